This design comes from an exercise in tuning for small area on the open sky130 flow, not from production work. At most, simulation tests tie the RTL to the original design; equivalence was not proved. Order is by start time. A run may have started before the one above it ended, and the first run may already hold edits. Not every run is shown, and edits may drop behaviour that the tests do not exercise. Only the layout flow was run in runs 6, 8 to 11, 21, 22, 24, 25 and 36; the RTL was not checked for function there. Power and IR drop assume default switching activity.

$ cat flow/run.sh
#!/bin/bash
# synth_recipe.tcl (not shown) runs the flow's synth.tcl, then flattens the netlist and writes it again
# the make line also repeats each setting of config.mk as NAME=value (left out here)
make -C /OpenROAD-flow-scripts/flow DESIGN_CONFIG=/design/flow/config.mk WORK_HOME=/design/flow/orfs CLKGATE_MAP_FILE= SYNTH_SCRIPT=/design/flow/synth_recipe.tcl finish
$ cat flow/config.mk
export PLATFORM = sky130hd
export DESIGN_NAME = ALU_sync
export DESIGN_NICKNAME = ALU_sync
export VERILOG_FILES = /design/flow/design.v
export SDC_FILE = /design/flow/constraint.sdc
export NUM_CORES = 4
export LEC_CHECK = 0
export CAP_MARGIN = 20
export CORE_MARGIN = 2
export CORE_UTILIZATION = 40
export SLEW_MARGIN = 20
$ cat flow/constraint.sdc
create_clock -name core_clock -period 35.0 [get_ports {clk}]
set_input_delay 7.0000 -clock core_clock [delete_from_list [all_inputs] [get_ports {clk}]]
set_output_delay 7.0000 -clock core_clock [all_outputs]
set_load 0.01 [all_outputs]
$ cat flow/design.v
module ALU_sync (
  input  wire        clk,           
  input  wire [15:0] A, B,          
  input  wire [3:0]  ALU_FUN,       
  output reg  [15:0] ALU_OUT,       
  output reg         Carry_flag,    
  output reg         Arith_flag,    
  output reg         Logic_flag,    
  output reg         CMP_flag,      
  output reg         Shift_flag     
);
always @(posedge clk ) begin
    Carry_flag  <= 0;
    Arith_flag  <= 0;
    Logic_flag  <= 0;
    CMP_flag    <= 0;
    Shift_flag  <= 0;
    case (ALU_FUN)
        4'b0000:begin  
        {Carry_flag,ALU_OUT} <= A+B;
        Arith_flag<=1;
        end
        4'b0001: begin   
        {Carry_flag, ALU_OUT} <= {1'b0, A} - {1'b0, B};
        Arith_flag <= 1;
      end
        4'b0010: begin   
        ALU_OUT <= A*B;
        Arith_flag <= 1;
      end
        4'b0011: begin   
        ALU_OUT <= (B != 0) ? A / B : 16'b0;   
        Arith_flag <= 1;
      end
      4'b0100: begin   
        ALU_OUT <= A & B;
        Logic_flag <= 1;
      end
      4'b0101: begin   
        ALU_OUT <= A | B;
        Logic_flag <= 1;
      end  
      4'b0110: begin   
        ALU_OUT <= ~(A & B);
        Logic_flag <= 1;
      end
      4'b0111: begin   
        ALU_OUT <= ~(A | B);
        Logic_flag <= 1;
      end        
      4'b1000: begin   
        ALU_OUT <= A ^ B;
        Logic_flag <= 1;
      end  
      4'b1001: begin   
        ALU_OUT <= ~(A ^ B);
        Logic_flag <= 1;
      end        
      4'b1010: begin   
        if (A==B) 
            ALU_OUT<=1;
            else
            ALU_OUT<=0;
        CMP_flag <= 1;
      end
      4'b1011: begin   
       if (A>B) 
            ALU_OUT<=2;
            else
            ALU_OUT<=0;
        CMP_flag <= 1;
      end 
      4'b1100: begin   
        if (A<B) 
            ALU_OUT<=3;
            else
            ALU_OUT<=0;
        CMP_flag <= 1;
      end
      4'b1101: begin   
        ALU_OUT <= A >> 1;
        Shift_flag <= 1;
      end
      4'b1110: begin   
        ALU_OUT <= A << 1;
        Shift_flag <= 1;
      end
      default: begin
        ALU_OUT <= 16'b0;
      end 
    endcase
end
endmodule
==> notes.md, run 1 <==
result of the run=complete, no violations; Pins Over Slew Limit=0; H-tree lvl count=1; clock sinks=21; min-delay worst type=input pin to flop; Setup CP Type=input pin to flop; Root Driver=clkbuf_16; Hold Vio Cnt, Final=0; Post-Synth Adder-Cell Area=0.316; Slowest-stage cell, CP=clkdlybuf4s50_1; sequential share of the synthesized area=0.0290; largest net degree at the start of global routing=61; grt total ovfl=0; main combinational cell family by area after synthesis=adder cells; final wirelength=57700 um; Num CTS Buffers=3; Synth top area share=0.203; FF+latch count, synth=21; post-layout util=0.450; Post-layout nets=2384; Max Cap Viol=0; Yosys top cell by area=ha_1; leakage power=7.21 nW; Critical Path End=ALU_OUT[0]$_DFF_P_; total track usage=0.296; Slowest Stage Delay on Critical Path=0.61 ns; Post-Syn Area per Cell=7.32 um^2; pwr dens=40.3 nW/um^2; Syn-to-layout area delta=10.5%; Ports=58; CP Data Required Time=35.15 ns; Die W=195 um; Mapped Nets=2339; final setup vio count=0; delay-heaviest family, CP=compound AO/OA/AOI/OAI gates; asr flop ratio synth=0; mux cell area share after synthesis=0.0167; crit path from=B[13]; residual DRC count=0; Yosys cell types=96; number of global-route vias before repair=15.3k; Post-synth top flop=dfxtp_1; ANT nets after route=0; Synth Area in Simple Gates=0.197; DPL Wire Length=44400 um; Fin Hold WS=7.62 ns; xor/xnor share of the synthesized area=0.0682; Via density=6.29; cell count after synthesis=1984; worst vdd rail ir drop=0.0371 mV; Mapped Area=14500 um^2; CP Max Fanout=18; critical path capture point type=flop; CTS tree=done; Slew headroom=0.296; total number of vias=15.7k; Critical Path Source Type=input pin; Critical Path Stages=118; synth top area cells=ha_1, fa_1, nand2_1; Synth warnings=1; first-pass GRT wire length=88200 um; crit path DAT=34.00 ns; number of synthesized flops with an enable pin=0; Compound-Gate Fraction of Synth Area=0.291; DRT iter0 DRCs=1591; Hold Crit Start=ALU_FUN[0]; proportion of layout cells with a drive suffix above 1=0.0922; Tmin final=33.85 ns; Core Region=35700 um^2; Die H=195 um; routability congestion estimate=0.996; # fillers=3678; initial antenna violation count=1; area of the die=37800 um^2; Highest Clock Rate=29.5 MHz; CP bufs+invs=10; starting density of the core=0.407; most frequent CP cell=ha_1; Final Cycle Share=0.967; Rows=69; I/O Buffers=57; clock slew at reported path FFs=0.08 ns; maximum buffer depth of the clock tree=2; WL per Instance=23.2 um; Slew @ Worst Pin=1.05 ns; first-pass iteration count of the detailed router=5
metrics by stage:
stage          cells  area (um^2)  total power [mW]  setup TNS [ns]  setup WS [ns]
2_1_floorplan   1984        14500             0.430               0           2.70
3_3_place_gp    2479        15700             0.593               0          0.131
3_5_place_dp    2479        15700             0.602          -0.451         -0.451
4_1_cts         2483        15800             0.635               0         0.0646
5_1_grt         2490        16000             0.702          -0.146         -0.146
6_report        2490        16000             0.647               0           1.15
logic make-up after synthesis:
logic type / Yosys count
AO/OA/AOI/OAI: 602
buffers and inverters: 285
multiplexers: 23
XOR/XNOR: 113
AND/OR/NAND/NOR: 622
flip-flops: 21
adder cells (fa/ha/maj): 318
cell usage after synthesis (all sizes together), types with 16 or more instances:
master	n
nand2	201
a21o	43
o21ai	120
a21oi	124
xnor2	80
nand3	33
clkbuf	79
a31oi	29
a211oi	24
nand2b	18
o221ai	16
inv	190
fa	82
or3	24
o211ai	28
o21a	43
a221oi	22
xor2	33
dfxtp	21
ha	236
nor3	64
nor2	189
cell usage in the layout, fill, tap and decap left out, types with 25 or more instances in the layout:
master,netlist,final
nor3_1,63,60
o21a_1,42,40
ha_1,236,236
nand3_1,33,32
nand2_1,201,200
o211ai_1,25,25
inv_1,189,189
xnor2_1,80,80
xor2_1,33,33
o21ai_0,111,103
clkdlybuf4s50_1,0,56
a31oi_1,28,27
a21o_1,41,40
nor2_1,189,187
fa_1,82,82
a21oi_1,122,114
buf_4,1,73
power by group:
| group | internal (mW) | switching [mW] |
|---|---|---|
| sequential | 0.0293 | 0.00277 |
| clock | 0.0157 | 0.0125 |
| combinational | 0.236 | 0.351 |
worst min-delay path by stage:
stage | endpoint | slack (ns) | cells past startpoint
CTS | ALU_OUT[1]$_DFF_P_ | 7.59 | 5
finish | ALU_OUT[2]$_DFF_P_ | 7.62 | 4
global route | ALU_OUT[2]$_DFF_P_ | 7.63 | 4
floorplan | Arith_flag$_DFF_P_ | 7.12 | 1
global placement | ALU_OUT[14] | 7.73 | 1
detailed placement | ALU_OUT[1] | 7.74 | 1
flip-flops by register name, summed over array words and instances (netlist names):
| signal | count |
|---|---|
| ALU_OUT | 16 |
| CMP_flag | 1 |
| Shift_flag | 1 |
| Carry_flag | 1 |
| Logic_flag | 1 |
| Arith_flag | 1 |
layout make-up:
class	count	area, um^2	area share
diodes	1	2.50	0.000156
clock buffers	4	78.8	0.00492
inverters	195	733	0.0457
multi-input cells	1678	13100	0.818
flip-flops and latches	21	420	0.0262
well taps	461	577	0.0360
repair buffers	130	1110	0.0695
tightest hold or removal path, stage by stage:
cell and delay (ns):
buf_2 0.10, buf_4 0.31, a21oi_1 0.21, o21ai_0 0.17
what timing repair did:
action | 4_1_cts | 5_1_grt
endpoints found under the hold margin | 0 | 0
hold buffers | 0 | 0
pin swaps | 0 | 7
setup endpoints to repair | 1 | 2
buffers inserted | 0 | 6
resized for setup | 5 | 49
per-layer routing:
metal,global-route usage,wire [um],vias to the layer above
met1,0.398,24700,7504
met4,0.122,2480,0
li1,-,-,7235
met2,0.480,25600,776
met5,0,0,-
met3,0.0364,4980,158
==> inputs of run 2 (changes only) <==
==> flow/design.v (replaced) <==
module ALU_sync (
  input  wire        clk,
  input  wire [15:0] A, B,
  input  wire [3:0]  ALU_FUN,
  output reg  [15:0] ALU_OUT,
  output reg         Carry_flag,
  output reg         Arith_flag,
  output reg         Logic_flag,
  output reg         CMP_flag,
  output reg         Shift_flag
);
  wire op_add = (ALU_FUN == 4'b0000);
  wire op_sub = (ALU_FUN == 4'b0001);
  wire op_mul = (ALU_FUN == 4'b0010);
  wire op_div = (ALU_FUN == 4'b0011);
  wire op_eq  = (ALU_FUN == 4'b1010);
  wire op_gt  = (ALU_FUN == 4'b1011);
  wire op_lt  = (ALU_FUN == 4'b1100);
  wire op_shr = (ALU_FUN == 4'b1101);
  wire op_shl = (ALU_FUN == 4'b1110);
  wire op_cmp = op_eq | op_gt | op_lt;
  wire sub0 = op_sub | op_cmp | op_div;
  wire fresh_en = ~op_mul;
  wire [15:0] bz;
  assign bz[0] = 1'b1;
  assign bz[1] = ~|B[15:15];
  assign bz[2] = ~|B[15:14];
  assign bz[3] = ~|B[15:13];
  assign bz[4] = ~|B[15:12];
  assign bz[5] = ~|B[15:11];
  assign bz[6] = ~|B[15:10];
  assign bz[7] = ~|B[15:9];
  assign bz[8] = ~|B[15:8];
  assign bz[9] = ~|B[15:7];
  assign bz[10] = ~|B[15:6];
  assign bz[11] = ~|B[15:5];
  assign bz[12] = ~|B[15:4];
  assign bz[13] = ~|B[15:3];
  assign bz[14] = ~|B[15:2];
  assign bz[15] = ~|B[15:1];
  wire bnz = |B;
  wire [0:0] x15, y15, s15;
  wire c15, q15;
  assign x15 = A[15] & fresh_en;
  assign y15 = op_mul ? (A[0:0] & {1{B[15]}}) : ~B[0:0];
  wire [1:0] k15;
  assign k15[0] = ~op_mul;
  assign s15[0] = x15[0] ^ y15[0] ^ k15[0];
  assign k15[1] = (x15[0] & y15[0]) | (k15[0] & (x15[0] ^ y15[0]));
  assign c15 = k15[1];
  assign q15 = c15 & bz[15];
  wire sel15 = op_mul | (op_div & q15);
  wire [0:0] o15 = sel15 ? s15 : x15;
  wire [1:0] x14, y14, s14;
  wire c14, q14;
  assign x14 = {o15, A[14] & fresh_en};
  assign y14 = op_mul ? (A[1:0] & {2{B[14]}}) : ~B[1:0];
  wire [2:0] k14;
  assign k14[0] = ~op_mul;
  assign s14[0] = x14[0] ^ y14[0] ^ k14[0];
  assign k14[1] = (x14[0] & y14[0]) | (k14[0] & (x14[0] ^ y14[0]));
  assign s14[1] = x14[1] ^ y14[1] ^ k14[1];
  assign k14[2] = (x14[1] & y14[1]) | (k14[1] & (x14[1] ^ y14[1]));
  assign c14 = k14[2];
  assign q14 = c14 & bz[14];
  wire sel14 = op_mul | (op_div & q14);
  wire [1:0] o14 = sel14 ? s14 : x14;
  wire [2:0] x13, y13, s13;
  wire c13, q13;
  assign x13 = {o14, A[13] & fresh_en};
  assign y13 = op_mul ? (A[2:0] & {3{B[13]}}) : ~B[2:0];
  wire [2:0] p13 = x13 ^ y13;
  wire [2:0] g13;
  assign g13[0] = (x13[0] & y13[0]) | (~op_mul & p13[0]);
  assign g13[2:1] = x13[2:1] & y13[2:1];
  wire G13_0 = g13[1] | (p13[1] & g13[0]);
  wire G13_1 = g13[2] | (p13[2] & G13_0);
  assign s13[0] = p13[0] ^ ~op_mul;
  assign s13[1] = p13[1] ^ g13[0];
  assign s13[2] = p13[2] ^ G13_0;
  assign c13 = G13_1;
  assign q13 = c13 & bz[13];
  wire sel13 = op_mul | (op_div & q13);
  wire [2:0] o13 = sel13 ? s13 : x13;
  wire [3:0] x12, y12, s12;
  wire c12, q12;
  assign x12 = {o13, A[12] & fresh_en};
  assign y12 = op_mul ? (A[3:0] & {4{B[12]}}) : ~B[3:0];
  wire [3:0] p12 = x12 ^ y12;
  wire [3:0] g12;
  assign g12[0] = (x12[0] & y12[0]) | (~op_mul & p12[0]);
  assign g12[3:1] = x12[3:1] & y12[3:1];
  wire G12_0 = g12[1] | (p12[1] & g12[0]);
  wire G12_1 = g12[3] | (p12[3] & g12[2]);
  wire P12_1 = p12[3] & p12[2];
  wire G12_2 = g12[2] | (p12[2] & G12_0);
  wire G12_3 = G12_1 | (P12_1 & G12_0);
  assign s12[0] = p12[0] ^ ~op_mul;
  assign s12[1] = p12[1] ^ g12[0];
  assign s12[2] = p12[2] ^ G12_0;
  assign s12[3] = p12[3] ^ G12_2;
  assign c12 = G12_3;
  assign q12 = c12 & bz[12];
  wire sel12 = op_mul | (op_div & q12);
  wire [3:0] o12 = sel12 ? s12 : x12;
  wire [4:0] x11, y11, s11;
  wire c11, q11;
  assign x11 = {o12, A[11] & fresh_en};
  assign y11 = op_mul ? (A[4:0] & {5{B[11]}}) : ~B[4:0];
  wire [4:0] p11 = x11 ^ y11;
  wire [4:0] g11;
  assign g11[0] = (x11[0] & y11[0]) | (~op_mul & p11[0]);
  assign g11[4:1] = x11[4:1] & y11[4:1];
  wire G11_0 = g11[1] | (p11[1] & g11[0]);
  wire G11_1 = g11[3] | (p11[3] & g11[2]);
  wire P11_1 = p11[3] & p11[2];
  wire G11_2 = g11[2] | (p11[2] & G11_0);
  wire G11_3 = G11_1 | (P11_1 & G11_0);
  wire G11_4 = g11[4] | (p11[4] & G11_3);
  assign s11[0] = p11[0] ^ ~op_mul;
  assign s11[1] = p11[1] ^ g11[0];
  assign s11[2] = p11[2] ^ G11_0;
  assign s11[3] = p11[3] ^ G11_2;
  assign s11[4] = p11[4] ^ G11_3;
  assign c11 = G11_4;
  assign q11 = c11 & bz[11];
  wire sel11 = op_mul | (op_div & q11);
  wire [4:0] o11 = sel11 ? s11 : x11;
  wire [5:0] x10, y10, s10;
  wire c10, q10;
  assign x10 = {o11, A[10] & fresh_en};
  assign y10 = op_mul ? (A[5:0] & {6{B[10]}}) : ~B[5:0];
  wire [5:0] p10 = x10 ^ y10;
  wire [5:0] g10;
  assign g10[0] = (x10[0] & y10[0]) | (~op_mul & p10[0]);
  assign g10[5:1] = x10[5:1] & y10[5:1];
  wire G10_0 = g10[1] | (p10[1] & g10[0]);
  wire G10_1 = g10[3] | (p10[3] & g10[2]);
  wire P10_1 = p10[3] & p10[2];
  wire G10_2 = g10[5] | (p10[5] & g10[4]);
  wire P10_2 = p10[5] & p10[4];
  wire G10_3 = g10[2] | (p10[2] & G10_0);
  wire G10_4 = G10_1 | (P10_1 & G10_0);
  wire G10_5 = g10[4] | (p10[4] & G10_4);
  wire G10_6 = G10_2 | (P10_2 & G10_4);
  assign s10[0] = p10[0] ^ ~op_mul;
  assign s10[1] = p10[1] ^ g10[0];
  assign s10[2] = p10[2] ^ G10_0;
  assign s10[3] = p10[3] ^ G10_3;
  assign s10[4] = p10[4] ^ G10_4;
  assign s10[5] = p10[5] ^ G10_5;
  assign c10 = G10_6;
  assign q10 = c10 & bz[10];
  wire sel10 = op_mul | (op_div & q10);
  wire [5:0] o10 = sel10 ? s10 : x10;
  wire [6:0] x9, y9, s9;
  wire c9, q9;
  assign x9 = {o10, A[9] & fresh_en};
  assign y9 = op_mul ? (A[6:0] & {7{B[9]}}) : ~B[6:0];
  wire [6:0] p9 = x9 ^ y9;
  wire [6:0] g9;
  assign g9[0] = (x9[0] & y9[0]) | (~op_mul & p9[0]);
  assign g9[6:1] = x9[6:1] & y9[6:1];
  wire G9_0 = g9[1] | (p9[1] & g9[0]);
  wire G9_1 = g9[3] | (p9[3] & g9[2]);
  wire P9_1 = p9[3] & p9[2];
  wire G9_2 = g9[5] | (p9[5] & g9[4]);
  wire P9_2 = p9[5] & p9[4];
  wire G9_3 = g9[2] | (p9[2] & G9_0);
  wire G9_4 = G9_1 | (P9_1 & G9_0);
  wire G9_5 = g9[6] | (p9[6] & G9_2);
  wire P9_5 = p9[6] & P9_2;
  wire G9_6 = g9[4] | (p9[4] & G9_4);
  wire G9_7 = G9_2 | (P9_2 & G9_4);
  wire G9_8 = G9_5 | (P9_5 & G9_4);
  assign s9[0] = p9[0] ^ ~op_mul;
  assign s9[1] = p9[1] ^ g9[0];
  assign s9[2] = p9[2] ^ G9_0;
  assign s9[3] = p9[3] ^ G9_3;
  assign s9[4] = p9[4] ^ G9_4;
  assign s9[5] = p9[5] ^ G9_6;
  assign s9[6] = p9[6] ^ G9_7;
  assign c9 = G9_8;
  assign q9 = c9 & bz[9];
  wire sel9 = op_mul | (op_div & q9);
  wire [6:0] o9 = sel9 ? s9 : x9;
  wire [7:0] x8, y8, s8;
  wire c8, q8;
  assign x8 = {o9, A[8] & fresh_en};
  assign y8 = op_mul ? (A[7:0] & {8{B[8]}}) : ~B[7:0];
  wire [7:0] p8 = x8 ^ y8;
  wire [7:0] g8;
  assign g8[0] = (x8[0] & y8[0]) | (~op_mul & p8[0]);
  assign g8[7:1] = x8[7:1] & y8[7:1];
  wire G8_0 = g8[1] | (p8[1] & g8[0]);
  wire G8_1 = g8[3] | (p8[3] & g8[2]);
  wire P8_1 = p8[3] & p8[2];
  wire G8_2 = g8[5] | (p8[5] & g8[4]);
  wire P8_2 = p8[5] & p8[4];
  wire G8_3 = g8[7] | (p8[7] & g8[6]);
  wire P8_3 = p8[7] & p8[6];
  wire G8_4 = g8[2] | (p8[2] & G8_0);
  wire G8_5 = G8_1 | (P8_1 & G8_0);
  wire G8_6 = g8[6] | (p8[6] & G8_2);
  wire P8_6 = p8[6] & P8_2;
  wire G8_7 = G8_3 | (P8_3 & G8_2);
  wire P8_7 = P8_3 & P8_2;
  wire G8_8 = g8[4] | (p8[4] & G8_5);
  wire G8_9 = G8_2 | (P8_2 & G8_5);
  wire G8_10 = G8_6 | (P8_6 & G8_5);
  wire G8_11 = G8_7 | (P8_7 & G8_5);
  assign s8[0] = p8[0] ^ ~op_mul;
  assign s8[1] = p8[1] ^ g8[0];
  assign s8[2] = p8[2] ^ G8_0;
  assign s8[3] = p8[3] ^ G8_4;
  assign s8[4] = p8[4] ^ G8_5;
  assign s8[5] = p8[5] ^ G8_8;
  assign s8[6] = p8[6] ^ G8_9;
  assign s8[7] = p8[7] ^ G8_10;
  assign c8 = G8_11;
  assign q8 = c8 & bz[8];
  wire sel8 = op_mul | (op_div & q8);
  wire [7:0] o8 = sel8 ? s8 : x8;
  wire [8:0] x7, y7, s7;
  wire c7, q7;
  assign x7 = {o8, A[7] & fresh_en};
  assign y7 = op_mul ? (A[8:0] & {9{B[7]}}) : ~B[8:0];
  wire [8:0] p7 = x7 ^ y7;
  wire [8:0] g7;
  assign g7[0] = (x7[0] & y7[0]) | (~op_mul & p7[0]);
  assign g7[8:1] = x7[8:1] & y7[8:1];
  wire G7_0 = g7[1] | (p7[1] & g7[0]);
  wire G7_1 = g7[3] | (p7[3] & g7[2]);
  wire P7_1 = p7[3] & p7[2];
  wire G7_2 = g7[5] | (p7[5] & g7[4]);
  wire P7_2 = p7[5] & p7[4];
  wire G7_3 = g7[7] | (p7[7] & g7[6]);
  wire P7_3 = p7[7] & p7[6];
  wire G7_4 = g7[2] | (p7[2] & G7_0);
  wire G7_5 = G7_1 | (P7_1 & G7_0);
  wire G7_6 = g7[6] | (p7[6] & G7_2);
  wire P7_6 = p7[6] & P7_2;
  wire G7_7 = G7_3 | (P7_3 & G7_2);
  wire P7_7 = P7_3 & P7_2;
  wire G7_8 = g7[4] | (p7[4] & G7_5);
  wire G7_9 = G7_2 | (P7_2 & G7_5);
  wire G7_10 = G7_6 | (P7_6 & G7_5);
  wire G7_11 = G7_7 | (P7_7 & G7_5);
  wire G7_12 = g7[8] | (p7[8] & G7_11);
  assign s7[0] = p7[0] ^ ~op_mul;
  assign s7[1] = p7[1] ^ g7[0];
  assign s7[2] = p7[2] ^ G7_0;
  assign s7[3] = p7[3] ^ G7_4;
  assign s7[4] = p7[4] ^ G7_5;
  assign s7[5] = p7[5] ^ G7_8;
  assign s7[6] = p7[6] ^ G7_9;
  assign s7[7] = p7[7] ^ G7_10;
  assign s7[8] = p7[8] ^ G7_11;
  assign c7 = G7_12;
  assign q7 = c7 & bz[7];
  wire sel7 = op_mul | (op_div & q7);
  wire [8:0] o7 = sel7 ? s7 : x7;
  wire [9:0] x6, y6, s6;
  wire c6, q6;
  assign x6 = {o7, A[6] & fresh_en};
  assign y6 = op_mul ? (A[9:0] & {10{B[6]}}) : ~B[9:0];
  wire [9:0] p6 = x6 ^ y6;
  wire [9:0] g6;
  assign g6[0] = (x6[0] & y6[0]) | (~op_mul & p6[0]);
  assign g6[9:1] = x6[9:1] & y6[9:1];
  wire G6_0 = g6[1] | (p6[1] & g6[0]);
  wire G6_1 = g6[3] | (p6[3] & g6[2]);
  wire P6_1 = p6[3] & p6[2];
  wire G6_2 = g6[5] | (p6[5] & g6[4]);
  wire P6_2 = p6[5] & p6[4];
  wire G6_3 = g6[7] | (p6[7] & g6[6]);
  wire P6_3 = p6[7] & p6[6];
  wire G6_4 = g6[9] | (p6[9] & g6[8]);
  wire P6_4 = p6[9] & p6[8];
  wire G6_5 = g6[2] | (p6[2] & G6_0);
  wire G6_6 = G6_1 | (P6_1 & G6_0);
  wire G6_7 = g6[6] | (p6[6] & G6_2);
  wire P6_7 = p6[6] & P6_2;
  wire G6_8 = G6_3 | (P6_3 & G6_2);
  wire P6_8 = P6_3 & P6_2;
  wire G6_9 = g6[4] | (p6[4] & G6_6);
  wire G6_10 = G6_2 | (P6_2 & G6_6);
  wire G6_11 = G6_7 | (P6_7 & G6_6);
  wire G6_12 = G6_8 | (P6_8 & G6_6);
  wire G6_13 = g6[8] | (p6[8] & G6_12);
  wire G6_14 = G6_4 | (P6_4 & G6_12);
  assign s6[0] = p6[0] ^ ~op_mul;
  assign s6[1] = p6[1] ^ g6[0];
  assign s6[2] = p6[2] ^ G6_0;
  assign s6[3] = p6[3] ^ G6_5;
  assign s6[4] = p6[4] ^ G6_6;
  assign s6[5] = p6[5] ^ G6_9;
  assign s6[6] = p6[6] ^ G6_10;
  assign s6[7] = p6[7] ^ G6_11;
  assign s6[8] = p6[8] ^ G6_12;
  assign s6[9] = p6[9] ^ G6_13;
  assign c6 = G6_14;
  assign q6 = c6 & bz[6];
  wire sel6 = op_mul | (op_div & q6);
  wire [9:0] o6 = sel6 ? s6 : x6;
  wire [10:0] x5, y5, s5;
  wire c5, q5;
  assign x5 = {o6, A[5] & fresh_en};
  assign y5 = op_mul ? (A[10:0] & {11{B[5]}}) : ~B[10:0];
  wire [10:0] p5 = x5 ^ y5;
  wire [10:0] g5;
  assign g5[0] = (x5[0] & y5[0]) | (~op_mul & p5[0]);
  assign g5[10:1] = x5[10:1] & y5[10:1];
  wire G5_0 = g5[1] | (p5[1] & g5[0]);
  wire G5_1 = g5[3] | (p5[3] & g5[2]);
  wire P5_1 = p5[3] & p5[2];
  wire G5_2 = g5[5] | (p5[5] & g5[4]);
  wire P5_2 = p5[5] & p5[4];
  wire G5_3 = g5[7] | (p5[7] & g5[6]);
  wire P5_3 = p5[7] & p5[6];
  wire G5_4 = g5[9] | (p5[9] & g5[8]);
  wire P5_4 = p5[9] & p5[8];
  wire G5_5 = g5[2] | (p5[2] & G5_0);
  wire G5_6 = G5_1 | (P5_1 & G5_0);
  wire G5_7 = g5[6] | (p5[6] & G5_2);
  wire P5_7 = p5[6] & P5_2;
  wire G5_8 = G5_3 | (P5_3 & G5_2);
  wire P5_8 = P5_3 & P5_2;
  wire G5_9 = g5[10] | (p5[10] & G5_4);
  wire P5_9 = p5[10] & P5_4;
  wire G5_10 = g5[4] | (p5[4] & G5_6);
  wire G5_11 = G5_2 | (P5_2 & G5_6);
  wire G5_12 = G5_7 | (P5_7 & G5_6);
  wire G5_13 = G5_8 | (P5_8 & G5_6);
  wire G5_14 = g5[8] | (p5[8] & G5_13);
  wire G5_15 = G5_4 | (P5_4 & G5_13);
  wire G5_16 = G5_9 | (P5_9 & G5_13);
  assign s5[0] = p5[0] ^ ~op_mul;
  assign s5[1] = p5[1] ^ g5[0];
  assign s5[2] = p5[2] ^ G5_0;
  assign s5[3] = p5[3] ^ G5_5;
  assign s5[4] = p5[4] ^ G5_6;
  assign s5[5] = p5[5] ^ G5_10;
  assign s5[6] = p5[6] ^ G5_11;
  assign s5[7] = p5[7] ^ G5_12;
  assign s5[8] = p5[8] ^ G5_13;
  assign s5[9] = p5[9] ^ G5_14;
  assign s5[10] = p5[10] ^ G5_15;
  assign c5 = G5_16;
  assign q5 = c5 & bz[5];
  wire sel5 = op_mul | (op_div & q5);
  wire [10:0] o5 = sel5 ? s5 : x5;
  wire [11:0] x4, y4, s4;
  wire c4, q4;
  assign x4 = {o5, A[4] & fresh_en};
  assign y4 = op_mul ? (A[11:0] & {12{B[4]}}) : ~B[11:0];
  wire [11:0] p4 = x4 ^ y4;
  wire [11:0] g4;
  assign g4[0] = (x4[0] & y4[0]) | (~op_mul & p4[0]);
  assign g4[11:1] = x4[11:1] & y4[11:1];
  wire G4_0 = g4[1] | (p4[1] & g4[0]);
  wire G4_1 = g4[3] | (p4[3] & g4[2]);
  wire P4_1 = p4[3] & p4[2];
  wire G4_2 = g4[5] | (p4[5] & g4[4]);
  wire P4_2 = p4[5] & p4[4];
  wire G4_3 = g4[7] | (p4[7] & g4[6]);
  wire P4_3 = p4[7] & p4[6];
  wire G4_4 = g4[9] | (p4[9] & g4[8]);
  wire P4_4 = p4[9] & p4[8];
  wire G4_5 = g4[11] | (p4[11] & g4[10]);
  wire P4_5 = p4[11] & p4[10];
  wire G4_6 = g4[2] | (p4[2] & G4_0);
  wire G4_7 = G4_1 | (P4_1 & G4_0);
  wire G4_8 = g4[6] | (p4[6] & G4_2);
  wire P4_8 = p4[6] & P4_2;
  wire G4_9 = G4_3 | (P4_3 & G4_2);
  wire P4_9 = P4_3 & P4_2;
  wire G4_10 = g4[10] | (p4[10] & G4_4);
  wire P4_10 = p4[10] & P4_4;
  wire G4_11 = G4_5 | (P4_5 & G4_4);
  wire P4_11 = P4_5 & P4_4;
  wire G4_12 = g4[4] | (p4[4] & G4_7);
  wire G4_13 = G4_2 | (P4_2 & G4_7);
  wire G4_14 = G4_8 | (P4_8 & G4_7);
  wire G4_15 = G4_9 | (P4_9 & G4_7);
  wire G4_16 = g4[8] | (p4[8] & G4_15);
  wire G4_17 = G4_4 | (P4_4 & G4_15);
  wire G4_18 = G4_10 | (P4_10 & G4_15);
  wire G4_19 = G4_11 | (P4_11 & G4_15);
  assign s4[0] = p4[0] ^ ~op_mul;
  assign s4[1] = p4[1] ^ g4[0];
  assign s4[2] = p4[2] ^ G4_0;
  assign s4[3] = p4[3] ^ G4_6;
  assign s4[4] = p4[4] ^ G4_7;
  assign s4[5] = p4[5] ^ G4_12;
  assign s4[6] = p4[6] ^ G4_13;
  assign s4[7] = p4[7] ^ G4_14;
  assign s4[8] = p4[8] ^ G4_15;
  assign s4[9] = p4[9] ^ G4_16;
  assign s4[10] = p4[10] ^ G4_17;
  assign s4[11] = p4[11] ^ G4_18;
  assign c4 = G4_19;
  assign q4 = c4 & bz[4];
  wire sel4 = op_mul | (op_div & q4);
  wire [11:0] o4 = sel4 ? s4 : x4;
  wire [12:0] x3, y3, s3;
  wire c3, q3;
  assign x3 = {o4, A[3] & fresh_en};
  assign y3 = op_mul ? (A[12:0] & {13{B[3]}}) : ~B[12:0];
  wire [12:0] p3 = x3 ^ y3;
  wire [12:0] g3;
  assign g3[0] = (x3[0] & y3[0]) | (~op_mul & p3[0]);
  assign g3[12:1] = x3[12:1] & y3[12:1];
  wire G3_0 = g3[1] | (p3[1] & g3[0]);
  wire G3_1 = g3[3] | (p3[3] & g3[2]);
  wire P3_1 = p3[3] & p3[2];
  wire G3_2 = g3[5] | (p3[5] & g3[4]);
  wire P3_2 = p3[5] & p3[4];
  wire G3_3 = g3[7] | (p3[7] & g3[6]);
  wire P3_3 = p3[7] & p3[6];
  wire G3_4 = g3[9] | (p3[9] & g3[8]);
  wire P3_4 = p3[9] & p3[8];
  wire G3_5 = g3[11] | (p3[11] & g3[10]);
  wire P3_5 = p3[11] & p3[10];
  wire G3_6 = g3[2] | (p3[2] & G3_0);
  wire G3_7 = G3_1 | (P3_1 & G3_0);
  wire G3_8 = g3[6] | (p3[6] & G3_2);
  wire P3_8 = p3[6] & P3_2;
  wire G3_9 = G3_3 | (P3_3 & G3_2);
  wire P3_9 = P3_3 & P3_2;
  wire G3_10 = g3[10] | (p3[10] & G3_4);
  wire P3_10 = p3[10] & P3_4;
  wire G3_11 = G3_5 | (P3_5 & G3_4);
  wire P3_11 = P3_5 & P3_4;
  wire G3_12 = g3[4] | (p3[4] & G3_7);
  wire G3_13 = G3_2 | (P3_2 & G3_7);
  wire G3_14 = G3_8 | (P3_8 & G3_7);
  wire G3_15 = G3_9 | (P3_9 & G3_7);
  wire G3_16 = g3[12] | (p3[12] & G3_11);
  wire P3_16 = p3[12] & P3_11;
  wire G3_17 = g3[8] | (p3[8] & G3_15);
  wire G3_18 = G3_4 | (P3_4 & G3_15);
  wire G3_19 = G3_10 | (P3_10 & G3_15);
  wire G3_20 = G3_11 | (P3_11 & G3_15);
  wire G3_21 = G3_16 | (P3_16 & G3_15);
  assign s3[0] = p3[0] ^ ~op_mul;
  assign s3[1] = p3[1] ^ g3[0];
  assign s3[2] = p3[2] ^ G3_0;
  assign s3[3] = p3[3] ^ G3_6;
  assign s3[4] = p3[4] ^ G3_7;
  assign s3[5] = p3[5] ^ G3_12;
  assign s3[6] = p3[6] ^ G3_13;
  assign s3[7] = p3[7] ^ G3_14;
  assign s3[8] = p3[8] ^ G3_15;
  assign s3[9] = p3[9] ^ G3_17;
  assign s3[10] = p3[10] ^ G3_18;
  assign s3[11] = p3[11] ^ G3_19;
  assign s3[12] = p3[12] ^ G3_20;
  assign c3 = G3_21;
  assign q3 = c3 & bz[3];
  wire sel3 = op_mul | (op_div & q3);
  wire [12:0] o3 = sel3 ? s3 : x3;
  wire [13:0] x2, y2, s2;
  wire c2, q2;
  assign x2 = {o3, A[2] & fresh_en};
  assign y2 = op_mul ? (A[13:0] & {14{B[2]}}) : ~B[13:0];
  wire [13:0] p2 = x2 ^ y2;
  wire [13:0] g2;
  assign g2[0] = (x2[0] & y2[0]) | (~op_mul & p2[0]);
  assign g2[13:1] = x2[13:1] & y2[13:1];
  wire G2_0 = g2[1] | (p2[1] & g2[0]);
  wire G2_1 = g2[3] | (p2[3] & g2[2]);
  wire P2_1 = p2[3] & p2[2];
  wire G2_2 = g2[5] | (p2[5] & g2[4]);
  wire P2_2 = p2[5] & p2[4];
  wire G2_3 = g2[7] | (p2[7] & g2[6]);
  wire P2_3 = p2[7] & p2[6];
  wire G2_4 = g2[9] | (p2[9] & g2[8]);
  wire P2_4 = p2[9] & p2[8];
  wire G2_5 = g2[11] | (p2[11] & g2[10]);
  wire P2_5 = p2[11] & p2[10];
  wire G2_6 = g2[13] | (p2[13] & g2[12]);
  wire P2_6 = p2[13] & p2[12];
  wire G2_7 = g2[2] | (p2[2] & G2_0);
  wire G2_8 = G2_1 | (P2_1 & G2_0);
  wire G2_9 = g2[6] | (p2[6] & G2_2);
  wire P2_9 = p2[6] & P2_2;
  wire G2_10 = G2_3 | (P2_3 & G2_2);
  wire P2_10 = P2_3 & P2_2;
  wire G2_11 = g2[10] | (p2[10] & G2_4);
  wire P2_11 = p2[10] & P2_4;
  wire G2_12 = G2_5 | (P2_5 & G2_4);
  wire P2_12 = P2_5 & P2_4;
  wire G2_13 = g2[4] | (p2[4] & G2_8);
  wire G2_14 = G2_2 | (P2_2 & G2_8);
  wire G2_15 = G2_9 | (P2_9 & G2_8);
  wire G2_16 = G2_10 | (P2_10 & G2_8);
  wire G2_17 = g2[12] | (p2[12] & G2_12);
  wire P2_17 = p2[12] & P2_12;
  wire G2_18 = G2_6 | (P2_6 & G2_12);
  wire P2_18 = P2_6 & P2_12;
  wire G2_19 = g2[8] | (p2[8] & G2_16);
  wire G2_20 = G2_4 | (P2_4 & G2_16);
  wire G2_21 = G2_11 | (P2_11 & G2_16);
  wire G2_22 = G2_12 | (P2_12 & G2_16);
  wire G2_23 = G2_17 | (P2_17 & G2_16);
  wire G2_24 = G2_18 | (P2_18 & G2_16);
  assign s2[0] = p2[0] ^ ~op_mul;
  assign s2[1] = p2[1] ^ g2[0];
  assign s2[2] = p2[2] ^ G2_0;
  assign s2[3] = p2[3] ^ G2_7;
  assign s2[4] = p2[4] ^ G2_8;
  assign s2[5] = p2[5] ^ G2_13;
  assign s2[6] = p2[6] ^ G2_14;
  assign s2[7] = p2[7] ^ G2_15;
  assign s2[8] = p2[8] ^ G2_16;
  assign s2[9] = p2[9] ^ G2_19;
  assign s2[10] = p2[10] ^ G2_20;
  assign s2[11] = p2[11] ^ G2_21;
  assign s2[12] = p2[12] ^ G2_22;
  assign s2[13] = p2[13] ^ G2_23;
  assign c2 = G2_24;
  assign q2 = c2 & bz[2];
  wire sel2 = op_mul | (op_div & q2);
  wire [13:0] o2 = sel2 ? s2 : x2;
  wire [14:0] x1, y1, s1;
  wire c1, q1;
  assign x1 = {o2, A[1] & fresh_en};
  assign y1 = op_mul ? (A[14:0] & {15{B[1]}}) : ~B[14:0];
  wire [14:0] p1 = x1 ^ y1;
  wire [14:0] g1;
  assign g1[0] = (x1[0] & y1[0]) | (~op_mul & p1[0]);
  assign g1[14:1] = x1[14:1] & y1[14:1];
  wire G1_0 = g1[1] | (p1[1] & g1[0]);
  wire G1_1 = g1[3] | (p1[3] & g1[2]);
  wire P1_1 = p1[3] & p1[2];
  wire G1_2 = g1[5] | (p1[5] & g1[4]);
  wire P1_2 = p1[5] & p1[4];
  wire G1_3 = g1[7] | (p1[7] & g1[6]);
  wire P1_3 = p1[7] & p1[6];
  wire G1_4 = g1[9] | (p1[9] & g1[8]);
  wire P1_4 = p1[9] & p1[8];
  wire G1_5 = g1[11] | (p1[11] & g1[10]);
  wire P1_5 = p1[11] & p1[10];
  wire G1_6 = g1[13] | (p1[13] & g1[12]);
  wire P1_6 = p1[13] & p1[12];
  wire G1_7 = g1[2] | (p1[2] & G1_0);
  wire G1_8 = G1_1 | (P1_1 & G1_0);
  wire G1_9 = g1[6] | (p1[6] & G1_2);
  wire P1_9 = p1[6] & P1_2;
  wire G1_10 = G1_3 | (P1_3 & G1_2);
  wire P1_10 = P1_3 & P1_2;
  wire G1_11 = g1[10] | (p1[10] & G1_4);
  wire P1_11 = p1[10] & P1_4;
  wire G1_12 = G1_5 | (P1_5 & G1_4);
  wire P1_12 = P1_5 & P1_4;
  wire G1_13 = g1[14] | (p1[14] & G1_6);
  wire P1_13 = p1[14] & P1_6;
  wire G1_14 = g1[4] | (p1[4] & G1_8);
  wire G1_15 = G1_2 | (P1_2 & G1_8);
  wire G1_16 = G1_9 | (P1_9 & G1_8);
  wire G1_17 = G1_10 | (P1_10 & G1_8);
  wire G1_18 = g1[12] | (p1[12] & G1_12);
  wire P1_18 = p1[12] & P1_12;
  wire G1_19 = G1_6 | (P1_6 & G1_12);
  wire P1_19 = P1_6 & P1_12;
  wire G1_20 = G1_13 | (P1_13 & G1_12);
  wire P1_20 = P1_13 & P1_12;
  wire G1_21 = g1[8] | (p1[8] & G1_17);
  wire G1_22 = G1_4 | (P1_4 & G1_17);
  wire G1_23 = G1_11 | (P1_11 & G1_17);
  wire G1_24 = G1_12 | (P1_12 & G1_17);
  wire G1_25 = G1_18 | (P1_18 & G1_17);
  wire G1_26 = G1_19 | (P1_19 & G1_17);
  wire G1_27 = G1_20 | (P1_20 & G1_17);
  assign s1[0] = p1[0] ^ ~op_mul;
  assign s1[1] = p1[1] ^ g1[0];
  assign s1[2] = p1[2] ^ G1_0;
  assign s1[3] = p1[3] ^ G1_7;
  assign s1[4] = p1[4] ^ G1_8;
  assign s1[5] = p1[5] ^ G1_14;
  assign s1[6] = p1[6] ^ G1_15;
  assign s1[7] = p1[7] ^ G1_16;
  assign s1[8] = p1[8] ^ G1_17;
  assign s1[9] = p1[9] ^ G1_21;
  assign s1[10] = p1[10] ^ G1_22;
  assign s1[11] = p1[11] ^ G1_23;
  assign s1[12] = p1[12] ^ G1_24;
  assign s1[13] = p1[13] ^ G1_25;
  assign s1[14] = p1[14] ^ G1_26;
  assign c1 = G1_27;
  assign q1 = c1 & bz[1];
  wire sel1 = op_mul | (op_div & q1);
  wire [14:0] o1 = sel1 ? s1 : x1;
  wire [15:0] x0, y0, s0;
  wire c0, q0;
  assign x0 = {o1, A[0] & fresh_en};
  assign y0 = op_mul ? (A & {16{B[0]}}) : (B ^ {16{sub0}});
  wire [15:0] p0 = x0 ^ y0;
  wire [15:0] g0;
  assign g0[0] = (x0[0] & y0[0]) | (sub0 & p0[0]);
  assign g0[15:1] = x0[15:1] & y0[15:1];
  wire G0_0 = g0[1] | (p0[1] & g0[0]);
  wire G0_1 = g0[3] | (p0[3] & g0[2]);
  wire P0_1 = p0[3] & p0[2];
  wire G0_2 = g0[5] | (p0[5] & g0[4]);
  wire P0_2 = p0[5] & p0[4];
  wire G0_3 = g0[7] | (p0[7] & g0[6]);
  wire P0_3 = p0[7] & p0[6];
  wire G0_4 = g0[9] | (p0[9] & g0[8]);
  wire P0_4 = p0[9] & p0[8];
  wire G0_5 = g0[11] | (p0[11] & g0[10]);
  wire P0_5 = p0[11] & p0[10];
  wire G0_6 = g0[13] | (p0[13] & g0[12]);
  wire P0_6 = p0[13] & p0[12];
  wire G0_7 = g0[15] | (p0[15] & g0[14]);
  wire P0_7 = p0[15] & p0[14];
  wire G0_8 = g0[2] | (p0[2] & G0_0);
  wire G0_9 = G0_1 | (P0_1 & G0_0);
  wire G0_10 = g0[6] | (p0[6] & G0_2);
  wire P0_10 = p0[6] & P0_2;
  wire G0_11 = G0_3 | (P0_3 & G0_2);
  wire P0_11 = P0_3 & P0_2;
  wire G0_12 = g0[10] | (p0[10] & G0_4);
  wire P0_12 = p0[10] & P0_4;
  wire G0_13 = G0_5 | (P0_5 & G0_4);
  wire P0_13 = P0_5 & P0_4;
  wire G0_14 = g0[14] | (p0[14] & G0_6);
  wire P0_14 = p0[14] & P0_6;
  wire G0_15 = G0_7 | (P0_7 & G0_6);
  wire P0_15 = P0_7 & P0_6;
  wire G0_16 = g0[4] | (p0[4] & G0_9);
  wire G0_17 = G0_2 | (P0_2 & G0_9);
  wire G0_18 = G0_10 | (P0_10 & G0_9);
  wire G0_19 = G0_11 | (P0_11 & G0_9);
  wire G0_20 = g0[12] | (p0[12] & G0_13);
  wire P0_20 = p0[12] & P0_13;
  wire G0_21 = G0_6 | (P0_6 & G0_13);
  wire P0_21 = P0_6 & P0_13;
  wire G0_22 = G0_14 | (P0_14 & G0_13);
  wire P0_22 = P0_14 & P0_13;
  wire G0_23 = G0_15 | (P0_15 & G0_13);
  wire P0_23 = P0_15 & P0_13;
  wire G0_24 = g0[8] | (p0[8] & G0_19);
  wire G0_25 = G0_4 | (P0_4 & G0_19);
  wire G0_26 = G0_12 | (P0_12 & G0_19);
  wire G0_27 = G0_13 | (P0_13 & G0_19);
  wire G0_28 = G0_20 | (P0_20 & G0_19);
  wire G0_29 = G0_21 | (P0_21 & G0_19);
  wire G0_30 = G0_22 | (P0_22 & G0_19);
  wire G0_31 = G0_23 | (P0_23 & G0_19);
  assign s0[0] = p0[0] ^ sub0;
  assign s0[1] = p0[1] ^ g0[0];
  assign s0[2] = p0[2] ^ G0_0;
  assign s0[3] = p0[3] ^ G0_8;
  assign s0[4] = p0[4] ^ G0_9;
  assign s0[5] = p0[5] ^ G0_16;
  assign s0[6] = p0[6] ^ G0_17;
  assign s0[7] = p0[7] ^ G0_18;
  assign s0[8] = p0[8] ^ G0_19;
  assign s0[9] = p0[9] ^ G0_24;
  assign s0[10] = p0[10] ^ G0_25;
  assign s0[11] = p0[11] ^ G0_26;
  assign s0[12] = p0[12] ^ G0_27;
  assign s0[13] = p0[13] ^ G0_28;
  assign s0[14] = p0[14] ^ G0_29;
  assign s0[15] = p0[15] ^ G0_30;
  assign c0 = G0_31;
  assign q0 = c0 & bz[0];
  wire [15:0] quo = {q15, q14, q13, q12, q11, q10, q9, q8, q7, q6, q5, q4, q3, q2, q1, q0};
  wire c0_out = c0;
  wire eq = ~|s0;
  wire lt = ~c0;
  wire gt = c0 & ~eq;
  reg [15:0] logic_out;
  always @(*) begin
    case (ALU_FUN)
      4'b0100: logic_out = A & B;
      4'b0101: logic_out = A | B;
      4'b0110: logic_out = ~(A & B);
      4'b0111: logic_out = ~(A | B);
      4'b1000: logic_out = A ^ B;
      4'b1001: logic_out = ~(A ^ B);
      default: logic_out = 16'b0;
    endcase
  end
  wire arith0 = op_add | op_sub | op_mul;
  wire [15:0] res = ({16{arith0}} & s0)
                  | ({16{op_div & bnz}} & quo)
                  | logic_out
                  | {14'b0, (op_gt & gt) | (op_lt & lt), (op_eq & eq) | (op_lt & lt)}
                  | ({16{op_shr}} & {1'b0, A[15:1]})
                  | ({16{op_shl}} & {A[14:0], 1'b0});
  always @(posedge clk) begin
    ALU_OUT    <= res;
    Carry_flag <= (op_add & c0) | (op_sub & ~c0);
    Arith_flag <= (ALU_FUN[3:2] == 2'b00);
    Logic_flag <= (ALU_FUN >= 4'b0100) & (ALU_FUN <= 4'b1001);
    CMP_flag   <= op_cmp;
    Shift_flag <= op_shr | op_shl;
  end
endmodule
--- a/flow/config.mk
+++ b/flow/config.mk
@@ -7,2 +7,3 @@
 export LEC_CHECK = 0
+export ABC_AREA = 1
 export CAP_MARGIN = 20
==> run 2 against run 1 <==
Combinational power shrank 47%; clock power shrank 3%; via count fell by 25%; design area decreased by 25%; count of clock-buffer cells in the layout shrank 1; power is 43% lower; utilization increased by 2.7 points; global-route usage rose by 0.15 points; largest power group unchanged; sequential power fell by 4%; maximum frequency increased by 2.3%; final cell count down 20%; critical path depth grew 50.
==> notes.md, run 2 <==
Die W=165 um; Commonest cells post-synth=nand2_1, inv_1, ha_1; Slew @ Worst Pin=0.985 ns; worst setup margin=1.91 ns; Slew headroom=0.343; number of flip-flops in the largest register=16; sequential share of power=0.082; DPL Wire Length=30700 um; Root Driver=clkbuf_16; number of synthesized flops with an enable pin=0; Slowest-stage cell, CP=fa_1; most frequent CP cell=nand2_1; total track usage=0.298; Via density=5.89; Combinational Power Share=0.844; total number of vias=11.8k; first-pass iteration count of the detailed router=6; Max Cap Viol=0; Synth warnings=1; number of global-route vias before repair=11.2k; Mapped Area=10300 um^2; starting density of the core=0.408; Setup CP Type=input pin to flop; Final Cycle Share=0.945; Pins Over Slew Limit=0; I/O Buffers=57; final wirelength=41200 um; crit path DAT=33.23 ns; grt total ovfl=0; Yosys top cell by area=ha_1; leakage power=5.84 nW; maximum buffer depth of the clock tree=2; most frequent cell after synthesis=nand2_1; CTS tree=done; clock sinks=21; DRT iter0 DRCs=1295; synth top area cells=ha_1, nand2_1, fa_1; largest net degree at the start of global routing=61; Place WS=-0.265 ns; H-tree lvl count=1; Rows=58; Post-Syn Area per Cell=6.54 um^2; pwr dens=30.8 nW/um^2; Post-CTS Hold Buffers=0; proportion of layout cells with a drive suffix above 1=0.157; Ports=58; Synth top area share=0.164; cell area after layout=12100 um^2; Critical Path Source Type=input pin; Die H=165 um; Slowest Stage Delay on Critical Path=0.55 ns; Net Sw Frac=0.550; critical path capture point type=flop; WL per Instance=20.6 um; asr flop ratio synth=0; ant diodes=0; sequential share of the synthesized area=0.0408; sw power=0.204 mW; CP Data Required Time=35.14 ns; Post-synth top flop=dfxtp_1; min-delay worst type=input pin to flop; clock network fraction of design power=0.074; Post-layout nets=1899; Yosys cell types=60; first-pass GRT wire length=62400 um; cell count after synthesis=1576; area of the die=27100 um^2; worst vdd rail ir drop=0.0194 mV; Hold Vio Cnt, Final=0; FF+latch count, synth=21; initial antenna violation count=0; Highest Clock Rate=30.2 MHz; routability congestion estimate=1.00; commonest non-fill, non-tap cells in the layout=nand2_1, inv_1, ha_1; residual DRC count=0; Post-DP Area=11400 um^2; result of the run=complete, no violations; Core Region=25300 um^2; Int Pwr=0.167 mW; Tmin final=33.09 ns; Mapped Nets=1801; Syn-to-layout area delta=16.9%; final setup vio count=0; most common cell after layout, fill and taps aside=nand2_1; Num CTS Buffers=3; Largest Register=ALU_OUT; clock slew at reported path FFs=0.07 ns; ANT nets after route=0; CP Max Fanout=9
[run 2: cell families after synthesis]
logic type | count (synthesis) | synth area share
buffers and inverters | 274 | 0.112
DFF | 21 | 0.0408
xor gates and xnor gates | 62 | 0.0527
adders and majority gates | 188 | 0.267
muxes | 5 | 0.00498
AOI/OAI and AO/OA | 379 | 0.230
and+or+nand+nor | 647 | 0.293
[run 2: routing by layer]
layer  wire length [um]  share of wire  up-vias  track usage
li1                   -              -     5574            -
met1              17100           0.42     5449        0.398
met2              18300           0.44      634        0.472
met3               3780          0.092      146       0.0490
met4               1990          0.048        0        0.132
met5                  0              0        -            0
[run 2: power groups by stage]
stage	clock, mW	combinational [mW]	sequential [mW]
after floorplan	0	0.205	0.0327
after global placement	0	0.289	0.0311
after detailed placement	0	0.288	0.0312
after CTS	0.0270	0.290	0.0306
after global routing	0.0280	0.348	0.0308
final	0.0274	0.313	0.0306
[run 2: timing repair]
item                                    4_1_cts  5_1_grt
cloned                                        0        9
gates resized for setup                       2       91
buffers inserted                              0       33
pin swaps                                     0       11
endpoints found under the setup margin        2       17
[run 2: area by class of cell]
type / instances / area, um^2
Fill cell: 2605 / 13200
Timing Repair Buffer: 149 / 1260
Clock inverter: 1 / 5.00
Clock buffer: 3 / 75.1
Tap cell: 330 / 413
Sequential cell: 21 / 420
Multi-Input combinational cell: 1282 / 9010
Timing Repair inverter: 8 / 55.1
Inverter: 209 / 810
[run 2: final timing paths]
kind,startpoint,end,slack [ns],cells past startpoint
setup / recovery,ALU_FUN[1],ALU_OUT[1]$_DFF_P_,1.91,168
hold / removal,ALU_FUN[3],Carry_flag$_DFF_P_,7.54,3
[run 2: through the flow]
stage                     instances  hold WS (ns)  utilization  setup TNS [ns]  total power [mW]
after floorplan                1576          7.10            -               0             0.237
after global placement         1957          7.74        0.451               0             0.320
after detailed placement       1957          7.74        0.451          -0.562             0.319
after CTS                      1961          7.54        0.454               0             0.348
after global routing           2003          7.56        0.477          -0.105             0.406
final                          2003          7.54        0.477               0             0.371
[run 2: critical path: cells and delay by family]
kind	cells	cell delay (ns)
adder cells (fa/ha/maj)	22	8.31
AO/OA/AOI/OAI	29	4.80
AND/OR/NAND/NOR	94	9.65
XOR/XNOR	2	0.33
multiplexers	1	0.25
buffers and inverters	20	2.85
==> run 3: too many edits to list; what changed since run 2 <==
flow/design.v: 702 -> 958 lines; modules unchanged: 0
  ALU_sync: edited, 702 -> 958 lines, shown in part
==> module ALU_sync, changes in run 3, first 53 of 1266 lines <==
@@ -41,2 +41,3 @@
   wire bnz = |B;
+  wire [15:0] ya = op_mul ? A : ~B;
   wire [0:0] x15, y15, s15;
@@ -44,3 +45,3 @@
   assign x15 = A[15] & fresh_en;
-  assign y15 = op_mul ? (A[0:0] & {1{B[15]}}) : ~B[0:0];
+  assign y15 = ya[0:0];
   wire [1:0] k15;
@@ -51,3 +52,3 @@
   assign q15 = c15 & bz[15];
-  wire sel15 = op_mul | (op_div & q15);
+  wire sel15 = (op_mul & B[15]) | (op_div & q15);
   wire [0:0] o15 = sel15 ? s15 : x15;
@@ -56,3 +57,3 @@
   assign x14 = {o15, A[14] & fresh_en};
-  assign y14 = op_mul ? (A[1:0] & {2{B[14]}}) : ~B[1:0];
+  assign y14 = ya[1:0];
   wire [2:0] k14;
@@ -65,3 +66,3 @@
   assign q14 = c14 & bz[14];
-  wire sel14 = op_mul | (op_div & q14);
+  wire sel14 = (op_mul & B[14]) | (op_div & q14);
   wire [1:0] o14 = sel14 ? s14 : x14;
@@ -70,3 +71,3 @@
   assign x13 = {o14, A[13] & fresh_en};
-  assign y13 = op_mul ? (A[2:0] & {3{B[13]}}) : ~B[2:0];
+  assign y13 = ya[2:0];
   wire [2:0] p13 = x13 ^ y13;
@@ -76,3 +77,5 @@
   wire G13_0 = g13[1] | (p13[1] & g13[0]);
-  wire G13_1 = g13[2] | (p13[2] & G13_0);
+  wire G13_1 = g13[2] | (p13[2] & g13[1]);
+  wire P13_1 = p13[2] & p13[1];
+  wire G13_2 = G13_1 | (P13_1 & g13[0]);
   assign s13[0] = p13[0] ^ ~op_mul;
@@ -80,5 +83,5 @@
   assign s13[2] = p13[2] ^ G13_0;
-  assign c13 = G13_1;
+  assign c13 = G13_2;
   assign q13 = c13 & bz[13];
-  wire sel13 = op_mul | (op_div & q13);
+  wire sel13 = (op_mul & B[13]) | (op_div & q13);
   wire [2:0] o13 = sel13 ? s13 : x13;
@@ -87,3 +90,3 @@
   assign x12 = {o13, A[12] & fresh_en};
-  assign y12 = op_mul ? (A[3:0] & {4{B[12]}}) : ~B[3:0];
+  assign y12 = ya[3:0];
   wire [3:0] p12 = x12 ^ y12;
@@ -93,6 +96,8 @@
   wire G12_0 = g12[1] | (p12[1] & g12[0]);
-  wire G12_1 = g12[3] | (p12[3] & g12[2]);
-  wire P12_1 = p12[3] & p12[2];
--- a/flow/config.mk
+++ b/flow/config.mk
@@ -10,3 +10,3 @@
 export CORE_MARGIN = 2
-export CORE_UTILIZATION = 40
+export CORE_UTILIZATION = 60
 export SLEW_MARGIN = 20
==> run 3 against run 2 <==
Now fails the layout checks on negative setup slack; first-iteration DRC count increased by 15%; highest routed layer unchanged; count of clock-buffer cells in the layout unchanged; sequential share of layout area decreased by 0.44 points; routed wire length increased by 6.5%; combinational power increased by 12%; flip-flop and latch count unchanged; critical endpoint is now ALU_OUT[8]$_DFF_P_; maximum frequency decreased by 6.4%; design area increased by 15%; non-clock buffer count increased by 89; utilization increased by 35 points; global-route usage increased by 9.3 points; largest power group unchanged; via count increased by 14%.
==> notes.md, run 3 <==
result of the run=failed layout checks; violated checks=negative setup slack; FF+latch count, synth=21; total track usage=0.390; CTS tree=done; maximum buffer depth of the clock tree=2; residual DRC count=0; Final Cycle Share=1.01; Post-DP Area=11500 um^2; Slowest Stage Delay on Critical Path=0.85 ns; initial antenna violation count=1; cell area after layout=13800 um^2; Post-Syn Area per Cell=6.25 um^2; Hold Vio Cnt, Final=0; DRT iter0 DRCs=1488; Via density=6.49; clock slew at reported path FFs=0.07 ns; proportion of layout cells with a drive suffix above 1=0.285; Synth top area share=0.186; Num CTS Buffers=3; number of flip-flops in the largest register=16; Hold Crit Start=ALU_FUN[3]; critical path capture point type=flop; Yosys cell types=55; Tmin final=35.36 ns; most frequent CP cell=nand2_1; Pins Over Slew Limit=0; largest net degree at the start of global routing=34; grt total ovfl=0; ANT nets after route=0; first-pass iteration count of the detailed router=6; final wirelength=43900 um; Slew @ Worst Pin=1.07 ns; final setup vio count=8; Yosys top cell by area=ha_1; Ports=58; Slew headroom=0.268; CP Data Required Time=35.11 ns; Die W=135 um; worst setup margin=-0.359 ns; end of the worst hold path=Logic_flag$_DFF_P_; Post-synth top flop=dfxtp_1; most common cell after layout, fill and taps aside=nand2_1; Synth warnings=1; DPL Wire Length=28400 um; RSZ-0062 raised after global routing=yes; Syn-to-layout area delta=34.9%; most frequent cell after synthesis=nand2_1; CP Max Fanout=10; first-pass GRT wire length=56300 um; Highest Clock Rate=28.3 MHz; worst vdd rail ir drop=0.0239 mV; number of synthesized flops with an enable pin=0; starting density of the core=0.615; Max Cap Viol=0; Hold Path Cell Cnt=3; Post-layout nets=2075; total number of vias=13.5k; H-tree lvl count=1; Mapped Area=10200 um^2; I/O Buffers=57; sequential share of the synthesized area=0.0411; ant diodes=0; crit path DAT=35.47 ns; clock sinks=21; number of global-route vias before repair=11.1k; leakage power=6.80 nW; Core Region=16600 um^2; pwr dens=29.6 nW/um^2; Rows=47; Slowest-stage cell, CP=a2111oi_0; Die H=135 um; asr flop ratio synth=0; Final Total Pwr=0.408 mW; Setup CP Type=input pin to flop; Critical Path Source Type=input pin; commonest non-fill, non-tap cells in the layout=nand2_1, inv_1, buf_4; synth top area cells=ha_1, nand2_1, inv_1; min-delay worst type=input pin to flop; Post-CTS Hold Buffers=0; Root Driver=clkbuf_16; area of the die=18100 um^2; WL per Instance=21.2 um; cell count after synthesis=1638; Commonest cells post-synth=nand2_1, inv_1, ha_1; Mapped Nets=1857; Largest Register=ALU_OUT; routability congestion estimate=1.05
-- run 3: cells by family after synthesis --
group / after synthesis / share of synthesized area
simple gates: 752 / 0.342
compound gates: 325 / 0.201
buf+inv: 287 / 0.110
fa+ha+maj: 182 / 0.245
xor+xnor: 71 / 0.0608
flops: 21 / 0.0411
-- run 3: report_power, final --
part,switching (mW),internal [mW],leakage [nW]
clock network,0.0105,0.0154,0.0409
registers,0.00143,0.0282,0.176
logic,0.205,0.148,6.58
-- run 3: stage by stage --
| step | setup TNS (ns) | instances | utilization | hold slack [ns] | setup slack (ns) |
|---|---|---|---|---|---|
| 3_3_place_gp | -13.88 | 1957 | 0.689 | 7.72 | -1.49 |
| 4_1_cts | 0 | 1988 | 0.717 | 7.47 | 0.0190 |
| 3_5_place_dp | -24.33 | 1957 | 0.689 | 7.73 | -2.10 |
| 5_1_grt | -15.95 | 2075 | 0.829 | 7.04 | -1.52 |
| 6_report | -2.00 | 2075 | 0.829 | 7.04 | -0.359 |
| 2_1_floorplan | 0 | 1638 | - | 7.09 | 1.82 |
-- run 3: layout make-up --
type	count	area, um^2
fill	1067	2840
multi-input combinational	1330	9980
clock buffer	3	75.1
timing repair inverter	4	30.0
clock inverter	1	5.00
tap	220	275
inverter	258	1010
sequential	21	420
timing repair buffer	238	2010
-- run 3: timing repair --
item	in CTS	in global routing
endpoints found under the hold margin	0	0
gates resized for setup	36	271
setup endpoints to repair	17	17
setup buffers	26	84
cloned	1	3
pin swaps	12	187
-- run 3: worst max-delay path by stage --
| stage | startpoint | endpoint | slack, ns |
|---|---|---|---|
| global placement | ALU_FUN[1] | ALU_OUT[13]$_DFF_P_ | -1.49 |
| CTS | ALU_FUN[1] | ALU_OUT[0]$_DFF_P_ | 0.02 |
| detailed placement | ALU_FUN[1] | ALU_OUT[13]$_DFF_P_ | -2.10 |
| floorplan | ALU_FUN[1] | ALU_OUT[0]$_DFF_P_ | 1.82 |
| global route | B[1] | ALU_OUT[1]$_DFF_P_ | -1.52 |
| finish | B[14] | ALU_OUT[8]$_DFF_P_ | -0.36 |
-- run 3: layer usage --
layer,vias up,GRT usage,wire length [um]
li1,5912,-,-
met1,6140,0.492,15900
met2,1068,0.663,19400
met3,356,0.0661,4780
met4,0,0.157,3760
met5,-,0,0
-- run 3: worst max-delay path: cells and delay by family --
kind	cells	cell delay, ns
AO/OA/AOI/OAI	63	9.88
AND/OR/NAND/NOR	99	10.79
buffers and inverters	23	3.11
XOR/XNOR	1	0.27
adder cells (fa/ha/maj)	15	4.31
==> inputs of run 4 (changes only) <==
==> flow/design.v (replaced) <==
module ALU_sync (
  input  wire        clk,
  input  wire [15:0] A, B,
  input  wire [3:0]  ALU_FUN,
  output reg  [15:0] ALU_OUT,
  output reg         Carry_flag,
  output reg         Arith_flag,
  output reg         Logic_flag,
  output reg         CMP_flag,
  output reg         Shift_flag
);
  wire op_add = (ALU_FUN == 4'b0000);
  wire op_sub = (ALU_FUN == 4'b0001);
  wire op_mul = (ALU_FUN == 4'b0010);
  wire op_div = (ALU_FUN == 4'b0011);
  wire op_eq  = (ALU_FUN == 4'b1010);
  wire op_gt  = (ALU_FUN == 4'b1011);
  wire op_lt  = (ALU_FUN == 4'b1100);
  wire op_shr = (ALU_FUN == 4'b1101);
  wire op_shl = (ALU_FUN == 4'b1110);
  wire op_cmp = op_eq | op_gt | op_lt;
  wire sub0 = op_sub | op_cmp | op_div;
  wire fresh_en = ~op_mul;
  wire [15:0] bz;
  assign bz[0] = 1'b1;
  assign bz[1] = ~|B[15:15];
  assign bz[2] = ~|B[15:14];
  assign bz[3] = ~|B[15:13];
  assign bz[4] = ~|B[15:12];
  assign bz[5] = ~|B[15:11];
  assign bz[6] = ~|B[15:10];
  assign bz[7] = ~|B[15:9];
  assign bz[8] = ~|B[15:8];
  assign bz[9] = ~|B[15:7];
  assign bz[10] = ~|B[15:6];
  assign bz[11] = ~|B[15:5];
  assign bz[12] = ~|B[15:4];
  assign bz[13] = ~|B[15:3];
  assign bz[14] = ~|B[15:2];
  assign bz[15] = ~|B[15:1];
  wire bnz = |B;
  wire [15:0] ya = op_mul ? A : ~B;
  wire [0:0] x15, y15, s15;
  wire c15, q15;
  assign x15 = A[15] & fresh_en;
  assign y15 = ya[0:0];
  wire [1:0] k15;
  assign k15[0] = ~op_mul;
  assign s15[0] = x15[0] ^ y15[0] ^ k15[0];
  assign k15[1] = (x15[0] & y15[0]) | (k15[0] & (x15[0] ^ y15[0]));
  assign c15 = k15[1];
  assign q15 = c15 & bz[15];
  wire sel15 = (op_mul & B[15]) | (op_div & q15);
  wire [0:0] o15 = sel15 ? s15 : x15;
  wire [1:0] x14, y14, s14;
  wire c14, q14;
  assign x14 = {o15, A[14] & fresh_en};
  assign y14 = ya[1:0];
  wire [2:0] k14;
  assign k14[0] = ~op_mul;
  assign s14[0] = x14[0] ^ y14[0] ^ k14[0];
  assign k14[1] = (x14[0] & y14[0]) | (k14[0] & (x14[0] ^ y14[0]));
  assign s14[1] = x14[1] ^ y14[1] ^ k14[1];
  assign k14[2] = (x14[1] & y14[1]) | (k14[1] & (x14[1] ^ y14[1]));
  assign c14 = k14[2];
  assign q14 = c14 & bz[14];
  wire sel14 = (op_mul & B[14]) | (op_div & q14);
  wire [1:0] o14 = sel14 ? s14 : x14;
  wire [2:0] x13, y13, s13;
  wire c13, q13;
  assign x13 = {o14, A[13] & fresh_en};
  assign y13 = ya[2:0];
  wire [2:0] p13 = x13 ^ y13;
  wire [2:0] g13;
  assign g13[0] = (x13[0] & y13[0]) | (~op_mul & p13[0]);
  assign g13[2:1] = x13[2:1] & y13[2:1];
  wire G13_0 = g13[1] | (p13[1] & g13[0]);
  wire G13_1 = g13[2] | (p13[2] & G13_0);
  assign s13[0] = p13[0] ^ ~op_mul;
  assign s13[1] = p13[1] ^ g13[0];
  assign s13[2] = p13[2] ^ G13_0;
  assign c13 = G13_1;
  assign q13 = c13 & bz[13];
  wire sel13 = (op_mul & B[13]) | (op_div & q13);
  wire [2:0] o13 = sel13 ? s13 : x13;
  wire [3:0] x12, y12, s12;
  wire c12, q12;
  assign x12 = {o13, A[12] & fresh_en};
  assign y12 = ya[3:0];
  wire [3:0] p12 = x12 ^ y12;
  wire [3:0] g12;
  assign g12[0] = (x12[0] & y12[0]) | (~op_mul & p12[0]);
  assign g12[3:1] = x12[3:1] & y12[3:1];
  wire G12_0 = g12[1] | (p12[1] & g12[0]);
  wire G12_1 = g12[3] | (p12[3] & g12[2]);
  wire P12_1 = p12[3] & p12[2];
  wire G12_2 = g12[2] | (p12[2] & G12_0);
  wire G12_3 = G12_1 | (P12_1 & G12_0);
  assign s12[0] = p12[0] ^ ~op_mul;
  assign s12[1] = p12[1] ^ g12[0];
  assign s12[2] = p12[2] ^ G12_0;
  assign s12[3] = p12[3] ^ G12_2;
  assign c12 = G12_3;
  assign q12 = c12 & bz[12];
  wire sel12 = (op_mul & B[12]) | (op_div & q12);
  wire [3:0] o12 = sel12 ? s12 : x12;
  wire [4:0] x11, y11, s11;
  wire c11, q11;
  assign x11 = {o12, A[11] & fresh_en};
  assign y11 = ya[4:0];
  wire [4:0] p11 = x11 ^ y11;
  wire [4:0] g11;
  assign g11[0] = (x11[0] & y11[0]) | (~op_mul & p11[0]);
  assign g11[4:1] = x11[4:1] & y11[4:1];
  wire G11_0 = g11[1] | (p11[1] & g11[0]);
  wire G11_1 = g11[3] | (p11[3] & g11[2]);
  wire P11_1 = p11[3] & p11[2];
  wire G11_2 = g11[2] | (p11[2] & G11_0);
  wire G11_3 = G11_1 | (P11_1 & G11_0);
  wire G11_4 = g11[4] | (p11[4] & G11_3);
  assign s11[0] = p11[0] ^ ~op_mul;
  assign s11[1] = p11[1] ^ g11[0];
  assign s11[2] = p11[2] ^ G11_0;
  assign s11[3] = p11[3] ^ G11_2;
  assign s11[4] = p11[4] ^ G11_3;
  assign c11 = G11_4;
  assign q11 = c11 & bz[11];
  wire sel11 = (op_mul & B[11]) | (op_div & q11);
  wire [4:0] o11 = sel11 ? s11 : x11;
  wire [5:0] x10, y10, s10;
  wire c10, q10;
  assign x10 = {o11, A[10] & fresh_en};
  assign y10 = ya[5:0];
  wire [5:0] p10 = x10 ^ y10;
  wire [5:0] g10;
  assign g10[0] = (x10[0] & y10[0]) | (~op_mul & p10[0]);
  assign g10[5:1] = x10[5:1] & y10[5:1];
  wire G10_0 = g10[1] | (p10[1] & g10[0]);
  wire G10_1 = g10[3] | (p10[3] & g10[2]);
  wire P10_1 = p10[3] & p10[2];
  wire G10_2 = g10[5] | (p10[5] & g10[4]);
  wire P10_2 = p10[5] & p10[4];
  wire G10_3 = g10[2] | (p10[2] & G10_0);
  wire G10_4 = G10_1 | (P10_1 & G10_0);
  wire G10_5 = g10[4] | (p10[4] & G10_4);
  wire G10_6 = G10_2 | (P10_2 & G10_4);
  assign s10[0] = p10[0] ^ ~op_mul;
  assign s10[1] = p10[1] ^ g10[0];
  assign s10[2] = p10[2] ^ G10_0;
  assign s10[3] = p10[3] ^ G10_3;
  assign s10[4] = p10[4] ^ G10_4;
  assign s10[5] = p10[5] ^ G10_5;
  assign c10 = G10_6;
  assign q10 = c10 & bz[10];
  wire sel10 = (op_mul & B[10]) | (op_div & q10);
  wire [5:0] o10 = sel10 ? s10 : x10;
  wire [6:0] x9, y9, s9;
  wire c9, q9;
  assign x9 = {o10, A[9] & fresh_en};
  assign y9 = ya[6:0];
  wire [6:0] p9 = x9 ^ y9;
  wire [6:0] g9;
  assign g9[0] = (x9[0] & y9[0]) | (~op_mul & p9[0]);
  assign g9[6:1] = x9[6:1] & y9[6:1];
  wire G9_0 = g9[1] | (p9[1] & g9[0]);
  wire G9_1 = g9[3] | (p9[3] & g9[2]);
  wire P9_1 = p9[3] & p9[2];
  wire G9_2 = g9[5] | (p9[5] & g9[4]);
  wire P9_2 = p9[5] & p9[4];
  wire G9_3 = g9[2] | (p9[2] & G9_0);
  wire G9_4 = G9_1 | (P9_1 & G9_0);
  wire G9_5 = g9[6] | (p9[6] & G9_2);
  wire P9_5 = p9[6] & P9_2;
  wire G9_6 = g9[4] | (p9[4] & G9_4);
  wire G9_7 = G9_2 | (P9_2 & G9_4);
  wire G9_8 = G9_5 | (P9_5 & G9_4);
  assign s9[0] = p9[0] ^ ~op_mul;
  assign s9[1] = p9[1] ^ g9[0];
  assign s9[2] = p9[2] ^ G9_0;
  assign s9[3] = p9[3] ^ G9_3;
  assign s9[4] = p9[4] ^ G9_4;
  assign s9[5] = p9[5] ^ G9_6;
  assign s9[6] = p9[6] ^ G9_7;
  assign c9 = G9_8;
  assign q9 = c9 & bz[9];
  wire sel9 = (op_mul & B[9]) | (op_div & q9);
  wire [6:0] o9 = sel9 ? s9 : x9;
  wire [7:0] x8, y8, s8;
  wire c8, q8;
  assign x8 = {o9, A[8] & fresh_en};
  assign y8 = ya[7:0];
  wire [7:0] p8 = x8 ^ y8;
  wire [7:0] g8;
  assign g8[0] = (x8[0] & y8[0]) | (~op_mul & p8[0]);
  assign g8[7:1] = x8[7:1] & y8[7:1];
  wire G8_0 = g8[1] | (p8[1] & g8[0]);
  wire G8_1 = g8[3] | (p8[3] & g8[2]);
  wire P8_1 = p8[3] & p8[2];
  wire G8_2 = g8[5] | (p8[5] & g8[4]);
  wire P8_2 = p8[5] & p8[4];
  wire G8_3 = g8[7] | (p8[7] & g8[6]);
  wire P8_3 = p8[7] & p8[6];
  wire G8_4 = g8[2] | (p8[2] & G8_0);
  wire G8_5 = G8_1 | (P8_1 & G8_0);
  wire G8_6 = g8[6] | (p8[6] & G8_2);
  wire P8_6 = p8[6] & P8_2;
  wire G8_7 = G8_3 | (P8_3 & G8_2);
  wire P8_7 = P8_3 & P8_2;
  wire G8_8 = g8[4] | (p8[4] & G8_5);
  wire G8_9 = G8_2 | (P8_2 & G8_5);
  wire G8_10 = G8_6 | (P8_6 & G8_5);
  wire G8_11 = G8_7 | (P8_7 & G8_5);
  assign s8[0] = p8[0] ^ ~op_mul;
  assign s8[1] = p8[1] ^ g8[0];
  assign s8[2] = p8[2] ^ G8_0;
  assign s8[3] = p8[3] ^ G8_4;
  assign s8[4] = p8[4] ^ G8_5;
  assign s8[5] = p8[5] ^ G8_8;
  assign s8[6] = p8[6] ^ G8_9;
  assign s8[7] = p8[7] ^ G8_10;
  assign c8 = G8_11;
  assign q8 = c8 & bz[8];
  wire sel8 = (op_mul & B[8]) | (op_div & q8);
  wire [7:0] o8 = sel8 ? s8 : x8;
  wire [8:0] x7, y7, s7;
  wire c7, q7;
  assign x7 = {o8, A[7] & fresh_en};
  assign y7 = ya[8:0];
  wire [8:0] p7 = x7 ^ y7;
  wire [8:0] g7;
  assign g7[0] = (x7[0] & y7[0]) | (~op_mul & p7[0]);
  assign g7[8:1] = x7[8:1] & y7[8:1];
  wire G7_0 = g7[1] | (p7[1] & g7[0]);
  wire G7_1 = g7[3] | (p7[3] & g7[2]);
  wire P7_1 = p7[3] & p7[2];
  wire G7_2 = g7[5] | (p7[5] & g7[4]);
  wire P7_2 = p7[5] & p7[4];
  wire G7_3 = g7[7] | (p7[7] & g7[6]);
  wire P7_3 = p7[7] & p7[6];
  wire G7_4 = g7[2] | (p7[2] & G7_0);
  wire G7_5 = G7_1 | (P7_1 & G7_0);
  wire G7_6 = g7[6] | (p7[6] & G7_2);
  wire P7_6 = p7[6] & P7_2;
  wire G7_7 = G7_3 | (P7_3 & G7_2);
  wire P7_7 = P7_3 & P7_2;
  wire G7_8 = g7[4] | (p7[4] & G7_5);
  wire G7_9 = G7_2 | (P7_2 & G7_5);
  wire G7_10 = G7_6 | (P7_6 & G7_5);
  wire G7_11 = G7_7 | (P7_7 & G7_5);
  wire G7_12 = g7[8] | (p7[8] & G7_11);
  assign s7[0] = p7[0] ^ ~op_mul;
  assign s7[1] = p7[1] ^ g7[0];
  assign s7[2] = p7[2] ^ G7_0;
  assign s7[3] = p7[3] ^ G7_4;
  assign s7[4] = p7[4] ^ G7_5;
  assign s7[5] = p7[5] ^ G7_8;
  assign s7[6] = p7[6] ^ G7_9;
  assign s7[7] = p7[7] ^ G7_10;
  assign s7[8] = p7[8] ^ G7_11;
  assign c7 = G7_12;
  assign q7 = c7 & bz[7];
  wire sel7 = (op_mul & B[7]) | (op_div & q7);
  wire [8:0] o7 = sel7 ? s7 : x7;
  wire [9:0] x6, y6, s6;
  wire c6, q6;
  assign x6 = {o7, A[6] & fresh_en};
  assign y6 = ya[9:0];
  wire [9:0] p6 = x6 ^ y6;
  wire [9:0] g6;
  assign g6[0] = (x6[0] & y6[0]) | (~op_mul & p6[0]);
  assign g6[9:1] = x6[9:1] & y6[9:1];
  wire G6_0 = g6[1] | (p6[1] & g6[0]);
  wire G6_1 = g6[3] | (p6[3] & g6[2]);
  wire P6_1 = p6[3] & p6[2];
  wire G6_2 = g6[5] | (p6[5] & g6[4]);
  wire P6_2 = p6[5] & p6[4];
  wire G6_3 = g6[7] | (p6[7] & g6[6]);
  wire P6_3 = p6[7] & p6[6];
  wire G6_4 = g6[9] | (p6[9] & g6[8]);
  wire P6_4 = p6[9] & p6[8];
  wire G6_5 = g6[2] | (p6[2] & G6_0);
  wire G6_6 = G6_1 | (P6_1 & G6_0);
  wire G6_7 = g6[6] | (p6[6] & G6_2);
  wire P6_7 = p6[6] & P6_2;
  wire G6_8 = G6_3 | (P6_3 & G6_2);
  wire P6_8 = P6_3 & P6_2;
  wire G6_9 = g6[4] | (p6[4] & G6_6);
  wire G6_10 = G6_2 | (P6_2 & G6_6);
  wire G6_11 = G6_7 | (P6_7 & G6_6);
  wire G6_12 = G6_8 | (P6_8 & G6_6);
  wire G6_13 = g6[8] | (p6[8] & G6_12);
  wire G6_14 = G6_4 | (P6_4 & G6_12);
  assign s6[0] = p6[0] ^ ~op_mul;
  assign s6[1] = p6[1] ^ g6[0];
  assign s6[2] = p6[2] ^ G6_0;
  assign s6[3] = p6[3] ^ G6_5;
  assign s6[4] = p6[4] ^ G6_6;
  assign s6[5] = p6[5] ^ G6_9;
  assign s6[6] = p6[6] ^ G6_10;
  assign s6[7] = p6[7] ^ G6_11;
  assign s6[8] = p6[8] ^ G6_12;
  assign s6[9] = p6[9] ^ G6_13;
  assign c6 = G6_14;
  assign q6 = c6 & bz[6];
  wire sel6 = (op_mul & B[6]) | (op_div & q6);
  wire [9:0] o6 = sel6 ? s6 : x6;
  wire [10:0] x5, y5, s5;
  wire c5, q5;
  assign x5 = {o6, A[5] & fresh_en};
  assign y5 = ya[10:0];
  wire [10:0] p5 = x5 ^ y5;
  wire [10:0] g5;
  assign g5[0] = (x5[0] & y5[0]) | (~op_mul & p5[0]);
  assign g5[10:1] = x5[10:1] & y5[10:1];
  wire G5_0 = g5[1] | (p5[1] & g5[0]);
  wire G5_1 = g5[3] | (p5[3] & g5[2]);
  wire P5_1 = p5[3] & p5[2];
  wire G5_2 = g5[5] | (p5[5] & g5[4]);
  wire P5_2 = p5[5] & p5[4];
  wire G5_3 = g5[7] | (p5[7] & g5[6]);
  wire P5_3 = p5[7] & p5[6];
  wire G5_4 = g5[9] | (p5[9] & g5[8]);
  wire P5_4 = p5[9] & p5[8];
  wire G5_5 = g5[2] | (p5[2] & G5_0);
  wire G5_6 = G5_1 | (P5_1 & G5_0);
  wire G5_7 = g5[6] | (p5[6] & G5_2);
  wire P5_7 = p5[6] & P5_2;
  wire G5_8 = G5_3 | (P5_3 & G5_2);
  wire P5_8 = P5_3 & P5_2;
  wire G5_9 = g5[10] | (p5[10] & G5_4);
  wire P5_9 = p5[10] & P5_4;
  wire G5_10 = g5[4] | (p5[4] & G5_6);
  wire G5_11 = G5_2 | (P5_2 & G5_6);
  wire G5_12 = G5_7 | (P5_7 & G5_6);
  wire G5_13 = G5_8 | (P5_8 & G5_6);
  wire G5_14 = g5[8] | (p5[8] & G5_13);
  wire G5_15 = G5_4 | (P5_4 & G5_13);
  wire G5_16 = G5_9 | (P5_9 & G5_13);
  assign s5[0] = p5[0] ^ ~op_mul;
  assign s5[1] = p5[1] ^ g5[0];
  assign s5[2] = p5[2] ^ G5_0;
  assign s5[3] = p5[3] ^ G5_5;
  assign s5[4] = p5[4] ^ G5_6;
  assign s5[5] = p5[5] ^ G5_10;
  assign s5[6] = p5[6] ^ G5_11;
  assign s5[7] = p5[7] ^ G5_12;
  assign s5[8] = p5[8] ^ G5_13;
  assign s5[9] = p5[9] ^ G5_14;
  assign s5[10] = p5[10] ^ G5_15;
  assign c5 = G5_16;
  assign q5 = c5 & bz[5];
  wire sel5 = (op_mul & B[5]) | (op_div & q5);
  wire [10:0] o5 = sel5 ? s5 : x5;
  wire [11:0] x4, y4, s4;
  wire c4, q4;
  assign x4 = {o5, A[4] & fresh_en};
  assign y4 = ya[11:0];
  wire [11:0] p4 = x4 ^ y4;
  wire [11:0] g4;
  assign g4[0] = (x4[0] & y4[0]) | (~op_mul & p4[0]);
  assign g4[11:1] = x4[11:1] & y4[11:1];
  wire G4_0 = g4[1] | (p4[1] & g4[0]);
  wire G4_1 = g4[3] | (p4[3] & g4[2]);
  wire P4_1 = p4[3] & p4[2];
  wire G4_2 = g4[5] | (p4[5] & g4[4]);
  wire P4_2 = p4[5] & p4[4];
  wire G4_3 = g4[7] | (p4[7] & g4[6]);
  wire P4_3 = p4[7] & p4[6];
  wire G4_4 = g4[9] | (p4[9] & g4[8]);
  wire P4_4 = p4[9] & p4[8];
  wire G4_5 = g4[11] | (p4[11] & g4[10]);
  wire P4_5 = p4[11] & p4[10];
  wire G4_6 = g4[2] | (p4[2] & G4_0);
  wire G4_7 = G4_1 | (P4_1 & G4_0);
  wire G4_8 = g4[6] | (p4[6] & G4_2);
  wire P4_8 = p4[6] & P4_2;
  wire G4_9 = G4_3 | (P4_3 & G4_2);
  wire P4_9 = P4_3 & P4_2;
  wire G4_10 = g4[10] | (p4[10] & G4_4);
  wire P4_10 = p4[10] & P4_4;
  wire G4_11 = G4_5 | (P4_5 & G4_4);
  wire P4_11 = P4_5 & P4_4;
  wire G4_12 = g4[4] | (p4[4] & G4_7);
  wire G4_13 = G4_2 | (P4_2 & G4_7);
  wire G4_14 = G4_8 | (P4_8 & G4_7);
  wire G4_15 = G4_9 | (P4_9 & G4_7);
  wire G4_16 = g4[8] | (p4[8] & G4_15);
  wire G4_17 = G4_4 | (P4_4 & G4_15);
  wire G4_18 = G4_10 | (P4_10 & G4_15);
  wire G4_19 = G4_11 | (P4_11 & G4_15);
  assign s4[0] = p4[0] ^ ~op_mul;
  assign s4[1] = p4[1] ^ g4[0];
  assign s4[2] = p4[2] ^ G4_0;
  assign s4[3] = p4[3] ^ G4_6;
  assign s4[4] = p4[4] ^ G4_7;
  assign s4[5] = p4[5] ^ G4_12;
  assign s4[6] = p4[6] ^ G4_13;
  assign s4[7] = p4[7] ^ G4_14;
  assign s4[8] = p4[8] ^ G4_15;
  assign s4[9] = p4[9] ^ G4_16;
  assign s4[10] = p4[10] ^ G4_17;
  assign s4[11] = p4[11] ^ G4_18;
  assign c4 = G4_19;
  assign q4 = c4 & bz[4];
  wire sel4 = (op_mul & B[4]) | (op_div & q4);
  wire [11:0] o4 = sel4 ? s4 : x4;
  wire [12:0] x3, y3, s3;
  wire c3, q3;
  assign x3 = {o4, A[3] & fresh_en};
  assign y3 = ya[12:0];
  wire [12:0] p3 = x3 ^ y3;
  wire [12:0] g3;
  assign g3[0] = (x3[0] & y3[0]) | (~op_mul & p3[0]);
  assign g3[12:1] = x3[12:1] & y3[12:1];
  wire G3_0 = g3[1] | (p3[1] & g3[0]);
  wire G3_1 = g3[3] | (p3[3] & g3[2]);
  wire P3_1 = p3[3] & p3[2];
  wire G3_2 = g3[5] | (p3[5] & g3[4]);
  wire P3_2 = p3[5] & p3[4];
  wire G3_3 = g3[7] | (p3[7] & g3[6]);
  wire P3_3 = p3[7] & p3[6];
  wire G3_4 = g3[9] | (p3[9] & g3[8]);
  wire P3_4 = p3[9] & p3[8];
  wire G3_5 = g3[11] | (p3[11] & g3[10]);
  wire P3_5 = p3[11] & p3[10];
  wire G3_6 = g3[2] | (p3[2] & G3_0);
  wire G3_7 = G3_1 | (P3_1 & G3_0);
  wire G3_8 = g3[6] | (p3[6] & G3_2);
  wire P3_8 = p3[6] & P3_2;
  wire G3_9 = G3_3 | (P3_3 & G3_2);
  wire P3_9 = P3_3 & P3_2;
  wire G3_10 = g3[10] | (p3[10] & G3_4);
  wire P3_10 = p3[10] & P3_4;
  wire G3_11 = G3_5 | (P3_5 & G3_4);
  wire P3_11 = P3_5 & P3_4;
  wire G3_12 = g3[4] | (p3[4] & G3_7);
  wire G3_13 = G3_2 | (P3_2 & G3_7);
  wire G3_14 = G3_8 | (P3_8 & G3_7);
  wire G3_15 = G3_9 | (P3_9 & G3_7);
  wire G3_16 = g3[12] | (p3[12] & G3_11);
  wire P3_16 = p3[12] & P3_11;
  wire G3_17 = g3[8] | (p3[8] & G3_15);
  wire G3_18 = G3_4 | (P3_4 & G3_15);
  wire G3_19 = G3_10 | (P3_10 & G3_15);
  wire G3_20 = G3_11 | (P3_11 & G3_15);
  wire G3_21 = G3_16 | (P3_16 & G3_15);
  assign s3[0] = p3[0] ^ ~op_mul;
  assign s3[1] = p3[1] ^ g3[0];
  assign s3[2] = p3[2] ^ G3_0;
  assign s3[3] = p3[3] ^ G3_6;
  assign s3[4] = p3[4] ^ G3_7;
  assign s3[5] = p3[5] ^ G3_12;
  assign s3[6] = p3[6] ^ G3_13;
  assign s3[7] = p3[7] ^ G3_14;
  assign s3[8] = p3[8] ^ G3_15;
  assign s3[9] = p3[9] ^ G3_17;
  assign s3[10] = p3[10] ^ G3_18;
  assign s3[11] = p3[11] ^ G3_19;
  assign s3[12] = p3[12] ^ G3_20;
  assign c3 = G3_21;
  assign q3 = c3 & bz[3];
  wire sel3 = (op_mul & B[3]) | (op_div & q3);
  wire [12:0] o3 = sel3 ? s3 : x3;
  wire [13:0] x2, y2, s2;
  wire c2, q2;
  assign x2 = {o3, A[2] & fresh_en};
  assign y2 = ya[13:0];
  wire [13:0] p2 = x2 ^ y2;
  wire [13:0] g2;
  assign g2[0] = (x2[0] & y2[0]) | (~op_mul & p2[0]);
  assign g2[13:1] = x2[13:1] & y2[13:1];
  wire G2_0 = g2[1] | (p2[1] & g2[0]);
  wire G2_1 = g2[3] | (p2[3] & g2[2]);
  wire P2_1 = p2[3] & p2[2];
  wire G2_2 = g2[5] | (p2[5] & g2[4]);
  wire P2_2 = p2[5] & p2[4];
  wire G2_3 = g2[7] | (p2[7] & g2[6]);
  wire P2_3 = p2[7] & p2[6];
  wire G2_4 = g2[9] | (p2[9] & g2[8]);
  wire P2_4 = p2[9] & p2[8];
  wire G2_5 = g2[11] | (p2[11] & g2[10]);
  wire P2_5 = p2[11] & p2[10];
  wire G2_6 = g2[13] | (p2[13] & g2[12]);
  wire P2_6 = p2[13] & p2[12];
  wire G2_7 = g2[2] | (p2[2] & G2_0);
  wire G2_8 = G2_1 | (P2_1 & G2_0);
  wire G2_9 = g2[6] | (p2[6] & G2_2);
  wire P2_9 = p2[6] & P2_2;
  wire G2_10 = G2_3 | (P2_3 & G2_2);
  wire P2_10 = P2_3 & P2_2;
  wire G2_11 = g2[10] | (p2[10] & G2_4);
  wire P2_11 = p2[10] & P2_4;
  wire G2_12 = G2_5 | (P2_5 & G2_4);
  wire P2_12 = P2_5 & P2_4;
  wire G2_13 = g2[4] | (p2[4] & G2_8);
  wire G2_14 = G2_2 | (P2_2 & G2_8);
  wire G2_15 = G2_9 | (P2_9 & G2_8);
  wire G2_16 = G2_10 | (P2_10 & G2_8);
  wire G2_17 = g2[12] | (p2[12] & G2_12);
  wire P2_17 = p2[12] & P2_12;
  wire G2_18 = G2_6 | (P2_6 & G2_12);
  wire P2_18 = P2_6 & P2_12;
  wire G2_19 = g2[8] | (p2[8] & G2_16);
  wire G2_20 = G2_4 | (P2_4 & G2_16);
  wire G2_21 = G2_11 | (P2_11 & G2_16);
  wire G2_22 = G2_12 | (P2_12 & G2_16);
  wire G2_23 = G2_17 | (P2_17 & G2_16);
  wire G2_24 = G2_18 | (P2_18 & G2_16);
  assign s2[0] = p2[0] ^ ~op_mul;
  assign s2[1] = p2[1] ^ g2[0];
  assign s2[2] = p2[2] ^ G2_0;
  assign s2[3] = p2[3] ^ G2_7;
  assign s2[4] = p2[4] ^ G2_8;
  assign s2[5] = p2[5] ^ G2_13;
  assign s2[6] = p2[6] ^ G2_14;
  assign s2[7] = p2[7] ^ G2_15;
  assign s2[8] = p2[8] ^ G2_16;
  assign s2[9] = p2[9] ^ G2_19;
  assign s2[10] = p2[10] ^ G2_20;
  assign s2[11] = p2[11] ^ G2_21;
  assign s2[12] = p2[12] ^ G2_22;
  assign s2[13] = p2[13] ^ G2_23;
  assign c2 = G2_24;
  assign q2 = c2 & bz[2];
  wire sel2 = (op_mul & B[2]) | (op_div & q2);
  wire [13:0] o2 = sel2 ? s2 : x2;
  wire [14:0] x1, y1, s1;
  wire c1, q1;
  assign x1 = {o2, A[1] & fresh_en};
  assign y1 = ya[14:0];
  wire [14:0] p1 = x1 ^ y1;
  wire [14:0] g1;
  assign g1[0] = (x1[0] & y1[0]) | (~op_mul & p1[0]);
  assign g1[14:1] = x1[14:1] & y1[14:1];
  wire G1_0 = g1[1] | (p1[1] & g1[0]);
  wire G1_1 = g1[3] | (p1[3] & g1[2]);
  wire P1_1 = p1[3] & p1[2];
  wire G1_2 = g1[5] | (p1[5] & g1[4]);
  wire P1_2 = p1[5] & p1[4];
  wire G1_3 = g1[7] | (p1[7] & g1[6]);
  wire P1_3 = p1[7] & p1[6];
  wire G1_4 = g1[9] | (p1[9] & g1[8]);
  wire P1_4 = p1[9] & p1[8];
  wire G1_5 = g1[11] | (p1[11] & g1[10]);
  wire P1_5 = p1[11] & p1[10];
  wire G1_6 = g1[13] | (p1[13] & g1[12]);
  wire P1_6 = p1[13] & p1[12];
  wire G1_7 = g1[2] | (p1[2] & G1_0);
  wire G1_8 = G1_1 | (P1_1 & G1_0);
  wire G1_9 = g1[6] | (p1[6] & G1_2);
  wire P1_9 = p1[6] & P1_2;
  wire G1_10 = G1_3 | (P1_3 & G1_2);
  wire P1_10 = P1_3 & P1_2;
  wire G1_11 = g1[10] | (p1[10] & G1_4);
  wire P1_11 = p1[10] & P1_4;
  wire G1_12 = G1_5 | (P1_5 & G1_4);
  wire P1_12 = P1_5 & P1_4;
  wire G1_13 = g1[14] | (p1[14] & G1_6);
  wire P1_13 = p1[14] & P1_6;
  wire G1_14 = g1[4] | (p1[4] & G1_8);
  wire G1_15 = G1_2 | (P1_2 & G1_8);
  wire G1_16 = G1_9 | (P1_9 & G1_8);
  wire G1_17 = G1_10 | (P1_10 & G1_8);
  wire G1_18 = g1[12] | (p1[12] & G1_12);
  wire P1_18 = p1[12] & P1_12;
  wire G1_19 = G1_6 | (P1_6 & G1_12);
  wire P1_19 = P1_6 & P1_12;
  wire G1_20 = G1_13 | (P1_13 & G1_12);
  wire P1_20 = P1_13 & P1_12;
  wire G1_21 = g1[8] | (p1[8] & G1_17);
  wire G1_22 = G1_4 | (P1_4 & G1_17);
  wire G1_23 = G1_11 | (P1_11 & G1_17);
  wire G1_24 = G1_12 | (P1_12 & G1_17);
  wire G1_25 = G1_18 | (P1_18 & G1_17);
  wire G1_26 = G1_19 | (P1_19 & G1_17);
  wire G1_27 = G1_20 | (P1_20 & G1_17);
  assign s1[0] = p1[0] ^ ~op_mul;
  assign s1[1] = p1[1] ^ g1[0];
  assign s1[2] = p1[2] ^ G1_0;
  assign s1[3] = p1[3] ^ G1_7;
  assign s1[4] = p1[4] ^ G1_8;
  assign s1[5] = p1[5] ^ G1_14;
  assign s1[6] = p1[6] ^ G1_15;
  assign s1[7] = p1[7] ^ G1_16;
  assign s1[8] = p1[8] ^ G1_17;
  assign s1[9] = p1[9] ^ G1_21;
  assign s1[10] = p1[10] ^ G1_22;
  assign s1[11] = p1[11] ^ G1_23;
  assign s1[12] = p1[12] ^ G1_24;
  assign s1[13] = p1[13] ^ G1_25;
  assign s1[14] = p1[14] ^ G1_26;
  assign c1 = G1_27;
  assign q1 = c1 & bz[1];
  wire sel1 = (op_mul & B[1]) | (op_div & q1);
  wire [14:0] o1 = sel1 ? s1 : x1;
  wire [15:0] x0, y0, s0;
  wire c0, q0;
  assign x0 = {o1, A[0] & fresh_en};
  assign y0 = op_mul ? A : (B ^ {16{sub0}});
  wire [15:0] p0 = x0 ^ y0;
  wire [15:0] g0;
  assign g0[0] = (x0[0] & y0[0]) | (sub0 & p0[0]);
  assign g0[15:1] = x0[15:1] & y0[15:1];
  wire G0_0 = g0[1] | (p0[1] & g0[0]);
  wire G0_1 = g0[3] | (p0[3] & g0[2]);
  wire P0_1 = p0[3] & p0[2];
  wire G0_2 = g0[5] | (p0[5] & g0[4]);
  wire P0_2 = p0[5] & p0[4];
  wire G0_3 = g0[7] | (p0[7] & g0[6]);
  wire P0_3 = p0[7] & p0[6];
  wire G0_4 = g0[9] | (p0[9] & g0[8]);
  wire P0_4 = p0[9] & p0[8];
  wire G0_5 = g0[11] | (p0[11] & g0[10]);
  wire P0_5 = p0[11] & p0[10];
  wire G0_6 = g0[13] | (p0[13] & g0[12]);
  wire P0_6 = p0[13] & p0[12];
  wire G0_7 = g0[15] | (p0[15] & g0[14]);
  wire P0_7 = p0[15] & p0[14];
  wire G0_8 = g0[2] | (p0[2] & G0_0);
  wire G0_9 = G0_1 | (P0_1 & G0_0);
  wire G0_10 = g0[6] | (p0[6] & G0_2);
  wire P0_10 = p0[6] & P0_2;
  wire G0_11 = G0_3 | (P0_3 & G0_2);
  wire P0_11 = P0_3 & P0_2;
  wire G0_12 = g0[10] | (p0[10] & G0_4);
  wire P0_12 = p0[10] & P0_4;
  wire G0_13 = G0_5 | (P0_5 & G0_4);
  wire P0_13 = P0_5 & P0_4;
  wire G0_14 = g0[14] | (p0[14] & G0_6);
  wire P0_14 = p0[14] & P0_6;
  wire G0_15 = G0_7 | (P0_7 & G0_6);
  wire P0_15 = P0_7 & P0_6;
  wire G0_16 = g0[4] | (p0[4] & G0_9);
  wire G0_17 = G0_2 | (P0_2 & G0_9);
  wire G0_18 = G0_10 | (P0_10 & G0_9);
  wire G0_19 = G0_11 | (P0_11 & G0_9);
  wire G0_20 = g0[12] | (p0[12] & G0_13);
  wire P0_20 = p0[12] & P0_13;
  wire G0_21 = G0_6 | (P0_6 & G0_13);
  wire P0_21 = P0_6 & P0_13;
  wire G0_22 = G0_14 | (P0_14 & G0_13);
  wire P0_22 = P0_14 & P0_13;
  wire G0_23 = G0_15 | (P0_15 & G0_13);
  wire P0_23 = P0_15 & P0_13;
  wire G0_24 = g0[8] | (p0[8] & G0_19);
  wire G0_25 = G0_4 | (P0_4 & G0_19);
  wire G0_26 = G0_12 | (P0_12 & G0_19);
  wire G0_27 = G0_13 | (P0_13 & G0_19);
  wire G0_28 = G0_20 | (P0_20 & G0_19);
  wire G0_29 = G0_21 | (P0_21 & G0_19);
  wire G0_30 = G0_22 | (P0_22 & G0_19);
  wire G0_31 = G0_23 | (P0_23 & G0_19);
  assign s0[0] = p0[0] ^ sub0;
  assign s0[1] = p0[1] ^ g0[0];
  assign s0[2] = p0[2] ^ G0_0;
  assign s0[3] = p0[3] ^ G0_8;
  assign s0[4] = p0[4] ^ G0_9;
  assign s0[5] = p0[5] ^ G0_16;
  assign s0[6] = p0[6] ^ G0_17;
  assign s0[7] = p0[7] ^ G0_18;
  assign s0[8] = p0[8] ^ G0_19;
  assign s0[9] = p0[9] ^ G0_24;
  assign s0[10] = p0[10] ^ G0_25;
  assign s0[11] = p0[11] ^ G0_26;
  assign s0[12] = p0[12] ^ G0_27;
  assign s0[13] = p0[13] ^ G0_28;
  assign s0[14] = p0[14] ^ G0_29;
  assign s0[15] = p0[15] ^ G0_30;
  assign c0 = G0_31;
  assign q0 = c0 & bz[0];
  wire [15:0] quo = {q15, q14, q13, q12, q11, q10, q9, q8, q7, q6, q5, q4, q3, q2, q1, q0};
  wire c0_out = c0;
  wire eq = ~|s0;
  wire lt = ~c0;
  wire gt = c0 & ~eq;
  reg [15:0] logic_out;
  always @(*) begin
    case (ALU_FUN)
      4'b0100: logic_out = A & B;
      4'b0101: logic_out = A | B;
      4'b0110: logic_out = ~(A & B);
      4'b0111: logic_out = ~(A | B);
      4'b1000: logic_out = A ^ B;
      4'b1001: logic_out = ~(A ^ B);
      default: logic_out = 16'b0;
    endcase
  end
  wire arith0 = op_add | op_sub | (op_mul & B[0]);
  wire [15:0] res = ({16{arith0}} & s0)
                  | ({16{op_mul & ~B[0]}} & x0)
                  | ({16{op_div & bnz}} & quo)
                  | logic_out
                  | {14'b0, (op_gt & gt) | (op_lt & lt), (op_eq & eq) | (op_lt & lt)}
                  | ({16{op_shr}} & {1'b0, A[15:1]})
                  | ({16{op_shl}} & {A[14:0], 1'b0});
  always @(posedge clk) begin
    ALU_OUT    <= res;
    Carry_flag <= (op_add & c0) | (op_sub & ~c0);
    Arith_flag <= (ALU_FUN[3:2] == 2'b00);
    Logic_flag <= (ALU_FUN >= 4'b0100) & (ALU_FUN <= 4'b1001);
    CMP_flag   <= op_cmp;
    Shift_flag <= op_shr | op_shl;
  end
endmodule
==> run 4 against run 3 <==
The flow now stops in clock tree synthesis; synthesized area down 3.4%; synthesized cell count fell by 13%.
==> notes.md, run 4 <==
Post-Syn Area per Cell=6.97 um^2; Mapped Area=9880 um^2; Post-CTS Hold Buffers=0; Mapped Nets=1653; cell count after synthesis=1417; Post-synth top flop=dfxtp_1; result of the run=stopped before the end; Die W=132 um; Yosys top cell by area=ha_1; stage reached=clock tree synthesis; number of synthesized flops with an enable pin=0; Synth warnings=1; most frequent cell after synthesis=nand2_1; Ports=58; FF+latch count, synth=21; Rows=46; clock sinks=21; CTS resizes=153; Root Driver=clkbuf_16; Num CTS Buffers=3; sequential share of the synthesized area=0.0425; I/O Buffers=57; Synth top area share=0.170; Die H=132 um; # placed instances=2075; Post-CTS Setup Inserts=218; Commonest cells post-synth=nand2_1, inv_1, ha_1; Yosys cell types=64; Place WS=-2.42 ns; synth top area cells=ha_1, fa_1, nand2_1; maximum buffer depth of the clock tree=2; Error=[ERROR DPL-0038] Utilization greater than 100%, impossible to legalize; asr flop ratio synth=0; starting density of the core=0.618; Post-DP Area=13700 um^2; routability congestion estimate=1.03; H-tree lvl count=1; DPL Wire Length=29000 um
run 4: worst max-delay path by stage:
stage,startpoint,endpoint,slack (ns),cells after the start
global placement,ALU_FUN[3],ALU_OUT[0]$_DFF_P_,-1.18,234
detailed placement,ALU_FUN[0],ALU_OUT[1]$_DFF_P_,-2.42,230
floorplan,ALU_FUN[3],ALU_OUT[1]$_DFF_P_,0.01,240
run 4: cells by family after synthesis:
group                      synth area share
AOI/OAI and AO/OA                     0.167
xor gates and xnor gates             0.0470
adders and majority gates             0.301
buffers and inverters                 0.107
DFF                                  0.0425
and+or+nand+nor                       0.335
run 4: power by group through the flow:
stage               clock [mW]  sequential, mW  combinational, mW
global placement             0          0.0296              0.290
detailed placement           0          0.0297              0.304
floorplan                    0          0.0319              0.168
==> inputs of run 5 (changes only) <==
==> flow/design.v: back to that of run 2 <==
==> flow/flow/run.sh (new file) <==
#!/bin/bash
# The standard layout, with the input and output port buffers made from
# the platform's smallest plain buffer instead of the resizer's default pick.
set -euo pipefail
export BUFFER_PORTS_ARGS="-buffer_cell sky130_fd_sc_hd__buf_1"
bash standard.sh "BUFFER_PORTS_ARGS=-buffer_cell sky130_fd_sc_hd__buf_1" finish > standard.log 2>&1
==> flow/standard.sh (new file) <==
#!/bin/bash
# synth_recipe.tcl (not shown) runs the flow's synth.tcl, then flattens the netlist and writes it again
# the make line also repeats each setting of config.mk as NAME=value (left out here)
make -C /OpenROAD-flow-scripts/flow DESIGN_CONFIG=/design/flow/config.mk WORK_HOME=/design/flow/orfs CLKGATE_MAP_FILE= SYNTH_SCRIPT=/design/flow/synth_recipe.tcl "${@:-finish}"
--- a/flow/config.mk
+++ b/flow/config.mk
@@ -10,3 +10,3 @@
 export CORE_MARGIN = 2
-export CORE_UTILIZATION = 60
+export CORE_UTILIZATION = 40
 export SLEW_MARGIN = 20
removed: flow/run.sh
==> run 5 against run 4 <==
Synthesized area increased by 4.3%; the run now finishes clean; synthesized cell count increased by 11%.
==> notes.md, run 5 <==
ant diodes=0; Critical Path Source Type=input pin; final wirelength=40000 um; Setup CP Type=input pin to flop; min-delay worst type=input pin to flop; residual DRC count=0; CTS tree=done; Largest Register=ALU_OUT; routability congestion estimate=1.01; # placed instances=1946; Post-Synth Adder-Cell Area=0.267; area of the die=27100 um^2; Die H=165 um; Post-synth top flop=dfxtp_1; clock sinks=21; Pins Over Slew Limit=0; WL per Instance=20.3 um; final setup vio count=0; FF+latch count, synth=21; Slowest Stage Delay on Critical Path=0.54 ns; Tmin final=33.01 ns; Slew headroom=0.369; number of global-route vias before repair=10.6k; clock slew at reported path FFs=0.06 ns; Synth warnings=1; grt total ovfl=0; total track usage=0.285; Post-Syn Area per Cell=6.54 um^2; number of flip-flops in the largest register=16; Final Cycle Share=0.943; # fillers=2691; Post-layout nets=1867; commonest non-fill, non-tap cells in the layout=nand2_1, inv_1, ha_1; largest net degree at the start of global routing=95; Slowest-stage cell, CP=fa_1; first-pass GRT wire length=59700 um; Post-CTS Hold Buffers=0; Highest Clock Rate=30.3 MHz; Ports=58; post-route insts no fill=1971; maximum buffer depth of the clock tree=2; leakage power=5.52 nW; I/O Buffers=57; DPL Wire Length=30200 um; Yosys top cell by area=ha_1; CP Data Required Time=35.13 ns; Rows=58; total number of vias=11.6k; initial antenna violation count=0; post-layout util=0.449; xor/xnor share of the synthesized area=0.0527; Hold Vio Cnt, Final=0; Synth Area in Simple Gates=0.293; Via density=5.90; Max Cap Viol=0; main combinational cell family by area after synthesis=simple AND/OR/NAND/NOR gates; Syn-to-layout area delta=9.99%; DRT iter0 DRCs=995; H-tree lvl count=1; crit path DAT=33.14 ns; asr flop ratio synth=0; proportion of layout cells with a drive suffix above 1=0.126; result of the run=complete, no violations; mux cell area share after synthesis=0.00498; synth top area cells=ha_1, nand2_1, fa_1; Mapped Nets=1801; Mapped Area=10300 um^2; sequential share of the synthesized area=0.0408; Slew @ Worst Pin=0.946 ns; most frequent CP cell=nand2_1; Die W=165 um; delay-heaviest family, CP=simple AND/OR/NAND/NOR gates; ANT nets after route=0; Root Driver=clkbuf_16; Synth top area share=0.164; number of synthesized flops with an enable pin=0; Core Region=25300 um^2; Yosys cell types=60; CP bufs+invs=16; most common cell after layout, fill and taps aside=nand2_1; CP Max Fanout=16; Compound-Gate Fraction of Synth Area=0.230; starting density of the core=0.408; first-pass iteration count of the detailed router=6; worst vdd rail ir drop=0.0191 mV; critical path capture point type=flop; Place WS=0.323 ns; worst setup margin=1.99 ns; cell count after synthesis=1576; most frequent cell after synthesis=nand2_1; Num CTS Buffers=3; pwr dens=30.7 nW/um^2; Commonest cells post-synth=nand2_1, inv_1, ha_1
run 5: final cells by class:
class                           count  area, um^2  area share
Multi-Input combinational cell   1282        8880       0.783
Inverter                          209         810      0.0714
Timing Repair Buffer              117         678      0.0598
Sequential cell                    21         420      0.0371
Tap cell                          330         413      0.0364
Clock buffer                        3        75.1     0.00662
Timing Repair inverter              8        55.1     0.00486
Clock inverter                      1        5.00    0.000441
run 5: power breakdown:
group,total [mW],switching (mW),leakage [nW],internal [mW]
clock network,0.0270,0.0115,0.0409,0.0155
registers,0.0303,0.00172,0.176,0.0286
logic,0.291,0.184,5.30,0.108
run 5: worst paths after layout:
kind,from,endpoint,depth (start not counted)
min,ALU_FUN[3],Carry_flag$_DFF_P_,2
max,ALU_FUN[2],ALU_OUT[1]$_DFF_P_,171
run 5: cell families (layout without fill, tap and decap cells):
| family | count (synthesis) | after routing |
|---|---|---|
| xor+xnor | 62 | 62 |
| buf+inv | 274 | 338 |
| mux | 5 | 5 |
| compound gates | 379 | 379 |
| fa+ha+maj | 188 | 188 |
| flops | 21 | 21 |
| simple gates | 647 | 648 |
run 5: metal layers:
metal,global-route usage,wire [um]
met5,0,0
met4,0.108,1730
met3,0.0382,3150
met2,0.462,17900
met1,0.386,17300
run 5: timing repair:
item,4_1_cts,5_1_grt
setup buffers,0,12
setup endpoints to repair,0,17
resized for setup,0,62
run 5: through the flow:
stage / setup TNS, ns / cell area [um^2] / hold WS (ns) / total power, mW
floorplan: 0 / 10300 / 7.10 / 0.237
detailed placement: 0 / 11000 / 7.36 / 0.309
global route: -0.156 / 11300 / 7.07 / 0.383
finish: 0 / 11300 / 7.06 / 0.348
global placement: 0 / 11000 / 7.35 / 0.310
CTS: 0 / 11000 / 7.08 / 0.337
## Run 6: large edit since run 5, in outline
flow/design.v: 702 -> 921 lines; modules unchanged: 0
  ALU_sync: edited, 702 -> 921 lines, shown in part
==> module ALU_sync, changes in run 6, first 53 of 1095 lines <==
@@ -41,2 +41,3 @@
   wire bnz = |B;
+  wire [15:0] ya = op_mul ? A : ~B;
   wire [0:0] x15, y15, s15;
@@ -44,3 +45,3 @@
   assign x15 = A[15] & fresh_en;
-  assign y15 = op_mul ? (A[0:0] & {1{B[15]}}) : ~B[0:0];
+  assign y15 = ya[0:0];
   wire [1:0] k15;
@@ -51,3 +52,3 @@
   assign q15 = c15 & bz[15];
-  wire sel15 = op_mul | (op_div & q15);
+  wire sel15 = (op_mul & B[15]) | (op_div & q15);
   wire [0:0] o15 = sel15 ? s15 : x15;
@@ -56,3 +57,3 @@
   assign x14 = {o15, A[14] & fresh_en};
-  assign y14 = op_mul ? (A[1:0] & {2{B[14]}}) : ~B[1:0];
+  assign y14 = ya[1:0];
   wire [2:0] k14;
@@ -65,3 +66,3 @@
   assign q14 = c14 & bz[14];
-  wire sel14 = op_mul | (op_div & q14);
+  wire sel14 = (op_mul & B[14]) | (op_div & q14);
   wire [1:0] o14 = sel14 ? s14 : x14;
@@ -70,3 +71,3 @@
   assign x13 = {o14, A[13] & fresh_en};
-  assign y13 = op_mul ? (A[2:0] & {3{B[13]}}) : ~B[2:0];
+  assign y13 = ya[2:0];
   wire [2:0] p13 = x13 ^ y13;
@@ -82,3 +83,3 @@
   assign q13 = c13 & bz[13];
-  wire sel13 = op_mul | (op_div & q13);
+  wire sel13 = (op_mul & B[13]) | (op_div & q13);
   wire [2:0] o13 = sel13 ? s13 : x13;
@@ -87,3 +88,3 @@
   assign x12 = {o13, A[12] & fresh_en};
-  assign y12 = op_mul ? (A[3:0] & {4{B[12]}}) : ~B[3:0];
+  assign y12 = ya[3:0];
   wire [3:0] p12 = x12 ^ y12;
@@ -103,3 +104,3 @@
   assign q12 = c12 & bz[12];
-  wire sel12 = op_mul | (op_div & q12);
+  wire sel12 = (op_mul & B[12]) | (op_div & q12);
   wire [3:0] o12 = sel12 ? s12 : x12;
@@ -108,3 +109,3 @@
   assign x11 = {o12, A[11] & fresh_en};
-  assign y11 = op_mul ? (A[4:0] & {5{B[11]}}) : ~B[4:0];
+  assign y11 = ya[4:0];
   wire [4:0] p11 = x11 ^ y11;
@@ -126,3 +127,3 @@
   assign q11 = c11 & bz[11];
-  wire sel11 = op_mul | (op_div & q11);
+  wire sel11 = (op_mul & B[11]) | (op_div & q11);
==> run 6 against run 5 <==
Still clean; via count decreased by 0.31%; design area increased by 12%; global-route usage decreased by 1.4 points; final cell count increased by 6.8%; critical path depth increased by 33; routed wire length decreased by 5.2%; die area decreased by 2.6%; non-clock buffer count increased by 63; critical endpoint is now ALU_OUT[13]$_DFF_P_.
==> notes.md, run 6 <==
Yosys top cell by area=ha_1; Max Cap Viol=0; Mapped Nets=1833; clock slew at reported path FFs=0.07 ns; CP Max Fanout=7; final wirelength=37900 um; Synth top area share=0.158; initial antenna violation count=2; Highest Clock Rate=29.8 MHz; Synth Area in Simple Gates=0.347; Num CTS Buffers=3; Rows=57; worst setup margin=1.42 ns; total number of vias=11.6k; Slowest-stage cell, CP=fa_1; Yosys cell types=61; CP Data Required Time=35.16 ns; Synth warnings=1; Post-Syn Area per Cell=6.16 um^2; grt total ovfl=0; I/O Buffers=57; Hold Crit Start=ALU_FUN[2]; pwr dens=28.5 nW/um^2; end of the worst hold path=Arith_flag$_DFF_P_; most common cell after layout, fill and taps aside=nand2_1; maximum buffer depth of the clock tree=2; worst vdd rail ir drop=0.0171 mV; most frequent cell after synthesis=nand2_1; starting density of the core=0.410; ANT nets after route=0; min-delay worst type=input pin to flop; Slew headroom=0.330; Post-CTS Hold Buffers=0; clock sinks=21; asr flop ratio synth=0; Final TNS setup=0 ns; Via density=5.50; Post-Synth Adder-Cell Area=0.240; proportion of layout cells with a drive suffix above 1=0.252; DRT iter0 DRCs=916; Hold Path Cell Cnt=3; H-tree lvl count=1; first-pass GRT wire length=57000 um; Post-synth top flop=dfxtp_1; Slowest Stage Delay on Critical Path=0.43 ns; number of synthesized flops with an enable pin=0; Slew @ Worst Pin=1.00 ns; Root Driver=clkbuf_16; Compound-Gate Fraction of Synth Area=0.206; critical path capture point type=flop; Critical Path Source Type=input pin; result of the run=complete, no violations; leakage power=6.12 nW; Hold Vio Cnt, Final=0; Mapped Area=10000 um^2; xor/xnor share of the synthesized area=0.0437; mux cell area share after synthesis=0; Final Total Pwr=0.361 mW; total track usage=0.272; number of global-route vias before repair=10.7k; CTS tree=done; most frequent CP cell=nand2_2; Setup CP Type=input pin to flop; Largest Register=ALU_OUT; WL per Instance=18.0 um; sequential share of the synthesized area=0.0419; residual DRC count=0; number of flip-flops in the largest register=16; Commonest cells post-synth=nand2_1, inv_1, nand3_1; Syn-to-layout area delta=26.1%; final setup vio count=0; commonest non-fill, non-tap cells in the layout=nand2_1, inv_1, nand3_1; routability congestion estimate=0.974; cell count after synthesis=1628; Die H=162 um; # fillers=2487; area of the die=26400 um^2; Tmin final=33.58 ns; Core Region=24500 um^2; Pins Over Slew Limit=0; FF+latch count, synth=21; Final Cycle Share=0.959; Place WS=-1.55 ns; synth top area cells=ha_1, nand2_1, inv_1; DPL Wire Length=29200 um; first-pass iteration count of the detailed router=6; main combinational cell family by area after synthesis=simple AND/OR/NAND/NOR gates; Die W=162 um; Ports=58; largest net degree at the start of global routing=45; crit path DAT=33.74 ns; Post-layout nets=1987
## run 6: worst max-delay path by stage
stage	start	end	slack, ns	cells past startpoint
2_1_floorplan	ALU_FUN[1]	ALU_OUT[1]$_DFF_P_	0.92	209
3_3_place_gp	ALU_FUN[2]	ALU_OUT[0]$_DFF_P_	-1.10	206
3_5_place_dp	ALU_FUN[2]	ALU_OUT[1]$_DFF_P_	-1.55	205
4_1_cts	ALU_FUN[0]	ALU_OUT[1]$_DFF_P_	0.02	204
5_1_grt	ALU_FUN[0]	ALU_OUT[13]$_DFF_P_	-0.44	212
6_report	ALU_FUN[3]	ALU_OUT[13]$_DFF_P_	1.42	204
## run 6: what timing repair did
action,in CTS,in global routing
resized for setup,21,230
setup buffers,6,66
setup endpoints to repair,17,17
pin swaps,1,93
cloned,0,5
## run 6: area by class of cell
cell class | instances | area, um^2 | area share
Antenna cell | 1 | 2.50 | 0.000198
Timing Repair inverter | 3 | 20.0 | 0.00158
Clock inverter | 1 | 5.00 | 0.000396
Inverter | 274 | 1080 | 0.0854
Timing Repair Buffer | 180 | 1200 | 0.0948
Tap cell | 324 | 405 | 0.0321
Multi-Input combinational cell | 1299 | 9440 | 0.746
Sequential cell | 21 | 420 | 0.0333
Clock buffer | 3 | 75.1 | 0.00594
## run 6: kinds of logic (layout without fill, tap and decap cells)
family,after synthesis,count (layout)
buffers and inverters,308,461
adders and majority gates,168,168
AOI/OAI and AO/OA,334,334
DFF,21,21
and+or+nand+nor,747,747
other,0,1
xor gates and xnor gates,50,50
## run 6: critical path, delay by kind of cell
| family | cells | cell delay, ns |
|---|---|---|
| AO/OA/AOI/OAI | 63 | 8.06 |
| AND/OR/NAND/NOR | 85 | 8.90 |
| buffers and inverters | 36 | 3.50 |
| XOR/XNOR | 1 | 0.13 |
| adder cells (fa/ha/maj) | 19 | 6.06 |
## run 6: stage by stage
step | util | hold WS, ns | instances | area, um^2
2_1_floorplan | - | 7.09 | 1628 | 10000
3_3_place_gp | 0.443 | 7.39 | 2024 | 10800
3_5_place_dp | 0.443 | 7.38 | 2024 | 10800
4_1_cts | 0.452 | 7.11 | 2034 | 11000
5_1_grt | 0.517 | 7.10 | 2105 | 12600
6_report | 0.517 | 7.09 | 2106 | 12600
## run 6: power by group
part	total (mW)	switching (mW)	leakage (nW)	internal, mW
Combinational	0.305	0.181	5.91	0.124
Clock	0.0259	0.0105	0.0409	0.0154
Sequential	0.0298	0.00133	0.175	0.0285
Total	0.361	0.193	6.12	0.168
## run 6: metal layers
layer	vias to the layer above	GRT usage	wire length (um)
met5	-	0	13
met4	2	0.0925	1520
met3	114	0.0362	2710
met2	395	0.451	17200
met1	5378	0.363	16500
li1	5695	-	-
==> inputs of run 7 (changes only) <==
==> flow/design.v: back to that of run 2 <==
==> flow/flow/run.sh (replaced) <==
#!/bin/bash
# The standard layout, with the input and output port buffers made from
# the platform's smallest plain buffer instead of the resizer's default pick,
# and after global routing, downsizing of gates on paths with slack to spare.
set -euo pipefail
export BUFFER_PORTS_ARGS="-buffer_cell sky130_fd_sc_hd__buf_1"
export RECOVER_POWER=100
bash standard.sh "BUFFER_PORTS_ARGS=-buffer_cell sky130_fd_sc_hd__buf_1" RECOVER_POWER=100 finish > standard.log 2>&1
==> run 7 against run 6 <==
Highest routed layer is now met4; sequential power increased by 2%; routed wire length increased by 5.5%; die area increased by 2.7%.
==> notes.md, run 7 <==
result of the run=complete, no violations; cell area after layout=11300 um^2; Slowest Stage Delay on Critical Path=0.54 ns; met2 usage=0.462; Slew headroom=0.374; most frequent cell after synthesis=nand2_1; Post-layout nets=1867; Post-DP Area=11000 um^2; starting density of the core=0.408; Slowest-stage cell, CP=fa_1; Setup CP Type=input pin to flop; Slew @ Worst Pin=0.938 ns; Mapped Area=10300 um^2; Die W=165 um; Fin Hold WS=7.06 ns; Post-Syn Area per Cell=6.54 um^2; Largest Register=ALU_OUT; Root Driver=clkbuf_16; Critical Path Source Type=input pin; Final Cycle Share=0.942; Hold Vio Cnt, Final=0; Commonest cells post-synth=nand2_1, inv_1, ha_1; Int Pwr=0.152 mW; sequential share of the synthesized area=0.0408; grt total ovfl=0; Combinational Power Share=0.836; first-pass GRT wire length=59700 um; critical path capture point type=flop; Mapped Nets=1801; number of synthesized flops with an enable pin=0; first-pass iteration count of the detailed router=7; Rows=58; WL per Instance=20.3 um; DRT iter0 DRCs=997; Core Region=25300 um^2; commonest non-fill, non-tap cells in the layout=nand2_1, inv_1, ha_1; most common cell after layout, fill and taps aside=nand2_1; Post-CTS Hold Buffers=0; post-layout util=0.449; Yosys top cell by area=ha_1; asr flop ratio synth=0; pwr dens=30.7 nW/um^2; clock slew at reported path FFs=0.06 ns; sequential share of power=0.087; final wirelength=40000 um; maximum buffer depth of the clock tree=2; synth top area cells=ha_1, nand2_1, fa_1; mux cell area share after synthesis=0.00498; ANT nets after route=0; total track usage=0.285; Pins Over Slew Limit=0; Compound-Gate Fraction of Synth Area=0.230; clock network fraction of design power=0.077; Highest Clock Rate=30.3 MHz; Max Cap Viol=0; GR peak layer=met2; sw power=0.197 mW; Post-synth top flop=dfxtp_1; Yosys cell types=60; largest net degree at the start of global routing=95; Synth top area share=0.164; Die H=165 um; crit path DAT=33.12 ns; residual DRC count=0; Post-Synth Adder-Cell Area=0.267; DPL Wire Length=30200 um; Num CTS Buffers=3; total number of vias=11.6k; main combinational cell family by area after synthesis=simple AND/OR/NAND/NOR gates; worst vdd rail ir drop=0.0190 mV; area of the die=27100 um^2; Place WS=0.323 ns; CTS tree=done; min-delay worst type=input pin to flop; most frequent CP cell=nand2_1; CP Max Fanout=16; number of global-route vias before repair=10.6k; GR Util met3=0.0382; worst setup margin=2.02 ns; leakage power=5.52 nW; M1 GR Usage=0.386; xor/xnor share of the synthesized area=0.0527; H-tree lvl count=1; cell count after synthesis=1576; Synth warnings=1; initial antenna violation count=0; Tmin final=32.98 ns; number of flip-flops in the largest register=16; Ports=58; proportion of layout cells with a drive suffix above 1=0.126; Final TNS setup=0 ns; clock sinks=21; Net Sw Frac=0.565; Via density=5.88; CP Data Required Time=35.13 ns; Synth Area in Simple Gates=0.293; final setup vio count=0; I/O Buffers=57; Syn-to-layout area delta=9.95%; ant diodes=0; FF+latch count, synth=21; routability congestion estimate=1.01
-- run 7: layer usage --
layer,share of wire,vias up
li1,-,5512
met1,0.43,5417
met5,0,-
met2,0.45,552
met4,0.042,0
met3,0.079,117
-- run 7: cell type report --
cell class                 count  area [um^2]
clock inverter                 1         5.00
multi-input combinational   1282         8880
tap                          330          413
fill                        2691        13900
inverter                     209          810
clock buffer                   3         75.1
timing repair buffer         117          674
sequential                    21          420
timing repair inverter         8         55.1
-- run 7: critical path: cells and delay by family --
family / cells / cell delay, ns
simple gates: 101 / 10.34
fa+ha+maj: 21 / 8.11
compound gates: 31 / 5.13
buf+inv: 16 / 2.05
mux: 1 / 0.27
xor+xnor: 1 / 0.14
-- run 7: path summary, 6_finish.rpt --
check        from                  to  slack (ns)  depth (start not counted)
max    ALU_FUN[2]  ALU_OUT[1]$_DFF_P_        2.02                        171
min    ALU_FUN[3]  Carry_flag$_DFF_P_        7.06                          2
-- run 7: logic make-up (layout without fill, tap and decap cells) --
group	Yosys count	in the layout
AND/OR/NAND/NOR	647	648
AO/OA/AOI/OAI	379	379
buffers and inverters	274	338
adder cells (fa/ha/maj)	188	188
XOR/XNOR	62	62
flip-flops	21	21
multiplexers	5	5
-- run 7: power by group through the flow --
stage                     logic [mW]  clock network, mW  registers (mW)
after floorplan                0.205                  0          0.0327
after global placement         0.279                  0          0.0310
after detailed placement       0.278                  0          0.0309
after CTS                      0.280             0.0272          0.0304
after global routing           0.324             0.0274          0.0308
final                          0.291             0.0270          0.0303
-- run 7: what timing repair did --
action | 4_1_cts | 5_1_grt
resized for setup | 0 | 62
setup endpoints to repair | 0 | 17
buffers inserted | 0 | 12
-- run 7: through the flow --
step                power [mW]  cells
floorplan                0.237   1576
global placement         0.310   1946
detailed placement       0.309   1946
CTS                      0.337   1950
global route             0.383   1971
finish                   0.348   1971
==> inputs of run 8 (changes only) <==
--- a/flow/design.v
+++ b/flow/design.v
@@ -41,2 +41,3 @@
   wire bnz = |B;
+  wire [15:0] ya = op_mul ? A : ~B;
   wire [0:0] x15, y15, s15;
@@ -44,3 +45,3 @@
   assign x15 = A[15] & fresh_en;
-  assign y15 = op_mul ? (A[0:0] & {1{B[15]}}) : ~B[0:0];
+  assign y15 = ya[0:0];
   wire [1:0] k15;
@@ -51,3 +52,3 @@
   assign q15 = c15 & bz[15];
-  wire sel15 = op_mul | (op_div & q15);
+  wire sel15 = (op_mul & B[15]) | (op_div & q15);
   wire [0:0] o15 = sel15 ? s15 : x15;
@@ -56,3 +57,3 @@
   assign x14 = {o15, A[14] & fresh_en};
-  assign y14 = op_mul ? (A[1:0] & {2{B[14]}}) : ~B[1:0];
+  assign y14 = ya[1:0];
   wire [2:0] k14;
@@ -65,3 +66,3 @@
   assign q14 = c14 & bz[14];
-  wire sel14 = op_mul | (op_div & q14);
+  wire sel14 = (op_mul & B[14]) | (op_div & q14);
   wire [1:0] o14 = sel14 ? s14 : x14;
@@ -70,3 +71,3 @@
   assign x13 = {o14, A[13] & fresh_en};
-  assign y13 = op_mul ? (A[2:0] & {3{B[13]}}) : ~B[2:0];
+  assign y13 = ya[2:0];
   wire [2:0] p13 = x13 ^ y13;
@@ -82,3 +83,3 @@
   assign q13 = c13 & bz[13];
-  wire sel13 = op_mul | (op_div & q13);
+  wire sel13 = (op_mul & B[13]) | (op_div & q13);
   wire [2:0] o13 = sel13 ? s13 : x13;
@@ -87,3 +88,3 @@
   assign x12 = {o13, A[12] & fresh_en};
-  assign y12 = op_mul ? (A[3:0] & {4{B[12]}}) : ~B[3:0];
+  assign y12 = ya[3:0];
   wire [3:0] p12 = x12 ^ y12;
@@ -103,3 +104,3 @@
   assign q12 = c12 & bz[12];
-  wire sel12 = op_mul | (op_div & q12);
+  wire sel12 = (op_mul & B[12]) | (op_div & q12);
   wire [3:0] o12 = sel12 ? s12 : x12;
@@ -108,3 +109,3 @@
   assign x11 = {o12, A[11] & fresh_en};
-  assign y11 = op_mul ? (A[4:0] & {5{B[11]}}) : ~B[4:0];
+  assign y11 = ya[4:0];
   wire [4:0] p11 = x11 ^ y11;
@@ -126,3 +127,3 @@
   assign q11 = c11 & bz[11];
-  wire sel11 = op_mul | (op_div & q11);
+  wire sel11 = (op_mul & B[11]) | (op_div & q11);
   wire [4:0] o11 = sel11 ? s11 : x11;
@@ -131,3 +132,3 @@
   assign x10 = {o11, A[10] & fresh_en};
-  assign y10 = op_mul ? (A[5:0] & {6{B[10]}}) : ~B[5:0];
+  assign y10 = ya[5:0];
   wire [5:0] p10 = x10 ^ y10;
@@ -153,3 +154,3 @@
   assign q10 = c10 & bz[10];
-  wire sel10 = op_mul | (op_div & q10);
+  wire sel10 = (op_mul & B[10]) | (op_div & q10);
   wire [5:0] o10 = sel10 ? s10 : x10;
@@ -158,3 +159,3 @@
   assign x9 = {o10, A[9] & fresh_en};
-  assign y9 = op_mul ? (A[6:0] & {7{B[9]}}) : ~B[6:0];
+  assign y9 = ya[6:0];
   wire [6:0] p9 = x9 ^ y9;
@@ -184,3 +185,3 @@
   assign q9 = c9 & bz[9];
-  wire sel9 = op_mul | (op_div & q9);
+  wire sel9 = (op_mul & B[9]) | (op_div & q9);
   wire [6:0] o9 = sel9 ? s9 : x9;
@@ -189,3 +190,3 @@
   assign x8 = {o9, A[8] & fresh_en};
-  assign y8 = op_mul ? (A[7:0] & {8{B[8]}}) : ~B[7:0];
+  assign y8 = ya[7:0];
   wire [7:0] p8 = x8 ^ y8;
@@ -221,3 +222,3 @@
   assign q8 = c8 & bz[8];
-  wire sel8 = op_mul | (op_div & q8);
+  wire sel8 = (op_mul & B[8]) | (op_div & q8);
   wire [7:0] o8 = sel8 ? s8 : x8;
@@ -226,3 +227,3 @@
   assign x7 = {o8, A[7] & fresh_en};
-  assign y7 = op_mul ? (A[8:0] & {9{B[7]}}) : ~B[8:0];
+  assign y7 = ya[8:0];
   wire [8:0] p7 = x7 ^ y7;
@@ -260,3 +261,3 @@
   assign q7 = c7 & bz[7];
-  wire sel7 = op_mul | (op_div & q7);
+  wire sel7 = (op_mul & B[7]) | (op_div & q7);
   wire [8:0] o7 = sel7 ? s7 : x7;
@@ -265,3 +266,3 @@
   assign x6 = {o7, A[6] & fresh_en};
-  assign y6 = op_mul ? (A[9:0] & {10{B[6]}}) : ~B[9:0];
+  assign y6 = ya[9:0];
   wire [9:0] p6 = x6 ^ y6;
@@ -303,3 +304,3 @@
   assign q6 = c6 & bz[6];
-  wire sel6 = op_mul | (op_div & q6);
+  wire sel6 = (op_mul & B[6]) | (op_div & q6);
   wire [9:0] o6 = sel6 ? s6 : x6;
@@ -308,3 +309,3 @@
   assign x5 = {o6, A[5] & fresh_en};
-  assign y5 = op_mul ? (A[10:0] & {11{B[5]}}) : ~B[10:0];
+  assign y5 = ya[10:0];
   wire [10:0] p5 = x5 ^ y5;
@@ -350,3 +351,3 @@
   assign q5 = c5 & bz[5];
-  wire sel5 = op_mul | (op_div & q5);
+  wire sel5 = (op_mul & B[5]) | (op_div & q5);
   wire [10:0] o5 = sel5 ? s5 : x5;
@@ -355,3 +356,3 @@
   assign x4 = {o5, A[4] & fresh_en};
-  assign y4 = op_mul ? (A[11:0] & {12{B[4]}}) : ~B[11:0];
+  assign y4 = ya[11:0];
   wire [11:0] p4 = x4 ^ y4;
@@ -403,3 +404,3 @@
   assign q4 = c4 & bz[4];
-  wire sel4 = op_mul | (op_div & q4);
+  wire sel4 = (op_mul & B[4]) | (op_div & q4);
   wire [11:0] o4 = sel4 ? s4 : x4;
@@ -408,3 +409,3 @@
   assign x3 = {o4, A[3] & fresh_en};
-  assign y3 = op_mul ? (A[12:0] & {13{B[3]}}) : ~B[12:0];
+  assign y3 = ya[12:0];
   wire [12:0] p3 = x3 ^ y3;
@@ -460,3 +461,3 @@
   assign q3 = c3 & bz[3];
-  wire sel3 = op_mul | (op_div & q3);
+  wire sel3 = (op_mul & B[3]) | (op_div & q3);
   wire [12:0] o3 = sel3 ? s3 : x3;
@@ -465,3 +466,3 @@
   assign x2 = {o3, A[2] & fresh_en};
-  assign y2 = op_mul ? (A[13:0] & {14{B[2]}}) : ~B[13:0];
+  assign y2 = ya[13:0];
   wire [13:0] p2 = x2 ^ y2;
@@ -523,3 +524,3 @@
   assign q2 = c2 & bz[2];
-  wire sel2 = op_mul | (op_div & q2);
+  wire sel2 = (op_mul & B[2]) | (op_div & q2);
   wire [13:0] o2 = sel2 ? s2 : x2;
@@ -528,3 +529,3 @@
   assign x1 = {o2, A[1] & fresh_en};
-  assign y1 = op_mul ? (A[14:0] & {15{B[1]}}) : ~B[14:0];
+  assign y1 = ya[14:0];
   wire [14:0] p1 = x1 ^ y1;
@@ -592,3 +593,3 @@
   assign q1 = c1 & bz[1];
-  wire sel1 = op_mul | (op_div & q1);
+  wire sel1 = (op_mul & B[1]) | (op_div & q1);
   wire [14:0] o1 = sel1 ? s1 : x1;
@@ -597,3 +598,3 @@
   assign x0 = {o1, A[0] & fresh_en};
-  assign y0 = op_mul ? (A & {16{B[0]}}) : (B ^ {16{sub0}});
+  assign y0 = op_mul ? A : (B ^ {16{sub0}});
   wire [15:0] p0 = x0 ^ y0;
@@ -674,2 +675,3 @@
   wire gt = c0 & ~eq;
+  wire [15:0] la = g0, lx = p0, lo = p0 | g0;
   reg [15:0] logic_out;
@@ -677,8 +679,8 @@
     case (ALU_FUN)
-      4'b0100: logic_out = A & B;
-      4'b0101: logic_out = A | B;
-      4'b0110: logic_out = ~(A & B);
-      4'b0111: logic_out = ~(A | B);
-      4'b1000: logic_out = A ^ B;
-      4'b1001: logic_out = ~(A ^ B);
+      4'b0100: logic_out = la;
+      4'b0101: logic_out = lo;
+      4'b0110: logic_out = ~la;
+      4'b0111: logic_out = ~lo;
+      4'b1000: logic_out = lx;
+      4'b1001: logic_out = ~lx;
       default: logic_out = 16'b0;
@@ -686,4 +688,5 @@
   end
-  wire arith0 = op_add | op_sub | op_mul;
+  wire arith0 = op_add | op_sub | (op_mul & B[0]);
   wire [15:0] res = ({16{arith0}} & s0)
+                  | ({16{op_mul & ~B[0]}} & x0)
                   | ({16{op_div & bnz}} & quo)
==> flow/flow/run.sh (replaced) <==
#!/bin/bash
# The standard layout with three changes:
# - synthesis leaves adders to ABC (no fixed full/half-adder cells), so ABC
#   sees whole paths from the inputs to the registers;
# - ABC's area script maps against a delay target (flow/abc_area.script);
# - the port buffers are the platform's smallest plain buffer.
# ORFS reads its scripts from a copy in this folder that differs from the
# installed one only in abc_area.script.
set -euo pipefail
here=$(pwd)
rm -rf "$here/orfs_scripts"
cp -r "$FLOW_HOME/scripts" "$here/orfs_scripts"
cp "$here/flow/abc_area.script" "$here/orfs_scripts/abc_area.script"
export BUFFER_PORTS_ARGS="-buffer_cell sky130_fd_sc_hd__buf_1"
bash standard.sh "SCRIPTS_DIR=$here/orfs_scripts" "ADDER_MAP_FILE=" \
  "BUFFER_PORTS_ARGS=-buffer_cell sky130_fd_sc_hd__buf_1" finish > standard.log 2>&1
==> flow/flow/abc_area.script (new file) <==
strash
dch
map -D 24000
topo
stime -c
buffer -c
upsize -c
dnsize -c
==> run 8 against run 7 <==
Clock power down 9.3%; sequential share of layout area down 0.13 points; die area down 12%; still clean on timing, DRC and antenna; critical path type unchanged; count of clock-buffer cells in the layout unchanged; critical endpoint unchanged; design area up 3.7%; flip-flop and latch count unchanged; first-iteration DRC count up 29%; critical path depth up 18; synthesized cell count up 9.8%.
==> notes.md, run 8 <==
Post-DP Area=9480 um^2; Die W=154 um; total number of vias=12.2k; ant diodes=0; clock sinks=21; min-delay worst type=input pin to flop; Root Driver=clkbuf_16; initial antenna violation count=0; residual DRC count=0; total track usage=0.265; Syn-to-layout area delta=30.7%; CP Max Fanout=14; cell count after synthesis=1730; Slew headroom=0.277; first-pass iteration count of the detailed router=8; # placed instances=2049; pwr dens=30.3 nW/um^2; Largest Register=ALU_OUT; Final Cycle Share=0.980; routability congestion estimate=1.04; CP Data Required Time=35.09 ns; Post-synth top flop=dfxtp_1; # fillers=2219; worst vdd rail ir drop=0.0179 mV; Post-Syn Area per Cell=5.20 um^2; FF+latch count, synth=21; proportion of layout cells with a drive suffix above 1=0.239; CTS tree=done; DRT iter0 DRCs=1287; number of synthesized flops with an enable pin=0; Place WS=-1.68 ns; Core Region=22000 um^2; DPL Wire Length=25700 um; critical path capture point type=flop; Die H=154 um; largest net degree at the start of global routing=47; area of the die=23700 um^2; Rows=54; asr flop ratio synth=0; Commonest cells post-synth=nand2_1, nor2_1, inv_1; H-tree lvl count=1; worst setup margin=0.716 ns; most common cell after layout, fill and taps aside=nand2_1; final wirelength=36600 um; Slew @ Worst Pin=1.08 ns; leakage power=5.64 nW; number of flip-flops in the largest register=16; Num CTS Buffers=3; Critical Path Source Type=input pin; Post-CTS Hold Buffers=0; Slowest-stage cell, CP=o41ai_4; ANT nets after route=0; Pins Over Slew Limit=0; post-layout util=0.535; Post-layout nets=1930; Highest Clock Rate=29.2 MHz; clock slew at reported path FFs=0.06 ns; Via density=5.62; number of global-route vias before repair=9961; sequential share of the synthesized area=0.0467; cell area after layout=11800 um^2; synth top area cells=nand2_1, nor2_1, inv_1; I/O Buffers=57; Mapped Area=8990 um^2; final setup vio count=0; Ports=58; post-route insts no fill=2172; Slowest Stage Delay on Critical Path=0.51 ns; Synth warnings=1; RSZ-0062 raised after global routing=yes; Max Cap Viol=0; Yosys cell types=64; maximum buffer depth of the clock tree=2; Yosys top cell by area=nand2_1; Hold Vio Cnt, Final=0; commonest non-fill, non-tap cells in the layout=nand2_1, nor2_1, inv_1; Setup CP Type=input pin to flop; WL per Instance=16.8 um; Tmin final=34.28 ns; Mapped Nets=1767; Synth top area share=0.149; result of the run=complete, no violations; grt total ovfl=0; Final Total Pwr=0.356 mW; most frequent cell after synthesis=nand2_1; crit path DAT=34.37 ns; first-pass GRT wire length=51100 um; starting density of the core=0.410
## run 8: worst paths after layout
check                 startpoint                  to  slack, ns  cells after the start
worst max-delay path       B[12]  ALU_OUT[1]$_DFF_P_       0.72                    189
worst min-delay path  ALU_FUN[3]  Arith_flag$_DFF_P_       7.07                      2
## run 8: where the power goes
group / internal, mW / switching (mW) / total [mW] / leakage, nW
clock network: 0.0154 / 0.00914 / 0.0245 / 0.0409
registers: 0.0285 / 0.00117 / 0.0297 / 0.175
logic: 0.108 / 0.194 / 0.302 / 5.42
## run 8: cells by family after synthesis
kind of cell,synth area share
adder cells (fa/ha/maj),0.00125
buffers and inverters,0.161
multiplexers,0.00111
AND/OR/NAND/NOR,0.384
AO/OA/AOI/OAI,0.298
flip-flops,0.0467
XOR/XNOR,0.107
## run 8: metrics by stage
stage	setup TNS, ns	hold slack (ns)
3_3_place_gp	-4.33	7.34
6_report	0	7.07
5_1_grt	-3.64	7.11
4_1_cts	0	7.08
3_5_place_dp	-11.24	7.34
2_1_floorplan	0	7.12
## run 8: worst max-delay path: cells and delay by family
kind                       cells  cell delay [ns]
AOI/OAI and AO/OA             63            12.12
adders and majority gates      1             0.35
buffers and inverters         39             4.25
and+or+nand+nor               86            10.58
## run 8: routing by layer
layer	up-vias	wire, um	GRT usage
met2	621	16600	0.430
met3	92	3290	0.0234
met5	-	0	0
li1	5976	-	-
met4	0	1560	0.112
met1	5528	15100	0.361
## run 8: final cells by class
cell class,instances,area [um^2],area share
Clock buffer,3,75.1,0.00639
Clock inverter,1,5.00,0.000426
Inverter,300,1150,0.0975
Multi-Input combinational cell,1364,8350,0.710
Sequential cell,21,420,0.0358
Tap cell,280,350,0.0298
Timing Repair Buffer,201,1380,0.118
Timing Repair inverter,2,22.5,0.00192
## run 8: repair_timing
action,in CTS,in global routing
pin swaps,5,107
gates cloned,1,7
endpoints found under the setup margin,16,17
buffers inserted,5,106
resized for setup,26,266
==> inputs of run 9 (changes only) <==
==> flow/design.v (replaced) <==
module ALU_sync (
  input  wire        clk,
  input  wire [15:0] A, B,
  input  wire [3:0]  ALU_FUN,
  output reg  [15:0] ALU_OUT,
  output reg         Carry_flag,
  output reg         Arith_flag,
  output reg         Logic_flag,
  output reg         CMP_flag,
  output reg         Shift_flag
);
  wire op_add = (ALU_FUN == 4'b0000);
  wire op_sub = (ALU_FUN == 4'b0001);
  wire op_mul = (ALU_FUN == 4'b0010);
  wire op_div = (ALU_FUN == 4'b0011);
  wire op_eq  = (ALU_FUN == 4'b1010);
  wire op_gt  = (ALU_FUN == 4'b1011);
  wire op_lt  = (ALU_FUN == 4'b1100);
  wire op_shr = (ALU_FUN == 4'b1101);
  wire op_shl = (ALU_FUN == 4'b1110);
  wire op_cmp = op_eq | op_gt | op_lt;
  wire sub0 = op_sub | op_cmp | op_div;
  wire fresh_en = ~op_mul;
  wire [15:0] bz;
  assign bz[0] = 1'b1;
  assign bz[1] = ~|B[15:15];
  assign bz[2] = ~|B[15:14];
  assign bz[3] = ~|B[15:13];
  assign bz[4] = ~|B[15:12];
  assign bz[5] = ~|B[15:11];
  assign bz[6] = ~|B[15:10];
  assign bz[7] = ~|B[15:9];
  assign bz[8] = ~|B[15:8];
  assign bz[9] = ~|B[15:7];
  assign bz[10] = ~|B[15:6];
  assign bz[11] = ~|B[15:5];
  assign bz[12] = ~|B[15:4];
  assign bz[13] = ~|B[15:3];
  assign bz[14] = ~|B[15:2];
  assign bz[15] = ~|B[15:1];
  wire bnz = |B;
  wire [15:0] ya = op_mul ? A : ~B;
  wire [0:0] x15, y15, s15;
  wire c15, q15;
  assign x15 = A[15] & fresh_en;
  assign y15 = ya[0:0];
  wire [1:0] k15;
  assign k15[0] = ~op_mul;
  assign s15[0] = x15[0] ^ y15[0] ^ k15[0];
  assign k15[1] = (x15[0] & y15[0]) | (k15[0] & (x15[0] ^ y15[0]));
  assign c15 = k15[1];
  assign q15 = c15 & bz[15];
  wire sel15 = (op_mul & B[15]) | (op_div & q15);
  wire [0:0] o15 = sel15 ? s15 : x15;
  wire [1:0] x14, y14, s14;
  wire c14, q14;
  assign x14 = {o15, A[14] & fresh_en};
  assign y14 = ya[1:0];
  wire [2:0] k14;
  assign k14[0] = ~op_mul;
  assign s14[0] = x14[0] ^ y14[0] ^ k14[0];
  assign k14[1] = (x14[0] & y14[0]) | (k14[0] & (x14[0] ^ y14[0]));
  assign s14[1] = x14[1] ^ y14[1] ^ k14[1];
  assign k14[2] = (x14[1] & y14[1]) | (k14[1] & (x14[1] ^ y14[1]));
  assign c14 = k14[2];
  assign q14 = c14 & bz[14];
  wire sel14 = (op_mul & B[14]) | (op_div & q14);
  wire [1:0] o14 = sel14 ? s14 : x14;
  wire [2:0] x13, y13, s13;
  wire c13, q13;
  assign x13 = {o14, A[13] & fresh_en};
  assign y13 = ya[2:0];
  wire [3:0] k13;
  assign k13[0] = ~op_mul;
  assign s13[0] = x13[0] ^ y13[0] ^ k13[0];
  assign k13[1] = (x13[0] & y13[0]) | (k13[0] & (x13[0] ^ y13[0]));
  assign s13[1] = x13[1] ^ y13[1] ^ k13[1];
  assign k13[2] = (x13[1] & y13[1]) | (k13[1] & (x13[1] ^ y13[1]));
  assign s13[2] = x13[2] ^ y13[2] ^ k13[2];
  assign k13[3] = (x13[2] & y13[2]) | (k13[2] & (x13[2] ^ y13[2]));
  assign c13 = k13[3];
  assign q13 = c13 & bz[13];
  wire sel13 = (op_mul & B[13]) | (op_div & q13);
  wire [2:0] o13 = sel13 ? s13 : x13;
  wire [3:0] x12, y12, s12;
  wire c12, q12;
  assign x12 = {o13, A[12] & fresh_en};
  assign y12 = ya[3:0];
  wire [4:0] k12;
  assign k12[0] = ~op_mul;
  assign s12[0] = x12[0] ^ y12[0] ^ k12[0];
  assign k12[1] = (x12[0] & y12[0]) | (k12[0] & (x12[0] ^ y12[0]));
  assign s12[1] = x12[1] ^ y12[1] ^ k12[1];
  assign k12[2] = (x12[1] & y12[1]) | (k12[1] & (x12[1] ^ y12[1]));
  assign s12[2] = x12[2] ^ y12[2] ^ k12[2];
  assign k12[3] = (x12[2] & y12[2]) | (k12[2] & (x12[2] ^ y12[2]));
  assign s12[3] = x12[3] ^ y12[3] ^ k12[3];
  assign k12[4] = (x12[3] & y12[3]) | (k12[3] & (x12[3] ^ y12[3]));
  assign c12 = k12[4];
  assign q12 = c12 & bz[12];
  wire sel12 = (op_mul & B[12]) | (op_div & q12);
  wire [3:0] o12 = sel12 ? s12 : x12;
  wire [4:0] x11, y11, s11;
  wire c11, q11;
  assign x11 = {o12, A[11] & fresh_en};
  assign y11 = ya[4:0];
  wire [5:0] k11;
  assign k11[0] = ~op_mul;
  assign s11[0] = x11[0] ^ y11[0] ^ k11[0];
  assign k11[1] = (x11[0] & y11[0]) | (k11[0] & (x11[0] ^ y11[0]));
  assign s11[1] = x11[1] ^ y11[1] ^ k11[1];
  assign k11[2] = (x11[1] & y11[1]) | (k11[1] & (x11[1] ^ y11[1]));
  assign s11[2] = x11[2] ^ y11[2] ^ k11[2];
  assign k11[3] = (x11[2] & y11[2]) | (k11[2] & (x11[2] ^ y11[2]));
  assign s11[3] = x11[3] ^ y11[3] ^ k11[3];
  assign k11[4] = (x11[3] & y11[3]) | (k11[3] & (x11[3] ^ y11[3]));
  assign s11[4] = x11[4] ^ y11[4] ^ k11[4];
  assign k11[5] = (x11[4] & y11[4]) | (k11[4] & (x11[4] ^ y11[4]));
  assign c11 = k11[5];
  assign q11 = c11 & bz[11];
  wire sel11 = (op_mul & B[11]) | (op_div & q11);
  wire [4:0] o11 = sel11 ? s11 : x11;
  wire [5:0] x10, y10, s10;
  wire c10, q10;
  assign x10 = {o11, A[10] & fresh_en};
  assign y10 = ya[5:0];
  wire [6:0] k10;
  assign k10[0] = ~op_mul;
  assign s10[0] = x10[0] ^ y10[0] ^ k10[0];
  assign k10[1] = (x10[0] & y10[0]) | (k10[0] & (x10[0] ^ y10[0]));
  assign s10[1] = x10[1] ^ y10[1] ^ k10[1];
  assign k10[2] = (x10[1] & y10[1]) | (k10[1] & (x10[1] ^ y10[1]));
  assign s10[2] = x10[2] ^ y10[2] ^ k10[2];
  assign k10[3] = (x10[2] & y10[2]) | (k10[2] & (x10[2] ^ y10[2]));
  assign s10[3] = x10[3] ^ y10[3] ^ k10[3];
  assign k10[4] = (x10[3] & y10[3]) | (k10[3] & (x10[3] ^ y10[3]));
  assign s10[4] = x10[4] ^ y10[4] ^ k10[4];
  assign k10[5] = (x10[4] & y10[4]) | (k10[4] & (x10[4] ^ y10[4]));
  assign s10[5] = x10[5] ^ y10[5] ^ k10[5];
  assign k10[6] = (x10[5] & y10[5]) | (k10[5] & (x10[5] ^ y10[5]));
  assign c10 = k10[6];
  assign q10 = c10 & bz[10];
  wire sel10 = (op_mul & B[10]) | (op_div & q10);
  wire [5:0] o10 = sel10 ? s10 : x10;
  wire [6:0] x9, y9, s9;
  wire c9, q9;
  assign x9 = {o10, A[9] & fresh_en};
  assign y9 = ya[6:0];
  wire [7:0] k9;
  assign k9[0] = ~op_mul;
  assign s9[0] = x9[0] ^ y9[0] ^ k9[0];
  assign k9[1] = (x9[0] & y9[0]) | (k9[0] & (x9[0] ^ y9[0]));
  assign s9[1] = x9[1] ^ y9[1] ^ k9[1];
  assign k9[2] = (x9[1] & y9[1]) | (k9[1] & (x9[1] ^ y9[1]));
  assign s9[2] = x9[2] ^ y9[2] ^ k9[2];
  assign k9[3] = (x9[2] & y9[2]) | (k9[2] & (x9[2] ^ y9[2]));
  assign s9[3] = x9[3] ^ y9[3] ^ k9[3];
  assign k9[4] = (x9[3] & y9[3]) | (k9[3] & (x9[3] ^ y9[3]));
  assign s9[4] = x9[4] ^ y9[4] ^ k9[4];
  assign k9[5] = (x9[4] & y9[4]) | (k9[4] & (x9[4] ^ y9[4]));
  assign s9[5] = x9[5] ^ y9[5] ^ k9[5];
  assign k9[6] = (x9[5] & y9[5]) | (k9[5] & (x9[5] ^ y9[5]));
  assign s9[6] = x9[6] ^ y9[6] ^ k9[6];
  assign k9[7] = (x9[6] & y9[6]) | (k9[6] & (x9[6] ^ y9[6]));
  assign c9 = k9[7];
  assign q9 = c9 & bz[9];
  wire sel9 = (op_mul & B[9]) | (op_div & q9);
  wire [6:0] o9 = sel9 ? s9 : x9;
  wire [7:0] x8, y8, s8;
  wire c8, q8;
  assign x8 = {o9, A[8] & fresh_en};
  assign y8 = ya[7:0];
  wire [8:0] k8;
  assign k8[0] = ~op_mul;
  assign s8[0] = x8[0] ^ y8[0] ^ k8[0];
  assign k8[1] = (x8[0] & y8[0]) | (k8[0] & (x8[0] ^ y8[0]));
  assign s8[1] = x8[1] ^ y8[1] ^ k8[1];
  assign k8[2] = (x8[1] & y8[1]) | (k8[1] & (x8[1] ^ y8[1]));
  assign s8[2] = x8[2] ^ y8[2] ^ k8[2];
  assign k8[3] = (x8[2] & y8[2]) | (k8[2] & (x8[2] ^ y8[2]));
  assign s8[3] = x8[3] ^ y8[3] ^ k8[3];
  assign k8[4] = (x8[3] & y8[3]) | (k8[3] & (x8[3] ^ y8[3]));
  assign s8[4] = x8[4] ^ y8[4] ^ k8[4];
  assign k8[5] = (x8[4] & y8[4]) | (k8[4] & (x8[4] ^ y8[4]));
  assign s8[5] = x8[5] ^ y8[5] ^ k8[5];
  assign k8[6] = (x8[5] & y8[5]) | (k8[5] & (x8[5] ^ y8[5]));
  assign s8[6] = x8[6] ^ y8[6] ^ k8[6];
  assign k8[7] = (x8[6] & y8[6]) | (k8[6] & (x8[6] ^ y8[6]));
  assign s8[7] = x8[7] ^ y8[7] ^ k8[7];
  assign k8[8] = (x8[7] & y8[7]) | (k8[7] & (x8[7] ^ y8[7]));
  assign c8 = k8[8];
  assign q8 = c8 & bz[8];
  wire sel8 = (op_mul & B[8]) | (op_div & q8);
  wire [7:0] o8 = sel8 ? s8 : x8;
  wire [8:0] x7, y7, s7;
  wire c7, q7;
  assign x7 = {o8, A[7] & fresh_en};
  assign y7 = ya[8:0];
  wire [9:0] k7;
  assign k7[0] = ~op_mul;
  assign s7[0] = x7[0] ^ y7[0] ^ k7[0];
  assign k7[1] = (x7[0] & y7[0]) | (k7[0] & (x7[0] ^ y7[0]));
  assign s7[1] = x7[1] ^ y7[1] ^ k7[1];
  assign k7[2] = (x7[1] & y7[1]) | (k7[1] & (x7[1] ^ y7[1]));
  assign s7[2] = x7[2] ^ y7[2] ^ k7[2];
  assign k7[3] = (x7[2] & y7[2]) | (k7[2] & (x7[2] ^ y7[2]));
  assign s7[3] = x7[3] ^ y7[3] ^ k7[3];
  assign k7[4] = (x7[3] & y7[3]) | (k7[3] & (x7[3] ^ y7[3]));
  assign s7[4] = x7[4] ^ y7[4] ^ k7[4];
  assign k7[5] = (x7[4] & y7[4]) | (k7[4] & (x7[4] ^ y7[4]));
  assign s7[5] = x7[5] ^ y7[5] ^ k7[5];
  assign k7[6] = (x7[5] & y7[5]) | (k7[5] & (x7[5] ^ y7[5]));
  assign s7[6] = x7[6] ^ y7[6] ^ k7[6];
  assign k7[7] = (x7[6] & y7[6]) | (k7[6] & (x7[6] ^ y7[6]));
  assign s7[7] = x7[7] ^ y7[7] ^ k7[7];
  assign k7[8] = (x7[7] & y7[7]) | (k7[7] & (x7[7] ^ y7[7]));
  assign s7[8] = x7[8] ^ y7[8] ^ k7[8];
  assign k7[9] = (x7[8] & y7[8]) | (k7[8] & (x7[8] ^ y7[8]));
  assign c7 = k7[9];
  assign q7 = c7 & bz[7];
  wire sel7 = (op_mul & B[7]) | (op_div & q7);
  wire [8:0] o7 = sel7 ? s7 : x7;
  wire [9:0] x6, y6, s6;
  wire c6, q6;
  assign x6 = {o7, A[6] & fresh_en};
  assign y6 = ya[9:0];
  wire [10:0] k6;
  assign k6[0] = ~op_mul;
  assign s6[0] = x6[0] ^ y6[0] ^ k6[0];
  assign k6[1] = (x6[0] & y6[0]) | (k6[0] & (x6[0] ^ y6[0]));
  assign s6[1] = x6[1] ^ y6[1] ^ k6[1];
  assign k6[2] = (x6[1] & y6[1]) | (k6[1] & (x6[1] ^ y6[1]));
  assign s6[2] = x6[2] ^ y6[2] ^ k6[2];
  assign k6[3] = (x6[2] & y6[2]) | (k6[2] & (x6[2] ^ y6[2]));
  assign s6[3] = x6[3] ^ y6[3] ^ k6[3];
  assign k6[4] = (x6[3] & y6[3]) | (k6[3] & (x6[3] ^ y6[3]));
  assign s6[4] = x6[4] ^ y6[4] ^ k6[4];
  assign k6[5] = (x6[4] & y6[4]) | (k6[4] & (x6[4] ^ y6[4]));
  assign s6[5] = x6[5] ^ y6[5] ^ k6[5];
  assign k6[6] = (x6[5] & y6[5]) | (k6[5] & (x6[5] ^ y6[5]));
  assign s6[6] = x6[6] ^ y6[6] ^ k6[6];
  assign k6[7] = (x6[6] & y6[6]) | (k6[6] & (x6[6] ^ y6[6]));
  assign s6[7] = x6[7] ^ y6[7] ^ k6[7];
  assign k6[8] = (x6[7] & y6[7]) | (k6[7] & (x6[7] ^ y6[7]));
  assign s6[8] = x6[8] ^ y6[8] ^ k6[8];
  assign k6[9] = (x6[8] & y6[8]) | (k6[8] & (x6[8] ^ y6[8]));
  assign s6[9] = x6[9] ^ y6[9] ^ k6[9];
  assign k6[10] = (x6[9] & y6[9]) | (k6[9] & (x6[9] ^ y6[9]));
  assign c6 = k6[10];
  assign q6 = c6 & bz[6];
  wire sel6 = (op_mul & B[6]) | (op_div & q6);
  wire [9:0] o6 = sel6 ? s6 : x6;
  wire [10:0] x5, y5, s5;
  wire c5, q5;
  assign x5 = {o6, A[5] & fresh_en};
  assign y5 = ya[10:0];
  wire [11:0] k5;
  assign k5[0] = ~op_mul;
  assign s5[0] = x5[0] ^ y5[0] ^ k5[0];
  assign k5[1] = (x5[0] & y5[0]) | (k5[0] & (x5[0] ^ y5[0]));
  assign s5[1] = x5[1] ^ y5[1] ^ k5[1];
  assign k5[2] = (x5[1] & y5[1]) | (k5[1] & (x5[1] ^ y5[1]));
  assign s5[2] = x5[2] ^ y5[2] ^ k5[2];
  assign k5[3] = (x5[2] & y5[2]) | (k5[2] & (x5[2] ^ y5[2]));
  assign s5[3] = x5[3] ^ y5[3] ^ k5[3];
  assign k5[4] = (x5[3] & y5[3]) | (k5[3] & (x5[3] ^ y5[3]));
  assign s5[4] = x5[4] ^ y5[4] ^ k5[4];
  assign k5[5] = (x5[4] & y5[4]) | (k5[4] & (x5[4] ^ y5[4]));
  assign s5[5] = x5[5] ^ y5[5] ^ k5[5];
  assign k5[6] = (x5[5] & y5[5]) | (k5[5] & (x5[5] ^ y5[5]));
  assign s5[6] = x5[6] ^ y5[6] ^ k5[6];
  assign k5[7] = (x5[6] & y5[6]) | (k5[6] & (x5[6] ^ y5[6]));
  assign s5[7] = x5[7] ^ y5[7] ^ k5[7];
  assign k5[8] = (x5[7] & y5[7]) | (k5[7] & (x5[7] ^ y5[7]));
  assign s5[8] = x5[8] ^ y5[8] ^ k5[8];
  assign k5[9] = (x5[8] & y5[8]) | (k5[8] & (x5[8] ^ y5[8]));
  assign s5[9] = x5[9] ^ y5[9] ^ k5[9];
  assign k5[10] = (x5[9] & y5[9]) | (k5[9] & (x5[9] ^ y5[9]));
  assign s5[10] = x5[10] ^ y5[10] ^ k5[10];
  assign k5[11] = (x5[10] & y5[10]) | (k5[10] & (x5[10] ^ y5[10]));
  assign c5 = k5[11];
  assign q5 = c5 & bz[5];
  wire sel5 = (op_mul & B[5]) | (op_div & q5);
  wire [10:0] o5 = sel5 ? s5 : x5;
  wire [11:0] x4, y4, s4;
  wire c4, q4;
  assign x4 = {o5, A[4] & fresh_en};
  assign y4 = ya[11:0];
  wire [12:0] k4;
  assign k4[0] = ~op_mul;
  assign s4[0] = x4[0] ^ y4[0] ^ k4[0];
  assign k4[1] = (x4[0] & y4[0]) | (k4[0] & (x4[0] ^ y4[0]));
  assign s4[1] = x4[1] ^ y4[1] ^ k4[1];
  assign k4[2] = (x4[1] & y4[1]) | (k4[1] & (x4[1] ^ y4[1]));
  assign s4[2] = x4[2] ^ y4[2] ^ k4[2];
  assign k4[3] = (x4[2] & y4[2]) | (k4[2] & (x4[2] ^ y4[2]));
  assign s4[3] = x4[3] ^ y4[3] ^ k4[3];
  assign k4[4] = (x4[3] & y4[3]) | (k4[3] & (x4[3] ^ y4[3]));
  assign s4[4] = x4[4] ^ y4[4] ^ k4[4];
  assign k4[5] = (x4[4] & y4[4]) | (k4[4] & (x4[4] ^ y4[4]));
  assign s4[5] = x4[5] ^ y4[5] ^ k4[5];
  assign k4[6] = (x4[5] & y4[5]) | (k4[5] & (x4[5] ^ y4[5]));
  assign s4[6] = x4[6] ^ y4[6] ^ k4[6];
  assign k4[7] = (x4[6] & y4[6]) | (k4[6] & (x4[6] ^ y4[6]));
  assign s4[7] = x4[7] ^ y4[7] ^ k4[7];
  assign k4[8] = (x4[7] & y4[7]) | (k4[7] & (x4[7] ^ y4[7]));
  assign s4[8] = x4[8] ^ y4[8] ^ k4[8];
  assign k4[9] = (x4[8] & y4[8]) | (k4[8] & (x4[8] ^ y4[8]));
  assign s4[9] = x4[9] ^ y4[9] ^ k4[9];
  assign k4[10] = (x4[9] & y4[9]) | (k4[9] & (x4[9] ^ y4[9]));
  assign s4[10] = x4[10] ^ y4[10] ^ k4[10];
  assign k4[11] = (x4[10] & y4[10]) | (k4[10] & (x4[10] ^ y4[10]));
  assign s4[11] = x4[11] ^ y4[11] ^ k4[11];
  assign k4[12] = (x4[11] & y4[11]) | (k4[11] & (x4[11] ^ y4[11]));
  assign c4 = k4[12];
  assign q4 = c4 & bz[4];
  wire sel4 = (op_mul & B[4]) | (op_div & q4);
  wire [11:0] o4 = sel4 ? s4 : x4;
  wire [12:0] x3, y3, s3;
  wire c3, q3;
  assign x3 = {o4, A[3] & fresh_en};
  assign y3 = ya[12:0];
  wire [13:0] k3;
  assign k3[0] = ~op_mul;
  assign s3[0] = x3[0] ^ y3[0] ^ k3[0];
  assign k3[1] = (x3[0] & y3[0]) | (k3[0] & (x3[0] ^ y3[0]));
  assign s3[1] = x3[1] ^ y3[1] ^ k3[1];
  assign k3[2] = (x3[1] & y3[1]) | (k3[1] & (x3[1] ^ y3[1]));
  assign s3[2] = x3[2] ^ y3[2] ^ k3[2];
  assign k3[3] = (x3[2] & y3[2]) | (k3[2] & (x3[2] ^ y3[2]));
  assign s3[3] = x3[3] ^ y3[3] ^ k3[3];
  assign k3[4] = (x3[3] & y3[3]) | (k3[3] & (x3[3] ^ y3[3]));
  assign s3[4] = x3[4] ^ y3[4] ^ k3[4];
  assign k3[5] = (x3[4] & y3[4]) | (k3[4] & (x3[4] ^ y3[4]));
  assign s3[5] = x3[5] ^ y3[5] ^ k3[5];
  assign k3[6] = (x3[5] & y3[5]) | (k3[5] & (x3[5] ^ y3[5]));
  assign s3[6] = x3[6] ^ y3[6] ^ k3[6];
  assign k3[7] = (x3[6] & y3[6]) | (k3[6] & (x3[6] ^ y3[6]));
  assign s3[7] = x3[7] ^ y3[7] ^ k3[7];
  assign k3[8] = (x3[7] & y3[7]) | (k3[7] & (x3[7] ^ y3[7]));
  assign s3[8] = x3[8] ^ y3[8] ^ k3[8];
  assign k3[9] = (x3[8] & y3[8]) | (k3[8] & (x3[8] ^ y3[8]));
  assign s3[9] = x3[9] ^ y3[9] ^ k3[9];
  assign k3[10] = (x3[9] & y3[9]) | (k3[9] & (x3[9] ^ y3[9]));
  assign s3[10] = x3[10] ^ y3[10] ^ k3[10];
  assign k3[11] = (x3[10] & y3[10]) | (k3[10] & (x3[10] ^ y3[10]));
  assign s3[11] = x3[11] ^ y3[11] ^ k3[11];
  assign k3[12] = (x3[11] & y3[11]) | (k3[11] & (x3[11] ^ y3[11]));
  assign s3[12] = x3[12] ^ y3[12] ^ k3[12];
  assign k3[13] = (x3[12] & y3[12]) | (k3[12] & (x3[12] ^ y3[12]));
  assign c3 = k3[13];
  assign q3 = c3 & bz[3];
  wire sel3 = (op_mul & B[3]) | (op_div & q3);
  wire [12:0] o3 = sel3 ? s3 : x3;
  wire [13:0] x2, y2, s2;
  wire c2, q2;
  assign x2 = {o3, A[2] & fresh_en};
  assign y2 = ya[13:0];
  wire [14:0] k2;
  assign k2[0] = ~op_mul;
  assign s2[0] = x2[0] ^ y2[0] ^ k2[0];
  assign k2[1] = (x2[0] & y2[0]) | (k2[0] & (x2[0] ^ y2[0]));
  assign s2[1] = x2[1] ^ y2[1] ^ k2[1];
  assign k2[2] = (x2[1] & y2[1]) | (k2[1] & (x2[1] ^ y2[1]));
  assign s2[2] = x2[2] ^ y2[2] ^ k2[2];
  assign k2[3] = (x2[2] & y2[2]) | (k2[2] & (x2[2] ^ y2[2]));
  assign s2[3] = x2[3] ^ y2[3] ^ k2[3];
  assign k2[4] = (x2[3] & y2[3]) | (k2[3] & (x2[3] ^ y2[3]));
  assign s2[4] = x2[4] ^ y2[4] ^ k2[4];
  assign k2[5] = (x2[4] & y2[4]) | (k2[4] & (x2[4] ^ y2[4]));
  assign s2[5] = x2[5] ^ y2[5] ^ k2[5];
  assign k2[6] = (x2[5] & y2[5]) | (k2[5] & (x2[5] ^ y2[5]));
  assign s2[6] = x2[6] ^ y2[6] ^ k2[6];
  assign k2[7] = (x2[6] & y2[6]) | (k2[6] & (x2[6] ^ y2[6]));
  assign s2[7] = x2[7] ^ y2[7] ^ k2[7];
  assign k2[8] = (x2[7] & y2[7]) | (k2[7] & (x2[7] ^ y2[7]));
  assign s2[8] = x2[8] ^ y2[8] ^ k2[8];
  assign k2[9] = (x2[8] & y2[8]) | (k2[8] & (x2[8] ^ y2[8]));
  assign s2[9] = x2[9] ^ y2[9] ^ k2[9];
  assign k2[10] = (x2[9] & y2[9]) | (k2[9] & (x2[9] ^ y2[9]));
  assign s2[10] = x2[10] ^ y2[10] ^ k2[10];
  assign k2[11] = (x2[10] & y2[10]) | (k2[10] & (x2[10] ^ y2[10]));
  assign s2[11] = x2[11] ^ y2[11] ^ k2[11];
  assign k2[12] = (x2[11] & y2[11]) | (k2[11] & (x2[11] ^ y2[11]));
  assign s2[12] = x2[12] ^ y2[12] ^ k2[12];
  assign k2[13] = (x2[12] & y2[12]) | (k2[12] & (x2[12] ^ y2[12]));
  assign s2[13] = x2[13] ^ y2[13] ^ k2[13];
  assign k2[14] = (x2[13] & y2[13]) | (k2[13] & (x2[13] ^ y2[13]));
  assign c2 = k2[14];
  assign q2 = c2 & bz[2];
  wire sel2 = (op_mul & B[2]) | (op_div & q2);
  wire [13:0] o2 = sel2 ? s2 : x2;
  wire [14:0] x1, y1, s1;
  wire c1, q1;
  assign x1 = {o2, A[1] & fresh_en};
  assign y1 = ya[14:0];
  wire [15:0] k1;
  assign k1[0] = ~op_mul;
  assign s1[0] = x1[0] ^ y1[0] ^ k1[0];
  assign k1[1] = (x1[0] & y1[0]) | (k1[0] & (x1[0] ^ y1[0]));
  assign s1[1] = x1[1] ^ y1[1] ^ k1[1];
  assign k1[2] = (x1[1] & y1[1]) | (k1[1] & (x1[1] ^ y1[1]));
  assign s1[2] = x1[2] ^ y1[2] ^ k1[2];
  assign k1[3] = (x1[2] & y1[2]) | (k1[2] & (x1[2] ^ y1[2]));
  assign s1[3] = x1[3] ^ y1[3] ^ k1[3];
  assign k1[4] = (x1[3] & y1[3]) | (k1[3] & (x1[3] ^ y1[3]));
  assign s1[4] = x1[4] ^ y1[4] ^ k1[4];
  assign k1[5] = (x1[4] & y1[4]) | (k1[4] & (x1[4] ^ y1[4]));
  assign s1[5] = x1[5] ^ y1[5] ^ k1[5];
  assign k1[6] = (x1[5] & y1[5]) | (k1[5] & (x1[5] ^ y1[5]));
  assign s1[6] = x1[6] ^ y1[6] ^ k1[6];
  assign k1[7] = (x1[6] & y1[6]) | (k1[6] & (x1[6] ^ y1[6]));
  assign s1[7] = x1[7] ^ y1[7] ^ k1[7];
  assign k1[8] = (x1[7] & y1[7]) | (k1[7] & (x1[7] ^ y1[7]));
  assign s1[8] = x1[8] ^ y1[8] ^ k1[8];
  assign k1[9] = (x1[8] & y1[8]) | (k1[8] & (x1[8] ^ y1[8]));
  assign s1[9] = x1[9] ^ y1[9] ^ k1[9];
  assign k1[10] = (x1[9] & y1[9]) | (k1[9] & (x1[9] ^ y1[9]));
  assign s1[10] = x1[10] ^ y1[10] ^ k1[10];
  assign k1[11] = (x1[10] & y1[10]) | (k1[10] & (x1[10] ^ y1[10]));
  assign s1[11] = x1[11] ^ y1[11] ^ k1[11];
  assign k1[12] = (x1[11] & y1[11]) | (k1[11] & (x1[11] ^ y1[11]));
  assign s1[12] = x1[12] ^ y1[12] ^ k1[12];
  assign k1[13] = (x1[12] & y1[12]) | (k1[12] & (x1[12] ^ y1[12]));
  assign s1[13] = x1[13] ^ y1[13] ^ k1[13];
  assign k1[14] = (x1[13] & y1[13]) | (k1[13] & (x1[13] ^ y1[13]));
  assign s1[14] = x1[14] ^ y1[14] ^ k1[14];
  assign k1[15] = (x1[14] & y1[14]) | (k1[14] & (x1[14] ^ y1[14]));
  assign c1 = k1[15];
  assign q1 = c1 & bz[1];
  wire sel1 = (op_mul & B[1]) | (op_div & q1);
  wire [14:0] o1 = sel1 ? s1 : x1;
  wire [15:0] x0, y0, s0;
  wire c0, q0;
  assign x0 = {o1, A[0] & fresh_en};
  assign y0 = op_mul ? A : (B ^ {16{sub0}});
  wire [16:0] k0;
  assign k0[0] = sub0;
  assign s0[0] = x0[0] ^ y0[0] ^ k0[0];
  assign k0[1] = (x0[0] & y0[0]) | (k0[0] & (x0[0] ^ y0[0]));
  assign s0[1] = x0[1] ^ y0[1] ^ k0[1];
  assign k0[2] = (x0[1] & y0[1]) | (k0[1] & (x0[1] ^ y0[1]));
  assign s0[2] = x0[2] ^ y0[2] ^ k0[2];
  assign k0[3] = (x0[2] & y0[2]) | (k0[2] & (x0[2] ^ y0[2]));
  assign s0[3] = x0[3] ^ y0[3] ^ k0[3];
  assign k0[4] = (x0[3] & y0[3]) | (k0[3] & (x0[3] ^ y0[3]));
  assign s0[4] = x0[4] ^ y0[4] ^ k0[4];
  assign k0[5] = (x0[4] & y0[4]) | (k0[4] & (x0[4] ^ y0[4]));
  assign s0[5] = x0[5] ^ y0[5] ^ k0[5];
  assign k0[6] = (x0[5] & y0[5]) | (k0[5] & (x0[5] ^ y0[5]));
  assign s0[6] = x0[6] ^ y0[6] ^ k0[6];
  assign k0[7] = (x0[6] & y0[6]) | (k0[6] & (x0[6] ^ y0[6]));
  assign s0[7] = x0[7] ^ y0[7] ^ k0[7];
  assign k0[8] = (x0[7] & y0[7]) | (k0[7] & (x0[7] ^ y0[7]));
  assign s0[8] = x0[8] ^ y0[8] ^ k0[8];
  assign k0[9] = (x0[8] & y0[8]) | (k0[8] & (x0[8] ^ y0[8]));
  assign s0[9] = x0[9] ^ y0[9] ^ k0[9];
  assign k0[10] = (x0[9] & y0[9]) | (k0[9] & (x0[9] ^ y0[9]));
  assign s0[10] = x0[10] ^ y0[10] ^ k0[10];
  assign k0[11] = (x0[10] & y0[10]) | (k0[10] & (x0[10] ^ y0[10]));
  assign s0[11] = x0[11] ^ y0[11] ^ k0[11];
  assign k0[12] = (x0[11] & y0[11]) | (k0[11] & (x0[11] ^ y0[11]));
  assign s0[12] = x0[12] ^ y0[12] ^ k0[12];
  assign k0[13] = (x0[12] & y0[12]) | (k0[12] & (x0[12] ^ y0[12]));
  assign s0[13] = x0[13] ^ y0[13] ^ k0[13];
  assign k0[14] = (x0[13] & y0[13]) | (k0[13] & (x0[13] ^ y0[13]));
  assign s0[14] = x0[14] ^ y0[14] ^ k0[14];
  assign k0[15] = (x0[14] & y0[14]) | (k0[14] & (x0[14] ^ y0[14]));
  assign s0[15] = x0[15] ^ y0[15] ^ k0[15];
  assign k0[16] = (x0[15] & y0[15]) | (k0[15] & (x0[15] ^ y0[15]));
  assign c0 = k0[16];
  assign q0 = c0 & bz[0];
  wire [15:0] quo = {q15, q14, q13, q12, q11, q10, q9, q8, q7, q6, q5, q4, q3, q2, q1, q0};
  wire c0_out = c0;
  wire eq = &p0;
  wire lt = ~c0;
  wire gt = c0 & ~eq;
  wire [15:0] la = g0, lx = p0, lo = p0 | g0;
  reg [15:0] logic_out;
  always @(*) begin
    case (ALU_FUN)
      4'b0100: logic_out = la;
      4'b0101: logic_out = lo;
      4'b0110: logic_out = ~la;
      4'b0111: logic_out = ~lo;
      4'b1000: logic_out = lx;
      4'b1001: logic_out = ~lx;
      default: logic_out = 16'b0;
    endcase
  end
  wire arith0 = op_add | op_sub | (op_mul & B[0]);
  wire [15:0] res = ({16{arith0}} & s0)
                  | ({16{op_mul & ~B[0]}} & x0)
                  | ({16{op_div & bnz}} & quo)
                  | logic_out
                  | {14'b0, (op_gt & gt) | (op_lt & lt), (op_eq & eq) | (op_lt & lt)}
                  | ({16{op_shr}} & {1'b0, A[15:1]})
                  | ({16{op_shl}} & {A[14:0], 1'b0});
  always @(posedge clk) begin
    ALU_OUT    <= res;
    Carry_flag <= (op_add & c0) | (op_sub & ~c0);
    Arith_flag <= (ALU_FUN[3:2] == 2'b00);
    Logic_flag <= (ALU_FUN >= 4'b0100) & (ALU_FUN <= 4'b1001);
    CMP_flag   <= op_cmp;
    Shift_flag <= op_shr | op_shl;
  end
endmodule
--- a/flow/config.mk
+++ b/flow/config.mk
@@ -11,2 +11,3 @@
 export CORE_UTILIZATION = 40
+export GPL_TIMING_DRIVEN = 0
 export SLEW_MARGIN = 20
==> run 9 against run 8 <==
The layout now fails its checks (negative setup slack); maximum frequency is 3.7% lower; combinational power is 6% higher; sequential power is 6% lower; critical path type unchanged; design area is 4.5% higher; utilization is 5.4 points higher; via count is 13% lower.
==> notes.md, run 9 <==
result of the run=failed layout checks; violated checks=negative setup slack; number of global-route vias before repair=9662; total track usage=0.271; Slew @ Worst Pin=0.975 ns; number of synthesized flops with an enable pin=0; cell count after synthesis=1324; first-pass iteration count of the detailed router=6; starting density of the core=0.403; clock slew at reported path FFs=0.05 ns; Hold Vio Cnt, Final=0; Max Cap Viol=0; Post-Syn Area per Cell=6.34 um^2; ANT nets after route=0; Synth warnings=5; met2 usage=0.475; Pins Over Slew Limit=0; CP Max Fanout=8; total number of vias=10.6k; Largest Register=ALU_OUT; register area=420 um^2; first-pass GRT wire length=48500 um; GR peak layer=met2; Synth top area share=0.126; maximum buffer depth of the clock tree=2; DRT iter0 DRCs=780; sequential share of the synthesized area=0.0501; largest net degree at the start of global routing=12; Yosys cell types=66; M1 GR Usage=0.348; cell area after layout=12300 um^2; proportion of layout cells with a drive suffix above 1=0.418; Rows=53; min-delay worst type=input pin to flop; I/O Buffers=57; Core Region=20800 um^2; CTS tree=done; Die H=149 um; Slowest Stage Delay on Critical Path=0.36 ns; Mapped Nets=1361; Post-CTS Hold Buffers=0; Setup CP Type=input pin to flop; pwr dens=30.1 nW/um^2; final wirelength=32900 um; Post-DP Area=8960 um^2; Num CTS Buffers=3; Via density=5.41; Slew headroom=0.350; initial antenna violation count=0; Post-synth top flop=dfxtp_1; Final Cycle Share=1.02; Mapped Area=8400 um^2; # placed instances=1656; Hold Path Cell Cnt=2; Ports=58; worst vdd rail ir drop=0.0209 mV; Slowest-stage cell, CP=a32oi_4; commonest non-fill, non-tap cells in the layout=buf_4, nand2_1, nor2_1; grt total ovfl=0; Final TNS setup=-4.53 ns; Root Driver=clkbuf_16; worst setup margin=-0.610 ns; Syn-to-layout area delta=46.2%; routability congestion estimate=0.935; # fillers=1855; crit path DAT=35.70 ns; Die W=149 um; WL per Instance=16.8 um; most frequent cell after synthesis=nand2_1; GR Util met3=0.0291; H-tree lvl count=1; critical path capture point type=flop; FF+latch count, synth=21; area of the die=22200 um^2; CP bufs+invs=60; most common cell after layout, fill and taps aside=buf_4; clock sinks=21; RSZ-0062 raised after global routing=yes; number of flip-flops in the largest register=16; Yosys top cell by area=nand2_1; Tmin final=35.61 ns; leakage power=5.89 nW; final setup vio count=10; Critical Path Source Type=input pin; residual DRC count=0; Post-layout nets=1725; end of the worst hold path=Arith_flag$_DFF_P_; delay-heaviest family, CP=compound AO/OA/AOI/OAI gates; asr flop ratio synth=0; Highest Clock Rate=28.1 MHz; Commonest cells post-synth=nand2_1, nor2_1, inv_1; most frequent CP cell=buf_4; CP Data Required Time=35.09 ns; ant diodes=0; synth top area cells=nand2_1, xor2_1, nor2_1; area of the multi-input gates=7750 um^2; Hold Crit Start=ALU_FUN[2]; post-route insts no fill=1962; DPL Wire Length=21600 um
==> run 9: area by class of cell <==
class | count | area share
Multi-Input combinational cell | 1105 | 0.631
Timing Repair Buffer | 359 | 0.211
Sequential cell | 21 | 0.0342
Tap cell | 275 | 0.0280
Buffer | 51 | 0.0438
Inverter | 147 | 0.0460
Clock buffer | 4 | 0.00642
==> run 9: logic make-up after synthesis <==
| kind of cell | share of synthesized area |
|---|---|
| AO/OA/AOI/OAI | 0.331 |
| XOR/XNOR | 0.151 |
| adder cells (fa/ha/maj) | 0.00268 |
| buffers and inverters | 0.130 |
| flip-flops | 0.0501 |
| AND/OR/NAND/NOR | 0.335 |
==> run 9: through the flow <==
| stage | util | hold WS, ns | total power, mW | worst slack, ns |
|---|---|---|---|---|
| 2_1_floorplan | - | 7.08 | 0.199 | 2.40 |
| 3_3_place_gp | 0.430 | 7.29 | 0.233 | -3.74 |
| 3_5_place_dp | 0.430 | 7.29 | 0.238 | -4.10 |
| 4_1_cts | 0.542 | 7.03 | 0.326 | -0.925 |
| 5_1_grt | 0.590 | 7.05 | 0.396 | -1.94 |
| 6_report | 0.590 | 7.04 | 0.370 | -0.610 |
==> run 9: timing repair <==
action,4_1_cts,5_1_grt
gates resized for setup,109,113
endpoints found under the setup margin,17,17
gates cloned,0,0
setup buffers,231,79
pin swaps,153,187
==> run 9: how the worst max path moves through the flow <==
stage           from                  end  slack [ns]  depth (start not counted)
2_1_floorplan  B[13]   ALU_OUT[0]$_DFF_P_        2.40                        227
3_3_place_gp   B[13]   ALU_OUT[0]$_DFF_P_       -3.74                        230
3_5_place_dp   B[13]   ALU_OUT[0]$_DFF_P_       -4.10                        230
4_1_cts        B[15]   ALU_OUT[0]$_DFF_P_       -0.92                        231
5_1_grt        B[13]   Carry_flag$_DFF_P_       -1.94                        231
6_report       B[13]  ALU_OUT[13]$_DFF_P_       -0.61                        223
==> run 9: power by group <==
part	switching, mW	internal (mW)	leakage (nW)
sequential	0.000701	0.0272	0.175
combinational	0.169	0.149	5.67
clock	0.00769	0.0155	0.0382
==> run 9: layer usage <==
metal	vias to the layer above	wire length, um
li1	5098	-
met1	4945	13400
met2	434	15500
met3	138	2420
met4	0	1530
met5	-	0
==> inputs of run 10 (changes only) <==
==> flow/design.v: back to that of run 8 <==
==> run 10 against run 9 <==
The run now finishes clean; synthesized cell count increased by 31%; final cell count increased by 12%; die area increased by 6.9%; setup slack improved by 1.4 ns; maximum frequency increased by 4.0%; non-clock buffer count decreased by 189; routed wire length increased by 9.9%; count of clock-buffer cells in the layout decreased by 1; via count increased by 15%; hold slack improved by 0.016 ns; design area decreased by 1.4%; largest power group unchanged.
==> notes.md, run 10 <==
result of the run=complete, no violations; WL per Instance=16.5 um; final wirelength=36200 um; initial antenna violation count=0; pwr dens=30.6 nW/um^2; Critical Path End=ALU_OUT[1]$_DFF_P_; proportion of layout cells with a drive suffix above 1=0.271; Slew @ Worst Pin=1.15 ns; Slew headroom=0.236; ant diodes=0; synth top area cells=nand2_1, nor2_1, inv_1; number of global-route vias before repair=10.5k; number of synthesized flops with an enable pin=0; sequential share of the synthesized area=0.0467; worst vdd rail ir drop=0.0178 mV; Root Driver=clkbuf_16; Setup CP Type=input pin to flop; post-route insts no fill=2189; min-delay worst type=input pin to flop; commonest non-fill, non-tap cells in the layout=nand2_1, nor2_1, inv_1; Core Region=22000 um^2; Max Cap Viol=0; Fin Hold WS=7.05 ns; Place WS=-3.30 ns; CP Data Required Time=35.09 ns; # placed instances=2067; Tmin final=34.25 ns; largest net degree at the start of global routing=13; FF+latch count, synth=21; final setup vio count=0; Final Cycle Share=0.978; Mapped Area=8990 um^2; total number of vias=12.2k; most frequent CP cell=nor2_2; I/O Buffers=57; DRT iter0 DRCs=959; Highest Clock Rate=29.2 MHz; Num CTS Buffers=3; starting density of the core=0.410; CTS tree=done; Pins Over Slew Limit=0; Synth warnings=1; most common cell after layout, fill and taps aside=nand2_1; Post-layout nets=1947; Syn-to-layout area delta=34.6%; Rows=54; CP Max Fanout=10; crit path from=B[12]; Largest Register=ALU_OUT; Ports=58; clock slew at reported path FFs=0.06 ns; Via density=5.56; ANT nets after route=0; asr flop ratio synth=0; met3 wire len=2370 um; total track usage=0.272; worst setup margin=0.755 ns; post-layout util=0.551; Hold Vio Cnt, Final=0; CP bufs+invs=34; delay-heaviest family, CP=compound AO/OA/AOI/OAI gates; Die W=154 um; Mapped Nets=1767; cell area after layout=12100 um^2; Slowest-stage cell, CP=o41ai_4; Post-DP Area=9560 um^2; met1 WL=15300 um; routability congestion estimate=0.962; number of flip-flops in the largest register=16; first-pass iteration count of the detailed router=7; Post-Syn Area per Cell=5.20 um^2; most frequent cell after synthesis=nand2_1; Yosys cell types=64; Post-synth top flop=dfxtp_1; RSZ-0062 raised after global routing=yes; residual DRC count=0; Highest Signal Layer=met4; Commonest cells post-synth=nand2_1, nor2_1, inv_1; Critical Path Source Type=input pin; Die H=154 um; DPL Wire Length=26600 um; area of the die=23700 um^2; Yosys top cell by area=nand2_1; Synth top area share=0.149; Slowest Stage Delay on Critical Path=0.46 ns; cell count after synthesis=1730; leakage power=5.72 nW; Post-CTS Hold Buffers=0; maximum buffer depth of the clock tree=2; first-pass GRT wire length=52900 um; clock sinks=21; grt total ovfl=0; critical path capture point type=flop; met2 wire len=16900 um; crit path DAT=34.34 ns; Critical Path Stages=188; H-tree lvl count=1
## run 10: changes by cell type after synthesis, sizes merged, moves of 15 or more
cell	delta
a2111oi	+15
or2	-19
o21ai	+17
xnor2	-16
nor2	+208
o21bai	-28
nand3	-26
inv	+149
o22ai	+26
nand2	+37
nor3	+19
## run 10: cells by family (layout without fill, tap and decap cells)
family / Yosys count / count (layout) / synth area share
simple gates: 843 / 843 / 0.384
mux: 1 / 1 / 0.00111
xor+xnor: 110 / 110 / 0.107
compound gates: 406 / 406 / 0.298
fa+ha+maj: 1 / 1 / 0.00125
buf+inv: 348 / 527 / 0.161
flops: 21 / 21 / 0.0467
## run 10: worst min-delay path by stage
stage | startpoint | endpoint | slack (ns) | depth (start not counted)
global route | ALU_FUN[2] | Arith_flag$_DFF_P_ | 7.10 | 2
detailed placement | ALU_FUN[3] | Arith_flag$_DFF_P_ | 7.31 | 2
CTS | ALU_FUN[3] | Arith_flag$_DFF_P_ | 7.05 | 2
global placement | ALU_FUN[2] | Arith_flag$_DFF_P_ | 7.31 | 2
finish | ALU_FUN[3] | Arith_flag$_DFF_P_ | 7.05 | 2
floorplan | ALU_FUN[2] | Arith_flag$_DFF_P_ | 7.12 | 1
## run 10: what timing repair did
action	in CTS	in global routing
setup buffers	23	86
gates cloned	0	8
pin swaps	23	128
setup endpoints to repair	17	17
resized for setup	73	299
## run 10: cell type report
cell class                      instances  area (um^2)
Fill cell                            2241         9850
Multi-Input combinational cell       1361         8560
Timing Repair Buffer                  173         1180
Inverter                              300         1140
Sequential cell                        21          420
Buffer                                 48          360
Tap cell                              280          350
Clock buffer                            3         75.1
Timing Repair inverter                  2         15.0
Clock inverter                          1         5.00
## run 10: per-layer routing
layer,global-route usage,vias to the layer above
met4,0.101,0
li1,-,5992
met3,0.0197,125
met2,0.467,500
met1,0.356,5555
met5,0,-
## run 10: through the flow
step                      power, mW  setup TNS, ns
after floorplan               0.214              0
after global placement        0.263         -30.35
after detailed placement      0.266         -37.76
after CTS                     0.315              0
after global routing          0.401          -2.05
final                         0.371              0
## run 10: power breakdown
group	leakage, nW	internal, mW	switching, mW
Combinational	5.50	0.116	0.200
Clock	0.0409	0.0154	0.00978
Sequential	0.175	0.0285	0.000997
Total	5.72	0.160	0.211
--- run 11: outline of the changes from run 10 ---
flow/design.v: 705 -> 959 lines; modules unchanged: 0
  ALU_sync: edited, 705 -> 959 lines, shown in part
==> module ALU_sync, changes in run 11, first 50 of 1126 lines <==
@@ -77,3 +77,5 @@
   wire G13_0 = g13[1] | (p13[1] & g13[0]);
-  wire G13_1 = g13[2] | (p13[2] & G13_0);
+  wire G13_1 = g13[2] | (p13[2] & g13[1]);
+  wire P13_1 = p13[2] & p13[1];
+  wire G13_2 = G13_1 | (P13_1 & g13[0]);
   assign s13[0] = p13[0] ^ ~op_mul;
@@ -81,3 +83,3 @@
   assign s13[2] = p13[2] ^ G13_0;
-  assign c13 = G13_1;
+  assign c13 = G13_2;
   assign q13 = c13 & bz[13];
@@ -94,6 +96,8 @@
   wire G12_0 = g12[1] | (p12[1] & g12[0]);
-  wire G12_1 = g12[3] | (p12[3] & g12[2]);
-  wire P12_1 = p12[3] & p12[2];
-  wire G12_2 = g12[2] | (p12[2] & G12_0);
-  wire G12_3 = G12_1 | (P12_1 & G12_0);
+  wire G12_1 = g12[2] | (p12[2] & g12[1]);
+  wire P12_1 = p12[2] & p12[1];
+  wire G12_2 = g12[3] | (p12[3] & g12[2]);
+  wire P12_2 = p12[3] & p12[2];
+  wire G12_3 = G12_1 | (P12_1 & g12[0]);
+  wire G12_4 = G12_2 | (P12_2 & G12_0);
   assign s12[0] = p12[0] ^ ~op_mul;
@@ -101,4 +105,4 @@
   assign s12[2] = p12[2] ^ G12_0;
-  assign s12[3] = p12[3] ^ G12_2;
-  assign c12 = G12_3;
+  assign s12[3] = p12[3] ^ G12_3;
+  assign c12 = G12_4;
   assign q12 = c12 & bz[12];
@@ -115,7 +119,13 @@
   wire G11_0 = g11[1] | (p11[1] & g11[0]);
-  wire G11_1 = g11[3] | (p11[3] & g11[2]);
-  wire P11_1 = p11[3] & p11[2];
-  wire G11_2 = g11[2] | (p11[2] & G11_0);
-  wire G11_3 = G11_1 | (P11_1 & G11_0);
-  wire G11_4 = g11[4] | (p11[4] & G11_3);
+  wire G11_1 = g11[2] | (p11[2] & g11[1]);
+  wire P11_1 = p11[2] & p11[1];
+  wire G11_2 = g11[3] | (p11[3] & g11[2]);
+  wire P11_2 = p11[3] & p11[2];
+  wire G11_3 = g11[4] | (p11[4] & g11[3]);
+  wire P11_3 = p11[4] & p11[3];
+  wire G11_4 = G11_1 | (P11_1 & g11[0]);
+  wire G11_5 = G11_2 | (P11_2 & G11_0);
+  wire G11_6 = G11_3 | (P11_3 & G11_1);
+  wire P11_6 = P11_3 & P11_1;
+  wire G11_7 = G11_6 | (P11_6 & g11[0]);
removed: flow/flow/abc_area.script
==> flow/flow/run.sh (replaced) <==
#!/bin/bash
# The standard layout, with the input and output port buffers made from
# the platform's smallest plain buffer instead of the resizer's default pick.
set -euo pipefail
export BUFFER_PORTS_ARGS="-buffer_cell sky130_fd_sc_hd__buf_1"
bash standard.sh "BUFFER_PORTS_ARGS=-buffer_cell sky130_fd_sc_hd__buf_1" finish > standard.log 2>&1
--- a/flow/config.mk
+++ b/flow/config.mk
@@ -11,3 +11,2 @@
 export CORE_UTILIZATION = 40
-export GPL_TIMING_DRIVEN = 0
 export SLEW_MARGIN = 20
==> run 11 against run 10 <==
Still clean on timing, DRC and antenna; utilization decreased by 2.5 points; via count decreased by 2.8%; clock power is essentially flat; critical path depth increased by 29; hold slack better by 0.029 ns; global-route usage about the same; setup slack gained 0.39 ns; critical path type unchanged; critical endpoint unchanged; highest routed layer unchanged.
==> notes.md, run 11 <==
Synth warnings=1; area of the multi-input gates=9540 um^2; crit path DAT=33.99 ns; Core Region=25100 um^2; initial antenna violation count=0; Tmin final=33.85 ns; Slowest-stage cell, CP=fa_2; first-pass iteration count of the detailed router=6; critical path capture point type=flop; Final Total Pwr=0.403 mW; clock sinks=21; Pins Over Slew Limit=0; Slowest Stage Delay on Critical Path=0.40 ns; Highest Clock Rate=29.5 MHz; Yosys top cell by area=ha_1; Post-layout nets=2048; H-tree lvl count=1; first-pass GRT wire length=57400 um; met2 wire len=17400 um; min-delay worst type=input pin to flop; most frequent cell after synthesis=nand2_1; Post-CTS Hold Buffers=0; Yosys cell types=60; Via density=5.44; Fin Hold WS=7.08 ns; final wirelength=38700 um; starting density of the core=0.406; delay-heaviest family, CP=compound AO/OA/AOI/OAI gates; DPL Wire Length=30100 um; Highest Signal Layer=met4; Critical Path Source Type=input pin; total number of vias=11.8k; register area=420 um^2; number of flip-flops in the largest register=16; Die H=164 um; sequential share of the synthesized area=0.0412; CP Data Required Time=35.14 ns; synth top area cells=ha_1, nand2_1, inv_1; final setup vio count=0; number of global-route vias before repair=10.7k; Post-Syn Area per Cell=6.26 um^2; Mapped Area=10200 um^2; # fillers=2559; Slew @ Worst Pin=0.930 ns; grt total ovfl=0; CTS tree=done; Die W=164 um; area of the die=26800 um^2; DRT iter0 DRCs=920; result of the run=complete, no violations; Commonest cells post-synth=nand2_1, inv_1, ha_1; WL per Instance=17.8 um; Root Driver=clkbuf_16; Mapped Nets=1832; ANT nets after route=0; Setup CP Type=input pin to flop; Largest Register=ALU_OUT; CP Max Fanout=8; Syn-to-layout area delta=29.5%; clock slew at reported path FFs=0.07 ns; crit path from=ALU_FUN[1]; commonest non-fill, non-tap cells in the layout=nand2_1, inv_1, buf_4; met3 wire len=2190 um; most common cell after layout, fill and taps aside=nand2_1; asr flop ratio synth=0; ant diodes=0; total track usage=0.272; cell count after synthesis=1629; Post-synth top flop=dfxtp_1; worst vdd rail ir drop=0.0236 mV; routability congestion estimate=0.967; Final Cycle Share=0.967; Synth top area share=0.167; Critical Path End=ALU_OUT[1]$_DFF_P_; most frequent CP cell=o21ai_2; Slew headroom=0.364; leakage power=6.51 nW; met1 WL=17300 um; Max Cap Viol=0; Hold Vio Cnt, Final=0; number of synthesized flops with an enable pin=0; pwr dens=30.5 nW/um^2; FF+latch count, synth=21; CP bufs+invs=34; Rows=58; largest net degree at the start of global routing=29; I/O Buffers=57; Num CTS Buffers=3; proportion of layout cells with a drive suffix above 1=0.294; Critical Path Stages=217; Ports=58; residual DRC count=0; maximum buffer depth of the clock tree=2
==> run 11: cell count changes in the layout (fill, tap and decap cells not counted), moves of 32 or more <==
cell,delta
a21oi_1,+32
buf_4,+57
ha_1,+99
ha_4,+34
nand2_1,-32
nand2_2,+36
nand3_1,+76
nand3_2,+40
nor2_1,-158
nor2_2,-69
o21ai_1,-46
==> run 11: worst min path at each step <==
stage	slack [ns]	cells past startpoint	endpoint	startpoint
5_1_grt	7.11	3	Logic_flag$_DFF_P_	ALU_FUN[1]
3_3_place_gp	7.37	3	Logic_flag$_DFF_P_	ALU_FUN[3]
6_report	7.08	3	Logic_flag$_DFF_P_	ALU_FUN[1]
3_5_place_dp	7.37	3	Logic_flag$_DFF_P_	ALU_FUN[3]
2_1_floorplan	7.09	1	Logic_flag$_DFF_P_	ALU_FUN[3]
4_1_cts	7.09	3	Logic_flag$_DFF_P_	ALU_FUN[3]
==> run 11: layer usage <==
| layer | track usage | up-vias |
|---|---|---|
| met5 | 0 | - |
| met4 | 0.102 | 0 |
| met3 | 0.0170 | 97 |
| met1 | 0.374 | 5490 |
| li1 | - | 5836 |
| met2 | 0.447 | 412 |
==> run 11: per-stage QoR <==
step	setup TNS [ns]	cells	setup slack, ns	utilization	instance area (um^2)
2_1_floorplan	0	1629	1.36	-	10200
3_3_place_gp	-4.49	2082	-0.752	0.453	11400
3_5_place_dp	-13.75	2082	-1.53	0.453	11400
4_1_cts	0	2100	0.00485	0.464	11700
5_1_grt	-2.76	2174	-0.505	0.526	13200
6_report	0	2174	1.15	0.526	13200
==> run 11: what timing repair did <==
item / CTS / global route
resized for setup: 23 / 207
endpoints found under the setup margin: 14 / 17
gates cloned: 0 / 3
setup buffers: 14 / 71
pin swaps: 4 / 134
==> run 11: layout make-up <==
cell class / count / share of cell area
Multi-Input combinational cell: 1297 / 0.723
Timing Repair Buffer: 237 / 0.123
Inverter: 283 / 0.0837
Sequential cell: 21 / 0.0318
Tap cell: 330 / 0.0313
Clock buffer: 3 / 0.00569
Timing Repair inverter: 2 / 0.000758
Clock inverter: 1 / 0.000379
==> run 11: cell families after synthesis <==
family,synth area share
xor gates and xnor gates,0.0662
adders and majority gates,0.226
DFF,0.0412
buffers and inverters,0.124
and+or+nand+nor,0.322
AOI/OAI and AO/OA,0.220
==> run 11: report_power, final <==
| part | internal (mW) | switching [mW] | total (mW) |
|---|---|---|---|
| Combinational | 0.142 | 0.204 | 0.346 |
| Sequential | 0.0303 | 0.00154 | 0.0318 |
| Clock | 0.0154 | 0.0101 | 0.0255 |
| Total | 0.187 | 0.216 | 0.403 |
==> inputs of run 12 (changes only) <==
==> flow/design.v: back to that of run 2 <==
--- a/flow/config.mk
+++ b/flow/config.mk
@@ -10,3 +10,3 @@
 export CORE_MARGIN = 2
-export CORE_UTILIZATION = 40
+export CORE_UTILIZATION = 50
 export SLEW_MARGIN = 20
==> run 12 against run 11 <==
Still clean on timing, DRC and antenna; via count hardly changed; utilization is 4.6 points higher; clock power is 8.2% higher; global-route usage is 9.1 points higher; combinational power is 13% lower; hold slack worse by 0.051 ns; synthesized area is 1.1% higher; count of clock-buffer cells in the layout stayed put; synthesized cell count is 3.3% lower; final cell count is 10% lower; critical endpoint unchanged; highest routed layer unchanged.
==> notes.md, run 12 <==
result of the run=complete, no violations; largest net degree at the start of global routing=45; maximum buffer depth of the clock tree=2; ANT nets after route=0; most frequent CP cell=nand2_1; Largest Register=ALU_OUT; Max Cap Viol=0; Hold Vio Cnt, Final=0; Post-Syn Area per Cell=6.54 um^2; sw power=0.203 mW; final wirelength=40900 um; DPL Wire Length=30500 um; min-delay worst type=input pin to flop; commonest non-fill, non-tap cells in the layout=nand2_1, inv_1, ha_1; initial antenna violation count=0; most common cell after layout, fill and taps aside=nand2_1; Highest Clock Rate=30.1 MHz; Via density=6.07; Die W=148 um; Commonest cells post-synth=nand2_1, inv_1, ha_1; pwr dens=31.1 nW/um^2; total number of vias=11.8k; Post-synth top flop=dfxtp_1; Synth top area share=0.164; number of synthesized flops with an enable pin=0; Critical Path Source Type=input pin; Core Region=20200 um^2; crit path DAT=33.33 ns; clock network fraction of design power=0.077; Slowest-stage cell, CP=o21ai_0; grt total ovfl=0; CTS tree=done; Die H=148 um; Hold Crit Start=ALU_FUN[2]; residual DRC count=0; Rows=52; Yosys top cell by area=ha_1; Ports=58; end of the worst hold path=Carry_flag$_DFF_P_; Combinational Power Share=0.840; Num CTS Buffers=3; Net Sw Frac=0.564; Setup CP Type=input pin to flop; leakage power=5.70 nW; first-pass GRT wire length=61800 um; final setup vio count=0; asr flop ratio synth=0; Syn-to-layout area delta=12.3%; routability congestion estimate=0.997; Post-CTS Hold Buffers=0; proportion of layout cells with a drive suffix above 1=0.155; most frequent cell after synthesis=nand2_1; critical path capture point type=flop; clock sinks=21; WL per Instance=21.0 um; Mapped Nets=1801; area of the die=21800 um^2; first-pass iteration count of the detailed router=6; total track usage=0.363; clock slew at reported path FFs=0.08 ns; FF+latch count, synth=21; DRT iter0 DRCs=1141; Post-DP Area=10900 um^2; Synth warnings=1; sequential share of the synthesized area=0.0408; H-tree lvl count=1; number of flip-flops in the largest register=16; Root Driver=clkbuf_16; CP Max Fanout=11; Tmin final=33.19 ns; Fin Hold WS=7.03 ns; ant diodes=0; CP Data Required Time=35.14 ns; I/O Buffers=57; Mapped Area=10300 um^2; Slew headroom=0.393; Int Pwr=0.157 mW; cell count after synthesis=1576; starting density of the core=0.509; # fillers=2098; synth top area cells=ha_1, nand2_1, fa_1; Pins Over Slew Limit=0; Yosys cell types=60; worst vdd rail ir drop=0.0203 mV; Post-layout nets=1905; Slew @ Worst Pin=0.904 ns; cell area after layout=11600 um^2; sequential share of power=0.084; Final Cycle Share=0.948; number of global-route vias before repair=10.8k; Slowest Stage Delay on Critical Path=0.58 ns; Hold Path Cell Cnt=2
## run 12: cell count changes after synthesis, moves of 25 or more
| cell | change |
|---|---|
| a21oi_1 | -47 |
| clkbuf_1 | +25 |
| inv_1 | -54 |
| o31ai_1 | +61 |
| a31oi_1 | +47 |
| nand3_1 | -32 |
## run 12: worst max-delay path by stage
stage / start / to / slack (ns) / cells past startpoint
after floorplan: ALU_FUN[3] / ALU_OUT[1]$_DFF_P_ / 2.57 / 181
after global placement: ALU_FUN[3] / ALU_OUT[1]$_DFF_P_ / 0.86 / 174
after detailed placement: ALU_FUN[1] / ALU_OUT[1]$_DFF_P_ / 0.25 / 173
after CTS: ALU_FUN[1] / ALU_OUT[1]$_DFF_P_ / 0.46 / 174
after global routing: ALU_FUN[3] / ALU_OUT[1]$_DFF_P_ / -0.14 / 185
final: ALU_FUN[3] / ALU_OUT[1]$_DFF_P_ / 1.81 / 173
## run 12: stage by stage
stage	power [mW]	std cells	setup WS [ns]	setup TNS (ns)	utilization
5_1_grt	0.395	1949	-0.138	-0.247	0.572
6_report	0.360	1949	1.81	0	0.572
2_1_floorplan	0.237	1576	2.57	0	-
3_3_place_gp	0.311	1891	0.863	0	0.539
3_5_place_dp	0.311	1891	0.248	0	0.539
4_1_cts	0.340	1895	0.464	0	0.543
## run 12: cell families (layout without fill, tap and decap cells)
kind of cell             after synthesis  in the layout  synth area share
XOR/XNOR                              62             62            0.0527
AND/OR/NAND/NOR                      647            650             0.293
adder cells (fa/ha/maj)              188            188             0.267
multiplexers                           5              5           0.00498
buffers and inverters                274            374             0.112
flip-flops                            21             21            0.0408
AO/OA/AOI/OAI                        379            379             0.230
## run 12: layout make-up
cell class              instances  area, um^2  area share
clock buffers                   3        75.1     0.00648
clock inverters                 1        5.00    0.000432
inverters                     209         810      0.0699
multi-input cells            1284        8940       0.772
flip-flops and latches         21         420      0.0363
well taps                     270         338      0.0292
repair buffers                154         945      0.0816
repair inverters                7        47.5     0.00411
## run 12: power groups by stage
stage               combinational (mW)  clock, mW  sequential [mW]
floorplan                        0.205          0           0.0327
global placement                 0.280          0           0.0305
detailed placement               0.280          0           0.0306
CTS                              0.282     0.0277           0.0301
global route                     0.337     0.0282           0.0304
finish                           0.302     0.0276           0.0301
## run 12: metal layers
metal  GRT usage  share of wire
met4       0.138          0.046
met1       0.509           0.41
met5           0              0
met2       0.557           0.43
met3      0.0627           0.11
## run 12: worst max-delay path, delay by kind of cell
family	cells	cell delay, ns
multiplexers	1	0.28
AND/OR/NAND/NOR	100	10.60
buffers and inverters	21	2.78
adder cells (fa/ha/maj)	20	7.41
XOR/XNOR	1	0.19
AO/OA/AOI/OAI	30	5.03
## run 12: timing repair
action | in CTS | in global routing
buffers inserted | 0 | 44
resized for setup | 0 | 78
setup endpoints to repair | 0 | 17
==> inputs of run 13 (changes only) <==
==> flow/flow/run.sh (replaced) <==
#!/bin/bash
# The standard layout with two changes:
# - ABC's area script maps for area only (flow/abc_area.script);
# - the port buffers are the platform's smallest plain buffer.
# ORFS reads its scripts from a copy in this folder that differs from the
# installed one only in abc_area.script.
set -euo pipefail
here=$(pwd)
rm -rf "$here/orfs_scripts"
cp -r "$FLOW_HOME/scripts" "$here/orfs_scripts"
cp "$here/flow/abc_area.script" "$here/orfs_scripts/abc_area.script"
export BUFFER_PORTS_ARGS="-buffer_cell sky130_fd_sc_hd__buf_1"
bash standard.sh "SCRIPTS_DIR=$here/orfs_scripts" \
  "BUFFER_PORTS_ARGS=-buffer_cell sky130_fd_sc_hd__buf_1" finish > standard.log 2>&1
==> flow/flow/abc_area.script (new file) <==
strash
dch
map -a
topo
stime -c
buffer -c
upsize -c
dnsize -c
--- a/flow/config.mk
+++ b/flow/config.mk
@@ -10,3 +10,3 @@
 export CORE_MARGIN = 2
-export CORE_UTILIZATION = 50
+export CORE_UTILIZATION = 40
 export SLEW_MARGIN = 20
==> run 13 against run 12 <==
Still clean on timing, DRC and antenna; utilization decreased by 7.2 points; design area increased by 7.8%; sequential power increased by 5%; power up 11%; maximum frequency decreased by 1.7%; hold slack better by 0.050 ns; routed wire length shrank 2.7%; count of clock-buffer cells in the layout unchanged; die area increased by 21%.
==> notes.md, run 13 <==
result of the run=complete, no violations; DPL Wire Length=28600 um; Place WS=-0.720 ns; proportion of layout cells with a drive suffix above 1=0.293; starting density of the core=0.403; Synth top area share=0.168; first-pass iteration count of the detailed router=6; critical path capture point type=flop; Post-synth top flop=dfxtp_1; # fillers=2517; leakage power=5.57 nW; M1 GR Usage=0.370; Max Cap Viol=0; Largest Register=ALU_OUT; Slew @ Worst Pin=0.795 ns; ant diodes=0; DRT iter0 DRCs=973; final wirelength=39800 um; Slowest-stage cell, CP=fa_1; Hold Crit Start=ALU_FUN[1]; Slowest Stage Delay on Critical Path=0.47 ns; Die H=163 um; pwr dens=31.9 nW/um^2; Post-DP Area=10900 um^2; number of global-route vias before repair=10.2k; Root Driver=clkbuf_16; Commonest cells post-synth=nor2_1, nand2_1, inv_1; cell area after layout=12500 um^2; Critical Path Source Type=input pin; Via density=5.90; Synth warnings=1; Post-Syn Area per Cell=7.07 um^2; Yosys cell types=69; first-pass GRT wire length=57700 um; final setup vio count=0; area of the die=26400 um^2; total track usage=0.281; FF+latch count, synth=21; Tmin final=33.76 ns; cell count after synthesis=1423; number of flip-flops in the largest register=16; initial antenna violation count=0; Mapped Area=10100 um^2; end of the worst hold path=Logic_flag$_DFF_P_; number of synthesized flops with an enable pin=0; Core Region=25000 um^2; min-delay worst type=input pin to flop; Pins Over Slew Limit=0; largest net degree at the start of global routing=117; I/O Buffers=57; Ports=58; maximum buffer depth of the clock tree=2; synth top area cells=ha_1, fa_1, nor2_1; CP Data Required Time=35.14 ns; delay-heaviest family, CP=compound AO/OA/AOI/OAI gates; Critical Path Stages=170; Hold Vio Cnt, Final=0; GR Util met3=0.0430; GR peak layer=met2; clock sinks=21; Post-layout nets=1812; Highest Clock Rate=29.6 MHz; Setup CP Type=input pin to flop; routability congestion estimate=0.965; CP bufs+invs=23; Hold Path Cell Cnt=3; ANT nets after route=0; H-tree lvl count=1; grt total ovfl=0; Final Cycle Share=0.965; CP Max Fanout=8; most frequent cell after synthesis=nor2_1; crit path from=ALU_FUN[1]; CTS tree=done; Mapped Nets=1648; residual DRC count=0; Yosys top cell by area=ha_1; commonest non-fill, non-tap cells in the layout=nand2_1, buf_4, nor2_1; Num CTS Buffers=3; sequential share of the synthesized area=0.0418; WL per Instance=20.8 um; Die W=163 um; total number of vias=11.3k; Slew headroom=0.470; crit path DAT=33.90 ns; worst setup margin=1.24 ns; asr flop ratio synth=0; clock slew at reported path FFs=0.07 ns; worst vdd rail ir drop=0.0246 mV; Syn-to-layout area delta=24.1%; met2 usage=0.469; Rows=58
## run 13: cell count changes after synthesis, sizes merged, moves of 5 or more
| cell | previous run | this run |
|---|---|---|
| a31oi | 53 | 58 |
| a221oi | 8 | 13 |
| a22oi | 2 | 7 |
| nor2 | 100 | 179 |
| xnor2 | 24 | 19 |
| a21oi | 73 | 129 |
| nand3 | 92 | 26 |
| o21ai | 105 | 77 |
| o2111ai | 9 | 15 |
| inv | 199 | 169 |
| a211oi | 26 | 16 |
| xor2 | 38 | 58 |
| nand2 | 412 | 211 |
## run 13: cells by family (layout without fill, tap and decap cells)
kind of cell               Yosys count  after routing  synth area share
buffers and inverters              248            403             0.114
AOI/OAI and AO/OA                  426            426             0.280
adders and majority gates          188            188             0.273
and+or+nand+nor                    455            463             0.214
muxes                                8              8           0.00858
DFF                                 21             21            0.0418
xor gates and xnor gates            77             77            0.0678
## run 13: through the flow
stage	total power [mW]	utilization	setup TNS [ns]	hold WS, ns	std cells
after floorplan	0.240	-	0	7.08	1423
after global placement	0.311	0.437	-0.266	7.36	1831
after detailed placement	0.314	0.437	-1.87	7.35	1831
after CTS	0.344	0.443	0	7.08	1838
after global routing	0.431	0.500	-0.922	7.12	1916
final	0.398	0.500	0	7.08	1916
## run 13: repair_timing
action                                 4_1_cts  5_1_grt
resized for setup                           12      200
buffers inserted                             3       69
setup endpoints to repair                    4       17
pin swaps                                    1       93
cloned                                       0        9
endpoints found under the hold margin        0        0
hold buffers                                 0        0
## run 13: cell type report
type                            instances  area (um^2)  share of cell area
Clock buffer                            3         75.1             0.00601
Clock inverter                          1         5.00            0.000401
Inverter                              182          723              0.0579
Multi-Input combinational cell       1162         9370               0.751
Sequential cell                        21          420              0.0337
Tap cell                              330          413              0.0331
Timing Repair Buffer                  217         1480               0.118
## run 13: worst max path at each step
stage | end | slack [ns]
after global placement | ALU_OUT[1]$_DFF_P_ | -0.17
after CTS | ALU_OUT[1]$_DFF_P_ | 0.07
final | ALU_OUT[1]$_DFF_P_ | 1.24
after detailed placement | ALU_OUT[1]$_DFF_P_ | -0.72
after floorplan | ALU_OUT[1]$_DFF_P_ | 1.25
after global routing | ALU_OUT[1]$_DFF_P_ | -0.35
## run 13: layer usage
| layer | vias up | wire length [um] |
|---|---|---|
| met5 | - | 0 |
| met1 | 5361 | 16500 |
| met4 | 0 | 1620 |
| met3 | 120 | 3340 |
| met2 | 519 | 18400 |
| li1 | 5297 | - |
## run 13: power by group
group	internal, mW	leakage [nW]	total (mW)	switching, mW
clock	0.0154	0.0409	0.0262	0.0108
combinational	0.136	5.36	0.340	0.204
sequential	0.0288	0.176	0.0315	0.00275
total	0.180	5.57	0.398	0.218
## run 13: worst min-delay path, stage by stage
cell,delay [ns]
buf_1,0.11
buf_4,0.14
a211oi_1,0.06
==> inputs of run 14 (changes only) <==
==> flow/flow/run.sh (replaced) <==
#!/bin/bash
# The standard layout, with the input and output port buffers made from
# the platform's smallest plain buffer instead of the resizer's default pick.
set -euo pipefail
export BUFFER_PORTS_ARGS="-buffer_cell sky130_fd_sc_hd__buf_1"
bash standard.sh "BUFFER_PORTS_ARGS=-buffer_cell sky130_fd_sc_hd__buf_1" finish > standard.log 2>&1
--- a/flow/config.mk
+++ b/flow/config.mk
@@ -10,3 +10,3 @@
 export CORE_MARGIN = 2
-export CORE_UTILIZATION = 40
+export CORE_UTILIZATION = 30
 export SLEW_MARGIN = 20
removed: flow/flow/abc_area.script
==> run 14 against run 13 <==
Hold slack got worse by 0.026 ns; synthesized cell count increased by 11%; flip-flop and latch count is the same; first-iteration DRC count up 43%; synthesized area increased by 2.5%; via count grew 4.3%; non-clock buffer count is 88 lower; power fell by 11%; critical path depth rose by 5; largest cell class unchanged.
==> notes.md, run 14 <==
result of the run=complete, no violations; pwr dens=30.6 nW/um^2; maximum buffer depth of the clock tree=2; Yosys cell types=60; Mapped Nets=1801; Post-synth top flop=dfxtp_1; synth top area cells=ha_1, nand2_1, fa_1; worst setup margin=2.12 ns; Root Driver=clkbuf_16; Pins Over Slew Limit=0; Setup CP Type=input pin to flop; Highest Clock Rate=30.4 MHz; ANT nets after route=0; Slowest Stage Delay on Critical Path=0.52 ns; critical path capture point type=flop; Mapped Area=10300 um^2; Slew headroom=0.324; total track usage=0.219; commonest non-fill, non-tap cells in the layout=nand2_1, inv_1, ha_1; first-pass iteration count of the detailed router=6; most frequent CP cell=nand2_1; Place WS=0.240 ns; Rows=67; asr flop ratio synth=0; total number of vias=11.8k; Largest Register=ALU_OUT; Die W=189 um; sequential share of the synthesized area=0.0408; clock sinks=21; number of global-route vias before repair=11.2k; number of flip-flops in the largest register=16; Ports=58; worst vdd rail ir drop=0.0163 mV; Critical Path Source Type=input pin; post-layout util=0.344; starting density of the core=0.306; cell area after layout=11600 um^2; most common cell after layout, fill and taps aside=nand2_1; Num CTS Buffers=3; Hold Crit Start=ALU_FUN[1]; Tmin final=32.88 ns; crit path DAT=33.02 ns; CP Data Required Time=35.14 ns; DRT iter0 DRCs=1396; Core Region=33700 um^2; I/O Buffers=57; number of synthesized flops with an enable pin=0; post-route insts no fill=2101; Syn-to-layout area delta=12.4%; proportion of layout cells with a drive suffix above 1=0.137; Post-Syn Area per Cell=6.54 um^2; Final Cycle Share=0.939; grt total ovfl=0; largest net degree at the start of global routing=54; cell count after synthesis=1576; H-tree lvl count=1; Synth warnings=1; Slew @ Worst Pin=1.01 ns; # fillers=3647; final wirelength=41000 um; Post-DP Area=11000 um^2; DPL Wire Length=31000 um; Die H=189 um; crit path from=ALU_FUN[2]; Yosys top cell by area=ha_1; CTS tree=done; Commonest cells post-synth=nand2_1, inv_1, ha_1; Post-layout nets=1878; final setup vio count=0; Final Total Pwr=0.355 mW; # placed instances=2056; initial antenna violation count=1; most frequent cell after synthesis=nand2_1; Post-CTS Hold Buffers=0; min-delay worst type=input pin to flop; Max Cap Viol=0; Slowest-stage cell, CP=fa_1; WL per Instance=19.5 um; first-pass GRT wire length=62200 um; Synth top area share=0.164; leakage power=5.56 nW; clock slew at reported path FFs=0.08 ns; area of the die=35900 um^2; Hold Vio Cnt, Final=0; Hold Path Cell Cnt=3; routability congestion estimate=0.985; CP Max Fanout=16; residual DRC count=0; FF+latch count, synth=21; Via density=5.61
-- run 14: cells by family (layout without fill, tap and decap cells) --
logic type,after synthesis,after routing,synth area share
simple gates,647,648,0.293
compound gates,379,379,0.230
buf+inv,274,349,0.112
fa+ha+maj,188,188,0.267
xor+xnor,62,62,0.0527
flops,21,21,0.0408
mux,5,5,0.00498
other cells,0,1,0
-- run 14: layout make-up --
class,instances,area (um^2),share of cell area
multi-input combinational,1282,8910,0.769
inverter,209,810,0.0699
timing repair buffer,129,756,0.0652
tap,448,561,0.0484
sequential,21,420,0.0363
clock buffer,4,78.8,0.00680
timing repair inverter,7,50.0,0.00432
antenna,1,2.50,0.000216
-- run 14: path summary, 6_finish.rpt --
kind            endpoint  slack (ns)
max   ALU_OUT[1]$_DFF_P_        2.12
min     CMP_flag$_DFF_P_        7.06
-- run 14: stage by stage --
step,TNS (ns),hold slack [ns]
CTS,0,7.06
detailed placement,0,7.34
global route,-0.154,7.07
finish,0,7.06
floorplan,0,7.10
global placement,0,7.34
-- run 14: power by group --
part	internal (mW)	switching (mW)
clock	0.0157	0.0120
sequential	0.0286	0.00211
combinational	0.110	0.187
total	0.154	0.201
-- run 14: critical path, delay by kind of cell --
family | cells | cell delay (ns)
and+or+nand+nor | 106 | 11.05
adders and majority gates | 21 | 8.09
AOI/OAI and AO/OA | 28 | 4.05
buffers and inverters | 18 | 2.32
muxes | 1 | 0.24
xor gates and xnor gates | 1 | 0.20
-- run 14: layer usage --
metal,global-route usage,part of all wire,vias to the layer above
met5,0,0,-
met4,0.101,0.050,0
met3,0.0209,0.088,136
met2,0.349,0.44,617
met1,0.299,0.43,5485
li1,-,-,5545
-- run 14: repair_timing --
action | 4_1_cts | 5_1_grt
setup endpoints to repair | 0 | 17
gates resized for setup | 0 | 79
setup buffers | 0 | 32
==> inputs of run 15 (changes only) <==
--- a/flow/config.mk
+++ b/flow/config.mk
@@ -10,3 +10,4 @@
 export CORE_MARGIN = 2
-export CORE_UTILIZATION = 30
+export CORE_UTILIZATION = 40
+export GPL_TIMING_DRIVEN = 0
 export SLEW_MARGIN = 20
==> run 15 against run 14 <==
Still clean; via count is 0.29% higher; synthesized area unchanged; utilization increased by 12 points; final cell count is 4.9% lower; first-iteration DRC count down 23%; maximum frequency down 1.4%; routed wire length rose by 7.4%; combinational power rose by 3%; critical path depth up 8; critical endpoint unchanged; largest cell class unchanged.
==> notes.md, run 15 <==
Num CTS Buffers=3; proportion of layout cells with a drive suffix above 1=0.143; Root Driver=clkbuf_16; Mapped Nets=1801; residual DRC count=0; asr flop ratio synth=0; CTS tree=done; Setup CP Type=input pin to flop; starting density of the core=0.408; FF+latch count, synth=21; clock slew at reported path FFs=0.07 ns; number of global-route vias before repair=10.8k; Critical Path Source Type=input pin; WL per Instance=22.0 um; ANT nets after route=0; CP Max Fanout=10; Syn-to-layout area delta=13.4%; Post-CTS Hold Buffers=0; Hold Vio Cnt, Final=0; maximum buffer depth of the clock tree=2; Post-layout nets=1895; Die H=165 um; crit path DAT=33.51 ns; Hold Crit Start=ALU_FUN[2]; Hold Path Cell Cnt=2; commonest non-fill, non-tap cells in the layout=nand2_1, inv_1, ha_1; I/O Buffers=57; result of the run=complete, no violations; Net Sw Frac=0.567; leakage power=5.63 nW; pwr dens=31.2 nW/um^2; clock network fraction of design power=0.076; Ports=58; end of the worst hold path=Carry_flag$_DFF_P_; Yosys top cell by area=ha_1; Largest Register=ALU_OUT; DPL Wire Length=34100 um; Mapped Area=10300 um^2; Post-Syn Area per Cell=6.54 um^2; sequential share of power=0.082; Max Cap Viol=0; final setup vio count=0; grt total ovfl=0; Int Pwr=0.158 mW; sequential share of the synthesized area=0.0408; H-tree lvl count=1; Slew headroom=0.206; clock sinks=21; Synth warnings=1; Final TNS setup=0 ns; Yosys cell types=60; final wirelength=44000 um; Fin Hold WS=7.02 ns; largest net degree at the start of global routing=24; critical path capture point type=flop; Pins Over Slew Limit=0; most common cell after layout, fill and taps aside=nand2_1; total number of vias=11.8k; Die W=165 um; most frequent cell after synthesis=nand2_1; number of flip-flops in the largest register=16; Slowest Stage Delay on Critical Path=0.47 ns; first-pass iteration count of the detailed router=6; DRT iter0 DRCs=1074; Highest Clock Rate=30.0 MHz; Slowest-stage cell, CP=fa_2; cell count after synthesis=1576; initial antenna violation count=0; Final Cycle Share=0.953; Tmin final=33.35 ns; Combinational Power Share=0.842; Core Region=25300 um^2; CP Data Required Time=35.16 ns; Post-synth top flop=dfxtp_1; number of synthesized flops with an enable pin=0; most frequent CP cell=nand2_2; synth top area cells=ha_1, nand2_1, fa_1; first-pass GRT wire length=64300 um; total track usage=0.318; ant diodes=0; sw power=0.206 mW; routability congestion estimate=1.04; worst vdd rail ir drop=0.0186 mV; Synth top area share=0.164; min-delay worst type=input pin to flop; Via density=5.91; Slew @ Worst Pin=1.19 ns; area of the die=27100 um^2; Commonest cells post-synth=nand2_1, inv_1, ha_1; Rows=58
==> run 15: cell counts after synthesis <==
No cell type changed its count.
==> run 15: final cells by class <==
type,instances,area [um^2]
Sequential cell,21,420
Clock buffer,3,75.1
Buffer,64,448
Fill cell,2679,13600
Multi-Input combinational cell,1281,9060
Clock inverter,1,5.00
Timing Repair Buffer,90,467
Inverter,209,800
Tap cell,330,413
==> run 15: per-layer routing <==
metal | vias to the layer above | global-route usage | share of wire
li1 | 5561 | - | -
met1 | 5482 | 0.430 | 0.43
met3 | 167 | 0.0359 | 0.081
met5 | - | 0 | 0
met4 | 0 | 0.188 | 0.069
met2 | 607 | 0.486 | 0.42
==> run 15: through the flow <==
stage               cell area [um^2]  setup WS [ns]  utilization  instances  power [mW]
floorplan                      10300           2.57            -       1576       0.237
global placement               10900          -3.30        0.433       1963       0.306
detailed placement             10900          -2.98        0.433       1963       0.310
CTS                            11200         0.0165        0.442       1971       0.343
global route                   11700         -0.190        0.463       1999       0.399
finish                         11700           1.65        0.463       1999       0.364
==> run 15: worst max-delay path by stage <==
stage / cells past startpoint / startpoint / end / slack [ns]
6_report: 183 / ALU_FUN[1] / ALU_OUT[1]$_DFF_P_ / 1.65
5_1_grt: 191 / ALU_FUN[1] / ALU_OUT[1]$_DFF_P_ / -0.19
4_1_cts: 184 / ALU_FUN[1] / ALU_OUT[1]$_DFF_P_ / 0.02
3_5_place_dp: 178 / ALU_FUN[2] / ALU_OUT[1]$_DFF_P_ / -2.98
3_3_place_gp: 178 / ALU_FUN[3] / ALU_OUT[1]$_DFF_P_ / -3.30
2_1_floorplan: 181 / ALU_FUN[3] / ALU_OUT[1]$_DFF_P_ / 2.57
==> run 15: critical path: cells and delay by family <==
kind | cells | cell delay [ns]
AND/OR/NAND/NOR | 108 | 11.36
multiplexers | 1 | 0.24
adder cells (fa/ha/maj) | 20 | 7.67
buffers and inverters | 26 | 2.91
AO/OA/AOI/OAI | 28 | 4.24
==> run 15: cell families (layout without fill, tap and decap cells) <==
family,count (synthesis),count (layout),share of synthesized area
buffers and inverters,274,367,0.112
muxes,5,5,0.00498
DFF,21,21,0.0408
adders and majority gates,188,188,0.267
AOI/OAI and AO/OA,379,379,0.230
and+or+nand+nor,647,647,0.293
xor gates and xnor gates,62,62,0.0527
==> run 15: power groups by stage <==
stage	Sequential (mW)	Clock, mW	Combinational (mW)
after global placement	0.0302	0	0.276
after CTS	0.0299	0.0276	0.285
after global routing	0.0302	0.0282	0.340
after floorplan	0.0327	0	0.205
after detailed placement	0.0303	0	0.280
final	0.0298	0.0277	0.307
==> run 15: repair_timing <==
item | in CTS | in global routing
pin swaps | 1 | 31
setup endpoints to repair | 17 | 17
buffers inserted | 4 | 29
resized for setup | 55 | 108
==> inputs of run 16 (changes only) <==
--- a/flow/config.mk
+++ b/flow/config.mk
@@ -11,3 +11,3 @@
 export CORE_UTILIZATION = 40
-export GPL_TIMING_DRIVEN = 0
+export CTS_BUF_LIST = sky130_fd_sc_hd__clkbuf_4 sky130_fd_sc_hd__clkbuf_8
 export SLEW_MARGIN = 20
==> run 16 against run 15 <==
Combinational power down 5%; hold slack improved by 0.021 ns; sequential power grew 2%; synthesized area stayed put; largest power group unchanged.
==> notes.md, run 16 <==
pwr dens=30.2 nW/um^2; Via density=5.87; cell count after synthesis=1576; Mapped Area=10300 um^2; Ports=58; Fin Hold WS=7.04 ns; sequential share of the synthesized area=0.0408; Setup CP Type=input pin to flop; area of the die=27100 um^2; clock sinks=21; Final Total Pwr=0.341 mW; final wirelength=39900 um; WL per Instance=20.3 um; total track usage=0.285; number of flip-flops in the largest register=16; min-delay worst type=input pin to flop; Pins Over Slew Limit=0; Post-DP Area=11000 um^2; ant diodes=0; crit path DAT=33.12 ns; residual DRC count=0; asr flop ratio synth=0; I/O Buffers=57; starting density of the core=0.408; first-pass GRT wire length=59700 um; delay-heaviest family, CP=simple AND/OR/NAND/NOR gates; Slowest Stage Delay on Critical Path=0.54 ns; synth top area cells=ha_1, nand2_1, fa_1; number of synthesized flops with an enable pin=0; Core Region=25300 um^2; first-pass iteration count of the detailed router=6; Highest Clock Rate=30.3 MHz; ANT nets after route=0; routability congestion estimate=1.01; Hold Vio Cnt, Final=0; CP Max Fanout=16; leakage power=5.51 nW; Critical Path Source Type=input pin; H-tree lvl count=1; maximum buffer depth of the clock tree=2; Mapped Nets=1801; Max Cap Viol=0; Syn-to-layout area delta=9.63%; initial antenna violation count=0; result of the run=complete, no violations; grt total ovfl=0; DPL Wire Length=30200 um; number of global-route vias before repair=10.6k; FF+latch count, synth=21; CP bufs+invs=16; most common cell after layout, fill and taps aside=nand2_1; Die W=165 um; Post-layout nets=1867; Largest Register=ALU_OUT; met2 wire len=17900 um; met1 WL=17000 um; Synth warnings=1; # placed instances=1946; commonest non-fill, non-tap cells in the layout=nand2_1, inv_1, ha_1; Post-CTS Hold Buffers=0; Yosys cell types=60; critical path capture point type=flop; proportion of layout cells with a drive suffix above 1=0.126; largest net degree at the start of global routing=95; most frequent CP cell=nand2_1; Rows=58; CTS tree=done; Commonest cells post-synth=nand2_1, inv_1, ha_1; DRT iter0 DRCs=1055; Slew headroom=0.374; Slew @ Worst Pin=0.938 ns; most frequent cell after synthesis=nand2_1; Tmin final=32.96 ns; Post-Syn Area per Cell=6.54 um^2; met3 wire len=3390 um; Yosys top cell by area=ha_1; Num CTS Buffers=3; Slowest-stage cell, CP=fa_1; clock slew at reported path FFs=0.09 ns; Post-synth top flop=dfxtp_1; total number of vias=11.6k; Synth top area share=0.164; Highest Signal Layer=met4; worst vdd rail ir drop=0.0146 mV; CP Data Required Time=35.16 ns; cell area after layout=11300 um^2; Final Cycle Share=0.942; Root Driver=clkbuf_8; post-route insts no fill=1971; final setup vio count=0; Die H=165 um
[run 16: changes by cell type in the layout (fill, tap and decap cells not counted), sizes merged]
cell / delta
clkbuf: -41
clkinvlp: +13
buf: +6
inv: -3
clkinv: -2
clkdlybuf4s15: -1
dlygate4sd3: -1
nand2: +1
[run 16: cell type report]
type,instances,area (um^2)
well taps,330,413
inverters,209,810
repair inverters,8,55.1
repair buffers,117,678
fillers,2694,14000
clock inverters,1,5.00
flip-flops and latches,21,420
clock buffers,3,41.3
multi-input cells,1282,8880
[run 16: path summary, 6_finish.rpt]
kind                  startpoint                  to  slack, ns  depth (start not counted)
worst max-delay path  ALU_FUN[2]  ALU_OUT[1]$_DFF_P_       2.04                        171
worst min-delay path  ALU_FUN[3]  Carry_flag$_DFF_P_       7.04                          2
[run 16: cells by family (layout without fill, tap and decap cells)]
logic type | count (synthesis) | in the layout | synth area share
and+or+nand+nor | 647 | 648 | 0.293
AOI/OAI and AO/OA | 379 | 379 | 0.230
buffers and inverters | 274 | 338 | 0.112
adders and majority gates | 188 | 188 | 0.267
xor gates and xnor gates | 62 | 62 | 0.0527
DFF | 21 | 21 | 0.0408
muxes | 5 | 5 | 0.00498
[run 16: what timing repair did]
| item | in CTS | in global routing |
|---|---|---|
| setup endpoints to repair | 0 | 17 |
| gates resized for setup | 0 | 61 |
| setup buffers | 0 | 12 |
[run 16: power by group]
group          internal, mW  switching, mW  leakage, nW  total (mW)
registers            0.0286        0.00171        0.176      0.0303
clock network       0.00804         0.0115       0.0255      0.0195
logic                 0.108          0.183         5.30       0.291
total                 0.144          0.197         5.51       0.341
[run 16: per-stage QoR]
| step | setup slack [ns] | utilization | setup TNS, ns |
|---|---|---|---|
| 3_5_place_dp | 0.323 | 0.434 | 0 |
| 3_3_place_gp | 0.772 | 0.434 | 0 |
| 4_1_cts | 0.512 | 0.435 | 0 |
| 5_1_grt | -0.0904 | 0.447 | -0.135 |
| 2_1_floorplan | 2.57 | - | 0 |
| 6_report | 2.04 | 0.447 | 0 |
[run 16: layer usage]
metal	vias up	global-route usage
li1	5514	-
met1	5398	0.383
met2	540	0.464
met3	111	0.0429
met4	0	0.0996
met5	-	0
==> inputs of run 17 (changes only) <==
--- a/flow/config.mk
+++ b/flow/config.mk
@@ -11,3 +11,4 @@
 export CORE_UTILIZATION = 40
-export CTS_BUF_LIST = sky130_fd_sc_hd__clkbuf_4 sky130_fd_sc_hd__clkbuf_8
+export CTS_BUF_LIST = sky130_fd_sc_hd__clkbuf_8
+export PLACE_DENSITY = 0.45
 export SLEW_MARGIN = 20
==> run 17 against run 16 <==
Synthesized cell count unchanged; first-iteration DRC count grew 7.6%; hold slack got worse by 0.0046 ns; utilization up 1.0 points; final cell count increased by 1.4%; power grew 3.9%; die area stayed put; non-clock buffer count up 27; critical path depth rose by 7; design area grew 2.3%; critical endpoint unchanged; largest cell class unchanged; largest power group unchanged; highest routed layer unchanged.
==> notes.md, run 17 <==
CTS tree=done; Place WS=0.585 ns; most frequent cell after synthesis=nand2_1; number of flip-flops in the largest register=16; ant diodes=0; grt total ovfl=0; first-pass iteration count of the detailed router=8; most common cell after layout, fill and taps aside=nand2_1; Hold Vio Cnt, Final=0; commonest non-fill, non-tap cells in the layout=nand2_1, inv_1, ha_1; Critical Path Source Type=input pin; Highest Clock Rate=30.5 MHz; starting density of the core=0.408; Yosys cell types=60; Slew @ Worst Pin=0.974 ns; Yosys top cell by area=ha_1; Syn-to-layout area delta=12.1%; area of the die=27100 um^2; Slew headroom=0.348; largest net degree at the start of global routing=101; GR Util met3=0.0465; DRT iter0 DRCs=1135; Slowest Stage Delay on Critical Path=0.50 ns; Num CTS Buffers=3; min-delay worst type=input pin to flop; Synth warnings=1; Ports=58; xor/xnor share of the synthesized area=0.0527; first-pass GRT wire length=65000 um; Largest Register=ALU_OUT; M1 GR Usage=0.439; cell area after layout=11600 um^2; met2 usage=0.507; critical path capture point type=flop; DPL Wire Length=33400 um; mux cell area share after synthesis=0.00498; asr flop ratio synth=0; Mapped Nets=1801; residual DRC count=0; main combinational cell family by area after synthesis=simple AND/OR/NAND/NOR gates; Commonest cells post-synth=nand2_1, inv_1, ha_1; proportion of layout cells with a drive suffix above 1=0.150; Mapped Area=10300 um^2; I/O Buffers=57; leakage power=5.66 nW; Post-Synth Adder-Cell Area=0.267; most frequent CP cell=nand2_1; Pins Over Slew Limit=0; Post-Syn Area per Cell=6.54 um^2; Max Cap Viol=0; sequential share of the synthesized area=0.0408; Fin Hold WS=7.04 ns; Post-layout nets=1894; Tmin final=32.76 ns; Hold Path Cell Cnt=2; Die H=165 um; final setup vio count=0; Compound-Gate Fraction of Synth Area=0.230; maximum buffer depth of the clock tree=2; Synth Area in Simple Gates=0.293; CP Data Required Time=35.17 ns; Synth top area share=0.164; total number of vias=11.6k; number of global-route vias before repair=10.9k; Root Driver=clkbuf_8; routability congestion estimate=0.940; H-tree lvl count=1; clock sinks=21; total track usage=0.319; worst vdd rail ir drop=0.0171 mV; ANT nets after route=0; initial antenna violation count=0; pwr dens=30.6 nW/um^2; Die W=165 um; Post-synth top flop=dfxtp_1; CP Max Fanout=11; synth top area cells=ha_1, nand2_1, fa_1; Core Region=25300 um^2; Via density=5.82; cell count after synthesis=1576; Post-DP Area=11000 um^2; result of the run=complete, no violations; worst setup margin=2.24 ns; WL per Instance=21.9 um; GR peak layer=met2; Slowest-stage cell, CP=fa_1; crit path DAT=32.93 ns; Setup CP Type=input pin to flop; Rows=58; number of synthesized flops with an enable pin=0; clock slew at reported path FFs=0.09 ns; Final Cycle Share=0.936; FF+latch count, synth=21; final wirelength=43700 um
## run 17: cell counts after synthesis
No cell type changed its count.
## run 17: power breakdown
part           total [mW]  internal, mW  leakage (nW)  switching, mW
clock              0.0198       0.00805        0.0255         0.0118
sequential         0.0300        0.0285         0.176        0.00143
combinational       0.304         0.113          5.46          0.191
## run 17: worst paths after layout
path / from / end / slack, ns
setup / recovery: ALU_FUN[1] / ALU_OUT[1]$_DFF_P_ / 2.24
hold / removal: ALU_FUN[2] / Carry_flag$_DFF_P_ / 7.04
## run 17: worst max-delay path: cells and delay by family
kind | cells | cell delay [ns]
AO/OA/AOI/OAI | 25 | 3.82
multiplexers | 1 | 0.24
AND/OR/NAND/NOR | 110 | 10.97
adder cells (fa/ha/maj) | 21 | 8.32
buffers and inverters | 21 | 2.46
## run 17: cell type report
class,count,area [um^2]
fillers,2746,13700
multi-input cells,1283,8930
repair buffers,144,896
inverters,209,808
flip-flops and latches,21,420
well taps,330,413
repair inverters,7,47.5
clock buffers,3,41.3
clock inverters,1,5.00
## run 17: timing repair
action | in CTS | in global routing
resized for setup | 0 | 85
setup endpoints to repair | 0 | 17
endpoints found under the hold margin | 0 | 0
buffers inserted | 0 | 29
hold buffers | 0 | 0
## run 17: metrics by stage
| stage | util | instances | TNS [ns] | total power [mW] |
|---|---|---|---|---|
| after global routing | 0.458 | 1998 | -0.173 | 0.389 |
| after global placement | 0.437 | 1956 | 0 | 0.320 |
| after floorplan | - | 1576 | 0 | 0.237 |
| after CTS | 0.438 | 1960 | 0 | 0.338 |
| after detailed placement | 0.437 | 1956 | 0 | 0.316 |
| final | 0.458 | 1998 | 0 | 0.354 |
## run 17: routing by layer
layer,wire [um],vias up
li1,-,5567
met2,19300,506
met1,19200,5454
met5,0,-
met4,1770,0
met3,3460,108
## run 17: kinds of logic (layout without fill, tap and decap cells)
group / count (synthesis) / in the layout
AOI/OAI and AO/OA: 379 / 379
and+or+nand+nor: 647 / 649
DFF: 21 / 21
buffers and inverters: 274 / 364
adders and majority gates: 188 / 188
muxes: 5 / 5
xor gates and xnor gates: 62 / 62
==> inputs of run 18 (changes only) <==
--- a/flow/config.mk
+++ b/flow/config.mk
@@ -12,3 +12,3 @@
 export CTS_BUF_LIST = sky130_fd_sc_hd__clkbuf_8
-export PLACE_DENSITY = 0.45
+export PLACE_DENSITY = 0.75
 export SLEW_MARGIN = 20
==> run 18 against run 17 <==
Sequential power is 1% higher; still clean; global-route usage fell by 5.0 points; utilization is 0.94 points lower; design area shrank 2.1%; clock power fell by 2%; flip-flop and latch count did not move; combinational power down 3%.
==> notes.md, run 18 <==
result of the run=complete, no violations; CP Max Fanout=8; final wirelength=37800 um; final setup vio count=0; asr flop ratio synth=0; I/O Buffers=57; number of global-route vias before repair=10.7k; Post-Syn Area per Cell=6.54 um^2; Largest Register=ALU_OUT; commonest non-fill, non-tap cells in the layout=nand2_1, inv_1, ha_1; number of synthesized flops with an enable pin=0; first-pass iteration count of the detailed router=6; leakage power=5.53 nW; area of the die=27100 um^2; Final Cycle Share=0.949; # placed instances=1934; WL per Instance=19.2 um; H-tree lvl count=1; largest net degree at the start of global routing=53; GR peak layer=met2; Final Total Pwr=0.344 mW; synth top area cells=ha_1, nand2_1, fa_1; Tmin final=33.22 ns; crit path DAT=33.37 ns; Rows=58; critical path capture point type=flop; FF+latch count, synth=21; GR Util met3=0.0487; Hold Path Cell Cnt=3; routability congestion estimate=1.00; DPL Wire Length=28400 um; Post-DP Area=10800 um^2; cell area after layout=11300 um^2; Critical Path Source Type=input pin; Slew headroom=0.318; Pins Over Slew Limit=0; Mapped Nets=1801; Setup CP Type=input pin to flop; Root Driver=clkbuf_8; Yosys top cell by area=ha_1; most frequent cell after synthesis=nand2_1; M1 GR Usage=0.360; Die H=165 um; first-pass GRT wire length=57500 um; Slowest-stage cell, CP=fa_1; Die W=165 um; worst vdd rail ir drop=0.0185 mV; maximum buffer depth of the clock tree=2; number of flip-flops in the largest register=16; ant diodes=0; Post-synth top flop=dfxtp_1; Synth top area share=0.164; CP Data Required Time=35.15 ns; most frequent CP cell=nand2_1; Via density=6.02; Hold Crit Start=ALU_FUN[1]; worst setup margin=1.78 ns; Hold Vio Cnt, Final=0; Max Cap Viol=0; starting density of the core=0.408; grt total ovfl=0; initial antenna violation count=2; Ports=58; min-delay worst type=input pin to flop; Place WS=0.263 ns; Synth warnings=1; residual DRC count=0; pwr dens=30.4 nW/um^2; Highest Clock Rate=30.1 MHz; most common cell after layout, fill and taps aside=nand2_1; DRT iter0 DRCs=1502; post-route insts no fill=1972; Slowest Stage Delay on Critical Path=0.53 ns; Core Region=25300 um^2; Num CTS Buffers=3; Yosys cell types=60; proportion of layout cells with a drive suffix above 1=0.129; sequential share of the synthesized area=0.0408; cell count after synthesis=1576; Syn-to-layout area delta=9.82%; Final TNS setup=0 ns; Slew @ Worst Pin=1.02 ns; Commonest cells post-synth=nand2_1, inv_1, ha_1; met2 usage=0.417; end of the worst hold path=CMP_flag$_DFF_P_; ANT nets after route=0; clock sinks=21; CTS tree=done; total track usage=0.269; Mapped Area=10300 um^2; total number of vias=11.9k; Post-layout nets=1868; clock slew at reported path FFs=0.09 ns
==> run 18: how the worst max path moves through the flow <==
stage                    start                  to  slack (ns)
floorplan           ALU_FUN[3]  ALU_OUT[1]$_DFF_P_        2.57
global placement    ALU_FUN[1]  ALU_OUT[1]$_DFF_P_        1.07
detailed placement  ALU_FUN[3]  ALU_OUT[1]$_DFF_P_        0.26
CTS                 ALU_FUN[3]  ALU_OUT[1]$_DFF_P_        0.44
global route        ALU_FUN[2]  ALU_OUT[1]$_DFF_P_       -0.24
finish              ALU_FUN[2]  ALU_OUT[1]$_DFF_P_        1.78
==> run 18: layout make-up <==
| class | instances | area [um^2] |
|---|---|---|
| Timing Repair inverter | 3 | 20.0 |
| Inverter | 209 | 810 |
| Clock inverter | 1 | 5.00 |
| Fill cell | 2573 | 13900 |
| Clock buffer | 3 | 41.3 |
| Sequential cell | 21 | 420 |
| Timing Repair Buffer | 124 | 729 |
| Tap cell | 330 | 413 |
| Multi-Input combinational cell | 1281 | 8880 |
==> run 18: metal layers <==
| layer | wire, um | vias up | share of wire |
|---|---|---|---|
| met5 | 16 | - | 0.00042 |
| met4 | 1950 | 2 | 0.052 |
| met3 | 4590 | 175 | 0.12 |
| met2 | 16300 | 780 | 0.43 |
| met1 | 15000 | 5411 | 0.40 |
| li1 | - | 5500 | - |
==> run 18: kinds of logic after synthesis <==
logic type,share of synthesized area
and+or+nand+nor,0.293
AOI/OAI and AO/OA,0.230
buffers and inverters,0.112
adders and majority gates,0.267
xor gates and xnor gates,0.0527
DFF,0.0408
muxes,0.00498
==> run 18: worst max-delay path: cells and delay by family <==
kind	cells	cell delay [ns]
muxes	2	0.64
AOI/OAI and AO/OA	29	4.51
adders and majority gates	19	7.18
and+or+nand+nor	106	11.09
buffers and inverters	21	2.93
==> run 18: report_power, final <==
part / internal, mW / switching (mW) / total, mW
sequential: 0.0286 / 0.00185 / 0.0304
combinational: 0.109 / 0.185 / 0.294
clock: 0.00803 / 0.0114 / 0.0194
total: 0.146 / 0.198 / 0.344
==> run 18: timing repair <==
action                     in CTS  in global routing
setup endpoints to repair       0                 17
hold buffers                    0                  0
gates resized for setup         0                 63
setup buffers                   0                 31
==> run 18: stage by stage <==
stage / hold WS (ns) / util
after floorplan: 7.10 / -
final: 7.08 / 0.448
after CTS: 7.07 / 0.431
after global routing: 7.12 / 0.448
after global placement: 7.37 / 0.429
after detailed placement: 7.36 / 0.429
==> inputs of run 19 (changes only) <==
--- a/flow/config.mk
+++ b/flow/config.mk
@@ -11,4 +11,3 @@
 export CORE_UTILIZATION = 40
-export CTS_BUF_LIST = sky130_fd_sc_hd__clkbuf_8
-export PLACE_DENSITY = 0.75
+export SETUP_SLACK_MARGIN = -0.8
 export SLEW_MARGIN = 20
==> run 19 against run 18 <==
Still clean on timing, DRC and antenna; hold slack got worse by 0.025 ns; via count is 3.6% lower; sequential power about the same; combinational power decreased by 2%; global-route usage up 1.7 points; largest power group unchanged; maximum frequency down 0.91%; power is 0.43% higher.
==> notes.md, run 19 <==
Place WS=0.323 ns; commonest non-fill, non-tap cells in the layout=nand2_1, inv_1, ha_1; Post-synth top flop=dfxtp_1; Setup CP Type=input pin to flop; Pins Over Slew Limit=0; Synth Area in Simple Gates=0.293; sequential share of the synthesized area=0.0408; DPL Wire Length=30200 um; H-tree lvl count=1; pwr dens=30.9 nW/um^2; maximum buffer depth of the clock tree=2; Commonest cells post-synth=nand2_1, inv_1, ha_1; Synth top area share=0.164; Num CTS Buffers=3; routability congestion estimate=1.01; Largest Register=ALU_OUT; Critical Path Source Type=input pin; Compound-Gate Fraction of Synth Area=0.230; Hold Crit Start=ALU_FUN[3]; FF+latch count, synth=21; result of the run=complete, no violations; most frequent cell after synthesis=nand2_1; residual DRC count=0; WL per Instance=20.2 um; Post-Synth Adder-Cell Area=0.267; initial antenna violation count=0; asr flop ratio synth=0; ant diodes=0; number of global-route vias before repair=10.6k; number of flip-flops in the largest register=16; cell count after synthesis=1576; Die H=165 um; Post-DP Area=11000 um^2; most common cell after layout, fill and taps aside=nand2_1; xor/xnor share of the synthesized area=0.0527; mux cell area share after synthesis=0.00498; Tmin final=33.53 ns; Die W=165 um; Slew @ Worst Pin=0.924 ns; worst setup margin=1.47 ns; final setup vio count=0; most frequent CP cell=nand2_1; Via density=5.84; Post-layout nets=1854; Syn-to-layout area delta=8.55%; clock sinks=21; cell area after layout=11200 um^2; Yosys top cell by area=ha_1; critical path capture point type=flop; Ports=58; Hold Path Cell Cnt=2; Core Region=25300 um^2; crit path DAT=33.66 ns; Slowest Stage Delay on Critical Path=0.53 ns; Slowest-stage cell, CP=fa_1; Hold Vio Cnt, Final=0; DRT iter0 DRCs=972; first-pass iteration count of the detailed router=5; end of the worst hold path=Carry_flag$_DFF_P_; CP Max Fanout=17; starting density of the core=0.408; CP Data Required Time=35.13 ns; Mapped Nets=1801; main combinational cell family by area after synthesis=simple AND/OR/NAND/NOR gates; I/O Buffers=57; Final Cycle Share=0.958; total track usage=0.285; Post-Syn Area per Cell=6.54 um^2; Synth warnings=1; first-pass GRT wire length=59700 um; grt total ovfl=0; worst vdd rail ir drop=0.0189 mV; Root Driver=clkbuf_16; Mapped Area=10300 um^2; synth top area cells=ha_1, nand2_1, fa_1; Slew headroom=0.384; Final TNS setup=0 ns; CTS tree=done; Fin Hold WS=7.06 ns; final wirelength=39600 um; ANT nets after route=0; proportion of layout cells with a drive suffix above 1=0.113; Rows=58; post-layout util=0.443; clock slew at reported path FFs=0.06 ns; total number of vias=11.4k; leakage power=5.46 nW; Max Cap Viol=0; Post-CTS Hold Buffers=0; Highest Clock Rate=29.8 MHz; area of the die=27100 um^2; largest net degree at the start of global routing=95; min-delay worst type=input pin to flop; Yosys cell types=60; number of synthesized flops with an enable pin=0
==> run 19: cell count changes in the layout (fill, tap and decap cells not counted), sizes merged <==
| cell | delta |
|---|---|
| clkinvlp | +2 |
| buf | -17 |
| clkbuf | +1 |
==> run 19: worst max path at each step <==
stage | startpoint | end | slack (ns) | cells past startpoint
floorplan | ALU_FUN[3] | ALU_OUT[1]$_DFF_P_ | 2.57 | 181
global placement | ALU_FUN[3] | ALU_OUT[1]$_DFF_P_ | 0.77 | 167
detailed placement | ALU_FUN[3] | ALU_OUT[1]$_DFF_P_ | 0.32 | 171
CTS | ALU_FUN[3] | ALU_OUT[1]$_DFF_P_ | 0.49 | 171
global route | ALU_FUN[1] | ALU_OUT[1]$_DFF_P_ | -0.85 | 188
finish | ALU_FUN[2] | ALU_OUT[1]$_DFF_P_ | 1.47 | 172
==> run 19: cell type report <==
type	instances	area [um^2]
timing repair buffer	108	611
timing repair inverter	5	35.0
fill	2688	14100
clock buffer	3	75.1
multi-input combinational	1281	8820
inverter	209	810
sequential	21	420
clock inverter	1	5.00
tap	330	413
==> run 19: layer usage <==
layer	global-route usage	vias to the layer above	wire, um
li1	-	5483	-
met1	0.386	5238	16800
met2	0.462	586	17600
met3	0.0382	132	3450
met4	0.108	0	1790
met5	0	-	0
==> run 19: logic make-up (layout without fill, tap and decap cells) <==
group,Yosys count,count (layout)
DFF,21,21
muxes,5,5
AOI/OAI and AO/OA,379,379
buffers and inverters,274,326
and+or+nand+nor,647,647
xor gates and xnor gates,62,62
adders and majority gates,188,188
==> run 19: stage by stage <==
stage          total power [mW]  instances
4_1_cts                   0.337       1950
6_report                  0.345       1958
3_5_place_dp              0.309       1946
3_3_place_gp              0.310       1946
2_1_floorplan             0.237       1576
5_1_grt                   0.379       1958
==> run 19: timing repair <==
action,CTS,global route
buffers inserted,0,3
endpoints found under the setup margin,0,17
gates resized for setup,0,42
==> run 19: critical path, delay by kind of cell <==
| kind | cells | cell delay (ns) |
|---|---|---|
| xor+xnor | 1 | 0.16 |
| mux | 1 | 0.27 |
| simple gates | 106 | 11.37 |
| compound gates | 27 | 4.54 |
| fa+ha+maj | 20 | 7.95 |
| buf+inv | 17 | 2.27 |
==> run 19: power breakdown <==
group          internal [mW]  switching [mW]  total [mW]
clock                 0.0155          0.0116      0.0271
combinational          0.106           0.182       0.288
sequential            0.0286         0.00170      0.0303
total                  0.150           0.195       0.345
==> inputs of run 20 (changes only) <==
--- a/flow/config.mk
+++ b/flow/config.mk
@@ -11,3 +11,3 @@
 export CORE_UTILIZATION = 40
-export SETUP_SLACK_MARGIN = -0.8
+export SETUP_SLACK_MARGIN = -1.1
 export SLEW_MARGIN = 20
==> run 20 against run 19 <==
Setup slack got worse by 0.20 ns; utilization shrank 0.14 points; flip-flop and latch count did not move; combinational power about the same; maximum frequency shrank 0.61%; count of clock-buffer cells in the layout did not move; synthesized area is the same; non-clock buffer count is the same; synthesized cell count stayed put; clock power hardly changed; hold slack better by 0.00087 ns; sequential power about the same.
==> notes.md, run 20 <==
Tmin final=33.73 ns; Synth warnings=1; Hold Crit Start=ALU_FUN[3]; initial antenna violation count=0; maximum buffer depth of the clock tree=2; Die W=165 um; critical path capture point type=flop; cell area after layout=11200 um^2; asr flop ratio synth=0; Commonest cells post-synth=nand2_1, inv_1, ha_1; most common cell after layout, fill and taps aside=nand2_1; total track usage=0.285; first-pass iteration count of the detailed router=6; Hold Path Cell Cnt=2; Mapped Nets=1801; Largest Register=ALU_OUT; routability congestion estimate=1.01; Post-layout nets=1853; Core Region=25300 um^2; area of the die=27100 um^2; DRT iter0 DRCs=1068; clock slew at reported path FFs=0.06 ns; Highest Clock Rate=29.6 MHz; number of flip-flops in the largest register=16; I/O Buffers=57; H-tree lvl count=1; Critical Path Source Type=input pin; # fillers=2696; Slowest-stage cell, CP=fa_1; ANT nets after route=0; Die H=165 um; leakage power=5.46 nW; Mapped Area=10300 um^2; result of the run=complete, no violations; crit path DAT=33.87 ns; Root Driver=clkbuf_16; worst setup margin=1.27 ns; grt total ovfl=0; proportion of layout cells with a drive suffix above 1=0.111; CP Data Required Time=35.13 ns; CP bufs+invs=17; cell count after synthesis=1576; worst vdd rail ir drop=0.0189 mV; total number of vias=11.5k; Post-Syn Area per Cell=6.54 um^2; Yosys cell types=60; Ports=58; ant diodes=0; clock sinks=21; Hold Vio Cnt, Final=0; number of synthesized flops with an enable pin=0; first-pass GRT wire length=59700 um; Yosys top cell by area=ha_1; # placed instances=1946; final wirelength=39600 um; Slowest Stage Delay on Critical Path=0.54 ns; sequential share of the synthesized area=0.0408; Max Cap Viol=0; Place WS=0.323 ns; residual DRC count=0; Num CTS Buffers=3; starting density of the core=0.408; CTS tree=done; Slew headroom=0.367; synth top area cells=ha_1, nand2_1, fa_1; Post-DP Area=11000 um^2; Rows=58; post-layout util=0.442; Final Cycle Share=0.964; most frequent cell after synthesis=nand2_1; Post-synth top flop=dfxtp_1; number of global-route vias before repair=10.6k; largest net degree at the start of global routing=95; Fin Hold WS=7.06 ns; min-delay worst type=input pin to flop; delay-heaviest family, CP=simple AND/OR/NAND/NOR gates; FF+latch count, synth=21; Via density=5.85; commonest non-fill, non-tap cells in the layout=nand2_1, inv_1, ha_1; most frequent CP cell=nand2_1; Syn-to-layout area delta=8.19%; Setup CP Type=input pin to flop; pwr dens=30.9 nW/um^2; WL per Instance=20.2 um; final setup vio count=0; Pins Over Slew Limit=0; DPL Wire Length=30200 um; CP Max Fanout=17; post-route insts no fill=1957; Slew @ Worst Pin=0.948 ns; Synth top area share=0.164; end of the worst hold path=Carry_flag$_DFF_P_
-- run 20: final cells by class --
cell class | instances | area, um^2 | share of cell area
Multi-Input combinational cell | 1281 | 8790 | 0.788
Clock buffer | 3 | 75.1 | 0.00673
Clock inverter | 1 | 5.00 | 0.000449
Timing Repair Buffer | 108 | 611 | 0.0548
Tap cell | 330 | 413 | 0.0370
Timing Repair inverter | 4 | 27.5 | 0.00247
Sequential cell | 21 | 420 | 0.0377
Inverter | 209 | 810 | 0.0726
-- run 20: worst max path at each step --
stage	from	cells past startpoint	to	slack, ns
after floorplan	ALU_FUN[3]	181	ALU_OUT[1]$_DFF_P_	2.57
after detailed placement	ALU_FUN[3]	171	ALU_OUT[1]$_DFF_P_	0.32
after global placement	ALU_FUN[3]	167	ALU_OUT[1]$_DFF_P_	0.77
final	ALU_FUN[2]	177	ALU_OUT[1]$_DFF_P_	1.27
after CTS	ALU_FUN[3]	171	ALU_OUT[1]$_DFF_P_	0.49
after global routing	ALU_FUN[1]	188	ALU_OUT[1]$_DFF_P_	-1.16
-- run 20: per-stage QoR --
step,power (mW),TNS [ns]
floorplan,0.237,0
global placement,0.310,0
detailed placement,0.309,0
CTS,0.337,0
global route,0.378,-6.03
finish,0.344,0
-- run 20: routing by layer --
metal,wire (um),share of wire,global-route usage
met1,16800,0.42,0.386
met2,17600,0.45,0.462
met4,1720,0.043,0.108
met5,0,0,0
met3,3480,0.088,0.0382
-- run 20: repair_timing --
action                                  4_1_cts  5_1_grt
resized for setup                             0       34
setup buffers                                 0        3
hold endpoints to repair                      0        0
hold buffers                                  0        0
endpoints found under the setup margin        0       12
-- run 20: kinds of logic (layout without fill, tap and decap cells) --
logic type	Yosys count	in the layout	share of synthesized area
xor+xnor	62	62	0.0527
flops	21	21	0.0408
buf+inv	274	325	0.112
mux	5	5	0.00498
compound gates	379	379	0.230
fa+ha+maj	188	188	0.267
simple gates	647	647	0.293
-- run 20: report_power, final --
part,internal (mW),switching (mW)
Combinational,0.106,0.181
Sequential,0.0286,0.00175
Clock,0.0155,0.0117
Total,0.150,0.194
==> inputs of run 21 (changes only) <==
--- a/flow/design.v
+++ b/flow/design.v
@@ -41,66 +41,13 @@
   wire bnz = |B;
-  wire [0:0] x15, y15, s15;
-  wire c15, q15;
-  assign x15 = A[15] & fresh_en;
-  assign y15 = op_mul ? (A[0:0] & {1{B[15]}}) : ~B[0:0];
-  wire [1:0] k15;
-  assign k15[0] = ~op_mul;
-  assign s15[0] = x15[0] ^ y15[0] ^ k15[0];
-  assign k15[1] = (x15[0] & y15[0]) | (k15[0] & (x15[0] ^ y15[0]));
-  assign c15 = k15[1];
-  assign q15 = c15 & bz[15];
-  wire sel15 = op_mul | (op_div & q15);
-  wire [0:0] o15 = sel15 ? s15 : x15;
-  wire [1:0] x14, y14, s14;
-  wire c14, q14;
-  assign x14 = {o15, A[14] & fresh_en};
-  assign y14 = op_mul ? (A[1:0] & {2{B[14]}}) : ~B[1:0];
-  wire [2:0] k14;
-  assign k14[0] = ~op_mul;
-  assign s14[0] = x14[0] ^ y14[0] ^ k14[0];
-  assign k14[1] = (x14[0] & y14[0]) | (k14[0] & (x14[0] ^ y14[0]));
-  assign s14[1] = x14[1] ^ y14[1] ^ k14[1];
-  assign k14[2] = (x14[1] & y14[1]) | (k14[1] & (x14[1] ^ y14[1]));
-  assign c14 = k14[2];
-  assign q14 = c14 & bz[14];
-  wire sel14 = op_mul | (op_div & q14);
-  wire [1:0] o14 = sel14 ? s14 : x14;
-  wire [2:0] x13, y13, s13;
-  wire c13, q13;
-  assign x13 = {o14, A[13] & fresh_en};
-  assign y13 = op_mul ? (A[2:0] & {3{B[13]}}) : ~B[2:0];
-  wire [2:0] p13 = x13 ^ y13;
-  wire [2:0] g13;
-  assign g13[0] = (x13[0] & y13[0]) | (~op_mul & p13[0]);
-  assign g13[2:1] = x13[2:1] & y13[2:1];
-  wire G13_0 = g13[1] | (p13[1] & g13[0]);
-  wire G13_1 = g13[2] | (p13[2] & G13_0);
-  assign s13[0] = p13[0] ^ ~op_mul;
-  assign s13[1] = p13[1] ^ g13[0];
-  assign s13[2] = p13[2] ^ G13_0;
-  assign c13 = G13_1;
-  assign q13 = c13 & bz[13];
-  wire sel13 = op_mul | (op_div & q13);
-  wire [2:0] o13 = sel13 ? s13 : x13;
-  wire [3:0] x12, y12, s12;
-  wire c12, q12;
-  assign x12 = {o13, A[12] & fresh_en};
-  assign y12 = op_mul ? (A[3:0] & {4{B[12]}}) : ~B[3:0];
-  wire [3:0] p12 = x12 ^ y12;
-  wire [3:0] g12;
-  assign g12[0] = (x12[0] & y12[0]) | (~op_mul & p12[0]);
-  assign g12[3:1] = x12[3:1] & y12[3:1];
-  wire G12_0 = g12[1] | (p12[1] & g12[0]);
-  wire G12_1 = g12[3] | (p12[3] & g12[2]);
-  wire P12_1 = p12[3] & p12[2];
-  wire G12_2 = g12[2] | (p12[2] & G12_0);
-  wire G12_3 = G12_1 | (P12_1 & G12_0);
-  assign s12[0] = p12[0] ^ ~op_mul;
-  assign s12[1] = p12[1] ^ g12[0];
-  assign s12[2] = p12[2] ^ G12_0;
-  assign s12[3] = p12[3] ^ G12_2;
-  assign c12 = G12_3;
-  assign q12 = c12 & bz[12];
-  wire sel12 = op_mul | (op_div & q12);
-  wire [3:0] o12 = sel12 ? s12 : x12;
+  wire [3:0] ta = A[15:12];
+  wire [3:0] tb = B[3:0];
+  wire tdiv = bz[12] & (tb != 4'd0);
+  wire [3:0] tq = tdiv ? ta / tb : 4'd0;
+  wire [3:0] tr = tdiv ? ta % tb : ta;
+  wire [3:0] tm = A[3:0] * B[15:12];
+  wire [3:0] o12 = op_mul ? tm : (op_div ? tr : ta);
+  wire q15 = tq[3];
+  wire q14 = tq[2];
+  wire q13 = tq[1];
+  wire q12 = tq[0];
   wire [4:0] x11, y11, s11;
--- a/flow/config.mk
+++ b/flow/config.mk
@@ -11,3 +11,3 @@
 export CORE_UTILIZATION = 40
-export SETUP_SLACK_MARGIN = -1.1
+export SETUP_SLACK_MARGIN = -0.8
 export SLEW_MARGIN = 20
==> run 21 against run 20 <==
Synthesized cell count rose by 2.0%; routed wire length rose by 1.3%; design area rose by 0.16%; sequential share of layout area barely moved; global-route usage fell by 0.69 points; clock power rose by 4%; still clean on timing, DRC and antenna; die area rose by 2.4%; count of clock-buffer cells in the layout did not move; flip-flop and latch count did not move; largest power group unchanged; non-clock buffer count fell by 20; largest cell class unchanged; first-iteration DRC count rose by 24%.
==> notes.md, run 21 <==
sequential share of the synthesized area=0.0398; number of synthesized flops with an enable pin=0; maximum buffer depth of the clock tree=2; FF+latch count, synth=21; proportion of layout cells with a drive suffix above 1=0.102; register area=420 um^2; leakage power=5.52 nW; synth top area cells=ha_1, nand2_1, fa_1; Largest Register=ALU_OUT; Tmin final=33.74 ns; Slew headroom=0.423; Num CTS Buffers=3; CP Max Fanout=20; worst vdd rail ir drop=0.0172 mV; clock slew at reported path FFs=0.07 ns; area of the die=27700 um^2; commonest non-fill, non-tap cells in the layout=nand2_1, inv_1, ha_1; result of the run=complete, no violations; Root Driver=clkbuf_16; Slew @ Worst Pin=0.865 ns; Syn-to-layout area delta=5.72%; final wirelength=40100 um; number of global-route vias before repair=10.8k; Pins Over Slew Limit=0; cell area after layout=11200 um^2; clock sinks=21; largest net degree at the start of global routing=62; ant diodes=0; DRT iter0 DRCs=1321; total track usage=0.278; crit path from=B[2]; # fillers=2785; Combinational Power Share=0.828; initial antenna violation count=0; CTS tree=done; Slowest-stage cell, CP=fa_1; post-layout util=0.430; Die H=167 um; Commonest cells post-synth=nand2_1, inv_1, ha_1; Yosys cell types=60; Slowest Stage Delay on Critical Path=0.49 ns; Int Pwr=0.146 mW; DPL Wire Length=30500 um; H-tree lvl count=1; Setup CP Type=input pin to flop; worst setup margin=1.26 ns; pwr dens=30.5 nW/um^2; residual DRC count=0; area of the multi-input gates=8900 um^2; Via density=5.92; Mapped Area=10600 um^2; # placed instances=1958; Post-DP Area=10900 um^2; Max Cap Viol=0; Hold Vio Cnt, Final=0; post-route insts no fill=1976; most common cell after layout, fill and taps aside=nand2_1; sequential share of power=0.090; grt total ovfl=0; first-pass GRT wire length=61000 um; Place WS=-0.259 ns; sw power=0.195 mW; CP Data Required Time=35.12 ns; clock network fraction of design power=0.083; asr flop ratio synth=0; WL per Instance=20.3 um; crit path DAT=33.87 ns; most frequent CP cell=nand2_1; Critical Path Source Type=input pin; Die W=167 um; cell count after synthesis=1607; first-pass iteration count of the detailed router=6; min-delay worst type=input pin to flop; Critical Path End=ALU_OUT[0]$_DFF_P_; most frequent cell after synthesis=nand2_1; ANT nets after route=0; Rows=59; Mapped Nets=1842; I/O Buffers=57; Final Cycle Share=0.964; Synth top area share=0.179; Post-synth top flop=dfxtp_1; final setup vio count=0; number of flip-flops in the largest register=16; starting density of the core=0.407; Highest Clock Rate=29.6 MHz; Ports=58; Post-layout nets=1877; Net Sw Frac=0.573; Yosys top cell by area=ha_1; Post-Syn Area per Cell=6.57 um^2; total number of vias=11.7k; routability congestion estimate=1.00; Final Total Pwr=0.341 mW; Core Region=26000 um^2; critical path capture point type=flop; Synth warnings=1
[run 21: cell type report]
cell class / instances / area share
sequential: 21 / 0.0376
inverter: 227 / 0.0790
timing repair buffer: 88 / 0.0400
timing repair inverter: 3 / 0.00202
clock inverter: 1 / 0.000448
clock buffer: 3 / 0.00672
tap: 335 / 0.0375
multi-input combinational: 1298 / 0.797
[run 21: power groups by stage]
stage               logic [mW]  clock network (mW)  registers (mW)
floorplan                0.201                   0          0.0328
global placement         0.271                   0          0.0312
global route             0.316              0.0293          0.0309
CTS                      0.273              0.0285          0.0306
finish                   0.282              0.0281          0.0306
detailed placement       0.271                   0          0.0311
[run 21: routing by layer]
layer / track usage / wire, um / up-vias
met2: 0.441 / 17800 / 601
met3: 0.0307 / 3860 / 119
met5: 0 / 0 / -
met4: 0.113 / 1590 / 0
met1: 0.386 / 16900 / 5425
li1: - / - / 5552
[run 21: per-stage QoR]
| stage | hold slack (ns) | TNS [ns] |
|---|---|---|
| final | 7.11 | 0 |
| after global routing | 7.13 | -3.98 |
| after CTS | 7.14 | -0.0685 |
| after detailed placement | 7.39 | -0.562 |
| after global placement | 7.39 | 0 |
| after floorplan | 7.09 | 0 |
[run 21: kinds of logic after synthesis]
kind of cell / synth area share
AND/OR/NAND/NOR: 0.274
AO/OA/AOI/OAI: 0.237
buffers and inverters: 0.122
adder cells (fa/ha/maj): 0.268
XOR/XNOR: 0.0564
flip-flops: 0.0398
multiplexers: 0.00201
[run 21: how the worst min path moves through the flow]
stage | slack [ns] | from | end | depth (start not counted)
after floorplan | 7.09 | ALU_FUN[2] | Arith_flag$_DFF_P_ | 1
after global placement | 7.39 | ALU_OUT[2]$_DFF_P_ | ALU_OUT[2] | 1
after detailed placement | 7.39 | ALU_OUT[2]$_DFF_P_ | ALU_OUT[2] | 1
after CTS | 7.14 | ALU_FUN[1] | Logic_flag$_DFF_P_ | 2
after global routing | 7.13 | A[15] | ALU_OUT[14]$_DFF_P_ | 3
final | 7.11 | A[15] | ALU_OUT[14]$_DFF_P_ | 3
[run 21: worst max-delay path: cells and delay by family]
kind	cells	cell delay, ns
simple gates	90	10.24
buf+inv	15	2.14
compound gates	42	7.30
xor+xnor	1	0.13
fa+ha+maj	18	6.93
[run 21: repair_timing]
action | in CTS | in global routing
buffers inserted | 0 | 11
setup endpoints to repair | 0 | 17
hold buffers | 0 | 0
gates resized for setup | 0 | 45
==> inputs of run 22 (changes only) <==
--- a/flow/design.v
+++ b/flow/design.v
@@ -41,13 +41,30 @@
   wire bnz = |B;
-  wire [3:0] ta = A[15:12];
-  wire [3:0] tb = B[3:0];
-  wire tdiv = bz[12] & (tb != 4'd0);
-  wire [3:0] tq = tdiv ? ta / tb : 4'd0;
-  wire [3:0] tr = tdiv ? ta % tb : ta;
-  wire [3:0] tm = A[3:0] * B[15:12];
-  wire [3:0] o12 = op_mul ? tm : (op_div ? tr : ta);
-  wire q15 = tq[3];
-  wire q14 = tq[2];
-  wire q13 = tq[1];
-  wire q12 = tq[0];
+  wire [2:0] ta = A[15:13];
+  wire [2:0] tb = B[2:0];
+  wire tdiv = bz[13] & (tb != 3'd0);
+  wire [2:0] tq = tdiv ? ta / tb : 3'd0;
+  wire [2:0] tr = tdiv ? ta % tb : ta;
+  wire [2:0] tm = A[2:0] * B[15:13];
+  wire [2:0] o13 = op_mul ? tm : (op_div ? tr : ta);
+  wire q15 = tq[2];
+  wire q14 = tq[1];
+  wire q13 = tq[0];
+  wire [3:0] x12, y12, s12;
+  wire c12, q12;
+  assign x12 = {o13, A[12] & fresh_en};
+  assign y12 = op_mul ? (A[3:0] & {4{B[12]}}) : ~B[3:0];
+  wire [4:0] k12;
+  assign k12[0] = ~op_mul;
+  assign s12[0] = x12[0] ^ y12[0] ^ k12[0];
+  assign k12[1] = (x12[0] & y12[0]) | (k12[0] & (x12[0] ^ y12[0]));
+  assign s12[1] = x12[1] ^ y12[1] ^ k12[1];
+  assign k12[2] = (x12[1] & y12[1]) | (k12[1] & (x12[1] ^ y12[1]));
+  assign s12[2] = x12[2] ^ y12[2] ^ k12[2];
+  assign k12[3] = (x12[2] & y12[2]) | (k12[2] & (x12[2] ^ y12[2]));
+  assign s12[3] = x12[3] ^ y12[3] ^ k12[3];
+  assign k12[4] = (x12[3] & y12[3]) | (k12[3] & (x12[3] ^ y12[3]));
+  assign c12 = k12[4];
+  assign q12 = c12 & bz[12];
+  wire sel12 = op_mul | (op_div & q12);
+  wire [3:0] o12 = sel12 ? s12 : x12;
   wire [4:0] x11, y11, s11;
@@ -56,18 +73,15 @@
   assign y11 = op_mul ? (A[4:0] & {5{B[11]}}) : ~B[4:0];
-  wire [4:0] p11 = x11 ^ y11;
-  wire [4:0] g11;
-  assign g11[0] = (x11[0] & y11[0]) | (~op_mul & p11[0]);
-  assign g11[4:1] = x11[4:1] & y11[4:1];
-  wire G11_0 = g11[1] | (p11[1] & g11[0]);
-  wire G11_1 = g11[3] | (p11[3] & g11[2]);
-  wire P11_1 = p11[3] & p11[2];
-  wire G11_2 = g11[2] | (p11[2] & G11_0);
-  wire G11_3 = G11_1 | (P11_1 & G11_0);
-  wire G11_4 = g11[4] | (p11[4] & G11_3);
-  assign s11[0] = p11[0] ^ ~op_mul;
-  assign s11[1] = p11[1] ^ g11[0];
-  assign s11[2] = p11[2] ^ G11_0;
-  assign s11[3] = p11[3] ^ G11_2;
-  assign s11[4] = p11[4] ^ G11_3;
-  assign c11 = G11_4;
+  wire [5:0] k11;
+  assign k11[0] = ~op_mul;
+  assign s11[0] = x11[0] ^ y11[0] ^ k11[0];
+  assign k11[1] = (x11[0] & y11[0]) | (k11[0] & (x11[0] ^ y11[0]));
+  assign s11[1] = x11[1] ^ y11[1] ^ k11[1];
+  assign k11[2] = (x11[1] & y11[1]) | (k11[1] & (x11[1] ^ y11[1]));
+  assign s11[2] = x11[2] ^ y11[2] ^ k11[2];
+  assign k11[3] = (x11[2] & y11[2]) | (k11[2] & (x11[2] ^ y11[2]));
+  assign s11[3] = x11[3] ^ y11[3] ^ k11[3];
+  assign k11[4] = (x11[3] & y11[3]) | (k11[3] & (x11[3] ^ y11[3]));
+  assign s11[4] = x11[4] ^ y11[4] ^ k11[4];
+  assign k11[5] = (x11[4] & y11[4]) | (k11[4] & (x11[4] ^ y11[4]));
+  assign c11 = k11[5];
   assign q11 = c11 & bz[11];
@@ -79,22 +93,17 @@
   assign y10 = op_mul ? (A[5:0] & {6{B[10]}}) : ~B[5:0];
-  wire [5:0] p10 = x10 ^ y10;
-  wire [5:0] g10;
-  assign g10[0] = (x10[0] & y10[0]) | (~op_mul & p10[0]);
-  assign g10[5:1] = x10[5:1] & y10[5:1];
-  wire G10_0 = g10[1] | (p10[1] & g10[0]);
-  wire G10_1 = g10[3] | (p10[3] & g10[2]);
-  wire P10_1 = p10[3] & p10[2];
-  wire G10_2 = g10[5] | (p10[5] & g10[4]);
-  wire P10_2 = p10[5] & p10[4];
-  wire G10_3 = g10[2] | (p10[2] & G10_0);
-  wire G10_4 = G10_1 | (P10_1 & G10_0);
-  wire G10_5 = g10[4] | (p10[4] & G10_4);
-  wire G10_6 = G10_2 | (P10_2 & G10_4);
-  assign s10[0] = p10[0] ^ ~op_mul;
-  assign s10[1] = p10[1] ^ g10[0];
-  assign s10[2] = p10[2] ^ G10_0;
-  assign s10[3] = p10[3] ^ G10_3;
-  assign s10[4] = p10[4] ^ G10_4;
-  assign s10[5] = p10[5] ^ G10_5;
-  assign c10 = G10_6;
+  wire [6:0] k10;
+  assign k10[0] = ~op_mul;
+  assign s10[0] = x10[0] ^ y10[0] ^ k10[0];
+  assign k10[1] = (x10[0] & y10[0]) | (k10[0] & (x10[0] ^ y10[0]));
+  assign s10[1] = x10[1] ^ y10[1] ^ k10[1];
+  assign k10[2] = (x10[1] & y10[1]) | (k10[1] & (x10[1] ^ y10[1]));
+  assign s10[2] = x10[2] ^ y10[2] ^ k10[2];
+  assign k10[3] = (x10[2] & y10[2]) | (k10[2] & (x10[2] ^ y10[2]));
+  assign s10[3] = x10[3] ^ y10[3] ^ k10[3];
+  assign k10[4] = (x10[3] & y10[3]) | (k10[3] & (x10[3] ^ y10[3]));
+  assign s10[4] = x10[4] ^ y10[4] ^ k10[4];
+  assign k10[5] = (x10[4] & y10[4]) | (k10[4] & (x10[4] ^ y10[4]));
+  assign s10[5] = x10[5] ^ y10[5] ^ k10[5];
+  assign k10[6] = (x10[5] & y10[5]) | (k10[5] & (x10[5] ^ y10[5]));
+  assign c10 = k10[6];
   assign q10 = c10 & bz[10];
@@ -106,26 +115,19 @@
   assign y9 = op_mul ? (A[6:0] & {7{B[9]}}) : ~B[6:0];
-  wire [6:0] p9 = x9 ^ y9;
-  wire [6:0] g9;
-  assign g9[0] = (x9[0] & y9[0]) | (~op_mul & p9[0]);
-  assign g9[6:1] = x9[6:1] & y9[6:1];
-  wire G9_0 = g9[1] | (p9[1] & g9[0]);
-  wire G9_1 = g9[3] | (p9[3] & g9[2]);
-  wire P9_1 = p9[3] & p9[2];
-  wire G9_2 = g9[5] | (p9[5] & g9[4]);
-  wire P9_2 = p9[5] & p9[4];
-  wire G9_3 = g9[2] | (p9[2] & G9_0);
-  wire G9_4 = G9_1 | (P9_1 & G9_0);
-  wire G9_5 = g9[6] | (p9[6] & G9_2);
-  wire P9_5 = p9[6] & P9_2;
-  wire G9_6 = g9[4] | (p9[4] & G9_4);
-  wire G9_7 = G9_2 | (P9_2 & G9_4);
-  wire G9_8 = G9_5 | (P9_5 & G9_4);
-  assign s9[0] = p9[0] ^ ~op_mul;
-  assign s9[1] = p9[1] ^ g9[0];
-  assign s9[2] = p9[2] ^ G9_0;
-  assign s9[3] = p9[3] ^ G9_3;
-  assign s9[4] = p9[4] ^ G9_4;
-  assign s9[5] = p9[5] ^ G9_6;
-  assign s9[6] = p9[6] ^ G9_7;
-  assign c9 = G9_8;
+  wire [7:0] k9;
+  assign k9[0] = ~op_mul;
+  assign s9[0] = x9[0] ^ y9[0] ^ k9[0];
+  assign k9[1] = (x9[0] & y9[0]) | (k9[0] & (x9[0] ^ y9[0]));
+  assign s9[1] = x9[1] ^ y9[1] ^ k9[1];
+  assign k9[2] = (x9[1] & y9[1]) | (k9[1] & (x9[1] ^ y9[1]));
+  assign s9[2] = x9[2] ^ y9[2] ^ k9[2];
+  assign k9[3] = (x9[2] & y9[2]) | (k9[2] & (x9[2] ^ y9[2]));
+  assign s9[3] = x9[3] ^ y9[3] ^ k9[3];
+  assign k9[4] = (x9[3] & y9[3]) | (k9[3] & (x9[3] ^ y9[3]));
+  assign s9[4] = x9[4] ^ y9[4] ^ k9[4];
+  assign k9[5] = (x9[4] & y9[4]) | (k9[4] & (x9[4] ^ y9[4]));
+  assign s9[5] = x9[5] ^ y9[5] ^ k9[5];
+  assign k9[6] = (x9[5] & y9[5]) | (k9[5] & (x9[5] ^ y9[5]));
+  assign s9[6] = x9[6] ^ y9[6] ^ k9[6];
+  assign k9[7] = (x9[6] & y9[6]) | (k9[6] & (x9[6] ^ y9[6]));
+  assign c9 = k9[7];
   assign q9 = c9 & bz[9];
==> run 22 against run 21 <==
Count of clock-buffer cells in the layout did not move; sequential power fell by 2%; routed wire length fell by 0.39%; critical path depth rose by 17; largest power group unchanged; largest cell class unchanged; maximum frequency fell by 0.61%; sequential share of layout area fell by 0.31 points; global-route usage rose by 1.5 points; hold slack improved by 0.023 ns; combinational power rose by 15%; via count fell by 0.46%.
==> notes.md, run 22 <==
Largest Register=ALU_OUT; DRT iter0 DRCs=1143; Slowest-stage cell, CP=fa_1; CP Max Fanout=10; crit path from=B[0]; Synth top area share=0.163; sequential share of power=0.079; final wirelength=40000 um; Tmin final=33.95 ns; # fillers=2656; main combinational cell family by area after synthesis=adder cells; Compound-Gate Fraction of Synth Area=0.233; I/O Buffers=57; routability congestion estimate=0.999; Yosys cell types=54; Via density=5.68; Post-layout nets=1946; area of the die=26400 um^2; clock slew at reported path FFs=0.06 ns; Num CTS Buffers=3; worst setup margin=1.05 ns; Slowest Stage Delay on Critical Path=0.45 ns; Final Cycle Share=0.970; WL per Instance=19.5 um; Rows=58; Post-Syn Area per Cell=6.48 um^2; number of global-route vias before repair=10.8k; total track usage=0.293; xor/xnor share of the synthesized area=0.0487; grt total ovfl=0; Slew @ Worst Pin=1.10 ns; Net Sw Frac=0.534; critical path capture point type=flop; Hold Path Cell Cnt=2; synth top area cells=ha_1, nand2_1, fa_1; worst vdd rail ir drop=0.0193 mV; min-delay worst type=input pin to flop; first-pass GRT wire length=60200 um; Synth Area in Simple Gates=0.278; Ports=58; Int Pwr=0.176 mW; sequential share of the synthesized area=0.0418; Die H=163 um; first-pass iteration count of the detailed router=5; Slew headroom=0.259; Die W=163 um; initial antenna violation count=1; ANT nets after route=0; cell count after synthesis=1554; Hold Vio Cnt, Final=0; Hold Crit Start=ALU_FUN[2]; crit path DAT=34.08 ns; commonest non-fill, non-tap cells in the layout=nand2_1, inv_1, buf_4; sw power=0.202 mW; number of flip-flops in the largest register=16; starting density of the core=0.403; Post-Synth Adder-Cell Area=0.280; leakage power=5.93 nW; FF+latch count, synth=21; Pins Over Slew Limit=0; clock network fraction of design power=0.065; Commonest cells post-synth=nand2_1, inv_1, o21ai_0; Mapped Area=10100 um^2; most frequent cell after synthesis=nand2_1; Place WS=-0.834 ns; Mapped Nets=1781; asr flop ratio synth=0; number of synthesized flops with an enable pin=0; mux cell area share after synthesis=0.00199; residual DRC count=0; Core Region=25000 um^2; result of the run=complete, no violations; DPL Wire Length=31100 um; CTS tree=done; Synth warnings=1; proportion of layout cells with a drive suffix above 1=0.204; Post-synth top flop=dfxtp_1; maximum buffer depth of the clock tree=2; total number of vias=11.6k; final setup vio count=0; clock sinks=21; Combinational Power Share=0.856; Root Driver=clkbuf_16; Highest Clock Rate=29.5 MHz; end of the worst hold path=Arith_flag$_DFF_P_; Max Cap Viol=0; most common cell after layout, fill and taps aside=nand2_1; CP Data Required Time=35.13 ns; Syn-to-layout area delta=21.1%; H-tree lvl count=1; Critical Path Source Type=input pin; largest net degree at the start of global routing=51; Post-CTS Hold Buffers=0; Final Total Pwr=0.378 mW; Yosys top cell by area=ha_1; Setup CP Type=input pin to flop; pwr dens=31.0 nW/um^2
run 22: worst max path at each step:
| stage | to | slack, ns |
|---|---|---|
| after global placement | ALU_OUT[0]$_DFF_P_ | -0.41 |
| after floorplan | ALU_OUT[1]$_DFF_P_ | 1.10 |
| final | ALU_OUT[1]$_DFF_P_ | 1.05 |
| after CTS | ALU_OUT[0]$_DFF_P_ | -0.75 |
| after detailed placement | ALU_OUT[0]$_DFF_P_ | -0.83 |
| after global routing | ALU_OUT[1]$_DFF_P_ | -0.97 |
run 22: cells by family after synthesis:
kind of cell,after synthesis
mux,2
compound gates,384
flops,21
fa+ha+maj,190
xor+xnor,56
buf+inv,287
simple gates,614
run 22: stage by stage:
stage / TNS [ns] / area, um^2 / instances / hold WS, ns / utilization
final: 0 / 12200 / 2049 / 7.13 / 0.488
after global routing: -5.41 / 12200 / 2049 / 7.16 / 0.488
after CTS: -3.40 / 11500 / 2026 / 7.13 / 0.462
after detailed placement: -4.24 / 11400 / 2022 / 7.38 / 0.458
after global placement: -1.21 / 11400 / 2022 / 7.39 / 0.458
after floorplan: 0 / 10100 / 1554 / 7.09 / -
run 22: worst max-delay path, delay by kind of cell:
family          cells  cell delay, ns
compound gates     30            4.10
buf+inv            33            3.34
mux                 1            0.25
simple gates       85            9.00
xor+xnor            1            0.16
fa+ha+maj          33           10.27
run 22: timing repair:
item,CTS,global route
resized for setup,0,162
setup buffers,0,22
endpoints found under the setup margin,0,17
run 22: area by class of cell:
class                           instances  area (um^2)  area share
Sequential cell                        21          420      0.0345
Antenna cell                            1         2.50    0.000205
Multi-Input combinational cell       1247         8940       0.733
Inverter                              229          885      0.0726
Tap cell                              330          413      0.0339
Timing Repair Buffer                  214         1430       0.117
Clock inverter                          1         5.00    0.000411
Clock buffer                            3         75.1     0.00616
Timing Repair inverter                  3         20.0     0.00164
run 22: power groups by stage:
stage          clock [mW]  combinational [mW]  sequential (mW)
2_1_floorplan           0               0.191           0.0328
3_3_place_gp            0               0.291           0.0303
3_5_place_dp            0               0.293           0.0304
4_1_cts            0.0244               0.295           0.0299
5_1_grt            0.0255               0.359           0.0303
6_report           0.0245               0.323           0.0299
run 22: layer usage:
| layer | track usage | vias up | routed length [um] |
|---|---|---|---|
| li1 | - | 5597 | - |
| met1 | 0.404 | 5441 | 17200 |
| met2 | 0.480 | 499 | 18000 |
| met3 | 0.0290 | 106 | 3190 |
| met4 | 0.0990 | 0 | 1530 |
| met5 | 0 | - | 0 |
==> inputs of run 23 (changes only) <==
--- a/flow/design.v
+++ b/flow/design.v
@@ -55,13 +55,16 @@
   assign y12 = op_mul ? (A[3:0] & {4{B[12]}}) : ~B[3:0];
-  wire [4:0] k12;
-  assign k12[0] = ~op_mul;
-  assign s12[0] = x12[0] ^ y12[0] ^ k12[0];
-  assign k12[1] = (x12[0] & y12[0]) | (k12[0] & (x12[0] ^ y12[0]));
-  assign s12[1] = x12[1] ^ y12[1] ^ k12[1];
-  assign k12[2] = (x12[1] & y12[1]) | (k12[1] & (x12[1] ^ y12[1]));
-  assign s12[2] = x12[2] ^ y12[2] ^ k12[2];
-  assign k12[3] = (x12[2] & y12[2]) | (k12[2] & (x12[2] ^ y12[2]));
-  assign s12[3] = x12[3] ^ y12[3] ^ k12[3];
-  assign k12[4] = (x12[3] & y12[3]) | (k12[3] & (x12[3] ^ y12[3]));
-  assign c12 = k12[4];
+  wire [3:0] p12 = x12 ^ y12;
+  wire [3:0] g12;
+  assign g12[0] = (x12[0] & y12[0]) | (~op_mul & p12[0]);
+  assign g12[3:1] = x12[3:1] & y12[3:1];
+  wire G12_0 = g12[1] | (p12[1] & g12[0]);
+  wire G12_1 = g12[3] | (p12[3] & g12[2]);
+  wire P12_1 = p12[3] & p12[2];
+  wire G12_2 = g12[2] | (p12[2] & G12_0);
+  wire G12_3 = G12_1 | (P12_1 & G12_0);
+  assign s12[0] = p12[0] ^ ~op_mul;
+  assign s12[1] = p12[1] ^ g12[0];
+  assign s12[2] = p12[2] ^ G12_0;
+  assign s12[3] = p12[3] ^ G12_2;
+  assign c12 = G12_3;
   assign q12 = c12 & bz[12];
@@ -73,15 +76,18 @@
   assign y11 = op_mul ? (A[4:0] & {5{B[11]}}) : ~B[4:0];
-  wire [5:0] k11;
-  assign k11[0] = ~op_mul;
-  assign s11[0] = x11[0] ^ y11[0] ^ k11[0];
-  assign k11[1] = (x11[0] & y11[0]) | (k11[0] & (x11[0] ^ y11[0]));
-  assign s11[1] = x11[1] ^ y11[1] ^ k11[1];
-  assign k11[2] = (x11[1] & y11[1]) | (k11[1] & (x11[1] ^ y11[1]));
-  assign s11[2] = x11[2] ^ y11[2] ^ k11[2];
-  assign k11[3] = (x11[2] & y11[2]) | (k11[2] & (x11[2] ^ y11[2]));
-  assign s11[3] = x11[3] ^ y11[3] ^ k11[3];
-  assign k11[4] = (x11[3] & y11[3]) | (k11[3] & (x11[3] ^ y11[3]));
-  assign s11[4] = x11[4] ^ y11[4] ^ k11[4];
-  assign k11[5] = (x11[4] & y11[4]) | (k11[4] & (x11[4] ^ y11[4]));
-  assign c11 = k11[5];
+  wire [4:0] p11 = x11 ^ y11;
+  wire [4:0] g11;
+  assign g11[0] = (x11[0] & y11[0]) | (~op_mul & p11[0]);
+  assign g11[4:1] = x11[4:1] & y11[4:1];
+  wire G11_0 = g11[1] | (p11[1] & g11[0]);
+  wire G11_1 = g11[3] | (p11[3] & g11[2]);
+  wire P11_1 = p11[3] & p11[2];
+  wire G11_2 = g11[2] | (p11[2] & G11_0);
+  wire G11_3 = G11_1 | (P11_1 & G11_0);
+  wire G11_4 = g11[4] | (p11[4] & G11_3);
+  assign s11[0] = p11[0] ^ ~op_mul;
+  assign s11[1] = p11[1] ^ g11[0];
+  assign s11[2] = p11[2] ^ G11_0;
+  assign s11[3] = p11[3] ^ G11_2;
+  assign s11[4] = p11[4] ^ G11_3;
+  assign c11 = G11_4;
   assign q11 = c11 & bz[11];
@@ -93,17 +99,22 @@
   assign y10 = op_mul ? (A[5:0] & {6{B[10]}}) : ~B[5:0];
-  wire [6:0] k10;
-  assign k10[0] = ~op_mul;
-  assign s10[0] = x10[0] ^ y10[0] ^ k10[0];
-  assign k10[1] = (x10[0] & y10[0]) | (k10[0] & (x10[0] ^ y10[0]));
-  assign s10[1] = x10[1] ^ y10[1] ^ k10[1];
-  assign k10[2] = (x10[1] & y10[1]) | (k10[1] & (x10[1] ^ y10[1]));
-  assign s10[2] = x10[2] ^ y10[2] ^ k10[2];
-  assign k10[3] = (x10[2] & y10[2]) | (k10[2] & (x10[2] ^ y10[2]));
-  assign s10[3] = x10[3] ^ y10[3] ^ k10[3];
-  assign k10[4] = (x10[3] & y10[3]) | (k10[3] & (x10[3] ^ y10[3]));
-  assign s10[4] = x10[4] ^ y10[4] ^ k10[4];
-  assign k10[5] = (x10[4] & y10[4]) | (k10[4] & (x10[4] ^ y10[4]));
-  assign s10[5] = x10[5] ^ y10[5] ^ k10[5];
-  assign k10[6] = (x10[5] & y10[5]) | (k10[5] & (x10[5] ^ y10[5]));
-  assign c10 = k10[6];
+  wire [5:0] p10 = x10 ^ y10;
+  wire [5:0] g10;
+  assign g10[0] = (x10[0] & y10[0]) | (~op_mul & p10[0]);
+  assign g10[5:1] = x10[5:1] & y10[5:1];
+  wire G10_0 = g10[1] | (p10[1] & g10[0]);
+  wire G10_1 = g10[3] | (p10[3] & g10[2]);
+  wire P10_1 = p10[3] & p10[2];
+  wire G10_2 = g10[5] | (p10[5] & g10[4]);
+  wire P10_2 = p10[5] & p10[4];
+  wire G10_3 = g10[2] | (p10[2] & G10_0);
+  wire G10_4 = G10_1 | (P10_1 & G10_0);
+  wire G10_5 = g10[4] | (p10[4] & G10_4);
+  wire G10_6 = G10_2 | (P10_2 & G10_4);
+  assign s10[0] = p10[0] ^ ~op_mul;
+  assign s10[1] = p10[1] ^ g10[0];
+  assign s10[2] = p10[2] ^ G10_0;
+  assign s10[3] = p10[3] ^ G10_3;
+  assign s10[4] = p10[4] ^ G10_4;
+  assign s10[5] = p10[5] ^ G10_5;
+  assign c10 = G10_6;
   assign q10 = c10 & bz[10];
@@ -115,19 +126,26 @@
   assign y9 = op_mul ? (A[6:0] & {7{B[9]}}) : ~B[6:0];
-  wire [7:0] k9;
-  assign k9[0] = ~op_mul;
-  assign s9[0] = x9[0] ^ y9[0] ^ k9[0];
-  assign k9[1] = (x9[0] & y9[0]) | (k9[0] & (x9[0] ^ y9[0]));
-  assign s9[1] = x9[1] ^ y9[1] ^ k9[1];
-  assign k9[2] = (x9[1] & y9[1]) | (k9[1] & (x9[1] ^ y9[1]));
-  assign s9[2] = x9[2] ^ y9[2] ^ k9[2];
-  assign k9[3] = (x9[2] & y9[2]) | (k9[2] & (x9[2] ^ y9[2]));
-  assign s9[3] = x9[3] ^ y9[3] ^ k9[3];
-  assign k9[4] = (x9[3] & y9[3]) | (k9[3] & (x9[3] ^ y9[3]));
-  assign s9[4] = x9[4] ^ y9[4] ^ k9[4];
-  assign k9[5] = (x9[4] & y9[4]) | (k9[4] & (x9[4] ^ y9[4]));
-  assign s9[5] = x9[5] ^ y9[5] ^ k9[5];
-  assign k9[6] = (x9[5] & y9[5]) | (k9[5] & (x9[5] ^ y9[5]));
-  assign s9[6] = x9[6] ^ y9[6] ^ k9[6];
-  assign k9[7] = (x9[6] & y9[6]) | (k9[6] & (x9[6] ^ y9[6]));
-  assign c9 = k9[7];
+  wire [6:0] p9 = x9 ^ y9;
+  wire [6:0] g9;
+  assign g9[0] = (x9[0] & y9[0]) | (~op_mul & p9[0]);
+  assign g9[6:1] = x9[6:1] & y9[6:1];
+  wire G9_0 = g9[1] | (p9[1] & g9[0]);
+  wire G9_1 = g9[3] | (p9[3] & g9[2]);
+  wire P9_1 = p9[3] & p9[2];
+  wire G9_2 = g9[5] | (p9[5] & g9[4]);
+  wire P9_2 = p9[5] & p9[4];
+  wire G9_3 = g9[2] | (p9[2] & G9_0);
+  wire G9_4 = G9_1 | (P9_1 & G9_0);
+  wire G9_5 = g9[6] | (p9[6] & G9_2);
+  wire P9_5 = p9[6] & P9_2;
+  wire G9_6 = g9[4] | (p9[4] & G9_4);
+  wire G9_7 = G9_2 | (P9_2 & G9_4);
+  wire G9_8 = G9_5 | (P9_5 & G9_4);
+  assign s9[0] = p9[0] ^ ~op_mul;
+  assign s9[1] = p9[1] ^ g9[0];
+  assign s9[2] = p9[2] ^ G9_0;
+  assign s9[3] = p9[3] ^ G9_3;
+  assign s9[4] = p9[4] ^ G9_4;
+  assign s9[5] = p9[5] ^ G9_6;
+  assign s9[6] = p9[6] ^ G9_7;
+  assign c9 = G9_8;
   assign q9 = c9 & bz[9];
==> run 23 against run 22 <==
Still clean; final cell count shrank 3.7%; design area down 9.3%; first-iteration DRC count up 11%; combinational power shrank 13%; setup slack improved by 0.90 ns; critical path depth decreased by 13; utilization down 6.0 points; sequential share of layout area up 0.35 points; maximum frequency increased by 2.7%; sequential power about the same; die area grew 3.4%; largest cell class unchanged; highest routed layer unchanged.
==> notes.md, run 23 <==
result of the run=complete, no violations; area of the die=27300 um^2; initial antenna violation count=0; total track usage=0.292; Hold Vio Cnt, Final=0; clock slew at reported path FFs=0.08 ns; CTS tree=done; Final TNS setup=0 ns; Rows=59; largest net degree at the start of global routing=64; Ports=58; Post-DP Area=10900 um^2; Core Region=25800 um^2; synth top area cells=ha_1, nand2_1, fa_1; CP Data Required Time=35.13 ns; Yosys top cell by area=ha_1; Post-layout nets=1870; WL per Instance=20.2 um; clock network fraction of design power=0.086; most frequent cell after synthesis=nand2_1; first-pass GRT wire length=61100 um; sw power=0.194 mW; number of global-route vias before repair=10.7k; Tmin final=33.05 ns; Via density=5.80; critical path capture point type=flop; area of the multi-input gates=8800 um^2; Syn-to-layout area delta=6.10%; Commonest cells post-synth=nand2_1, inv_1, ha_1; cell count after synthesis=1617; ANT nets after route=0; residual DRC count=0; Combinational Power Share=0.825; Synth warnings=1; Max Cap Viol=0; clock sinks=21; Hold Path Cell Cnt=2; leakage power=5.47 nW; register area=420 um^2; Slowest Stage Delay on Critical Path=0.46 ns; # fillers=2811; Mapped Area=10400 um^2; grt total ovfl=0; Synth top area share=0.173; first-pass iteration count of the detailed router=8; final wirelength=39900 um; Slew @ Worst Pin=0.882 ns; Yosys cell types=51; FF+latch count, synth=21; DPL Wire Length=30900 um; number of flip-flops in the largest register=16; Root Driver=clkbuf_16; Critical Path Source Type=input pin; sequential share of the synthesized area=0.0404; commonest non-fill, non-tap cells in the layout=nand2_1, inv_1, ha_1; routability congestion estimate=0.959; post-route insts no fill=1973; Post-CTS Hold Buffers=0; sequential share of power=0.089; CP Max Fanout=21; Net Sw Frac=0.572; Slew headroom=0.407; total number of vias=11.4k; Die W=165 um; Largest Register=ALU_OUT; cell area after layout=11100 um^2; Pins Over Slew Limit=0; Slowest-stage cell, CP=fa_1; final setup vio count=0; Setup CP Type=input pin to flop; ant diodes=0; min-delay worst type=input pin to flop; Post-synth top flop=dfxtp_1; maximum buffer depth of the clock tree=2; asr flop ratio synth=0; Final Cycle Share=0.944; # placed instances=1963; met2 wire len=17100 um; most frequent CP cell=nand2_1; Fin Hold WS=7.05 ns; Post-Syn Area per Cell=6.44 um^2; post-layout util=0.428; met1 WL=17300 um; Mapped Nets=1848; crit path DAT=33.18 ns; Highest Signal Layer=met4; proportion of layout cells with a drive suffix above 1=0.0769; number of synthesized flops with an enable pin=0; most common cell after layout, fill and taps aside=nand2_1; H-tree lvl count=1; Highest Clock Rate=30.3 MHz; DRT iter0 DRCs=1270; I/O Buffers=57; worst vdd rail ir drop=0.0187 mV; Die H=165 um; starting density of the core=0.403; end of the worst hold path=Logic_flag$_DFF_P_; Int Pwr=0.145 mW; Hold Crit Start=ALU_FUN[1]; met3 wire len=3830 um; pwr dens=30.8 nW/um^2; Num CTS Buffers=3
[run 23: cell count changes after synthesis, moves of 5 or more]
cell      delta
buf_6        +6
clkbuf_8     -5
clkinv_1     -6
fa_1         -9
ha_1        +13
inv_1       +17
nand2_1     +16
nor2_1       -7
nor4_1       +6
xor2_1       +5
[run 23: cell type report]
| class | count | share of cell area |
|---|---|---|
| multi-input combinational | 1291 | 0.796 |
| timing repair buffer | 82 | 0.0367 |
| clock buffer | 3 | 0.00679 |
| tap | 335 | 0.0379 |
| inverter | 240 | 0.0839 |
| clock inverter | 1 | 0.000679 |
| sequential | 21 | 0.0380 |
[run 23: routing by layer]
layer | vias up | global-route usage
met5 | - | 0
met4 | 0 | 0.108
li1 | 5510 | -
met1 | 5254 | 0.401
met3 | 128 | 0.0557
met2 | 543 | 0.453
[run 23: critical path: cells and delay by family]
kind            cells  cell delay, ns
compound gates     46            8.26
fa+ha+maj          18            6.11
buf+inv            19            2.57
simple gates       87            9.21
[run 23: power by group through the flow]
stage          sequential, mW  combinational, mW  clock [mW]
2_1_floorplan          0.0328              0.200           0
3_3_place_gp           0.0307              0.271           0
3_5_place_dp           0.0307              0.272           0
4_1_cts                0.0302              0.274      0.0286
5_1_grt                0.0307              0.315      0.0293
6_report               0.0302              0.280      0.0292
[run 23: logic make-up (layout without fill, tap and decap cells)]
family	after synthesis	in the layout	share of synthesized area
buffers and inverters	305	326	0.119
multiplexers	3	3	0.00288
adder cells (fa/ha/maj)	194	194	0.269
XOR/XNOR	65	65	0.0547
AND/OR/NAND/NOR	637	637	0.286
AO/OA/AOI/OAI	392	392	0.228
flip-flops	21	21	0.0404
[run 23: how the worst max path moves through the flow]
stage / endpoint / cells after the start / startpoint / slack [ns]
2_1_floorplan: ALU_OUT[0]$_DFF_P_ / 170 / B[0] / 4.58
3_3_place_gp: ALU_OUT[0]$_DFF_P_ / 160 / B[1] / 0.71
3_5_place_dp: ALU_OUT[0]$_DFF_P_ / 160 / B[1] / 0.18
4_1_cts: ALU_OUT[0]$_DFF_P_ / 160 / B[1] / 0.40
5_1_grt: ALU_OUT[0]$_DFF_P_ / 171 / B[0] / -0.79
6_report: ALU_OUT[0]$_DFF_P_ / 170 / B[0] / 1.95
[run 23: metrics by stage]
step	total power [mW]	worst slack (ns)
after floorplan	0.233	4.58
after global placement	0.302	0.710
after detailed placement	0.302	0.181
after CTS	0.332	0.402
after global routing	0.375	-0.789
final	0.340	1.95
[run 23: repair_timing]
action                     CTS  global route
buffers inserted             0             6
setup endpoints to repair    0            17
gates resized for setup      0            34
==> inputs of run 24 (changes only) <==
--- a/flow/design.v
+++ b/flow/design.v
@@ -41,83 +41,15 @@
   wire bnz = |B;
-  wire [2:0] ta = A[15:13];
-  wire [2:0] tb = B[2:0];
-  wire tdiv = bz[13] & (tb != 3'd0);
-  wire [2:0] tq = tdiv ? ta / tb : 3'd0;
-  wire [2:0] tr = tdiv ? ta % tb : ta;
-  wire [2:0] tm = A[2:0] * B[15:13];
-  wire [2:0] o13 = op_mul ? tm : (op_div ? tr : ta);
-  wire q15 = tq[2];
-  wire q14 = tq[1];
-  wire q13 = tq[0];
-  wire [3:0] x12, y12, s12;
-  wire c12, q12;
-  assign x12 = {o13, A[12] & fresh_en};
-  assign y12 = op_mul ? (A[3:0] & {4{B[12]}}) : ~B[3:0];
-  wire [3:0] p12 = x12 ^ y12;
-  wire [3:0] g12;
-  assign g12[0] = (x12[0] & y12[0]) | (~op_mul & p12[0]);
-  assign g12[3:1] = x12[3:1] & y12[3:1];
-  wire G12_0 = g12[1] | (p12[1] & g12[0]);
-  wire G12_1 = g12[3] | (p12[3] & g12[2]);
-  wire P12_1 = p12[3] & p12[2];
-  wire G12_2 = g12[2] | (p12[2] & G12_0);
-  wire G12_3 = G12_1 | (P12_1 & G12_0);
-  assign s12[0] = p12[0] ^ ~op_mul;
-  assign s12[1] = p12[1] ^ g12[0];
-  assign s12[2] = p12[2] ^ G12_0;
-  assign s12[3] = p12[3] ^ G12_2;
-  assign c12 = G12_3;
-  assign q12 = c12 & bz[12];
-  wire sel12 = op_mul | (op_div & q12);
-  wire [3:0] o12 = sel12 ? s12 : x12;
-  wire [4:0] x11, y11, s11;
-  wire c11, q11;
-  assign x11 = {o12, A[11] & fresh_en};
-  assign y11 = op_mul ? (A[4:0] & {5{B[11]}}) : ~B[4:0];
-  wire [4:0] p11 = x11 ^ y11;
-  wire [4:0] g11;
-  assign g11[0] = (x11[0] & y11[0]) | (~op_mul & p11[0]);
-  assign g11[4:1] = x11[4:1] & y11[4:1];
-  wire G11_0 = g11[1] | (p11[1] & g11[0]);
-  wire G11_1 = g11[3] | (p11[3] & g11[2]);
-  wire P11_1 = p11[3] & p11[2];
-  wire G11_2 = g11[2] | (p11[2] & G11_0);
-  wire G11_3 = G11_1 | (P11_1 & G11_0);
-  wire G11_4 = g11[4] | (p11[4] & G11_3);
-  assign s11[0] = p11[0] ^ ~op_mul;
-  assign s11[1] = p11[1] ^ g11[0];
-  assign s11[2] = p11[2] ^ G11_0;
-  assign s11[3] = p11[3] ^ G11_2;
-  assign s11[4] = p11[4] ^ G11_3;
-  assign c11 = G11_4;
-  assign q11 = c11 & bz[11];
-  wire sel11 = op_mul | (op_div & q11);
-  wire [4:0] o11 = sel11 ? s11 : x11;
-  wire [5:0] x10, y10, s10;
-  wire c10, q10;
-  assign x10 = {o11, A[10] & fresh_en};
-  assign y10 = op_mul ? (A[5:0] & {6{B[10]}}) : ~B[5:0];
-  wire [5:0] p10 = x10 ^ y10;
-  wire [5:0] g10;
-  assign g10[0] = (x10[0] & y10[0]) | (~op_mul & p10[0]);
-  assign g10[5:1] = x10[5:1] & y10[5:1];
-  wire G10_0 = g10[1] | (p10[1] & g10[0]);
-  wire G10_1 = g10[3] | (p10[3] & g10[2]);
-  wire P10_1 = p10[3] & p10[2];
-  wire G10_2 = g10[5] | (p10[5] & g10[4]);
-  wire P10_2 = p10[5] & p10[4];
-  wire G10_3 = g10[2] | (p10[2] & G10_0);
-  wire G10_4 = G10_1 | (P10_1 & G10_0);
-  wire G10_5 = g10[4] | (p10[4] & G10_4);
-  wire G10_6 = G10_2 | (P10_2 & G10_4);
-  assign s10[0] = p10[0] ^ ~op_mul;
-  assign s10[1] = p10[1] ^ g10[0];
-  assign s10[2] = p10[2] ^ G10_0;
-  assign s10[3] = p10[3] ^ G10_3;
-  assign s10[4] = p10[4] ^ G10_4;
-  assign s10[5] = p10[5] ^ G10_5;
-  assign c10 = G10_6;
-  assign q10 = c10 & bz[10];
-  wire sel10 = op_mul | (op_div & q10);
-  wire [5:0] o10 = sel10 ? s10 : x10;
+  wire [5:0] ta = A[15:10];
+  wire [5:0] tb = B[5:0];
+  wire tdiv = bz[10] & (tb != 6'd0);
+  wire [5:0] tq = tdiv ? ta / tb : 6'd0;
+  wire [5:0] tr = tdiv ? ta % tb : ta;
+  wire [5:0] tm = A[5:0] * B[15:10];
+  wire [5:0] o10 = op_mul ? tm : (op_div ? tr : ta);
+  wire q15 = tq[5];
+  wire q14 = tq[4];
+  wire q13 = tq[3];
+  wire q12 = tq[2];
+  wire q11 = tq[1];
+  wire q10 = tq[0];
   wire [6:0] x9, y9, s9;
==> run 24 against run 23 <==
Still clean on timing, DRC and antenna; synthesized area is 0.32% lower; synthesized cell count down 0.37%; maximum frequency down 0.56%; design area increased by 2.3%; highest routed layer unchanged.
==> notes.md, run 24 <==
result of the run=complete, no violations; leakage power=5.56 nW; Syn-to-layout area delta=8.86%; Yosys cell types=54; asr flop ratio synth=0; crit path DAT=33.39 ns; routability congestion estimate=0.997; area of the die=27300 um^2; Post-CTS Hold Buffers=0; proportion of layout cells with a drive suffix above 1=0.0902; CTS tree=done; Slowest Stage Delay on Critical Path=0.55 ns; total track usage=0.290; critical path capture point type=flop; residual DRC count=0; DPL Wire Length=30800 um; Mapped Area=10400 um^2; Post-layout nets=1906; min-delay worst type=input pin to flop; Rows=58; Synth top area share=0.192; Die H=165 um; CP bufs+invs=16; cell area after layout=11300 um^2; grt total ovfl=0; most common cell after layout, fill and taps aside=nand2_1; first-pass iteration count of the detailed router=6; Slowest-stage cell, CP=or4_1; post-route insts no fill=1993; CP Max Fanout=16; Hold Crit Start=ALU_FUN[3]; Highest Clock Rate=30.1 MHz; most frequent CP cell=nand2_1; ANT nets after route=0; starting density of the core=0.410; number of synthesized flops with an enable pin=0; most frequent cell after synthesis=nand2_1; maximum buffer depth of the clock tree=2; Die W=165 um; sequential share of the synthesized area=0.0405; Yosys top cell by area=ha_1; Critical Path Stages=164; worst vdd rail ir drop=0.0181 mV; number of global-route vias before repair=10.8k; Post-Syn Area per Cell=6.44 um^2; Largest Register=ALU_OUT; Critical Path Source Type=input pin; total number of vias=11.7k; Mapped Nets=1853; number of flip-flops in the largest register=16; crit path from=B[1]; Slew @ Worst Pin=0.844 ns; delay-heaviest family, CP=simple AND/OR/NAND/NOR gates; pwr dens=29.4 nW/um^2; Hold Path Cell Cnt=2; Final Cycle Share=0.950; commonest non-fill, non-tap cells in the layout=nand2_1, inv_1, ha_1; clock sinks=21; clock slew at reported path FFs=0.07 ns; Setup CP Type=input pin to flop; initial antenna violation count=0; Final Total Pwr=0.333 mW; Hold Vio Cnt, Final=0; largest net degree at the start of global routing=61; H-tree lvl count=1; Num CTS Buffers=3; I/O Buffers=57; FF+latch count, synth=21; final setup vio count=0; CP Data Required Time=35.15 ns; Post-synth top flop=dfxtp_1; ant diodes=0; final wirelength=40100 um; cell count after synthesis=1611; DRT iter0 DRCs=1126; Commonest cells post-synth=nand2_1, inv_1, ha_1; Pins Over Slew Limit=0; Tmin final=33.23 ns; Core Region=25300 um^2; Post-DP Area=10900 um^2; Ports=58; synth top area cells=ha_1, nand2_1, fa_1; Max Cap Viol=0; Via density=5.85; Synth warnings=1; first-pass GRT wire length=60800 um; WL per Instance=20.1 um; # placed instances=1964; Root Driver=clkbuf_16; Slew headroom=0.436
run 24: cell types whose count changed in the layout (fill, tap and decap cells not counted), sizes merged, moves of 6 or more:
cell / before / now
a221oi: 1 / 8
buf: 82 / 100
ha: 144 / 159
inv: 226 / 203
nand2: 390 / 403
nand3: 96 / 69
nor2: 104 / 114
nor4: 8 / 0
o21ai: 133 / 125
o22ai: 15 / 9
o31ai: 69 / 63
xnor2: 24 / 33
xor2: 41 / 47
run 24: timing repair:
| item | in CTS | in global routing |
|---|---|---|
| gates resized for setup | 0 | 42 |
| setup buffers | 0 | 18 |
| endpoints found under the setup margin | 0 | 17 |
run 24: through the flow:
step	setup TNS (ns)	utilization	setup WS, ns	hold WS, ns
floorplan	0	-	2.84	7.08
global placement	0	0.432	0.820	7.34
detailed placement	0	0.432	0.177	7.35
CTS	0	0.435	0.350	7.07
global route	-1.84	0.446	-0.791	7.09
finish	0	0.446	1.77	7.07
run 24: report_power, final:
group | leakage [nW] | switching, mW | internal (mW) | total (mW)
Combinational | 5.35 | 0.175 | 0.101 | 0.276
Sequential | 0.176 | 0.00135 | 0.0285 | 0.0299
Clock | 0.0409 | 0.0117 | 0.0155 | 0.0271
run 24: kinds of logic (layout without fill, tap and decap cells):
logic type	after synthesis	after routing	synth area share
AND/OR/NAND/NOR	624	624	0.266
buffers and inverters	280	332	0.106
XOR/XNOR	80	80	0.0675
flip-flops	21	21	0.0405
multiplexers	2	2	0.00193
adder cells (fa/ha/maj)	205	205	0.280
AO/OA/AOI/OAI	399	399	0.238
run 24: worst paths after layout:
path                              to
setup / recovery  ALU_OUT[0]$_DFF_P_
hold / removal    Logic_flag$_DFF_P_
run 24: metal layers:
metal  vias up  GRT usage  part of all wire
met5         -          0                 0
met4         0      0.107             0.037
met3        97     0.0362             0.096
met2       578      0.448              0.43
met1      5417      0.411              0.44
li1       5572          -                 -
run 24: layout make-up:
class                   count  area, um^2
repair buffers            102         567
multi-input cells        1310        8930
flip-flops and latches     21         420
clock inverters             1        5.00
clock buffers               3        75.1
inverters                 219         850
well taps                 330         413
repair inverters            7        45.0
fillers                  2678       14000
==> inputs of run 25 (changes only) <==
--- a/flow/design.v
+++ b/flow/design.v
@@ -41,15 +41,84 @@
   wire bnz = |B;
-  wire [5:0] ta = A[15:10];
-  wire [5:0] tb = B[5:0];
-  wire tdiv = bz[10] & (tb != 6'd0);
-  wire [5:0] tq = tdiv ? ta / tb : 6'd0;
-  wire [5:0] tr = tdiv ? ta % tb : ta;
-  wire [5:0] tm = A[5:0] * B[15:10];
-  wire [5:0] o10 = op_mul ? tm : (op_div ? tr : ta);
-  wire q15 = tq[5];
-  wire q14 = tq[4];
-  wire q13 = tq[3];
-  wire q12 = tq[2];
-  wire q11 = tq[1];
-  wire q10 = tq[0];
+  wire [15:0] ya = op_mul ? A : ~B;
+  wire [2:0] ta = A[15:13];
+  wire [2:0] tb = B[2:0];
+  wire tdiv = bz[13] & (tb != 3'd0);
+  wire [2:0] tq = tdiv ? ta / tb : 3'd0;
+  wire [2:0] tr = tdiv ? ta % tb : ta;
+  wire [2:0] tm = A[2:0] * B[15:13];
+  wire [2:0] o13 = op_mul ? tm : (op_div ? tr : ta);
+  wire q15 = tq[2];
+  wire q14 = tq[1];
+  wire q13 = tq[0];
+  wire [3:0] x12, y12, s12;
+  wire c12, q12;
+  assign x12 = {o13, A[12] & fresh_en};
+  assign y12 = ya[3:0];
+  wire [3:0] p12 = x12 ^ y12;
+  wire [3:0] g12;
+  assign g12[0] = (x12[0] & y12[0]) | (~op_mul & p12[0]);
+  assign g12[3:1] = x12[3:1] & y12[3:1];
+  wire G12_0 = g12[1] | (p12[1] & g12[0]);
+  wire G12_1 = g12[3] | (p12[3] & g12[2]);
+  wire P12_1 = p12[3] & p12[2];
+  wire G12_2 = g12[2] | (p12[2] & G12_0);
+  wire G12_3 = G12_1 | (P12_1 & G12_0);
+  assign s12[0] = p12[0] ^ ~op_mul;
+  assign s12[1] = p12[1] ^ g12[0];
+  assign s12[2] = p12[2] ^ G12_0;
+  assign s12[3] = p12[3] ^ G12_2;
+  assign c12 = G12_3;
+  assign q12 = c12 & bz[12];
+  wire sel12 = (op_mul & B[12]) | (op_div & q12);
+  wire [3:0] o12 = sel12 ? s12 : x12;
+  wire [4:0] x11, y11, s11;
+  wire c11, q11;
+  assign x11 = {o12, A[11] & fresh_en};
+  assign y11 = ya[4:0];
+  wire [4:0] p11 = x11 ^ y11;
+  wire [4:0] g11;
+  assign g11[0] = (x11[0] & y11[0]) | (~op_mul & p11[0]);
+  assign g11[4:1] = x11[4:1] & y11[4:1];
+  wire G11_0 = g11[1] | (p11[1] & g11[0]);
+  wire G11_1 = g11[3] | (p11[3] & g11[2]);
+  wire P11_1 = p11[3] & p11[2];
+  wire G11_2 = g11[2] | (p11[2] & G11_0);
+  wire G11_3 = G11_1 | (P11_1 & G11_0);
+  wire G11_4 = g11[4] | (p11[4] & G11_3);
+  assign s11[0] = p11[0] ^ ~op_mul;
+  assign s11[1] = p11[1] ^ g11[0];
+  assign s11[2] = p11[2] ^ G11_0;
+  assign s11[3] = p11[3] ^ G11_2;
+  assign s11[4] = p11[4] ^ G11_3;
+  assign c11 = G11_4;
+  assign q11 = c11 & bz[11];
+  wire sel11 = (op_mul & B[11]) | (op_div & q11);
+  wire [4:0] o11 = sel11 ? s11 : x11;
+  wire [5:0] x10, y10, s10;
+  wire c10, q10;
+  assign x10 = {o11, A[10] & fresh_en};
+  assign y10 = ya[5:0];
+  wire [5:0] p10 = x10 ^ y10;
+  wire [5:0] g10;
+  assign g10[0] = (x10[0] & y10[0]) | (~op_mul & p10[0]);
+  assign g10[5:1] = x10[5:1] & y10[5:1];
+  wire G10_0 = g10[1] | (p10[1] & g10[0]);
+  wire G10_1 = g10[3] | (p10[3] & g10[2]);
+  wire P10_1 = p10[3] & p10[2];
+  wire G10_2 = g10[5] | (p10[5] & g10[4]);
+  wire P10_2 = p10[5] & p10[4];
+  wire G10_3 = g10[2] | (p10[2] & G10_0);
+  wire G10_4 = G10_1 | (P10_1 & G10_0);
+  wire G10_5 = g10[4] | (p10[4] & G10_4);
+  wire G10_6 = G10_2 | (P10_2 & G10_4);
+  assign s10[0] = p10[0] ^ ~op_mul;
+  assign s10[1] = p10[1] ^ g10[0];
+  assign s10[2] = p10[2] ^ G10_0;
+  assign s10[3] = p10[3] ^ G10_3;
+  assign s10[4] = p10[4] ^ G10_4;
+  assign s10[5] = p10[5] ^ G10_5;
+  assign c10 = G10_6;
+  assign q10 = c10 & bz[10];
+  wire sel10 = (op_mul & B[10]) | (op_div & q10);
+  wire [5:0] o10 = sel10 ? s10 : x10;
   wire [6:0] x9, y9, s9;
@@ -57,3 +126,3 @@
   assign x9 = {o10, A[9] & fresh_en};
-  assign y9 = op_mul ? (A[6:0] & {7{B[9]}}) : ~B[6:0];
+  assign y9 = ya[6:0];
   wire [6:0] p9 = x9 ^ y9;
@@ -83,3 +152,3 @@
   assign q9 = c9 & bz[9];
-  wire sel9 = op_mul | (op_div & q9);
+  wire sel9 = (op_mul & B[9]) | (op_div & q9);
   wire [6:0] o9 = sel9 ? s9 : x9;
@@ -88,3 +157,3 @@
   assign x8 = {o9, A[8] & fresh_en};
-  assign y8 = op_mul ? (A[7:0] & {8{B[8]}}) : ~B[7:0];
+  assign y8 = ya[7:0];
   wire [7:0] p8 = x8 ^ y8;
@@ -120,3 +189,3 @@
   assign q8 = c8 & bz[8];
-  wire sel8 = op_mul | (op_div & q8);
+  wire sel8 = (op_mul & B[8]) | (op_div & q8);
   wire [7:0] o8 = sel8 ? s8 : x8;
@@ -125,3 +194,3 @@
   assign x7 = {o8, A[7] & fresh_en};
-  assign y7 = op_mul ? (A[8:0] & {9{B[7]}}) : ~B[8:0];
+  assign y7 = ya[8:0];
   wire [8:0] p7 = x7 ^ y7;
@@ -159,3 +228,3 @@
   assign q7 = c7 & bz[7];
-  wire sel7 = op_mul | (op_div & q7);
+  wire sel7 = (op_mul & B[7]) | (op_div & q7);
   wire [8:0] o7 = sel7 ? s7 : x7;
@@ -164,3 +233,3 @@
   assign x6 = {o7, A[6] & fresh_en};
-  assign y6 = op_mul ? (A[9:0] & {10{B[6]}}) : ~B[9:0];
+  assign y6 = ya[9:0];
   wire [9:0] p6 = x6 ^ y6;
@@ -202,3 +271,3 @@
   assign q6 = c6 & bz[6];
-  wire sel6 = op_mul | (op_div & q6);
+  wire sel6 = (op_mul & B[6]) | (op_div & q6);
   wire [9:0] o6 = sel6 ? s6 : x6;
@@ -207,3 +276,3 @@
   assign x5 = {o6, A[5] & fresh_en};
-  assign y5 = op_mul ? (A[10:0] & {11{B[5]}}) : ~B[10:0];
+  assign y5 = ya[10:0];
   wire [10:0] p5 = x5 ^ y5;
@@ -249,3 +318,3 @@
   assign q5 = c5 & bz[5];
-  wire sel5 = op_mul | (op_div & q5);
+  wire sel5 = (op_mul & B[5]) | (op_div & q5);
   wire [10:0] o5 = sel5 ? s5 : x5;
@@ -254,3 +323,3 @@
   assign x4 = {o5, A[4] & fresh_en};
-  assign y4 = op_mul ? (A[11:0] & {12{B[4]}}) : ~B[11:0];
+  assign y4 = ya[11:0];
   wire [11:0] p4 = x4 ^ y4;
@@ -302,3 +371,3 @@
   assign q4 = c4 & bz[4];
-  wire sel4 = op_mul | (op_div & q4);
+  wire sel4 = (op_mul & B[4]) | (op_div & q4);
   wire [11:0] o4 = sel4 ? s4 : x4;
@@ -307,3 +376,3 @@
   assign x3 = {o4, A[3] & fresh_en};
-  assign y3 = op_mul ? (A[12:0] & {13{B[3]}}) : ~B[12:0];
+  assign y3 = ya[12:0];
   wire [12:0] p3 = x3 ^ y3;
@@ -359,3 +428,3 @@
   assign q3 = c3 & bz[3];
-  wire sel3 = op_mul | (op_div & q3);
+  wire sel3 = (op_mul & B[3]) | (op_div & q3);
   wire [12:0] o3 = sel3 ? s3 : x3;
@@ -364,3 +433,3 @@
   assign x2 = {o3, A[2] & fresh_en};
-  assign y2 = op_mul ? (A[13:0] & {14{B[2]}}) : ~B[13:0];
+  assign y2 = ya[13:0];
   wire [13:0] p2 = x2 ^ y2;
@@ -422,3 +491,3 @@
   assign q2 = c2 & bz[2];
-  wire sel2 = op_mul | (op_div & q2);
+  wire sel2 = (op_mul & B[2]) | (op_div & q2);
   wire [13:0] o2 = sel2 ? s2 : x2;
@@ -427,3 +496,3 @@
   assign x1 = {o2, A[1] & fresh_en};
-  assign y1 = op_mul ? (A[14:0] & {15{B[1]}}) : ~B[14:0];
+  assign y1 = ya[14:0];
   wire [14:0] p1 = x1 ^ y1;
@@ -491,3 +560,3 @@
   assign q1 = c1 & bz[1];
-  wire sel1 = op_mul | (op_div & q1);
+  wire sel1 = (op_mul & B[1]) | (op_div & q1);
   wire [14:0] o1 = sel1 ? s1 : x1;
@@ -496,3 +565,3 @@
   assign x0 = {o1, A[0] & fresh_en};
-  assign y0 = op_mul ? (A & {16{B[0]}}) : (B ^ {16{sub0}});
+  assign y0 = op_mul ? A : (B ^ {16{sub0}});
   wire [15:0] p0 = x0 ^ y0;
@@ -585,4 +654,5 @@
   end
-  wire arith0 = op_add | op_sub | op_mul;
+  wire arith0 = op_add | op_sub | (op_mul & B[0]);
   wire [15:0] res = ({16{arith0}} & s0)
+                  | ({16{op_mul & ~B[0]}} & x0)
                   | ({16{op_div & bnz}} & quo)
==> run 25 against run 24 <==
Still clean on timing, DRC and antenna; utilization rose by 2.3 points; critical path depth rose by 59; non-clock buffer count rose by 36; power fell by 11%; global-route usage fell by 4.1 points; hold slack improved by 0.0062 ns; combinational power fell by 12%; die area fell by 5.6%; largest power group unchanged.
==> notes.md, run 25 <==
mux cell area share after synthesis=0; xor/xnor share of the synthesized area=0.0510; sequential share of power=0.098; Synth Area in Simple Gates=0.361; Hold Vio Cnt, Final=0; area of the die=25700 um^2; FF+latch count, synth=21; clock slew at reported path FFs=0.06 ns; most common cell after layout, fill and taps aside=nand2_1; Post-DP Area=10500 um^2; Critical Path Source Type=input pin; crit path DAT=33.70 ns; residual DRC count=0; Int Pwr=0.140 mW; Slew headroom=0.271; Yosys cell types=58; area of the multi-input gates=8780 um^2; Tmin final=33.57 ns; grt total ovfl=0; met1 WL=14200 um; register area=420 um^2; number of global-route vias before repair=9514; Hold Path Cell Cnt=2; Root Driver=clkbuf_16; met2 wire len=15600 um; Final TNS setup=0 ns; Die W=160 um; starting density of the core=0.405; DPL Wire Length=25600 um; Combinational Power Share=0.821; Highest Clock Rate=29.8 MHz; CP Data Required Time=35.13 ns; Pins Over Slew Limit=0; number of synthesized flops with an enable pin=0; Slowest Stage Delay on Critical Path=0.40 ns; CP Max Fanout=11; commonest non-fill, non-tap cells in the layout=nand2_1, inv_1, ha_1; Die H=160 um; sequential share of the synthesized area=0.0430; Final Total Pwr=0.296 mW; Synth warnings=1; DRT iter0 DRCs=637; # placed instances=1829; min-delay worst type=input pin to flop; delay-heaviest family, CP=simple AND/OR/NAND/NOR gates; final wirelength=32900 um; H-tree lvl count=1; total track usage=0.249; Syn-to-layout area delta=15.9%; Net Sw Frac=0.526; Highest Signal Layer=met4; Core Region=24200 um^2; Post-Syn Area per Cell=6.79 um^2; leakage power=5.66 nW; clock sinks=21; ANT nets after route=0; asr flop ratio synth=0; Rows=57; synth top area cells=ha_1, nand2_1, fa_1; Compound-Gate Fraction of Synth Area=0.142; largest net degree at the start of global routing=27; Final Cycle Share=0.959; Commonest cells post-synth=nand2_1, inv_1, ha_1; cell area after layout=11300 um^2; I/O Buffers=57; most frequent CP cell=nand2_1; end of the worst hold path=Logic_flag$_DFF_P_; maximum buffer depth of the clock tree=2; Num CTS Buffers=3; routability congestion estimate=0.933; # fillers=2508; worst vdd rail ir drop=0.0192 mV; post-route insts no fill=1879; initial antenna violation count=0; WL per Instance=17.5 um; cell count after synthesis=1441; first-pass iteration count of the detailed router=5; most frequent cell after synthesis=nand2_1; Setup CP Type=input pin to flop; Fin Hold WS=7.07 ns; Largest Register=ALU_OUT; Yosys top cell by area=ha_1; Slowest-stage cell, CP=fa_1; Mapped Nets=1679; Post-synth top flop=dfxtp_1; Via density=5.35; Mapped Area=9790 um^2; proportion of layout cells with a drive suffix above 1=0.205; Max Cap Viol=0; Post-Synth Adder-Cell Area=0.303; CP bufs+invs=23; Hold Crit Start=ALU_FUN[3]; Post-CTS Hold Buffers=0; result of the run=complete, no violations; critical path capture point type=flop; Slew @ Worst Pin=1.09 ns; total number of vias=10.1k; first-pass GRT wire length=51300 um; CTS tree=done; number of flip-flops in the largest register=16; sw power=0.156 mW; Synth top area share=0.180; pwr dens=26.1 nW/um^2; Post-layout nets=1794; main combinational cell family by area after synthesis=simple AND/OR/NAND/NOR gates; Ports=58; clock network fraction of design power=0.080; ant diodes=0; met3 wire len=1640 um; final setup vio count=0
[run 25: changes by cell type after synthesis, sizes merged, moves of 19 or more]
cell / change
nand3: +91
o31ai: -62
o21ai: -52
nor2: -39
a21oi: -37
or2: +34
a31oi: -29
and2: +22
xor2: -20
clkbuf: -19
[run 25: worst max-delay path by stage]
stage,startpoint,end,cells past startpoint
global placement,B[0],ALU_OUT[1]$_DFF_P_,223
finish,B[0],ALU_OUT[1]$_DFF_P_,223
global route,B[0],ALU_OUT[0]$_DFF_P_,232
CTS,B[0],ALU_OUT[1]$_DFF_P_,223
detailed placement,B[0],ALU_OUT[1]$_DFF_P_,223
floorplan,ALU_FUN[2],ALU_OUT[1]$_DFF_P_,212
[run 25: power by group through the flow]
stage	combinational [mW]	sequential (mW)	clock (mW)
after floorplan	0.163	0.0320	0
after global placement	0.220	0.0297	0
after detailed placement	0.224	0.0298	0
after CTS	0.225	0.0293	0.0244
after global routing	0.274	0.0295	0.0255
final	0.243	0.0291	0.0238
[run 25: layout make-up]
class,instances,area share
Inverter,203,0.0726
Multi-Input combinational cell,1189,0.774
Sequential cell,21,0.0371
Clock buffer,3,0.00662
Clock inverter,1,0.000441
Timing Repair Buffer,138,0.0733
Tap cell,324,0.0357
[run 25: timing repair]
action | in CTS | in global routing
cloned | 0 | 1
buffers inserted | 0 | 45
endpoints found under the setup margin | 3 | 17
hold endpoints to repair | 0 | 0
gates resized for setup | 2 | 96
pin swaps | 0 | 31
[run 25: routing by layer]
layer  vias to the layer above  GRT usage
li1                       4977          -
met1                      4702      0.322
met2                       305      0.431
met3                        67     0.0176
met4                         0      0.102
met5                         -          0
[run 25: cell families after synthesis]
kind of cell / Yosys count
compound gates: 208
simple gates: 722
flops: 21
fa+ha+maj: 201
xor+xnor: 57
buf+inv: 232
[run 25: through the flow]
step	worst slack, ns	utilization
after floorplan	2.51	-
after global placement	-0.570	0.434
after detailed placement	-1.15	0.434
after CTS	-0.756	0.437
after global routing	-1.20	0.469
final	1.43	0.469
==> inputs of run 26 (changes only) <==
==> flow/design.v: back to that of run 23 <==
--- a/flow/config.mk
+++ b/flow/config.mk
@@ -11,3 +11,3 @@
 export CORE_UTILIZATION = 40
-export SETUP_SLACK_MARGIN = -0.8
+export SETUP_SLACK_MARGIN = -1.2
 export SLEW_MARGIN = 20
==> run 26 against run 25 <==
Clock power is 21% higher; synthesized area is 6.4% higher; flip-flop and latch count stayed put; still clean.
==> notes.md, run 26 <==
result of the run=complete, no violations; # placed instances=1963; most frequent cell after synthesis=nand2_1; Core Region=25800 um^2; synth top area cells=ha_1, nand2_1, fa_1; Post-CTS Hold Buffers=0; Hold Vio Cnt, Final=0; Largest Register=ALU_OUT; clock sinks=21; first-pass GRT wire length=61100 um; Syn-to-layout area delta=5.87%; CP Max Fanout=21; CTS tree=done; sequential share of the synthesized area=0.0404; Num CTS Buffers=3; cell count after synthesis=1617; starting density of the core=0.403; clock slew at reported path FFs=0.08 ns; Final Cycle Share=0.955; DRT iter0 DRCs=1205; Slew headroom=0.406; Slowest-stage cell, CP=fa_1; post-route insts no fill=1972; critical path capture point type=flop; Post-synth top flop=dfxtp_1; Slew @ Worst Pin=0.883 ns; number of synthesized flops with an enable pin=0; Ports=58; crit path DAT=33.57 ns; Mapped Nets=1848; Place WS=0.181 ns; initial antenna violation count=0; most frequent CP cell=nand2_1; Synth warnings=1; Yosys cell types=51; first-pass iteration count of the detailed router=8; Die W=165 um; residual DRC count=0; Yosys top cell by area=ha_1; Max Cap Viol=0; asr flop ratio synth=0; min-delay worst type=input pin to flop; number of global-route vias before repair=10.7k; routability congestion estimate=0.959; total track usage=0.292; Pins Over Slew Limit=0; ANT nets after route=0; Setup CP Type=input pin to flop; # fillers=2813; area of the die=27300 um^2; Die H=165 um; WL per Instance=20.3 um; Highest Clock Rate=29.9 MHz; ant diodes=0; Critical Path Source Type=input pin; H-tree lvl count=1; Via density=5.81; number of flip-flops in the largest register=16; Final Total Pwr=0.339 mW; Fin Hold WS=7.04 ns; I/O Buffers=57; Rows=59; final wirelength=40000 um; total number of vias=11.5k; Tmin final=33.43 ns; FF+latch count, synth=21; largest net degree at the start of global routing=64; grt total ovfl=0; Post-Syn Area per Cell=6.44 um^2; final setup vio count=0; worst setup margin=1.57 ns; pwr dens=30.8 nW/um^2; Post-layout nets=1869; proportion of layout cells with a drive suffix above 1=0.0757; maximum buffer depth of the clock tree=2; Slowest Stage Delay on Critical Path=0.46 ns; Root Driver=clkbuf_16; commonest non-fill, non-tap cells in the layout=nand2_1, inv_1, ha_1; Commonest cells post-synth=nand2_1, inv_1, ha_1; Synth top area share=0.173; worst vdd rail ir drop=0.0187 mV; Mapped Area=10400 um^2; leakage power=5.46 nW; post-layout util=0.427; CP Data Required Time=35.13 ns; most common cell after layout, fill and taps aside=nand2_1; DPL Wire Length=30900 um
==> run 26: cells by family (layout without fill, tap and decap cells) <==
group,after synthesis,after routing,share of synthesized area
and+or+nand+nor,637,637,0.286
AOI/OAI and AO/OA,392,392,0.228
buffers and inverters,305,325,0.119
adders and majority gates,194,194,0.269
xor gates and xnor gates,65,65,0.0547
DFF,21,21,0.0404
muxes,3,3,0.00288
==> run 26: timing repair <==
action,CTS,global route
setup buffers,0,5
endpoints found under the setup margin,0,13
gates resized for setup,0,27
==> run 26: path summary, 6_finish.rpt <==
| path | start | to | slack (ns) | cells past startpoint |
|---|---|---|---|---|
| min | ALU_FUN[1] | Logic_flag$_DFF_P_ | 7.04 | 2 |
| max | B[0] | ALU_OUT[0]$_DFF_P_ | 1.57 | 168 |
==> run 26: where the power goes <==
part | internal, mW | switching [mW] | total (mW)
clock network | 0.0156 | 0.0131 | 0.0288
registers | 0.0286 | 0.00159 | 0.0302
logic | 0.101 | 0.179 | 0.280
==> run 26: final cells by class <==
| class | instances | area [um^2] | area share |
|---|---|---|---|
| multi-input cells | 1291 | 8780 | 0.797 |
| repair buffers | 81 | 394 | 0.0357 |
| clock buffers | 3 | 75.1 | 0.00681 |
| clock inverters | 1 | 7.51 | 0.000681 |
| inverters | 240 | 927 | 0.0841 |
| flip-flops and latches | 21 | 420 | 0.0381 |
| well taps | 335 | 419 | 0.0380 |
==> run 26: worst max-delay path, delay by kind of cell <==
| family | cells | cell delay, ns |
|---|---|---|
| buffers and inverters | 18 | 2.50 |
| AOI/OAI and AO/OA | 47 | 8.71 |
| adders and majority gates | 18 | 6.34 |
| and+or+nand+nor | 85 | 8.94 |
==> run 26: stage by stage <==
step	TNS (ns)	area, um^2
floorplan	0	10400
global placement	0	10900
detailed placement	0	10900
CTS	0	10900
global route	-7.22	11000
finish	0	11000
==> run 26: routing by layer <==
metal,up-vias,share of wire,track usage
met5,-,0,0
met3,119,0.098,0.0557
li1,5504,-,-
met4,0,0.042,0.108
met1,5240,0.43,0.401
met2,598,0.43,0.453
==> inputs of run 27 (changes only) <==
==> flow/flow/run.sh (replaced) <==
#!/bin/bash
# The standard layout with two changes:
# - ABC's area script maps twice, each time with structural choices (flow/abc_area.script);
# - the port buffers are the platform's smallest plain buffer.
# ORFS reads its scripts from a copy in this folder that differs from the
# installed one only in abc_area.script.
set -euo pipefail
here=$(pwd)
rm -rf "$here/orfs_scripts"
cp -r "$FLOW_HOME/scripts" "$here/orfs_scripts"
cp "$here/flow/abc_area.script" "$here/orfs_scripts/abc_area.script"
export BUFFER_PORTS_ARGS="-buffer_cell sky130_fd_sc_hd__buf_1"
bash standard.sh "SCRIPTS_DIR=$here/orfs_scripts" \
  "BUFFER_PORTS_ARGS=-buffer_cell sky130_fd_sc_hd__buf_1" finish > standard.log 2>&1
==> flow/flow/abc_area.script (new file) <==
strash
dch
map -B 0.9
strash
dch
map -B 0.9
topo
stime -c
buffer -c
upsize -c
dnsize -c
--- a/flow/config.mk
+++ b/flow/config.mk
@@ -11,3 +11,3 @@
 export CORE_UTILIZATION = 40
-export SETUP_SLACK_MARGIN = -1.2
+export SETUP_SLACK_MARGIN = -0.8
 export SLEW_MARGIN = 20
==> run 27 against run 26 <==
Still clean; combinational power fell by 4%; first-iteration DRC count increased by 19%; global-route usage decreased by 1.1 points; sequential power hardly changed; die area shrank 1.9%; final cell count is 0.86% higher; design area down 1.1%; sequential share of layout area barely moved; flip-flop and latch count did not move; critical endpoint is now ALU_OUT[1]$_DFF_P_.
==> notes.md, run 27 <==
result of the run=complete, no violations; area of the multi-input gates=8630 um^2; number of global-route vias before repair=10.4k; routability congestion estimate=1.01; Place WS=-0.147 ns; DRT iter0 DRCs=1431; pwr dens=30.2 nW/um^2; xor/xnor share of the synthesized area=0.0497; H-tree lvl count=1; Via density=5.69; I/O Buffers=57; Core Region=25100 um^2; ANT nets after route=0; register area=420 um^2; final setup vio count=0; first-pass GRT wire length=58300 um; number of flip-flops in the largest register=16; Yosys cell types=53; most frequent CP cell=nand2_2; CTS tree=done; Combinational Power Share=0.819; starting density of the core=0.407; Int Pwr=0.141 mW; ant diodes=0; critical path capture point type=flop; Tmin final=33.38 ns; mux cell area share after synthesis=0.00196; commonest non-fill, non-tap cells in the layout=nand2_1, inv_1, o21ai_0; WL per Instance=19.2 um; initial antenna violation count=0; Post-synth top flop=dfxtp_1; synth top area cells=ha_1, nand2_1, o21ai_0; Ports=58; worst setup margin=1.62 ns; Highest Clock Rate=30.0 MHz; first-pass iteration count of the detailed router=6; maximum buffer depth of the clock tree=2; Final Cycle Share=0.954; Setup CP Type=input pin to flop; FF+latch count, synth=21; sequential share of the synthesized area=0.0412; # fillers=2743; Post-Syn Area per Cell=6.26 um^2; largest net degree at the start of global routing=42; total track usage=0.281; Pins Over Slew Limit=0; Compound-Gate Fraction of Synth Area=0.216; Synth top area share=0.176; Net Sw Frac=0.572; sw power=0.188 mW; Max Cap Viol=0; main combinational cell family by area after synthesis=simple AND/OR/NAND/NOR gates; min-delay worst type=input pin to flop; DPL Wire Length=29600 um; asr flop ratio synth=0; Syn-to-layout area delta=6.74%; Die W=164 um; clock sinks=21; Yosys top cell by area=ha_1; CP Data Required Time=35.14 ns; Mapped Area=10200 um^2; Final Total Pwr=0.329 mW; most frequent cell after synthesis=nand2_1; Slowest Stage Delay on Critical Path=0.51 ns; Slew headroom=0.384; Commonest cells post-synth=nand2_1, inv_1, o21ai_0; residual DRC count=0; Synth warnings=1; Largest Register=ALU_OUT; Slowest-stage cell, CP=or3b_2; grt total ovfl=0; proportion of layout cells with a drive suffix above 1=0.0772; clock slew at reported path FFs=0.07 ns; clock network fraction of design power=0.089; Synth Area in Simple Gates=0.298; most common cell after layout, fill and taps aside=nand2_1; sequential share of power=0.092; number of synthesized flops with an enable pin=0; Final TNS setup=0 ns; leakage power=5.56 nW; Rows=58; total number of vias=11.3k; Hold Vio Cnt, Final=0; final wirelength=38200 um; Root Driver=clkbuf_16; CP Max Fanout=17; cell count after synthesis=1632; Mapped Nets=1863; Post-layout nets=1891; worst vdd rail ir drop=0.0194 mV; Post-Synth Adder-Cell Area=0.274; Num CTS Buffers=3; area of the die=26800 um^2; Critical Path Source Type=input pin; Die H=164 um; crit path DAT=33.52 ns; Slew @ Worst Pin=0.920 ns
## run 27: timing repair
| item | 4_1_cts | 5_1_grt |
|---|---|---|
| setup buffers | 0 | 4 |
| resized for setup | 0 | 39 |
| hold endpoints to repair | 0 | 0 |
| hold buffers | 0 | 0 |
| setup endpoints to repair | 0 | 15 |
## run 27: routing by layer
| metal | up-vias | global-route usage | wire length [um] | part of all wire |
|---|---|---|---|---|
| li1 | 5474 | - | - | - |
| met1 | 5211 | 0.390 | 16600 | 0.43 |
| met2 | 535 | 0.448 | 17000 | 0.44 |
| met3 | 103 | 0.0402 | 3350 | 0.087 |
| met4 | 0 | 0.0877 | 1290 | 0.034 |
| met5 | - | 0 | 0 | 0 |
## run 27: final timing paths
kind,from,end,cells past startpoint
max,A[15],ALU_OUT[1]$_DFF_P_,165
min,ALU_FUN[1],Logic_flag$_DFF_P_,2
## run 27: power groups by stage
stage                     registers [mW]  logic (mW)  clock network, mW
after global placement            0.0308       0.259                  0
final                             0.0301       0.269             0.0294
after CTS                         0.0302       0.261             0.0293
after detailed placement          0.0308       0.259                  0
after global routing              0.0306       0.304             0.0302
after floorplan                   0.0328       0.192                  0
## run 27: cells by family after synthesis
logic type	Yosys count
AOI/OAI and AO/OA	390
muxes	2
DFF	21
and+or+nand+nor	651
xor gates and xnor gates	58
buffers and inverters	316
adders and majority gates	194
## run 27: stage by stage
| stage | hold slack [ns] | cells | cell area (um^2) | util |
|---|---|---|---|---|
| after global routing | 7.09 | 1989 | 10900 | 0.434 |
| final | 7.06 | 1989 | 10900 | 0.434 |
| after floorplan | 7.09 | 1632 | 10200 | - |
| after global placement | 7.35 | 1977 | 10700 | 0.426 |
| after CTS | 7.06 | 1981 | 10800 | 0.429 |
| after detailed placement | 7.34 | 1977 | 10700 | 0.426 |
## run 27: critical path, delay by kind of cell
family,cells,cell delay [ns]
simple gates,89,9.89
fa+ha+maj,21,7.83
compound gates,35,6.23
buf+inv,19,2.36
xor+xnor,1,0.13
## run 27: area by class of cell
cell class                 count  share of cell area
multi-input combinational   1295               0.791
inverter                     262              0.0916
sequential                    21              0.0386
tap                          330              0.0379
timing repair buffer          73              0.0309
clock buffer                   4             0.00723
timing repair inverter         4             0.00252
==> inputs of run 28 (changes only) <==
--- a/flow/flow/run.sh
+++ b/flow/flow/run.sh
@@ -2,3 +2,3 @@
 # The standard layout with two changes:
-# - ABC's area script maps twice, each time with structural choices (flow/abc_area.script);
+# - ABC's area script maps for area only (flow/abc_area.script);
 # - the port buffers are the platform's smallest plain buffer.
==> flow/flow/abc_area.script (replaced) <==
strash
dch
map -a
topo
stime -c
buffer -c
upsize -c
dnsize -c
==> run 28 against run 27 <==
Still clean; flip-flop and latch count did not move; setup slack got worse by 0.18 ns; routed wire length rose by 0.60%; clock power fell by 9.9%; critical path depth fell by 1; sequential power barely moved; power rose by 4.0%; first-iteration DRC count fell by 30%; design area fell by 0.56%; sequential share of layout area barely moved; critical path type unchanged; highest routed layer is now met5.
==> notes.md, run 28 <==
critical path capture point type=flop; Hold Path Cell Cnt=2; clock slew at reported path FFs=0.07 ns; DRT iter0 DRCs=996; Setup CP Type=input pin to flop; Synth top area share=0.178; Die W=163 um; most common cell after layout, fill and taps aside=nor2_1; Place WS=-0.403 ns; Post-Syn Area per Cell=7.02 um^2; Slew headroom=0.462; Core Region=25000 um^2; most frequent CP cell=inv_1; final wirelength=38500 um; cell count after synthesis=1446; ANT nets after route=0; result of the run=complete, no violations; CP bufs+invs=20; # placed instances=1801; Hold Crit Start=ALU_FUN[1]; H-tree lvl count=1; min-delay worst type=input pin to flop; number of flip-flops in the largest register=16; Ports=58; Slowest Stage Delay on Critical Path=0.48 ns; Slew @ Worst Pin=0.806 ns; sw power=0.192 mW; number of synthesized flops with an enable pin=0; Yosys top cell by area=ha_1; Combinational Power Share=0.834; Mapped Area=10100 um^2; first-pass iteration count of the detailed router=8; WL per Instance=21.3 um; area of the die=26700 um^2; Synth warnings=1; Hold Vio Cnt, Final=0; post-route insts no fill=1807; Highest Clock Rate=29.8 MHz; synth top area cells=ha_1, fa_1, nor2_1; post-layout util=0.433; Post-CTS Hold Buffers=0; Max Cap Viol=0; Largest Register=ALU_OUT; Num CTS Buffers=3; Die H=163 um; initial antenna violation count=1; FF+latch count, synth=21; total track usage=0.285; delay-heaviest family, CP=compound AO/OA/AOI/OAI gates; worst vdd rail ir drop=0.0188 mV; final setup vio count=0; Post-layout nets=1709; sequential share of the synthesized area=0.0414; asr flop ratio synth=0; clock network fraction of design power=0.077; I/O Buffers=57; Rows=58; Post-DP Area=10600 um^2; DPL Wire Length=29200 um; CTS tree=done; Critical Path Source Type=input pin; first-pass GRT wire length=58600 um; Slowest-stage cell, CP=o21ai_0; routability congestion estimate=0.983; sequential share of power=0.088; ant diodes=0; Final Cycle Share=0.959; largest net degree at the start of global routing=64; Net Sw Frac=0.560; Tmin final=33.56 ns; worst setup margin=1.44 ns; clock sinks=21; end of the worst hold path=Logic_flag$_DFF_P_; Commonest cells post-synth=nor2_1, inv_1, nand2_1; grt total ovfl=0; Mapped Nets=1677; Root Driver=clkbuf_16; cell area after layout=10800 um^2; Int Pwr=0.151 mW; Yosys cell types=73; CP Data Required Time=35.13 ns; number of global-route vias before repair=10.2k; proportion of layout cells with a drive suffix above 1=0.132; crit path DAT=33.69 ns; pwr dens=31.5 nW/um^2; Pins Over Slew Limit=0; most frequent cell after synthesis=nor2_1; Via density=5.96; residual DRC count=0; CP Max Fanout=25; maximum buffer depth of the clock tree=2; Syn-to-layout area delta=6.86%; Fin Hold WS=7.05 ns; total number of vias=10.8k; leakage power=4.94 nW; commonest non-fill, non-tap cells in the layout=nor2_1, inv_1, nand2_1; starting density of the core=0.405; Post-synth top flop=dfxtp_1
run 28: kinds of logic (layout without fill, tap and decap cells):
logic type,after synthesis,count (layout),synth area share
simple gates,450,450,0.207
compound gates,435,435,0.282
buf+inv,262,293,0.116
fa+ha+maj,194,194,0.276
xor+xnor,79,79,0.0697
flops,21,21,0.0414
mux,5,5,0.00715
run 28: metal layers:
| metal | GRT usage | share of wire | vias up |
|---|---|---|---|
| met2 | 0.466 | 0.46 | 546 |
| met5 | 0 | 0.00029 | - |
| met4 | 0.114 | 0.045 | 2 |
| met1 | 0.374 | 0.41 | 5044 |
| li1 | - | - | 5062 |
| met3 | 0.0462 | 0.089 | 124 |
run 28: worst max path at each step:
stage	end	slack, ns	cells after the start	start
2_1_floorplan	ALU_OUT[0]$_DFF_P_	3.40	173	B[0]
3_3_place_gp	ALU_OUT[0]$_DFF_P_	0.61	164	A[15]
3_5_place_dp	ALU_OUT[0]$_DFF_P_	-0.40	166	A[15]
4_1_cts	ALU_OUT[0]$_DFF_P_	-0.20	166	A[15]
5_1_grt	ALU_OUT[0]$_DFF_P_	-0.84	173	B[0]
6_report	ALU_OUT[0]$_DFF_P_	1.44	164	A[15]
run 28: stage by stage:
step | setup TNS, ns | power (mW)
final | 0 | 0.342
after detailed placement | -0.862 | 0.306
after global routing | -3.69 | 0.374
after global placement | 0 | 0.305
after CTS | -0.315 | 0.334
after floorplan | 0 | 0.238
run 28: layout make-up:
| type | instances | area, um^2 |
|---|---|---|
| sequential | 21 | 420 |
| inverter | 202 | 812 |
| clock inverter | 1 | 7.51 |
| clock buffer | 3 | 75.1 |
| timing repair buffer | 87 | 453 |
| fill | 2604 | 14200 |
| tap | 330 | 413 |
| multi-input combinational | 1163 | 8660 |
run 28: repair_timing:
action                     4_1_cts  5_1_grt
resized for setup                0       39
buffers inserted                 0        2
setup endpoints to repair        0       17
run 28: power by group through the flow:
stage	Clock, mW	Sequential [mW]	Combinational, mW
final	0.0265	0.0303	0.285
after global routing	0.0273	0.0306	0.316
after CTS	0.0265	0.0302	0.277
after detailed placement	0	0.0306	0.275
after global placement	0	0.0307	0.274
after floorplan	0	0.0331	0.205
==> inputs of run 29 (changes only) <==
--- a/flow/flow/run.sh
+++ b/flow/flow/run.sh
@@ -2,3 +2,3 @@
 # The standard layout with two changes:
-# - ABC's area script maps for area only (flow/abc_area.script);
+# - ABC's area script maps for area only, twice (flow/abc_area.script);
 # - the port buffers are the platform's smallest plain buffer.
==> flow/flow/abc_area.script (replaced) <==
strash
dch
map -a
strash
dch
map -a
topo
stime -c
buffer -c
upsize -c
dnsize -c
==> run 29 against run 28 <==
Still clean; routed wire length shrank 5.5%; count of clock-buffer cells in the layout is the same; die area shrank 3.9%; first-iteration DRC count grew 5.6%.
==> notes.md, run 29 <==
result of the run=complete, no violations; Setup CP Type=input pin to flop; post-layout util=0.451; most common cell after layout, fill and taps aside=nand2_1; Mapped Area=9730 um^2; area of the die=25600 um^2; CP Max Fanout=17; I/O Buffers=57; starting density of the core=0.404; Core Region=24100 um^2; worst setup margin=1.17 ns; Rows=57; WL per Instance=20.1 um; asr flop ratio synth=0; Mapped Nets=1636; grt total ovfl=0; number of flip-flops in the largest register=16; Post-DP Area=10400 um^2; Final Cycle Share=0.967; pwr dens=30.9 nW/um^2; total track usage=0.273; Die H=160 um; commonest non-fill, non-tap cells in the layout=nand2_1, inv_1, nor2_1; Net Sw Frac=0.549; FF+latch count, synth=21; Tmin final=33.83 ns; leakage power=5.03 nW; Synth top area share=0.185; sw power=0.184 mW; most frequent cell after synthesis=nand2_1; proportion of layout cells with a drive suffix above 1=0.163; initial antenna violation count=0; number of global-route vias before repair=9821; Yosys top cell by area=ha_1; clock network fraction of design power=0.082; ANT nets after route=0; number of synthesized flops with an enable pin=0; Via density=5.81; min-delay worst type=input pin to flop; H-tree lvl count=1; Die W=160 um; CP Data Required Time=35.12 ns; Place WS=-0.341 ns; Num CTS Buffers=3; Yosys cell types=74; first-pass GRT wire length=55100 um; largest net degree at the start of global routing=32; Int Pwr=0.151 mW; clock sinks=21; clock slew at reported path FFs=0.08 ns; Critical Path Source Type=input pin; synth top area cells=ha_1, fa_1, o21ai_0; cell count after synthesis=1405; Commonest cells post-synth=nand2_1, inv_1, o21ai_0; Syn-to-layout area delta=11.6%; worst vdd rail ir drop=0.0196 mV; CTS tree=done; first-pass iteration count of the detailed router=5; Slowest Stage Delay on Critical Path=0.48 ns; routability congestion estimate=0.991; Root Driver=clkbuf_16; Highest Clock Rate=29.6 MHz; Post-synth top flop=dfxtp_1; Final Total Pwr=0.335 mW; total number of vias=10.5k; Hold Vio Cnt, Final=0; critical path capture point type=flop; cell area after layout=10900 um^2; final wirelength=36300 um; most frequent CP cell=nand2_1; residual DRC count=0; Post-layout nets=1718; sequential share of power=0.089; Pins Over Slew Limit=0; Fin Hold WS=7.03 ns; Max Cap Viol=0; DPL Wire Length=27900 um; DRT iter0 DRCs=1052; Post-Syn Area per Cell=6.93 um^2; Largest Register=ALU_OUT; Slew headroom=0.257; ant diodes=0; Slowest-stage cell, CP=fa_1; final setup vio count=0; Synth warnings=1; maximum buffer depth of the clock tree=2; sequential share of the synthesized area=0.0432; crit path DAT=33.95 ns; Ports=58; Slew @ Worst Pin=1.11 ns; Combinational Power Share=0.828
==> run 29: changes by cell type after synthesis, moves of 12 or more <==
cell      delta
clkbuf_1    -14
nand2_1     +19
nor2_1      -25
o21ai_0     +81
o31ai_1     -67
a31oi_1     -29
xor2_1      -12
==> run 29: kinds of logic (layout without fill, tap and decap cells) <==
logic type / after synthesis / in the layout / synth area share
AO/OA/AOI/OAI: 447 / 448 / 0.286
XOR/XNOR: 75 / 75 / 0.0690
adder cells (fa/ha/maj): 194 / 194 / 0.288
buffers and inverters: 234 / 311 / 0.104
flip-flops: 21 / 21 / 0.0432
multiplexers: 11 / 11 / 0.0129
AND/OR/NAND/NOR: 423 / 426 / 0.198
==> run 29: final timing paths <==
path  cells past startpoint       start                 end  slack [ns]
min                       2  ALU_FUN[2]  Arith_flag$_DFF_P_        7.03
max                     168        B[0]  ALU_OUT[1]$_DFF_P_        1.17
==> run 29: timing repair <==
action	CTS	global route
setup endpoints to repair	0	17
hold buffers	0	0
resized for setup	0	67
buffers inserted	0	9
==> run 29: power by group through the flow <==
| stage | clock network [mW] | logic, mW | registers (mW) |
|---|---|---|---|
| 2_1_floorplan | 0 | 0.196 | 0.0327 |
| 3_3_place_gp | 0 | 0.259 | 0.0304 |
| 3_5_place_dp | 0 | 0.262 | 0.0305 |
| 4_1_cts | 0.0277 | 0.264 | 0.0300 |
| 5_1_grt | 0.0281 | 0.309 | 0.0302 |
| 6_report | 0.0277 | 0.278 | 0.0299 |
==> run 29: worst max-delay path, delay by kind of cell <==
| kind | cells | cell delay [ns] |
|---|---|---|
| AO/OA/AOI/OAI | 61 | 9.02 |
| AND/OR/NAND/NOR | 64 | 7.95 |
| adder cells (fa/ha/maj) | 19 | 6.98 |
| buffers and inverters | 21 | 1.95 |
| multiplexers | 3 | 1.02 |
==> run 29: routing by layer <==
metal	global-route usage	vias to the layer above	part of all wire
met5	0	-	0
met4	0.0733	0	0.028
met3	0.0387	86	0.090
met2	0.440	481	0.45
met1	0.381	4996	0.43
li1	-	4947	-
==> run 29: cell type report <==
class                      instances  area (um^2)
inverter                         191          732
fill                            2649        13200
clock buffer                       3         75.1
timing repair buffer             116          672
multi-input combinational       1154         8550
tap                              324          405
sequential                        21          420
clock inverter                     1         7.51
==> run 29: stage by stage <==
stage | TNS [ns] | instances
floorplan | 0 | 1405
global placement | 0 | 1793
detailed placement | -0.864 | 1793
CTS | -0.322 | 1797
global route | -3.91 | 1810
finish | 0 | 1810
==> inputs of run 30 (changes only) <==
--- a/flow/flow/run.sh
+++ b/flow/flow/run.sh
@@ -2,3 +2,3 @@
 # The standard layout with two changes:
-# - ABC's area script maps for area only, twice (flow/abc_area.script);
+# - ABC's area script maps for area only (flow/abc_area.script);
 # - the port buffers are the platform's smallest plain buffer.
==> flow/flow/abc_area.script (replaced) <==
strash
dch
map -a
topo
stime -c
buffer -c
upsize -c
dnsize -c
--- a/flow/config.mk
+++ b/flow/config.mk
@@ -11,3 +11,3 @@
 export CORE_UTILIZATION = 40
-export SETUP_SLACK_MARGIN = -0.8
+export SETUP_SLACK_MARGIN = -1.1
 export SLEW_MARGIN = 20
==> run 30 against run 29 <==
Critical path depth decreased by 4; setup slack better by 0.015 ns; die area grew 4.1%; hold slack gained 0.023 ns; clock power shrank 5%; synthesized area grew 4.2%; combinational power grew 2%; flip-flop and latch count unchanged; non-clock buffer count is 31 lower; synthesized cell count up 2.9%; utilization is 1.9 points lower; critical path type unchanged; largest cell class unchanged.
==> notes.md, run 30 <==
result of the run=complete, no violations; Mapped Nets=1677; largest net degree at the start of global routing=64; Pins Over Slew Limit=0; Slowest-stage cell, CP=fa_1; total number of vias=10.7k; Tmin final=33.82 ns; most common cell after layout, fill and taps aside=nor2_1; Post-layout nets=1707; Hold Crit Start=ALU_FUN[1]; CP Data Required Time=35.13 ns; Post-CTS Hold Buffers=0; Critical Path Source Type=input pin; Slowest Stage Delay on Critical Path=0.48 ns; area of the die=26700 um^2; Highest Clock Rate=29.6 MHz; clock sinks=21; pwr dens=31.5 nW/um^2; Core Region=25000 um^2; clock slew at reported path FFs=0.07 ns; DPL Wire Length=29200 um; Ports=58; final wirelength=38500 um; Rows=58; total track usage=0.285; Die H=163 um; Syn-to-layout area delta=6.56%; Highest Signal Layer=met5; WL per Instance=21.3 um; Final TNS setup=0 ns; Root Driver=clkbuf_16; I/O Buffers=57; min-delay worst type=input pin to flop; worst vdd rail ir drop=0.0188 mV; post-layout util=0.432; met3 wire len=3600 um; asr flop ratio synth=0; FF+latch count, synth=21; Num CTS Buffers=3; most frequent CP cell=inv_1; number of flip-flops in the largest register=16; maximum buffer depth of the clock tree=2; number of global-route vias before repair=10.2k; critical path capture point type=flop; proportion of layout cells with a drive suffix above 1=0.129; Yosys cell types=73; CP Max Fanout=25; cell count after synthesis=1446; Synth warnings=1; grt total ovfl=0; Yosys top cell by area=ha_1; commonest non-fill, non-tap cells in the layout=nor2_1, inv_1, nand2_1; Slew @ Worst Pin=0.811 ns; starting density of the core=0.405; ANT nets after route=0; Synth top area share=0.178; number of synthesized flops with an enable pin=0; Fin Hold WS=7.05 ns; Commonest cells post-synth=nor2_1, inv_1, nand2_1; Largest Register=ALU_OUT; Mapped Area=10100 um^2; Final Cycle Share=0.966; Hold Path Cell Cnt=2; CTS tree=done; final setup vio count=0; Max Cap Viol=0; Post-synth top flop=dfxtp_1; met2 wire len=17400 um; Die W=163 um; synth top area cells=ha_1, fa_1, nor2_1; residual DRC count=0; DRT iter0 DRCs=985; Via density=5.95; Final Total Pwr=0.341 mW; Setup CP Type=input pin to flop; first-pass iteration count of the detailed router=5; leakage power=4.93 nW; sequential share of the synthesized area=0.0414; Post-Syn Area per Cell=7.02 um^2; H-tree lvl count=1; end of the worst hold path=Logic_flag$_DFF_P_; routability congestion estimate=0.983; initial antenna violation count=1; Hold Vio Cnt, Final=0; ant diodes=0; Slew headroom=0.459; met1 WL=15700 um; most frequent cell after synthesis=nor2_1; crit path DAT=33.94 ns; first-pass GRT wire length=58600 um
[run 30: cell count changes after synthesis, sizes merged, moves of 9 or more]
cell	change
o21ai	-90
o31ai	+67
a31oi	+22
nor2	+21
clkbuf	+18
nand2	-14
xor2	+13
inv	+11
o2111ai	+10
a21oi	-9
xnor2	-9
[run 30: where the power goes]
| part | total, mW | switching [mW] | internal (mW) | leakage [nW] |
|---|---|---|---|---|
| Sequential | 0.0302 | 0.00145 | 0.0288 | 0.176 |
| Clock | 0.0264 | 0.0108 | 0.0155 | 0.0371 |
| Combinational | 0.284 | 0.178 | 0.106 | 4.72 |
| Total | 0.341 | 0.191 | 0.150 | 4.93 |
[run 30: per-layer routing]
layer | up-vias | global-route usage
met4 | 2 | 0.114
met2 | 565 | 0.466
met1 | 4999 | 0.374
li1 | 5049 | -
met3 | 130 | 0.0462
met5 | - | 0
[run 30: how the worst max path moves through the flow]
stage	startpoint	to	cells after the start
floorplan	B[0]	ALU_OUT[0]$_DFF_P_	173
global placement	A[15]	ALU_OUT[0]$_DFF_P_	164
detailed placement	A[15]	ALU_OUT[0]$_DFF_P_	166
CTS	A[15]	ALU_OUT[0]$_DFF_P_	166
global route	B[0]	ALU_OUT[0]$_DFF_P_	171
finish	A[15]	ALU_OUT[0]$_DFF_P_	164
[run 30: what timing repair did]
item,4_1_cts,5_1_grt
setup endpoints to repair,0,17
buffers inserted,0,0
resized for setup,0,35
[run 30: through the flow]
step	cells	instance area, um^2	setup WS (ns)
4_1_cts	1805	10700	-0.196
6_report	1805	10800	1.18
3_5_place_dp	1801	10600	-0.403
2_1_floorplan	1446	10100	3.40
5_1_grt	1805	10800	-1.11
3_3_place_gp	1801	10600	0.609
[run 30: worst max-delay path: cells and delay by family]
kind / cells / cell delay [ns]
fa+ha+maj: 19 / 7.48
simple gates: 61 / 7.04
mux: 1 / 0.33
compound gates: 62 / 10.14
buf+inv: 21 / 1.91
[run 30: cell type report]
| type | count | area [um^2] |
|---|---|---|
| Inverter | 202 | 812 |
| Clock inverter | 1 | 7.51 |
| Multi-Input combinational cell | 1163 | 8640 |
| Timing Repair Buffer | 85 | 438 |
| Tap cell | 330 | 413 |
| Clock buffer | 3 | 75.1 |
| Fill cell | 2607 | 14200 |
| Sequential cell | 21 | 420 |
[run 30: cells by family (layout without fill, tap and decap cells)]
| family | Yosys count | in the layout | share of synthesized area |
|---|---|---|---|
| AOI/OAI and AO/OA | 435 | 435 | 0.282 |
| xor gates and xnor gates | 79 | 79 | 0.0697 |
| adders and majority gates | 194 | 194 | 0.276 |
| buffers and inverters | 262 | 291 | 0.116 |
| DFF | 21 | 21 | 0.0414 |
| muxes | 5 | 5 | 0.00715 |
| and+or+nand+nor | 450 | 450 | 0.207 |
==> inputs of run 31 (changes only) <==
--- a/flow/config.mk
+++ b/flow/config.mk
@@ -10,4 +10,4 @@
 export CORE_MARGIN = 2
-export CORE_UTILIZATION = 40
-export SETUP_SLACK_MARGIN = -1.1
+export CORE_UTILIZATION = 45
+export SETUP_SLACK_MARGIN = -0.8
 export SLEW_MARGIN = 20
==> run 31 against run 30 <==
Flip-flop and latch count unchanged; final cell count down 1.9%; global-route usage up 3.3 points; maximum frequency up 0.75%; highest routed layer is now met4; synthesized area unchanged; utilization up 6.4 points; setup slack better by 0.25 ns; largest cell class unchanged; hold slack better by 0.016 ns; count of clock-buffer cells in the layout up 1.
==> notes.md, run 31 <==
Net Sw Frac=0.556; Rows=54; post-layout util=0.495; maximum buffer depth of the clock tree=2; I/O Buffers=57; Setup CP Type=input pin to flop; DPL Wire Length=29100 um; CP Data Required Time=35.11 ns; Int Pwr=0.152 mW; clock network fraction of design power=0.072; Tmin final=33.56 ns; synth top area cells=ha_1, fa_1, nor2_1; routability congestion estimate=1.03; delay-heaviest family, CP=compound AO/OA/AOI/OAI gates; WL per Instance=21.8 um; Max Cap Viol=0; Root Driver=clkbuf_16; Post-layout nets=1722; first-pass iteration count of the detailed router=5; Synth warnings=1; most frequent CP cell=inv_1; clock sinks=21; area of the die=23800 um^2; Largest Register=ALU_OUT; CP bufs+invs=24; critical path capture point type=flop; FF+latch count, synth=21; sequential share of the synthesized area=0.0414; Die W=154 um; Synth top area share=0.178; Slew headroom=0.313; Final Cycle Share=0.959; Combinational Power Share=0.840; Fin Hold WS=7.07 ns; worst vdd rail ir drop=0.0206 mV; largest net degree at the start of global routing=64; first-pass GRT wire length=59000 um; final setup vio count=0; number of flip-flops in the largest register=16; CTS tree=done; Mapped Area=10100 um^2; leakage power=4.99 nW; Syn-to-layout area delta=7.23%; Post-Syn Area per Cell=7.02 um^2; result of the run=complete, no violations; Post-DP Area=10600 um^2; Pins Over Slew Limit=0; proportion of layout cells with a drive suffix above 1=0.141; sw power=0.191 mW; Critical Path Source Type=input pin; total number of vias=10.8k; clock slew at reported path FFs=0.06 ns; ant diodes=0; Yosys top cell by area=ha_1; DRT iter0 DRCs=1073; Slew @ Worst Pin=1.03 ns; Post-synth top flop=dfxtp_1; Slowest Stage Delay on Critical Path=0.51 ns; crit path DAT=33.67 ns; most common cell after layout, fill and taps aside=nor2_1; Commonest cells post-synth=nor2_1, inv_1, nand2_1; commonest non-fill, non-tap cells in the layout=nor2_1, inv_1, nand2_1; grt total ovfl=0; ANT nets after route=0; number of synthesized flops with an enable pin=0; Num CTS Buffers=3; post-route insts no fill=1770; starting density of the core=0.462; cell area after layout=10900 um^2; Ports=58; Highest Clock Rate=29.8 MHz; final wirelength=38600 um; Mapped Nets=1677; Slowest-stage cell, CP=fa_1; Die H=154 um; initial antenna violation count=0; Hold Vio Cnt, Final=0; H-tree lvl count=1; CP Max Fanout=25; residual DRC count=0; total track usage=0.319; Final TNS setup=0 ns; cell count after synthesis=1446; most frequent cell after synthesis=nor2_1; Via density=6.10; min-delay worst type=input pin to flop; Core Region=22000 um^2; Yosys cell types=73; number of global-route vias before repair=10.4k; # placed instances=1756; sequential share of power=0.088; asr flop ratio synth=0; pwr dens=31.6 nW/um^2
-- run 31: layout make-up --
cell class,instances,area [um^2]
Fill cell,2263,11100
Multi-Input combinational cell,1163,8680
Inverter,202,812
Timing Repair Buffer,100,537
Sequential cell,21,420
Tap cell,280,350
Clock buffer,4,78.8
-- run 31: kinds of logic (layout without fill, tap and decap cells) --
logic type / Yosys count / in the layout / synth area share
compound gates: 435 / 435 / 0.282
xor+xnor: 79 / 79 / 0.0697
fa+ha+maj: 194 / 194 / 0.276
buf+inv: 262 / 306 / 0.116
flops: 21 / 21 / 0.0414
mux: 5 / 5 / 0.00715
simple gates: 450 / 450 / 0.207
-- run 31: worst paths after layout --
path | start | end | slack (ns) | depth (start not counted)
max | B[0] | ALU_OUT[1]$_DFF_P_ | 1.44 | 165
min | ALU_FUN[1] | Logic_flag$_DFF_P_ | 7.07 | 2
-- run 31: per-stage QoR --
step | power, mW | setup slack (ns)
2_1_floorplan | 0.238 | 3.40
3_3_place_gp | 0.307 | 0.773
3_5_place_dp | 0.308 | -0.00141
4_1_cts | 0.335 | 0.212
5_1_grt | 0.377 | -0.845
6_report | 0.343 | 1.44
-- run 31: what timing repair did --
item / 4_1_cts / 5_1_grt
hold buffers: 0 / 0
buffers inserted: 0 / 11
endpoints found under the hold margin: 0 / 0
resized for setup: 0 / 37
endpoints found under the setup margin: 0 / 17
-- run 31: power by group through the flow --
stage / registers [mW] / clock network, mW / logic [mW]
final: 0.0301 / 0.0247 / 0.288
after global routing: 0.0307 / 0.0265 / 0.320
after CTS: 0.0301 / 0.0251 / 0.280
after detailed placement: 0.0305 / 0 / 0.278
after global placement: 0.0305 / 0 / 0.276
after floorplan: 0.0331 / 0 / 0.205
-- run 31: per-layer routing --
metal / up-vias / routed length [um] / global-route usage
met3: 158 / 3460 / 0.0431
li1: 5083 / - / -
met1: 4976 / 15400 / 0.412
met4: 0 / 2500 / 0.164
met2: 578 / 17200 / 0.519
met5: - / 0 / 0
==> inputs of run 32 (changes only) <==
--- a/flow/flow/run.sh
+++ b/flow/flow/run.sh
@@ -2,3 +2,3 @@
 # The standard layout with two changes:
-# - ABC's area script maps for area only (flow/abc_area.script);
+# - ABC's area script maps for area only and sizes without buffering (flow/abc_area.script);
 # - the port buffers are the platform's smallest plain buffer.
==> flow/flow/abc_area.script (replaced) <==
strash
dch
map -a
topo
stime -c
upsize -c
dnsize -c
--- a/flow/config.mk
+++ b/flow/config.mk
@@ -10,3 +10,3 @@
 export CORE_MARGIN = 2
-export CORE_UTILIZATION = 45
+export CORE_UTILIZATION = 40
 export SETUP_SLACK_MARGIN = -0.8
==> run 32 against run 31 <==
Design area grew 2.1%; critical path depth is 4 lower; power increased by 0.63%; synthesized area shrank 2.9%; non-clock buffer count decreased by 2; maximum frequency down 0.35%; flip-flop and latch count is the same; hold slack got worse by 0.012 ns; critical endpoint is now ALU_OUT[0]$_DFF_P_; highest routed layer unchanged.
==> notes.md, run 32 <==
result of the run=complete, no violations; most frequent cell after synthesis=nor2_1; Post-Synth Adder-Cell Area=0.284; Max Cap Viol=0; post-layout util=0.458; end of the worst hold path=Arith_flag$_DFF_P_; number of synthesized flops with an enable pin=0; Syn-to-layout area delta=12.7%; worst setup margin=1.32 ns; first-pass GRT wire length=56000 um; pwr dens=31.1 nW/um^2; critical path capture point type=flop; Slowest Stage Delay on Critical Path=0.51 ns; Die H=161 um; Synth top area share=0.183; DPL Wire Length=27000 um; clock slew at reported path FFs=0.07 ns; Largest Register=ALU_OUT; Slowest-stage cell, CP=fa_1; grt total ovfl=0; Num CTS Buffers=3; ANT nets after route=0; Die W=161 um; total track usage=0.276; residual DRC count=0; total number of vias=10.6k; asr flop ratio synth=0; CP bufs+invs=19; area of the die=25900 um^2; commonest non-fill, non-tap cells in the layout=nor2_1, clkinv_1, nand2_1; Ports=58; Final Cycle Share=0.962; Critical Path Source Type=input pin; final wirelength=36500 um; CP Data Required Time=35.15 ns; Synth Area in Simple Gates=0.222; cell count after synthesis=1386; Final Total Pwr=0.345 mW; H-tree lvl count=1; Hold Path Cell Cnt=2; Mapped Area=9850 um^2; leakage power=4.53 nW; Mapped Nets=1617; Post-Syn Area per Cell=7.11 um^2; Fin Hold WS=7.05 ns; starting density of the core=0.406; Highest Clock Rate=29.7 MHz; maximum buffer depth of the clock tree=2; proportion of layout cells with a drive suffix above 1=0.138; final setup vio count=0; Place WS=-1.15 ns; Core Region=24200 um^2; main combinational cell family by area after synthesis=compound AO/OA/AOI/OAI gates; clock sinks=21; # placed instances=1797; synth top area cells=ha_1, fa_1, nor2_1; Post-layout nets=1722; Critical Path Stages=161; Yosys top cell by area=ha_1; Root Driver=clkbuf_16; routability congestion estimate=0.907; Setup CP Type=input pin to flop; ant diodes=0; Post-synth top flop=dfxtp_1; Post-CTS Hold Buffers=0; CTS tree=done; Compound-Gate Fraction of Synth Area=0.291; DRT iter0 DRCs=898; Hold Vio Cnt, Final=0; mux cell area share after synthesis=0.00736; Commonest cells post-synth=nor2_1, clkinv_1, nand2_1; Rows=57; Pins Over Slew Limit=0; initial antenna violation count=0; number of flip-flops in the largest register=16; most common cell after layout, fill and taps aside=nor2_1; FF+latch count, synth=21; delay-heaviest family, CP=compound AO/OA/AOI/OAI gates; CP Max Fanout=22; Via density=5.84; Slew headroom=0.240; most frequent CP cell=nor2_1; worst vdd rail ir drop=0.0157 mV; Synth warnings=1; Tmin final=33.68 ns; Slew @ Worst Pin=1.14 ns; xor/xnor share of the synthesized area=0.0717; sequential share of the synthesized area=0.0427; crit path DAT=33.83 ns; Yosys cell types=71; first-pass iteration count of the detailed router=5; min-delay worst type=input pin to flop; I/O Buffers=57; WL per Instance=20.1 um; number of global-route vias before repair=10.1k; post-route insts no fill=1814; largest net degree at the start of global routing=78; Hold Crit Start=ALU_FUN[3]
## run 32: changes by cell type after synthesis, moves of 20 or more
cell / before / now
nand2_2: 36 / 16
clkinv_1: 6 / 170
clkbuf_1: 42 / 0
inv_1: 168 / 6
## run 32: timing repair
action                                  4_1_cts  5_1_grt
buffers inserted                              0       11
cloned                                        0        2
endpoints found under the hold margin         0        0
gates resized for setup                       3       61
pin swaps                                     0       11
endpoints found under the setup margin        2       17
## run 32: per-stage QoR
step | TNS (ns) | area [um^2]
detailed placement | -5.14 | 10700
finish | 0 | 11100
global route | -2.58 | 11100
CTS | -1.89 | 10800
floorplan | 0 | 9850
global placement | -3.73 | 10700
## run 32: cell type report
| cell class | count | area [um^2] |
|---|---|---|
| fillers | 2520 | 13100 |
| multi-input cells | 1165 | 8850 |
| inverters | 202 | 812 |
| repair buffers | 98 | 534 |
| flip-flops and latches | 21 | 420 |
| well taps | 324 | 405 |
| clock buffers | 3 | 75.1 |
| clock inverters | 1 | 5.00 |
## run 32: how the worst max path moves through the flow
| stage | start | end | slack (ns) |
|---|---|---|---|
| 2_1_floorplan | B[0] | ALU_OUT[0]$_DFF_P_ | 2.84 |
| 3_3_place_gp | B[0] | ALU_OUT[0]$_DFF_P_ | -1.0 |
| 3_5_place_dp | B[0] | ALU_OUT[0]$_DFF_P_ | -1.15 |
| 4_1_cts | B[0] | ALU_OUT[0]$_DFF_P_ | -0.71 |
| 5_1_grt | B[0] | ALU_OUT[0]$_DFF_P_ | -0.77 |
| 6_report | B[0] | ALU_OUT[0]$_DFF_P_ | 1.32 |
## run 32: report_power, final
part | switching, mW | leakage [nW] | total (mW) | internal (mW)
combinational | 0.176 | 4.31 | 0.286 | 0.109
clock | 0.0130 | 0.0409 | 0.0285 | 0.0155
sequential | 0.00246 | 0.176 | 0.0313 | 0.0288
## run 32: cell families (layout without fill, tap and decap cells)
family | Yosys count | count (layout)
AOI/OAI and AO/OA | 435 | 435
buffers and inverters | 202 | 304
DFF | 21 | 21
muxes | 5 | 5
xor gates and xnor gates | 79 | 79
and+or+nand+nor | 450 | 452
adders and majority gates | 194 | 194
## run 32: per-layer routing
| metal | vias up | global-route usage | wire length (um) |
|---|---|---|---|
| li1 | 5108 | - | - |
| met4 | 0 | 0.134 | 1920 |
| met1 | 4932 | 0.370 | 15700 |
| met2 | 436 | 0.436 | 16000 |
| met5 | - | 0 | 0 |
| met3 | 120 | 0.0393 | 2870 |
==> inputs of run 33 (changes only) <==
--- a/flow/flow/run.sh
+++ b/flow/flow/run.sh
@@ -2,3 +2,3 @@
 # The standard layout with two changes:
-# - ABC's area script maps for area only and sizes without buffering (flow/abc_area.script);
+# - ABC's area script maps for area only, after a fast choice computation (flow/abc_area.script);
 # - the port buffers are the platform's smallest plain buffer.
==> flow/flow/abc_area.script (replaced) <==
strash
dch -f
map -a
topo
stime -c
buffer -c
upsize -c
dnsize -c
==> run 33 against run 32 <==
Global-route usage grew 0.98 points; hold slack worse by 0.019 ns; final cell count grew 2.6%; combinational power about the same; power is 1.8% lower; sequential power down 4%; synthesized area up 0.13%; non-clock buffer count is 25 higher; flip-flop and latch count did not move; sequential share of layout area about the same; via count up 3.5%.
==> notes.md, run 33 <==
clock sinks=21; Post-layout nets=1769; final wirelength=38700 um; Slew @ Worst Pin=0.782 ns; asr flop ratio synth=0; Yosys top cell by area=ha_1; residual DRC count=0; Slowest Stage Delay on Critical Path=0.49 ns; number of global-route vias before repair=10.3k; worst vdd rail ir drop=0.0181 mV; starting density of the core=0.407; Final TNS setup=0 ns; total track usage=0.286; pwr dens=30.6 nW/um^2; H-tree lvl count=1; number of synthesized flops with an enable pin=0; result of the run=complete, no violations; crit path DAT=34.08 ns; Synth warnings=1; CTS tree=done; total number of vias=11.0k; initial antenna violation count=0; critical path capture point type=flop; synth top area cells=ha_1, fa_1, nand2_1; Largest Register=ALU_OUT; Tmin final=33.97 ns; WL per Instance=20.8 um; min-delay worst type=input pin to flop; DRT iter0 DRCs=1151; Mapped Area=9870 um^2; ant diodes=0; commonest non-fill, non-tap cells in the layout=nand2_1, inv_1, nor2_1; Max Cap Viol=0; Pins Over Slew Limit=0; Final Cycle Share=0.970; proportion of layout cells with a drive suffix above 1=0.135; Critical Path Source Type=input pin; Die H=161 um; CP Max Fanout=11; # placed instances=1839; cell count after synthesis=1466; Hold Vio Cnt, Final=0; Commonest cells post-synth=nand2_1, inv_1, nor2_1; Syn-to-layout area delta=12.1%; Core Region=24200 um^2; Synth top area share=0.183; DPL Wire Length=29200 um; clock slew at reported path FFs=0.06 ns; sequential share of the synthesized area=0.0426; Post-Syn Area per Cell=6.73 um^2; post-layout util=0.456; Fin Hold WS=7.03 ns; leakage power=5.22 nW; Slowest-stage cell, CP=fa_1; Num CTS Buffers=3; Root Driver=clkbuf_16; most frequent cell after synthesis=nand2_1; Final Total Pwr=0.339 mW; first-pass GRT wire length=58300 um; Ports=58; final setup vio count=0; Post-synth top flop=dfxtp_1; maximum buffer depth of the clock tree=2; most frequent CP cell=inv_1; Highest Clock Rate=29.4 MHz; FF+latch count, synth=21; post-route insts no fill=1861; largest net degree at the start of global routing=52; area of the die=25900 um^2; I/O Buffers=57; CP Data Required Time=35.11 ns; Via density=5.90; Setup CP Type=input pin to flop; ANT nets after route=0; Rows=57; Slew headroom=0.465; Mapped Nets=1697; Die W=161 um; grt total ovfl=0; Yosys cell types=64; number of flip-flops in the largest register=16; first-pass iteration count of the detailed router=6; most common cell after layout, fill and taps aside=nand2_1; routability congestion estimate=0.937
[run 33: cell families after synthesis]
| family | synth area share |
|---|---|
| buffers and inverters | 0.113 |
| adders and majority gates | 0.284 |
| muxes | 0.00583 |
| AOI/OAI and AO/OA | 0.282 |
| xor gates and xnor gates | 0.0741 |
| and+or+nand+nor | 0.199 |
| DFF | 0.0426 |
[run 33: worst max-delay path: cells and delay by family]
family | cells | cell delay, ns
AO/OA/AOI/OAI | 60 | 9.50
AND/OR/NAND/NOR | 61 | 7.55
adder cells (fa/ha/maj) | 18 | 6.51
buffers and inverters | 33 | 3.28
XOR/XNOR | 1 | 0.16
[run 33: worst paths after layout]
check	from	endpoint	slack, ns	cells after the start
max	B[0]	ALU_OUT[1]$_DFF_P_	1.03	173
min	ALU_FUN[2]	Arith_flag$_DFF_P_	7.03	2
[run 33: final cells by class]
type                            count  area (um^2)
Clock buffer                        4         78.8
Fill cell                        2593        13200
Inverter                          223          842
Multi-Input combinational cell   1166         8610
Sequential cell                    21          420
Tap cell                          324          405
Timing Repair Buffer              123          707
[run 33: where the power goes]
group / internal, mW / total (mW) / switching, mW
sequential: 0.0286 / 0.0299 / 0.00137
clock: 0.0156 / 0.0250 / 0.00947
combinational: 0.106 / 0.284 / 0.178
[run 33: routing by layer]
layer / up-vias / global-route usage / routed length, um
met4: 0 / 0.101 / 1520
met3: 99 / 0.0285 / 3250
met2: 562 / 0.463 / 17300
met1: 5123 / 0.396 / 16600
li1: 5188 / - / -
met5: - / 0 / 0
[run 33: what timing repair did]
action	in CTS	in global routing
hold buffers	0	0
setup endpoints to repair	0	17
setup buffers	0	13
resized for setup	0	70
[run 33: per-stage QoR]
stage	area, um^2	setup slack [ns]
final	11100	1.03
after floorplan	9870	3.22
after CTS	10700	-0.460
after detailed placement	10600	-0.616
after global routing	11100	-0.947
after global placement	10600	0.0526
==> inputs of run 34 (changes only) <==
--- a/flow/flow/run.sh
+++ b/flow/flow/run.sh
@@ -2,3 +2,3 @@
 # The standard layout with two changes:
-# - ABC's area script maps for area only, after a fast choice computation (flow/abc_area.script);
+# - ABC's area script maps for area only (flow/abc_area.script);
 # - the port buffers are the platform's smallest plain buffer.
==> flow/flow/abc_area.script (replaced) <==
strash
dch
map -a
topo
stime -c
buffer -c
upsize -c
dnsize -c
--- a/flow/config.mk
+++ b/flow/config.mk
@@ -11,2 +11,3 @@
 export CORE_UTILIZATION = 40
+export GPL_ROUTABILITY_DRIVEN = 0
 export SETUP_SLACK_MARGIN = -0.8
==> run 34 against run 33 <==
Largest cell class unchanged; utilization decreased by 2.4 points; count of clock-buffer cells in the layout decreased by 1; maximum frequency is 1.1% higher; sequential power about the same; synthesized cell count shrank 1.4%; global-route usage shrank 0.65 points; final cell count fell by 2.9%; routed wire length down 2.1%; design area decreased by 2.1%.
==> notes.md, run 34 <==
result of the run=complete, no violations; Slew @ Worst Pin=0.936 ns; Synth Area in Simple Gates=0.207; most frequent CP cell=inv_1; maximum buffer depth of the clock tree=2; pwr dens=31.3 nW/um^2; Die H=163 um; Max Cap Viol=0; grt total ovfl=0; cell count after synthesis=1446; largest net degree at the start of global routing=55; Syn-to-layout area delta=6.81%; Post-Syn Area per Cell=7.02 um^2; initial antenna violation count=0; Ports=58; clock slew at reported path FFs=0.07 ns; Mapped Nets=1677; CP Max Fanout=25; Core Region=25000 um^2; crit path DAT=33.71 ns; Yosys cell types=73; total track usage=0.279; synth top area cells=ha_1, fa_1, nor2_1; xor/xnor share of the synthesized area=0.0697; Slowest Stage Delay on Critical Path=0.50 ns; Slowest-stage cell, CP=fa_1; ANT nets after route=0; Critical Path Source Type=input pin; Commonest cells post-synth=nor2_1, inv_1, nand2_1; area of the die=26700 um^2; ant diodes=0; FF+latch count, synth=21; most common cell after layout, fill and taps aside=nor2_1; Int Pwr=0.150 mW; Rows=58; CP Data Required Time=35.10 ns; DRT iter0 DRCs=1126; sequential share of power=0.089; Combinational Power Share=0.836; main combinational cell family by area after synthesis=compound AO/OA/AOI/OAI gates; area of the multi-input gates=8670 um^2; Final Cycle Share=0.960; Synth top area share=0.178; Hold Crit Start=ALU_FUN[1]; worst vdd rail ir drop=0.0243 mV; sw power=0.189 mW; DPL Wire Length=28900 um; sequential share of the synthesized area=0.0414; Synth warnings=1; end of the worst hold path=Logic_flag$_DFF_P_; Compound-Gate Fraction of Synth Area=0.282; first-pass GRT wire length=57700 um; total number of vias=10.8k; final setup vio count=0; Die W=163 um; proportion of layout cells with a drive suffix above 1=0.133; first-pass iteration count of the detailed router=6; number of global-route vias before repair=10.2k; Mapped Area=10100 um^2; # fillers=2624; WL per Instance=21.0 um; Setup CP Type=input pin to flop; Post-layout nets=1709; Post-Synth Adder-Cell Area=0.276; most frequent cell after synthesis=nor2_1; Final TNS setup=0 ns; final wirelength=37900 um; Net Sw Frac=0.557; min-delay worst type=input pin to flop; register area=420 um^2; Tmin final=33.61 ns; # placed instances=1801; starting density of the core=0.405; asr flop ratio synth=0; Pins Over Slew Limit=0; Largest Register=ALU_OUT; Highest Clock Rate=29.8 MHz; CTS tree=done; clock network fraction of design power=0.075; Via density=5.96; H-tree lvl count=1; delay-heaviest family, CP=compound AO/OA/AOI/OAI gates; Hold Vio Cnt, Final=0; Post-CTS Hold Buffers=0; mux cell area share after synthesis=0.00715; Yosys top cell by area=ha_1; number of synthesized flops with an enable pin=0; CP bufs+invs=21; critical path capture point type=flop; I/O Buffers=57; clock sinks=21; Slew headroom=0.376; number of flip-flops in the largest register=16; commonest non-fill, non-tap cells in the layout=nor2_1, inv_1, nand2_1; leakage power=4.94 nW; Num CTS Buffers=3; Post-synth top flop=dfxtp_1; residual DRC count=0; post-route insts no fill=1807; Hold Path Cell Cnt=2; Root Driver=clkbuf_16
[run 34: power by group through the flow]
stage	clock network [mW]	registers, mW	logic (mW)
after global routing	0.0269	0.0305	0.316
final	0.0254	0.0301	0.284
after global placement	0	0.0305	0.274
after detailed placement	0	0.0305	0.275
after CTS	0.0260	0.0301	0.277
after floorplan	0	0.0331	0.205
[run 34: final cells by class]
cell class / instances / share of cell area
clock buffers: 3 / 0.00693
inverters: 202 / 0.0749
flip-flops and latches: 21 / 0.0388
multi-input cells: 1163 / 0.800
well taps: 330 / 0.0381
clock inverters: 1 / 0.000462
repair buffers: 87 / 0.0406
[run 34: worst max path at each step]
stage           from                  to  depth (start not counted)
2_1_floorplan   B[0]  ALU_OUT[0]$_DFF_P_                        173
6_report       A[15]  ALU_OUT[1]$_DFF_P_                        159
3_3_place_gp   A[15]  ALU_OUT[1]$_DFF_P_                        164
3_5_place_dp   A[15]  ALU_OUT[0]$_DFF_P_                        166
4_1_cts        A[15]  ALU_OUT[0]$_DFF_P_                        168
5_1_grt         B[0]  ALU_OUT[1]$_DFF_P_                        172
[run 34: cell families (layout without fill, tap and decap cells)]
group,Yosys count,in the layout
adders and majority gates,194,194
AOI/OAI and AO/OA,435,435
muxes,5,5
DFF,21,21
xor gates and xnor gates,79,79
buffers and inverters,262,293
and+or+nand+nor,450,450
[run 34: timing repair]
| item | in CTS | in global routing |
|---|---|---|
| setup endpoints to repair | 0 | 17 |
| buffers inserted | 0 | 2 |
| resized for setup | 0 | 36 |
[run 34: stage by stage]
stage          instance area (um^2)  utilization  hold WS, ns  total power, mW  worst slack (ns)
2_1_floorplan                 10100            -         7.09            0.238              3.40
3_3_place_gp                  10600        0.424         7.32            0.304             0.703
3_5_place_dp                  10600        0.424         7.31            0.305            -0.117
4_1_cts                       10700        0.427         7.05            0.333            0.0405
5_1_grt                       10800        0.433         7.08            0.374            -0.910
6_report                      10800        0.433         7.06            0.339              1.39
[run 34: layer usage]
metal	wire, um	part of all wire	up-vias	track usage
met5	0	0	-	0
met4	1880	0.050	0	0.116
met3	3190	0.084	137	0.0356
met2	17000	0.45	535	0.454
met1	15800	0.42	5029	0.373
li1	-	-	5062	-
==> inputs of run 35 (changes only) <==
--- a/flow/design.v
+++ b/flow/design.v
@@ -638,5 +638,6 @@
   wire c0_out = c0;
-  wire eq = ~|s0;
+  wire eq = &p0;
   wire lt = ~c0;
   wire gt = c0 & ~eq;
+  wire [15:0] la = g0, lx = p0, lo = p0 | g0;
   reg [15:0] logic_out;
@@ -644,8 +645,8 @@
     case (ALU_FUN)
-      4'b0100: logic_out = A & B;
-      4'b0101: logic_out = A | B;
-      4'b0110: logic_out = ~(A & B);
-      4'b0111: logic_out = ~(A | B);
-      4'b1000: logic_out = A ^ B;
-      4'b1001: logic_out = ~(A ^ B);
+      4'b0100: logic_out = la;
+      4'b0101: logic_out = lo;
+      4'b0110: logic_out = ~la;
+      4'b0111: logic_out = ~lo;
+      4'b1000: logic_out = lx;
+      4'b1001: logic_out = ~lx;
       default: logic_out = 16'b0;
--- a/flow/config.mk
+++ b/flow/config.mk
@@ -11,3 +11,2 @@
 export CORE_UTILIZATION = 40
-export GPL_ROUTABILITY_DRIVEN = 0
 export SETUP_SLACK_MARGIN = -0.8
==> run 35 against run 34 <==
Power rose by 3.6%; first-iteration DRC count fell by 3.8%; sequential share of layout area increased by 0.070 points; via count shrank 1.1%; die area down 2.2%; maximum frequency grew 0.68%; routed wire length fell by 4.7%; largest power group unchanged.
==> notes.md, run 35 <==
Mapped Nets=1749; largest net degree at the start of global routing=43; initial antenna violation count=0; critical path capture point type=flop; Post-DP Area=10400 um^2; Largest Register=ALU_OUT; Tmin final=33.38 ns; Pins Over Slew Limit=0; H-tree lvl count=1; number of global-route vias before repair=10.2k; Hold Vio Cnt, Final=0; starting density of the core=0.408; Slowest-stage cell, CP=fa_1; clock sinks=21; synth top area cells=ha_1, fa_1, nor2_1; most frequent cell after synthesis=nor2_1; area of the die=26100 um^2; DPL Wire Length=28500 um; Die W=161 um; residual DRC count=0; ant diodes=0; # fillers=2564; most common cell after layout, fill and taps aside=nor2_1; I/O Buffers=57; Max Cap Viol=0; worst vdd rail ir drop=0.0208 mV; FF+latch count, synth=21; sequential share of the synthesized area=0.0424; total track usage=0.272; min-delay worst type=input pin to flop; Ports=58; total number of vias=10.6k; cell count after synthesis=1533; Slew headroom=0.431; cell area after layout=10600 um^2; Via density=5.64; number of synthesized flops with an enable pin=0; Highest Clock Rate=30.0 MHz; proportion of layout cells with a drive suffix above 1=0.0986; Root Driver=clkbuf_16; ANT nets after route=0; most frequent CP cell=nand2_1; asr flop ratio synth=0; Post-synth top flop=dfxtp_1; Num CTS Buffers=3; result of the run=complete, no violations; number of flip-flops in the largest register=16; Critical Path Source Type=input pin; grt total ovfl=0; Syn-to-layout area delta=7.36%; CP Data Required Time=35.08 ns; Synth warnings=1; CP Max Fanout=25; crit path DAT=33.46 ns; final setup vio count=0; CTS tree=done; Post-CTS Hold Buffers=0; Commonest cells post-synth=nor2_1, nand2_1, inv_1; Mapped Area=9910 um^2; commonest non-fill, non-tap cells in the layout=nor2_1, nand2_1, inv_1; Rows=57; final wirelength=36100 um; Post-Syn Area per Cell=6.47 um^2; first-pass iteration count of the detailed router=6; clock slew at reported path FFs=0.06 ns; Final Cycle Share=0.954; Yosys top cell by area=ha_1; Slew @ Worst Pin=0.847 ns; DRT iter0 DRCs=1083; WL per Instance=19.1 um; Yosys cell types=65; Core Region=24300 um^2; Final Total Pwr=0.351 mW; maximum buffer depth of the clock tree=2; routability congestion estimate=0.947; Slowest Stage Delay on Critical Path=0.45 ns; Post-layout nets=1779; Die H=161 um; Synth top area share=0.163; first-pass GRT wire length=56400 um; pwr dens=33.0 nW/um^2; post-layout util=0.438; Setup CP Type=input pin to flop; leakage power=4.98 nW
run 35: cell types whose count changed in the layout (fill, tap and decap cells not counted), sizes merged, moves of 7 or more:
cell	previous run	this run
xor2	60	52
nand3	29	37
nand2	193	232
ha	144	129
o31ai	69	38
nor3	12	24
inv	193	221
nor2	191	232
o21ai	87	115
a31oi	42	27
a21oi	138	158
o2111ai	17	10
run 35: cell type report:
type	instances	area, um^2	share of cell area
Clock buffer	4	78.8	0.00741
Inverter	231	875	0.0822
Multi-Input combinational cell	1226	8480	0.796
Sequential cell	21	420	0.0395
Tap cell	324	405	0.0381
Timing Repair Buffer	80	387	0.0363
run 35: worst paths after layout:
check | endpoint | slack (ns) | depth (start not counted) | from
max | ALU_OUT[9]$_DFF_P_ | 1.62 | 168 | B[0]
min | Arith_flag$_DFF_P_ | 7.05 | 2 | ALU_FUN[2]
run 35: where the power goes:
group,switching (mW),internal [mW]
logic,0.187,0.108
clock network,0.00857,0.0155
registers,0.00156,0.0310
run 35: timing repair:
| item | 4_1_cts | 5_1_grt |
|---|---|---|
| setup endpoints to repair | 0 | 17 |
| resized for setup | 0 | 36 |
| setup buffers | 0 | 2 |
run 35: through the flow:
stage	cells	setup slack (ns)	hold WS, ns	TNS, ns
floorplan	1533	3.56	7.12	0
global placement	1880	0.661	7.30	0
detailed placement	1880	-0.123	7.31	-0.123
CTS	1884	0.0926	7.05	0
global route	1886	-0.903	7.09	-7.44
finish	1886	1.62	7.05	0
run 35: routing by layer:
| metal | track usage | up-vias | part of all wire |
|---|---|---|---|
| li1 | - | 5222 | - |
| met1 | 0.366 | 4879 | 0.42 |
| met2 | 0.447 | 467 | 0.45 |
| met3 | 0.0311 | 78 | 0.084 |
| met4 | 0.108 | 0 | 0.042 |
| met5 | 0 | - | 0 |
run 35: logic make-up after synthesis:
group	Yosys count	synth area share
XOR/XNOR	70	0.0664
flip-flops	21	0.0424
AND/OR/NAND/NOR	553	0.244
adder cells (fa/ha/maj)	179	0.264
AO/OA/AOI/OAI	422	0.267
multiplexers	2	0.00202
buffers and inverters	286	0.114
run 35: worst max-delay path, delay by kind of cell:
family	cells	cell delay (ns)
buffers and inverters	23	2.40
AND/OR/NAND/NOR	72	7.95
AO/OA/AOI/OAI	53	8.94
XOR/XNOR	1	0.14
adder cells (fa/ha/maj)	19	6.98
==> inputs of run 36 (changes only) <==
--- a/flow/design.v
+++ b/flow/design.v
@@ -41,33 +41,13 @@
   wire bnz = |B;
-  wire [2:0] ta = A[15:13];
-  wire [2:0] tb = B[2:0];
-  wire tdiv = bz[13] & (tb != 3'd0);
-  wire [2:0] tq = tdiv ? ta / tb : 3'd0;
-  wire [2:0] tr = tdiv ? ta % tb : ta;
-  wire [2:0] tm = A[2:0] * B[15:13];
-  wire [2:0] o13 = op_mul ? tm : (op_div ? tr : ta);
-  wire q15 = tq[2];
-  wire q14 = tq[1];
-  wire q13 = tq[0];
-  wire [3:0] x12, y12, s12;
-  wire c12, q12;
-  assign x12 = {o13, A[12] & fresh_en};
-  assign y12 = op_mul ? (A[3:0] & {4{B[12]}}) : ~B[3:0];
-  wire [3:0] p12 = x12 ^ y12;
-  wire [3:0] g12;
-  assign g12[0] = (x12[0] & y12[0]) | (~op_mul & p12[0]);
-  assign g12[3:1] = x12[3:1] & y12[3:1];
-  wire G12_0 = g12[1] | (p12[1] & g12[0]);
-  wire G12_1 = g12[3] | (p12[3] & g12[2]);
-  wire P12_1 = p12[3] & p12[2];
-  wire G12_2 = g12[2] | (p12[2] & G12_0);
-  wire G12_3 = G12_1 | (P12_1 & G12_0);
-  assign s12[0] = p12[0] ^ ~op_mul;
-  assign s12[1] = p12[1] ^ g12[0];
-  assign s12[2] = p12[2] ^ G12_0;
-  assign s12[3] = p12[3] ^ G12_2;
-  assign c12 = G12_3;
-  assign q12 = c12 & bz[12];
-  wire sel12 = op_mul | (op_div & q12);
-  wire [3:0] o12 = sel12 ? s12 : x12;
+  wire [3:0] ta = A[15:12];
+  wire [3:0] tb = B[3:0];
+  wire tdiv = bz[12] & (tb != 4'd0);
+  wire [3:0] tq = tdiv ? ta / tb : 4'd0;
+  wire [3:0] tr = tdiv ? ta % tb : ta;
+  wire [3:0] tm = A[3:0] * B[15:12];
+  wire [3:0] o12 = op_mul ? tm : (op_div ? tr : ta);
+  wire q15 = tq[3];
+  wire q14 = tq[2];
+  wire q13 = tq[1];
+  wire q12 = tq[0];
   wire [4:0] x11, y11, s11;
==> run 36 against run 35 <==
Final cell count rose by 0.16%; first-iteration DRC count rose by 0.28%; clock power increased by 2%; synthesized cell count fell by 0.33%; flip-flop and latch count unchanged; sequential share of layout area is essentially flat; combinational power is 3% lower; count of clock-buffer cells in the layout down 1; maximum frequency decreased by 0.35%; hold slack lost 0.016 ns; critical endpoint is now ALU_OUT[15]$_DFF_P_; largest power group unchanged; highest routed layer is now met5.
==> notes.md, run 36 <==
result of the run=complete, no violations; asr flop ratio synth=0; Setup CP Type=input pin to flop; number of flip-flops in the largest register=16; Num CTS Buffers=3; sequential share of power=0.094; Int Pwr=0.150 mW; register area=420 um^2; post-layout util=0.437; cell count after synthesis=1528; Via density=5.73; delay-heaviest family, CP=compound AO/OA/AOI/OAI gates; starting density of the core=0.407; crit path from=B[0]; Largest Register=ALU_OUT; CP bufs+invs=27; Tmin final=33.50 ns; Die H=161 um; Yosys cell types=68; I/O Buffers=57; WL per Instance=19.3 um; Critical Path End=ALU_OUT[15]$_DFF_P_; post-route insts no fill=1889; Critical Path Stages=174; Yosys top cell by area=ha_1; Slowest Stage Delay on Critical Path=0.50 ns; final setup vio count=0; area of the die=25900 um^2; sw power=0.194 mW; largest net degree at the start of global routing=74; Slew headroom=0.255; # placed instances=1877; Mapped Nets=1748; synth top area cells=ha_1, fa_1, nor2_1; critical path capture point type=flop; clock network fraction of design power=0.072; Synth warnings=1; CP Max Fanout=28; Post-layout nets=1786; routability congestion estimate=0.959; Die W=161 um; Final Cycle Share=0.957; Mapped Area=9860 um^2; Slowest-stage cell, CP=fa_1; Syn-to-layout area delta=7.42%; final wirelength=36400 um; CTS tree=done; total number of vias=10.8k; ant diodes=0; Post-synth top flop=dfxtp_1; most common cell after layout, fill and taps aside=nor2_1; CP Data Required Time=35.09 ns; Commonest cells post-synth=nor2_1, nand2_1, inv_1; min-delay worst type=input pin to flop; crit path DAT=33.58 ns; Post-Syn Area per Cell=6.45 um^2; Critical Path Source Type=input pin; number of global-route vias before repair=10.2k; clock sinks=21; Net Sw Frac=0.565; Core Region=24200 um^2; Hold Vio Cnt, Final=0; Combinational Power Share=0.835; pwr dens=32.5 nW/um^2; first-pass GRT wire length=56200 um; DPL Wire Length=28700 um; Post-CTS Hold Buffers=0; H-tree lvl count=1; worst vdd rail ir drop=0.0267 mV; ANT nets after route=0; grt total ovfl=0; proportion of layout cells with a drive suffix above 1=0.0978; initial antenna violation count=1; most frequent cell after synthesis=nor2_1; # fillers=2648; Root Driver=clkbuf_16; sequential share of the synthesized area=0.0426; total track usage=0.274; leakage power=5.04 nW; Highest Clock Rate=29.9 MHz; residual DRC count=0; area of the multi-input gates=8380 um^2; FF+latch count, synth=21; Pins Over Slew Limit=0; most frequent CP cell=nor2_1; Slew @ Worst Pin=1.11 ns; commonest non-fill, non-tap cells in the layout=nor2_1, nand2_1, inv_1; Ports=58; Rows=57; Max Cap Viol=0; first-pass iteration count of the detailed router=8; DRT iter0 DRCs=1086; Synth top area share=0.173; maximum buffer depth of the clock tree=2; clock slew at reported path FFs=0.06 ns; number of synthesized flops with an enable pin=0
## run 36: cell types whose count changed in the layout (fill, tap and decap cells not counted), sizes merged, moves of 3 or more
cell     change
a2111oi      +4
a21oi       -22
a22oi        +5
clkinv       -3
fa           -3
ha           +7
inv         +15
nand2        -8
nand3        -8
nor2        -11
nor3         +6
o21ai       +29
o31ai       -10
xor2         +4
## run 36: area by class of cell
class	count	share of cell area
Timing Repair Buffer	81	0.0372
Tap cell	324	0.0383
Clock inverter	1	0.000472
Inverter	241	0.0861
Multi-Input combinational cell	1218	0.791
Clock buffer	3	0.00709
Sequential cell	21	0.0397
## run 36: per-layer routing
layer,global-route usage,share of wire,vias up
met4,0.0921,0.037,2
met3,0.0580,0.092,102
met1,0.369,0.43,4962
met2,0.435,0.44,519
li1,-,-,5232
met5,0,0.00036,-
## run 36: how the worst min path moves through the flow
stage	startpoint	end	slack [ns]	depth (start not counted)
finish	ALU_FUN[2]	Arith_flag$_DFF_P_	7.04	2
global route	ALU_FUN[2]	Arith_flag$_DFF_P_	7.06	2
CTS	ALU_FUN[2]	Arith_flag$_DFF_P_	7.03	2
detailed placement	ALU_FUN[2]	Arith_flag$_DFF_P_	7.30	2
global placement	ALU_FUN[2]	Arith_flag$_DFF_P_	7.29	2
floorplan	ALU_FUN[2]	Arith_flag$_DFF_P_	7.09	1
## run 36: what timing repair did
| action | in CTS | in global routing |
|---|---|---|
| resized for setup | 0 | 30 |
| setup buffers | 0 | 6 |
| setup endpoints to repair | 0 | 17 |
## run 36: stage by stage
stage          instance area, um^2  hold slack (ns)  power, mW  setup TNS, ns  worst slack [ns]
4_1_cts                      10500             7.03      0.336         -0.162            -0.162
3_3_place_gp                 10400             7.29      0.308              0             0.546
6_report                     10600             7.04      0.344              0              1.50
5_1_grt                      10600             7.06      0.380          -4.90            -0.830
3_5_place_dp                 10400             7.30      0.309         -0.281            -0.279
2_1_floorplan                 9860             7.09      0.242              0              3.79
## run 36: cells by family after synthesis
group / after synthesis / synth area share
flip-flops: 21 / 0.0426
multiplexers: 2 / 0.00203
buffers and inverters: 291 / 0.118
adder cells (fa/ha/maj): 183 / 0.268
AND/OR/NAND/NOR: 530 / 0.233
AO/OA/AOI/OAI: 428 / 0.269
XOR/XNOR: 73 / 0.0679
## run 36: power groups by stage
stage                     sequential, mW  clock [mW]  combinational [mW]
after floorplan                   0.0358           0               0.206
after global placement            0.0327           0               0.276
after detailed placement          0.0327           0               0.276
after CTS                         0.0323      0.0249               0.279
after global routing              0.0326      0.0261               0.322
final                             0.0322      0.0247               0.287
==> inputs of run 37 (changes only) <==
--- a/flow/design.v
+++ b/flow/design.v
@@ -41,13 +41,49 @@
   wire bnz = |B;
-  wire [3:0] ta = A[15:12];
-  wire [3:0] tb = B[3:0];
-  wire tdiv = bz[12] & (tb != 4'd0);
-  wire [3:0] tq = tdiv ? ta / tb : 4'd0;
-  wire [3:0] tr = tdiv ? ta % tb : ta;
-  wire [3:0] tm = A[3:0] * B[15:12];
-  wire [3:0] o12 = op_mul ? tm : (op_div ? tr : ta);
-  wire q15 = tq[3];
-  wire q14 = tq[2];
-  wire q13 = tq[1];
-  wire q12 = tq[0];
+  wire [1:0] ta = A[15:14];
+  wire [1:0] tb = B[1:0];
+  wire tdiv = bz[14] & (tb != 2'd0);
+  wire [1:0] tq = tdiv ? ta / tb : 2'd0;
+  wire [1:0] tr = tdiv ? ta % tb : ta;
+  wire [1:0] tm = A[1:0] * B[15:14];
+  wire [1:0] o14 = op_mul ? tm : (op_div ? tr : ta);
+  wire q15 = tq[1];
+  wire q14 = tq[0];
+  wire [2:0] x13, y13, s13;
+  wire c13, q13;
+  assign x13 = {o14, A[13] & fresh_en};
+  assign y13 = op_mul ? (A[2:0] & {3{B[13]}}) : ~B[2:0];
+  wire [2:0] p13 = x13 ^ y13;
+  wire [2:0] g13;
+  assign g13[0] = (x13[0] & y13[0]) | (~op_mul & p13[0]);
+  assign g13[2:1] = x13[2:1] & y13[2:1];
+  wire G13_0 = g13[1] | (p13[1] & g13[0]);
+  wire G13_1 = g13[2] | (p13[2] & G13_0);
+  assign s13[0] = p13[0] ^ ~op_mul;
+  assign s13[1] = p13[1] ^ g13[0];
+  assign s13[2] = p13[2] ^ G13_0;
+  assign c13 = G13_1;
+  assign q13 = c13 & bz[13];
+  wire sel13 = op_mul | (op_div & q13);
+  wire [2:0] o13 = sel13 ? s13 : x13;
+  wire [3:0] x12, y12, s12;
+  wire c12, q12;
+  assign x12 = {o13, A[12] & fresh_en};
+  assign y12 = op_mul ? (A[3:0] & {4{B[12]}}) : ~B[3:0];
+  wire [3:0] p12 = x12 ^ y12;
+  wire [3:0] g12;
+  assign g12[0] = (x12[0] & y12[0]) | (~op_mul & p12[0]);
+  assign g12[3:1] = x12[3:1] & y12[3:1];
+  wire G12_0 = g12[1] | (p12[1] & g12[0]);
+  wire G12_1 = g12[3] | (p12[3] & g12[2]);
+  wire P12_1 = p12[3] & p12[2];
+  wire G12_2 = g12[2] | (p12[2] & G12_0);
+  wire G12_3 = G12_1 | (P12_1 & G12_0);
+  assign s12[0] = p12[0] ^ ~op_mul;
+  assign s12[1] = p12[1] ^ g12[0];
+  assign s12[2] = p12[2] ^ G12_0;
+  assign s12[3] = p12[3] ^ G12_2;
+  assign c12 = G12_3;
+  assign q12 = c12 & bz[12];
+  wire sel12 = op_mul | (op_div & q12);
+  wire [3:0] o12 = sel12 ? s12 : x12;
   wire [4:0] x11, y11, s11;
==> run 37 against run 36 <==
Still clean on timing, DRC and antenna; combinational power about the same; hold slack worse by 0.0087 ns; die area fell by 0.52%; clock power hardly changed; power down 0.32%; sequential share of layout area barely moved; flip-flop and latch count unchanged; design area down 1.2%; synthesized cell count shrank 0.46%; setup slack improved by 0.20 ns.
==> notes.md, run 37 <==
cell count after synthesis=1521; Final Cycle Share=0.951; Slew headroom=0.309; maximum buffer depth of the clock tree=2; clock slew at reported path FFs=0.06 ns; worst vdd rail ir drop=0.0271 mV; commonest non-fill, non-tap cells in the layout=nor2_1, inv_1, nand2_1; Num CTS Buffers=3; Slowest Stage Delay on Critical Path=0.44 ns; Core Region=24200 um^2; ant diodes=0; routability congestion estimate=0.993; FF+latch count, synth=21; DRT iter0 DRCs=1094; Place WS=0.432 ns; total number of vias=10.8k; Final TNS setup=0 ns; min-delay worst type=input pin to flop; Max Cap Viol=0; CP bufs+invs=15; initial antenna violation count=0; number of synthesized flops with an enable pin=0; most frequent CP cell=nand2_1; Critical Path Source Type=input pin; synth top area cells=ha_1, fa_1, nor2_1; Rows=57; Die W=161 um; Highest Clock Rate=30.0 MHz; starting density of the core=0.406; proportion of layout cells with a drive suffix above 1=0.101; Ports=58; worst setup margin=1.71 ns; Post-DP Area=10300 um^2; Post-synth top flop=dfxtp_1; CTS tree=done; residual DRC count=0; ANT nets after route=0; Slew @ Worst Pin=1.04 ns; final wirelength=36600 um; Via density=5.75; grt total ovfl=0; Tmin final=33.29 ns; sequential share of the synthesized area=0.0429; result of the run=complete, no violations; total track usage=0.278; Synth warnings=1; Mapped Area=9810 um^2; Synth top area share=0.159; Hold Vio Cnt, Final=0; post-layout util=0.433; Yosys cell types=69; final setup vio count=0; clock sinks=21; Die H=161 um; DPL Wire Length=29000 um; delay-heaviest family, CP=compound AO/OA/AOI/OAI gates; Mapped Nets=1734; CP Max Fanout=26; critical path capture point type=flop; Setup CP Type=input pin to flop; Yosys top cell by area=ha_1; asr flop ratio synth=0; crit path DAT=33.40 ns; Slowest-stage cell, CP=fa_1; Fin Hold WS=7.03 ns; cell area after layout=10500 um^2; Commonest cells post-synth=nor2_1, inv_1, nand2_1; Largest Register=ALU_OUT; most common cell after layout, fill and taps aside=nor2_1; Syn-to-layout area delta=6.68%; Pins Over Slew Limit=0; area of the die=25800 um^2; number of flip-flops in the largest register=16; CP Data Required Time=35.11 ns; Post-Syn Area per Cell=6.45 um^2; I/O Buffers=57; first-pass iteration count of the detailed router=5; pwr dens=32.7 nW/um^2; most frequent cell after synthesis=nor2_1; Root Driver=clkbuf_16; leakage power=4.92 nW; first-pass GRT wire length=57000 um; WL per Instance=19.6 um; H-tree lvl count=1; largest net degree at the start of global routing=69; Post-CTS Hold Buffers=0; number of global-route vias before repair=10.1k; Post-layout nets=1763
==> run 37: cell types whose count changed in the layout (fill, tap and decap cells not counted), sizes merged, moves of 5 or more <==
cell / delta
ha: -11
o221ai: +5
a21oi: +25
nand2: -8
nor2: +5
nand3: +5
o21ai: -19
xor2: -6
==> run 37: area by class of cell <==
class                   count  area, um^2
well taps                 324         405
repair buffers             77         364
inverters                 240         931
multi-input cells        1207        8270
flip-flops and latches     21         420
clock inverters             1        5.00
clock buffers               3        75.1
fillers                  2632       13700
==> run 37: worst paths after layout <==
check / startpoint / endpoint / slack (ns) / cells past startpoint
setup / recovery: A[15] / ALU_OUT[0]$_DFF_P_ / 1.71 / 157
hold / removal: ALU_FUN[3] / Arith_flag$_DFF_P_ / 7.03 / 2
==> run 37: report_power, final <==
group / leakage, nW / internal [mW] / switching, mW
registers: 0.175 / 0.0291 / 0.00154
clock network: 0.0409 / 0.0154 / 0.00958
logic: 4.71 / 0.104 / 0.183
==> run 37: cell families (layout without fill, tap and decap cells) <==
family,Yosys count,count (layout),synth area share
xor gates and xnor gates,68,68,0.0615
muxes,3,3,0.00306
and+or+nand+nor,535,536,0.239
DFF,21,21,0.0429
adders and majority gates,176,176,0.263
buffers and inverters,294,321,0.122
AOI/OAI and AO/OA,424,424,0.268
==> run 37: timing repair <==
action | 4_1_cts | 5_1_grt
hold endpoints to repair | 0 | 0
endpoints found under the setup margin | 0 | 17
buffers inserted | 0 | 2
gates resized for setup | 0 | 31
==> run 37: stage by stage <==
stage	instances	total power, mW
3_5_place_dp	1866	0.309
3_3_place_gp	1866	0.309
2_1_floorplan	1521	0.242
4_1_cts	1870	0.337
6_report	1873	0.343
5_1_grt	1873	0.378
==> run 37: metal layers <==
metal  global-route usage  up-vias  share of wire
met5                    0        -              0
li1                     -     5165              -
met1                0.395     5091           0.44
met4               0.0782        0          0.028
met2                0.442      443           0.44
met3               0.0356       71          0.087

==> re-timing with driven ports <==
In the flow no input, the clock included, has a driving cell. The finished layouts below were timed again as built, in two steps.
Step 1 assumes that a clkbuf_16 drives the clock port and a buf_2 every other input.
Step 2 times the ports against the registers' clock, not the clock port: input delays grow and output delays shrink by t, the midpoint of the rising clock arrivals with the driver on.
Three values: no drivers, after step 1, after step 2; two values: the first two.
| run | t (ns) | slack for setup (ns) | worst setup path after step 2 | latest minus earliest clock arrival (ns) |
|---|---|---|---|---|
| run 1 | 0.309 | 1.149 / 1.164 / 0.855 | input to register | 0.015 / 0.014 |
| run 2 | 0.302 | 1.911 / 1.921 / 1.618 | input to register | 0.005 / 0.005 |
| run 3 | 0.294 | -0.359 / -0.357 / -0.652 | input to register | 0.003 / 0.003 |
| run 5 | 0.303 | 1.994 / 2.005 / 1.701 | input to register | 0.013 / 0.013 |
| run 6 | 0.300 | 1.422 / 1.439 / 1.138 | input to register | 0.012 / 0.013 |
| run 7 | 0.303 | 2.016 / 2.027 / 1.724 | input to register | 0.013 / 0.014 |
| run 8 | 0.289 | 0.716 / 0.718 / 0.429 | input to register | 0.012 / 0.012 |
| run 9 | 0.279 | -0.610 / -0.627 / -0.906 | input to register | 0.005 / 0.004 |
| run 10 | 0.293 | 0.755 / 0.766 / 0.473 | input to register | 0.009 / 0.008 |
| run 11 | 0.292 | 1.145 / 1.152 / 0.860 | input to register | 0.013 / 0.014 |
| run 12 | 0.304 | 1.810 / 1.826 / 1.522 | input to register | 0.009 / 0.009 |
| run 13 | 0.298 | 1.238 / 1.254 / 0.956 | input to register | 0.004 / 0.004 |
| run 14 | 0.307 | 2.122 / 2.144 / 1.837 | input to register | 0.002 / 0.002 |
| run 15 | 0.312 | 1.649 / 1.662 / 1.350 | input to register | 0.009 / 0.010 |
| run 16 | 0.321 | 2.038 / 2.044 / 1.723 | input to register | 0.023 / 0.024 |
| run 17 | 0.327 | 2.238 / 2.248 / 1.921 | input to register | 0.021 / 0.021 |
| run 18 | 0.316 | 1.778 / 1.787 / 1.471 | input to register | 0.023 / 0.023 |
| run 19 | 0.305 | 1.472 / 1.483 / 1.178 | input to register | 0.016 / 0.016 |
| run 20 | 0.305 | 1.268 / 1.278 / 0.973 | input to register | 0.016 / 0.015 |
| run 21 | 0.310 | 1.258 / 1.225 / 0.915 | input to register | 0.002 / 0.002 |
| run 22 | 0.285 | 1.052 / 1.062 / 0.777 | input to register | 0.006 / 0.006 |
| run 23 | 0.312 | 1.953 / 1.966 / 1.653 | input to register | 0.003 / 0.003 |
| run 24 | 0.295 | 1.767 / 1.772 / 1.477 | input to register | 0.007 / 0.007 |
| run 25 | 0.284 | 1.431 / 1.444 / 1.159 | input to register | 0.003 / 0.003 |
| run 26 | 0.311 | 1.566 / 1.579 / 1.268 | input to register | 0.003 / 0.003 |
| run 27 | 0.317 | 1.620 / 1.641 / 1.324 | input to register | 0.010 / 0.010 |
| run 28 | 0.295 | 1.438 / 1.450 / 1.155 | input to register | 0.011 / 0.012 |
| run 29 | 0.307 | 1.170 / 1.183 / 0.875 | input to register | 0.011 / 0.011 |
| run 30 | 0.295 | 1.185 / 1.197 / 0.901 | input to register | 0.013 / 0.013 |
| run 31 | 0.286 | 1.437 / 1.448 / 1.161 | input to register | 0.003 / 0.003 |
| run 32 | 0.314 | 1.317 / 1.326 / 1.012 | input to register | 0.016 / 0.017 |
| run 33 | 0.289 | 1.034 / 1.042 / 0.753 | input to register | 0.006 / 0.006 |
| run 34 | 0.292 | 1.392 / 1.405 / 1.113 | input to register | 0.005 / 0.005 |
| run 35 | 0.284 | 1.620 / 1.624 / 1.340 | input to register | 0.002 / 0.002 |
| run 36 | 0.287 | 1.504 / 1.511 / 1.224 | input to register | 0.006 / 0.006 |
| run 37 | 0.291 | 1.708 / 1.718 / 1.427 | input to register | 0.008 / 0.008 |
The setup slack of run 21, which loses most, moves by -0.033 ns with the drivers and by -0.343 ns with both steps.
